What follows belongs to an exercise in optimizing a design on an open flow for small area, a short achievable clock period and few clock cycles; a production flow would make more cautious choices.
Only simulation tests tie the RTL to the original design; equivalence was not proved.
Order is by start time. A run may have started before the one above it ended, and the first run may already hold edits.
Not every run is shown, and edits may drop behaviour that the tests do not exercise.
Power is estimated from default activity; no workload was simulated.

`flow/design.v`:
```
module Reg_param #(
parameter width=32,
parameter reset_value = 0
) 
(
input rst, clk, enable,
input [width-1:0]D,
output reg [width-1:0]Q);
always@(negedge rst, posedge clk) begin
    if(!rst)
		    Q  <= reset_value;
	 else if(enable)
		      Q <= D;
			else
			   Q <= Q;
	end
endmodule
module Mux2x1 #(parameter DATA_WIDTH = 32)
(
	input						Selector,
	input			[DATA_WIDTH-1:0]	I_0,
	input			[DATA_WIDTH-1:0]	I_1,
	output reg 	[DATA_WIDTH-1:0]	Mux_Out
);
	always@(*) begin
		case (Selector)
			0	:	Mux_Out = I_0;
			1	:	Mux_Out = I_1;
		endcase	
	end
endmodule
module Mux4x1 #(parameter DATA_WIDTH = 32)
(
	input			[1:0]					Selector,
	input			[DATA_WIDTH-1:0]	I_0,
	input			[DATA_WIDTH-1:0]	I_1,
	input			[DATA_WIDTH-1:0]	I_2,
	input			[DATA_WIDTH-1:0]	I_3,
	output reg 	[DATA_WIDTH-1:0]	Mux_Out
);
	always@(*) begin
		case (Selector)
			0	:	Mux_Out = I_0;
			1	:	Mux_Out = I_1;
			2	:	Mux_Out = I_2;
			3	:	Mux_Out = I_3;
		endcase	
	end	
endmodule
module Mux #(parameter WIDTH = 32)(
input [4:0]       Sel,
input [WIDTH-1:0] Din0, 
input [WIDTH-1:0] Din1,
input [WIDTH-1:0] Din2,
input [WIDTH-1:0] Din3,
input [WIDTH-1:0] Din4,
input [WIDTH-1:0] Din5,
input [WIDTH-1:0] Din6,
input [WIDTH-1:0] Din7,
input [WIDTH-1:0] Din8,
input [WIDTH-1:0] Din9,
input [WIDTH-1:0] Din10,
input [WIDTH-1:0] Din11,
input [WIDTH-1:0] Din12,
input [WIDTH-1:0] Din13,
input [WIDTH-1:0] Din14,
input [WIDTH-1:0] Din15,
input [WIDTH-1:0] Din16,
input [WIDTH-1:0] Din17,
input [WIDTH-1:0] Din18,
input [WIDTH-1:0] Din19,
input [WIDTH-1:0] Din20,
input [WIDTH-1:0] Din21,
input [WIDTH-1:0] Din22,
input [WIDTH-1:0] Din23,
input [WIDTH-1:0] Din24,
input [WIDTH-1:0] Din25,
input [WIDTH-1:0] Din26,
input [WIDTH-1:0] Din27,
input [WIDTH-1:0] Din28,
input [WIDTH-1:0] Din29,
input [WIDTH-1:0] Din30,
input [WIDTH-1:0] Din31,
output reg [WIDTH-1:0] Dout );
always @ (*) begin
    case(Sel)
	     5'b00000    : Dout = Din0;
		  5'b00001    : Dout = Din1;
		  5'b00010    : Dout = Din2;
		  5'b00011    : Dout = Din3;
		  5'b00100    : Dout = Din4;
		  5'b00101    : Dout = Din5;
		  5'b00110    : Dout = Din6;
		  5'b00111    : Dout = Din7;
		  5'b01000    : Dout = Din8;
		  5'b01001    : Dout = Din9;
		  5'b01010    : Dout = Din10;
		  5'b01011    : Dout = Din11;
		  5'b01100    : Dout = Din12;
		  5'b01101    : Dout = Din13;
		  5'b01110    : Dout = Din14;
		  5'b01111    : Dout = Din15;
		  5'b10000    : Dout = Din16;
		  5'b10001    : Dout = Din17;
		  5'b10010    : Dout = Din18;
		  5'b10011    : Dout = Din19;
		  5'b10100    : Dout = Din20;
		  5'b10101    : Dout = Din21;
		  5'b10110    : Dout = Din22;
		  5'b10111    : Dout = Din23;
		  5'b11000    : Dout = Din24;
		  5'b11001    : Dout = Din25;
		  5'b11010    : Dout = Din26;
		  5'b11011    : Dout = Din27;
		  5'b11100    : Dout = Din28;
		  5'b11101    : Dout = Din29;
		  5'b11110    : Dout = Din30;
		  5'b11111    : Dout = Din31;
    endcase
end      
endmodule
module Decoder_Onehot
(
	input			[4:0]		Write_Register,
	output reg	[31:0]	one_hot
);
	always@(*) begin
		case (Write_Register)
			0	:	one_hot = 32'b00000000_00000000_00000000_00000001;
			1	:	one_hot = 32'b00000000_00000000_00000000_00000010;
			2	:	one_hot = 32'b00000000_00000000_00000000_00000100;
			3	:	one_hot = 32'b00000000_00000000_00000000_00001000;
			4	:	one_hot = 32'b00000000_00000000_00000000_00010000;
			5	:	one_hot = 32'b00000000_00000000_00000000_00100000;
			6	:	one_hot = 32'b00000000_00000000_00000000_01000000;
			7	:	one_hot = 32'b00000000_00000000_00000000_10000000;
			8	:	one_hot = 32'b00000000_00000000_00000001_00000000;
			9	:	one_hot = 32'b00000000_00000000_00000010_00000000;
			10	:	one_hot = 32'b00000000_00000000_00000100_00000000;
			11	:	one_hot = 32'b00000000_00000000_00001000_00000000;
			12	:	one_hot = 32'b00000000_00000000_00010000_00000000;
			13	:	one_hot = 32'b00000000_00000000_00100000_00000000;
			14	:	one_hot = 32'b00000000_00000000_01000000_00000000;
			15	:	one_hot = 32'b00000000_00000000_10000000_00000000;
			16	:	one_hot = 32'b00000000_00000001_00000000_00000000;
			17	:	one_hot = 32'b00000000_00000010_00000000_00000000;
			18	:	one_hot = 32'b00000000_00000100_00000000_00000000;
			19	:	one_hot = 32'b00000000_00001000_00000000_00000000;
			20	:	one_hot = 32'b00000000_00010000_00000000_00000000;
			21	:	one_hot = 32'b00000000_00100000_00000000_00000000;
			22	:	one_hot = 32'b00000000_01000000_00000000_00000000;
			23	:	one_hot = 32'b00000000_10000000_00000000_00000000;
			24	:	one_hot = 32'b00000001_00000000_00000000_00000000;
			25	:	one_hot = 32'b00000010_00000000_00000000_00000000;
			26	:	one_hot = 32'b00000100_00000000_00000000_00000000;
			27	:	one_hot = 32'b00001000_00000000_00000000_00000000;
			28	:	one_hot = 32'b00010000_00000000_00000000_00000000;
			29	:	one_hot = 32'b00100000_00000000_00000000_00000000;
			30	:	one_hot = 32'b01000000_00000000_00000000_00000000;
			31	:	one_hot = 32'b10000000_00000000_00000000_00000000;
		endcase
	end	
endmodule
module Reg_File # (parameter ADDR_WIDTH=5, parameter DATA_WIDTH=32)
	(
	input [ADDR_WIDTH-1:0] A1, A2, A3,
	input rst, clk,
	input WE3, 
	input [DATA_WIDTH-1:0] WD3, 
	output [DATA_WIDTH-1:0]RD1, RD2
	);
wire [DATA_WIDTH-1:0] q [DATA_WIDTH-1:0];
wire [DATA_WIDTH-1:0] one_hot;
Decoder_Onehot dec (.Write_Register(A3), .one_hot(one_hot) );
Reg_param zero (.rst(rst), .clk(clk), .enable(one_hot[0]  & WE3 ), .D(0),   .Q(q[0]));
Reg_param ra   (.rst(rst), .clk(clk), .enable(one_hot[1]  & WE3 ), .D(WD3), .Q(q[1]));
Reg_param #(.reset_value(32'h7fffeffc)) sp   (.rst(rst), .clk(clk), .enable(one_hot[2]  & WE3),  .D(WD3), .Q(q[2]));
Reg_param gp   (.rst(rst), .clk(clk), .enable(one_hot[3]  & WE3),  .D(WD3), .Q(q[3]));
Reg_param tp   (.rst(rst), .clk(clk), .enable(one_hot[4]  & WE3),  .D(WD3), .Q(q[4]));
Reg_param t0   (.rst(rst), .clk(clk), .enable(one_hot[5]  & WE3),  .D(WD3), .Q(q[5]));
Reg_param t1   (.rst(rst), .clk(clk), .enable(one_hot[6]  & WE3),  .D(WD3), .Q(q[6]));
Reg_param t2   (.rst(rst), .clk(clk), .enable(one_hot[7]  & WE3),  .D(WD3), .Q(q[7]));
Reg_param s0   (.rst(rst), .clk(clk), .enable(one_hot[8]  & WE3),  .D(WD3), .Q(q[8]));
Reg_param s1   (.rst(rst), .clk(clk), .enable(one_hot[9]  & WE3),  .D(WD3), .Q(q[9]));
Reg_param a0   (.rst(rst), .clk(clk), .enable(one_hot[10] & WE3), .D(WD3), .Q(q[10]));
Reg_param a1   (.rst(rst), .clk(clk), .enable(one_hot[11] & WE3), .D(WD3), .Q(q[11]));
Reg_param a2   (.rst(rst), .clk(clk), .enable(one_hot[12] & WE3), .D(WD3), .Q(q[12]));
Reg_param a3   (.rst(rst), .clk(clk), .enable(one_hot[13] & WE3), .D(WD3), .Q(q[13]));
Reg_param a4   (.rst(rst), .clk(clk), .enable(one_hot[14] & WE3), .D(WD3), .Q(q[14]));
Reg_param a5   (.rst(rst), .clk(clk), .enable(one_hot[15] & WE3), .D(WD3), .Q(q[15]));
Reg_param a6   (.rst(rst), .clk(clk), .enable(one_hot[16] & WE3), .D(WD3), .Q(q[16]));
Reg_param a7   (.rst(rst), .clk(clk), .enable(one_hot[17] & WE3), .D(WD3), .Q(q[17]));
Reg_param s2   (.rst(rst), .clk(clk), .enable(one_hot[18] & WE3), .D(WD3), .Q(q[18]));
Reg_param s3   (.rst(rst), .clk(clk), .enable(one_hot[19] & WE3), .D(WD3), .Q(q[19]));
Reg_param s4   (.rst(rst), .clk(clk), .enable(one_hot[20] & WE3), .D(WD3), .Q(q[20]));
Reg_param s5   (.rst(rst), .clk(clk), .enable(one_hot[21] & WE3), .D(WD3), .Q(q[21]));
Reg_param s6   (.rst(rst), .clk(clk), .enable(one_hot[22] & WE3), .D(WD3), .Q(q[22]));
Reg_param s7   (.rst(rst), .clk(clk), .enable(one_hot[23] & WE3), .D(WD3), .Q(q[23]));
Reg_param s8   (.rst(rst), .clk(clk), .enable(one_hot[24] & WE3), .D(WD3), .Q(q[24]));
Reg_param s9   (.rst(rst), .clk(clk), .enable(one_hot[25] & WE3), .D(WD3), .Q(q[25]));
Reg_param s10   (.rst(rst), .clk(clk), .enable(one_hot[26] & WE3), .D(WD3), .Q(q[26]));
Reg_param s11   (.rst(rst), .clk(clk), .enable(one_hot[27] & WE3), .D(WD3), .Q(q[27]));
Reg_param t3   (.rst(rst), .clk(clk), .enable(one_hot[28] & WE3), .D(WD3), .Q(q[28]));
Reg_param t4   (.rst(rst), .clk(clk), .enable(one_hot[29] & WE3), .D(WD3), .Q(q[29]));
Reg_param t5   (.rst(rst), .clk(clk), .enable(one_hot[30] & WE3), .D(WD3), .Q(q[30]));
Reg_param t6   (.rst(rst), .clk(clk), .enable(one_hot[31] & WE3), .D(WD3), .Q(q[31]));
Mux Mux1to32_1 (
						  .Sel(A1),
						  .Din0(q[0]), 
						  .Din1(q[1]),
						  .Din2(q[2]),
						  .Din3(q[3]),
						  .Din4(q[4]),
						  .Din5(q[5]),
						  .Din6(q[6]),
						  .Din7(q[7]),
						  .Din8(q[8]),
						  .Din9(q[9]),
						  .Din10(q[10]),
						  .Din11(q[11]),
						  .Din12(q[12]),
						  .Din13(q[13]),
						  .Din14(q[14]),
						  .Din15(q[15]),
						  .Din16(q[16]),
						  .Din17(q[17]),
						  .Din18(q[18]),
						  .Din19(q[19]),
						  .Din20(q[20]),
						  .Din21(q[21]),
						  .Din22(q[22]),
						  .Din23(q[23]),
						  .Din24(q[24]),
						  .Din25(q[25]),
						  .Din26(q[26]),
						  .Din27(q[27]),
						  .Din28(q[28]),
						  .Din29(q[29]),
						  .Din30(q[30]),
						  .Din31(q[31]),
						  .Dout(RD1) 
					);
Mux Mux1to32_2 (
						  .Sel(A2),
						  .Din0(q[0]), 
						  .Din1(q[1]),
						  .Din2(q[2]),
						  .Din3(q[3]),
						  .Din4(q[4]),
						  .Din5(q[5]),
						  .Din6(q[6]),
						  .Din7(q[7]),
						  .Din8(q[8]),
						  .Din9(q[9]),
						  .Din10(q[10]),
						  .Din11(q[11]),
						  .Din12(q[12]),
						  .Din13(q[13]),
						  .Din14(q[14]),
						  .Din15(q[15]),
						  .Din16(q[16]),
						  .Din17(q[17]),
						  .Din18(q[18]),
						  .Din19(q[19]),
						  .Din20(q[20]),
						  .Din21(q[21]),
						  .Din22(q[22]),
						  .Din23(q[23]),
						  .Din24(q[24]),
						  .Din25(q[25]),
						  .Din26(q[26]),
						  .Din27(q[27]),
						  .Din28(q[28]),
						  .Din29(q[29]),
						  .Din30(q[30]),
						  .Din31(q[31]),
						  .Dout(RD2) 
					);
endmodule
module Decoder(
    input [31:0] instr,
    output [6:0] opcode,
    output [2:0] funct3,
    output [6:0] funct7,
    output [4:0] rs1,
    output [4:0] rs2,
    output [4:0] rd,
    output [11:0] imm
);
assign opcode = instr[6:0];
assign funct3 = instr[14:12];
assign funct7 = instr[31:25];
assign rs1 = instr[19:15];
assign rs2 = instr[24:20];
assign rd = instr[11:7];
assign imm = { {20{instr[31]}}, instr[31:20] };
endmodule
module rv32i_imm_gen (
  input [6:0] opcode,
  input [2:0] funct3,
  input [6:0] funct7,
  input [4:0] rs1,
  input [4:0] rs2,
  input [4:0] rd,
  input [11:0] imm_in,
  output reg [31:0] imm
);
  always @* begin
    case (opcode)
      7'h03:  
        imm = { {20{imm_in[11] }} , {imm_in[11:0]} };
      7'h13:  
        case (funct3)
          3'b000:  
				 imm = { {20{imm_in[11] }} , {imm_in[11:0]} };
          3'b010:  
             imm = { {20{imm_in[11] }} , {imm_in[11:0]} };
          3'b011:  
             imm = { {20{imm_in[11] }} , {imm_in[11:0]} };
          3'b100:  
             imm = { {20{imm_in[11] }} , {imm_in[11:0]} };
          3'b110:  
            imm = { {20{imm_in[11] }} , {imm_in[11:0]} };
          3'b111:  
            imm = { {20{imm_in[11] }} , {imm_in[11:0]} };
          3'b001:  
			   imm = { {27{imm_in[11]}} , {imm_in[4:0]} };
			 3'b101:  
			   imm = { {27{imm_in[11]}} , {imm_in[4:0]} };
			 default:imm = 1;  
		 endcase
      7'h6F:  
		  imm = {  {12{imm_in[11] }},  rs1[4:0]   , funct3[2:0] , imm_in[0], imm_in[10:1], 1'b0};
		7'h63:  
		    imm = {   {20{funct7[6]}} , rd[0], funct7[5:0], rd[4:1], 1'b0};
		7'h23:  
		  imm = {  {20{funct7[6]}} ,funct7[6:0],rd[4:0] };
		7'h67:  
	     imm = { {20{imm_in[11] }} , {imm_in[11:0]} };
		7'h33:  
		  imm = { {16{1'b0}}, rs2[4:0], funct7[6:0] };
		7'h17:   
		  imm = { funct7[6:0], rs2[4:0], rs1[4:0] , funct3[2:0], {12{1'b0}} };
		default:imm = 1;  
    endcase
  end
 endmodule 
module ALU # (parameter DATA_WIDTH = 32)
(
	input			[3: 0]					Control,
	input			[DATA_WIDTH-1: 0]		A,
	input			[DATA_WIDTH-1: 0]		B,
	output reg 	[DATA_WIDTH-1: 0] 	Result
);
	always @ (*) begin
		Result = 32'b0;
		case (Control)
			4'b0000	:	Result = A + B;
			4'b0001	:	Result = A - B;
			4'b0010	:	Result = A * B;
			4'b0011	:	Result = A & B;
			4'b0100	:	Result = A | B;
			4'b0101	: 	Result = A ^ B;
			4'b0110	: 	Result = A << B;
			4'b0111	: 	Result = A >> B;
		    4'b1000	:	Result = (A < B) ? 32'd1 : 32'd0;
			default:		Result = 32'b0;
		endcase
	end
endmodule
module ALU_Decoder
(
	input 		[1:0]	ALU_Op,
	input 		[2:0]	Funct3,
	input       [6:0] Funct7,
	output reg	[3:0]	ALU_Control
);
	localparam	add_d  = 12'b00_xxx_xxxxxxx,
	            add    = 12'b10_000_0000000,
	            addi   = 12'b11_000_xxxxxxx,
	            sub 	 = 12'b01_xxx_xxxxxxx,
					mul    = 12'b10_000_0000001,
					slti   = 12'b11_010_xxxxxxx,
					slli   = 12'b11_001_xxxxxxx,
					sll    = 12'b10_001_0000000,
					andi   = 12'b11_111_xxxxxxx,
					andd   = 12'b10_111_xxxxxxx;
	always@({ALU_Op,Funct3, Funct7}) begin
		casex({ALU_Op,Funct3, Funct7})
		   add_d :  ALU_Control = 4'b0000;
			add	:	ALU_Control = 4'b0000;
			addi	:	ALU_Control = 4'b0000;
			sub	:	ALU_Control = 4'b0001;
			mul	:	ALU_Control = 4'b0010;
			andi	:	ALU_Control = 4'b0011;
			andd	:	ALU_Control = 4'b0011;
			slti   :	ALU_Control = 4'b1000;
			slli  :	ALU_Control = 4'b0110;
			sll   :	ALU_Control = 4'b0110;
			default: 	ALU_Control = 4'b0000;  
		endcase
	end
endmodule
module Control_Signals
(
	input 			clk,
	input 			reset,
	input		[6:0]	Op,
	input 	[2:0] Funct3,
	input 	[6:0] Funct7,
	output  			PC_Write,
	output			I_or_D,
	output 			Mem_Write,
	output 			IR_Write,
	output 	[1:0]	Mem_to_Reg,
	output 			Reg_Write,
	output 	[1:0]	ALU_Src_A,
	output 	[1:0]	ALU_Src_B,
	output 	[1:0]	ALU_Op,
	output 	[1:0]	PC_Src,
	output			Branch_n,
	output			Branch
);
	localparam	IF 			= 6'b000000,
					ID 			= 6'b000001,
					EX_R        = 6'b000010,
					EX_I        = 6'b001100,
					JAL         = 6'b001101,
					BEQ         = 6'b001110,
					BNE         = 6'b001111,
					LWSW        = 6'b010000,
					LW          = 6'b100001,
					SW          = 6'b100010,
					JALR        = 6'b100100,
					EX_U_AUIPC	= 6'b011011,
					EX_R_MUL    = 6'b011100,
					WB_R 	      = 6'b011101,
					WB_I	      = 6'b011110,
					WB_J        = 6'b100011,
					M_WB        = 6'b011111,
				   M_WB2       = 6'b100101;
	reg	[5:0]		state ;
	reg	[5:0]		next_state;
	reg	[16:0]	control_bus;
	always@(posedge clk) begin
		if(!reset) state <= IF; 
		else state <= next_state;
	end
	always@(state or Op or Funct3 or Funct7) begin
		control_bus = 17'b0_0_0_0_00_00_0_00_00_00_00_0;
		case (state)
			IF	:	begin
						control_bus = 17'b1_0_0_1_00_0_00_01_00_00_0_0;     
						next_state = ID;
					end
			ID		:	begin
							  control_bus = 17'b0_0_0_0_00_0_10_10_00_00_0_0;
						   next_state =    					  (Op == 7'b011_0011) ? (Funct7 == 7'b000_0001) ? EX_R_MUL : EX_R : 
							                                (Op == 7'b110_0011) ? (Funct3 == 3'b000)       ? BEQ     : BNE  :
																	  (Op == 7'b001_0011) ? EX_I :
																	  (Op == 7'b110_1111) ? JAL  :
																	  (Op == 7'b010_0011) ? LWSW : 
																	  (Op == 7'b110_0111) ? JALR : 
																	  (Op == 7'b000_0011) ? LWSW :
																	  (Op == 7'b001_0111) ? EX_U_AUIPC : IF;
                     end 
			EX_R	:	begin
							control_bus = 17'b0_0_0_0_00_0_01_00_10_00_0_0; 
							next_state = WB_R;
						end
		EX_R_MUL	:	begin
							control_bus = 17'b0_0_0_0_00_0_01_00_10_00_0_0; 
							next_state = WB_R;
						end
			WB_R	:	begin
							control_bus = 17'b0_0_0_0_00_1_01_00_00_00_0_0;
							next_state = IF;
						end
			EX_I	: 	begin
							control_bus = 17'b0_0_0_0_00_0_01_10_11_00_0_0 ;
							next_state = WB_I;
						end 
			WB_I	:	begin
							control_bus = 17'b0_0_0_0_00_1_01_00_00_00_0_0;
							next_state = IF;
						end
		 LW		:	begin
							  control_bus = 17'b0_1_0_0_00_0_01_10_00_00_0_0;
							next_state = M_WB;
						end
		 SW		:	begin
							control_bus = 17'b0_1_1_0_00_0_00_00_00_00_0_0;
							next_state = IF;
						end
		JAL		:  begin
						  control_bus = 17'b0_0_0_0_00_0_00_11_00_00_0_0;
						  next_state = WB_J;
						end
		WB_J		:	begin
							  control_bus = 17'b1_0_0_0_00_1_10_10_00_00_0_0;
							next_state = IF;
						end
      BEQ	   :  begin
									control_bus = 17'b0_0_0_0_00_0_01_00_01_10_0_1;
									next_state = IF;
								end
		BNE	   :  begin
									control_bus = 17'b0_0_0_0_00_0_01_00_01_10_1_0;
									next_state = IF;
								end
       LWSW	   :	begin
							control_bus = 17'b0_0_0_0_00_0_01_10_00_00_0_0;
							next_state =  (Op == 7'b010_0011) ? SW : LW ;
						end
		JALR		:	begin
							control_bus = 17'b1_0_0_0_00_0_01_00_00_00_0_0;
							next_state = IF;
						end
		 M_WB	   :	begin
							control_bus = 17'b0_1_0_0_01_1_01_00_00_00_0_0;
							next_state = IF;
						end
	EX_U_AUIPC	:  begin
							control_bus = 17'b0_0_0_0_00_1_10_10_00_00_0_0;
							next_state = IF;
						end
			default	:	next_state = IF;
		endcase
	end
	assign PC_Write 		= control_bus[16];
	assign I_or_D 			= control_bus[15];
	assign Mem_Write 		= control_bus[14];
	assign IR_Write 		= control_bus[13];
	assign Mem_to_Reg 	= control_bus[12:11];
	assign Reg_Write   	= control_bus[10];
	assign ALU_Src_A 		= control_bus[9:8];
	assign ALU_Src_B 		= control_bus[7:6];
	assign ALU_Op    		= control_bus[5:4];
	assign PC_Src    		= control_bus[3:2];
	assign Branch_n 		= control_bus[1];
	assign Branch   		= control_bus[0];
endmodule
module Control_Unit
(
	input 			clk,
	input 			reset,
	input		[6:0]	Op,
	input 	[2:0] Funct3,
	input 	[6:0] Funct7,
	input				Zero,
	output  			PC_En,
	output			I_or_D,
	output 			Mem_Write,
	output 			IR_Write,
	output 	[1:0]	Mem_to_Reg,
	output 			Reg_Write,
	output 	[1:0]	ALU_Src_A,
	output 	[1:0]	ALU_Src_B,
	output 	[3:0]	ALU_Control,
	output 	[1:0]	PC_Src
);
	wire			PC_Write;
	wire			Branch, Branch_n;
	wire	[1:0]	ALU_Op;
	Control_Signals	State_and_Signals	(
														.clk			(clk),
														.reset		(reset),
														.Op			(Op),
														.Funct3		(Funct3),
														.Funct7		(Funct7),
														.PC_Write	(PC_Write),
														.I_or_D		(I_or_D),
														.Mem_Write	(Mem_Write),
														.IR_Write	(IR_Write),
														.Mem_to_Reg	(Mem_to_Reg),
														.Reg_Write	(Reg_Write),
														.ALU_Src_A	(ALU_Src_A),
														.ALU_Src_B	(ALU_Src_B),
														.ALU_Op		(ALU_Op),
														.PC_Src		(PC_Src),
														.Branch_n	(Branch_n),
														.Branch		(Branch)
													);
	ALU_Decoder	Operation	(
										.ALU_Op			(ALU_Op),
										.Funct3			(Funct3),
										.Funct7        (Funct7),
										.ALU_Control	(ALU_Control)
									);
	assign PC_En = PC_Write | (Branch & Zero) | (Branch_n & (!Zero) )  ;
endmodule
module Data_Path #(parameter DATA_WIDTH = 32)(
input clk, reset,
input IRWrite, 			 
input [3:0] ALUControl,  
input IorD,					 
input RegWrite,          
input [1:0] ALUSrcA,     
input [1:0] ALUSrcB,     
input MemWrite,          
input [1:0] MemtoReg,    
input PCEn,					 
input [1:0] PCSrc,   	 
output Zero,
output [6:0] Op,
output [2:0] Funct3,
output [6:0] Funct7,
output [DATA_WIDTH-1:0] mem_addr,   
output [DATA_WIDTH-1:0] mem_wdata,  
input [DATA_WIDTH-1:0] mem_rdata    
);
wire [DATA_WIDTH-1:0] pc, pc_next;
wire [DATA_WIDTH-1:0] ALUOut;
wire [DATA_WIDTH-1:0] Adr;
wire [DATA_WIDTH-1:0] Read_Data;
wire [DATA_WIDTH-1:0] Instr;
wire [6:0] op_d, op_q;
wire [2:0] funct3_d, funct3_q;
wire [6:0] funct7_d, funct7_q;
wire [4:0] rs1_d, rs1_q;
wire [4:0] rs2_d, rs2_q;
wire [4:0] rd_d, rd_q;
wire [11:0] imm_d, imm_q;
wire [DATA_WIDTH-1:0] Write_Data;
wire [DATA_WIDTH-1:0] Data;
wire [DATA_WIDTH-1:0] rd1, rd2, a, b;
wire [DATA_WIDTH-1:0] SrcA, SrcB;
wire [DATA_WIDTH-1:0] ALUResult;
wire [DATA_WIDTH-1:0] Sign_Imm;
wire [DATA_WIDTH-1:0] Shifted_Imm;
wire [DATA_WIDTH-1:0] OldPC;
Reg_param  #
					(
								 .reset_value(32'h400000)
					) 
					Pc 
					(
								 .rst(reset), 
								 .clk(clk), 
								 .enable(PCEn), 
								 .D(pc_next), 
								 .Q(pc)
					);
Mux2x1 instr_or_data (
								 .Selector(IorD),
								 .I_0(pc),
								 .I_1(ALUOut),
								 .Mux_Out(Adr)
						   );
assign mem_addr = Adr;
assign mem_wdata = b;
assign Read_Data = mem_rdata;
Decoder Decoder_rv32I (
								 .instr(Read_Data),  
								 .opcode(op_d),
								 .funct3(funct3_d),
								 .funct7(funct7_d),
								 .rs1(rs1_d),
								 .rs2(rs2_d),
								 .rd(rd_d),
								 .imm(imm_d)
                      );
Reg_param #(.width(7)) IR_opcode (
																			.rst(reset), 
																			.clk(clk), 
																			.enable(IRWrite),	
																			.D(op_d),	
																			.Q(op_q)
																	  );
Reg_param #(.width(5)) IR_rd (
																			.rst(reset), 
																			.clk(clk), 
																			.enable(IRWrite),	
																			.D(rd_d),	
																			.Q(rd_q)
																	  );
Reg_param #(.width(5)) IR_rs1 (
																			.rst(reset), 
																			.clk(clk), 
																			.enable(IRWrite),	
																			.D(rs1_d),	
																			.Q(rs1_q)
																	  );
Reg_param #(.width(5)) IR_rs2 (
																			.rst(reset), 
																			.clk(clk), 
																			.enable(IRWrite),	
																			.D(rs2_d),	
																			.Q(rs2_q)
																	  );
Reg_param #(.width(3)) IR_funct3 (
																			.rst(reset), 
																			.clk(clk), 
																			.enable(IRWrite),	
																			.D(funct3_d),	
																			.Q(funct3_q)
																	  );
Reg_param #(.width(7)) IR_funct7 (
																			.rst(reset), 
																			.clk(clk), 
																			.enable(IRWrite),	
																			.D(funct7_d),	
																			.Q(funct7_q)
																	  );
Reg_param #(.width(12)) IR_imm (
																			.rst(reset), 
																			.clk(clk), 
																			.enable(IRWrite),	
																			.D(imm_d),	
																			.Q(imm_q)
																	  );
Reg_param old_PC (
																			.rst(reset), 
																			.clk(clk), 
																			.enable(IRWrite), 
																			.D(pc), 
																			.Q(OldPC)
																	  );
Reg_param Memory_Data_register (
											.rst(reset), 
											.clk(clk), 
											.enable(1'b1), 
											.D(Read_Data), 
											.Q(Data)
								);
Mux4x1 Write_data_mux ( 
													.Selector(MemtoReg), 
													.I_0(ALUOut), 
													.I_1(Data), 
													.I_2(32'b0), 
													.I_3(32'b0), 
													.Mux_Out(Write_Data)
						    );
rv32i_imm_gen imm_gen  (
												  .opcode(op_q),
												  .funct3(funct3_q),
												  .rs1(rs1_q),
												  .rs2(rs2_q),
												  .rd(rd_q),
												  .funct7(funct7_q),
												  .imm_in(imm_q),
												  .imm(Sign_Imm)
												);
Reg_File Reg_file (
													.A1(rs1_q),  
													.A2(rs2_q), 
													.A3(rd_q),
												   .rst(reset), .clk(clk), 
											   	.WE3(RegWrite), .WD3(Write_Data),
													.RD1(rd1), .RD2(rd2)
                  );
Reg_param A_Register (
													.rst(reset), 
													.clk(clk), 
													.enable(1'b1), 
													.D(rd1), 
													.Q(a)
							);
Reg_param B_Register (
													.rst(reset), 
													.clk(clk), 
													.enable(1'b1), 
													.D(rd2), 
													.Q(b)
							);
Mux4x1 mux_a_input    ( 
													.Selector(ALUSrcA), 
													.I_0(pc), 
													.I_1(a), 
													.I_2(OldPC), 
													.I_3(32'h0), 
													.Mux_Out(SrcA)
						    );							
Mux4x1 mux_b_input    ( 
													.Selector(ALUSrcB), 
													.I_0(b), 
													.I_1(4), 
													.I_2(Sign_Imm), 
													.I_3(0), 
													.Mux_Out(SrcB)
						    );
ALU Alu (
													.Control(ALUControl),
													.A(SrcA),
													.B(SrcB),
													.Result(ALUResult)
        );
Reg_param Result_register (
													.rst(reset), 
													.clk(clk), 
													.enable(1'b1), 
													.D(ALUResult), 
													.Q(ALUOut)
							);
Mux4x1 Result_mux (
								 .Selector(PCSrc),
								 .I_0(ALUResult),
								 .I_1(ALUOut),
								 .I_2(ALUOut),
								 .I_3(ALUResult - 4),
								 .Mux_Out(pc_next)
						   );
assign Op = op_q;
assign Funct3 = funct3_q;
assign Funct7 = funct7_q;
assign Zero = !ALUResult;
endmodule
module Riscv_Multi_Cycle
(
	input 			clk,
	input 			reset,
	output	[31:0]	mem_addr,
	output	[31:0]	mem_wdata,
	output			mem_we,
	input		[31:0]	mem_rdata
);
	wire	[6:0]	Op_w;
	wire	[2:0] Funct3_w;
	wire	[6:0] Funct7_w;
	wire			Zero_w;
	wire 			PC_En_w;
	wire 			I_or_D_w;
	wire 			Mem_Write_w;
	wire 			IR_Write_w;
	wire 	[1:0]	Mem_to_Reg_w;
	wire 			Reg_Write_w;
	wire 	[1:0]	ALU_Src_A_w;
	wire	[1:0]	ALU_Src_B_w;
	wire 	[3:0]	ALU_Control_w;
	wire 	[1:0]	PC_Src_w;
	assign mem_we = Mem_Write_w;
	Control_Unit	Control	(
										.clk				(clk),
										.reset			(reset),
										.Op				(Op_w),
										.Funct3			(Funct3_w),
										.Funct7			(Funct7_w),
										.Zero				(Zero_w),
										.PC_En			(PC_En_w),
										.I_or_D			(I_or_D_w),
										.Mem_Write		(Mem_Write_w),
										.IR_Write		(IR_Write_w),
										.Mem_to_Reg		(Mem_to_Reg_w),
										.Reg_Write		(Reg_Write_w),
										.ALU_Src_A		(ALU_Src_A_w),
										.ALU_Src_B		(ALU_Src_B_w),
										.ALU_Control	(ALU_Control_w),
										.PC_Src			(PC_Src_w)
									);
	Data_Path	#
					(
						.DATA_WIDTH(32)
					)
					DataPath	(
									.clk				(clk),
									.reset			(reset),
									.PCEn			   (PC_En_w),
									.IorD			   (I_or_D_w),
									.MemWrite		(Mem_Write_w),
									.IRWrite		   (IR_Write_w),
									.MemtoReg		(Mem_to_Reg_w),
									.RegWrite		(Reg_Write_w),
									.ALUSrcA		   (ALU_Src_A_w),
									.ALUSrcB		   (ALU_Src_B_w),
									.ALUControl	   (ALU_Control_w),
									.PCSrc			(PC_Src_w),
									.Zero				(Zero_w),
									.Op				(Op_w),
									.Funct3			(Funct3_w),
									.Funct7			(Funct7_w),
									.mem_addr      (mem_addr),
									.mem_wdata     (mem_wdata),
									.mem_rdata     (mem_rdata)
								);
endmodule
```
`flow/run.sh`:
```
#!/bin/bash
# synth_recipe.tcl (not shown) runs the flow's synth.tcl, then flattens the netlist and writes it again
# the make line also repeats each setting of config.mk as NAME=value (left out here)
make -C /OpenROAD-flow-scripts/flow DESIGN_CONFIG=/design/flow/config.mk WORK_HOME=/design/flow/orfs CLKGATE_MAP_FILE= SYNTH_SCRIPT=/design/flow/synth_recipe.tcl finish
```
`flow/config.mk`:
```
export PLATFORM = sky130hd
export DESIGN_NAME = Riscv_Multi_Cycle
export DESIGN_NICKNAME = Riscv_Multi_Cycle
export VERILOG_FILES = /design/flow/design.v
export SDC_FILE = /design/flow/constraint.sdc
export NUM_CORES = 4
export LEC_CHECK = 0
export CAP_MARGIN = 20
export CORE_MARGIN = 2
export CORE_UTILIZATION = 40
export SLEW_MARGIN = 20
```
`flow/constraint.sdc`:
```
create_clock -name core_clock -period 12.0 [get_ports {clk}]
set_input_delay 2.4000 -clock core_clock [delete_from_list [all_inputs] [get_ports {clk}]]
set_output_delay 2.4000 -clock core_clock [all_outputs]
set_load 0.01 [all_outputs]
```
==> results of run 1 <==
## worst max-delay path, delay by kind of cell (launching register included)
kind	cells	cell delay [ns]
XOR/XNOR	1	0.40
buffers and inverters	6	1.21
flip-flops	1	0.68
AO/OA/AOI/OAI	9	2.64
multiplexers	1	0.38
AND/OR/NAND/NOR	9	2.65
adder cells (fa/ha/maj)	9	3.66
## timing repair
item / CTS / global route
gates resized for setup: 0 / 5
hold buffers: 0 / 0
buffers inserted: 0 / 1
endpoints found under the hold margin: 0 / 0
endpoints found under the setup margin: 0 / 32
## power breakdown
| part | internal, mW | leakage (nW) | switching [mW] | total (mW) |
|---|---|---|---|---|
| clock network | 2.44 | 2.24 | 1.95 | 4.39 |
| registers | 4.28 | 16.7 | 0.269 | 4.55 |
| logic | 1.57 | 19.8 | 4.00 | 5.57 |
| total | 8.30 | 38.7 | 6.22 | 14.5 |
## synth_stat cells, types with 26 or more instances
library cell  instances
inv_1               481
mux2_4               28
ha_1                187
xnor2_1              74
clkbuf_1            615
mux2i_1              52
a211oi_1             32
nand4_1              98
nor3_1               98
or4_1                61
o211ai_1             29
mux2_2               98
o21ai_0             672
buf_1                38
or3_1                31
a221oi_1            160
nor4_1               26
a31oi_1              46
nand3_1             258
dfstp_2              29
a21oi_1             598
nand2b_1             33
dfrtp_1            1187
a222oi_1             66
o22ai_1              26
a22o_1              160
buf_2                40
a22oi_1             627
nor2_1              997
fa_1                410
nand2_1             867
## routing by layer
layer  up-vias  share of wire [%]
met3      2199                 14
met4        48                9.7
met2      6359                 41
met1     37300                 35
li1      30200                  -
met5         -               0.15
## final cells by class
cell class | count | area share (%)
repair buffers | 420 | 4.14
clock buffers | 183 | 4.24
inverters | 496 | 2.12
flip-flops and latches | 1222 | 34.8
multi-input cells | 6137 | 49.9
clock inverters | 61 | 1.03
diodes | 33 | 0.0941
well taps | 2526 | 3.60
## kinds of logic after synthesis
| family | count (synthesis) |
|---|---|
| compound gates | 2669 |
| simple gates | 2588 |
| flops | 1222 |
| buf+inv | 1201 |
| fa+ha+maj | 597 |
| mux | 183 |
| xor+xnor | 100 |
## stage by stage
stage / power (mW) / hold slack, ns / setup WS, ns / util [%] / cells
after global routing: 14.8 / 0.512 / 0.00937 / 45.5 / 11000
after CTS: 14.2 / 0.496 / 0.154 / 45.4 / 11000
after floorplan: 7.27 / 0.442 / 1.51 / - / 8560
final: 14.5 / 0.493 / 0.241 / 45.5 / 11100
after detailed placement: 9.87 / 0.482 / 0.178 / 43.0 / 10800
after global placement: 9.87 / 0.461 / 0.256 / 43.0 / 10800
## path summary, 6_finish.rpt
check	cells past startpoint	start	end	slack (ns)
max in group asynchronous	3	reset	DataPath.Reg_file.a4.Q[30]	7.94
hold / removal	2	DataPath.old_PC.Q[24]	DataPath.old_PC.Q[24]	0.49
min in group asynchronous	1	reset	DataPath.Reg_file.a2.Q[23]	1.55
setup reg to reg	35	Control.State_and_Signals.state[4]	DataPath.Pc.Q[1]	0.24
setup / recovery	35	Control.State_and_Signals.state[4]	DataPath.Pc.Q[1]	0.24
hold reg to reg	2	DataPath.old_PC.Q[24]	DataPath.old_PC.Q[24]	0.49
==> summary.md, run 1 <==
| Metric | Value |
|---|---|
| Ys flop type | `dfrtp_1` |
| Unique masters post-synth | `111` |
| Met3 usage | `15.5%` |
| Final Cycle Share | `98.0%` |
| Async SR Flop Fraction | `99.5%` |
| Final Skew | `0.0776 ns` |
| Gr usage total | `40.7%` |
| Worst min path class | `reg -> reg` |
| Initial Util | `40.4%` |
| WL/cell | `37.2 microns` |
| Most frequent cells in the layout | `dfrtp_1, nor2_1, nand2_1, o21ai_0, a22oi_1` |
| Worst Setup End Kind | `flop` |
| Synth Area in Compound Gates | `22.7%` |
| Row cnt | `161` |
| Synthesis Warnings | `16` |
| Xor/xnor cell area share of the yosys netlist | `1.27%` |
| CP startpoint kind | `flop` |
| GRT overflow | `0` |
| Pin count of the biggest net entering global routing | `171` |
| Post-detail-place hpwl | `257 mm` |
| Area leader, netlist | `dfrtp_1` |
| Placed Area | `82900 sq um` |
| Clock Tree Buf Depth | `3` |
| Clock transition at path regs | `0.06 ns` |
| Adder-cell share of the synthesized area | `13.5%` |
| GP Congestion | `1.02` |
| Die area | `198000 sq um` |
| Syn-to-layout area delta | `12.7%` |
| Core footprint | `193000 sq um` |
| Largest family of logic cells by synthesized area | `compound AO/OA/AOI/OAI gates` |
| Critical path type | `reg -> reg` |
| GRT met1 Usage | `49.2%` |
| Critical Path AT | `12.43 ns` |
| Max-slew headroom | `17.8%` |
| Via count | `76100` |
| Die Wd | `445 microns` |
| Gr busiest metal | `met2` |
| P_leak | `38.7 nW` |
| 1st-iter DRT viols | `12900` |
| TritonCTS buffer count | `133` |
| Seq/Total Area, Yosys | `39.3%` |
| Num ports | `99` |
| Met2 usage | `58.4%` |
| Mapped Area | `77900 sq um` |
| Post-Synth Simple-Gate Area | `14.5%` |
| Cell area after layout | `87800 sq um` |
| First-pass GRT wire length | `571 mm` |
| CTS tree | `done` |
| DRC Markers | `0` |
| Count of final hold-check violations | `0` |
| Vias in the first global route | `73100` |
| First-pass detailed-route iteration total | `13` |
| Yosys reg bits | `1222` |
| Remaining antenna violation count | `0` |
| Drt via density | `6.87` |
| Slowest CP cell | `a2111oi_1` |
| Multi-input logic area | `43800 sq um` |
| Top cell by count, worst path | `fa_1` |
| Synth top area share | `38.1%` |
| Post-synth EDFFs | `0` |
| TNS Setup | `0 ns` |
| Initial antenna violation count | `34` |
| CTS root buffer | `clkbuf_16` |
| Layout cells sized above 1 | `10.7%` |
| CP max FO | `15` |
| Fillers | `18500` |
| Final setup viols | `0` |
| Die Y | `445 microns` |
| Outcome | `no timing/DRC/antenna violations` |
| Pwr Density | `165 nW/um^2` |
| Final #Nets | `9041` |
| Register area | `30600 sq um` |
| Total clock sinks | `1222` |
| Routed wire length | `412 mm` |
| Syn_area_per_cell | `9.10 sq um` |
| Worst skew pair latency | `0.82 ns` |
| Max Freq | `0.0850 GHz` |
| H-tree depth | `4` |
| Pins Over Slew Limit | `0` |
| Main area contributors after synthesis | `dfrtp_1, fa_1, a22oi_1` |
| # port buffers | `98` |
| Tightest Pin Transition | `1.23 ns` |
| Max IR drop VDD | `0.000114 V` |
| Post-synthesis cell count | `8560` |
| Max cap viols | `0` |
| Post-synthesis mux area share | `2.77%` |
| Worst EP required | `12.68 ns` |
| Most common cell after layout, fill and taps aside | `dfrtp_1` |
| RSZ-0062 raised after global routing | `false` |
| Crit path time final | `11.76 ns` |
| Max stage delay on crit path | `0.73 ns` |
Testbench counts, summed over its fixed seeds: cycles 159,219.
==> run 2, diff against run 1 <==
==> flow/design.v (replaced) <==
module mul_csa (input [31:0] a, input [31:0] b, output [31:0] s, output [31:0] c);
wire one0, two0, neg0;
wire pp0_0;
wire pp0_1;
wire pp0_2;
wire pp0_3;
wire pp0_4;
wire pp0_5;
wire pp0_6;
wire pp0_7;
wire pp0_8;
wire pp0_9;
wire pp0_10;
wire pp0_11;
wire pp0_12;
wire pp0_13;
wire pp0_14;
wire pp0_15;
wire pp0_16;
wire pp0_17;
wire pp0_18;
wire pp0_19;
wire pp0_20;
wire pp0_21;
wire pp0_22;
wire pp0_23;
wire pp0_24;
wire pp0_25;
wire pp0_26;
wire pp0_27;
wire pp0_28;
wire pp0_29;
wire pp0_30;
wire pp0_31;
wire one1, two1, neg1;
wire pp1_2;
wire pp1_3;
wire pp1_4;
wire pp1_5;
wire pp1_6;
wire pp1_7;
wire pp1_8;
wire pp1_9;
wire pp1_10;
wire pp1_11;
wire pp1_12;
wire pp1_13;
wire pp1_14;
wire pp1_15;
wire pp1_16;
wire pp1_17;
wire pp1_18;
wire pp1_19;
wire pp1_20;
wire pp1_21;
wire pp1_22;
wire pp1_23;
wire pp1_24;
wire pp1_25;
wire pp1_26;
wire pp1_27;
wire pp1_28;
wire pp1_29;
wire pp1_30;
wire pp1_31;
wire one2, two2, neg2;
wire pp2_4;
wire pp2_5;
wire pp2_6;
wire pp2_7;
wire pp2_8;
wire pp2_9;
wire pp2_10;
wire pp2_11;
wire pp2_12;
wire pp2_13;
wire pp2_14;
wire pp2_15;
wire pp2_16;
wire pp2_17;
wire pp2_18;
wire pp2_19;
wire pp2_20;
wire pp2_21;
wire pp2_22;
wire pp2_23;
wire pp2_24;
wire pp2_25;
wire pp2_26;
wire pp2_27;
wire pp2_28;
wire pp2_29;
wire pp2_30;
wire pp2_31;
wire one3, two3, neg3;
wire pp3_6;
wire pp3_7;
wire pp3_8;
wire pp3_9;
wire pp3_10;
wire pp3_11;
wire pp3_12;
wire pp3_13;
wire pp3_14;
wire pp3_15;
wire pp3_16;
wire pp3_17;
wire pp3_18;
wire pp3_19;
wire pp3_20;
wire pp3_21;
wire pp3_22;
wire pp3_23;
wire pp3_24;
wire pp3_25;
wire pp3_26;
wire pp3_27;
wire pp3_28;
wire pp3_29;
wire pp3_30;
wire pp3_31;
wire one4, two4, neg4;
wire pp4_8;
wire pp4_9;
wire pp4_10;
wire pp4_11;
wire pp4_12;
wire pp4_13;
wire pp4_14;
wire pp4_15;
wire pp4_16;
wire pp4_17;
wire pp4_18;
wire pp4_19;
wire pp4_20;
wire pp4_21;
wire pp4_22;
wire pp4_23;
wire pp4_24;
wire pp4_25;
wire pp4_26;
wire pp4_27;
wire pp4_28;
wire pp4_29;
wire pp4_30;
wire pp4_31;
wire one5, two5, neg5;
wire pp5_10;
wire pp5_11;
wire pp5_12;
wire pp5_13;
wire pp5_14;
wire pp5_15;
wire pp5_16;
wire pp5_17;
wire pp5_18;
wire pp5_19;
wire pp5_20;
wire pp5_21;
wire pp5_22;
wire pp5_23;
wire pp5_24;
wire pp5_25;
wire pp5_26;
wire pp5_27;
wire pp5_28;
wire pp5_29;
wire pp5_30;
wire pp5_31;
wire one6, two6, neg6;
wire pp6_12;
wire pp6_13;
wire pp6_14;
wire pp6_15;
wire pp6_16;
wire pp6_17;
wire pp6_18;
wire pp6_19;
wire pp6_20;
wire pp6_21;
wire pp6_22;
wire pp6_23;
wire pp6_24;
wire pp6_25;
wire pp6_26;
wire pp6_27;
wire pp6_28;
wire pp6_29;
wire pp6_30;
wire pp6_31;
wire one7, two7, neg7;
wire pp7_14;
wire pp7_15;
wire pp7_16;
wire pp7_17;
wire pp7_18;
wire pp7_19;
wire pp7_20;
wire pp7_21;
wire pp7_22;
wire pp7_23;
wire pp7_24;
wire pp7_25;
wire pp7_26;
wire pp7_27;
wire pp7_28;
wire pp7_29;
wire pp7_30;
wire pp7_31;
wire one8, two8, neg8;
wire pp8_16;
wire pp8_17;
wire pp8_18;
wire pp8_19;
wire pp8_20;
wire pp8_21;
wire pp8_22;
wire pp8_23;
wire pp8_24;
wire pp8_25;
wire pp8_26;
wire pp8_27;
wire pp8_28;
wire pp8_29;
wire pp8_30;
wire pp8_31;
wire one9, two9, neg9;
wire pp9_18;
wire pp9_19;
wire pp9_20;
wire pp9_21;
wire pp9_22;
wire pp9_23;
wire pp9_24;
wire pp9_25;
wire pp9_26;
wire pp9_27;
wire pp9_28;
wire pp9_29;
wire pp9_30;
wire pp9_31;
wire one10, two10, neg10;
wire pp10_20;
wire pp10_21;
wire pp10_22;
wire pp10_23;
wire pp10_24;
wire pp10_25;
wire pp10_26;
wire pp10_27;
wire pp10_28;
wire pp10_29;
wire pp10_30;
wire pp10_31;
wire one11, two11, neg11;
wire pp11_22;
wire pp11_23;
wire pp11_24;
wire pp11_25;
wire pp11_26;
wire pp11_27;
wire pp11_28;
wire pp11_29;
wire pp11_30;
wire pp11_31;
wire one12, two12, neg12;
wire pp12_24;
wire pp12_25;
wire pp12_26;
wire pp12_27;
wire pp12_28;
wire pp12_29;
wire pp12_30;
wire pp12_31;
wire one13, two13, neg13;
wire pp13_26;
wire pp13_27;
wire pp13_28;
wire pp13_29;
wire pp13_30;
wire pp13_31;
wire one14, two14, neg14;
wire pp14_28;
wire pp14_29;
wire pp14_30;
wire pp14_31;
wire one15, two15, neg15;
wire pp15_30;
wire pp15_31;
wire s1, co2;
wire s3, co4;
wire s5, co6;
wire s7, co8;
wire s9, co10;
wire s11, co12;
wire s13, co14;
wire s15, co16;
wire s17, co18;
wire s19, co20;
wire s21, co22;
wire s23, co24;
wire s25, co26;
wire s27, co28;
wire s29, co30;
wire s31, co32;
wire s33, co34;
wire s35, co36;
wire s37, co38;
wire s39, co40;
wire s41, co42;
wire s43, co44;
wire s45, co46;
wire s47, co48;
wire s49, co50;
wire s51, co52;
wire s53, co54;
wire s55, co56;
wire s57, co58;
wire s59, co60;
wire s61, co62;
wire s63, co64;
wire s65, co66;
wire s67, co68;
wire s69, co70;
wire s71, co72;
wire s73, co74;
wire s75, co76;
wire s77, co78;
wire s79, co80;
wire s81, co82;
wire s83, co84;
wire s85, co86;
wire s87, co88;
wire s89, co90;
wire s91, co92;
wire s93, co94;
wire s95, co96;
wire s97, co98;
wire s99, co100;
wire s101, co102;
wire s103, co104;
wire s105, co106;
wire s107, co108;
wire s109, co110;
wire s111, co112;
wire s113, co114;
wire s115, co116;
wire s117, co118;
wire s119, co120;
wire s121, co122;
wire s123, co124;
wire s125, co126;
wire s127, co128;
wire s129, co130;
wire s131, co132;
wire s133, co134;
wire s135, co136;
wire s137, co138;
wire s139, co140;
wire s141, co142;
wire s143, co144;
wire s145, co146;
wire s147, co148;
wire s149, co150;
wire s151, co152;
wire s153, co154;
wire s155, co156;
wire s157, co158;
wire s159, co160;
wire s161, co162;
wire s163, co164;
wire s165, co166;
wire s167, co168;
wire s169, co170;
wire s171, co172;
wire s173, co174;
wire s175, co176;
wire s177, co178;
wire s179, co180;
wire s181, co182;
wire s183, co184;
wire s185, co186;
wire s187, co188;
wire s189, co190;
wire s191, co192;
wire s193, co194;
wire s195, co196;
wire s197, co198;
wire s199, co200;
wire s201, co202;
wire s203, co204;
wire s205, co206;
wire s207, co208;
wire s209, co210;
wire s211, co212;
wire s213, co214;
wire s215, co216;
wire s217, co218;
wire s219, co220;
wire s221, co222;
wire s223, co224;
wire s225, co226;
wire s227, co228;
wire s229, co230;
wire s231, co232;
wire s233, co234;
wire s235, co236;
wire s237, co238;
wire s239, co240;
wire s241, co242;
wire s243, co244;
wire s245, co246;
wire s247, co248;
wire s249, co250;
wire s251, co252;
wire s253, co254;
wire s255, co256;
wire s257, co258;
wire s259, co260;
wire s261, co262;
wire s263, co264;
wire s265, co266;
wire s267, co268;
wire s269, co270;
wire s271, co272;
wire s273, co274;
wire s275, co276;
wire s277, co278;
wire s279, co280;
wire s281, co282;
wire s283, co284;
wire s285, co286;
wire s287, co288;
wire s289, co290;
wire s291, co292;
wire s293, co294;
wire s295, co296;
wire s297, co298;
wire s299, co300;
wire s301, co302;
wire s303, co304;
wire s305, co306;
wire s307, co308;
wire s309, co310;
wire s311, co312;
wire s313, co314;
wire s315, co316;
wire s317, co318;
wire s319, co320;
wire s321, co322;
wire s323, co324;
wire s325, co326;
wire s327, co328;
wire s329, co330;
wire s331, co332;
wire s333, co334;
wire s335, co336;
wire s337, co338;
wire s339, co340;
wire s341, co342;
wire s343, co344;
wire s345, co346;
wire s347, co348;
wire s349, co350;
wire s351, co352;
wire s353, co354;
wire s355, co356;
wire s357, co358;
wire s359, co360;
wire s361, co362;
wire s363, co364;
wire s365, co366;
wire s367, co368;
wire s369, co370;
wire s371, co372;
wire s373, co374;
wire s375, co376;
wire s377, co378;
wire s379, co380;
wire s381, co382;
wire s383, co384;
wire s385, co386;
wire s387, co388;
wire s389, co390;
wire s391, co392;
wire s393, co394;
wire s395, co396;
wire s397, co398;
wire s399, co400;
wire s401, co402;
wire s403, co404;
wire s405, co406;
wire s407, co408;
wire s409, co410;
wire s411, co412;
wire s413, co414;
wire s415, co416;
wire s417, co418;
wire s419, co420;
wire s421, co422;
wire s423, co424;
wire s425, co426;
wire s427, co428;
wire s429, co430;
wire s431, co432;
wire s433, co434;
wire s435, co436;
wire s437, co438;
wire s439, co440;
wire s441, co442;
wire s443, co444;
wire s445, co446;
wire s447, co448;
wire s449, co450;
wire s451, co452;
wire s453, co454;
wire s455, co456;
wire s457, co458;
wire s459, co460;
wire s461, co462;
wire s463, co464;
wire s465, co466;
wire s467, co468;
wire s469, co470;
wire s471, co472;
wire s473, co474;
wire s475, co476;
wire s477, co478;
wire s479, co480;
assign one0 = b[0] ^ 1'b0;
assign two0 = (b[1] & ~b[0] & ~1'b0) | (~b[1] & b[0] & 1'b0);
assign neg0 = b[1];
assign pp0_0 = ((one0 & a[0]) | (two0 & 1'b0)) ^ neg0;
assign pp0_1 = ((one0 & a[1]) | (two0 & a[0])) ^ neg0;
assign pp0_2 = ((one0 & a[2]) | (two0 & a[1])) ^ neg0;
assign pp0_3 = ((one0 & a[3]) | (two0 & a[2])) ^ neg0;
assign pp0_4 = ((one0 & a[4]) | (two0 & a[3])) ^ neg0;
assign pp0_5 = ((one0 & a[5]) | (two0 & a[4])) ^ neg0;
assign pp0_6 = ((one0 & a[6]) | (two0 & a[5])) ^ neg0;
assign pp0_7 = ((one0 & a[7]) | (two0 & a[6])) ^ neg0;
assign pp0_8 = ((one0 & a[8]) | (two0 & a[7])) ^ neg0;
assign pp0_9 = ((one0 & a[9]) | (two0 & a[8])) ^ neg0;
assign pp0_10 = ((one0 & a[10]) | (two0 & a[9])) ^ neg0;
assign pp0_11 = ((one0 & a[11]) | (two0 & a[10])) ^ neg0;
assign pp0_12 = ((one0 & a[12]) | (two0 & a[11])) ^ neg0;
assign pp0_13 = ((one0 & a[13]) | (two0 & a[12])) ^ neg0;
assign pp0_14 = ((one0 & a[14]) | (two0 & a[13])) ^ neg0;
assign pp0_15 = ((one0 & a[15]) | (two0 & a[14])) ^ neg0;
assign pp0_16 = ((one0 & a[16]) | (two0 & a[15])) ^ neg0;
assign pp0_17 = ((one0 & a[17]) | (two0 & a[16])) ^ neg0;
assign pp0_18 = ((one0 & a[18]) | (two0 & a[17])) ^ neg0;
assign pp0_19 = ((one0 & a[19]) | (two0 & a[18])) ^ neg0;
assign pp0_20 = ((one0 & a[20]) | (two0 & a[19])) ^ neg0;
assign pp0_21 = ((one0 & a[21]) | (two0 & a[20])) ^ neg0;
assign pp0_22 = ((one0 & a[22]) | (two0 & a[21])) ^ neg0;
assign pp0_23 = ((one0 & a[23]) | (two0 & a[22])) ^ neg0;
assign pp0_24 = ((one0 & a[24]) | (two0 & a[23])) ^ neg0;
assign pp0_25 = ((one0 & a[25]) | (two0 & a[24])) ^ neg0;
assign pp0_26 = ((one0 & a[26]) | (two0 & a[25])) ^ neg0;
assign pp0_27 = ((one0 & a[27]) | (two0 & a[26])) ^ neg0;
assign pp0_28 = ((one0 & a[28]) | (two0 & a[27])) ^ neg0;
assign pp0_29 = ((one0 & a[29]) | (two0 & a[28])) ^ neg0;
assign pp0_30 = ((one0 & a[30]) | (two0 & a[29])) ^ neg0;
assign pp0_31 = ((one0 & a[31]) | (two0 & a[30])) ^ neg0;
assign one1 = b[2] ^ b[1];
assign two1 = (b[3] & ~b[2] & ~b[1]) | (~b[3] & b[2] & b[1]);
assign neg1 = b[3];
assign pp1_2 = ((one1 & a[0]) | (two1 & 1'b0)) ^ neg1;
assign pp1_3 = ((one1 & a[1]) | (two1 & a[0])) ^ neg1;
assign pp1_4 = ((one1 & a[2]) | (two1 & a[1])) ^ neg1;
assign pp1_5 = ((one1 & a[3]) | (two1 & a[2])) ^ neg1;
assign pp1_6 = ((one1 & a[4]) | (two1 & a[3])) ^ neg1;
assign pp1_7 = ((one1 & a[5]) | (two1 & a[4])) ^ neg1;
assign pp1_8 = ((one1 & a[6]) | (two1 & a[5])) ^ neg1;
assign pp1_9 = ((one1 & a[7]) | (two1 & a[6])) ^ neg1;
assign pp1_10 = ((one1 & a[8]) | (two1 & a[7])) ^ neg1;
assign pp1_11 = ((one1 & a[9]) | (two1 & a[8])) ^ neg1;
assign pp1_12 = ((one1 & a[10]) | (two1 & a[9])) ^ neg1;
assign pp1_13 = ((one1 & a[11]) | (two1 & a[10])) ^ neg1;
assign pp1_14 = ((one1 & a[12]) | (two1 & a[11])) ^ neg1;
assign pp1_15 = ((one1 & a[13]) | (two1 & a[12])) ^ neg1;
assign pp1_16 = ((one1 & a[14]) | (two1 & a[13])) ^ neg1;
assign pp1_17 = ((one1 & a[15]) | (two1 & a[14])) ^ neg1;
assign pp1_18 = ((one1 & a[16]) | (two1 & a[15])) ^ neg1;
assign pp1_19 = ((one1 & a[17]) | (two1 & a[16])) ^ neg1;
assign pp1_20 = ((one1 & a[18]) | (two1 & a[17])) ^ neg1;
assign pp1_21 = ((one1 & a[19]) | (two1 & a[18])) ^ neg1;
assign pp1_22 = ((one1 & a[20]) | (two1 & a[19])) ^ neg1;
assign pp1_23 = ((one1 & a[21]) | (two1 & a[20])) ^ neg1;
assign pp1_24 = ((one1 & a[22]) | (two1 & a[21])) ^ neg1;
assign pp1_25 = ((one1 & a[23]) | (two1 & a[22])) ^ neg1;
assign pp1_26 = ((one1 & a[24]) | (two1 & a[23])) ^ neg1;
assign pp1_27 = ((one1 & a[25]) | (two1 & a[24])) ^ neg1;
assign pp1_28 = ((one1 & a[26]) | (two1 & a[25])) ^ neg1;
assign pp1_29 = ((one1 & a[27]) | (two1 & a[26])) ^ neg1;
assign pp1_30 = ((one1 & a[28]) | (two1 & a[27])) ^ neg1;
assign pp1_31 = ((one1 & a[29]) | (two1 & a[28])) ^ neg1;
assign one2 = b[4] ^ b[3];
assign two2 = (b[5] & ~b[4] & ~b[3]) | (~b[5] & b[4] & b[3]);
assign neg2 = b[5];
assign pp2_4 = ((one2 & a[0]) | (two2 & 1'b0)) ^ neg2;
assign pp2_5 = ((one2 & a[1]) | (two2 & a[0])) ^ neg2;
assign pp2_6 = ((one2 & a[2]) | (two2 & a[1])) ^ neg2;
assign pp2_7 = ((one2 & a[3]) | (two2 & a[2])) ^ neg2;
assign pp2_8 = ((one2 & a[4]) | (two2 & a[3])) ^ neg2;
assign pp2_9 = ((one2 & a[5]) | (two2 & a[4])) ^ neg2;
assign pp2_10 = ((one2 & a[6]) | (two2 & a[5])) ^ neg2;
assign pp2_11 = ((one2 & a[7]) | (two2 & a[6])) ^ neg2;
assign pp2_12 = ((one2 & a[8]) | (two2 & a[7])) ^ neg2;
assign pp2_13 = ((one2 & a[9]) | (two2 & a[8])) ^ neg2;
assign pp2_14 = ((one2 & a[10]) | (two2 & a[9])) ^ neg2;
assign pp2_15 = ((one2 & a[11]) | (two2 & a[10])) ^ neg2;
assign pp2_16 = ((one2 & a[12]) | (two2 & a[11])) ^ neg2;
assign pp2_17 = ((one2 & a[13]) | (two2 & a[12])) ^ neg2;
assign pp2_18 = ((one2 & a[14]) | (two2 & a[13])) ^ neg2;
assign pp2_19 = ((one2 & a[15]) | (two2 & a[14])) ^ neg2;
assign pp2_20 = ((one2 & a[16]) | (two2 & a[15])) ^ neg2;
assign pp2_21 = ((one2 & a[17]) | (two2 & a[16])) ^ neg2;
assign pp2_22 = ((one2 & a[18]) | (two2 & a[17])) ^ neg2;
assign pp2_23 = ((one2 & a[19]) | (two2 & a[18])) ^ neg2;
assign pp2_24 = ((one2 & a[20]) | (two2 & a[19])) ^ neg2;
assign pp2_25 = ((one2 & a[21]) | (two2 & a[20])) ^ neg2;
assign pp2_26 = ((one2 & a[22]) | (two2 & a[21])) ^ neg2;
assign pp2_27 = ((one2 & a[23]) | (two2 & a[22])) ^ neg2;
assign pp2_28 = ((one2 & a[24]) | (two2 & a[23])) ^ neg2;
assign pp2_29 = ((one2 & a[25]) | (two2 & a[24])) ^ neg2;
assign pp2_30 = ((one2 & a[26]) | (two2 & a[25])) ^ neg2;
assign pp2_31 = ((one2 & a[27]) | (two2 & a[26])) ^ neg2;
assign one3 = b[6] ^ b[5];
assign two3 = (b[7] & ~b[6] & ~b[5]) | (~b[7] & b[6] & b[5]);
assign neg3 = b[7];
assign pp3_6 = ((one3 & a[0]) | (two3 & 1'b0)) ^ neg3;
assign pp3_7 = ((one3 & a[1]) | (two3 & a[0])) ^ neg3;
assign pp3_8 = ((one3 & a[2]) | (two3 & a[1])) ^ neg3;
assign pp3_9 = ((one3 & a[3]) | (two3 & a[2])) ^ neg3;
assign pp3_10 = ((one3 & a[4]) | (two3 & a[3])) ^ neg3;
assign pp3_11 = ((one3 & a[5]) | (two3 & a[4])) ^ neg3;
assign pp3_12 = ((one3 & a[6]) | (two3 & a[5])) ^ neg3;
assign pp3_13 = ((one3 & a[7]) | (two3 & a[6])) ^ neg3;
assign pp3_14 = ((one3 & a[8]) | (two3 & a[7])) ^ neg3;
assign pp3_15 = ((one3 & a[9]) | (two3 & a[8])) ^ neg3;
assign pp3_16 = ((one3 & a[10]) | (two3 & a[9])) ^ neg3;
assign pp3_17 = ((one3 & a[11]) | (two3 & a[10])) ^ neg3;
assign pp3_18 = ((one3 & a[12]) | (two3 & a[11])) ^ neg3;
assign pp3_19 = ((one3 & a[13]) | (two3 & a[12])) ^ neg3;
assign pp3_20 = ((one3 & a[14]) | (two3 & a[13])) ^ neg3;
assign pp3_21 = ((one3 & a[15]) | (two3 & a[14])) ^ neg3;
assign pp3_22 = ((one3 & a[16]) | (two3 & a[15])) ^ neg3;
assign pp3_23 = ((one3 & a[17]) | (two3 & a[16])) ^ neg3;
assign pp3_24 = ((one3 & a[18]) | (two3 & a[17])) ^ neg3;
assign pp3_25 = ((one3 & a[19]) | (two3 & a[18])) ^ neg3;
assign pp3_26 = ((one3 & a[20]) | (two3 & a[19])) ^ neg3;
assign pp3_27 = ((one3 & a[21]) | (two3 & a[20])) ^ neg3;
assign pp3_28 = ((one3 & a[22]) | (two3 & a[21])) ^ neg3;
assign pp3_29 = ((one3 & a[23]) | (two3 & a[22])) ^ neg3;
assign pp3_30 = ((one3 & a[24]) | (two3 & a[23])) ^ neg3;
assign pp3_31 = ((one3 & a[25]) | (two3 & a[24])) ^ neg3;
assign one4 = b[8] ^ b[7];
assign two4 = (b[9] & ~b[8] & ~b[7]) | (~b[9] & b[8] & b[7]);
assign neg4 = b[9];
assign pp4_8 = ((one4 & a[0]) | (two4 & 1'b0)) ^ neg4;
assign pp4_9 = ((one4 & a[1]) | (two4 & a[0])) ^ neg4;
assign pp4_10 = ((one4 & a[2]) | (two4 & a[1])) ^ neg4;
assign pp4_11 = ((one4 & a[3]) | (two4 & a[2])) ^ neg4;
assign pp4_12 = ((one4 & a[4]) | (two4 & a[3])) ^ neg4;
assign pp4_13 = ((one4 & a[5]) | (two4 & a[4])) ^ neg4;
assign pp4_14 = ((one4 & a[6]) | (two4 & a[5])) ^ neg4;
assign pp4_15 = ((one4 & a[7]) | (two4 & a[6])) ^ neg4;
assign pp4_16 = ((one4 & a[8]) | (two4 & a[7])) ^ neg4;
assign pp4_17 = ((one4 & a[9]) | (two4 & a[8])) ^ neg4;
assign pp4_18 = ((one4 & a[10]) | (two4 & a[9])) ^ neg4;
assign pp4_19 = ((one4 & a[11]) | (two4 & a[10])) ^ neg4;
assign pp4_20 = ((one4 & a[12]) | (two4 & a[11])) ^ neg4;
assign pp4_21 = ((one4 & a[13]) | (two4 & a[12])) ^ neg4;
assign pp4_22 = ((one4 & a[14]) | (two4 & a[13])) ^ neg4;
assign pp4_23 = ((one4 & a[15]) | (two4 & a[14])) ^ neg4;
assign pp4_24 = ((one4 & a[16]) | (two4 & a[15])) ^ neg4;
assign pp4_25 = ((one4 & a[17]) | (two4 & a[16])) ^ neg4;
assign pp4_26 = ((one4 & a[18]) | (two4 & a[17])) ^ neg4;
assign pp4_27 = ((one4 & a[19]) | (two4 & a[18])) ^ neg4;
assign pp4_28 = ((one4 & a[20]) | (two4 & a[19])) ^ neg4;
assign pp4_29 = ((one4 & a[21]) | (two4 & a[20])) ^ neg4;
assign pp4_30 = ((one4 & a[22]) | (two4 & a[21])) ^ neg4;
assign pp4_31 = ((one4 & a[23]) | (two4 & a[22])) ^ neg4;
assign one5 = b[10] ^ b[9];
assign two5 = (b[11] & ~b[10] & ~b[9]) | (~b[11] & b[10] & b[9]);
assign neg5 = b[11];
assign pp5_10 = ((one5 & a[0]) | (two5 & 1'b0)) ^ neg5;
assign pp5_11 = ((one5 & a[1]) | (two5 & a[0])) ^ neg5;
assign pp5_12 = ((one5 & a[2]) | (two5 & a[1])) ^ neg5;
assign pp5_13 = ((one5 & a[3]) | (two5 & a[2])) ^ neg5;
assign pp5_14 = ((one5 & a[4]) | (two5 & a[3])) ^ neg5;
assign pp5_15 = ((one5 & a[5]) | (two5 & a[4])) ^ neg5;
assign pp5_16 = ((one5 & a[6]) | (two5 & a[5])) ^ neg5;
assign pp5_17 = ((one5 & a[7]) | (two5 & a[6])) ^ neg5;
assign pp5_18 = ((one5 & a[8]) | (two5 & a[7])) ^ neg5;
assign pp5_19 = ((one5 & a[9]) | (two5 & a[8])) ^ neg5;
assign pp5_20 = ((one5 & a[10]) | (two5 & a[9])) ^ neg5;
assign pp5_21 = ((one5 & a[11]) | (two5 & a[10])) ^ neg5;
assign pp5_22 = ((one5 & a[12]) | (two5 & a[11])) ^ neg5;
assign pp5_23 = ((one5 & a[13]) | (two5 & a[12])) ^ neg5;
assign pp5_24 = ((one5 & a[14]) | (two5 & a[13])) ^ neg5;
assign pp5_25 = ((one5 & a[15]) | (two5 & a[14])) ^ neg5;
assign pp5_26 = ((one5 & a[16]) | (two5 & a[15])) ^ neg5;
assign pp5_27 = ((one5 & a[17]) | (two5 & a[16])) ^ neg5;
assign pp5_28 = ((one5 & a[18]) | (two5 & a[17])) ^ neg5;
assign pp5_29 = ((one5 & a[19]) | (two5 & a[18])) ^ neg5;
assign pp5_30 = ((one5 & a[20]) | (two5 & a[19])) ^ neg5;
assign pp5_31 = ((one5 & a[21]) | (two5 & a[20])) ^ neg5;
assign one6 = b[12] ^ b[11];
assign two6 = (b[13] & ~b[12] & ~b[11]) | (~b[13] & b[12] & b[11]);
assign neg6 = b[13];
assign pp6_12 = ((one6 & a[0]) | (two6 & 1'b0)) ^ neg6;
assign pp6_13 = ((one6 & a[1]) | (two6 & a[0])) ^ neg6;
assign pp6_14 = ((one6 & a[2]) | (two6 & a[1])) ^ neg6;
assign pp6_15 = ((one6 & a[3]) | (two6 & a[2])) ^ neg6;
assign pp6_16 = ((one6 & a[4]) | (two6 & a[3])) ^ neg6;
assign pp6_17 = ((one6 & a[5]) | (two6 & a[4])) ^ neg6;
assign pp6_18 = ((one6 & a[6]) | (two6 & a[5])) ^ neg6;
assign pp6_19 = ((one6 & a[7]) | (two6 & a[6])) ^ neg6;
assign pp6_20 = ((one6 & a[8]) | (two6 & a[7])) ^ neg6;
assign pp6_21 = ((one6 & a[9]) | (two6 & a[8])) ^ neg6;
assign pp6_22 = ((one6 & a[10]) | (two6 & a[9])) ^ neg6;
assign pp6_23 = ((one6 & a[11]) | (two6 & a[10])) ^ neg6;
assign pp6_24 = ((one6 & a[12]) | (two6 & a[11])) ^ neg6;
assign pp6_25 = ((one6 & a[13]) | (two6 & a[12])) ^ neg6;
assign pp6_26 = ((one6 & a[14]) | (two6 & a[13])) ^ neg6;
assign pp6_27 = ((one6 & a[15]) | (two6 & a[14])) ^ neg6;
assign pp6_28 = ((one6 & a[16]) | (two6 & a[15])) ^ neg6;
assign pp6_29 = ((one6 & a[17]) | (two6 & a[16])) ^ neg6;
assign pp6_30 = ((one6 & a[18]) | (two6 & a[17])) ^ neg6;
assign pp6_31 = ((one6 & a[19]) | (two6 & a[18])) ^ neg6;
assign one7 = b[14] ^ b[13];
assign two7 = (b[15] & ~b[14] & ~b[13]) | (~b[15] & b[14] & b[13]);
assign neg7 = b[15];
assign pp7_14 = ((one7 & a[0]) | (two7 & 1'b0)) ^ neg7;
assign pp7_15 = ((one7 & a[1]) | (two7 & a[0])) ^ neg7;
assign pp7_16 = ((one7 & a[2]) | (two7 & a[1])) ^ neg7;
assign pp7_17 = ((one7 & a[3]) | (two7 & a[2])) ^ neg7;
assign pp7_18 = ((one7 & a[4]) | (two7 & a[3])) ^ neg7;
assign pp7_19 = ((one7 & a[5]) | (two7 & a[4])) ^ neg7;
assign pp7_20 = ((one7 & a[6]) | (two7 & a[5])) ^ neg7;
assign pp7_21 = ((one7 & a[7]) | (two7 & a[6])) ^ neg7;
assign pp7_22 = ((one7 & a[8]) | (two7 & a[7])) ^ neg7;
assign pp7_23 = ((one7 & a[9]) | (two7 & a[8])) ^ neg7;
assign pp7_24 = ((one7 & a[10]) | (two7 & a[9])) ^ neg7;
assign pp7_25 = ((one7 & a[11]) | (two7 & a[10])) ^ neg7;
assign pp7_26 = ((one7 & a[12]) | (two7 & a[11])) ^ neg7;
assign pp7_27 = ((one7 & a[13]) | (two7 & a[12])) ^ neg7;
assign pp7_28 = ((one7 & a[14]) | (two7 & a[13])) ^ neg7;
assign pp7_29 = ((one7 & a[15]) | (two7 & a[14])) ^ neg7;
assign pp7_30 = ((one7 & a[16]) | (two7 & a[15])) ^ neg7;
assign pp7_31 = ((one7 & a[17]) | (two7 & a[16])) ^ neg7;
assign one8 = b[16] ^ b[15];
assign two8 = (b[17] & ~b[16] & ~b[15]) | (~b[17] & b[16] & b[15]);
assign neg8 = b[17];
assign pp8_16 = ((one8 & a[0]) | (two8 & 1'b0)) ^ neg8;
assign pp8_17 = ((one8 & a[1]) | (two8 & a[0])) ^ neg8;
assign pp8_18 = ((one8 & a[2]) | (two8 & a[1])) ^ neg8;
assign pp8_19 = ((one8 & a[3]) | (two8 & a[2])) ^ neg8;
assign pp8_20 = ((one8 & a[4]) | (two8 & a[3])) ^ neg8;
assign pp8_21 = ((one8 & a[5]) | (two8 & a[4])) ^ neg8;
assign pp8_22 = ((one8 & a[6]) | (two8 & a[5])) ^ neg8;
assign pp8_23 = ((one8 & a[7]) | (two8 & a[6])) ^ neg8;
assign pp8_24 = ((one8 & a[8]) | (two8 & a[7])) ^ neg8;
assign pp8_25 = ((one8 & a[9]) | (two8 & a[8])) ^ neg8;
assign pp8_26 = ((one8 & a[10]) | (two8 & a[9])) ^ neg8;
assign pp8_27 = ((one8 & a[11]) | (two8 & a[10])) ^ neg8;
assign pp8_28 = ((one8 & a[12]) | (two8 & a[11])) ^ neg8;
assign pp8_29 = ((one8 & a[13]) | (two8 & a[12])) ^ neg8;
assign pp8_30 = ((one8 & a[14]) | (two8 & a[13])) ^ neg8;
assign pp8_31 = ((one8 & a[15]) | (two8 & a[14])) ^ neg8;
assign one9 = b[18] ^ b[17];
assign two9 = (b[19] & ~b[18] & ~b[17]) | (~b[19] & b[18] & b[17]);
assign neg9 = b[19];
assign pp9_18 = ((one9 & a[0]) | (two9 & 1'b0)) ^ neg9;
assign pp9_19 = ((one9 & a[1]) | (two9 & a[0])) ^ neg9;
assign pp9_20 = ((one9 & a[2]) | (two9 & a[1])) ^ neg9;
assign pp9_21 = ((one9 & a[3]) | (two9 & a[2])) ^ neg9;
assign pp9_22 = ((one9 & a[4]) | (two9 & a[3])) ^ neg9;
assign pp9_23 = ((one9 & a[5]) | (two9 & a[4])) ^ neg9;
assign pp9_24 = ((one9 & a[6]) | (two9 & a[5])) ^ neg9;
assign pp9_25 = ((one9 & a[7]) | (two9 & a[6])) ^ neg9;
assign pp9_26 = ((one9 & a[8]) | (two9 & a[7])) ^ neg9;
assign pp9_27 = ((one9 & a[9]) | (two9 & a[8])) ^ neg9;
assign pp9_28 = ((one9 & a[10]) | (two9 & a[9])) ^ neg9;
assign pp9_29 = ((one9 & a[11]) | (two9 & a[10])) ^ neg9;
assign pp9_30 = ((one9 & a[12]) | (two9 & a[11])) ^ neg9;
assign pp9_31 = ((one9 & a[13]) | (two9 & a[12])) ^ neg9;
assign one10 = b[20] ^ b[19];
assign two10 = (b[21] & ~b[20] & ~b[19]) | (~b[21] & b[20] & b[19]);
assign neg10 = b[21];
assign pp10_20 = ((one10 & a[0]) | (two10 & 1'b0)) ^ neg10;
assign pp10_21 = ((one10 & a[1]) | (two10 & a[0])) ^ neg10;
assign pp10_22 = ((one10 & a[2]) | (two10 & a[1])) ^ neg10;
assign pp10_23 = ((one10 & a[3]) | (two10 & a[2])) ^ neg10;
assign pp10_24 = ((one10 & a[4]) | (two10 & a[3])) ^ neg10;
assign pp10_25 = ((one10 & a[5]) | (two10 & a[4])) ^ neg10;
assign pp10_26 = ((one10 & a[6]) | (two10 & a[5])) ^ neg10;
assign pp10_27 = ((one10 & a[7]) | (two10 & a[6])) ^ neg10;
assign pp10_28 = ((one10 & a[8]) | (two10 & a[7])) ^ neg10;
assign pp10_29 = ((one10 & a[9]) | (two10 & a[8])) ^ neg10;
assign pp10_30 = ((one10 & a[10]) | (two10 & a[9])) ^ neg10;
assign pp10_31 = ((one10 & a[11]) | (two10 & a[10])) ^ neg10;
assign one11 = b[22] ^ b[21];
assign two11 = (b[23] & ~b[22] & ~b[21]) | (~b[23] & b[22] & b[21]);
assign neg11 = b[23];
assign pp11_22 = ((one11 & a[0]) | (two11 & 1'b0)) ^ neg11;
assign pp11_23 = ((one11 & a[1]) | (two11 & a[0])) ^ neg11;
assign pp11_24 = ((one11 & a[2]) | (two11 & a[1])) ^ neg11;
assign pp11_25 = ((one11 & a[3]) | (two11 & a[2])) ^ neg11;
assign pp11_26 = ((one11 & a[4]) | (two11 & a[3])) ^ neg11;
assign pp11_27 = ((one11 & a[5]) | (two11 & a[4])) ^ neg11;
assign pp11_28 = ((one11 & a[6]) | (two11 & a[5])) ^ neg11;
assign pp11_29 = ((one11 & a[7]) | (two11 & a[6])) ^ neg11;
assign pp11_30 = ((one11 & a[8]) | (two11 & a[7])) ^ neg11;
assign pp11_31 = ((one11 & a[9]) | (two11 & a[8])) ^ neg11;
assign one12 = b[24] ^ b[23];
assign two12 = (b[25] & ~b[24] & ~b[23]) | (~b[25] & b[24] & b[23]);
assign neg12 = b[25];
assign pp12_24 = ((one12 & a[0]) | (two12 & 1'b0)) ^ neg12;
assign pp12_25 = ((one12 & a[1]) | (two12 & a[0])) ^ neg12;
assign pp12_26 = ((one12 & a[2]) | (two12 & a[1])) ^ neg12;
assign pp12_27 = ((one12 & a[3]) | (two12 & a[2])) ^ neg12;
assign pp12_28 = ((one12 & a[4]) | (two12 & a[3])) ^ neg12;
assign pp12_29 = ((one12 & a[5]) | (two12 & a[4])) ^ neg12;
assign pp12_30 = ((one12 & a[6]) | (two12 & a[5])) ^ neg12;
assign pp12_31 = ((one12 & a[7]) | (two12 & a[6])) ^ neg12;
assign one13 = b[26] ^ b[25];
assign two13 = (b[27] & ~b[26] & ~b[25]) | (~b[27] & b[26] & b[25]);
assign neg13 = b[27];
assign pp13_26 = ((one13 & a[0]) | (two13 & 1'b0)) ^ neg13;
assign pp13_27 = ((one13 & a[1]) | (two13 & a[0])) ^ neg13;
assign pp13_28 = ((one13 & a[2]) | (two13 & a[1])) ^ neg13;
assign pp13_29 = ((one13 & a[3]) | (two13 & a[2])) ^ neg13;
assign pp13_30 = ((one13 & a[4]) | (two13 & a[3])) ^ neg13;
assign pp13_31 = ((one13 & a[5]) | (two13 & a[4])) ^ neg13;
assign one14 = b[28] ^ b[27];
assign two14 = (b[29] & ~b[28] & ~b[27]) | (~b[29] & b[28] & b[27]);
assign neg14 = b[29];
assign pp14_28 = ((one14 & a[0]) | (two14 & 1'b0)) ^ neg14;
assign pp14_29 = ((one14 & a[1]) | (two14 & a[0])) ^ neg14;
assign pp14_30 = ((one14 & a[2]) | (two14 & a[1])) ^ neg14;
assign pp14_31 = ((one14 & a[3]) | (two14 & a[2])) ^ neg14;
assign one15 = b[30] ^ b[29];
assign two15 = (b[31] & ~b[30] & ~b[29]) | (~b[31] & b[30] & b[29]);
assign neg15 = b[31];
assign pp15_30 = ((one15 & a[0]) | (two15 & 1'b0)) ^ neg15;
assign pp15_31 = ((one15 & a[1]) | (two15 & a[0])) ^ neg15;
assign s1 = pp0_24 ^ pp1_24;
assign co2 = pp0_24 & pp1_24;
assign s3 = pp0_25 ^ pp1_25;
assign co4 = pp0_25 & pp1_25;
assign s5 = pp0_26 ^ pp1_26 ^ pp2_26;
assign co6 = (pp0_26 & pp1_26) | (pp0_26 & pp2_26) | (pp1_26 & pp2_26);
assign s7 = pp3_26 ^ pp4_26;
assign co8 = pp3_26 & pp4_26;
assign s9 = pp0_27 ^ pp1_27 ^ pp2_27;
assign co10 = (pp0_27 & pp1_27) | (pp0_27 & pp2_27) | (pp1_27 & pp2_27);
assign s11 = pp3_27 ^ pp4_27;
assign co12 = pp3_27 & pp4_27;
assign s13 = pp0_28 ^ pp1_28 ^ pp2_28;
assign co14 = (pp0_28 & pp1_28) | (pp0_28 & pp2_28) | (pp1_28 & pp2_28);
assign s15 = pp3_28 ^ pp4_28 ^ pp5_28;
assign co16 = (pp3_28 & pp4_28) | (pp3_28 & pp5_28) | (pp4_28 & pp5_28);
assign s17 = pp6_28 ^ pp7_28;
assign co18 = pp6_28 & pp7_28;
assign s19 = pp0_29 ^ pp1_29 ^ pp2_29;
assign co20 = (pp0_29 & pp1_29) | (pp0_29 & pp2_29) | (pp1_29 & pp2_29);
assign s21 = pp3_29 ^ pp4_29 ^ pp5_29;
assign co22 = (pp3_29 & pp4_29) | (pp3_29 & pp5_29) | (pp4_29 & pp5_29);
assign s23 = pp6_29 ^ pp7_29;
assign co24 = pp6_29 & pp7_29;
assign s25 = pp0_30 ^ pp1_30 ^ pp2_30;
assign co26 = (pp0_30 & pp1_30) | (pp0_30 & pp2_30) | (pp1_30 & pp2_30);
assign s27 = pp3_30 ^ pp4_30 ^ pp5_30;
assign co28 = (pp3_30 & pp4_30) | (pp3_30 & pp5_30) | (pp4_30 & pp5_30);
assign s29 = pp6_30 ^ pp7_30 ^ pp8_30;
assign co30 = (pp6_30 & pp7_30) | (pp6_30 & pp8_30) | (pp7_30 & pp8_30);
assign s31 = pp9_30 ^ pp10_30;
assign co32 = pp9_30 & pp10_30;
assign s33 = pp0_31 ^ pp1_31 ^ pp2_31;
assign co34 = (pp0_31 & pp1_31) | (pp0_31 & pp2_31) | (pp1_31 & pp2_31);
assign s35 = pp3_31 ^ pp4_31 ^ pp5_31;
assign co36 = (pp3_31 & pp4_31) | (pp3_31 & pp5_31) | (pp4_31 & pp5_31);
assign s37 = pp6_31 ^ pp7_31 ^ pp8_31;
assign co38 = (pp6_31 & pp7_31) | (pp6_31 & pp8_31) | (pp7_31 & pp8_31);
assign s39 = pp9_31 ^ pp10_31;
assign co40 = pp9_31 & pp10_31;
assign s41 = pp0_16 ^ pp1_16;
assign co42 = pp0_16 & pp1_16;
assign s43 = pp0_17 ^ pp1_17;
assign co44 = pp0_17 & pp1_17;
assign s45 = pp0_18 ^ pp1_18 ^ pp2_18;
assign co46 = (pp0_18 & pp1_18) | (pp0_18 & pp2_18) | (pp1_18 & pp2_18);
assign s47 = pp3_18 ^ pp4_18;
assign co48 = pp3_18 & pp4_18;
assign s49 = pp0_19 ^ pp1_19 ^ pp2_19;
assign co50 = (pp0_19 & pp1_19) | (pp0_19 & pp2_19) | (pp1_19 & pp2_19);
assign s51 = pp3_19 ^ pp4_19;
assign co52 = pp3_19 & pp4_19;
assign s53 = pp0_20 ^ pp1_20 ^ pp2_20;
assign co54 = (pp0_20 & pp1_20) | (pp0_20 & pp2_20) | (pp1_20 & pp2_20);
assign s55 = pp3_20 ^ pp4_20 ^ pp5_20;
assign co56 = (pp3_20 & pp4_20) | (pp3_20 & pp5_20) | (pp4_20 & pp5_20);
assign s57 = pp6_20 ^ pp7_20;
assign co58 = pp6_20 & pp7_20;
assign s59 = pp0_21 ^ pp1_21 ^ pp2_21;
assign co60 = (pp0_21 & pp1_21) | (pp0_21 & pp2_21) | (pp1_21 & pp2_21);
assign s61 = pp3_21 ^ pp4_21 ^ pp5_21;
assign co62 = (pp3_21 & pp4_21) | (pp3_21 & pp5_21) | (pp4_21 & pp5_21);
assign s63 = pp6_21 ^ pp7_21;
assign co64 = pp6_21 & pp7_21;
assign s65 = pp0_22 ^ pp1_22 ^ pp2_22;
assign co66 = (pp0_22 & pp1_22) | (pp0_22 & pp2_22) | (pp1_22 & pp2_22);
assign s67 = pp3_22 ^ pp4_22 ^ pp5_22;
assign co68 = (pp3_22 & pp4_22) | (pp3_22 & pp5_22) | (pp4_22 & pp5_22);
assign s69 = pp6_22 ^ pp7_22 ^ pp8_22;
assign co70 = (pp6_22 & pp7_22) | (pp6_22 & pp8_22) | (pp7_22 & pp8_22);
assign s71 = pp9_22 ^ pp10_22;
assign co72 = pp9_22 & pp10_22;
assign s73 = pp0_23 ^ pp1_23 ^ pp2_23;
assign co74 = (pp0_23 & pp1_23) | (pp0_23 & pp2_23) | (pp1_23 & pp2_23);
assign s75 = pp3_23 ^ pp4_23 ^ pp5_23;
assign co76 = (pp3_23 & pp4_23) | (pp3_23 & pp5_23) | (pp4_23 & pp5_23);
assign s77 = pp6_23 ^ pp7_23 ^ pp8_23;
assign co78 = (pp6_23 & pp7_23) | (pp6_23 & pp8_23) | (pp7_23 & pp8_23);
assign s79 = pp9_23 ^ pp10_23;
assign co80 = pp9_23 & pp10_23;
assign s81 = s1 ^ pp2_24 ^ pp3_24;
assign co82 = (s1 & pp2_24) | (s1 & pp3_24) | (pp2_24 & pp3_24);
assign s83 = pp4_24 ^ pp5_24 ^ pp6_24;
assign co84 = (pp4_24 & pp5_24) | (pp4_24 & pp6_24) | (pp5_24 & pp6_24);
assign s85 = pp7_24 ^ pp8_24 ^ pp9_24;
assign co86 = (pp7_24 & pp8_24) | (pp7_24 & pp9_24) | (pp8_24 & pp9_24);
assign s87 = pp10_24 ^ pp11_24 ^ pp12_24;
assign co88 = (pp10_24 & pp11_24) | (pp10_24 & pp12_24) | (pp11_24 & pp12_24);
assign s89 = co2 ^ s3 ^ pp2_25;
assign co90 = (co2 & s3) | (co2 & pp2_25) | (s3 & pp2_25);
assign s91 = pp3_25 ^ pp4_25 ^ pp5_25;
assign co92 = (pp3_25 & pp4_25) | (pp3_25 & pp5_25) | (pp4_25 & pp5_25);
assign s93 = pp6_25 ^ pp7_25 ^ pp8_25;
assign co94 = (pp6_25 & pp7_25) | (pp6_25 & pp8_25) | (pp7_25 & pp8_25);
assign s95 = pp9_25 ^ pp10_25 ^ pp11_25;
assign co96 = (pp9_25 & pp10_25) | (pp9_25 & pp11_25) | (pp10_25 & pp11_25);
assign s97 = co4 ^ s5 ^ s7;
assign co98 = (co4 & s5) | (co4 & s7) | (s5 & s7);
assign s99 = pp5_26 ^ pp6_26 ^ pp7_26;
assign co100 = (pp5_26 & pp6_26) | (pp5_26 & pp7_26) | (pp6_26 & pp7_26);
assign s101 = pp8_26 ^ pp9_26 ^ pp10_26;
assign co102 = (pp8_26 & pp9_26) | (pp8_26 & pp10_26) | (pp9_26 & pp10_26);
assign s103 = pp11_26 ^ pp12_26 ^ pp13_26;
assign co104 = (pp11_26 & pp12_26) | (pp11_26 & pp13_26) | (pp12_26 & pp13_26);
assign s105 = co6 ^ co8 ^ s9;
assign co106 = (co6 & co8) | (co6 & s9) | (co8 & s9);
assign s107 = s11 ^ pp5_27 ^ pp6_27;
assign co108 = (s11 & pp5_27) | (s11 & pp6_27) | (pp5_27 & pp6_27);
assign s109 = pp7_27 ^ pp8_27 ^ pp9_27;
assign co110 = (pp7_27 & pp8_27) | (pp7_27 & pp9_27) | (pp8_27 & pp9_27);
assign s111 = pp10_27 ^ pp11_27 ^ pp12_27;
assign co112 = (pp10_27 & pp11_27) | (pp10_27 & pp12_27) | (pp11_27 & pp12_27);
assign s113 = co10 ^ co12 ^ s13;
assign co114 = (co10 & co12) | (co10 & s13) | (co12 & s13);
assign s115 = s15 ^ s17 ^ pp8_28;
assign co116 = (s15 & s17) | (s15 & pp8_28) | (s17 & pp8_28);
assign s117 = pp9_28 ^ pp10_28 ^ pp11_28;
assign co118 = (pp9_28 & pp10_28) | (pp9_28 & pp11_28) | (pp10_28 & pp11_28);
assign s119 = pp12_28 ^ pp13_28 ^ pp14_28;
assign co120 = (pp12_28 & pp13_28) | (pp12_28 & pp14_28) | (pp13_28 & pp14_28);
assign s121 = co14 ^ co16 ^ co18;
assign co122 = (co14 & co16) | (co14 & co18) | (co16 & co18);
assign s123 = s19 ^ s21 ^ s23;
assign co124 = (s19 & s21) | (s19 & s23) | (s21 & s23);
assign s125 = pp8_29 ^ pp9_29 ^ pp10_29;
assign co126 = (pp8_29 & pp9_29) | (pp8_29 & pp10_29) | (pp9_29 & pp10_29);
assign s127 = pp11_29 ^ pp12_29 ^ pp13_29;
assign co128 = (pp11_29 & pp12_29) | (pp11_29 & pp13_29) | (pp12_29 & pp13_29);
assign s129 = co20 ^ co22 ^ co24;
assign co130 = (co20 & co22) | (co20 & co24) | (co22 & co24);
assign s131 = s25 ^ s27 ^ s29;
assign co132 = (s25 & s27) | (s25 & s29) | (s27 & s29);
assign s133 = s31 ^ pp11_30 ^ pp12_30;
assign co134 = (s31 & pp11_30) | (s31 & pp12_30) | (pp11_30 & pp12_30);
assign s135 = pp13_30 ^ pp14_30 ^ pp15_30;
assign co136 = (pp13_30 & pp14_30) | (pp13_30 & pp15_30) | (pp14_30 & pp15_30);
assign s137 = co26 ^ co28 ^ co30;
assign co138 = (co26 & co28) | (co26 & co30) | (co28 & co30);
assign s139 = co32 ^ s33 ^ s35;
assign co140 = (co32 & s33) | (co32 & s35) | (s33 & s35);
assign s141 = s37 ^ s39 ^ pp11_31;
assign co142 = (s37 & s39) | (s37 & pp11_31) | (s39 & pp11_31);
assign s143 = pp12_31 ^ pp13_31 ^ pp14_31;
assign co144 = (pp12_31 & pp13_31) | (pp12_31 & pp14_31) | (pp13_31 & pp14_31);
assign s145 = pp0_10 ^ pp1_10;
assign co146 = pp0_10 & pp1_10;
assign s147 = pp0_11 ^ pp1_11;
assign co148 = pp0_11 & pp1_11;
assign s149 = pp0_12 ^ pp1_12 ^ pp2_12;
assign co150 = (pp0_12 & pp1_12) | (pp0_12 & pp2_12) | (pp1_12 & pp2_12);
assign s151 = pp3_12 ^ pp4_12;
assign co152 = pp3_12 & pp4_12;
assign s153 = pp0_13 ^ pp1_13 ^ pp2_13;
assign co154 = (pp0_13 & pp1_13) | (pp0_13 & pp2_13) | (pp1_13 & pp2_13);
assign s155 = pp3_13 ^ pp4_13;
assign co156 = pp3_13 & pp4_13;
assign s157 = pp0_14 ^ pp1_14 ^ pp2_14;
assign co158 = (pp0_14 & pp1_14) | (pp0_14 & pp2_14) | (pp1_14 & pp2_14);
assign s159 = pp3_14 ^ pp4_14 ^ pp5_14;
assign co160 = (pp3_14 & pp4_14) | (pp3_14 & pp5_14) | (pp4_14 & pp5_14);
assign s161 = pp6_14 ^ pp7_14;
assign co162 = pp6_14 & pp7_14;
assign s163 = pp0_15 ^ pp1_15 ^ pp2_15;
assign co164 = (pp0_15 & pp1_15) | (pp0_15 & pp2_15) | (pp1_15 & pp2_15);
assign s165 = pp3_15 ^ pp4_15 ^ pp5_15;
assign co166 = (pp3_15 & pp4_15) | (pp3_15 & pp5_15) | (pp4_15 & pp5_15);
assign s167 = pp6_15 ^ pp7_15;
assign co168 = pp6_15 & pp7_15;
assign s169 = s41 ^ pp2_16 ^ pp3_16;
assign co170 = (s41 & pp2_16) | (s41 & pp3_16) | (pp2_16 & pp3_16);
assign s171 = pp4_16 ^ pp5_16 ^ pp6_16;
assign co172 = (pp4_16 & pp5_16) | (pp4_16 & pp6_16) | (pp5_16 & pp6_16);
assign s173 = pp7_16 ^ pp8_16 ^ neg8;
assign co174 = (pp7_16 & pp8_16) | (pp7_16 & neg8) | (pp8_16 & neg8);
assign s175 = co42 ^ s43 ^ pp2_17;
assign co176 = (co42 & s43) | (co42 & pp2_17) | (s43 & pp2_17);
assign s177 = pp3_17 ^ pp4_17 ^ pp5_17;
assign co178 = (pp3_17 & pp4_17) | (pp3_17 & pp5_17) | (pp4_17 & pp5_17);
assign s179 = pp6_17 ^ pp7_17 ^ pp8_17;
assign co180 = (pp6_17 & pp7_17) | (pp6_17 & pp8_17) | (pp7_17 & pp8_17);
assign s181 = co44 ^ s45 ^ s47;
assign co182 = (co44 & s45) | (co44 & s47) | (s45 & s47);
assign s183 = pp5_18 ^ pp6_18 ^ pp7_18;
assign co184 = (pp5_18 & pp6_18) | (pp5_18 & pp7_18) | (pp6_18 & pp7_18);
assign s185 = pp8_18 ^ pp9_18 ^ neg9;
assign co186 = (pp8_18 & pp9_18) | (pp8_18 & neg9) | (pp9_18 & neg9);
assign s187 = co46 ^ co48 ^ s49;
assign co188 = (co46 & co48) | (co46 & s49) | (co48 & s49);
assign s189 = s51 ^ pp5_19 ^ pp6_19;
assign co190 = (s51 & pp5_19) | (s51 & pp6_19) | (pp5_19 & pp6_19);
assign s191 = pp7_19 ^ pp8_19 ^ pp9_19;
assign co192 = (pp7_19 & pp8_19) | (pp7_19 & pp9_19) | (pp8_19 & pp9_19);
assign s193 = co50 ^ co52 ^ s53;
assign co194 = (co50 & co52) | (co50 & s53) | (co52 & s53);
assign s195 = s55 ^ s57 ^ pp8_20;
assign co196 = (s55 & s57) | (s55 & pp8_20) | (s57 & pp8_20);
assign s197 = pp9_20 ^ pp10_20 ^ neg10;
assign co198 = (pp9_20 & pp10_20) | (pp9_20 & neg10) | (pp10_20 & neg10);
assign s199 = co54 ^ co56 ^ co58;
assign co200 = (co54 & co56) | (co54 & co58) | (co56 & co58);
assign s201 = s59 ^ s61 ^ s63;
assign co202 = (s59 & s61) | (s59 & s63) | (s61 & s63);
assign s203 = pp8_21 ^ pp9_21 ^ pp10_21;
assign co204 = (pp8_21 & pp9_21) | (pp8_21 & pp10_21) | (pp9_21 & pp10_21);
assign s205 = co60 ^ co62 ^ co64;
assign co206 = (co60 & co62) | (co60 & co64) | (co62 & co64);
assign s207 = s65 ^ s67 ^ s69;
assign co208 = (s65 & s67) | (s65 & s69) | (s67 & s69);
assign s209 = s71 ^ pp11_22 ^ neg11;
assign co210 = (s71 & pp11_22) | (s71 & neg11) | (pp11_22 & neg11);
assign s211 = co66 ^ co68 ^ co70;
assign co212 = (co66 & co68) | (co66 & co70) | (co68 & co70);
assign s213 = co72 ^ s73 ^ s75;
assign co214 = (co72 & s73) | (co72 & s75) | (s73 & s75);
assign s215 = s77 ^ s79 ^ pp11_23;
assign co216 = (s77 & s79) | (s77 & pp11_23) | (s79 & pp11_23);
assign s217 = co74 ^ co76 ^ co78;
assign co218 = (co74 & co76) | (co74 & co78) | (co76 & co78);
assign s219 = co80 ^ s81 ^ s83;
assign co220 = (co80 & s81) | (co80 & s83) | (s81 & s83);
assign s221 = s85 ^ s87 ^ neg12;
assign co222 = (s85 & s87) | (s85 & neg12) | (s87 & neg12);
assign s223 = co82 ^ co84 ^ co86;
assign co224 = (co82 & co84) | (co82 & co86) | (co84 & co86);
assign s225 = co88 ^ s89 ^ s91;
assign co226 = (co88 & s89) | (co88 & s91) | (s89 & s91);
assign s227 = s93 ^ s95 ^ pp12_25;
assign co228 = (s93 & s95) | (s93 & pp12_25) | (s95 & pp12_25);
assign s229 = co90 ^ co92 ^ co94;
assign co230 = (co90 & co92) | (co90 & co94) | (co92 & co94);
assign s231 = co96 ^ s97 ^ s99;
assign co232 = (co96 & s97) | (co96 & s99) | (s97 & s99);
assign s233 = s101 ^ s103 ^ neg13;
assign co234 = (s101 & s103) | (s101 & neg13) | (s103 & neg13);
assign s235 = co98 ^ co100 ^ co102;
assign co236 = (co98 & co100) | (co98 & co102) | (co100 & co102);
assign s237 = co104 ^ s105 ^ s107;
assign co238 = (co104 & s105) | (co104 & s107) | (s105 & s107);
assign s239 = s109 ^ s111 ^ pp13_27;
assign co240 = (s109 & s111) | (s109 & pp13_27) | (s111 & pp13_27);
assign s241 = co106 ^ co108 ^ co110;
assign co242 = (co106 & co108) | (co106 & co110) | (co108 & co110);
assign s243 = co112 ^ s113 ^ s115;
assign co244 = (co112 & s113) | (co112 & s115) | (s113 & s115);
assign s245 = s117 ^ s119 ^ neg14;
assign co246 = (s117 & s119) | (s117 & neg14) | (s119 & neg14);
assign s247 = co114 ^ co116 ^ co118;
assign co248 = (co114 & co116) | (co114 & co118) | (co116 & co118);
assign s249 = co120 ^ s121 ^ s123;
assign co250 = (co120 & s121) | (co120 & s123) | (s121 & s123);
assign s251 = s125 ^ s127 ^ pp14_29;
assign co252 = (s125 & s127) | (s125 & pp14_29) | (s127 & pp14_29);
assign s253 = co122 ^ co124 ^ co126;
assign co254 = (co122 & co124) | (co122 & co126) | (co124 & co126);
assign s255 = co128 ^ s129 ^ s131;
assign co256 = (co128 & s129) | (co128 & s131) | (s129 & s131);
assign s257 = s133 ^ s135 ^ neg15;
assign co258 = (s133 & s135) | (s133 & neg15) | (s135 & neg15);
assign s259 = co130 ^ co132 ^ co134;
assign co260 = (co130 & co132) | (co130 & co134) | (co132 & co134);
assign s261 = co136 ^ s137 ^ s139;
assign co262 = (co136 & s137) | (co136 & s139) | (s137 & s139);
assign s263 = s141 ^ s143 ^ pp15_31;
assign co264 = (s141 & s143) | (s141 & pp15_31) | (s143 & pp15_31);
assign s265 = pp0_6 ^ pp1_6;
assign co266 = pp0_6 & pp1_6;
assign s267 = pp0_7 ^ pp1_7;
assign co268 = pp0_7 & pp1_7;
assign s269 = pp0_8 ^ pp1_8 ^ pp2_8;
assign co270 = (pp0_8 & pp1_8) | (pp0_8 & pp2_8) | (pp1_8 & pp2_8);
assign s271 = pp3_8 ^ pp4_8;
assign co272 = pp3_8 & pp4_8;
assign s273 = pp0_9 ^ pp1_9 ^ pp2_9;
assign co274 = (pp0_9 & pp1_9) | (pp0_9 & pp2_9) | (pp1_9 & pp2_9);
assign s275 = pp3_9 ^ pp4_9;
assign co276 = pp3_9 & pp4_9;
assign s277 = s145 ^ pp2_10 ^ pp3_10;
assign co278 = (s145 & pp2_10) | (s145 & pp3_10) | (pp2_10 & pp3_10);
assign s279 = pp4_10 ^ pp5_10 ^ neg5;
assign co280 = (pp4_10 & pp5_10) | (pp4_10 & neg5) | (pp5_10 & neg5);
assign s281 = co146 ^ s147 ^ pp2_11;
assign co282 = (co146 & s147) | (co146 & pp2_11) | (s147 & pp2_11);
assign s283 = pp3_11 ^ pp4_11 ^ pp5_11;
assign co284 = (pp3_11 & pp4_11) | (pp3_11 & pp5_11) | (pp4_11 & pp5_11);
assign s285 = co148 ^ s149 ^ s151;
assign co286 = (co148 & s149) | (co148 & s151) | (s149 & s151);
assign s287 = pp5_12 ^ pp6_12 ^ neg6;
assign co288 = (pp5_12 & pp6_12) | (pp5_12 & neg6) | (pp6_12 & neg6);
assign s289 = co150 ^ co152 ^ s153;
assign co290 = (co150 & co152) | (co150 & s153) | (co152 & s153);
assign s291 = s155 ^ pp5_13 ^ pp6_13;
assign co292 = (s155 & pp5_13) | (s155 & pp6_13) | (pp5_13 & pp6_13);
assign s293 = co154 ^ co156 ^ s157;
assign co294 = (co154 & co156) | (co154 & s157) | (co156 & s157);
assign s295 = s159 ^ s161 ^ neg7;
assign co296 = (s159 & s161) | (s159 & neg7) | (s161 & neg7);
assign s297 = co158 ^ co160 ^ co162;
assign co298 = (co158 & co160) | (co158 & co162) | (co160 & co162);
assign s299 = s163 ^ s165 ^ s167;
assign co300 = (s163 & s165) | (s163 & s167) | (s165 & s167);
assign s301 = co164 ^ co166 ^ co168;
assign co302 = (co164 & co166) | (co164 & co168) | (co166 & co168);
assign s303 = s169 ^ s171 ^ s173;
assign co304 = (s169 & s171) | (s169 & s173) | (s171 & s173);
assign s305 = co170 ^ co172 ^ co174;
assign co306 = (co170 & co172) | (co170 & co174) | (co172 & co174);
assign s307 = s175 ^ s177 ^ s179;
assign co308 = (s175 & s177) | (s175 & s179) | (s177 & s179);
assign s309 = co176 ^ co178 ^ co180;
assign co310 = (co176 & co178) | (co176 & co180) | (co178 & co180);
assign s311 = s181 ^ s183 ^ s185;
assign co312 = (s181 & s183) | (s181 & s185) | (s183 & s185);
assign s313 = co182 ^ co184 ^ co186;
assign co314 = (co182 & co184) | (co182 & co186) | (co184 & co186);
assign s315 = s187 ^ s189 ^ s191;
assign co316 = (s187 & s189) | (s187 & s191) | (s189 & s191);
assign s317 = co188 ^ co190 ^ co192;
assign co318 = (co188 & co190) | (co188 & co192) | (co190 & co192);
assign s319 = s193 ^ s195 ^ s197;
assign co320 = (s193 & s195) | (s193 & s197) | (s195 & s197);
assign s321 = co194 ^ co196 ^ co198;
assign co322 = (co194 & co196) | (co194 & co198) | (co196 & co198);
assign s323 = s199 ^ s201 ^ s203;
assign co324 = (s199 & s201) | (s199 & s203) | (s201 & s203);
assign s325 = co200 ^ co202 ^ co204;
assign co326 = (co200 & co202) | (co200 & co204) | (co202 & co204);
assign s327 = s205 ^ s207 ^ s209;
assign co328 = (s205 & s207) | (s205 & s209) | (s207 & s209);
assign s329 = co206 ^ co208 ^ co210;
assign co330 = (co206 & co208) | (co206 & co210) | (co208 & co210);
assign s331 = s211 ^ s213 ^ s215;
assign co332 = (s211 & s213) | (s211 & s215) | (s213 & s215);
assign s333 = co212 ^ co214 ^ co216;
assign co334 = (co212 & co214) | (co212 & co216) | (co214 & co216);
assign s335 = s217 ^ s219 ^ s221;
assign co336 = (s217 & s219) | (s217 & s221) | (s219 & s221);
assign s337 = co218 ^ co220 ^ co222;
assign co338 = (co218 & co220) | (co218 & co222) | (co220 & co222);
assign s339 = s223 ^ s225 ^ s227;
assign co340 = (s223 & s225) | (s223 & s227) | (s225 & s227);
assign s341 = co224 ^ co226 ^ co228;
assign co342 = (co224 & co226) | (co224 & co228) | (co226 & co228);
assign s343 = s229 ^ s231 ^ s233;
assign co344 = (s229 & s231) | (s229 & s233) | (s231 & s233);
assign s345 = co230 ^ co232 ^ co234;
assign co346 = (co230 & co232) | (co230 & co234) | (co232 & co234);
assign s347 = s235 ^ s237 ^ s239;
assign co348 = (s235 & s237) | (s235 & s239) | (s237 & s239);
assign s349 = co236 ^ co238 ^ co240;
assign co350 = (co236 & co238) | (co236 & co240) | (co238 & co240);
assign s351 = s241 ^ s243 ^ s245;
assign co352 = (s241 & s243) | (s241 & s245) | (s243 & s245);
assign s353 = co242 ^ co244 ^ co246;
assign co354 = (co242 & co244) | (co242 & co246) | (co244 & co246);
assign s355 = s247 ^ s249 ^ s251;
assign co356 = (s247 & s249) | (s247 & s251) | (s249 & s251);
assign s357 = co248 ^ co250 ^ co252;
assign co358 = (co248 & co250) | (co248 & co252) | (co250 & co252);
assign s359 = s253 ^ s255 ^ s257;
assign co360 = (s253 & s255) | (s253 & s257) | (s255 & s257);
assign s361 = co254 ^ co256 ^ co258;
assign co362 = (co254 & co256) | (co254 & co258) | (co256 & co258);
assign s363 = s259 ^ s261 ^ s263;
assign co364 = (s259 & s261) | (s259 & s263) | (s261 & s263);
assign s365 = pp0_4 ^ pp1_4;
assign co366 = pp0_4 & pp1_4;
assign s367 = pp0_5 ^ pp1_5;
assign co368 = pp0_5 & pp1_5;
assign s369 = s265 ^ pp2_6 ^ pp3_6;
assign co370 = (s265 & pp2_6) | (s265 & pp3_6) | (pp2_6 & pp3_6);
assign s371 = co266 ^ s267 ^ pp2_7;
assign co372 = (co266 & s267) | (co266 & pp2_7) | (s267 & pp2_7);
assign s373 = co268 ^ s269 ^ s271;
assign co374 = (co268 & s269) | (co268 & s271) | (s269 & s271);
assign s375 = co270 ^ co272 ^ s273;
assign co376 = (co270 & co272) | (co270 & s273) | (co272 & s273);
assign s377 = co274 ^ co276 ^ s277;
assign co378 = (co274 & co276) | (co274 & s277) | (co276 & s277);
assign s379 = co278 ^ co280 ^ s281;
assign co380 = (co278 & co280) | (co278 & s281) | (co280 & s281);
assign s381 = co282 ^ co284 ^ s285;
assign co382 = (co282 & co284) | (co282 & s285) | (co284 & s285);
assign s383 = co286 ^ co288 ^ s289;
assign co384 = (co286 & co288) | (co286 & s289) | (co288 & s289);
assign s385 = co290 ^ co292 ^ s293;
assign co386 = (co290 & co292) | (co290 & s293) | (co292 & s293);
assign s387 = co294 ^ co296 ^ s297;
assign co388 = (co294 & co296) | (co294 & s297) | (co296 & s297);
assign s389 = co298 ^ co300 ^ s301;
assign co390 = (co298 & co300) | (co298 & s301) | (co300 & s301);
assign s391 = co302 ^ co304 ^ s305;
assign co392 = (co302 & co304) | (co302 & s305) | (co304 & s305);
assign s393 = co306 ^ co308 ^ s309;
assign co394 = (co306 & co308) | (co306 & s309) | (co308 & s309);
assign s395 = co310 ^ co312 ^ s313;
assign co396 = (co310 & co312) | (co310 & s313) | (co312 & s313);
assign s397 = co314 ^ co316 ^ s317;
assign co398 = (co314 & co316) | (co314 & s317) | (co316 & s317);
assign s399 = co318 ^ co320 ^ s321;
assign co400 = (co318 & co320) | (co318 & s321) | (co320 & s321);
assign s401 = co322 ^ co324 ^ s325;
assign co402 = (co322 & co324) | (co322 & s325) | (co324 & s325);
assign s403 = co326 ^ co328 ^ s329;
assign co404 = (co326 & co328) | (co326 & s329) | (co328 & s329);
assign s405 = co330 ^ co332 ^ s333;
assign co406 = (co330 & co332) | (co330 & s333) | (co332 & s333);
assign s407 = co334 ^ co336 ^ s337;
assign co408 = (co334 & co336) | (co334 & s337) | (co336 & s337);
assign s409 = co338 ^ co340 ^ s341;
assign co410 = (co338 & co340) | (co338 & s341) | (co340 & s341);
assign s411 = co342 ^ co344 ^ s345;
assign co412 = (co342 & co344) | (co342 & s345) | (co344 & s345);
assign s413 = co346 ^ co348 ^ s349;
assign co414 = (co346 & co348) | (co346 & s349) | (co348 & s349);
assign s415 = co350 ^ co352 ^ s353;
assign co416 = (co350 & co352) | (co350 & s353) | (co352 & s353);
assign s417 = co354 ^ co356 ^ s357;
assign co418 = (co354 & co356) | (co354 & s357) | (co356 & s357);
assign s419 = co358 ^ co360 ^ s361;
assign co420 = (co358 & co360) | (co358 & s361) | (co360 & s361);
assign s421 = pp0_2 ^ pp1_2;
assign co422 = pp0_2 & pp1_2;
assign s423 = pp0_3 ^ pp1_3;
assign co424 = pp0_3 & pp1_3;
assign s425 = s365 ^ pp2_4 ^ neg2;
assign co426 = (s365 & pp2_4) | (s365 & neg2) | (pp2_4 & neg2);
assign s427 = co366 ^ s367 ^ pp2_5;
assign co428 = (co366 & s367) | (co366 & pp2_5) | (s367 & pp2_5);
assign s429 = co368 ^ s369 ^ neg3;
assign co430 = (co368 & s369) | (co368 & neg3) | (s369 & neg3);
assign s431 = co370 ^ s371 ^ pp3_7;
assign co432 = (co370 & s371) | (co370 & pp3_7) | (s371 & pp3_7);
assign s433 = co372 ^ s373 ^ neg4;
assign co434 = (co372 & s373) | (co372 & neg4) | (s373 & neg4);
assign s435 = co374 ^ s375 ^ s275;
assign co436 = (co374 & s375) | (co374 & s275) | (s375 & s275);
assign s437 = co376 ^ s377 ^ s279;
assign co438 = (co376 & s377) | (co376 & s279) | (s377 & s279);
assign s439 = co378 ^ s379 ^ s283;
assign co440 = (co378 & s379) | (co378 & s283) | (s379 & s283);
assign s441 = co380 ^ s381 ^ s287;
assign co442 = (co380 & s381) | (co380 & s287) | (s381 & s287);
assign s443 = co382 ^ s383 ^ s291;
assign co444 = (co382 & s383) | (co382 & s291) | (s383 & s291);
assign s445 = co384 ^ s385 ^ s295;
assign co446 = (co384 & s385) | (co384 & s295) | (s385 & s295);
assign s447 = co386 ^ s387 ^ s299;
assign co448 = (co386 & s387) | (co386 & s299) | (s387 & s299);
assign s449 = co388 ^ s389 ^ s303;
assign co450 = (co388 & s389) | (co388 & s303) | (s389 & s303);
assign s451 = co390 ^ s391 ^ s307;
assign co452 = (co390 & s391) | (co390 & s307) | (s391 & s307);
assign s453 = co392 ^ s393 ^ s311;
assign co454 = (co392 & s393) | (co392 & s311) | (s393 & s311);
assign s455 = co394 ^ s395 ^ s315;
assign co456 = (co394 & s395) | (co394 & s315) | (s395 & s315);
assign s457 = co396 ^ s397 ^ s319;
assign co458 = (co396 & s397) | (co396 & s319) | (s397 & s319);
assign s459 = co398 ^ s399 ^ s323;
assign co460 = (co398 & s399) | (co398 & s323) | (s399 & s323);
assign s461 = co400 ^ s401 ^ s327;
assign co462 = (co400 & s401) | (co400 & s327) | (s401 & s327);
assign s463 = co402 ^ s403 ^ s331;
assign co464 = (co402 & s403) | (co402 & s331) | (s403 & s331);
assign s465 = co404 ^ s405 ^ s335;
assign co466 = (co404 & s405) | (co404 & s335) | (s405 & s335);
assign s467 = co406 ^ s407 ^ s339;
assign co468 = (co406 & s407) | (co406 & s339) | (s407 & s339);
assign s469 = co408 ^ s409 ^ s343;
assign co470 = (co408 & s409) | (co408 & s343) | (s409 & s343);
assign s471 = co410 ^ s411 ^ s347;
assign co472 = (co410 & s411) | (co410 & s347) | (s411 & s347);
assign s473 = co412 ^ s413 ^ s351;
assign co474 = (co412 & s413) | (co412 & s351) | (s413 & s351);
assign s475 = co414 ^ s415 ^ s355;
assign co476 = (co414 & s415) | (co414 & s355) | (s415 & s355);
assign s477 = co416 ^ s417 ^ s359;
assign co478 = (co416 & s417) | (co416 & s359) | (s417 & s359);
assign s479 = co418 ^ s419 ^ s363;
assign co480 = (co418 & s419) | (co418 & s363) | (s419 & s363);
assign s = {co478, co476, co474, co472, co470, co468, co466, co464, co462, co460, co458, co456, co454, co452, co450, co448, co446, co444, co442, co440, co438, co436, co434, co432, co430, co428, co426, co424, co422, s421, pp0_1, pp0_0};
assign c = {s479, s477, s475, s473, s471, s469, s467, s465, s463, s461, s459, s457, s455, s453, s451, s449, s447, s445, s443, s441, s439, s437, s435, s433, s431, s429, s427, s425, s423, neg1, 1'b0, neg0};
endmodule
module Riscv_Multi_Cycle
(
	input 			clk,
	input 			reset,
	output	[31:0]	mem_addr,
	output	[31:0]	mem_wdata,
	output			mem_we,
	input		[31:0]	mem_rdata
);
	reg	[31:0]	f_pc;		 
	reg	[31:0]	tgt;		 
	reg	[31:0]	R;			 
	reg	[31:0]	D;			 
	reg			ir_v;		 
	reg			redir;	 
	reg			mph;		 
	reg			mst;		 
	reg			mulph;	 
	reg	[4:0]	prd;		 
	reg	[31:1]	oh1, oh2;	 
	reg	[4:0]	rd;
	reg	[11:0]	imm;		 
	reg			c_rtype, c_mul, c_lsw, c_sw, c_br, c_bne, c_jal, c_jalr, c_aui;
	reg			s_add, s_and, s_sll, s_slt, c_wr, ptk;
	reg	[31:1]	valid;		 
	wire	[1023:0]	xf;
	wire			wen;
	wire	[4:0]	waddr;
	wire	[31:0]	wdata;
	assign xf[31:0] = 32'b0;
	genvar gi;
	generate
		for (gi = 1; gi < 32; gi = gi + 1) begin : xr
			reg [31:0] q;
			if (gi == 2) begin : sp
				always @(posedge clk or negedge reset)
					if (!reset) q <= 32'h7FFFEFFC;
					else if (wen && waddr == gi) q <= wdata;
			end else begin : gp
				always @(posedge clk)
					if (wen && waddr == gi) q <= wdata;
			end
			assign xf[32*gi +: 32] = q;
		end
	endgenerate
	always @(posedge clk or negedge reset)
		if (!reset) valid <= 31'b0;
		else if (wen && waddr != 5'd0 && waddr != 5'd2) valid[waddr] <= 1'b1;
	wire	[31:1]	sel1 = oh1 & {valid[31:3], 1'b1, valid[1]};
	wire	[31:1]	sel2 = oh2 & {valid[31:3], 1'b1, valid[1]};
	reg	[31:0]	rs1v, rs2v;
	integer k;
	always @* begin
		rs1v = 32'b0;
		rs2v = 32'b0;
		for (k = 1; k < 32; k = k + 1) begin
			rs1v = rs1v | ({32{sel1[k]}} & xf[32*k +: 32]);
			rs2v = rs2v | ({32{sel2[k]}} & xf[32*k +: 32]);
		end
	end
	wire			ex = ir_v & ~mph & ~mulph;
	wire	[31:0]	simm = {{20{imm[11]}}, imm};
	wire	[31:0]	B = c_rtype ? rs2v : simm;
	wire	[31:0]	sum = rs1v + B;
	wire	[4:0]	shamt = c_rtype ? rs2v[4:0] : imm[4:0];
	wire			big = c_rtype & (|rs2v[31:5]);
	wire	[31:0]	sllv = big ? 32'b0 : (rs1v << shamt);
	wire			lo_lt = rs1v[10:0] < imm[10:0];
	wire			sltv = imm[11] ? (~&rs1v[31:11] | lo_lt) : (~|rs1v[31:11] & lo_lt);
	wire	[31:0]	alu_res = ({32{s_add}} & sum) | ({32{s_and}} & (rs1v & B)) |
							  ({32{s_sll}} & sllv) | {31'b0, s_slt & sltv} |
							  ({32{c_aui}} & tgt) | ({32{c_jal}} & f_pc);
	wire			eq = (rs1v == rs2v);
	wire			taken = c_bne ? ~eq : eq;
	wire			mispred = c_br & (taken ^ ptk);
	wire			squash = ex & (mispred | c_jalr);
	wire	[31:0]	ms, mc;
	mul_csa mul (.a(rs1v), .b(rs2v), .s(ms), .c(mc));
	assign wen   = (ex & c_wr) | (mph & ~mst) | mulph;
	assign waddr = (mph | mulph) ? prd : rd;
	assign wdata = mph ? mem_rdata : mulph ? (R + D) : alu_res;
	wire			fetch = ~mph & ~mulph;
	wire	[31:0]	F = redir ? R : (ir_v & ptk) ? tgt : f_pc;
	assign mem_addr  = mph ? R : F;
	assign mem_wdata = D;
	assign mem_we    = mst;
	wire	[31:0]	i = mem_rdata;
	wire	[4:0]	op = i[6:2];
	wire			is_r   = (op == 5'b01100);
	wire			is_i   = (op == 5'b00100);
	wire			is_aui = (op == 5'b00101);
	wire			is_lw  = (op == 5'b00000);
	wire			is_sw  = (op == 5'b01000);
	wire			is_br  = (op == 5'b11000);
	wire			is_jal = (op == 5'b11011);
	wire			is_jalr= (op == 5'b11001);
	wire			is_alu = (is_r & ~i[25]) | is_i;
	wire	[31:0]	dec1 = 32'b1 << i[19:15];
	wire	[31:0]	dec2 = 32'b1 << i[24:20];
	wire	[31:0]	bju = is_br  ? {{20{i[31]}}, i[7], i[30:25], i[11:8], 1'b0} :
							  is_jal ? {{12{i[31]}}, i[19:12], i[20], i[30:21], 1'b0} :
										  {i[31:12], 12'b0};
	always @(posedge clk or negedge reset) begin
		if (!reset) begin
			f_pc  <= 32'h00400000;
			ir_v  <= 1'b0;
			redir <= 1'b0;
			mph   <= 1'b0;
			mst   <= 1'b0;
			mulph <= 1'b0;
		end else begin
			redir <= squash;
			mph   <= ex & c_lsw;
			mst   <= ex & c_sw;
			mulph <= ex & c_mul;
			if (fetch) begin
				f_pc <= F + 32'd4;
				ir_v <= ~squash;
			end
		end
	end
	always @(posedge clk) begin
		if (fetch) begin
			tgt     <= F + bju;
			oh1     <= dec1[31:1];
			oh2     <= dec2[31:1];
			rd      <= i[11:7];
			imm     <= is_sw ? {i[31:25], i[11:7]} : i[31:20];
			c_rtype <= is_r;
			c_mul   <= is_r & i[25];
			c_lsw   <= is_lw | is_sw;
			c_sw    <= is_sw;
			c_br    <= is_br;
			c_bne   <= i[12];
			c_jal   <= is_jal;
			c_jalr  <= is_jalr;
			c_aui   <= is_aui;
			s_add   <= is_alu & (i[14:12] == 3'b000);
			s_sll   <= is_alu & (i[14:12] == 3'b001);
			s_slt   <= is_alu & (i[14:12] == 3'b010);
			s_and   <= is_alu & (i[14:12] == 3'b111);
			c_wr    <= is_alu | is_aui | is_jal;
			ptk     <= is_jal | (is_br & i[12]);
		end
		if (ex) begin
			prd <= rd;
			if (c_lsw)       R <= sum;
			else if (c_mul)  R <= ms;
			else if (c_jalr) R <= rs1v;
			else             R <= ptk ? f_pc : tgt;
			if (c_mul)       D <= mc;
			else             D <= rs2v;
		end
	end
endmodule
==> run 2 against run 1 <==
Net effect: register-to-register slack better by 1.8 ns; wire length grew 15%; flip-flop and latch count increased by 32; still clean on timing, DRC and antenna; core utilization is 0.16 points lower; highest routed layer unchanged; synthesized cell count down 15%; clock skew decreased by 0.0019 ns; non-clock buffer count is 36 higher; critical endpoint is now D[31]; final area down 0.66%; critical path depth decreased by 12; hold slack worse by 0.036 ns; sequential share of layout area grew 7.8 points; global-route usage is 5.8 points higher.
==> summary.md, run 2 <==
| Metric | Value |
|---|---|
| Outcome | `no timing/DRC/antenna violations` |
| CTS resizes | `0 (unchanged)` |
| Core footprint | `192000 sq um (-0.31%)` |
| TritonCTS buffer count | `145 (+9.0%)` |
| Gr usage total | `46.6% (+5.8 points)` |
| Critical Path AT | `10.51 ns (-1.92 ns)` |
| Synth top area share | `44.8% (+6.7 points)` |
| Post-synth EDFFs | `1155 (+1155)` |
| Critical path type | `reg -> reg` |
| Initial Util | `40.3% (-0.11 points)` |
| Final setup viols | `0 (unchanged)` |
| Worst-path cell chain | `and2_1 > a221o_1 > nor4_1 > nand2_1 > inv_1 > ha_1 > a22oi_1 > xnor2_1 > fa_1 > fa_1 > fa_1 > fa_1 > fa_1 > xnor2_1 > xnor2_1 > xnor2_1 > xnor2_1 > xnor2_1 > xnor2_1 > xnor2_1 > xnor3_1 > xnor2_1 > a21oi_1` |
| Post-Synth Simple-Gate Area | `15.3% (+0.77 points)` |
| Post-synthesis cell count | `7249 (-15%)` |
| Seq/Total Area, Yosys | `48.0% (+8.8 points)` |
| RSZ-0062 raised after global routing | `false` |
| WL/cell | `47.8 microns (+29%)` |
| Async SR Flop Fraction | `7.89% (-92 points)` |
| Hold_buf cts | `0 (unchanged)` |
| Synthesis Warnings | `1 (-15)` |
| Final Skew | `0.0757 ns (-0.00192 ns)` |
| Adder-cell share of the synthesized area | `8.10% (-5.4 points)` |
| Fillers | `17900 (-3.1%)` |
| Final #Nets | `7586 (-16%)` |
| GP Congestion | `1.07 (+4.6%)` |
| First-pass detailed-route iteration total | `9 (-4)` |
| Vias in the first global route | `68900 (-5.8%)` |
| CTS root buffer | `clkbuf_16` |
| Most common cell in the netlist | `edfxtp_1` |
| Top cell by count, worst path | `xnor2_1` |
| Max Freq | `0.100 GHz (+18%)` |
| CP startpoint kind | `flop` |
| Total clock sinks | `1254 (+2.6%)` |
| Num ports | `99 (unchanged)` |
| Worst Setup End Kind | `flop` |
| Die area | `197000 sq um (-0.58%)` |
| Ys flop type | `edfxtp_1` |
| Pin count of the biggest net entering global routing | `76 (-56%)` |
| First-pass GRT wire length | `621 mm (+8.8%)` |
| Clock transition at path regs | `0.07 ns (about the same)` |
| Setup Buffers After CTS | `0 (unchanged)` |
| Worst min path class | `reg -> reg` |
| Tightest Pin Transition | `1.44 ns (+0.211 ns)` |
| CP max FO | `22 (+7)` |
| Placed cell count | `9579 (-11%)` |
| Remaining antenna violation count | `0 (unchanged)` |
| Routed wire length | `474 mm (+15%)` |
| Most frequent cells in the layout | `edfxtp_1, nand3_1, a22oi_1, nand2_1, buf_4` |
| Pins Over Slew Limit | `0 (unchanged)` |
| Mapped Area | `77500 sq um (-0.58%)` |
| Post-synthesis mux area share | `2.72% (-0.048 points)` |
| List of most frequent post-synthesis cells | `edfxtp_1, nand3_1, a22oi_1, nand2_1, clkbuf_1` |
| Syn_area_per_cell | `10.7 sq um (+17%)` |
| Post-detail-place hpwl | `311 mm (+21%)` |
| Worst skew pair latency | `0.86 ns (+0.04 ns)` |
| Die Wd | `444 microns (-0.29%)` |
| Worst EP required | `12.54 ns (-0.14 ns)` |
| # port buffers | `98 (unchanged)` |
| TNS Setup | `0 ns (unchanged)` |
| Row cnt | `161 (unchanged)` |
| 1st-iter DRT viols | `16200 (+26%)` |
| Main area contributors after synthesis | `edfxtp_1, nand3_1, fa_1` |
| Syn-to-layout area delta | `12.6% (about the same)` |
| Max stage delay on crit path | `1.00 ns (+0.27 ns)` |
| Final Cycle Share | `83.1% (-15 points)` |
| Hold_ws | `0.457 ns (-0.0355 ns)` |
| GRT overflow | `0 (unchanged)` |
| Finished Core Util | `45.3% (-0.16 points)` |
| Largest family of logic cells by synthesized area | `compound AO/OA/AOI/OAI gates` |
| Area leader, netlist | `edfxtp_1` |
| Drt via density | `7.60 (+11%)` |
| Layout cells sized above 1 | `11.9% (+1.2 points)` |
| Via count | `75300 (-1.1%)` |
| Synth Area in Compound Gates | `16.5% (-6.3 points)` |
| H-tree depth | `4 (unchanged)` |
| Slowest CP cell | `nor4_1` |
| Unique masters post-synth | `99 (-11%)` |
| Count of final hold-check violations | `0 (unchanged)` |
| DRC Markers | `0 (unchanged)` |
| Max FFs per register | `992` |
| Max-slew headroom | `3.70% (-14 points)` |
| Multi-input logic area | `37000 sq um (-16%)` |
| Crit path time final | `9.97 ns (-1.79 ns)` |
| Reg with most FFs | `xr.q` |
| Post-route insts no fill | `9906 (-11%)` |
| Initial antenna violation count | `43 (+26%)` |
| Clock Tree Buf Depth | `3 (unchanged)` |
| Xor/xnor cell area share of the yosys netlist | `4.27% (+3.0 points)` |
| Max cap viols | `0 (unchanged)` |
| Die Y | `444 microns (-0.29%)` |
| Yosys reg bits | `1254 (+2.6%)` |
| Register area | `37200 sq um (+22%)` |
| CTS tree | `done` |
| Most common cell after layout, fill and taps aside | `edfxtp_1` |
==> run 2: cell count changes after synthesis, moves of 456 or more <==
cell      delta
dfrtp_1   -1117
edfxtp_1  +1155
nand2_1    -482
nand3_1    +582
nor2_1     -717
o21ai_0    -456
==> run 2: area by class of cell <==
class	count	area share (%)
Antenna cell	61	0.175
Clock buffer	191	4.55
Clock inverter	75	1.10
Inverter	284	1.23
Multi-Input combinational cell	5059	42.4
Sequential cell	1254	42.7
Tap cell	2526	3.62
Timing Repair Buffer	456	4.27
==> run 2: path summary, 6_finish.rpt <==
check / start / end / slack [ns] / cells after the start
max in group asynchronous: reset / mph / 8.45 / 3
min in group asynchronous: reset / xr[2].q[12] / 1.53 / 1
min reg2reg: rd[4] / prd[4] / 0.46 / 0
min: rd[4] / prd[4] / 0.46 / 0
max reg2reg: oh2[3] / D[31] / 2.03 / 23
max: oh2[3] / D[31] / 2.03 / 23
==> run 2: logic make-up (layout without fill, tap and decap cells) <==
family	after synthesis	after routing
buf+inv	936	1006
other cells	0	61
fa+ha+maj	395	395
mux	197	197
xor+xnor	373	373
flops	1254	1254
compound gates	1789	1789
simple gates	2305	2305
==> run 2: per-layer routing <==
metal  routed length (microns)  part of all wire, %  track usage, %
met1                    158000                   33            54.3
met2                    193000                   41            65.9
met4                     52100                   11            40.2
met5                       234                0.049           0.342
met3                     69600                   15            19.3
==> run 2: metrics by stage <==
step           setup WS, ns  area [sq um]
2_1_floorplan          4.17         77500
3_3_place_gp           2.19         82000
3_5_place_dp           2.54         82100
4_1_cts                2.48         87000
5_1_grt                2.19         87100
6_report               2.03         87200
==> run 2: critical path: cells and delay by family (launching register included) <==
family	cells	cell delay, ns
buf+inv	1	0.68
simple gates	3	2.23
fa+ha+maj	6	3.22
xor+xnor	10	1.98
flops	1	0.67
compound gates	3	0.83
Testbench counts for the RTL of run 2, summed over its fixed seeds: cycles 53,442.
Power of run 2 is left out: the tool's default activity adds up to more than one toggle a clock period on the data nets, which glitch-free logic cannot reach.
==> run 3, diff against run 2 <==
==> flow/design.v (replaced) <==
module mul_hi (input [31:0] a, input [31:0] b, output [15:0] s, output [15:0] c);
wire one8, two8, neg8;
wire pp8_16;
wire pp8_17;
wire pp8_18;
wire pp8_19;
wire pp8_20;
wire pp8_21;
wire pp8_22;
wire pp8_23;
wire pp8_24;
wire pp8_25;
wire pp8_26;
wire pp8_27;
wire pp8_28;
wire pp8_29;
wire pp8_30;
wire pp8_31;
wire one9, two9, neg9;
wire pp9_18;
wire pp9_19;
wire pp9_20;
wire pp9_21;
wire pp9_22;
wire pp9_23;
wire pp9_24;
wire pp9_25;
wire pp9_26;
wire pp9_27;
wire pp9_28;
wire pp9_29;
wire pp9_30;
wire pp9_31;
wire one10, two10, neg10;
wire pp10_20;
wire pp10_21;
wire pp10_22;
wire pp10_23;
wire pp10_24;
wire pp10_25;
wire pp10_26;
wire pp10_27;
wire pp10_28;
wire pp10_29;
wire pp10_30;
wire pp10_31;
wire one11, two11, neg11;
wire pp11_22;
wire pp11_23;
wire pp11_24;
wire pp11_25;
wire pp11_26;
wire pp11_27;
wire pp11_28;
wire pp11_29;
wire pp11_30;
wire pp11_31;
wire one12, two12, neg12;
wire pp12_24;
wire pp12_25;
wire pp12_26;
wire pp12_27;
wire pp12_28;
wire pp12_29;
wire pp12_30;
wire pp12_31;
wire one13, two13, neg13;
wire pp13_26;
wire pp13_27;
wire pp13_28;
wire pp13_29;
wire pp13_30;
wire pp13_31;
wire one14, two14, neg14;
wire pp14_28;
wire pp14_29;
wire pp14_30;
wire pp14_31;
wire one15, two15, neg15;
wire pp15_30;
wire pp15_31;
wire s1, co1;
wire s2, co2;
wire s3, co3;
wire s4, co4;
wire s5, co5;
wire s6, co6;
wire s7, co7;
wire s8, co8;
wire s9, co9;
wire s10, co10;
wire s11, co11;
wire s12, co12;
wire s13, co13;
wire s14, co14;
wire s15, co15;
wire s16, co16;
wire s17, co17;
wire s18, co18;
wire s19, co19;
wire s20, co20;
wire s21, co21;
wire s22, co22;
wire s23, co23;
wire s24, co24;
wire s25, co25;
wire s26, co26;
wire s27, co27;
wire s28, co28;
wire s29, co29;
wire s30, co30;
wire s31, co31;
wire s32, co32;
wire s33, co33;
wire s34, co34;
wire s35, co35;
wire s36, co36;
wire s37, co37;
wire s38, co38;
wire s39, co39;
wire s40, co40;
wire s41, co41;
wire s42, co42;
wire s43, co43;
wire s44, co44;
wire s45, co45;
wire s46, co46;
wire s47, co47;
wire s48, co48;
wire s49, co49;
wire s50, co50;
wire s51, co51;
wire s52, co52;
wire s53, co53;
wire s54, co54;
wire s55, co55;
wire s56, co56;
assign one8 = b[16] ^ b[15];
assign two8 = (b[17] & ~b[16] & ~b[15]) | (~b[17] & b[16] & b[15]);
assign neg8 = b[17];
assign pp8_16 = ((one8 & a[0]) | (two8 & 1'b0)) ^ neg8;
assign pp8_17 = ((one8 & a[1]) | (two8 & a[0])) ^ neg8;
assign pp8_18 = ((one8 & a[2]) | (two8 & a[1])) ^ neg8;
assign pp8_19 = ((one8 & a[3]) | (two8 & a[2])) ^ neg8;
assign pp8_20 = ((one8 & a[4]) | (two8 & a[3])) ^ neg8;
assign pp8_21 = ((one8 & a[5]) | (two8 & a[4])) ^ neg8;
assign pp8_22 = ((one8 & a[6]) | (two8 & a[5])) ^ neg8;
assign pp8_23 = ((one8 & a[7]) | (two8 & a[6])) ^ neg8;
assign pp8_24 = ((one8 & a[8]) | (two8 & a[7])) ^ neg8;
assign pp8_25 = ((one8 & a[9]) | (two8 & a[8])) ^ neg8;
assign pp8_26 = ((one8 & a[10]) | (two8 & a[9])) ^ neg8;
assign pp8_27 = ((one8 & a[11]) | (two8 & a[10])) ^ neg8;
assign pp8_28 = ((one8 & a[12]) | (two8 & a[11])) ^ neg8;
assign pp8_29 = ((one8 & a[13]) | (two8 & a[12])) ^ neg8;
assign pp8_30 = ((one8 & a[14]) | (two8 & a[13])) ^ neg8;
assign pp8_31 = ((one8 & a[15]) | (two8 & a[14])) ^ neg8;
assign one9 = b[18] ^ b[17];
assign two9 = (b[19] & ~b[18] & ~b[17]) | (~b[19] & b[18] & b[17]);
assign neg9 = b[19];
assign pp9_18 = ((one9 & a[0]) | (two9 & 1'b0)) ^ neg9;
assign pp9_19 = ((one9 & a[1]) | (two9 & a[0])) ^ neg9;
assign pp9_20 = ((one9 & a[2]) | (two9 & a[1])) ^ neg9;
assign pp9_21 = ((one9 & a[3]) | (two9 & a[2])) ^ neg9;
assign pp9_22 = ((one9 & a[4]) | (two9 & a[3])) ^ neg9;
assign pp9_23 = ((one9 & a[5]) | (two9 & a[4])) ^ neg9;
assign pp9_24 = ((one9 & a[6]) | (two9 & a[5])) ^ neg9;
assign pp9_25 = ((one9 & a[7]) | (two9 & a[6])) ^ neg9;
assign pp9_26 = ((one9 & a[8]) | (two9 & a[7])) ^ neg9;
assign pp9_27 = ((one9 & a[9]) | (two9 & a[8])) ^ neg9;
assign pp9_28 = ((one9 & a[10]) | (two9 & a[9])) ^ neg9;
assign pp9_29 = ((one9 & a[11]) | (two9 & a[10])) ^ neg9;
assign pp9_30 = ((one9 & a[12]) | (two9 & a[11])) ^ neg9;
assign pp9_31 = ((one9 & a[13]) | (two9 & a[12])) ^ neg9;
assign one10 = b[20] ^ b[19];
assign two10 = (b[21] & ~b[20] & ~b[19]) | (~b[21] & b[20] & b[19]);
assign neg10 = b[21];
assign pp10_20 = ((one10 & a[0]) | (two10 & 1'b0)) ^ neg10;
assign pp10_21 = ((one10 & a[1]) | (two10 & a[0])) ^ neg10;
assign pp10_22 = ((one10 & a[2]) | (two10 & a[1])) ^ neg10;
assign pp10_23 = ((one10 & a[3]) | (two10 & a[2])) ^ neg10;
assign pp10_24 = ((one10 & a[4]) | (two10 & a[3])) ^ neg10;
assign pp10_25 = ((one10 & a[5]) | (two10 & a[4])) ^ neg10;
assign pp10_26 = ((one10 & a[6]) | (two10 & a[5])) ^ neg10;
assign pp10_27 = ((one10 & a[7]) | (two10 & a[6])) ^ neg10;
assign pp10_28 = ((one10 & a[8]) | (two10 & a[7])) ^ neg10;
assign pp10_29 = ((one10 & a[9]) | (two10 & a[8])) ^ neg10;
assign pp10_30 = ((one10 & a[10]) | (two10 & a[9])) ^ neg10;
assign pp10_31 = ((one10 & a[11]) | (two10 & a[10])) ^ neg10;
assign one11 = b[22] ^ b[21];
assign two11 = (b[23] & ~b[22] & ~b[21]) | (~b[23] & b[22] & b[21]);
assign neg11 = b[23];
assign pp11_22 = ((one11 & a[0]) | (two11 & 1'b0)) ^ neg11;
assign pp11_23 = ((one11 & a[1]) | (two11 & a[0])) ^ neg11;
assign pp11_24 = ((one11 & a[2]) | (two11 & a[1])) ^ neg11;
assign pp11_25 = ((one11 & a[3]) | (two11 & a[2])) ^ neg11;
assign pp11_26 = ((one11 & a[4]) | (two11 & a[3])) ^ neg11;
assign pp11_27 = ((one11 & a[5]) | (two11 & a[4])) ^ neg11;
assign pp11_28 = ((one11 & a[6]) | (two11 & a[5])) ^ neg11;
assign pp11_29 = ((one11 & a[7]) | (two11 & a[6])) ^ neg11;
assign pp11_30 = ((one11 & a[8]) | (two11 & a[7])) ^ neg11;
assign pp11_31 = ((one11 & a[9]) | (two11 & a[8])) ^ neg11;
assign one12 = b[24] ^ b[23];
assign two12 = (b[25] & ~b[24] & ~b[23]) | (~b[25] & b[24] & b[23]);
assign neg12 = b[25];
assign pp12_24 = ((one12 & a[0]) | (two12 & 1'b0)) ^ neg12;
assign pp12_25 = ((one12 & a[1]) | (two12 & a[0])) ^ neg12;
assign pp12_26 = ((one12 & a[2]) | (two12 & a[1])) ^ neg12;
assign pp12_27 = ((one12 & a[3]) | (two12 & a[2])) ^ neg12;
assign pp12_28 = ((one12 & a[4]) | (two12 & a[3])) ^ neg12;
assign pp12_29 = ((one12 & a[5]) | (two12 & a[4])) ^ neg12;
assign pp12_30 = ((one12 & a[6]) | (two12 & a[5])) ^ neg12;
assign pp12_31 = ((one12 & a[7]) | (two12 & a[6])) ^ neg12;
assign one13 = b[26] ^ b[25];
assign two13 = (b[27] & ~b[26] & ~b[25]) | (~b[27] & b[26] & b[25]);
assign neg13 = b[27];
assign pp13_26 = ((one13 & a[0]) | (two13 & 1'b0)) ^ neg13;
assign pp13_27 = ((one13 & a[1]) | (two13 & a[0])) ^ neg13;
assign pp13_28 = ((one13 & a[2]) | (two13 & a[1])) ^ neg13;
assign pp13_29 = ((one13 & a[3]) | (two13 & a[2])) ^ neg13;
assign pp13_30 = ((one13 & a[4]) | (two13 & a[3])) ^ neg13;
assign pp13_31 = ((one13 & a[5]) | (two13 & a[4])) ^ neg13;
assign one14 = b[28] ^ b[27];
assign two14 = (b[29] & ~b[28] & ~b[27]) | (~b[29] & b[28] & b[27]);
assign neg14 = b[29];
assign pp14_28 = ((one14 & a[0]) | (two14 & 1'b0)) ^ neg14;
assign pp14_29 = ((one14 & a[1]) | (two14 & a[0])) ^ neg14;
assign pp14_30 = ((one14 & a[2]) | (two14 & a[1])) ^ neg14;
assign pp14_31 = ((one14 & a[3]) | (two14 & a[2])) ^ neg14;
assign one15 = b[30] ^ b[29];
assign two15 = (b[31] & ~b[30] & ~b[29]) | (~b[31] & b[30] & b[29]);
assign neg15 = b[31];
assign pp15_30 = ((one15 & a[0]) | (two15 & 1'b0)) ^ neg15;
assign pp15_31 = ((one15 & a[1]) | (two15 & a[0])) ^ neg15;
assign s1 = pp8_26 ^ pp9_26;
assign co1 = pp8_26 & pp9_26;
assign s2 = pp8_27 ^ pp9_27;
assign co2 = pp8_27 & pp9_27;
assign s3 = pp8_28 ^ pp9_28 ^ pp10_28;
assign co3 = (pp8_28 & pp9_28) | (pp8_28 & pp10_28) | (pp9_28 & pp10_28);
assign s4 = pp11_28 ^ pp12_28;
assign co4 = pp11_28 & pp12_28;
assign s5 = pp8_29 ^ pp9_29 ^ pp10_29;
assign co5 = (pp8_29 & pp9_29) | (pp8_29 & pp10_29) | (pp9_29 & pp10_29);
assign s6 = pp11_29 ^ pp12_29;
assign co6 = pp11_29 & pp12_29;
assign s7 = pp8_30 ^ pp9_30 ^ pp10_30;
assign co7 = (pp8_30 & pp9_30) | (pp8_30 & pp10_30) | (pp9_30 & pp10_30);
assign s8 = pp11_30 ^ pp12_30 ^ pp13_30;
assign co8 = (pp11_30 & pp12_30) | (pp11_30 & pp13_30) | (pp12_30 & pp13_30);
assign s9 = pp14_30 ^ pp15_30;
assign co9 = pp14_30 & pp15_30;
assign s10 = pp8_31 ^ pp9_31 ^ pp10_31;
assign co10 = (pp8_31 & pp9_31) | (pp8_31 & pp10_31) | (pp9_31 & pp10_31);
assign s11 = pp11_31 ^ pp12_31 ^ pp13_31;
assign co11 = (pp11_31 & pp12_31) | (pp11_31 & pp13_31) | (pp12_31 & pp13_31);
assign s12 = pp14_31 ^ pp15_31;
assign co12 = pp14_31 & pp15_31;
assign s13 = pp8_22 ^ pp9_22;
assign co13 = pp8_22 & pp9_22;
assign s14 = pp8_23 ^ pp9_23;
assign co14 = pp8_23 & pp9_23;
assign s15 = pp8_24 ^ pp9_24 ^ pp10_24;
assign co15 = (pp8_24 & pp9_24) | (pp8_24 & pp10_24) | (pp9_24 & pp10_24);
assign s16 = pp11_24 ^ pp12_24;
assign co16 = pp11_24 & pp12_24;
assign s17 = pp8_25 ^ pp9_25 ^ pp10_25;
assign co17 = (pp8_25 & pp9_25) | (pp8_25 & pp10_25) | (pp9_25 & pp10_25);
assign s18 = pp11_25 ^ pp12_25;
assign co18 = pp11_25 & pp12_25;
assign s19 = s1 ^ pp10_26 ^ pp11_26;
assign co19 = (s1 & pp10_26) | (s1 & pp11_26) | (pp10_26 & pp11_26);
assign s20 = pp12_26 ^ pp13_26 ^ neg13;
assign co20 = (pp12_26 & pp13_26) | (pp12_26 & neg13) | (pp13_26 & neg13);
assign s21 = co1 ^ s2 ^ pp10_27;
assign co21 = (co1 & s2) | (co1 & pp10_27) | (s2 & pp10_27);
assign s22 = pp11_27 ^ pp12_27 ^ pp13_27;
assign co22 = (pp11_27 & pp12_27) | (pp11_27 & pp13_27) | (pp12_27 & pp13_27);
assign s23 = co2 ^ s3 ^ s4;
assign co23 = (co2 & s3) | (co2 & s4) | (s3 & s4);
assign s24 = pp13_28 ^ pp14_28 ^ neg14;
assign co24 = (pp13_28 & pp14_28) | (pp13_28 & neg14) | (pp14_28 & neg14);
assign s25 = co3 ^ co4 ^ s5;
assign co25 = (co3 & co4) | (co3 & s5) | (co4 & s5);
assign s26 = s6 ^ pp13_29 ^ pp14_29;
assign co26 = (s6 & pp13_29) | (s6 & pp14_29) | (pp13_29 & pp14_29);
assign s27 = co5 ^ co6 ^ s7;
assign co27 = (co5 & co6) | (co5 & s7) | (co6 & s7);
assign s28 = s8 ^ s9 ^ neg15;
assign co28 = (s8 & s9) | (s8 & neg15) | (s9 & neg15);
assign s29 = co7 ^ co8 ^ co9;
assign co29 = (co7 & co8) | (co7 & co9) | (co8 & co9);
assign s30 = s10 ^ s11 ^ s12;
assign co30 = (s10 & s11) | (s10 & s12) | (s11 & s12);
assign s31 = pp8_20 ^ pp9_20;
assign co31 = pp8_20 & pp9_20;
assign s32 = pp8_21 ^ pp9_21;
assign co32 = pp8_21 & pp9_21;
assign s33 = s13 ^ pp10_22 ^ pp11_22;
assign co33 = (s13 & pp10_22) | (s13 & pp11_22) | (pp10_22 & pp11_22);
assign s34 = co13 ^ s14 ^ pp10_23;
assign co34 = (co13 & s14) | (co13 & pp10_23) | (s14 & pp10_23);
assign s35 = co14 ^ s15 ^ s16;
assign co35 = (co14 & s15) | (co14 & s16) | (s15 & s16);
assign s36 = co15 ^ co16 ^ s17;
assign co36 = (co15 & co16) | (co15 & s17) | (co16 & s17);
assign s37 = co17 ^ co18 ^ s19;
assign co37 = (co17 & co18) | (co17 & s19) | (co18 & s19);
assign s38 = co19 ^ co20 ^ s21;
assign co38 = (co19 & co20) | (co19 & s21) | (co20 & s21);
assign s39 = co21 ^ co22 ^ s23;
assign co39 = (co21 & co22) | (co21 & s23) | (co22 & s23);
assign s40 = co23 ^ co24 ^ s25;
assign co40 = (co23 & co24) | (co23 & s25) | (co24 & s25);
assign s41 = co25 ^ co26 ^ s27;
assign co41 = (co25 & co26) | (co25 & s27) | (co26 & s27);
assign s42 = co27 ^ co28 ^ s29;
assign co42 = (co27 & co28) | (co27 & s29) | (co28 & s29);
assign s43 = pp8_18 ^ pp9_18;
assign co43 = pp8_18 & pp9_18;
assign s44 = pp8_19 ^ pp9_19;
assign co44 = pp8_19 & pp9_19;
assign s45 = s31 ^ pp10_20 ^ neg10;
assign co45 = (s31 & pp10_20) | (s31 & neg10) | (pp10_20 & neg10);
assign s46 = co31 ^ s32 ^ pp10_21;
assign co46 = (co31 & s32) | (co31 & pp10_21) | (s32 & pp10_21);
assign s47 = co32 ^ s33 ^ neg11;
assign co47 = (co32 & s33) | (co32 & neg11) | (s33 & neg11);
assign s48 = co33 ^ s34 ^ pp11_23;
assign co48 = (co33 & s34) | (co33 & pp11_23) | (s34 & pp11_23);
assign s49 = co34 ^ s35 ^ neg12;
assign co49 = (co34 & s35) | (co34 & neg12) | (s35 & neg12);
assign s50 = co35 ^ s36 ^ s18;
assign co50 = (co35 & s36) | (co35 & s18) | (s36 & s18);
assign s51 = co36 ^ s37 ^ s20;
assign co51 = (co36 & s37) | (co36 & s20) | (s37 & s20);
assign s52 = co37 ^ s38 ^ s22;
assign co52 = (co37 & s38) | (co37 & s22) | (s38 & s22);
assign s53 = co38 ^ s39 ^ s24;
assign co53 = (co38 & s39) | (co38 & s24) | (s39 & s24);
assign s54 = co39 ^ s40 ^ s26;
assign co54 = (co39 & s40) | (co39 & s26) | (s40 & s26);
assign s55 = co40 ^ s41 ^ s28;
assign co55 = (co40 & s41) | (co40 & s28) | (s41 & s28);
assign s56 = co41 ^ s42 ^ s30;
assign co56 = (co41 & s42) | (co41 & s30) | (s42 & s30);
assign s = {co55, co54, co53, co52, co51, co50, co49, co48, co47, co46, co45, co44, co43, s43, pp8_17, pp8_16};
assign c = {s56, s55, s54, s53, s52, s51, s50, s49, s48, s47, s46, s45, s44, neg9, 1'b0, neg8};
endmodule
module mul_lo (input [31:0] a, input [31:0] b, input [15:0] xs, input [15:0] xc, output [31:0] s, output [31:0] c);
wire one0, two0, neg0;
wire pp0_0;
wire pp0_1;
wire pp0_2;
wire pp0_3;
wire pp0_4;
wire pp0_5;
wire pp0_6;
wire pp0_7;
wire pp0_8;
wire pp0_9;
wire pp0_10;
wire pp0_11;
wire pp0_12;
wire pp0_13;
wire pp0_14;
wire pp0_15;
wire pp0_16;
wire pp0_17;
wire pp0_18;
wire pp0_19;
wire pp0_20;
wire pp0_21;
wire pp0_22;
wire pp0_23;
wire pp0_24;
wire pp0_25;
wire pp0_26;
wire pp0_27;
wire pp0_28;
wire pp0_29;
wire pp0_30;
wire pp0_31;
wire one1, two1, neg1;
wire pp1_2;
wire pp1_3;
wire pp1_4;
wire pp1_5;
wire pp1_6;
wire pp1_7;
wire pp1_8;
wire pp1_9;
wire pp1_10;
wire pp1_11;
wire pp1_12;
wire pp1_13;
wire pp1_14;
wire pp1_15;
wire pp1_16;
wire pp1_17;
wire pp1_18;
wire pp1_19;
wire pp1_20;
wire pp1_21;
wire pp1_22;
wire pp1_23;
wire pp1_24;
wire pp1_25;
wire pp1_26;
wire pp1_27;
wire pp1_28;
wire pp1_29;
wire pp1_30;
wire pp1_31;
wire one2, two2, neg2;
wire pp2_4;
wire pp2_5;
wire pp2_6;
wire pp2_7;
wire pp2_8;
wire pp2_9;
wire pp2_10;
wire pp2_11;
wire pp2_12;
wire pp2_13;
wire pp2_14;
wire pp2_15;
wire pp2_16;
wire pp2_17;
wire pp2_18;
wire pp2_19;
wire pp2_20;
wire pp2_21;
wire pp2_22;
wire pp2_23;
wire pp2_24;
wire pp2_25;
wire pp2_26;
wire pp2_27;
wire pp2_28;
wire pp2_29;
wire pp2_30;
wire pp2_31;
wire one3, two3, neg3;
wire pp3_6;
wire pp3_7;
wire pp3_8;
wire pp3_9;
wire pp3_10;
wire pp3_11;
wire pp3_12;
wire pp3_13;
wire pp3_14;
wire pp3_15;
wire pp3_16;
wire pp3_17;
wire pp3_18;
wire pp3_19;
wire pp3_20;
wire pp3_21;
wire pp3_22;
wire pp3_23;
wire pp3_24;
wire pp3_25;
wire pp3_26;
wire pp3_27;
wire pp3_28;
wire pp3_29;
wire pp3_30;
wire pp3_31;
wire one4, two4, neg4;
wire pp4_8;
wire pp4_9;
wire pp4_10;
wire pp4_11;
wire pp4_12;
wire pp4_13;
wire pp4_14;
wire pp4_15;
wire pp4_16;
wire pp4_17;
wire pp4_18;
wire pp4_19;
wire pp4_20;
wire pp4_21;
wire pp4_22;
wire pp4_23;
wire pp4_24;
wire pp4_25;
wire pp4_26;
wire pp4_27;
wire pp4_28;
wire pp4_29;
wire pp4_30;
wire pp4_31;
wire one5, two5, neg5;
wire pp5_10;
wire pp5_11;
wire pp5_12;
wire pp5_13;
wire pp5_14;
wire pp5_15;
wire pp5_16;
wire pp5_17;
wire pp5_18;
wire pp5_19;
wire pp5_20;
wire pp5_21;
wire pp5_22;
wire pp5_23;
wire pp5_24;
wire pp5_25;
wire pp5_26;
wire pp5_27;
wire pp5_28;
wire pp5_29;
wire pp5_30;
wire pp5_31;
wire one6, two6, neg6;
wire pp6_12;
wire pp6_13;
wire pp6_14;
wire pp6_15;
wire pp6_16;
wire pp6_17;
wire pp6_18;
wire pp6_19;
wire pp6_20;
wire pp6_21;
wire pp6_22;
wire pp6_23;
wire pp6_24;
wire pp6_25;
wire pp6_26;
wire pp6_27;
wire pp6_28;
wire pp6_29;
wire pp6_30;
wire pp6_31;
wire one7, two7, neg7;
wire pp7_14;
wire pp7_15;
wire pp7_16;
wire pp7_17;
wire pp7_18;
wire pp7_19;
wire pp7_20;
wire pp7_21;
wire pp7_22;
wire pp7_23;
wire pp7_24;
wire pp7_25;
wire pp7_26;
wire pp7_27;
wire pp7_28;
wire pp7_29;
wire pp7_30;
wire pp7_31;
wire s1, co1;
wire s2, co2;
wire s3, co3;
wire s4, co4;
wire s5, co5;
wire s6, co6;
wire s7, co7;
wire s8, co8;
wire s9, co9;
wire s10, co10;
wire s11, co11;
wire s12, co12;
wire s13, co13;
wire s14, co14;
wire s15, co15;
wire s16, co16;
wire s17, co17;
wire s18, co18;
wire s19, co19;
wire s20, co20;
wire s21, co21;
wire s22, co22;
wire s23, co23;
wire s24, co24;
wire s25, co25;
wire s26, co26;
wire s27, co27;
wire s28, co28;
wire s29, co29;
wire s30, co30;
wire s31, co31;
wire s32, co32;
wire s33, co33;
wire s34, co34;
wire s35, co35;
wire s36, co36;
wire s37, co37;
wire s38, co38;
wire s39, co39;
wire s40, co40;
wire s41, co41;
wire s42, co42;
wire s43, co43;
wire s44, co44;
wire s45, co45;
wire s46, co46;
wire s47, co47;
wire s48, co48;
wire s49, co49;
wire s50, co50;
wire s51, co51;
wire s52, co52;
wire s53, co53;
wire s54, co54;
wire s55, co55;
wire s56, co56;
wire s57, co57;
wire s58, co58;
wire s59, co59;
wire s60, co60;
wire s61, co61;
wire s62, co62;
wire s63, co63;
wire s64, co64;
wire s65, co65;
wire s66, co66;
wire s67, co67;
wire s68, co68;
wire s69, co69;
wire s70, co70;
wire s71, co71;
wire s72, co72;
wire s73, co73;
wire s74, co74;
wire s75, co75;
wire s76, co76;
wire s77, co77;
wire s78, co78;
wire s79, co79;
wire s80, co80;
wire s81, co81;
wire s82, co82;
wire s83, co83;
wire s84, co84;
wire s85, co85;
wire s86, co86;
wire s87, co87;
wire s88, co88;
wire s89, co89;
wire s90, co90;
wire s91, co91;
wire s92, co92;
wire s93, co93;
wire s94, co94;
wire s95, co95;
wire s96, co96;
wire s97, co97;
wire s98, co98;
wire s99, co99;
wire s100, co100;
wire s101, co101;
wire s102, co102;
wire s103, co103;
wire s104, co104;
wire s105, co105;
wire s106, co106;
wire s107, co107;
wire s108, co108;
wire s109, co109;
wire s110, co110;
wire s111, co111;
wire s112, co112;
wire s113, co113;
wire s114, co114;
wire s115, co115;
wire s116, co116;
wire s117, co117;
wire s118, co118;
wire s119, co119;
wire s120, co120;
wire s121, co121;
wire s122, co122;
wire s123, co123;
wire s124, co124;
wire s125, co125;
wire s126, co126;
wire s127, co127;
wire s128, co128;
wire s129, co129;
wire s130, co130;
wire s131, co131;
wire s132, co132;
wire s133, co133;
wire s134, co134;
wire s135, co135;
wire s136, co136;
wire s137, co137;
wire s138, co138;
wire s139, co139;
wire s140, co140;
wire s141, co141;
wire s142, co142;
wire s143, co143;
wire s144, co144;
wire s145, co145;
wire s146, co146;
wire s147, co147;
wire s148, co148;
wire s149, co149;
wire s150, co150;
wire s151, co151;
wire s152, co152;
wire s153, co153;
wire s154, co154;
wire s155, co155;
wire s156, co156;
wire s157, co157;
wire s158, co158;
wire s159, co159;
wire s160, co160;
wire s161, co161;
wire s162, co162;
wire s163, co163;
wire s164, co164;
wire s165, co165;
wire s166, co166;
wire s167, co167;
wire s168, co168;
wire s169, co169;
wire s170, co170;
wire s171, co171;
wire s172, co172;
wire s173, co173;
wire s174, co174;
wire s175, co175;
wire s176, co176;
wire s177, co177;
wire s178, co178;
wire s179, co179;
wire s180, co180;
wire s181, co181;
wire s182, co182;
wire s183, co183;
wire s184, co184;
assign one0 = b[0] ^ 1'b0;
assign two0 = (b[1] & ~b[0] & ~1'b0) | (~b[1] & b[0] & 1'b0);
assign neg0 = b[1];
assign pp0_0 = ((one0 & a[0]) | (two0 & 1'b0)) ^ neg0;
assign pp0_1 = ((one0 & a[1]) | (two0 & a[0])) ^ neg0;
assign pp0_2 = ((one0 & a[2]) | (two0 & a[1])) ^ neg0;
assign pp0_3 = ((one0 & a[3]) | (two0 & a[2])) ^ neg0;
assign pp0_4 = ((one0 & a[4]) | (two0 & a[3])) ^ neg0;
assign pp0_5 = ((one0 & a[5]) | (two0 & a[4])) ^ neg0;
assign pp0_6 = ((one0 & a[6]) | (two0 & a[5])) ^ neg0;
assign pp0_7 = ((one0 & a[7]) | (two0 & a[6])) ^ neg0;
assign pp0_8 = ((one0 & a[8]) | (two0 & a[7])) ^ neg0;
assign pp0_9 = ((one0 & a[9]) | (two0 & a[8])) ^ neg0;
assign pp0_10 = ((one0 & a[10]) | (two0 & a[9])) ^ neg0;
assign pp0_11 = ((one0 & a[11]) | (two0 & a[10])) ^ neg0;
assign pp0_12 = ((one0 & a[12]) | (two0 & a[11])) ^ neg0;
assign pp0_13 = ((one0 & a[13]) | (two0 & a[12])) ^ neg0;
assign pp0_14 = ((one0 & a[14]) | (two0 & a[13])) ^ neg0;
assign pp0_15 = ((one0 & a[15]) | (two0 & a[14])) ^ neg0;
assign pp0_16 = ((one0 & a[16]) | (two0 & a[15])) ^ neg0;
assign pp0_17 = ((one0 & a[17]) | (two0 & a[16])) ^ neg0;
assign pp0_18 = ((one0 & a[18]) | (two0 & a[17])) ^ neg0;
assign pp0_19 = ((one0 & a[19]) | (two0 & a[18])) ^ neg0;
assign pp0_20 = ((one0 & a[20]) | (two0 & a[19])) ^ neg0;
assign pp0_21 = ((one0 & a[21]) | (two0 & a[20])) ^ neg0;
assign pp0_22 = ((one0 & a[22]) | (two0 & a[21])) ^ neg0;
assign pp0_23 = ((one0 & a[23]) | (two0 & a[22])) ^ neg0;
assign pp0_24 = ((one0 & a[24]) | (two0 & a[23])) ^ neg0;
assign pp0_25 = ((one0 & a[25]) | (two0 & a[24])) ^ neg0;
assign pp0_26 = ((one0 & a[26]) | (two0 & a[25])) ^ neg0;
assign pp0_27 = ((one0 & a[27]) | (two0 & a[26])) ^ neg0;
assign pp0_28 = ((one0 & a[28]) | (two0 & a[27])) ^ neg0;
assign pp0_29 = ((one0 & a[29]) | (two0 & a[28])) ^ neg0;
assign pp0_30 = ((one0 & a[30]) | (two0 & a[29])) ^ neg0;
assign pp0_31 = ((one0 & a[31]) | (two0 & a[30])) ^ neg0;
assign one1 = b[2] ^ b[1];
assign two1 = (b[3] & ~b[2] & ~b[1]) | (~b[3] & b[2] & b[1]);
assign neg1 = b[3];
assign pp1_2 = ((one1 & a[0]) | (two1 & 1'b0)) ^ neg1;
assign pp1_3 = ((one1 & a[1]) | (two1 & a[0])) ^ neg1;
assign pp1_4 = ((one1 & a[2]) | (two1 & a[1])) ^ neg1;
assign pp1_5 = ((one1 & a[3]) | (two1 & a[2])) ^ neg1;
assign pp1_6 = ((one1 & a[4]) | (two1 & a[3])) ^ neg1;
assign pp1_7 = ((one1 & a[5]) | (two1 & a[4])) ^ neg1;
assign pp1_8 = ((one1 & a[6]) | (two1 & a[5])) ^ neg1;
assign pp1_9 = ((one1 & a[7]) | (two1 & a[6])) ^ neg1;
assign pp1_10 = ((one1 & a[8]) | (two1 & a[7])) ^ neg1;
assign pp1_11 = ((one1 & a[9]) | (two1 & a[8])) ^ neg1;
assign pp1_12 = ((one1 & a[10]) | (two1 & a[9])) ^ neg1;
assign pp1_13 = ((one1 & a[11]) | (two1 & a[10])) ^ neg1;
assign pp1_14 = ((one1 & a[12]) | (two1 & a[11])) ^ neg1;
assign pp1_15 = ((one1 & a[13]) | (two1 & a[12])) ^ neg1;
assign pp1_16 = ((one1 & a[14]) | (two1 & a[13])) ^ neg1;
assign pp1_17 = ((one1 & a[15]) | (two1 & a[14])) ^ neg1;
assign pp1_18 = ((one1 & a[16]) | (two1 & a[15])) ^ neg1;
assign pp1_19 = ((one1 & a[17]) | (two1 & a[16])) ^ neg1;
assign pp1_20 = ((one1 & a[18]) | (two1 & a[17])) ^ neg1;
assign pp1_21 = ((one1 & a[19]) | (two1 & a[18])) ^ neg1;
assign pp1_22 = ((one1 & a[20]) | (two1 & a[19])) ^ neg1;
assign pp1_23 = ((one1 & a[21]) | (two1 & a[20])) ^ neg1;
assign pp1_24 = ((one1 & a[22]) | (two1 & a[21])) ^ neg1;
assign pp1_25 = ((one1 & a[23]) | (two1 & a[22])) ^ neg1;
assign pp1_26 = ((one1 & a[24]) | (two1 & a[23])) ^ neg1;
assign pp1_27 = ((one1 & a[25]) | (two1 & a[24])) ^ neg1;
assign pp1_28 = ((one1 & a[26]) | (two1 & a[25])) ^ neg1;
assign pp1_29 = ((one1 & a[27]) | (two1 & a[26])) ^ neg1;
assign pp1_30 = ((one1 & a[28]) | (two1 & a[27])) ^ neg1;
assign pp1_31 = ((one1 & a[29]) | (two1 & a[28])) ^ neg1;
assign one2 = b[4] ^ b[3];
assign two2 = (b[5] & ~b[4] & ~b[3]) | (~b[5] & b[4] & b[3]);
assign neg2 = b[5];
assign pp2_4 = ((one2 & a[0]) | (two2 & 1'b0)) ^ neg2;
assign pp2_5 = ((one2 & a[1]) | (two2 & a[0])) ^ neg2;
assign pp2_6 = ((one2 & a[2]) | (two2 & a[1])) ^ neg2;
assign pp2_7 = ((one2 & a[3]) | (two2 & a[2])) ^ neg2;
assign pp2_8 = ((one2 & a[4]) | (two2 & a[3])) ^ neg2;
assign pp2_9 = ((one2 & a[5]) | (two2 & a[4])) ^ neg2;
assign pp2_10 = ((one2 & a[6]) | (two2 & a[5])) ^ neg2;
assign pp2_11 = ((one2 & a[7]) | (two2 & a[6])) ^ neg2;
assign pp2_12 = ((one2 & a[8]) | (two2 & a[7])) ^ neg2;
assign pp2_13 = ((one2 & a[9]) | (two2 & a[8])) ^ neg2;
assign pp2_14 = ((one2 & a[10]) | (two2 & a[9])) ^ neg2;
assign pp2_15 = ((one2 & a[11]) | (two2 & a[10])) ^ neg2;
assign pp2_16 = ((one2 & a[12]) | (two2 & a[11])) ^ neg2;
assign pp2_17 = ((one2 & a[13]) | (two2 & a[12])) ^ neg2;
assign pp2_18 = ((one2 & a[14]) | (two2 & a[13])) ^ neg2;
assign pp2_19 = ((one2 & a[15]) | (two2 & a[14])) ^ neg2;
assign pp2_20 = ((one2 & a[16]) | (two2 & a[15])) ^ neg2;
assign pp2_21 = ((one2 & a[17]) | (two2 & a[16])) ^ neg2;
assign pp2_22 = ((one2 & a[18]) | (two2 & a[17])) ^ neg2;
assign pp2_23 = ((one2 & a[19]) | (two2 & a[18])) ^ neg2;
assign pp2_24 = ((one2 & a[20]) | (two2 & a[19])) ^ neg2;
assign pp2_25 = ((one2 & a[21]) | (two2 & a[20])) ^ neg2;
assign pp2_26 = ((one2 & a[22]) | (two2 & a[21])) ^ neg2;
assign pp2_27 = ((one2 & a[23]) | (two2 & a[22])) ^ neg2;
assign pp2_28 = ((one2 & a[24]) | (two2 & a[23])) ^ neg2;
assign pp2_29 = ((one2 & a[25]) | (two2 & a[24])) ^ neg2;
assign pp2_30 = ((one2 & a[26]) | (two2 & a[25])) ^ neg2;
assign pp2_31 = ((one2 & a[27]) | (two2 & a[26])) ^ neg2;
assign one3 = b[6] ^ b[5];
assign two3 = (b[7] & ~b[6] & ~b[5]) | (~b[7] & b[6] & b[5]);
assign neg3 = b[7];
assign pp3_6 = ((one3 & a[0]) | (two3 & 1'b0)) ^ neg3;
assign pp3_7 = ((one3 & a[1]) | (two3 & a[0])) ^ neg3;
assign pp3_8 = ((one3 & a[2]) | (two3 & a[1])) ^ neg3;
assign pp3_9 = ((one3 & a[3]) | (two3 & a[2])) ^ neg3;
assign pp3_10 = ((one3 & a[4]) | (two3 & a[3])) ^ neg3;
assign pp3_11 = ((one3 & a[5]) | (two3 & a[4])) ^ neg3;
assign pp3_12 = ((one3 & a[6]) | (two3 & a[5])) ^ neg3;
assign pp3_13 = ((one3 & a[7]) | (two3 & a[6])) ^ neg3;
assign pp3_14 = ((one3 & a[8]) | (two3 & a[7])) ^ neg3;
assign pp3_15 = ((one3 & a[9]) | (two3 & a[8])) ^ neg3;
assign pp3_16 = ((one3 & a[10]) | (two3 & a[9])) ^ neg3;
assign pp3_17 = ((one3 & a[11]) | (two3 & a[10])) ^ neg3;
assign pp3_18 = ((one3 & a[12]) | (two3 & a[11])) ^ neg3;
assign pp3_19 = ((one3 & a[13]) | (two3 & a[12])) ^ neg3;
assign pp3_20 = ((one3 & a[14]) | (two3 & a[13])) ^ neg3;
assign pp3_21 = ((one3 & a[15]) | (two3 & a[14])) ^ neg3;
assign pp3_22 = ((one3 & a[16]) | (two3 & a[15])) ^ neg3;
assign pp3_23 = ((one3 & a[17]) | (two3 & a[16])) ^ neg3;
assign pp3_24 = ((one3 & a[18]) | (two3 & a[17])) ^ neg3;
assign pp3_25 = ((one3 & a[19]) | (two3 & a[18])) ^ neg3;
assign pp3_26 = ((one3 & a[20]) | (two3 & a[19])) ^ neg3;
assign pp3_27 = ((one3 & a[21]) | (two3 & a[20])) ^ neg3;
assign pp3_28 = ((one3 & a[22]) | (two3 & a[21])) ^ neg3;
assign pp3_29 = ((one3 & a[23]) | (two3 & a[22])) ^ neg3;
assign pp3_30 = ((one3 & a[24]) | (two3 & a[23])) ^ neg3;
assign pp3_31 = ((one3 & a[25]) | (two3 & a[24])) ^ neg3;
assign one4 = b[8] ^ b[7];
assign two4 = (b[9] & ~b[8] & ~b[7]) | (~b[9] & b[8] & b[7]);
assign neg4 = b[9];
assign pp4_8 = ((one4 & a[0]) | (two4 & 1'b0)) ^ neg4;
assign pp4_9 = ((one4 & a[1]) | (two4 & a[0])) ^ neg4;
assign pp4_10 = ((one4 & a[2]) | (two4 & a[1])) ^ neg4;
assign pp4_11 = ((one4 & a[3]) | (two4 & a[2])) ^ neg4;
assign pp4_12 = ((one4 & a[4]) | (two4 & a[3])) ^ neg4;
assign pp4_13 = ((one4 & a[5]) | (two4 & a[4])) ^ neg4;
assign pp4_14 = ((one4 & a[6]) | (two4 & a[5])) ^ neg4;
assign pp4_15 = ((one4 & a[7]) | (two4 & a[6])) ^ neg4;
assign pp4_16 = ((one4 & a[8]) | (two4 & a[7])) ^ neg4;
assign pp4_17 = ((one4 & a[9]) | (two4 & a[8])) ^ neg4;
assign pp4_18 = ((one4 & a[10]) | (two4 & a[9])) ^ neg4;
assign pp4_19 = ((one4 & a[11]) | (two4 & a[10])) ^ neg4;
assign pp4_20 = ((one4 & a[12]) | (two4 & a[11])) ^ neg4;
assign pp4_21 = ((one4 & a[13]) | (two4 & a[12])) ^ neg4;
assign pp4_22 = ((one4 & a[14]) | (two4 & a[13])) ^ neg4;
assign pp4_23 = ((one4 & a[15]) | (two4 & a[14])) ^ neg4;
assign pp4_24 = ((one4 & a[16]) | (two4 & a[15])) ^ neg4;
assign pp4_25 = ((one4 & a[17]) | (two4 & a[16])) ^ neg4;
assign pp4_26 = ((one4 & a[18]) | (two4 & a[17])) ^ neg4;
assign pp4_27 = ((one4 & a[19]) | (two4 & a[18])) ^ neg4;
assign pp4_28 = ((one4 & a[20]) | (two4 & a[19])) ^ neg4;
assign pp4_29 = ((one4 & a[21]) | (two4 & a[20])) ^ neg4;
assign pp4_30 = ((one4 & a[22]) | (two4 & a[21])) ^ neg4;
assign pp4_31 = ((one4 & a[23]) | (two4 & a[22])) ^ neg4;
assign one5 = b[10] ^ b[9];
assign two5 = (b[11] & ~b[10] & ~b[9]) | (~b[11] & b[10] & b[9]);
assign neg5 = b[11];
assign pp5_10 = ((one5 & a[0]) | (two5 & 1'b0)) ^ neg5;
assign pp5_11 = ((one5 & a[1]) | (two5 & a[0])) ^ neg5;
assign pp5_12 = ((one5 & a[2]) | (two5 & a[1])) ^ neg5;
assign pp5_13 = ((one5 & a[3]) | (two5 & a[2])) ^ neg5;
assign pp5_14 = ((one5 & a[4]) | (two5 & a[3])) ^ neg5;
assign pp5_15 = ((one5 & a[5]) | (two5 & a[4])) ^ neg5;
assign pp5_16 = ((one5 & a[6]) | (two5 & a[5])) ^ neg5;
assign pp5_17 = ((one5 & a[7]) | (two5 & a[6])) ^ neg5;
assign pp5_18 = ((one5 & a[8]) | (two5 & a[7])) ^ neg5;
assign pp5_19 = ((one5 & a[9]) | (two5 & a[8])) ^ neg5;
assign pp5_20 = ((one5 & a[10]) | (two5 & a[9])) ^ neg5;
assign pp5_21 = ((one5 & a[11]) | (two5 & a[10])) ^ neg5;
assign pp5_22 = ((one5 & a[12]) | (two5 & a[11])) ^ neg5;
assign pp5_23 = ((one5 & a[13]) | (two5 & a[12])) ^ neg5;
assign pp5_24 = ((one5 & a[14]) | (two5 & a[13])) ^ neg5;
assign pp5_25 = ((one5 & a[15]) | (two5 & a[14])) ^ neg5;
assign pp5_26 = ((one5 & a[16]) | (two5 & a[15])) ^ neg5;
assign pp5_27 = ((one5 & a[17]) | (two5 & a[16])) ^ neg5;
assign pp5_28 = ((one5 & a[18]) | (two5 & a[17])) ^ neg5;
assign pp5_29 = ((one5 & a[19]) | (two5 & a[18])) ^ neg5;
assign pp5_30 = ((one5 & a[20]) | (two5 & a[19])) ^ neg5;
assign pp5_31 = ((one5 & a[21]) | (two5 & a[20])) ^ neg5;
assign one6 = b[12] ^ b[11];
assign two6 = (b[13] & ~b[12] & ~b[11]) | (~b[13] & b[12] & b[11]);
assign neg6 = b[13];
assign pp6_12 = ((one6 & a[0]) | (two6 & 1'b0)) ^ neg6;
assign pp6_13 = ((one6 & a[1]) | (two6 & a[0])) ^ neg6;
assign pp6_14 = ((one6 & a[2]) | (two6 & a[1])) ^ neg6;
assign pp6_15 = ((one6 & a[3]) | (two6 & a[2])) ^ neg6;
assign pp6_16 = ((one6 & a[4]) | (two6 & a[3])) ^ neg6;
assign pp6_17 = ((one6 & a[5]) | (two6 & a[4])) ^ neg6;
assign pp6_18 = ((one6 & a[6]) | (two6 & a[5])) ^ neg6;
assign pp6_19 = ((one6 & a[7]) | (two6 & a[6])) ^ neg6;
assign pp6_20 = ((one6 & a[8]) | (two6 & a[7])) ^ neg6;
assign pp6_21 = ((one6 & a[9]) | (two6 & a[8])) ^ neg6;
assign pp6_22 = ((one6 & a[10]) | (two6 & a[9])) ^ neg6;
assign pp6_23 = ((one6 & a[11]) | (two6 & a[10])) ^ neg6;
assign pp6_24 = ((one6 & a[12]) | (two6 & a[11])) ^ neg6;
assign pp6_25 = ((one6 & a[13]) | (two6 & a[12])) ^ neg6;
assign pp6_26 = ((one6 & a[14]) | (two6 & a[13])) ^ neg6;
assign pp6_27 = ((one6 & a[15]) | (two6 & a[14])) ^ neg6;
assign pp6_28 = ((one6 & a[16]) | (two6 & a[15])) ^ neg6;
assign pp6_29 = ((one6 & a[17]) | (two6 & a[16])) ^ neg6;
assign pp6_30 = ((one6 & a[18]) | (two6 & a[17])) ^ neg6;
assign pp6_31 = ((one6 & a[19]) | (two6 & a[18])) ^ neg6;
assign one7 = b[14] ^ b[13];
assign two7 = (b[15] & ~b[14] & ~b[13]) | (~b[15] & b[14] & b[13]);
assign neg7 = b[15];
assign pp7_14 = ((one7 & a[0]) | (two7 & 1'b0)) ^ neg7;
assign pp7_15 = ((one7 & a[1]) | (two7 & a[0])) ^ neg7;
assign pp7_16 = ((one7 & a[2]) | (two7 & a[1])) ^ neg7;
assign pp7_17 = ((one7 & a[3]) | (two7 & a[2])) ^ neg7;
assign pp7_18 = ((one7 & a[4]) | (two7 & a[3])) ^ neg7;
assign pp7_19 = ((one7 & a[5]) | (two7 & a[4])) ^ neg7;
assign pp7_20 = ((one7 & a[6]) | (two7 & a[5])) ^ neg7;
assign pp7_21 = ((one7 & a[7]) | (two7 & a[6])) ^ neg7;
assign pp7_22 = ((one7 & a[8]) | (two7 & a[7])) ^ neg7;
assign pp7_23 = ((one7 & a[9]) | (two7 & a[8])) ^ neg7;
assign pp7_24 = ((one7 & a[10]) | (two7 & a[9])) ^ neg7;
assign pp7_25 = ((one7 & a[11]) | (two7 & a[10])) ^ neg7;
assign pp7_26 = ((one7 & a[12]) | (two7 & a[11])) ^ neg7;
assign pp7_27 = ((one7 & a[13]) | (two7 & a[12])) ^ neg7;
assign pp7_28 = ((one7 & a[14]) | (two7 & a[13])) ^ neg7;
assign pp7_29 = ((one7 & a[15]) | (two7 & a[14])) ^ neg7;
assign pp7_30 = ((one7 & a[16]) | (two7 & a[15])) ^ neg7;
assign pp7_31 = ((one7 & a[17]) | (two7 & a[16])) ^ neg7;
assign s1 = pp0_16 ^ pp1_16;
assign co1 = pp0_16 & pp1_16;
assign s2 = pp0_17 ^ pp1_17 ^ pp2_17;
assign co2 = (pp0_17 & pp1_17) | (pp0_17 & pp2_17) | (pp1_17 & pp2_17);
assign s3 = pp0_18 ^ pp1_18 ^ pp2_18;
assign co3 = (pp0_18 & pp1_18) | (pp0_18 & pp2_18) | (pp1_18 & pp2_18);
assign s4 = pp0_19 ^ pp1_19 ^ pp2_19;
assign co4 = (pp0_19 & pp1_19) | (pp0_19 & pp2_19) | (pp1_19 & pp2_19);
assign s5 = pp0_20 ^ pp1_20 ^ pp2_20;
assign co5 = (pp0_20 & pp1_20) | (pp0_20 & pp2_20) | (pp1_20 & pp2_20);
assign s6 = pp0_21 ^ pp1_21 ^ pp2_21;
assign co6 = (pp0_21 & pp1_21) | (pp0_21 & pp2_21) | (pp1_21 & pp2_21);
assign s7 = pp0_22 ^ pp1_22 ^ pp2_22;
assign co7 = (pp0_22 & pp1_22) | (pp0_22 & pp2_22) | (pp1_22 & pp2_22);
assign s8 = pp0_23 ^ pp1_23 ^ pp2_23;
assign co8 = (pp0_23 & pp1_23) | (pp0_23 & pp2_23) | (pp1_23 & pp2_23);
assign s9 = pp0_24 ^ pp1_24 ^ pp2_24;
assign co9 = (pp0_24 & pp1_24) | (pp0_24 & pp2_24) | (pp1_24 & pp2_24);
assign s10 = pp0_25 ^ pp1_25 ^ pp2_25;
assign co10 = (pp0_25 & pp1_25) | (pp0_25 & pp2_25) | (pp1_25 & pp2_25);
assign s11 = pp0_26 ^ pp1_26 ^ pp2_26;
assign co11 = (pp0_26 & pp1_26) | (pp0_26 & pp2_26) | (pp1_26 & pp2_26);
assign s12 = pp0_27 ^ pp1_27 ^ pp2_27;
assign co12 = (pp0_27 & pp1_27) | (pp0_27 & pp2_27) | (pp1_27 & pp2_27);
assign s13 = pp0_28 ^ pp1_28 ^ pp2_28;
assign co13 = (pp0_28 & pp1_28) | (pp0_28 & pp2_28) | (pp1_28 & pp2_28);
assign s14 = pp0_29 ^ pp1_29 ^ pp2_29;
assign co14 = (pp0_29 & pp1_29) | (pp0_29 & pp2_29) | (pp1_29 & pp2_29);
assign s15 = pp0_30 ^ pp1_30 ^ pp2_30;
assign co15 = (pp0_30 & pp1_30) | (pp0_30 & pp2_30) | (pp1_30 & pp2_30);
assign s16 = pp0_31 ^ pp1_31 ^ pp2_31;
assign co16 = (pp0_31 & pp1_31) | (pp0_31 & pp2_31) | (pp1_31 & pp2_31);
assign s17 = pp0_10 ^ pp1_10;
assign co17 = pp0_10 & pp1_10;
assign s18 = pp0_11 ^ pp1_11;
assign co18 = pp0_11 & pp1_11;
assign s19 = pp0_12 ^ pp1_12 ^ pp2_12;
assign co19 = (pp0_12 & pp1_12) | (pp0_12 & pp2_12) | (pp1_12 & pp2_12);
assign s20 = pp3_12 ^ pp4_12;
assign co20 = pp3_12 & pp4_12;
assign s21 = pp0_13 ^ pp1_13 ^ pp2_13;
assign co21 = (pp0_13 & pp1_13) | (pp0_13 & pp2_13) | (pp1_13 & pp2_13);
assign s22 = pp3_13 ^ pp4_13;
assign co22 = pp3_13 & pp4_13;
assign s23 = pp0_14 ^ pp1_14 ^ pp2_14;
assign co23 = (pp0_14 & pp1_14) | (pp0_14 & pp2_14) | (pp1_14 & pp2_14);
assign s24 = pp3_14 ^ pp4_14 ^ pp5_14;
assign co24 = (pp3_14 & pp4_14) | (pp3_14 & pp5_14) | (pp4_14 & pp5_14);
assign s25 = pp6_14 ^ pp7_14;
assign co25 = pp6_14 & pp7_14;
assign s26 = pp0_15 ^ pp1_15 ^ pp2_15;
assign co26 = (pp0_15 & pp1_15) | (pp0_15 & pp2_15) | (pp1_15 & pp2_15);
assign s27 = pp3_15 ^ pp4_15 ^ pp5_15;
assign co27 = (pp3_15 & pp4_15) | (pp3_15 & pp5_15) | (pp4_15 & pp5_15);
assign s28 = pp6_15 ^ pp7_15;
assign co28 = pp6_15 & pp7_15;
assign s29 = s1 ^ pp2_16 ^ pp3_16;
assign co29 = (s1 & pp2_16) | (s1 & pp3_16) | (pp2_16 & pp3_16);
assign s30 = pp4_16 ^ pp5_16 ^ pp6_16;
assign co30 = (pp4_16 & pp5_16) | (pp4_16 & pp6_16) | (pp5_16 & pp6_16);
assign s31 = pp7_16 ^ xs[0] ^ xc[0];
assign co31 = (pp7_16 & xs[0]) | (pp7_16 & xc[0]) | (xs[0] & xc[0]);
assign s32 = co1 ^ s2 ^ pp3_17;
assign co32 = (co1 & s2) | (co1 & pp3_17) | (s2 & pp3_17);
assign s33 = pp4_17 ^ pp5_17 ^ pp6_17;
assign co33 = (pp4_17 & pp5_17) | (pp4_17 & pp6_17) | (pp5_17 & pp6_17);
assign s34 = pp7_17 ^ xs[1] ^ xc[1];
assign co34 = (pp7_17 & xs[1]) | (pp7_17 & xc[1]) | (xs[1] & xc[1]);
assign s35 = co2 ^ s3 ^ pp3_18;
assign co35 = (co2 & s3) | (co2 & pp3_18) | (s3 & pp3_18);
assign s36 = pp4_18 ^ pp5_18 ^ pp6_18;
assign co36 = (pp4_18 & pp5_18) | (pp4_18 & pp6_18) | (pp5_18 & pp6_18);
assign s37 = pp7_18 ^ xs[2] ^ xc[2];
assign co37 = (pp7_18 & xs[2]) | (pp7_18 & xc[2]) | (xs[2] & xc[2]);
assign s38 = co3 ^ s4 ^ pp3_19;
assign co38 = (co3 & s4) | (co3 & pp3_19) | (s4 & pp3_19);
assign s39 = pp4_19 ^ pp5_19 ^ pp6_19;
assign co39 = (pp4_19 & pp5_19) | (pp4_19 & pp6_19) | (pp5_19 & pp6_19);
assign s40 = pp7_19 ^ xs[3] ^ xc[3];
assign co40 = (pp7_19 & xs[3]) | (pp7_19 & xc[3]) | (xs[3] & xc[3]);
assign s41 = co4 ^ s5 ^ pp3_20;
assign co41 = (co4 & s5) | (co4 & pp3_20) | (s5 & pp3_20);
assign s42 = pp4_20 ^ pp5_20 ^ pp6_20;
assign co42 = (pp4_20 & pp5_20) | (pp4_20 & pp6_20) | (pp5_20 & pp6_20);
assign s43 = pp7_20 ^ xs[4] ^ xc[4];
assign co43 = (pp7_20 & xs[4]) | (pp7_20 & xc[4]) | (xs[4] & xc[4]);
assign s44 = co5 ^ s6 ^ pp3_21;
assign co44 = (co5 & s6) | (co5 & pp3_21) | (s6 & pp3_21);
assign s45 = pp4_21 ^ pp5_21 ^ pp6_21;
assign co45 = (pp4_21 & pp5_21) | (pp4_21 & pp6_21) | (pp5_21 & pp6_21);
assign s46 = pp7_21 ^ xs[5] ^ xc[5];
assign co46 = (pp7_21 & xs[5]) | (pp7_21 & xc[5]) | (xs[5] & xc[5]);
assign s47 = co6 ^ s7 ^ pp3_22;
assign co47 = (co6 & s7) | (co6 & pp3_22) | (s7 & pp3_22);
assign s48 = pp4_22 ^ pp5_22 ^ pp6_22;
assign co48 = (pp4_22 & pp5_22) | (pp4_22 & pp6_22) | (pp5_22 & pp6_22);
assign s49 = pp7_22 ^ xs[6] ^ xc[6];
assign co49 = (pp7_22 & xs[6]) | (pp7_22 & xc[6]) | (xs[6] & xc[6]);
assign s50 = co7 ^ s8 ^ pp3_23;
assign co50 = (co7 & s8) | (co7 & pp3_23) | (s8 & pp3_23);
assign s51 = pp4_23 ^ pp5_23 ^ pp6_23;
assign co51 = (pp4_23 & pp5_23) | (pp4_23 & pp6_23) | (pp5_23 & pp6_23);
assign s52 = pp7_23 ^ xs[7] ^ xc[7];
assign co52 = (pp7_23 & xs[7]) | (pp7_23 & xc[7]) | (xs[7] & xc[7]);
assign s53 = co8 ^ s9 ^ pp3_24;
assign co53 = (co8 & s9) | (co8 & pp3_24) | (s9 & pp3_24);
assign s54 = pp4_24 ^ pp5_24 ^ pp6_24;
assign co54 = (pp4_24 & pp5_24) | (pp4_24 & pp6_24) | (pp5_24 & pp6_24);
assign s55 = pp7_24 ^ xs[8] ^ xc[8];
assign co55 = (pp7_24 & xs[8]) | (pp7_24 & xc[8]) | (xs[8] & xc[8]);
assign s56 = co9 ^ s10 ^ pp3_25;
assign co56 = (co9 & s10) | (co9 & pp3_25) | (s10 & pp3_25);
assign s57 = pp4_25 ^ pp5_25 ^ pp6_25;
assign co57 = (pp4_25 & pp5_25) | (pp4_25 & pp6_25) | (pp5_25 & pp6_25);
assign s58 = pp7_25 ^ xs[9] ^ xc[9];
assign co58 = (pp7_25 & xs[9]) | (pp7_25 & xc[9]) | (xs[9] & xc[9]);
assign s59 = co10 ^ s11 ^ pp3_26;
assign co59 = (co10 & s11) | (co10 & pp3_26) | (s11 & pp3_26);
assign s60 = pp4_26 ^ pp5_26 ^ pp6_26;
assign co60 = (pp4_26 & pp5_26) | (pp4_26 & pp6_26) | (pp5_26 & pp6_26);
assign s61 = pp7_26 ^ xs[10] ^ xc[10];
assign co61 = (pp7_26 & xs[10]) | (pp7_26 & xc[10]) | (xs[10] & xc[10]);
assign s62 = co11 ^ s12 ^ pp3_27;
assign co62 = (co11 & s12) | (co11 & pp3_27) | (s12 & pp3_27);
assign s63 = pp4_27 ^ pp5_27 ^ pp6_27;
assign co63 = (pp4_27 & pp5_27) | (pp4_27 & pp6_27) | (pp5_27 & pp6_27);
assign s64 = pp7_27 ^ xs[11] ^ xc[11];
assign co64 = (pp7_27 & xs[11]) | (pp7_27 & xc[11]) | (xs[11] & xc[11]);
assign s65 = co12 ^ s13 ^ pp3_28;
assign co65 = (co12 & s13) | (co12 & pp3_28) | (s13 & pp3_28);
assign s66 = pp4_28 ^ pp5_28 ^ pp6_28;
assign co66 = (pp4_28 & pp5_28) | (pp4_28 & pp6_28) | (pp5_28 & pp6_28);
assign s67 = pp7_28 ^ xs[12] ^ xc[12];
assign co67 = (pp7_28 & xs[12]) | (pp7_28 & xc[12]) | (xs[12] & xc[12]);
assign s68 = co13 ^ s14 ^ pp3_29;
assign co68 = (co13 & s14) | (co13 & pp3_29) | (s14 & pp3_29);
assign s69 = pp4_29 ^ pp5_29 ^ pp6_29;
assign co69 = (pp4_29 & pp5_29) | (pp4_29 & pp6_29) | (pp5_29 & pp6_29);
assign s70 = pp7_29 ^ xs[13] ^ xc[13];
assign co70 = (pp7_29 & xs[13]) | (pp7_29 & xc[13]) | (xs[13] & xc[13]);
assign s71 = co14 ^ s15 ^ pp3_30;
assign co71 = (co14 & s15) | (co14 & pp3_30) | (s15 & pp3_30);
assign s72 = pp4_30 ^ pp5_30 ^ pp6_30;
assign co72 = (pp4_30 & pp5_30) | (pp4_30 & pp6_30) | (pp5_30 & pp6_30);
assign s73 = pp7_30 ^ xs[14] ^ xc[14];
assign co73 = (pp7_30 & xs[14]) | (pp7_30 & xc[14]) | (xs[14] & xc[14]);
assign s74 = co15 ^ s16 ^ pp3_31;
assign co74 = (co15 & s16) | (co15 & pp3_31) | (s16 & pp3_31);
assign s75 = pp4_31 ^ pp5_31 ^ pp6_31;
assign co75 = (pp4_31 & pp5_31) | (pp4_31 & pp6_31) | (pp5_31 & pp6_31);
assign s76 = pp7_31 ^ xs[15] ^ xc[15];
assign co76 = (pp7_31 & xs[15]) | (pp7_31 & xc[15]) | (xs[15] & xc[15]);
assign s77 = pp0_6 ^ pp1_6;
assign co77 = pp0_6 & pp1_6;
assign s78 = pp0_7 ^ pp1_7;
assign co78 = pp0_7 & pp1_7;
assign s79 = pp0_8 ^ pp1_8 ^ pp2_8;
assign co79 = (pp0_8 & pp1_8) | (pp0_8 & pp2_8) | (pp1_8 & pp2_8);
assign s80 = pp3_8 ^ pp4_8;
assign co80 = pp3_8 & pp4_8;
assign s81 = pp0_9 ^ pp1_9 ^ pp2_9;
assign co81 = (pp0_9 & pp1_9) | (pp0_9 & pp2_9) | (pp1_9 & pp2_9);
assign s82 = pp3_9 ^ pp4_9;
assign co82 = pp3_9 & pp4_9;
assign s83 = s17 ^ pp2_10 ^ pp3_10;
assign co83 = (s17 & pp2_10) | (s17 & pp3_10) | (pp2_10 & pp3_10);
assign s84 = pp4_10 ^ pp5_10 ^ neg5;
assign co84 = (pp4_10 & pp5_10) | (pp4_10 & neg5) | (pp5_10 & neg5);
assign s85 = co17 ^ s18 ^ pp2_11;
assign co85 = (co17 & s18) | (co17 & pp2_11) | (s18 & pp2_11);
assign s86 = pp3_11 ^ pp4_11 ^ pp5_11;
assign co86 = (pp3_11 & pp4_11) | (pp3_11 & pp5_11) | (pp4_11 & pp5_11);
assign s87 = co18 ^ s19 ^ s20;
assign co87 = (co18 & s19) | (co18 & s20) | (s19 & s20);
assign s88 = pp5_12 ^ pp6_12 ^ neg6;
assign co88 = (pp5_12 & pp6_12) | (pp5_12 & neg6) | (pp6_12 & neg6);
assign s89 = co19 ^ co20 ^ s21;
assign co89 = (co19 & co20) | (co19 & s21) | (co20 & s21);
assign s90 = s22 ^ pp5_13 ^ pp6_13;
assign co90 = (s22 & pp5_13) | (s22 & pp6_13) | (pp5_13 & pp6_13);
assign s91 = co21 ^ co22 ^ s23;
assign co91 = (co21 & co22) | (co21 & s23) | (co22 & s23);
assign s92 = s24 ^ s25 ^ neg7;
assign co92 = (s24 & s25) | (s24 & neg7) | (s25 & neg7);
assign s93 = co23 ^ co24 ^ co25;
assign co93 = (co23 & co24) | (co23 & co25) | (co24 & co25);
assign s94 = s26 ^ s27 ^ s28;
assign co94 = (s26 & s27) | (s26 & s28) | (s27 & s28);
assign s95 = co26 ^ co27 ^ co28;
assign co95 = (co26 & co27) | (co26 & co28) | (co27 & co28);
assign s96 = s29 ^ s30 ^ s31;
assign co96 = (s29 & s30) | (s29 & s31) | (s30 & s31);
assign s97 = co29 ^ co30 ^ co31;
assign co97 = (co29 & co30) | (co29 & co31) | (co30 & co31);
assign s98 = s32 ^ s33 ^ s34;
assign co98 = (s32 & s33) | (s32 & s34) | (s33 & s34);
assign s99 = co32 ^ co33 ^ co34;
assign co99 = (co32 & co33) | (co32 & co34) | (co33 & co34);
assign s100 = s35 ^ s36 ^ s37;
assign co100 = (s35 & s36) | (s35 & s37) | (s36 & s37);
assign s101 = co35 ^ co36 ^ co37;
assign co101 = (co35 & co36) | (co35 & co37) | (co36 & co37);
assign s102 = s38 ^ s39 ^ s40;
assign co102 = (s38 & s39) | (s38 & s40) | (s39 & s40);
assign s103 = co38 ^ co39 ^ co40;
assign co103 = (co38 & co39) | (co38 & co40) | (co39 & co40);
assign s104 = s41 ^ s42 ^ s43;
assign co104 = (s41 & s42) | (s41 & s43) | (s42 & s43);
assign s105 = co41 ^ co42 ^ co43;
assign co105 = (co41 & co42) | (co41 & co43) | (co42 & co43);
assign s106 = s44 ^ s45 ^ s46;
assign co106 = (s44 & s45) | (s44 & s46) | (s45 & s46);
assign s107 = co44 ^ co45 ^ co46;
assign co107 = (co44 & co45) | (co44 & co46) | (co45 & co46);
assign s108 = s47 ^ s48 ^ s49;
assign co108 = (s47 & s48) | (s47 & s49) | (s48 & s49);
assign s109 = co47 ^ co48 ^ co49;
assign co109 = (co47 & co48) | (co47 & co49) | (co48 & co49);
assign s110 = s50 ^ s51 ^ s52;
assign co110 = (s50 & s51) | (s50 & s52) | (s51 & s52);
assign s111 = co50 ^ co51 ^ co52;
assign co111 = (co50 & co51) | (co50 & co52) | (co51 & co52);
assign s112 = s53 ^ s54 ^ s55;
assign co112 = (s53 & s54) | (s53 & s55) | (s54 & s55);
assign s113 = co53 ^ co54 ^ co55;
assign co113 = (co53 & co54) | (co53 & co55) | (co54 & co55);
assign s114 = s56 ^ s57 ^ s58;
assign co114 = (s56 & s57) | (s56 & s58) | (s57 & s58);
assign s115 = co56 ^ co57 ^ co58;
assign co115 = (co56 & co57) | (co56 & co58) | (co57 & co58);
assign s116 = s59 ^ s60 ^ s61;
assign co116 = (s59 & s60) | (s59 & s61) | (s60 & s61);
assign s117 = co59 ^ co60 ^ co61;
assign co117 = (co59 & co60) | (co59 & co61) | (co60 & co61);
assign s118 = s62 ^ s63 ^ s64;
assign co118 = (s62 & s63) | (s62 & s64) | (s63 & s64);
assign s119 = co62 ^ co63 ^ co64;
assign co119 = (co62 & co63) | (co62 & co64) | (co63 & co64);
assign s120 = s65 ^ s66 ^ s67;
assign co120 = (s65 & s66) | (s65 & s67) | (s66 & s67);
assign s121 = co65 ^ co66 ^ co67;
assign co121 = (co65 & co66) | (co65 & co67) | (co66 & co67);
assign s122 = s68 ^ s69 ^ s70;
assign co122 = (s68 & s69) | (s68 & s70) | (s69 & s70);
assign s123 = co68 ^ co69 ^ co70;
assign co123 = (co68 & co69) | (co68 & co70) | (co69 & co70);
assign s124 = s71 ^ s72 ^ s73;
assign co124 = (s71 & s72) | (s71 & s73) | (s72 & s73);
assign s125 = co71 ^ co72 ^ co73;
assign co125 = (co71 & co72) | (co71 & co73) | (co72 & co73);
assign s126 = s74 ^ s75 ^ s76;
assign co126 = (s74 & s75) | (s74 & s76) | (s75 & s76);
assign s127 = pp0_4 ^ pp1_4;
assign co127 = pp0_4 & pp1_4;
assign s128 = pp0_5 ^ pp1_5;
assign co128 = pp0_5 & pp1_5;
assign s129 = s77 ^ pp2_6 ^ pp3_6;
assign co129 = (s77 & pp2_6) | (s77 & pp3_6) | (pp2_6 & pp3_6);
assign s130 = co77 ^ s78 ^ pp2_7;
assign co130 = (co77 & s78) | (co77 & pp2_7) | (s78 & pp2_7);
assign s131 = co78 ^ s79 ^ s80;
assign co131 = (co78 & s79) | (co78 & s80) | (s79 & s80);
assign s132 = co79 ^ co80 ^ s81;
assign co132 = (co79 & co80) | (co79 & s81) | (co80 & s81);
assign s133 = co81 ^ co82 ^ s83;
assign co133 = (co81 & co82) | (co81 & s83) | (co82 & s83);
assign s134 = co83 ^ co84 ^ s85;
assign co134 = (co83 & co84) | (co83 & s85) | (co84 & s85);
assign s135 = co85 ^ co86 ^ s87;
assign co135 = (co85 & co86) | (co85 & s87) | (co86 & s87);
assign s136 = co87 ^ co88 ^ s89;
assign co136 = (co87 & co88) | (co87 & s89) | (co88 & s89);
assign s137 = co89 ^ co90 ^ s91;
assign co137 = (co89 & co90) | (co89 & s91) | (co90 & s91);
assign s138 = co91 ^ co92 ^ s93;
assign co138 = (co91 & co92) | (co91 & s93) | (co92 & s93);
assign s139 = co93 ^ co94 ^ s95;
assign co139 = (co93 & co94) | (co93 & s95) | (co94 & s95);
assign s140 = co95 ^ co96 ^ s97;
assign co140 = (co95 & co96) | (co95 & s97) | (co96 & s97);
assign s141 = co97 ^ co98 ^ s99;
assign co141 = (co97 & co98) | (co97 & s99) | (co98 & s99);
assign s142 = co99 ^ co100 ^ s101;
assign co142 = (co99 & co100) | (co99 & s101) | (co100 & s101);
assign s143 = co101 ^ co102 ^ s103;
assign co143 = (co101 & co102) | (co101 & s103) | (co102 & s103);
assign s144 = co103 ^ co104 ^ s105;
assign co144 = (co103 & co104) | (co103 & s105) | (co104 & s105);
assign s145 = co105 ^ co106 ^ s107;
assign co145 = (co105 & co106) | (co105 & s107) | (co106 & s107);
assign s146 = co107 ^ co108 ^ s109;
assign co146 = (co107 & co108) | (co107 & s109) | (co108 & s109);
assign s147 = co109 ^ co110 ^ s111;
assign co147 = (co109 & co110) | (co109 & s111) | (co110 & s111);
assign s148 = co111 ^ co112 ^ s113;
assign co148 = (co111 & co112) | (co111 & s113) | (co112 & s113);
assign s149 = co113 ^ co114 ^ s115;
assign co149 = (co113 & co114) | (co113 & s115) | (co114 & s115);
assign s150 = co115 ^ co116 ^ s117;
assign co150 = (co115 & co116) | (co115 & s117) | (co116 & s117);
assign s151 = co117 ^ co118 ^ s119;
assign co151 = (co117 & co118) | (co117 & s119) | (co118 & s119);
assign s152 = co119 ^ co120 ^ s121;
assign co152 = (co119 & co120) | (co119 & s121) | (co120 & s121);
assign s153 = co121 ^ co122 ^ s123;
assign co153 = (co121 & co122) | (co121 & s123) | (co122 & s123);
assign s154 = co123 ^ co124 ^ s125;
assign co154 = (co123 & co124) | (co123 & s125) | (co124 & s125);
assign s155 = pp0_2 ^ pp1_2;
assign co155 = pp0_2 & pp1_2;
assign s156 = pp0_3 ^ pp1_3;
assign co156 = pp0_3 & pp1_3;
assign s157 = s127 ^ pp2_4 ^ neg2;
assign co157 = (s127 & pp2_4) | (s127 & neg2) | (pp2_4 & neg2);
assign s158 = co127 ^ s128 ^ pp2_5;
assign co158 = (co127 & s128) | (co127 & pp2_5) | (s128 & pp2_5);
assign s159 = co128 ^ s129 ^ neg3;
assign co159 = (co128 & s129) | (co128 & neg3) | (s129 & neg3);
assign s160 = co129 ^ s130 ^ pp3_7;
assign co160 = (co129 & s130) | (co129 & pp3_7) | (s130 & pp3_7);
assign s161 = co130 ^ s131 ^ neg4;
assign co161 = (co130 & s131) | (co130 & neg4) | (s131 & neg4);
assign s162 = co131 ^ s132 ^ s82;
assign co162 = (co131 & s132) | (co131 & s82) | (s132 & s82);
assign s163 = co132 ^ s133 ^ s84;
assign co163 = (co132 & s133) | (co132 & s84) | (s133 & s84);
assign s164 = co133 ^ s134 ^ s86;
assign co164 = (co133 & s134) | (co133 & s86) | (s134 & s86);
assign s165 = co134 ^ s135 ^ s88;
assign co165 = (co134 & s135) | (co134 & s88) | (s135 & s88);
assign s166 = co135 ^ s136 ^ s90;
assign co166 = (co135 & s136) | (co135 & s90) | (s136 & s90);
assign s167 = co136 ^ s137 ^ s92;
assign co167 = (co136 & s137) | (co136 & s92) | (s137 & s92);
assign s168 = co137 ^ s138 ^ s94;
assign co168 = (co137 & s138) | (co137 & s94) | (s138 & s94);
assign s169 = co138 ^ s139 ^ s96;
assign co169 = (co138 & s139) | (co138 & s96) | (s139 & s96);
assign s170 = co139 ^ s140 ^ s98;
assign co170 = (co139 & s140) | (co139 & s98) | (s140 & s98);
assign s171 = co140 ^ s141 ^ s100;
assign co171 = (co140 & s141) | (co140 & s100) | (s141 & s100);
assign s172 = co141 ^ s142 ^ s102;
assign co172 = (co141 & s142) | (co141 & s102) | (s142 & s102);
assign s173 = co142 ^ s143 ^ s104;
assign co173 = (co142 & s143) | (co142 & s104) | (s143 & s104);
assign s174 = co143 ^ s144 ^ s106;
assign co174 = (co143 & s144) | (co143 & s106) | (s144 & s106);
assign s175 = co144 ^ s145 ^ s108;
assign co175 = (co144 & s145) | (co144 & s108) | (s145 & s108);
assign s176 = co145 ^ s146 ^ s110;
assign co176 = (co145 & s146) | (co145 & s110) | (s146 & s110);
assign s177 = co146 ^ s147 ^ s112;
assign co177 = (co146 & s147) | (co146 & s112) | (s147 & s112);
assign s178 = co147 ^ s148 ^ s114;
assign co178 = (co147 & s148) | (co147 & s114) | (s148 & s114);
assign s179 = co148 ^ s149 ^ s116;
assign co179 = (co148 & s149) | (co148 & s116) | (s149 & s116);
assign s180 = co149 ^ s150 ^ s118;
assign co180 = (co149 & s150) | (co149 & s118) | (s150 & s118);
assign s181 = co150 ^ s151 ^ s120;
assign co181 = (co150 & s151) | (co150 & s120) | (s151 & s120);
assign s182 = co151 ^ s152 ^ s122;
assign co182 = (co151 & s152) | (co151 & s122) | (s152 & s122);
assign s183 = co152 ^ s153 ^ s124;
assign co183 = (co152 & s153) | (co152 & s124) | (s153 & s124);
assign s184 = co153 ^ s154 ^ s126;
assign co184 = (co153 & s154) | (co153 & s126) | (s154 & s126);
assign s = {co183, co182, co181, co180, co179, co178, co177, co176, co175, co174, co173, co172, co171, co170, co169, co168, co167, co166, co165, co164, co163, co162, co161, co160, co159, co158, co157, co156, co155, s155, pp0_1, pp0_0};
assign c = {s184, s183, s182, s181, s180, s179, s178, s177, s176, s175, s174, s173, s172, s171, s170, s169, s168, s167, s166, s165, s164, s163, s162, s161, s160, s159, s158, s157, s156, neg1, 1'b0, neg0};
endmodule
module Riscv_Multi_Cycle
(
	input 			clk,
	input 			reset,
	output	[31:0]	mem_addr,
	output	[31:0]	mem_wdata,
	output			mem_we,
	input		[31:0]	mem_rdata
);
	reg	[31:0]	f_pc;		 
	reg			vD;
	reg	[31:1]	oh1, oh2;	 
	reg	[4:0]	rs1D, rs2D, rdD;
	reg	[19:0]	immD;		 
	reg	[31:0]	tgtD;		 
	reg			d_rtype, d_mul, d_lw, d_sw, d_br, d_bne, d_jal, d_jalr, d_aui;
	reg			d_add, d_and, d_sll, d_slt, d_wr, ptkD;
	reg			vE;
	reg	[31:0]	A, B2;		 
	reg	[31:0]	X;			 
	reg	[4:0]	rdE;
	reg			e_mul, e_lw, e_sw, e_br, e_bne, e_jalr, e_x;
	reg			e_add, e_and, e_sll, e_slt, e_wr, ptkE;
	reg			mul2, mul3;		 
	reg			redir;			 
	reg			s_x, s_t;		 
	reg	[31:1]	valid;		 
	wire	[1023:0]	xf;
	wire			wen;
	wire	[31:0]	wdata;
	assign xf[31:0] = 32'b0;
	genvar gi;
	generate
		for (gi = 1; gi < 32; gi = gi + 1) begin : xr
			reg [31:0] q;
			always @(posedge clk)
				if (wen && rdE == gi) q <= wdata;
			assign xf[32*gi +: 32] = q;
		end
	endgenerate
	always @(posedge clk or negedge reset)
		if (!reset) valid <= 31'b0;
		else if (wen && rdE != 5'd0) valid[rdE] <= 1'b1;
	wire	[31:1]	sel1 = oh1 & valid;
	wire	[31:1]	sel2 = oh2 & valid;
	reg	[31:0]	rs1v, rs2v;
	integer k;
	always @* begin
		rs1v = (oh1[2] & ~valid[2]) ? 32'h7FFFEFFC : 32'b0;
		rs2v = (oh2[2] & ~valid[2]) ? 32'h7FFFEFFC : 32'b0;
		for (k = 1; k < 32; k = k + 1) begin
			rs1v = rs1v | ({32{sel1[k]}} & xf[32*k +: 32]);
			rs2v = rs2v | ({32{sel2[k]}} & xf[32*k +: 32]);
		end
	end
	wire			e_first = vE & ~mul2 & ~mul3;
	wire			e_mem = vE & (e_lw | e_sw);
	wire	[31:0]	sum = A + B2;
	wire	[31:0]	sllv = (|B2[31:5]) ? 32'b0 : (A << B2[4:0]);
	wire			lo_lt = A[10:0] < B2[10:0];
	wire			sltv = B2[11] ? (~&A[31:11] | lo_lt) : (~|A[31:11] & lo_lt);
	wire	[31:0]	alu_res = ({32{e_add | mul3}} & sum) | ({32{e_and}} & (A & B2)) |
							  ({32{e_sll}} & sllv) | {31'b0, e_slt & sltv} |
							  ({32{e_x}} & X);
	wire			taken = e_bne ^ (A == B2);
	wire			squash = e_first & ((e_br & (taken ^ ptkE)) | e_jalr);
	wire	[15:0]	hs, hc;
	wire	[31:0]	ls, lc;
	wire	[31:0]	simmD = {{20{immD[11]}}, immD[11:0]};
	wire	[31:0]	addrD = rs1v + simmD;
	mul_hi mh (.a(A), .b(B2), .s(hs), .c(hc));
	mul_lo ml (.a(A), .b(B2), .xs(X[31:16]), .xc(X[15:0]), .s(ls), .c(lc));
	assign wen   = (e_first & e_wr) | mul3;
	assign wdata = e_lw ? mem_rdata : alu_res;
	wire			e_done = ~vE | mul3 | ~e_mul;
	wire	[31:0]	F = s_x ? X : s_t ? tgtD : f_pc;
	assign mem_addr  = F;
	assign mem_wdata = B2;
	assign mem_we    = e_mem & e_sw;
	wire	[31:0]	i = mem_rdata;
	wire	[4:0]	op = i[6:2];
	wire			is_r   = (op == 5'b01100);
	wire			is_i   = (op == 5'b00100);
	wire			is_aui = (op == 5'b00101);
	wire			is_lw  = (op == 5'b00000);
	wire			is_sw  = (op == 5'b01000);
	wire			is_br  = (op == 5'b11000);
	wire			is_jal = (op == 5'b11011);
	wire			is_jalr= (op == 5'b11001);
	wire			is_alu = (is_r & ~i[25]) | is_i;
	wire	[31:0]	dec1 = 32'b1 << i[19:15];
	wire	[31:0]	dec2 = 32'b1 << i[24:20];
	wire	[20:0]	bj = ~i[2] ? {{9{i[31]}}, i[7], i[30:25], i[11:8], 1'b0} :
							 {i[31], i[19:12], i[20], i[30:21], 1'b0};
	wire	[21:0]	tlo = {1'b0, F[20:0]} + {1'b0, bj};
	wire	[10:0]	fhi_p = F[31:21] + 11'd1;
	wire	[10:0]	fhi_m = F[31:21] - 11'd1;
	wire	[10:0]	thi = (tlo[21] & ~i[31]) ? fhi_p : (~tlo[21] & i[31]) ? fhi_m : F[31:21];
	wire			ptk_in = is_jal | (is_br & i[12]);
	wire			byp1 = wen & (rs1D == rdE) & (rs1D != 5'd0);
	wire			byp2 = wen & (rs2D == rdE) & (rs2D != 5'd0);
	wire			d_adv = e_done & ~((d_lw | d_sw) & byp1);
	wire			ldD = ~e_mem & (d_adv | ~vD);
	wire			s_x_n = squash | (d_adv & vD & ~redir & (d_lw | d_sw));
	wire			s_t_n = ldD ? (~squash & ptk_in) : d_adv ? 1'b0 : (vD & ptkD);
	always @(posedge clk or negedge reset) begin
		if (!reset) begin
			f_pc  <= 32'h00400000;
			vD    <= 1'b0;
			vE    <= 1'b0;
			mul2  <= 1'b0;
			mul3  <= 1'b0;
			redir <= 1'b0;
			s_x   <= 1'b0;
			s_t   <= 1'b0;
		end else begin
			redir <= squash;
			s_x   <= s_x_n;
			s_t   <= s_t_n;
			mul2  <= e_first & e_mul;
			mul3  <= mul2;
			if (ldD) begin
				f_pc <= F + 32'd4;
				vD   <= ~squash;
			end else if (d_adv) begin
				if (vD & ptkD) f_pc <= tgtD;
				vD   <= 1'b0;
			end
			if (d_adv)
				vE   <= vD & ~squash & ~redir;
			else if (e_done)
				vE   <= 1'b0;
		end
	end
	always @(posedge clk) begin
		if (ldD) begin
			tgtD    <= {thi, tlo[20:0]};
			oh1     <= dec1[31:1];
			oh2     <= dec2[31:1];
			rs1D    <= i[19:15];
			rs2D    <= i[24:20];
			rdD     <= i[11:7];
			immD    <= is_aui ? i[31:12] - 20'd1 : {8'b0, is_sw ? {i[31:25], i[11:7]} : i[31:20]};
			d_rtype <= is_r;
			d_mul   <= is_r & i[25];
			d_lw    <= is_lw;
			d_sw    <= is_sw;
			d_br    <= is_br;
			d_bne   <= i[12];
			d_jal   <= is_jal;
			d_jalr  <= is_jalr;
			d_aui   <= is_aui;
			d_add   <= (is_alu & (i[14:12] == 3'b000)) | is_aui;
			d_sll   <= is_alu & (i[14:12] == 3'b001);
			d_slt   <= is_alu & (i[14:12] == 3'b010);
			d_and   <= is_alu & (i[14:12] == 3'b111);
			d_wr    <= is_alu | is_aui | is_jal | is_lw;
			ptkD    <= ptk_in;
		end
		if (d_adv) begin
			A       <= d_aui ? f_pc : byp1 ? wdata : rs1v;
			B2      <= d_aui ? {immD, 12'hFFC} : ~(d_rtype | d_sw | d_br) ? simmD : byp2 ? wdata : rs2v;
			X       <= (d_lw | d_sw) ? addrD : (d_jal | (d_br & ptkD)) ? f_pc : tgtD;
			rdE     <= rdD;
			e_mul   <= d_mul;
			e_lw    <= d_lw;
			e_sw    <= d_sw;
			e_br    <= d_br;
			e_bne   <= d_bne;
			e_jalr  <= d_jalr;
			e_x     <= d_jal;
			e_add   <= d_add;
			e_and   <= d_and;
			e_sll   <= d_sll;
			e_slt   <= d_slt;
			e_wr    <= d_wr;
			ptkE    <= ptkD;
		end else if (e_first & e_mul) begin
			X       <= {hs, hc};
		end else if (mul2) begin
			A       <= ls;
			B2      <= lc;
		end
		if (squash)
			X       <= e_jalr ? A : X;
	end
endmodule
==> flow/flow/run.sh (new file) <==
#!/bin/bash
# The standard layout (standard.sh: its synthesis, floorplan, placement, CTS and
# routing, unchanged), run with a stricter setup target for ORFS's timing repair:
# repair_timing aims for SETUP_SLACK_MARGIN ns of slack at the design's clock.
set -euo pipefail
export SETUP_SLACK_MARGIN=7
bash standard.sh > standard.log 2>&1
==> flow/standard.sh (new file) <==
#!/bin/bash
# synth_recipe.tcl (not shown) runs the flow's synth.tcl, then flattens the netlist and writes it again
# the make line also repeats each setting of config.mk as NAME=value (left out here)
make -C /OpenROAD-flow-scripts/flow DESIGN_CONFIG=/design/flow/config.mk WORK_HOME=/design/flow/orfs CLKGATE_MAP_FILE= SYNTH_SCRIPT=/design/flow/synth_recipe.tcl "${@:-finish}"
removed: flow/run.sh
==> run 3 against run 2 <==
Net effect: first-iteration DRC count decreased by 16%; critical path depth decreased by 9; via count decreased by 7.8%; wire length decreased by 17%; critical endpoint is now tgtD[24]; global-route usage decreased by 8.0 points; core utilization increased by 1.3 points; cell count decreased by 3.9%; flip-flop and latch count increased by 66; largest cell class unchanged; non-clock buffer count increased by 56; area after synthesis decreased by 0.11%; clock skew decreased by 0.052 ns.
==> summary.md, run 3 <==
| Metric | Value |
|---|---|
| Core footprint | `192000 sq um (unchanged)` |
| Final setup viols | `0 (unchanged)` |
| Max FFs per register | `992 (unchanged)` |
| Register area | `39300 sq um (+5.6%)` |
| Final Cycle Share | `42.6% (-40 points)` |
| Row cnt | `161 (unchanged)` |
| Most common cell in the netlist | `edfxtp_1` |
| GP Congestion | `1.01 (-4.9%)` |
| Initial Util | `40.2% (-0.044 points)` |
| Clock transition at path regs | `0.06 ns (about the same)` |
| Total clock sinks | `1320 (+5.3%)` |
| Die Y | `444 microns (about the same)` |
| RSZ-0062 raised after global routing | `true` |
| CTS root buffer | `clkbuf_16` |
| Clock Tree Buf Depth | `3 (unchanged)` |
| First-pass detailed-route iteration total | `11 (+2)` |
| Die area | `197000 sq um (-0.11%)` |
| Routed wire length | `393 mm (-17%)` |
| Worst r2r src | `B2[23]` |
| Seq/Total Area, Yosys | `50.8% (+2.8 points)` |
| Max cap viols | `0 (unchanged)` |
| Hold_buf cts | `0 (unchanged)` |
| Hold Path Sink | `rdE[3]` |
| H-tree depth | `4 (unchanged)` |
| CP startpoint kind | `primary input` |
| GRT overflow | `0 (unchanged)` |
| R2R depth | `10 (-57%)` |
| Num ports | `99 (unchanged)` |
| Setup slack, reg-to-reg | `6.93 ns (+4.90 ns)` |
| Worst skew pair latency | `0.81 ns (-0.05 ns)` |
| List of most frequent post-synthesis cells | `edfxtp_1, a22oi_1, clkbuf_1, nand2_1, a221oi_1` |
| Mapped Area | `77400 sq um (-0.11%)` |
| Unique masters post-synth | `91 (-8.1%)` |
| Synth top area share | `48.5% (+3.7 points)` |
| Via count | `69400 (-7.8%)` |
| Pin count of the biggest net entering global routing | `80 (+5.3%)` |
| CTS tree | `done` |
| Outcome | `no timing/DRC/antenna violations` |
| RR Endpoint | `B2[8]` |
| Worst Setup End Kind | `flop` |
| Ys flop type | `edfxtp_1` |
| Critical path type | `in -> reg` |
| 1st-iter DRT viols | `13600 (-16%)` |
| Syn-to-layout area delta | `16.0%` |
| Syn_area_per_cell | `11.4 sq um (+6.3%)` |
| Hold Startpoint | `rdD[3]` |
| Worst min path class | `reg -> reg` |
| Synthesis Warnings | `1 (unchanged)` |
| Yosys reg bits | `1320 (+5.3%)` |
| Initial antenna violation count | `26 (-40%)` |
| Worst EP required | `12.56 ns (+0.02 ns)` |
| Post-detail-place hpwl | `236 mm (-24%)` |
| Die Wd | `444 microns (about the same)` |
| Post-synth EDFFs | `1250 (+8.2%)` |
| Count of final hold-check violations | `0 (unchanged)` |
| Max-slew headroom | `13.2% (+9.5 points)` |
| Fillers | `17300 (-3.3%)` |
| DRC Markers | `0 (unchanged)` |
| Final #Nets | `7238 (-4.6%)` |
| Drt via density | `7.29 (-4.0%)` |
| Max Freq | `0.196 GHz (+95%)` |
| Final Skew | `0.0242 ns (-0.0515 ns)` |
| WL/cell | `41.3 microns (-14%)` |
| Remaining antenna violation count | `0 (unchanged)` |
| Multi-input logic area | `36200 sq um (-2.0%)` |
| Area leader, netlist | `edfxtp_1` |
| First-pass GRT wire length | `530 mm (-15%)` |
| Critical Path AT | `5.67 ns (-4.84 ns)` |
| Most frequent cells in the layout | `edfxtp_1, a22oi_1, nand2_1, a221oi_1, buf_4` |
| Post-synthesis cell count | `6810 (-6.1%)` |
| CP max FO | `8 (-64%)` |
| Tightest Pin Transition | `1.29 ns (-0.154 ns)` |
| Crit path time final | `5.11 ns (-4.86 ns)` |
| TNS Setup | `0 ns (unchanged)` |
| Finished Core Util | `46.6% (+1.3 points)` |
| Reg with most FFs | `xr.q` |
| Layout cells sized above 1 | `14.9% (+3.0 points)` |
| Gr usage total | `38.5% (-8.0 points)` |
| Pins Over Slew Limit | `0 (unchanged)` |
| TritonCTS buffer count | `138 (-4.8%)` |
| Main area contributors after synthesis | `edfxtp_1, fa_1, a22oi_1` |
| Async SR Flop Fraction | `5.30% (-2.6 points)` |
| Vias in the first global route | `64600 (-6.2%)` |
| # port buffers | `98 (unchanged)` |
| Hold depth | `0 (unchanged)` |
| Most common cell after layout, fill and taps aside | `edfxtp_1` |
run 3: cell families (layout without fill, tap and decap cells):
family	Yosys count	after routing	share of synthesized area [%]
buffers and inverters	900	1056	4.48
AND/OR/NAND/NOR	1472	1472	9.17
XOR/XNOR	356	356	4.03
AO/OA/AOI/OAI	2202	2203	20.9
adder cells (fa/ha/maj)	388	388	8.03
multiplexers	172	172	2.57
flip-flops	1320	1320	50.8
other	0	22	0
run 3: per-stage QoR:
stage / cell area, sq um / cells / worst slack [ns] / hold WS [ns]
after CTS: 88400 / 9436 / 6.74 / 0.417
after global placement: 81700 / 9085 / 5.20 / 0.402
final: 89700 / 9515 / 6.89 / 0.418
after detailed placement: 81700 / 9085 / 5.19 / 0.406
after floorplan: 77500 / 6810 / 6.26 / 0.396
after global routing: 89700 / 9494 / 6.83 / 0.423
run 3: layout make-up:
| cell class | instances | area share, % |
|---|---|---|
| Antenna cell | 22 | 0.0614 |
| Clock buffer | 175 | 4.12 |
| Clock inverter | 78 | 1.00 |
| Inverter | 288 | 1.29 |
| Multi-Input combinational cell | 4591 | 40.4 |
| Sequential cell | 1320 | 43.8 |
| Tap cell | 2526 | 3.52 |
| Timing Repair Buffer | 512 | 5.80 |
| Timing Repair inverter | 3 | 0.0265 |
run 3: how the worst max path moves through the flow:
stage / start / endpoint / slack, ns / cells after the start
final: mem_rdata[29] / tgtD[24] / 6.89 / 14
after global routing: mem_rdata[2] / tgtD[24] / 6.83 / 17
after CTS: mem_rdata[2] / tgtD[24] / 6.74 / 17
after detailed placement: mem_rdata[2] / tgtD[23] / 5.19 / 14
after global placement: mem_rdata[2] / tgtD[23] / 5.20 / 16
after floorplan: mem_rdata[2] / tgtD[22] / 6.26 / 16
run 3: routing by layer:
layer  up-vias  routed length, microns  share of wire [%]  GRT usage [%]
li1      26600                       -                  -              -
met1     33800                  130000                 33           45.3
met2      6941                  164000                 42           56.5
met3      2089                   59400                 15           15.2
met4        32                   39500                 10           29.4
met5         -                     498               0.13          0.293
run 3: worst max-delay path, stage by stage:
cell	delay [ns]
clkdlybuf4s50_1	0.45
buf_4	0.21
ha_1	0.30
and3_1	0.18
a211oi_1	0.31
nand2_1	0.13
a21o_1	0.20
o41a_4	0.39
a311oi_4	0.34
buf_12	0.18
buf_6	0.11
buf_16	0.13
mux2i_4	0.22
xnor2_1	0.09
run 3: repair_timing:
item / in CTS / in global routing
setup buffers: 78 / 52
pin swaps: 54 / 66
cloned: 20 / 4
gates resized for setup: 301 / 215
endpoints found under the setup margin: 370 / 266
hold endpoints to repair: 0 / 0
Testbench counts for the RTL of run 3, summed over its fixed seeds: cycles 57,563.
Power of run 3 is left out for the same reason.
==> run 4, diff against run 3 <==
--- a/flow/design.v
+++ b/flow/design.v
@@ -1346,6 +1346,7 @@
 	reg	[31:0]	f_pc;		 
 	reg			vD;
 	reg	[31:1]	oh1, oh2;	 
+	reg			i2_1, i2_2;	 
 	reg	[4:0]	rs1D, rs2D, rdD;
 	reg	[19:0]	immD;		 
 	reg	[31:0]	tgtD;		 
@@ -1355,7 +1356,7 @@
 	reg	[31:0]	A, B2;		 
 	reg	[31:0]	X;			 
 	reg	[4:0]	rdE;
-	reg			e_mul, e_lw, e_sw, e_br, e_bne, e_jalr, e_x;
+	reg			e_mul, e_lw, e_sw, e_br, e_bne, e_x;
 	reg			e_add, e_and, e_sll, e_slt, e_wr, ptkE;
 	reg			mul2, mul3;		 
 	reg			redir;			 
@@ -1377,16 +1378,14 @@
 	always @(posedge clk or negedge reset)
 		if (!reset) valid <= 31'b0;
 		else if (wen && rdE != 5'd0) valid[rdE] <= 1'b1;
-	wire	[31:1]	sel1 = oh1 & valid;
-	wire	[31:1]	sel2 = oh2 & valid;
 	reg	[31:0]	rs1v, rs2v;
 	integer k;
 	always @* begin
-		rs1v = (oh1[2] & ~valid[2]) ? 32'h7FFFEFFC : 32'b0;
-		rs2v = (oh2[2] & ~valid[2]) ? 32'h7FFFEFFC : 32'b0;
+		rs1v = i2_1 ? 32'h7FFFEFFC : 32'b0;
+		rs2v = i2_2 ? 32'h7FFFEFFC : 32'b0;
 		for (k = 1; k < 32; k = k + 1) begin
-			rs1v = rs1v | ({32{sel1[k]}} & xf[32*k +: 32]);
-			rs2v = rs2v | ({32{sel2[k]}} & xf[32*k +: 32]);
+			rs1v = rs1v | ({32{oh1[k]}} & xf[32*k +: 32]);
+			rs2v = rs2v | ({32{oh2[k]}} & xf[32*k +: 32]);
 		end
 	end
 	wire			e_first = vE & ~mul2 & ~mul3;
@@ -1399,7 +1398,7 @@
 							  ({32{e_sll}} & sllv) | {31'b0, e_slt & sltv} |
 							  ({32{e_x}} & X);
 	wire			taken = e_bne ^ (A == B2);
-	wire			squash = e_first & ((e_br & (taken ^ ptkE)) | e_jalr);
+	wire			squash = e_first & e_br & (taken ^ ptkE);
 	wire	[15:0]	hs, hc;
 	wire	[31:0]	ls, lc;
 	wire	[31:0]	simmD = {{20{immD[11]}}, immD[11:0]};
@@ -1410,7 +1409,7 @@
 	assign wdata = e_lw ? mem_rdata : alu_res;
 	wire			e_done = ~vE | mul3 | ~e_mul;
 	wire	[31:0]	F = s_x ? X : s_t ? tgtD : f_pc;
-	assign mem_addr  = F;
+	assign mem_addr  = {F[31:2], 2'b00};
 	assign mem_wdata = B2;
 	assign mem_we    = e_mem & e_sw;
 	wire	[31:0]	i = mem_rdata;
@@ -1426,6 +1425,10 @@
 	wire			is_alu = (is_r & ~i[25]) | is_i;
 	wire	[31:0]	dec1 = 32'b1 << i[19:15];
 	wire	[31:0]	dec2 = 32'b1 << i[24:20];
+	wire	[31:0]	decw = 32'b1 << rdE;
+	wire	[31:1]	vnext = valid | ({31{wen}} & decw[31:1]);
+	wire	[31:0]	dr1 = 32'b1 << rs1D;
+	wire	[31:0]	dr2 = 32'b1 << rs2D;
 	wire	[20:0]	bj = ~i[2] ? {{9{i[31]}}, i[7], i[30:25], i[11:8], 1'b0} :
 							 {i[31], i[19:12], i[20], i[30:21], 1'b0};
 	wire	[21:0]	tlo = {1'b0, F[20:0]} + {1'b0, bj};
@@ -1435,10 +1438,13 @@
 	wire			ptk_in = is_jal | (is_br & i[12]);
 	wire			byp1 = wen & (rs1D == rdE) & (rs1D != 5'd0);
 	wire			byp2 = wen & (rs2D == rdE) & (rs2D != 5'd0);
-	wire			d_adv = e_done & ~((d_lw | d_sw) & byp1);
-	wire			ldD = ~e_mem & (d_adv | ~vD);
-	wire			s_x_n = squash | (d_adv & vD & ~redir & (d_lw | d_sw));
-	wire			s_t_n = ldD ? (~squash & ptk_in) : d_adv ? 1'b0 : (vD & ptkD);
+	wire			d_adv = e_done & ~((d_lw | d_sw | d_jalr) & byp1);
+	wire			jadv = d_adv & vD & d_jalr;
+	wire			ldD = ~e_mem & (d_adv | ~vD) & ~jadv;
+	wire			d_res = d_br & ~byp1 & ~byp2;
+	wire			d_misp = d_adv & vD & d_res & (d_bne ^ (rs1v == rs2v) ^ ptkD);
+	wire			s_x_n = squash | d_misp | (d_adv & vD & ~redir & (d_lw | d_sw | d_jalr));
+	wire			s_t_n = ldD ? (~squash & ~d_misp & ptk_in) : d_adv ? 1'b0 : (vD & ptkD);
 	always @(posedge clk or negedge reset) begin
 		if (!reset) begin
 			f_pc  <= 32'h00400000;
@@ -1456,8 +1462,8 @@
 			mul2  <= e_first & e_mul;
 			mul3  <= mul2;
 			if (ldD) begin
-				f_pc <= F + 32'd4;
-				vD   <= ~squash;
+				f_pc <= {F[31:2] + 30'd1, 2'b00};
+				vD   <= ~squash & ~d_misp;
 			end else if (d_adv) begin
 				if (vD & ptkD) f_pc <= tgtD;
 				vD   <= 1'b0;
@@ -1470,9 +1476,11 @@
 	end
 	always @(posedge clk) begin
 		if (ldD) begin
-			tgtD    <= {thi, tlo[20:0]};
-			oh1     <= dec1[31:1];
-			oh2     <= dec2[31:1];
+			tgtD    <= {thi, tlo[20:2], 2'b00};
+			oh1     <= dec1[31:1] & vnext;
+			oh2     <= dec2[31:1] & vnext;
+			i2_1    <= dec1[2] & ~vnext[2];
+			i2_2    <= dec2[2] & ~vnext[2];
 			rs1D    <= i[19:15];
 			rs2D    <= i[24:20];
 			rdD     <= i[11:7];
@@ -1493,17 +1501,22 @@
 			d_wr    <= is_alu | is_aui | is_jal | is_lw;
 			ptkD    <= ptk_in;
 		end
+ 		if (!ldD) begin
+			oh1     <= oh1 | ({31{byp1}} & dr1[31:1]);
+			oh2     <= oh2 | ({31{byp2}} & dr2[31:1]);
+			i2_1    <= i2_1 & ~byp1;
+			i2_2    <= i2_2 & ~byp2;
+		end
 		if (d_adv) begin
 			A       <= d_aui ? f_pc : byp1 ? wdata : rs1v;
 			B2      <= d_aui ? {immD, 12'hFFC} : ~(d_rtype | d_sw | d_br) ? simmD : byp2 ? wdata : rs2v;
-			X       <= (d_lw | d_sw) ? addrD : (d_jal | (d_br & ptkD)) ? f_pc : tgtD;
+			X       <= (d_lw | d_sw | d_jalr) ? addrD : (d_jal | (d_br & ptkD)) ? f_pc : tgtD;
 			rdE     <= rdD;
 			e_mul   <= d_mul;
 			e_lw    <= d_lw;
 			e_sw    <= d_sw;
-			e_br    <= d_br;
+			e_br    <= d_br & ~d_res;
 			e_bne   <= d_bne;
-			e_jalr  <= d_jalr;
 			e_x     <= d_jal;
 			e_add   <= d_add;
 			e_and   <= d_and;
@@ -1517,7 +1530,7 @@
 			A       <= ls;
 			B2      <= lc;
 		end
-		if (squash)
-			X       <= e_jalr ? A : X;
+		if (squash)		 
+			X       <= X;
 	end
 endmodule
==> flow/flow/run.sh (replaced) <==
#!/bin/bash
# The standard layout (standard.sh: its synthesis, floorplan, placement, CTS and
# routing, unchanged), run with a stricter setup target for ORFS's timing repair:
# repair_timing aims for SETUP_SLACK_MARGIN ns of slack at the design's clock.
set -euo pipefail
export SETUP_SLACK_MARGIN=8
bash standard.sh > standard.log 2>&1
--- a/flow/config.mk
+++ b/flow/config.mk
@@ -7,5 +7,6 @@
 export LEC_CHECK = 0
 export CAP_MARGIN = 20
 export CORE_MARGIN = 2
-export CORE_UTILIZATION = 40
+export CORE_UTILIZATION = 55
 export SLEW_MARGIN = 20
+export TNS_END_PERCENT = 0
==> run 4 against run 3 <==
Net effect: critical path type is now reg -> reg; clock skew increased by 0.046 ns; global-route usage up 15 points; still clean on timing, DRC and antenna; synthesized cell count increased by 2.1%; core utilization up 17 points; count of clock-buffer cells in the layout down 5; via count increased by 5.5%; non-clock buffer count is 25 higher; area after synthesis increased by 0.49%; critical path depth did not move; final area about the same; die area fell by 27%; maximum frequency rose by 5.5%.
==> summary.md, run 4 <==
| Metric | Value |
|---|---|
| Adder-cell share of the synthesized area | `7.79% (-0.25 points)` |
| Layout cells sized above 1 | `16.1% (+1.2 points)` |
| Worst EP required | `12.56 ns (about the same)` |
| Syn_area_per_cell | `11.2 sq um (-1.6%)` |
| H-tree depth | `4 (unchanged)` |
| R2R depth | `14 (+4)` |
| Post-detail-place hpwl | `244 mm (+3.6%)` |
| Finished Core Util | `64.1% (+17 points)` |
| Max Freq | `0.206 GHz (+5.5%)` |
| Xor/xnor cell area share of the yosys netlist | `4.38% (+0.35 points)` |
| Tightest Pin Transition | `1.23 ns (-0.0645 ns)` |
| List of most frequent post-synthesis cells | `edfxtp_1, a22oi_1, a21oi_1, clkbuf_1` |
| Met3 usage | `23.3% (+8.1 points)` |
| Pins Over Slew Limit | `0 (unchanged)` |
| Worst Setup SP | `A[10]` |
| Clock Tree Buf Depth | `3 (unchanged)` |
| Worst-path cell chain | `buf_6 > ha_1 > nand4b_1 > or4_1 > nor2_1 > o21ai_0 > and2_1 > xnor2_1 > a22oi_1 > a2bb2oi_2 > buf_4 > mux2_2 > a21oi_1 > o21ai_0` |
| First-pass GRT wire length | `543 mm (+2.4%)` |
| Gr busiest metal | `met2` |
| Post-synthesis cell count | `6954 (+2.1%)` |
| Die Wd | `380 microns (-14%)` |
| # port buffers | `96 (-2.0%)` |
| Synthesis Warnings | `1 (unchanged)` |
| Core footprint | `140000 sq um (-27%)` |
| Most frequent cells in the layout | `edfxtp_1, a22oi_1, a21oi_1, nand2_1, buf_4` |
| Syn-to-layout area delta | `15.4%` |
| Reg with most FFs | `xr.q` |
| Largest family of logic cells by synthesized area | `compound AO/OA/AOI/OAI gates` |
| Unique masters post-synth | `91 (unchanged)` |
| Critical Path AT | `5.41 ns (-0.26 ns)` |
| 1st-iter DRT viols | `15800 (+16%)` |
| Final #Nets | `7443 (+2.8%)` |
| Max cap viols | `0 (unchanged)` |
| Worst min path class | `reg -> reg` |
| RSZ-0062 raised after global routing | `true` |
| Max FFs per register | `992 (unchanged)` |
| Final Skew | `0.0698 ns (+0.0456 ns)` |
| CP startpoint kind | `flop` |
| Initial Util | `55.6% (+15 points)` |
| Async SR Flop Fraction | `5.16% (-0.14 points)` |
| Synth Area in Compound Gates | `21.2% (+0.28 points)` |
| GRT overflow | `0 (unchanged)` |
| RR Endpoint | `B2[21]` |
| Die area | `144000 sq um (-27%)` |
| Gr usage total | `53.9% (+15 points)` |
| Most common cell after layout, fill and taps aside | `edfxtp_1` |
| Synth top area share | `45.8% (-2.7 points)` |
| Final Cycle Share | `40.4% (-2.2 points)` |
| TritonCTS buffer count | `142 (+2.9%)` |
| GRT met1 Usage | `63.2% (+18 points)` |
| Routed wire length | `401 mm (+2.1%)` |
| Clock transition at path regs | `0.07 ns (about the same)` |
| Max-slew headroom | `18.3% (+5.0 points)` |
| Worst r2r src | `A[10]` |
| Main area contributors after synthesis | `edfxtp_1, a22oi_1, fa_1` |
| Slowest CP cell | `a22oi_1` |
| Drt via density | `8.07 (+11%)` |
| Max stage delay on crit path | `0.64 ns (+0.19 ns)` |
| Crit path buffers/inverters | `2 (-3)` |
| Final setup viols | `0 (unchanged)` |
| Hold_ws | `0.421 ns (+0.00259 ns)` |
| Mapped Area | `77800 sq um (+0.49%)` |
| Total clock sinks | `1317 (-0.23%)` |
| Pin count of the biggest net entering global routing | `121 (+51%)` |
| Met2 usage | `75.4% (+19 points)` |
| Placed Area | `81100 sq um (-0.73%)` |
| Setup slack, reg-to-reg | `7.16 ns (+0.23 ns)` |
| Hold_buf cts | `0 (unchanged)` |
| Initial antenna violation count | `33 (+27%)` |
| CTS root buffer | `clkbuf_16` |
| Most common cell in the netlist | `edfxtp_1` |
| Worst Setup End Kind | `flop` |
| DRC Markers | `0 (unchanged)` |
| Ys flop type | `edfxtp_1` |
| Worst skew pair latency | `0.84 ns (+0.03 ns)` |
| Yosys reg bits | `1317 (-0.23%)` |
| CP max FO | `33 (+25)` |
| Critical path type | `reg -> reg` |
| Post-synth EDFFs | `1185 (-5.2%)` |
| WL/cell | `44.2 microns (+7.1%)` |
| Area leader, netlist | `edfxtp_1` |
| Remaining antenna violation count | `0 (unchanged)` |
| GP Congestion | `1.07 (+5.1%)` |
| Setup crit end | `B2[21]` |
| Count of final hold-check violations | `0 (unchanged)` |
| Post-Synth Simple-Gate Area | `9.76% (+0.58 points)` |
| TNS Setup | `0 ns (unchanged)` |
| First-pass detailed-route iteration total | `13 (+2)` |
| Row cnt | `137 (-15%)` |
| Levels on crit path | `14 (unchanged)` |
| CTS tree | `done` |
| Outcome | `no timing/DRC/antenna violations` |
| Kind of cell adding the most delay to the critical path | `simple AND/OR/NAND/NOR gates` |
| Vias in the first global route | `67800 (+5.0%)` |
| Crit path time final | `4.84 ns (-0.267 ns)` |
| Via count | `73300 (+5.5%)` |
| Die Y | `380 microns (-14%)` |
| Num ports | `99 (unchanged)` |
| Seq/Total Area, Yosys | `49.6% (-1.2 points)` |
| Cell area after layout | `89700 sq um (about the same)` |
| Top cell by count, worst path | `o21ai_0` |
| Post-synthesis mux area share | `2.59% (+0.013 points)` |
[run 4: cell count changes after synthesis, sizes merged, moves of 65 or more]
cell    before   now
edfxtp    1250  1185
nand2      429   361
buf        130   198
a221oi     348   226
a21oi      305   417
nand3      166   260
clkbuf     482   380
a22oi      482   777
a22o       310   183
[run 4: worst min-delay path by stage]
stage	slack, ns	cells past startpoint	startpoint	end
3_5_place_dp	0.40	0	d_and	e_and
6_report	0.42	0	d_and	e_and
2_1_floorplan	0.39	0	mul2	mul3
5_1_grt	0.42	0	d_and	e_and
3_3_place_gp	0.40	0	d_and	e_and
4_1_cts	0.42	0	d_and	e_and
[run 4: routing by layer]
metal	share of wire (%)	vias to the layer above
met3	17	2808
met5	0.058	-
met4	12	34
met2	40	8198
met1	31	35000
li1	-	27200
[run 4: per-stage QoR]
step,cells,worst slack (ns)
finish,9073,7.16
global route,9058,7.17
CTS,9001,7.32
detailed placement,8616,5.28
global placement,8616,5.30
floorplan,6955,6.67
[run 4: logic make-up after synthesis]
kind of cell               Yosys count
buffers and inverters              868
muxes                              161
and+or+nand+nor                   1516
other                                1
xor gates and xnor gates           389
adders and majority gates          372
DFF                               1317
AOI/OAI and AO/OA                 2330
[run 4: area by class of cell]
class | instances | area (sq um)
Tap cell | 1876 | 2350
Antenna cell | 16 | 40.0
Timing Repair Buffer | 537 | 5270
Inverter | 290 | 1190
Multi-Input combinational cell | 4771 | 37100
Clock buffer | 170 | 3740
Timing Repair inverter | 1 | 8.76
Sequential cell | 1317 | 38700
Clock inverter | 95 | 1290
Fill cell | 10900 | 50200
[run 4: timing repair]
action / in CTS / in global routing
resized for setup: 392 / 198
endpoints found under the setup margin: 1383 / 1153
buffers inserted: 101 / 52
cloned: 19 / 4
pin swaps: 47 / 68
Testbench counts for the RTL of run 4, summed over its fixed seeds: cycles 55,858.
Power of run 4 is left out for the same reason.
==> run 5, diff against run 4 <==
==> flow/flow/run.sh (replaced) <==
#!/bin/bash
# The standard layout (standard.sh: its synthesis, floorplan, placement, CTS and
# routing, unchanged) with three settings of ORFS's own:
#  - repair_timing aims for SETUP_SLACK_MARGIN ns of slack at the design's clock;
#  - the buffers that ORFS puts on every input and output port start as buf_4;
#  - CTS adds no dummy loads to the clock tree.
set -euo pipefail
export SETUP_SLACK_MARGIN=8
export BUFFER_PORTS_ARGS="-buffer_cell sky130_fd_sc_hd__buf_4"
export CTS_ARGS="-sink_clustering_enable -repair_clock_nets -dont_use_dummy_load"
bash standard.sh > standard.log 2>&1
==> run 5 against run 4 <==
Net effect: critical endpoint is now A[14]; wire length is 2.1% higher; area after synthesis unchanged; non-clock buffer count down 15; hold slack worse by 0.00089 ns; clock skew is 0.034 ns higher; register-to-register slack got worse by 0.08 ns; global-route usage rose by 1.3 points; maximum frequency decreased by 1.7%; via count is essentially flat; first-iteration DRC count rose by 7.3%; die area unchanged; cell count is 1.5% lower.
==> summary.md, run 5 <==
| Metric | Value |
|---|---|
| Outcome | `no timing/DRC/antenna violations` |
| Hold Path Sink | `rdE[2]` |
| Post-synthesis cell count | `6954 (unchanged)` |
| Worst min path class | `reg -> reg` |
| Reg with most FFs | `xr.q` |
| Count of final hold-check violations | `0 (unchanged)` |
| CTS root buffer | `clkbuf_16` |
| Syn_area_per_cell | `11.2 sq um (unchanged)` |
| List of most frequent post-synthesis cells | `edfxtp_1, a22oi_1, a21oi_1, clkbuf_1` |
| R2R depth | `14 (unchanged)` |
| GRT overflow | `0 (unchanged)` |
| Worst-path cell chain | `buf_8 > clkinvlp_4 > buf_4 > ha_1 > mux2i_1 > a21oi_1 > a21oi_1 > o21ai_0 > a2bb2oi_2 > buf_4 > nor2_1 > nor3_1 > a21oi_1 > o21ai_0` |
| First-pass GRT wire length | `552 mm (+1.6%)` |
| RR Endpoint | `A[14]` |
| Setup slack, reg-to-reg | `7.07 ns (-0.08 ns)` |
| Routed wire length | `410 mm (+2.1%)` |
| Seq/Total Area, Yosys | `49.6% (unchanged)` |
| Num ports | `99 (unchanged)` |
| Cell area after layout | `87900 sq um (-2.0%)` |
| TritonCTS buffer count | `141 (-0.70%)` |
| Most common cell after layout, fill and taps aside | `edfxtp_1` |
| Worst EP required | `12.50 ns (-0.06 ns)` |
| Async SR Flop Fraction | `5.16% (unchanged)` |
| # port buffers | `96 (unchanged)` |
| Synth top area share | `45.8% (unchanged)` |
| Die Wd | `380 microns (unchanged)` |
| Final Skew | `0.103 ns (+0.0336 ns)` |
| Max cap viols | `0 (unchanged)` |
| Unique masters post-synth | `91 (unchanged)` |
| Initial Util | `55.6% (unchanged)` |
| Crit path time final | `4.93 ns (+0.0833 ns)` |
| Post-detail-place hpwl | `254 mm (+3.9%)` |
| Worst Setup SP | `B2[0]` |
| Tightest Pin Transition | `1.21 ns (-0.0154 ns)` |
| Final #Nets | `7427 (-0.21%)` |
| CTS tree | `done` |
| Drt via density | `8.20 (+1.5%)` |
| Max-slew headroom | `19.3% (+1.0 points)` |
| Clock transition at path regs | `0.06 ns (about the same)` |
| RSZ-0062 raised after global routing | `true` |
| Die Y | `380 microns (unchanged)` |
| Via count | `73300 (+0.030%)` |
| CP startpoint kind | `flop` |
| Main area contributors after synthesis | `edfxtp_1, a22oi_1, fa_1` |
| Worst skew pair latency | `0.83 ns (about the same)` |
| Core footprint | `140000 sq um (unchanged)` |
| Post-synth EDFFs | `1185 (unchanged)` |
| WL/cell | `45.8 microns (+3.6%)` |
| Max stage delay on crit path | `0.64 ns (about the same)` |
| Gr usage total | `55.1% (+1.3 points)` |
| H-tree depth | `4 (unchanged)` |
| Placed Area | `80900 sq um (-0.26%)` |
| Most frequent cells in the layout | `edfxtp_1, a22oi_1, buf_4, a21oi_1, nand2_1` |
| Final Cycle Share | `41.1% (+0.69 points)` |
| Vias in the first global route | `67500 (-0.42%)` |
| Pin count of the biggest net entering global routing | `88 (-27%)` |
| GP Congestion | `1.10 (+2.8%)` |
| Die area | `144000 sq um (unchanged)` |
| Initial antenna violation count | `29 (-12%)` |
| Total clock sinks | `1317 (unchanged)` |
| Ys flop type | `edfxtp_1` |
| Hold depth | `0 (unchanged)` |
| Mapped Area | `77800 sq um (unchanged)` |
| Most common cell in the netlist | `edfxtp_1` |
| Yosys reg bits | `1317 (unchanged)` |
| Critical Path AT | `5.42 ns (about the same)` |
| Syn-to-layout area delta | `13.1%` |
| Pins Over Slew Limit | `0 (unchanged)` |
| Max Freq | `0.203 GHz (-1.7%)` |
| Row cnt | `137 (unchanged)` |
| Critical path type | `reg -> reg` |
| Worst r2r src | `B2[0]` |
| Clock Tree Buf Depth | `3 (unchanged)` |
| Max FFs per register | `992 (unchanged)` |
| Synthesis Warnings | `1 (unchanged)` |
| Area leader, netlist | `edfxtp_1` |
| Layout cells sized above 1 | `15.7% (-0.36 points)` |
| DRC Markers | `0 (unchanged)` |
| Worst Setup End Kind | `flop` |
| Final setup viols | `0 (unchanged)` |
| Hold Startpoint | `rdD[2]` |
| CP max FO | `41 (+24%)` |
| Remaining antenna violation count | `0 (unchanged)` |
| TNS Setup | `0 ns (unchanged)` |
| 1st-iter DRT viols | `16900 (+7.3%)` |
| Top cell by count, worst path | `a21oi_1` |
| Slowest CP cell | `a21oi_1` |
| First-pass detailed-route iteration total | `13 (unchanged)` |
[run 5: cell types whose count changed in the layout (fill, tap and decap cells not counted), sizes merged, moves of 6 or more]
cell	previous run	this run
dlygate4sd2	12	0
clkdlybuf4s15	9	0
clkdlybuf4s50	49	0
diode	16	22
inv	286	275
clkinv	66	4
buf	442	503
bufinv	22	0
clkbuf	180	143
[run 5: stage by stage]
step	worst slack, ns	instances	util, %	hold slack [ns]
CTS	7.43	8900	62.6	0.422
global placement	5.99	8613	57.8	0.401
global route	7.16	8922	62.8	0.424
detailed placement	5.94	8614	57.8	0.405
finish	7.07	8940	62.9	0.420
floorplan	6.67	6955	-	0.388
[run 5: cell type report]
type | instances | area (sq um)
repair buffers | 522 | 5160
inverters | 290 | 1160
diodes | 22 | 55.1
repair inverters | 1 | 7.51
well taps | 1876 | 2350
multi-input cells | 4771 | 37000
flip-flops and latches | 1317 | 38700
fillers | 11000 | 51900
clock buffers | 141 | 3530
[run 5: cell families (layout without fill, tap and decap cells)]
group	count (synthesis)	count (layout)	synth area share [%]
flip-flops	1317	1317	49.6
other	1	24	0.00482
AO/OA/AOI/OAI	2330	2331	21.2
XOR/XNOR	389	389	4.38
AND/OR/NAND/NOR	1516	1516	9.76
multiplexers	161	161	2.59
buffers and inverters	868	954	4.67
adder cells (fa/ha/maj)	372	372	7.79
[run 5: routing by layer]
layer / vias to the layer above / routed length (microns) / GRT usage (%)
met2: 8344 / 161000 / 76.2
met4: 22 / 50500 / 46.8
met5: - / 243 / 0.265
met1: 34900 / 128000 / 64.6
met3: 2984 / 70100 / 25.9
li1: 27100 / - / -
[run 5: how the worst max path moves through the flow]
stage                        to  slack [ns]  cells past startpoint
floorplan              tgtD[20]        6.67                     15
global placement       tgtD[27]        5.99                     14
detailed placement     tgtD[26]        5.94                     15
CTS                 mem_addr[8]        7.43                      7
global route           tgtD[23]        7.16                     17
finish                    A[14]        7.07                     14
[run 5: timing repair]
action,in CTS,in global routing
gates resized for setup,347,43
setup buffers,124,15
gates cloned,21,3
setup endpoints to repair,1383,1049
pin swaps,62,26
hold buffers,0,0
hold endpoints to repair,0,0
[run 5: worst max-delay path, delay by kind of cell (launching register included)]
| kind | cells | cell delay (ns) |
|---|---|---|
| mux | 1 | 0.23 |
| fa+ha+maj | 1 | 0.32 |
| simple gates | 2 | 0.19 |
| flops | 1 | 0.39 |
| buf+inv | 4 | 1.11 |
| compound gates | 6 | 2.36 |
Power of run 5 is left out for the same reason.
==> run 6, diff against run 5 <==
==> flow/design.v (replaced) <==
module mul_csa (input [31:0] a, input [15:0] one, input [15:0] two, input [15:0] neg,
                output [31:0] s, output [31:0] c);
wire pp0_0;
wire pp0_1;
wire pp0_2;
wire pp0_3;
wire pp0_4;
wire pp0_5;
wire pp0_6;
wire pp0_7;
wire pp0_8;
wire pp0_9;
wire pp0_10;
wire pp0_11;
wire pp0_12;
wire pp0_13;
wire pp0_14;
wire pp0_15;
wire pp0_16;
wire pp0_17;
wire pp0_18;
wire pp0_19;
wire pp0_20;
wire pp0_21;
wire pp0_22;
wire pp0_23;
wire pp0_24;
wire pp0_25;
wire pp0_26;
wire pp0_27;
wire pp0_28;
wire pp0_29;
wire pp0_30;
wire pp0_31;
wire pp1_2;
wire pp1_3;
wire pp1_4;
wire pp1_5;
wire pp1_6;
wire pp1_7;
wire pp1_8;
wire pp1_9;
wire pp1_10;
wire pp1_11;
wire pp1_12;
wire pp1_13;
wire pp1_14;
wire pp1_15;
wire pp1_16;
wire pp1_17;
wire pp1_18;
wire pp1_19;
wire pp1_20;
wire pp1_21;
wire pp1_22;
wire pp1_23;
wire pp1_24;
wire pp1_25;
wire pp1_26;
wire pp1_27;
wire pp1_28;
wire pp1_29;
wire pp1_30;
wire pp1_31;
wire pp2_4;
wire pp2_5;
wire pp2_6;
wire pp2_7;
wire pp2_8;
wire pp2_9;
wire pp2_10;
wire pp2_11;
wire pp2_12;
wire pp2_13;
wire pp2_14;
wire pp2_15;
wire pp2_16;
wire pp2_17;
wire pp2_18;
wire pp2_19;
wire pp2_20;
wire pp2_21;
wire pp2_22;
wire pp2_23;
wire pp2_24;
wire pp2_25;
wire pp2_26;
wire pp2_27;
wire pp2_28;
wire pp2_29;
wire pp2_30;
wire pp2_31;
wire pp3_6;
wire pp3_7;
wire pp3_8;
wire pp3_9;
wire pp3_10;
wire pp3_11;
wire pp3_12;
wire pp3_13;
wire pp3_14;
wire pp3_15;
wire pp3_16;
wire pp3_17;
wire pp3_18;
wire pp3_19;
wire pp3_20;
wire pp3_21;
wire pp3_22;
wire pp3_23;
wire pp3_24;
wire pp3_25;
wire pp3_26;
wire pp3_27;
wire pp3_28;
wire pp3_29;
wire pp3_30;
wire pp3_31;
wire pp4_8;
wire pp4_9;
wire pp4_10;
wire pp4_11;
wire pp4_12;
wire pp4_13;
wire pp4_14;
wire pp4_15;
wire pp4_16;
wire pp4_17;
wire pp4_18;
wire pp4_19;
wire pp4_20;
wire pp4_21;
wire pp4_22;
wire pp4_23;
wire pp4_24;
wire pp4_25;
wire pp4_26;
wire pp4_27;
wire pp4_28;
wire pp4_29;
wire pp4_30;
wire pp4_31;
wire pp5_10;
wire pp5_11;
wire pp5_12;
wire pp5_13;
wire pp5_14;
wire pp5_15;
wire pp5_16;
wire pp5_17;
wire pp5_18;
wire pp5_19;
wire pp5_20;
wire pp5_21;
wire pp5_22;
wire pp5_23;
wire pp5_24;
wire pp5_25;
wire pp5_26;
wire pp5_27;
wire pp5_28;
wire pp5_29;
wire pp5_30;
wire pp5_31;
wire pp6_12;
wire pp6_13;
wire pp6_14;
wire pp6_15;
wire pp6_16;
wire pp6_17;
wire pp6_18;
wire pp6_19;
wire pp6_20;
wire pp6_21;
wire pp6_22;
wire pp6_23;
wire pp6_24;
wire pp6_25;
wire pp6_26;
wire pp6_27;
wire pp6_28;
wire pp6_29;
wire pp6_30;
wire pp6_31;
wire pp7_14;
wire pp7_15;
wire pp7_16;
wire pp7_17;
wire pp7_18;
wire pp7_19;
wire pp7_20;
wire pp7_21;
wire pp7_22;
wire pp7_23;
wire pp7_24;
wire pp7_25;
wire pp7_26;
wire pp7_27;
wire pp7_28;
wire pp7_29;
wire pp7_30;
wire pp7_31;
wire pp8_16;
wire pp8_17;
wire pp8_18;
wire pp8_19;
wire pp8_20;
wire pp8_21;
wire pp8_22;
wire pp8_23;
wire pp8_24;
wire pp8_25;
wire pp8_26;
wire pp8_27;
wire pp8_28;
wire pp8_29;
wire pp8_30;
wire pp8_31;
wire pp9_18;
wire pp9_19;
wire pp9_20;
wire pp9_21;
wire pp9_22;
wire pp9_23;
wire pp9_24;
wire pp9_25;
wire pp9_26;
wire pp9_27;
wire pp9_28;
wire pp9_29;
wire pp9_30;
wire pp9_31;
wire pp10_20;
wire pp10_21;
wire pp10_22;
wire pp10_23;
wire pp10_24;
wire pp10_25;
wire pp10_26;
wire pp10_27;
wire pp10_28;
wire pp10_29;
wire pp10_30;
wire pp10_31;
wire pp11_22;
wire pp11_23;
wire pp11_24;
wire pp11_25;
wire pp11_26;
wire pp11_27;
wire pp11_28;
wire pp11_29;
wire pp11_30;
wire pp11_31;
wire pp12_24;
wire pp12_25;
wire pp12_26;
wire pp12_27;
wire pp12_28;
wire pp12_29;
wire pp12_30;
wire pp12_31;
wire pp13_26;
wire pp13_27;
wire pp13_28;
wire pp13_29;
wire pp13_30;
wire pp13_31;
wire pp14_28;
wire pp14_29;
wire pp14_30;
wire pp14_31;
wire pp15_30;
wire pp15_31;
wire s1, co1;
wire s2, co2;
wire s3, co3;
wire s4, co4;
wire s5, co5;
wire s6, co6;
wire s7, co7;
wire s8, co8;
wire s9, co9;
wire s10, co10;
wire s11, co11;
wire s12, co12;
wire s13, co13;
wire s14, co14;
wire s15, co15;
wire s16, co16;
wire s17, co17;
wire s18, co18;
wire s19, co19;
wire s20, co20;
wire s21, co21;
wire s22, co22;
wire s23, co23;
wire s24, co24;
wire s25, co25;
wire s26, co26;
wire s27, co27;
wire s28, co28;
wire s29, co29;
wire s30, co30;
wire s31, co31;
wire s32, co32;
wire s33, co33;
wire s34, co34;
wire s35, co35;
wire s36, co36;
wire s37, co37;
wire s38, co38;
wire s39, co39;
wire s40, co40;
wire s41, co41;
wire s42, co42;
wire s43, co43;
wire s44, co44;
wire s45, co45;
wire s46, co46;
wire s47, co47;
wire s48, co48;
wire s49, co49;
wire s50, co50;
wire s51, co51;
wire s52, co52;
wire s53, co53;
wire s54, co54;
wire s55, co55;
wire s56, co56;
wire s57, co57;
wire s58, co58;
wire s59, co59;
wire s60, co60;
wire s61, co61;
wire s62, co62;
wire s63, co63;
wire s64, co64;
wire s65, co65;
wire s66, co66;
wire s67, co67;
wire s68, co68;
wire s69, co69;
wire s70, co70;
wire s71, co71;
wire s72, co72;
wire s73, co73;
wire s74, co74;
wire s75, co75;
wire s76, co76;
wire s77, co77;
wire s78, co78;
wire s79, co79;
wire s80, co80;
wire s81, co81;
wire s82, co82;
wire s83, co83;
wire s84, co84;
wire s85, co85;
wire s86, co86;
wire s87, co87;
wire s88, co88;
wire s89, co89;
wire s90, co90;
wire s91, co91;
wire s92, co92;
wire s93, co93;
wire s94, co94;
wire s95, co95;
wire s96, co96;
wire s97, co97;
wire s98, co98;
wire s99, co99;
wire s100, co100;
wire s101, co101;
wire s102, co102;
wire s103, co103;
wire s104, co104;
wire s105, co105;
wire s106, co106;
wire s107, co107;
wire s108, co108;
wire s109, co109;
wire s110, co110;
wire s111, co111;
wire s112, co112;
wire s113, co113;
wire s114, co114;
wire s115, co115;
wire s116, co116;
wire s117, co117;
wire s118, co118;
wire s119, co119;
wire s120, co120;
wire s121, co121;
wire s122, co122;
wire s123, co123;
wire s124, co124;
wire s125, co125;
wire s126, co126;
wire s127, co127;
wire s128, co128;
wire s129, co129;
wire s130, co130;
wire s131, co131;
wire s132, co132;
wire s133, co133;
wire s134, co134;
wire s135, co135;
wire s136, co136;
wire s137, co137;
wire s138, co138;
wire s139, co139;
wire s140, co140;
wire s141, co141;
wire s142, co142;
wire s143, co143;
wire s144, co144;
wire s145, co145;
wire s146, co146;
wire s147, co147;
wire s148, co148;
wire s149, co149;
wire s150, co150;
wire s151, co151;
wire s152, co152;
wire s153, co153;
wire s154, co154;
wire s155, co155;
wire s156, co156;
wire s157, co157;
wire s158, co158;
wire s159, co159;
wire s160, co160;
wire s161, co161;
wire s162, co162;
wire s163, co163;
wire s164, co164;
wire s165, co165;
wire s166, co166;
wire s167, co167;
wire s168, co168;
wire s169, co169;
wire s170, co170;
wire s171, co171;
wire s172, co172;
wire s173, co173;
wire s174, co174;
wire s175, co175;
wire s176, co176;
wire s177, co177;
wire s178, co178;
wire s179, co179;
wire s180, co180;
wire s181, co181;
wire s182, co182;
wire s183, co183;
wire s184, co184;
wire s185, co185;
wire s186, co186;
wire s187, co187;
wire s188, co188;
wire s189, co189;
wire s190, co190;
wire s191, co191;
wire s192, co192;
wire s193, co193;
wire s194, co194;
wire s195, co195;
wire s196, co196;
wire s197, co197;
wire s198, co198;
wire s199, co199;
wire s200, co200;
wire s201, co201;
wire s202, co202;
wire s203, co203;
wire s204, co204;
wire s205, co205;
wire s206, co206;
wire s207, co207;
wire s208, co208;
wire s209, co209;
wire s210, co210;
wire s211, co211;
wire s212, co212;
wire s213, co213;
wire s214, co214;
wire s215, co215;
wire s216, co216;
wire s217, co217;
wire s218, co218;
wire s219, co219;
wire s220, co220;
wire s221, co221;
wire s222, co222;
wire s223, co223;
wire s224, co224;
wire s225, co225;
wire x226;
wire x227;
wire x228;
wire x229;
wire x230;
wire x231;
wire x232;
wire x233;
wire x234;
wire x235;
wire x236;
wire x237;
wire x238;
wire x239;
wire x240;
wire x241;
wire x242;
wire x243;
wire x244;
wire x245;
wire x246;
wire x247;
wire x248;
wire x249;
wire x250;
wire x251;
wire x252;
wire x253;
wire x254;
assign pp0_0 = ((one[0] & a[0]) | (two[0] & 1'b0)) ^ neg[0];
assign pp0_1 = ((one[0] & a[1]) | (two[0] & a[0])) ^ neg[0];
assign pp0_2 = ((one[0] & a[2]) | (two[0] & a[1])) ^ neg[0];
assign pp0_3 = ((one[0] & a[3]) | (two[0] & a[2])) ^ neg[0];
assign pp0_4 = ((one[0] & a[4]) | (two[0] & a[3])) ^ neg[0];
assign pp0_5 = ((one[0] & a[5]) | (two[0] & a[4])) ^ neg[0];
assign pp0_6 = ((one[0] & a[6]) | (two[0] & a[5])) ^ neg[0];
assign pp0_7 = ((one[0] & a[7]) | (two[0] & a[6])) ^ neg[0];
assign pp0_8 = ((one[0] & a[8]) | (two[0] & a[7])) ^ neg[0];
assign pp0_9 = ((one[0] & a[9]) | (two[0] & a[8])) ^ neg[0];
assign pp0_10 = ((one[0] & a[10]) | (two[0] & a[9])) ^ neg[0];
assign pp0_11 = ((one[0] & a[11]) | (two[0] & a[10])) ^ neg[0];
assign pp0_12 = ((one[0] & a[12]) | (two[0] & a[11])) ^ neg[0];
assign pp0_13 = ((one[0] & a[13]) | (two[0] & a[12])) ^ neg[0];
assign pp0_14 = ((one[0] & a[14]) | (two[0] & a[13])) ^ neg[0];
assign pp0_15 = ((one[0] & a[15]) | (two[0] & a[14])) ^ neg[0];
assign pp0_16 = ((one[0] & a[16]) | (two[0] & a[15])) ^ neg[0];
assign pp0_17 = ((one[0] & a[17]) | (two[0] & a[16])) ^ neg[0];
assign pp0_18 = ((one[0] & a[18]) | (two[0] & a[17])) ^ neg[0];
assign pp0_19 = ((one[0] & a[19]) | (two[0] & a[18])) ^ neg[0];
assign pp0_20 = ((one[0] & a[20]) | (two[0] & a[19])) ^ neg[0];
assign pp0_21 = ((one[0] & a[21]) | (two[0] & a[20])) ^ neg[0];
assign pp0_22 = ((one[0] & a[22]) | (two[0] & a[21])) ^ neg[0];
assign pp0_23 = ((one[0] & a[23]) | (two[0] & a[22])) ^ neg[0];
assign pp0_24 = ((one[0] & a[24]) | (two[0] & a[23])) ^ neg[0];
assign pp0_25 = ((one[0] & a[25]) | (two[0] & a[24])) ^ neg[0];
assign pp0_26 = ((one[0] & a[26]) | (two[0] & a[25])) ^ neg[0];
assign pp0_27 = ((one[0] & a[27]) | (two[0] & a[26])) ^ neg[0];
assign pp0_28 = ((one[0] & a[28]) | (two[0] & a[27])) ^ neg[0];
assign pp0_29 = ((one[0] & a[29]) | (two[0] & a[28])) ^ neg[0];
assign pp0_30 = ((one[0] & a[30]) | (two[0] & a[29])) ^ neg[0];
assign pp0_31 = ((one[0] & a[31]) | (two[0] & a[30])) ^ neg[0];
assign pp1_2 = ((one[1] & a[0]) | (two[1] & 1'b0)) ^ neg[1];
assign pp1_3 = ((one[1] & a[1]) | (two[1] & a[0])) ^ neg[1];
assign pp1_4 = ((one[1] & a[2]) | (two[1] & a[1])) ^ neg[1];
assign pp1_5 = ((one[1] & a[3]) | (two[1] & a[2])) ^ neg[1];
assign pp1_6 = ((one[1] & a[4]) | (two[1] & a[3])) ^ neg[1];
assign pp1_7 = ((one[1] & a[5]) | (two[1] & a[4])) ^ neg[1];
assign pp1_8 = ((one[1] & a[6]) | (two[1] & a[5])) ^ neg[1];
assign pp1_9 = ((one[1] & a[7]) | (two[1] & a[6])) ^ neg[1];
assign pp1_10 = ((one[1] & a[8]) | (two[1] & a[7])) ^ neg[1];
assign pp1_11 = ((one[1] & a[9]) | (two[1] & a[8])) ^ neg[1];
assign pp1_12 = ((one[1] & a[10]) | (two[1] & a[9])) ^ neg[1];
assign pp1_13 = ((one[1] & a[11]) | (two[1] & a[10])) ^ neg[1];
assign pp1_14 = ((one[1] & a[12]) | (two[1] & a[11])) ^ neg[1];
assign pp1_15 = ((one[1] & a[13]) | (two[1] & a[12])) ^ neg[1];
assign pp1_16 = ((one[1] & a[14]) | (two[1] & a[13])) ^ neg[1];
assign pp1_17 = ((one[1] & a[15]) | (two[1] & a[14])) ^ neg[1];
assign pp1_18 = ((one[1] & a[16]) | (two[1] & a[15])) ^ neg[1];
assign pp1_19 = ((one[1] & a[17]) | (two[1] & a[16])) ^ neg[1];
assign pp1_20 = ((one[1] & a[18]) | (two[1] & a[17])) ^ neg[1];
assign pp1_21 = ((one[1] & a[19]) | (two[1] & a[18])) ^ neg[1];
assign pp1_22 = ((one[1] & a[20]) | (two[1] & a[19])) ^ neg[1];
assign pp1_23 = ((one[1] & a[21]) | (two[1] & a[20])) ^ neg[1];
assign pp1_24 = ((one[1] & a[22]) | (two[1] & a[21])) ^ neg[1];
assign pp1_25 = ((one[1] & a[23]) | (two[1] & a[22])) ^ neg[1];
assign pp1_26 = ((one[1] & a[24]) | (two[1] & a[23])) ^ neg[1];
assign pp1_27 = ((one[1] & a[25]) | (two[1] & a[24])) ^ neg[1];
assign pp1_28 = ((one[1] & a[26]) | (two[1] & a[25])) ^ neg[1];
assign pp1_29 = ((one[1] & a[27]) | (two[1] & a[26])) ^ neg[1];
assign pp1_30 = ((one[1] & a[28]) | (two[1] & a[27])) ^ neg[1];
assign pp1_31 = ((one[1] & a[29]) | (two[1] & a[28])) ^ neg[1];
assign pp2_4 = ((one[2] & a[0]) | (two[2] & 1'b0)) ^ neg[2];
assign pp2_5 = ((one[2] & a[1]) | (two[2] & a[0])) ^ neg[2];
assign pp2_6 = ((one[2] & a[2]) | (two[2] & a[1])) ^ neg[2];
assign pp2_7 = ((one[2] & a[3]) | (two[2] & a[2])) ^ neg[2];
assign pp2_8 = ((one[2] & a[4]) | (two[2] & a[3])) ^ neg[2];
assign pp2_9 = ((one[2] & a[5]) | (two[2] & a[4])) ^ neg[2];
assign pp2_10 = ((one[2] & a[6]) | (two[2] & a[5])) ^ neg[2];
assign pp2_11 = ((one[2] & a[7]) | (two[2] & a[6])) ^ neg[2];
assign pp2_12 = ((one[2] & a[8]) | (two[2] & a[7])) ^ neg[2];
assign pp2_13 = ((one[2] & a[9]) | (two[2] & a[8])) ^ neg[2];
assign pp2_14 = ((one[2] & a[10]) | (two[2] & a[9])) ^ neg[2];
assign pp2_15 = ((one[2] & a[11]) | (two[2] & a[10])) ^ neg[2];
assign pp2_16 = ((one[2] & a[12]) | (two[2] & a[11])) ^ neg[2];
assign pp2_17 = ((one[2] & a[13]) | (two[2] & a[12])) ^ neg[2];
assign pp2_18 = ((one[2] & a[14]) | (two[2] & a[13])) ^ neg[2];
assign pp2_19 = ((one[2] & a[15]) | (two[2] & a[14])) ^ neg[2];
assign pp2_20 = ((one[2] & a[16]) | (two[2] & a[15])) ^ neg[2];
assign pp2_21 = ((one[2] & a[17]) | (two[2] & a[16])) ^ neg[2];
assign pp2_22 = ((one[2] & a[18]) | (two[2] & a[17])) ^ neg[2];
assign pp2_23 = ((one[2] & a[19]) | (two[2] & a[18])) ^ neg[2];
assign pp2_24 = ((one[2] & a[20]) | (two[2] & a[19])) ^ neg[2];
assign pp2_25 = ((one[2] & a[21]) | (two[2] & a[20])) ^ neg[2];
assign pp2_26 = ((one[2] & a[22]) | (two[2] & a[21])) ^ neg[2];
assign pp2_27 = ((one[2] & a[23]) | (two[2] & a[22])) ^ neg[2];
assign pp2_28 = ((one[2] & a[24]) | (two[2] & a[23])) ^ neg[2];
assign pp2_29 = ((one[2] & a[25]) | (two[2] & a[24])) ^ neg[2];
assign pp2_30 = ((one[2] & a[26]) | (two[2] & a[25])) ^ neg[2];
assign pp2_31 = ((one[2] & a[27]) | (two[2] & a[26])) ^ neg[2];
assign pp3_6 = ((one[3] & a[0]) | (two[3] & 1'b0)) ^ neg[3];
assign pp3_7 = ((one[3] & a[1]) | (two[3] & a[0])) ^ neg[3];
assign pp3_8 = ((one[3] & a[2]) | (two[3] & a[1])) ^ neg[3];
assign pp3_9 = ((one[3] & a[3]) | (two[3] & a[2])) ^ neg[3];
assign pp3_10 = ((one[3] & a[4]) | (two[3] & a[3])) ^ neg[3];
assign pp3_11 = ((one[3] & a[5]) | (two[3] & a[4])) ^ neg[3];
assign pp3_12 = ((one[3] & a[6]) | (two[3] & a[5])) ^ neg[3];
assign pp3_13 = ((one[3] & a[7]) | (two[3] & a[6])) ^ neg[3];
assign pp3_14 = ((one[3] & a[8]) | (two[3] & a[7])) ^ neg[3];
assign pp3_15 = ((one[3] & a[9]) | (two[3] & a[8])) ^ neg[3];
assign pp3_16 = ((one[3] & a[10]) | (two[3] & a[9])) ^ neg[3];
assign pp3_17 = ((one[3] & a[11]) | (two[3] & a[10])) ^ neg[3];
assign pp3_18 = ((one[3] & a[12]) | (two[3] & a[11])) ^ neg[3];
assign pp3_19 = ((one[3] & a[13]) | (two[3] & a[12])) ^ neg[3];
assign pp3_20 = ((one[3] & a[14]) | (two[3] & a[13])) ^ neg[3];
assign pp3_21 = ((one[3] & a[15]) | (two[3] & a[14])) ^ neg[3];
assign pp3_22 = ((one[3] & a[16]) | (two[3] & a[15])) ^ neg[3];
assign pp3_23 = ((one[3] & a[17]) | (two[3] & a[16])) ^ neg[3];
assign pp3_24 = ((one[3] & a[18]) | (two[3] & a[17])) ^ neg[3];
assign pp3_25 = ((one[3] & a[19]) | (two[3] & a[18])) ^ neg[3];
assign pp3_26 = ((one[3] & a[20]) | (two[3] & a[19])) ^ neg[3];
assign pp3_27 = ((one[3] & a[21]) | (two[3] & a[20])) ^ neg[3];
assign pp3_28 = ((one[3] & a[22]) | (two[3] & a[21])) ^ neg[3];
assign pp3_29 = ((one[3] & a[23]) | (two[3] & a[22])) ^ neg[3];
assign pp3_30 = ((one[3] & a[24]) | (two[3] & a[23])) ^ neg[3];
assign pp3_31 = ((one[3] & a[25]) | (two[3] & a[24])) ^ neg[3];
assign pp4_8 = ((one[4] & a[0]) | (two[4] & 1'b0)) ^ neg[4];
assign pp4_9 = ((one[4] & a[1]) | (two[4] & a[0])) ^ neg[4];
assign pp4_10 = ((one[4] & a[2]) | (two[4] & a[1])) ^ neg[4];
assign pp4_11 = ((one[4] & a[3]) | (two[4] & a[2])) ^ neg[4];
assign pp4_12 = ((one[4] & a[4]) | (two[4] & a[3])) ^ neg[4];
assign pp4_13 = ((one[4] & a[5]) | (two[4] & a[4])) ^ neg[4];
assign pp4_14 = ((one[4] & a[6]) | (two[4] & a[5])) ^ neg[4];
assign pp4_15 = ((one[4] & a[7]) | (two[4] & a[6])) ^ neg[4];
assign pp4_16 = ((one[4] & a[8]) | (two[4] & a[7])) ^ neg[4];
assign pp4_17 = ((one[4] & a[9]) | (two[4] & a[8])) ^ neg[4];
assign pp4_18 = ((one[4] & a[10]) | (two[4] & a[9])) ^ neg[4];
assign pp4_19 = ((one[4] & a[11]) | (two[4] & a[10])) ^ neg[4];
assign pp4_20 = ((one[4] & a[12]) | (two[4] & a[11])) ^ neg[4];
assign pp4_21 = ((one[4] & a[13]) | (two[4] & a[12])) ^ neg[4];
assign pp4_22 = ((one[4] & a[14]) | (two[4] & a[13])) ^ neg[4];
assign pp4_23 = ((one[4] & a[15]) | (two[4] & a[14])) ^ neg[4];
assign pp4_24 = ((one[4] & a[16]) | (two[4] & a[15])) ^ neg[4];
assign pp4_25 = ((one[4] & a[17]) | (two[4] & a[16])) ^ neg[4];
assign pp4_26 = ((one[4] & a[18]) | (two[4] & a[17])) ^ neg[4];
assign pp4_27 = ((one[4] & a[19]) | (two[4] & a[18])) ^ neg[4];
assign pp4_28 = ((one[4] & a[20]) | (two[4] & a[19])) ^ neg[4];
assign pp4_29 = ((one[4] & a[21]) | (two[4] & a[20])) ^ neg[4];
assign pp4_30 = ((one[4] & a[22]) | (two[4] & a[21])) ^ neg[4];
assign pp4_31 = ((one[4] & a[23]) | (two[4] & a[22])) ^ neg[4];
assign pp5_10 = ((one[5] & a[0]) | (two[5] & 1'b0)) ^ neg[5];
assign pp5_11 = ((one[5] & a[1]) | (two[5] & a[0])) ^ neg[5];
assign pp5_12 = ((one[5] & a[2]) | (two[5] & a[1])) ^ neg[5];
assign pp5_13 = ((one[5] & a[3]) | (two[5] & a[2])) ^ neg[5];
assign pp5_14 = ((one[5] & a[4]) | (two[5] & a[3])) ^ neg[5];
assign pp5_15 = ((one[5] & a[5]) | (two[5] & a[4])) ^ neg[5];
assign pp5_16 = ((one[5] & a[6]) | (two[5] & a[5])) ^ neg[5];
assign pp5_17 = ((one[5] & a[7]) | (two[5] & a[6])) ^ neg[5];
assign pp5_18 = ((one[5] & a[8]) | (two[5] & a[7])) ^ neg[5];
assign pp5_19 = ((one[5] & a[9]) | (two[5] & a[8])) ^ neg[5];
assign pp5_20 = ((one[5] & a[10]) | (two[5] & a[9])) ^ neg[5];
assign pp5_21 = ((one[5] & a[11]) | (two[5] & a[10])) ^ neg[5];
assign pp5_22 = ((one[5] & a[12]) | (two[5] & a[11])) ^ neg[5];
assign pp5_23 = ((one[5] & a[13]) | (two[5] & a[12])) ^ neg[5];
assign pp5_24 = ((one[5] & a[14]) | (two[5] & a[13])) ^ neg[5];
assign pp5_25 = ((one[5] & a[15]) | (two[5] & a[14])) ^ neg[5];
assign pp5_26 = ((one[5] & a[16]) | (two[5] & a[15])) ^ neg[5];
assign pp5_27 = ((one[5] & a[17]) | (two[5] & a[16])) ^ neg[5];
assign pp5_28 = ((one[5] & a[18]) | (two[5] & a[17])) ^ neg[5];
assign pp5_29 = ((one[5] & a[19]) | (two[5] & a[18])) ^ neg[5];
assign pp5_30 = ((one[5] & a[20]) | (two[5] & a[19])) ^ neg[5];
assign pp5_31 = ((one[5] & a[21]) | (two[5] & a[20])) ^ neg[5];
assign pp6_12 = ((one[6] & a[0]) | (two[6] & 1'b0)) ^ neg[6];
assign pp6_13 = ((one[6] & a[1]) | (two[6] & a[0])) ^ neg[6];
assign pp6_14 = ((one[6] & a[2]) | (two[6] & a[1])) ^ neg[6];
assign pp6_15 = ((one[6] & a[3]) | (two[6] & a[2])) ^ neg[6];
assign pp6_16 = ((one[6] & a[4]) | (two[6] & a[3])) ^ neg[6];
assign pp6_17 = ((one[6] & a[5]) | (two[6] & a[4])) ^ neg[6];
assign pp6_18 = ((one[6] & a[6]) | (two[6] & a[5])) ^ neg[6];
assign pp6_19 = ((one[6] & a[7]) | (two[6] & a[6])) ^ neg[6];
assign pp6_20 = ((one[6] & a[8]) | (two[6] & a[7])) ^ neg[6];
assign pp6_21 = ((one[6] & a[9]) | (two[6] & a[8])) ^ neg[6];
assign pp6_22 = ((one[6] & a[10]) | (two[6] & a[9])) ^ neg[6];
assign pp6_23 = ((one[6] & a[11]) | (two[6] & a[10])) ^ neg[6];
assign pp6_24 = ((one[6] & a[12]) | (two[6] & a[11])) ^ neg[6];
assign pp6_25 = ((one[6] & a[13]) | (two[6] & a[12])) ^ neg[6];
assign pp6_26 = ((one[6] & a[14]) | (two[6] & a[13])) ^ neg[6];
assign pp6_27 = ((one[6] & a[15]) | (two[6] & a[14])) ^ neg[6];
assign pp6_28 = ((one[6] & a[16]) | (two[6] & a[15])) ^ neg[6];
assign pp6_29 = ((one[6] & a[17]) | (two[6] & a[16])) ^ neg[6];
assign pp6_30 = ((one[6] & a[18]) | (two[6] & a[17])) ^ neg[6];
assign pp6_31 = ((one[6] & a[19]) | (two[6] & a[18])) ^ neg[6];
assign pp7_14 = ((one[7] & a[0]) | (two[7] & 1'b0)) ^ neg[7];
assign pp7_15 = ((one[7] & a[1]) | (two[7] & a[0])) ^ neg[7];
assign pp7_16 = ((one[7] & a[2]) | (two[7] & a[1])) ^ neg[7];
assign pp7_17 = ((one[7] & a[3]) | (two[7] & a[2])) ^ neg[7];
assign pp7_18 = ((one[7] & a[4]) | (two[7] & a[3])) ^ neg[7];
assign pp7_19 = ((one[7] & a[5]) | (two[7] & a[4])) ^ neg[7];
assign pp7_20 = ((one[7] & a[6]) | (two[7] & a[5])) ^ neg[7];
assign pp7_21 = ((one[7] & a[7]) | (two[7] & a[6])) ^ neg[7];
assign pp7_22 = ((one[7] & a[8]) | (two[7] & a[7])) ^ neg[7];
assign pp7_23 = ((one[7] & a[9]) | (two[7] & a[8])) ^ neg[7];
assign pp7_24 = ((one[7] & a[10]) | (two[7] & a[9])) ^ neg[7];
assign pp7_25 = ((one[7] & a[11]) | (two[7] & a[10])) ^ neg[7];
assign pp7_26 = ((one[7] & a[12]) | (two[7] & a[11])) ^ neg[7];
assign pp7_27 = ((one[7] & a[13]) | (two[7] & a[12])) ^ neg[7];
assign pp7_28 = ((one[7] & a[14]) | (two[7] & a[13])) ^ neg[7];
assign pp7_29 = ((one[7] & a[15]) | (two[7] & a[14])) ^ neg[7];
assign pp7_30 = ((one[7] & a[16]) | (two[7] & a[15])) ^ neg[7];
assign pp7_31 = ((one[7] & a[17]) | (two[7] & a[16])) ^ neg[7];
assign pp8_16 = ((one[8] & a[0]) | (two[8] & 1'b0)) ^ neg[8];
assign pp8_17 = ((one[8] & a[1]) | (two[8] & a[0])) ^ neg[8];
assign pp8_18 = ((one[8] & a[2]) | (two[8] & a[1])) ^ neg[8];
assign pp8_19 = ((one[8] & a[3]) | (two[8] & a[2])) ^ neg[8];
assign pp8_20 = ((one[8] & a[4]) | (two[8] & a[3])) ^ neg[8];
assign pp8_21 = ((one[8] & a[5]) | (two[8] & a[4])) ^ neg[8];
assign pp8_22 = ((one[8] & a[6]) | (two[8] & a[5])) ^ neg[8];
assign pp8_23 = ((one[8] & a[7]) | (two[8] & a[6])) ^ neg[8];
assign pp8_24 = ((one[8] & a[8]) | (two[8] & a[7])) ^ neg[8];
assign pp8_25 = ((one[8] & a[9]) | (two[8] & a[8])) ^ neg[8];
assign pp8_26 = ((one[8] & a[10]) | (two[8] & a[9])) ^ neg[8];
assign pp8_27 = ((one[8] & a[11]) | (two[8] & a[10])) ^ neg[8];
assign pp8_28 = ((one[8] & a[12]) | (two[8] & a[11])) ^ neg[8];
assign pp8_29 = ((one[8] & a[13]) | (two[8] & a[12])) ^ neg[8];
assign pp8_30 = ((one[8] & a[14]) | (two[8] & a[13])) ^ neg[8];
assign pp8_31 = ((one[8] & a[15]) | (two[8] & a[14])) ^ neg[8];
assign pp9_18 = ((one[9] & a[0]) | (two[9] & 1'b0)) ^ neg[9];
assign pp9_19 = ((one[9] & a[1]) | (two[9] & a[0])) ^ neg[9];
assign pp9_20 = ((one[9] & a[2]) | (two[9] & a[1])) ^ neg[9];
assign pp9_21 = ((one[9] & a[3]) | (two[9] & a[2])) ^ neg[9];
assign pp9_22 = ((one[9] & a[4]) | (two[9] & a[3])) ^ neg[9];
assign pp9_23 = ((one[9] & a[5]) | (two[9] & a[4])) ^ neg[9];
assign pp9_24 = ((one[9] & a[6]) | (two[9] & a[5])) ^ neg[9];
assign pp9_25 = ((one[9] & a[7]) | (two[9] & a[6])) ^ neg[9];
assign pp9_26 = ((one[9] & a[8]) | (two[9] & a[7])) ^ neg[9];
assign pp9_27 = ((one[9] & a[9]) | (two[9] & a[8])) ^ neg[9];
assign pp9_28 = ((one[9] & a[10]) | (two[9] & a[9])) ^ neg[9];
assign pp9_29 = ((one[9] & a[11]) | (two[9] & a[10])) ^ neg[9];
assign pp9_30 = ((one[9] & a[12]) | (two[9] & a[11])) ^ neg[9];
assign pp9_31 = ((one[9] & a[13]) | (two[9] & a[12])) ^ neg[9];
assign pp10_20 = ((one[10] & a[0]) | (two[10] & 1'b0)) ^ neg[10];
assign pp10_21 = ((one[10] & a[1]) | (two[10] & a[0])) ^ neg[10];
assign pp10_22 = ((one[10] & a[2]) | (two[10] & a[1])) ^ neg[10];
assign pp10_23 = ((one[10] & a[3]) | (two[10] & a[2])) ^ neg[10];
assign pp10_24 = ((one[10] & a[4]) | (two[10] & a[3])) ^ neg[10];
assign pp10_25 = ((one[10] & a[5]) | (two[10] & a[4])) ^ neg[10];
assign pp10_26 = ((one[10] & a[6]) | (two[10] & a[5])) ^ neg[10];
assign pp10_27 = ((one[10] & a[7]) | (two[10] & a[6])) ^ neg[10];
assign pp10_28 = ((one[10] & a[8]) | (two[10] & a[7])) ^ neg[10];
assign pp10_29 = ((one[10] & a[9]) | (two[10] & a[8])) ^ neg[10];
assign pp10_30 = ((one[10] & a[10]) | (two[10] & a[9])) ^ neg[10];
assign pp10_31 = ((one[10] & a[11]) | (two[10] & a[10])) ^ neg[10];
assign pp11_22 = ((one[11] & a[0]) | (two[11] & 1'b0)) ^ neg[11];
assign pp11_23 = ((one[11] & a[1]) | (two[11] & a[0])) ^ neg[11];
assign pp11_24 = ((one[11] & a[2]) | (two[11] & a[1])) ^ neg[11];
assign pp11_25 = ((one[11] & a[3]) | (two[11] & a[2])) ^ neg[11];
assign pp11_26 = ((one[11] & a[4]) | (two[11] & a[3])) ^ neg[11];
assign pp11_27 = ((one[11] & a[5]) | (two[11] & a[4])) ^ neg[11];
assign pp11_28 = ((one[11] & a[6]) | (two[11] & a[5])) ^ neg[11];
assign pp11_29 = ((one[11] & a[7]) | (two[11] & a[6])) ^ neg[11];
assign pp11_30 = ((one[11] & a[8]) | (two[11] & a[7])) ^ neg[11];
assign pp11_31 = ((one[11] & a[9]) | (two[11] & a[8])) ^ neg[11];
assign pp12_24 = ((one[12] & a[0]) | (two[12] & 1'b0)) ^ neg[12];
assign pp12_25 = ((one[12] & a[1]) | (two[12] & a[0])) ^ neg[12];
assign pp12_26 = ((one[12] & a[2]) | (two[12] & a[1])) ^ neg[12];
assign pp12_27 = ((one[12] & a[3]) | (two[12] & a[2])) ^ neg[12];
assign pp12_28 = ((one[12] & a[4]) | (two[12] & a[3])) ^ neg[12];
assign pp12_29 = ((one[12] & a[5]) | (two[12] & a[4])) ^ neg[12];
assign pp12_30 = ((one[12] & a[6]) | (two[12] & a[5])) ^ neg[12];
assign pp12_31 = ((one[12] & a[7]) | (two[12] & a[6])) ^ neg[12];
assign pp13_26 = ((one[13] & a[0]) | (two[13] & 1'b0)) ^ neg[13];
assign pp13_27 = ((one[13] & a[1]) | (two[13] & a[0])) ^ neg[13];
assign pp13_28 = ((one[13] & a[2]) | (two[13] & a[1])) ^ neg[13];
assign pp13_29 = ((one[13] & a[3]) | (two[13] & a[2])) ^ neg[13];
assign pp13_30 = ((one[13] & a[4]) | (two[13] & a[3])) ^ neg[13];
assign pp13_31 = ((one[13] & a[5]) | (two[13] & a[4])) ^ neg[13];
assign pp14_28 = ((one[14] & a[0]) | (two[14] & 1'b0)) ^ neg[14];
assign pp14_29 = ((one[14] & a[1]) | (two[14] & a[0])) ^ neg[14];
assign pp14_30 = ((one[14] & a[2]) | (two[14] & a[1])) ^ neg[14];
assign pp14_31 = ((one[14] & a[3]) | (two[14] & a[2])) ^ neg[14];
assign pp15_30 = ((one[15] & a[0]) | (two[15] & 1'b0)) ^ neg[15];
assign pp15_31 = ((one[15] & a[1]) | (two[15] & a[0])) ^ neg[15];
assign s1 = pp0_24 ^ pp1_24;
assign co1 = pp0_24 & pp1_24;
assign s2 = pp0_25 ^ pp1_25;
assign co2 = pp0_25 & pp1_25;
assign s3 = pp0_26 ^ pp1_26 ^ pp2_26;
assign co3 = (pp0_26 & pp1_26) | (pp0_26 & pp2_26) | (pp1_26 & pp2_26);
assign s4 = pp3_26 ^ pp4_26;
assign co4 = pp3_26 & pp4_26;
assign s5 = pp0_27 ^ pp1_27 ^ pp2_27;
assign co5 = (pp0_27 & pp1_27) | (pp0_27 & pp2_27) | (pp1_27 & pp2_27);
assign s6 = pp3_27 ^ pp4_27;
assign co6 = pp3_27 & pp4_27;
assign s7 = pp0_28 ^ pp1_28 ^ pp2_28;
assign co7 = (pp0_28 & pp1_28) | (pp0_28 & pp2_28) | (pp1_28 & pp2_28);
assign s8 = pp3_28 ^ pp4_28 ^ pp5_28;
assign co8 = (pp3_28 & pp4_28) | (pp3_28 & pp5_28) | (pp4_28 & pp5_28);
assign s9 = pp6_28 ^ pp7_28;
assign co9 = pp6_28 & pp7_28;
assign s10 = pp0_29 ^ pp1_29 ^ pp2_29;
assign co10 = (pp0_29 & pp1_29) | (pp0_29 & pp2_29) | (pp1_29 & pp2_29);
assign s11 = pp3_29 ^ pp4_29 ^ pp5_29;
assign co11 = (pp3_29 & pp4_29) | (pp3_29 & pp5_29) | (pp4_29 & pp5_29);
assign s12 = pp6_29 ^ pp7_29;
assign co12 = pp6_29 & pp7_29;
assign s13 = pp0_30 ^ pp1_30 ^ pp2_30;
assign co13 = (pp0_30 & pp1_30) | (pp0_30 & pp2_30) | (pp1_30 & pp2_30);
assign s14 = pp3_30 ^ pp4_30 ^ pp5_30;
assign co14 = (pp3_30 & pp4_30) | (pp3_30 & pp5_30) | (pp4_30 & pp5_30);
assign s15 = pp6_30 ^ pp7_30 ^ pp8_30;
assign co15 = (pp6_30 & pp7_30) | (pp6_30 & pp8_30) | (pp7_30 & pp8_30);
assign s16 = pp9_30 ^ pp10_30;
assign co16 = pp9_30 & pp10_30;
assign s17 = pp0_16 ^ pp1_16;
assign co17 = pp0_16 & pp1_16;
assign s18 = pp0_17 ^ pp1_17;
assign co18 = pp0_17 & pp1_17;
assign s19 = pp0_18 ^ pp1_18 ^ pp2_18;
assign co19 = (pp0_18 & pp1_18) | (pp0_18 & pp2_18) | (pp1_18 & pp2_18);
assign s20 = pp3_18 ^ pp4_18;
assign co20 = pp3_18 & pp4_18;
assign s21 = pp0_19 ^ pp1_19 ^ pp2_19;
assign co21 = (pp0_19 & pp1_19) | (pp0_19 & pp2_19) | (pp1_19 & pp2_19);
assign s22 = pp3_19 ^ pp4_19;
assign co22 = pp3_19 & pp4_19;
assign s23 = pp0_20 ^ pp1_20 ^ pp2_20;
assign co23 = (pp0_20 & pp1_20) | (pp0_20 & pp2_20) | (pp1_20 & pp2_20);
assign s24 = pp3_20 ^ pp4_20 ^ pp5_20;
assign co24 = (pp3_20 & pp4_20) | (pp3_20 & pp5_20) | (pp4_20 & pp5_20);
assign s25 = pp6_20 ^ pp7_20;
assign co25 = pp6_20 & pp7_20;
assign s26 = pp0_21 ^ pp1_21 ^ pp2_21;
assign co26 = (pp0_21 & pp1_21) | (pp0_21 & pp2_21) | (pp1_21 & pp2_21);
assign s27 = pp3_21 ^ pp4_21 ^ pp5_21;
assign co27 = (pp3_21 & pp4_21) | (pp3_21 & pp5_21) | (pp4_21 & pp5_21);
assign s28 = pp6_21 ^ pp7_21;
assign co28 = pp6_21 & pp7_21;
assign s29 = pp0_22 ^ pp1_22 ^ pp2_22;
assign co29 = (pp0_22 & pp1_22) | (pp0_22 & pp2_22) | (pp1_22 & pp2_22);
assign s30 = pp3_22 ^ pp4_22 ^ pp5_22;
assign co30 = (pp3_22 & pp4_22) | (pp3_22 & pp5_22) | (pp4_22 & pp5_22);
assign s31 = pp6_22 ^ pp7_22 ^ pp8_22;
assign co31 = (pp6_22 & pp7_22) | (pp6_22 & pp8_22) | (pp7_22 & pp8_22);
assign s32 = pp9_22 ^ pp10_22;
assign co32 = pp9_22 & pp10_22;
assign s33 = pp0_23 ^ pp1_23 ^ pp2_23;
assign co33 = (pp0_23 & pp1_23) | (pp0_23 & pp2_23) | (pp1_23 & pp2_23);
assign s34 = pp3_23 ^ pp4_23 ^ pp5_23;
assign co34 = (pp3_23 & pp4_23) | (pp3_23 & pp5_23) | (pp4_23 & pp5_23);
assign s35 = pp6_23 ^ pp7_23 ^ pp8_23;
assign co35 = (pp6_23 & pp7_23) | (pp6_23 & pp8_23) | (pp7_23 & pp8_23);
assign s36 = pp9_23 ^ pp10_23;
assign co36 = pp9_23 & pp10_23;
assign s37 = s1 ^ pp2_24 ^ pp3_24;
assign co37 = (s1 & pp2_24) | (s1 & pp3_24) | (pp2_24 & pp3_24);
assign s38 = pp4_24 ^ pp5_24 ^ pp6_24;
assign co38 = (pp4_24 & pp5_24) | (pp4_24 & pp6_24) | (pp5_24 & pp6_24);
assign s39 = pp7_24 ^ pp8_24 ^ pp9_24;
assign co39 = (pp7_24 & pp8_24) | (pp7_24 & pp9_24) | (pp8_24 & pp9_24);
assign s40 = pp10_24 ^ pp11_24 ^ pp12_24;
assign co40 = (pp10_24 & pp11_24) | (pp10_24 & pp12_24) | (pp11_24 & pp12_24);
assign s41 = co1 ^ s2 ^ pp2_25;
assign co41 = (co1 & s2) | (co1 & pp2_25) | (s2 & pp2_25);
assign s42 = pp3_25 ^ pp4_25 ^ pp5_25;
assign co42 = (pp3_25 & pp4_25) | (pp3_25 & pp5_25) | (pp4_25 & pp5_25);
assign s43 = pp6_25 ^ pp7_25 ^ pp8_25;
assign co43 = (pp6_25 & pp7_25) | (pp6_25 & pp8_25) | (pp7_25 & pp8_25);
assign s44 = pp9_25 ^ pp10_25 ^ pp11_25;
assign co44 = (pp9_25 & pp10_25) | (pp9_25 & pp11_25) | (pp10_25 & pp11_25);
assign s45 = co2 ^ s3 ^ s4;
assign co45 = (co2 & s3) | (co2 & s4) | (s3 & s4);
assign s46 = pp5_26 ^ pp6_26 ^ pp7_26;
assign co46 = (pp5_26 & pp6_26) | (pp5_26 & pp7_26) | (pp6_26 & pp7_26);
assign s47 = pp8_26 ^ pp9_26 ^ pp10_26;
assign co47 = (pp8_26 & pp9_26) | (pp8_26 & pp10_26) | (pp9_26 & pp10_26);
assign s48 = pp11_26 ^ pp12_26 ^ pp13_26;
assign co48 = (pp11_26 & pp12_26) | (pp11_26 & pp13_26) | (pp12_26 & pp13_26);
assign s49 = co3 ^ co4 ^ s5;
assign co49 = (co3 & co4) | (co3 & s5) | (co4 & s5);
assign s50 = s6 ^ pp5_27 ^ pp6_27;
assign co50 = (s6 & pp5_27) | (s6 & pp6_27) | (pp5_27 & pp6_27);
assign s51 = pp7_27 ^ pp8_27 ^ pp9_27;
assign co51 = (pp7_27 & pp8_27) | (pp7_27 & pp9_27) | (pp8_27 & pp9_27);
assign s52 = pp10_27 ^ pp11_27 ^ pp12_27;
assign co52 = (pp10_27 & pp11_27) | (pp10_27 & pp12_27) | (pp11_27 & pp12_27);
assign s53 = co5 ^ co6 ^ s7;
assign co53 = (co5 & co6) | (co5 & s7) | (co6 & s7);
assign s54 = s8 ^ s9 ^ pp8_28;
assign co54 = (s8 & s9) | (s8 & pp8_28) | (s9 & pp8_28);
assign s55 = pp9_28 ^ pp10_28 ^ pp11_28;
assign co55 = (pp9_28 & pp10_28) | (pp9_28 & pp11_28) | (pp10_28 & pp11_28);
assign s56 = pp12_28 ^ pp13_28 ^ pp14_28;
assign co56 = (pp12_28 & pp13_28) | (pp12_28 & pp14_28) | (pp13_28 & pp14_28);
assign s57 = co7 ^ co8 ^ co9;
assign co57 = (co7 & co8) | (co7 & co9) | (co8 & co9);
assign s58 = s10 ^ s11 ^ s12;
assign co58 = (s10 & s11) | (s10 & s12) | (s11 & s12);
assign s59 = pp8_29 ^ pp9_29 ^ pp10_29;
assign co59 = (pp8_29 & pp9_29) | (pp8_29 & pp10_29) | (pp9_29 & pp10_29);
assign s60 = pp11_29 ^ pp12_29 ^ pp13_29;
assign co60 = (pp11_29 & pp12_29) | (pp11_29 & pp13_29) | (pp12_29 & pp13_29);
assign s61 = co10 ^ co11 ^ co12;
assign co61 = (co10 & co11) | (co10 & co12) | (co11 & co12);
assign s62 = s13 ^ s14 ^ s15;
assign co62 = (s13 & s14) | (s13 & s15) | (s14 & s15);
assign s63 = s16 ^ pp11_30 ^ pp12_30;
assign co63 = (s16 & pp11_30) | (s16 & pp12_30) | (pp11_30 & pp12_30);
assign s64 = pp13_30 ^ pp14_30 ^ pp15_30;
assign co64 = (pp13_30 & pp14_30) | (pp13_30 & pp15_30) | (pp14_30 & pp15_30);
assign s65 = pp0_10 ^ pp1_10;
assign co65 = pp0_10 & pp1_10;
assign s66 = pp0_11 ^ pp1_11;
assign co66 = pp0_11 & pp1_11;
assign s67 = pp0_12 ^ pp1_12 ^ pp2_12;
assign co67 = (pp0_12 & pp1_12) | (pp0_12 & pp2_12) | (pp1_12 & pp2_12);
assign s68 = pp3_12 ^ pp4_12;
assign co68 = pp3_12 & pp4_12;
assign s69 = pp0_13 ^ pp1_13 ^ pp2_13;
assign co69 = (pp0_13 & pp1_13) | (pp0_13 & pp2_13) | (pp1_13 & pp2_13);
assign s70 = pp3_13 ^ pp4_13;
assign co70 = pp3_13 & pp4_13;
assign s71 = pp0_14 ^ pp1_14 ^ pp2_14;
assign co71 = (pp0_14 & pp1_14) | (pp0_14 & pp2_14) | (pp1_14 & pp2_14);
assign s72 = pp3_14 ^ pp4_14 ^ pp5_14;
assign co72 = (pp3_14 & pp4_14) | (pp3_14 & pp5_14) | (pp4_14 & pp5_14);
assign s73 = pp6_14 ^ pp7_14;
assign co73 = pp6_14 & pp7_14;
assign s74 = pp0_15 ^ pp1_15 ^ pp2_15;
assign co74 = (pp0_15 & pp1_15) | (pp0_15 & pp2_15) | (pp1_15 & pp2_15);
assign s75 = pp3_15 ^ pp4_15 ^ pp5_15;
assign co75 = (pp3_15 & pp4_15) | (pp3_15 & pp5_15) | (pp4_15 & pp5_15);
assign s76 = pp6_15 ^ pp7_15;
assign co76 = pp6_15 & pp7_15;
assign s77 = s17 ^ pp2_16 ^ pp3_16;
assign co77 = (s17 & pp2_16) | (s17 & pp3_16) | (pp2_16 & pp3_16);
assign s78 = pp4_16 ^ pp5_16 ^ pp6_16;
assign co78 = (pp4_16 & pp5_16) | (pp4_16 & pp6_16) | (pp5_16 & pp6_16);
assign s79 = pp7_16 ^ pp8_16 ^ neg[8];
assign co79 = (pp7_16 & pp8_16) | (pp7_16 & neg[8]) | (pp8_16 & neg[8]);
assign s80 = co17 ^ s18 ^ pp2_17;
assign co80 = (co17 & s18) | (co17 & pp2_17) | (s18 & pp2_17);
assign s81 = pp3_17 ^ pp4_17 ^ pp5_17;
assign co81 = (pp3_17 & pp4_17) | (pp3_17 & pp5_17) | (pp4_17 & pp5_17);
assign s82 = pp6_17 ^ pp7_17 ^ pp8_17;
assign co82 = (pp6_17 & pp7_17) | (pp6_17 & pp8_17) | (pp7_17 & pp8_17);
assign s83 = co18 ^ s19 ^ s20;
assign co83 = (co18 & s19) | (co18 & s20) | (s19 & s20);
assign s84 = pp5_18 ^ pp6_18 ^ pp7_18;
assign co84 = (pp5_18 & pp6_18) | (pp5_18 & pp7_18) | (pp6_18 & pp7_18);
assign s85 = pp8_18 ^ pp9_18 ^ neg[9];
assign co85 = (pp8_18 & pp9_18) | (pp8_18 & neg[9]) | (pp9_18 & neg[9]);
assign s86 = co19 ^ co20 ^ s21;
assign co86 = (co19 & co20) | (co19 & s21) | (co20 & s21);
assign s87 = s22 ^ pp5_19 ^ pp6_19;
assign co87 = (s22 & pp5_19) | (s22 & pp6_19) | (pp5_19 & pp6_19);
assign s88 = pp7_19 ^ pp8_19 ^ pp9_19;
assign co88 = (pp7_19 & pp8_19) | (pp7_19 & pp9_19) | (pp8_19 & pp9_19);
assign s89 = co21 ^ co22 ^ s23;
assign co89 = (co21 & co22) | (co21 & s23) | (co22 & s23);
assign s90 = s24 ^ s25 ^ pp8_20;
assign co90 = (s24 & s25) | (s24 & pp8_20) | (s25 & pp8_20);
assign s91 = pp9_20 ^ pp10_20 ^ neg[10];
assign co91 = (pp9_20 & pp10_20) | (pp9_20 & neg[10]) | (pp10_20 & neg[10]);
assign s92 = co23 ^ co24 ^ co25;
assign co92 = (co23 & co24) | (co23 & co25) | (co24 & co25);
assign s93 = s26 ^ s27 ^ s28;
assign co93 = (s26 & s27) | (s26 & s28) | (s27 & s28);
assign s94 = pp8_21 ^ pp9_21 ^ pp10_21;
assign co94 = (pp8_21 & pp9_21) | (pp8_21 & pp10_21) | (pp9_21 & pp10_21);
assign s95 = co26 ^ co27 ^ co28;
assign co95 = (co26 & co27) | (co26 & co28) | (co27 & co28);
assign s96 = s29 ^ s30 ^ s31;
assign co96 = (s29 & s30) | (s29 & s31) | (s30 & s31);
assign s97 = s32 ^ pp11_22 ^ neg[11];
assign co97 = (s32 & pp11_22) | (s32 & neg[11]) | (pp11_22 & neg[11]);
assign s98 = co29 ^ co30 ^ co31;
assign co98 = (co29 & co30) | (co29 & co31) | (co30 & co31);
assign s99 = co32 ^ s33 ^ s34;
assign co99 = (co32 & s33) | (co32 & s34) | (s33 & s34);
assign s100 = s35 ^ s36 ^ pp11_23;
assign co100 = (s35 & s36) | (s35 & pp11_23) | (s36 & pp11_23);
assign s101 = co33 ^ co34 ^ co35;
assign co101 = (co33 & co34) | (co33 & co35) | (co34 & co35);
assign s102 = co36 ^ s37 ^ s38;
assign co102 = (co36 & s37) | (co36 & s38) | (s37 & s38);
assign s103 = s39 ^ s40 ^ neg[12];
assign co103 = (s39 & s40) | (s39 & neg[12]) | (s40 & neg[12]);
assign s104 = co37 ^ co38 ^ co39;
assign co104 = (co37 & co38) | (co37 & co39) | (co38 & co39);
assign s105 = co40 ^ s41 ^ s42;
assign co105 = (co40 & s41) | (co40 & s42) | (s41 & s42);
assign s106 = s43 ^ s44 ^ pp12_25;
assign co106 = (s43 & s44) | (s43 & pp12_25) | (s44 & pp12_25);
assign s107 = co41 ^ co42 ^ co43;
assign co107 = (co41 & co42) | (co41 & co43) | (co42 & co43);
assign s108 = co44 ^ s45 ^ s46;
assign co108 = (co44 & s45) | (co44 & s46) | (s45 & s46);
assign s109 = s47 ^ s48 ^ neg[13];
assign co109 = (s47 & s48) | (s47 & neg[13]) | (s48 & neg[13]);
assign s110 = co45 ^ co46 ^ co47;
assign co110 = (co45 & co46) | (co45 & co47) | (co46 & co47);
assign s111 = co48 ^ s49 ^ s50;
assign co111 = (co48 & s49) | (co48 & s50) | (s49 & s50);
assign s112 = s51 ^ s52 ^ pp13_27;
assign co112 = (s51 & s52) | (s51 & pp13_27) | (s52 & pp13_27);
assign s113 = co49 ^ co50 ^ co51;
assign co113 = (co49 & co50) | (co49 & co51) | (co50 & co51);
assign s114 = co52 ^ s53 ^ s54;
assign co114 = (co52 & s53) | (co52 & s54) | (s53 & s54);
assign s115 = s55 ^ s56 ^ neg[14];
assign co115 = (s55 & s56) | (s55 & neg[14]) | (s56 & neg[14]);
assign s116 = co53 ^ co54 ^ co55;
assign co116 = (co53 & co54) | (co53 & co55) | (co54 & co55);
assign s117 = co56 ^ s57 ^ s58;
assign co117 = (co56 & s57) | (co56 & s58) | (s57 & s58);
assign s118 = s59 ^ s60 ^ pp14_29;
assign co118 = (s59 & s60) | (s59 & pp14_29) | (s60 & pp14_29);
assign s119 = co57 ^ co58 ^ co59;
assign co119 = (co57 & co58) | (co57 & co59) | (co58 & co59);
assign s120 = co60 ^ s61 ^ s62;
assign co120 = (co60 & s61) | (co60 & s62) | (s61 & s62);
assign s121 = s63 ^ s64 ^ neg[15];
assign co121 = (s63 & s64) | (s63 & neg[15]) | (s64 & neg[15]);
assign s122 = pp0_6 ^ pp1_6;
assign co122 = pp0_6 & pp1_6;
assign s123 = pp0_7 ^ pp1_7;
assign co123 = pp0_7 & pp1_7;
assign s124 = pp0_8 ^ pp1_8 ^ pp2_8;
assign co124 = (pp0_8 & pp1_8) | (pp0_8 & pp2_8) | (pp1_8 & pp2_8);
assign s125 = pp3_8 ^ pp4_8;
assign co125 = pp3_8 & pp4_8;
assign s126 = pp0_9 ^ pp1_9 ^ pp2_9;
assign co126 = (pp0_9 & pp1_9) | (pp0_9 & pp2_9) | (pp1_9 & pp2_9);
assign s127 = pp3_9 ^ pp4_9;
assign co127 = pp3_9 & pp4_9;
assign s128 = s65 ^ pp2_10 ^ pp3_10;
assign co128 = (s65 & pp2_10) | (s65 & pp3_10) | (pp2_10 & pp3_10);
assign s129 = pp4_10 ^ pp5_10 ^ neg[5];
assign co129 = (pp4_10 & pp5_10) | (pp4_10 & neg[5]) | (pp5_10 & neg[5]);
assign s130 = co65 ^ s66 ^ pp2_11;
assign co130 = (co65 & s66) | (co65 & pp2_11) | (s66 & pp2_11);
assign s131 = pp3_11 ^ pp4_11 ^ pp5_11;
assign co131 = (pp3_11 & pp4_11) | (pp3_11 & pp5_11) | (pp4_11 & pp5_11);
assign s132 = co66 ^ s67 ^ s68;
assign co132 = (co66 & s67) | (co66 & s68) | (s67 & s68);
assign s133 = pp5_12 ^ pp6_12 ^ neg[6];
assign co133 = (pp5_12 & pp6_12) | (pp5_12 & neg[6]) | (pp6_12 & neg[6]);
assign s134 = co67 ^ co68 ^ s69;
assign co134 = (co67 & co68) | (co67 & s69) | (co68 & s69);
assign s135 = s70 ^ pp5_13 ^ pp6_13;
assign co135 = (s70 & pp5_13) | (s70 & pp6_13) | (pp5_13 & pp6_13);
assign s136 = co69 ^ co70 ^ s71;
assign co136 = (co69 & co70) | (co69 & s71) | (co70 & s71);
assign s137 = s72 ^ s73 ^ neg[7];
assign co137 = (s72 & s73) | (s72 & neg[7]) | (s73 & neg[7]);
assign s138 = co71 ^ co72 ^ co73;
assign co138 = (co71 & co72) | (co71 & co73) | (co72 & co73);
assign s139 = s74 ^ s75 ^ s76;
assign co139 = (s74 & s75) | (s74 & s76) | (s75 & s76);
assign s140 = co74 ^ co75 ^ co76;
assign co140 = (co74 & co75) | (co74 & co76) | (co75 & co76);
assign s141 = s77 ^ s78 ^ s79;
assign co141 = (s77 & s78) | (s77 & s79) | (s78 & s79);
assign s142 = co77 ^ co78 ^ co79;
assign co142 = (co77 & co78) | (co77 & co79) | (co78 & co79);
assign s143 = s80 ^ s81 ^ s82;
assign co143 = (s80 & s81) | (s80 & s82) | (s81 & s82);
assign s144 = co80 ^ co81 ^ co82;
assign co144 = (co80 & co81) | (co80 & co82) | (co81 & co82);
assign s145 = s83 ^ s84 ^ s85;
assign co145 = (s83 & s84) | (s83 & s85) | (s84 & s85);
assign s146 = co83 ^ co84 ^ co85;
assign co146 = (co83 & co84) | (co83 & co85) | (co84 & co85);
assign s147 = s86 ^ s87 ^ s88;
assign co147 = (s86 & s87) | (s86 & s88) | (s87 & s88);
assign s148 = co86 ^ co87 ^ co88;
assign co148 = (co86 & co87) | (co86 & co88) | (co87 & co88);
assign s149 = s89 ^ s90 ^ s91;
assign co149 = (s89 & s90) | (s89 & s91) | (s90 & s91);
assign s150 = co89 ^ co90 ^ co91;
assign co150 = (co89 & co90) | (co89 & co91) | (co90 & co91);
assign s151 = s92 ^ s93 ^ s94;
assign co151 = (s92 & s93) | (s92 & s94) | (s93 & s94);
assign s152 = co92 ^ co93 ^ co94;
assign co152 = (co92 & co93) | (co92 & co94) | (co93 & co94);
assign s153 = s95 ^ s96 ^ s97;
assign co153 = (s95 & s96) | (s95 & s97) | (s96 & s97);
assign s154 = co95 ^ co96 ^ co97;
assign co154 = (co95 & co96) | (co95 & co97) | (co96 & co97);
assign s155 = s98 ^ s99 ^ s100;
assign co155 = (s98 & s99) | (s98 & s100) | (s99 & s100);
assign s156 = co98 ^ co99 ^ co100;
assign co156 = (co98 & co99) | (co98 & co100) | (co99 & co100);
assign s157 = s101 ^ s102 ^ s103;
assign co157 = (s101 & s102) | (s101 & s103) | (s102 & s103);
assign s158 = co101 ^ co102 ^ co103;
assign co158 = (co101 & co102) | (co101 & co103) | (co102 & co103);
assign s159 = s104 ^ s105 ^ s106;
assign co159 = (s104 & s105) | (s104 & s106) | (s105 & s106);
assign s160 = co104 ^ co105 ^ co106;
assign co160 = (co104 & co105) | (co104 & co106) | (co105 & co106);
assign s161 = s107 ^ s108 ^ s109;
assign co161 = (s107 & s108) | (s107 & s109) | (s108 & s109);
assign s162 = co107 ^ co108 ^ co109;
assign co162 = (co107 & co108) | (co107 & co109) | (co108 & co109);
assign s163 = s110 ^ s111 ^ s112;
assign co163 = (s110 & s111) | (s110 & s112) | (s111 & s112);
assign s164 = co110 ^ co111 ^ co112;
assign co164 = (co110 & co111) | (co110 & co112) | (co111 & co112);
assign s165 = s113 ^ s114 ^ s115;
assign co165 = (s113 & s114) | (s113 & s115) | (s114 & s115);
assign s166 = co113 ^ co114 ^ co115;
assign co166 = (co113 & co114) | (co113 & co115) | (co114 & co115);
assign s167 = s116 ^ s117 ^ s118;
assign co167 = (s116 & s117) | (s116 & s118) | (s117 & s118);
assign s168 = co116 ^ co117 ^ co118;
assign co168 = (co116 & co117) | (co116 & co118) | (co117 & co118);
assign s169 = s119 ^ s120 ^ s121;
assign co169 = (s119 & s120) | (s119 & s121) | (s120 & s121);
assign s170 = pp0_4 ^ pp1_4;
assign co170 = pp0_4 & pp1_4;
assign s171 = pp0_5 ^ pp1_5;
assign co171 = pp0_5 & pp1_5;
assign s172 = s122 ^ pp2_6 ^ pp3_6;
assign co172 = (s122 & pp2_6) | (s122 & pp3_6) | (pp2_6 & pp3_6);
assign s173 = co122 ^ s123 ^ pp2_7;
assign co173 = (co122 & s123) | (co122 & pp2_7) | (s123 & pp2_7);
assign s174 = co123 ^ s124 ^ s125;
assign co174 = (co123 & s124) | (co123 & s125) | (s124 & s125);
assign s175 = co124 ^ co125 ^ s126;
assign co175 = (co124 & co125) | (co124 & s126) | (co125 & s126);
assign s176 = co126 ^ co127 ^ s128;
assign co176 = (co126 & co127) | (co126 & s128) | (co127 & s128);
assign s177 = co128 ^ co129 ^ s130;
assign co177 = (co128 & co129) | (co128 & s130) | (co129 & s130);
assign s178 = co130 ^ co131 ^ s132;
assign co178 = (co130 & co131) | (co130 & s132) | (co131 & s132);
assign s179 = co132 ^ co133 ^ s134;
assign co179 = (co132 & co133) | (co132 & s134) | (co133 & s134);
assign s180 = co134 ^ co135 ^ s136;
assign co180 = (co134 & co135) | (co134 & s136) | (co135 & s136);
assign s181 = co136 ^ co137 ^ s138;
assign co181 = (co136 & co137) | (co136 & s138) | (co137 & s138);
assign s182 = co138 ^ co139 ^ s140;
assign co182 = (co138 & co139) | (co138 & s140) | (co139 & s140);
assign s183 = co140 ^ co141 ^ s142;
assign co183 = (co140 & co141) | (co140 & s142) | (co141 & s142);
assign s184 = co142 ^ co143 ^ s144;
assign co184 = (co142 & co143) | (co142 & s144) | (co143 & s144);
assign s185 = co144 ^ co145 ^ s146;
assign co185 = (co144 & co145) | (co144 & s146) | (co145 & s146);
assign s186 = co146 ^ co147 ^ s148;
assign co186 = (co146 & co147) | (co146 & s148) | (co147 & s148);
assign s187 = co148 ^ co149 ^ s150;
assign co187 = (co148 & co149) | (co148 & s150) | (co149 & s150);
assign s188 = co150 ^ co151 ^ s152;
assign co188 = (co150 & co151) | (co150 & s152) | (co151 & s152);
assign s189 = co152 ^ co153 ^ s154;
assign co189 = (co152 & co153) | (co152 & s154) | (co153 & s154);
assign s190 = co154 ^ co155 ^ s156;
assign co190 = (co154 & co155) | (co154 & s156) | (co155 & s156);
assign s191 = co156 ^ co157 ^ s158;
assign co191 = (co156 & co157) | (co156 & s158) | (co157 & s158);
assign s192 = co158 ^ co159 ^ s160;
assign co192 = (co158 & co159) | (co158 & s160) | (co159 & s160);
assign s193 = co160 ^ co161 ^ s162;
assign co193 = (co160 & co161) | (co160 & s162) | (co161 & s162);
assign s194 = co162 ^ co163 ^ s164;
assign co194 = (co162 & co163) | (co162 & s164) | (co163 & s164);
assign s195 = co164 ^ co165 ^ s166;
assign co195 = (co164 & co165) | (co164 & s166) | (co165 & s166);
assign s196 = co166 ^ co167 ^ s168;
assign co196 = (co166 & co167) | (co166 & s168) | (co167 & s168);
assign s197 = pp0_2 ^ pp1_2;
assign co197 = pp0_2 & pp1_2;
assign s198 = pp0_3 ^ pp1_3;
assign co198 = pp0_3 & pp1_3;
assign s199 = s170 ^ pp2_4 ^ neg[2];
assign co199 = (s170 & pp2_4) | (s170 & neg[2]) | (pp2_4 & neg[2]);
assign s200 = co170 ^ s171 ^ pp2_5;
assign co200 = (co170 & s171) | (co170 & pp2_5) | (s171 & pp2_5);
assign s201 = co171 ^ s172 ^ neg[3];
assign co201 = (co171 & s172) | (co171 & neg[3]) | (s172 & neg[3]);
assign s202 = co172 ^ s173 ^ pp3_7;
assign co202 = (co172 & s173) | (co172 & pp3_7) | (s173 & pp3_7);
assign s203 = co173 ^ s174 ^ neg[4];
assign co203 = (co173 & s174) | (co173 & neg[4]) | (s174 & neg[4]);
assign s204 = co174 ^ s175 ^ s127;
assign co204 = (co174 & s175) | (co174 & s127) | (s175 & s127);
assign s205 = co175 ^ s176 ^ s129;
assign co205 = (co175 & s176) | (co175 & s129) | (s176 & s129);
assign s206 = co176 ^ s177 ^ s131;
assign co206 = (co176 & s177) | (co176 & s131) | (s177 & s131);
assign s207 = co177 ^ s178 ^ s133;
assign co207 = (co177 & s178) | (co177 & s133) | (s178 & s133);
assign s208 = co178 ^ s179 ^ s135;
assign co208 = (co178 & s179) | (co178 & s135) | (s179 & s135);
assign s209 = co179 ^ s180 ^ s137;
assign co209 = (co179 & s180) | (co179 & s137) | (s180 & s137);
assign s210 = co180 ^ s181 ^ s139;
assign co210 = (co180 & s181) | (co180 & s139) | (s181 & s139);
assign s211 = co181 ^ s182 ^ s141;
assign co211 = (co181 & s182) | (co181 & s141) | (s182 & s141);
assign s212 = co182 ^ s183 ^ s143;
assign co212 = (co182 & s183) | (co182 & s143) | (s183 & s143);
assign s213 = co183 ^ s184 ^ s145;
assign co213 = (co183 & s184) | (co183 & s145) | (s184 & s145);
assign s214 = co184 ^ s185 ^ s147;
assign co214 = (co184 & s185) | (co184 & s147) | (s185 & s147);
assign s215 = co185 ^ s186 ^ s149;
assign co215 = (co185 & s186) | (co185 & s149) | (s186 & s149);
assign s216 = co186 ^ s187 ^ s151;
assign co216 = (co186 & s187) | (co186 & s151) | (s187 & s151);
assign s217 = co187 ^ s188 ^ s153;
assign co217 = (co187 & s188) | (co187 & s153) | (s188 & s153);
assign s218 = co188 ^ s189 ^ s155;
assign co218 = (co188 & s189) | (co188 & s155) | (s189 & s155);
assign s219 = co189 ^ s190 ^ s157;
assign co219 = (co189 & s190) | (co189 & s157) | (s190 & s157);
assign s220 = co190 ^ s191 ^ s159;
assign co220 = (co190 & s191) | (co190 & s159) | (s191 & s159);
assign s221 = co191 ^ s192 ^ s161;
assign co221 = (co191 & s192) | (co191 & s161) | (s192 & s161);
assign s222 = co192 ^ s193 ^ s163;
assign co222 = (co192 & s193) | (co192 & s163) | (s193 & s163);
assign s223 = co193 ^ s194 ^ s165;
assign co223 = (co193 & s194) | (co193 & s165) | (s194 & s165);
assign s224 = co194 ^ s195 ^ s167;
assign co224 = (co194 & s195) | (co194 & s167) | (s195 & s167);
assign s225 = co195 ^ s196 ^ s169;
assign co225 = (co195 & s196) | (co195 & s169) | (s196 & s169);
assign x226 = pp0_31 ^ pp1_31;
assign x227 = pp2_31 ^ pp3_31;
assign x228 = pp4_31 ^ pp5_31;
assign x229 = pp6_31 ^ pp7_31;
assign x230 = pp8_31 ^ pp9_31;
assign x231 = pp10_31 ^ pp11_31;
assign x232 = pp12_31 ^ pp13_31;
assign x233 = pp14_31 ^ pp15_31;
assign x234 = x226 ^ x227;
assign x235 = x228 ^ x229;
assign x236 = x230 ^ x231;
assign x237 = x232 ^ x233;
assign x238 = x234 ^ x235;
assign x239 = x236 ^ x237;
assign x240 = co13 ^ co14;
assign x241 = co15 ^ co16;
assign x242 = x238 ^ x239;
assign x243 = x240 ^ x241;
assign x244 = x242 ^ x243;
assign x245 = co61 ^ co62;
assign x246 = co63 ^ co64;
assign x247 = x244 ^ x245;
assign x248 = x246 ^ x247;
assign x249 = co119 ^ co120;
assign x250 = co121 ^ x248;
assign x251 = x249 ^ x250;
assign x252 = x251 ^ co168;
assign x253 = co169 ^ x252;
assign x254 = x253 ^ co196;
assign s = {co225, co224, co223, co222, co221, co220, co219, co218, co217, co216, co215, co214, co213, co212, co211, co210, co209, co208, co207, co206, co205, co204, co203, co202, co201, co200, co199, co198, co197, s197, pp0_1, pp0_0};
assign c = {x254, s225, s224, s223, s222, s221, s220, s219, s218, s217, s216, s215, s214, s213, s212, s211, s210, s209, s208, s207, s206, s205, s204, s203, s202, s201, s200, s199, s198, neg[1], 1'b0, neg[0]};
endmodule
module Riscv_Multi_Cycle
(
	input 			clk,
	input 			reset,
	output	[31:0]	mem_addr,
	output	[31:0]	mem_wdata,
	output			mem_we,
	input		[31:0]	mem_rdata
);
	reg	[31:0]	f_pc;		 
	reg			vD;
	reg	[31:1]	oh1, oh2;	 
	reg			i2_1, i2_2;	 
	reg	[4:0]	rs1D, rs2D, rdD;
	reg	[19:0]	immD;		 
	reg	[31:0]	tgtD;		 
	reg			d_rtype, d_mul, d_lw, d_sw, d_br, d_bne, d_jal, d_jalr, d_aui;
	reg			d_add, d_and, d_sll, d_slt, d_wr, ptkD;
	reg			vE;
	reg	[31:0]	A, B2;		 
	reg	[31:0]	X;			 
	reg	[15:0]	bone, btwo, bneg;	 
	reg	[4:0]	rdE;
	reg			e_mul, e_lw, e_sw, e_br, e_bne, e_x;
	reg			e_add, e_and, e_sll, e_slt, e_wr, ptkE;
	reg			mul2;			 
	reg			redir;			 
	reg			s_x, s_t;		 
	reg	[31:1]	valid;		 
	wire	[1023:0]	xf;
	wire			wen;
	wire	[31:0]	wdata;
	assign xf[31:0] = 32'b0;
	genvar gi;
	generate
		for (gi = 1; gi < 32; gi = gi + 1) begin : xr
			reg [31:0] q;
			always @(posedge clk)
				if (wen && rdE == gi) q <= wdata;
			assign xf[32*gi +: 32] = q;
		end
	endgenerate
	always @(posedge clk or negedge reset)
		if (!reset) valid <= 31'b0;
		else if (wen && rdE != 5'd0) valid[rdE] <= 1'b1;
	reg	[31:0]	rs1v, rs2v;
	integer k;
	always @* begin
		rs1v = i2_1 ? 32'h7FFFEFFC : 32'b0;
		rs2v = i2_2 ? 32'h7FFFEFFC : 32'b0;
		for (k = 1; k < 32; k = k + 1) begin
			rs1v = rs1v | ({32{oh1[k]}} & xf[32*k +: 32]);
			rs2v = rs2v | ({32{oh2[k]}} & xf[32*k +: 32]);
		end
	end
	wire			e_first = vE & ~mul2;
	wire			e_mem = vE & (e_lw | e_sw);
	wire	[31:0]	sum = A + B2;
	wire	[31:0]	sllv = (|B2[31:5]) ? 32'b0 : (A << B2[4:0]);
	wire			lo_lt = A[10:0] < B2[10:0];
	wire			sltv = B2[11] ? (~&A[31:11] | lo_lt) : (~|A[31:11] & lo_lt);
	wire	[31:0]	alu_res = ({32{e_add | mul2}} & sum) | ({32{e_and}} & (A & B2)) |
							  ({32{e_sll}} & sllv) | {31'b0, e_slt & sltv} |
							  ({32{e_x}} & X);
	wire			taken = e_bne ^ (A == B2);
	wire			squash = e_first & e_br & (taken ^ ptkE);
	wire	[31:0]	ls, lc;
	wire	[31:0]	simmD = {{20{immD[11]}}, immD[11:0]};
	wire	[31:0]	addrD = rs1v + simmD;
	mul_csa mul (.a(A), .one(bone), .two(btwo), .neg(bneg), .s(ls), .c(lc));
	wire	[32:0]	bx = {rs2v, 1'b0};
	reg	[15:0]	d_one, d_two, d_neg;
	integer j;
	always @* begin
		for (j = 0; j < 16; j = j + 1) begin
			d_one[j] = bx[2*j+1] ^ bx[2*j];
			d_two[j] = (bx[2*j+2] & ~bx[2*j+1] & ~bx[2*j]) | (~bx[2*j+2] & bx[2*j+1] & bx[2*j]);
			d_neg[j] = bx[2*j+2];
		end
	end
	assign wen   = (e_first & e_wr) | mul2;
	assign wdata = e_lw ? mem_rdata : alu_res;
	wire			e_done = ~vE | mul2 | ~e_mul;
	wire	[31:0]	F = s_x ? X : s_t ? tgtD : f_pc;
	assign mem_addr  = {F[31:2], 2'b00};
	assign mem_wdata = B2;
	assign mem_we    = e_mem & e_sw;
	wire	[31:0]	i = mem_rdata;
	wire	[4:0]	op = i[6:2];
	wire			is_r   = (op == 5'b01100);
	wire			is_i   = (op == 5'b00100);
	wire			is_aui = (op == 5'b00101);
	wire			is_lw  = (op == 5'b00000);
	wire			is_sw  = (op == 5'b01000);
	wire			is_br  = (op == 5'b11000);
	wire			is_jal = (op == 5'b11011);
	wire			is_jalr= (op == 5'b11001);
	wire			is_alu = (is_r & ~i[25]) | is_i;
	wire	[31:0]	dec1 = 32'b1 << i[19:15];
	wire	[31:0]	dec2 = 32'b1 << i[24:20];
	wire	[31:0]	decw = 32'b1 << rdE;
	wire	[31:1]	vnext = valid | ({31{wen}} & decw[31:1]);
	wire	[31:0]	dr1 = 32'b1 << rs1D;
	wire	[31:0]	dr2 = 32'b1 << rs2D;
	wire	[20:0]	bj = ~i[2] ? {{9{i[31]}}, i[7], i[30:25], i[11:8], 1'b0} :
							 {i[31], i[19:12], i[20], i[30:21], 1'b0};
	wire	[21:0]	tlo = {1'b0, F[20:0]} + {1'b0, bj};
	wire	[10:0]	fhi_p = F[31:21] + 11'd1;
	wire	[10:0]	fhi_m = F[31:21] - 11'd1;
	wire	[10:0]	thi = (tlo[21] & ~i[31]) ? fhi_p : (~tlo[21] & i[31]) ? fhi_m : F[31:21];
	wire			ptk_in = is_jal | (is_br & i[12]);
	wire			byp1 = wen & (rs1D == rdE) & (rs1D != 5'd0);
	wire			byp2 = wen & (rs2D == rdE) & (rs2D != 5'd0);
	wire			d_adv = e_done & ~((d_lw | d_sw | d_jalr) & byp1) & ~(d_mul & byp2);
	wire			jadv = d_adv & vD & d_jalr;
	wire			ldD = ~e_mem & (d_adv | ~vD) & ~jadv;
	wire			d_res = d_br & ~byp1 & ~byp2;
	wire			d_misp = d_adv & vD & d_res & (d_bne ^ (rs1v == rs2v) ^ ptkD);
	wire			s_x_n = squash | d_misp | (d_adv & vD & ~redir & (d_lw | d_sw | d_jalr));
	wire			s_t_n = ldD ? (~squash & ~d_misp & ptk_in) : d_adv ? 1'b0 : (vD & ptkD);
	always @(posedge clk or negedge reset) begin
		if (!reset) begin
			f_pc  <= 32'h00400000;
			vD    <= 1'b0;
			vE    <= 1'b0;
			mul2  <= 1'b0;
			redir <= 1'b0;
			s_x   <= 1'b0;
			s_t   <= 1'b0;
		end else begin
			redir <= squash;
			s_x   <= s_x_n;
			s_t   <= s_t_n;
			mul2  <= e_first & e_mul;
			if (ldD) begin
				f_pc <= {F[31:2] + 30'd1, 2'b00};
				vD   <= ~squash & ~d_misp;
			end else if (d_adv) begin
				if (vD & ptkD) f_pc <= tgtD;
				vD   <= 1'b0;
			end
			if (d_adv)
				vE   <= vD & ~squash & ~redir;
			else if (e_done)
				vE   <= 1'b0;
		end
	end
	always @(posedge clk) begin
		if (ldD) begin
			tgtD    <= {thi, tlo[20:2], 2'b00};
			oh1     <= dec1[31:1] & vnext;
			oh2     <= dec2[31:1] & vnext;
			i2_1    <= dec1[2] & ~vnext[2];
			i2_2    <= dec2[2] & ~vnext[2];
			rs1D    <= i[19:15];
			rs2D    <= i[24:20];
			rdD     <= i[11:7];
			immD    <= is_aui ? i[31:12] - 20'd1 : {8'b0, is_sw ? {i[31:25], i[11:7]} : i[31:20]};
			d_rtype <= is_r;
			d_mul   <= is_r & i[25];
			d_lw    <= is_lw;
			d_sw    <= is_sw;
			d_br    <= is_br;
			d_bne   <= i[12];
			d_jal   <= is_jal;
			d_jalr  <= is_jalr;
			d_aui   <= is_aui;
			d_add   <= (is_alu & (i[14:12] == 3'b000)) | is_aui;
			d_sll   <= is_alu & (i[14:12] == 3'b001);
			d_slt   <= is_alu & (i[14:12] == 3'b010);
			d_and   <= is_alu & (i[14:12] == 3'b111);
			d_wr    <= is_alu | is_aui | is_jal | is_lw;
			ptkD    <= ptk_in;
		end
 		if (!ldD) begin
			oh1     <= oh1 | ({31{byp1}} & dr1[31:1]);
			oh2     <= oh2 | ({31{byp2}} & dr2[31:1]);
			i2_1    <= i2_1 & ~byp1;
			i2_2    <= i2_2 & ~byp2;
		end
		if (d_adv) begin
			A       <= d_aui ? f_pc : byp1 ? wdata : rs1v;
			B2      <= d_aui ? {immD, 12'hFFC} : ~(d_rtype | d_sw | d_br) ? simmD : byp2 ? wdata : rs2v;
			X       <= (d_lw | d_sw | d_jalr) ? addrD : (d_jal | (d_br & ptkD)) ? f_pc : tgtD;
			rdE     <= rdD;
			e_mul   <= d_mul;
			e_lw    <= d_lw;
			e_sw    <= d_sw;
			e_br    <= d_br & ~d_res;
			e_bne   <= d_bne;
			e_x     <= d_jal;
			e_add   <= d_add;
			e_and   <= d_and;
			e_sll   <= d_sll;
			e_slt   <= d_slt;
			e_wr    <= d_wr;
			ptkE    <= ptkD;
			bone    <= d_one;
			btwo    <= d_two;
			bneg    <= d_neg;
		end else if (e_first & e_mul) begin
			A       <= ls;
			B2      <= lc;
		end
		if (squash)		 
			X       <= X;
	end
endmodule
==> run 6 against run 5 <==
Net effect: still clean on timing, DRC and antenna; die area shrank 1.0%; count of clock-buffer cells in the layout grew 5; non-clock buffer count shrank 103; synthesized cell count shrank 5.1%.
==> summary.md, run 6 <==
| Metric | Value |
|---|---|
| Remaining antenna violation count | `0 (unchanged)` |
| Gr usage total | `51.6% (-3.6 points)` |
| CP startpoint kind | `flop` |
| Worst skew pair latency | `0.83 ns (about the same)` |
| Worst Setup End Kind | `flop` |
| Post-synthesis cell count | `6598 (-5.1%)` |
| Crit path time final | `5.14 ns (+0.214 ns)` |
| Most frequent cells in the layout | `edfxtp_1, a22oi_1, buf_4, nand2_1, a21oi_1` |
| First-pass GRT wire length | `508 mm (-8.0%)` |
| Setup crit end | `s_t` |
| Worst r2r src | `oh2[27]` |
| Setup slack, reg-to-reg | `6.86 ns (-0.21 ns)` |
| Clock Tree Buf Depth | `3 (unchanged)` |
| Final #Nets | `6990 (-5.9%)` |
| RR Endpoint | `s_t` |
| Critical path type | `reg -> reg` |
| Post-synth EDFFs | `1233 (+4.1%)` |
| First-pass detailed-route iteration total | `11 (-2)` |
| Async SR Flop Fraction | `4.91% (-0.25 points)` |
| Area leader, netlist | `edfxtp_1` |
| CTS tree | `done` |
| Syn_area_per_cell | `11.7 sq um (+4.3%)` |
| TNS Setup | `0 ns (unchanged)` |
| Gr busiest metal | `met2` |
| Mapped Area | `77000 sq um (-1.0%)` |
| CP max FO | `20 (-51%)` |
| Yosys reg bits | `1364 (+3.6%)` |
| DRC Markers | `0 (unchanged)` |
| Reg with most FFs | `xr.q` |
| Routed wire length | `377 mm (-8.1%)` |
| Layout cells sized above 1 | `13.0% (-2.7 points)` |
| Met3 usage | `22.3% (-3.6 points)` |
| Main area contributors after synthesis | `edfxtp_1, a22oi_1, fa_1` |
| Num ports | `99 (unchanged)` |
| Synth top area share | `48.1% (+2.3 points)` |
| CTS root buffer | `clkbuf_16` |
| Seq/Total Area, Yosys | `51.9% (+2.3 points)` |
| Post-route insts no fill | `8510 (-4.8%)` |
| Post-detail-place hpwl | `229 mm (-9.6%)` |
| Ys flop type | `edfxtp_1` |
| RSZ-0062 raised after global routing | `true` |
| Most common cell after layout, fill and taps aside | `edfxtp_1` |
| Max-slew headroom | `8.84% (-10 points)` |
| Pin count of the biggest net entering global routing | `114 (+30%)` |
| List of most frequent post-synthesis cells | `edfxtp_1, a22oi_1, clkbuf_1, a21oi_1, nand2_1` |
| Max FFs per register | `992 (unchanged)` |
| Outcome | `no timing/DRC/antenna violations` |
| H-tree depth | `4 (unchanged)` |
| Max cap viols | `0 (unchanged)` |
| Drt via density | `8.06 (-1.7%)` |
| Worst EP required | `12.67 ns (+0.17 ns)` |
| Pins Over Slew Limit | `0 (unchanged)` |
| Total clock sinks | `1364 (+3.6%)` |
| Die Y | `378 microns (-0.50%)` |
| Hold_ws | `0.429 ns (+0.00888 ns)` |
| Unique masters post-synth | `85 (-6.6%)` |
| Initial Util | `55.3% (-0.29 points)` |
| Final Cycle Share | `42.8% (+1.8 points)` |
| Vias in the first global route | `63900 (-5.4%)` |
| TritonCTS buffer count | `146 (+3.5%)` |
| Worst Setup SP | `oh2[27]` |
| Most common cell in the netlist | `edfxtp_1` |
| Final setup viols | `0 (unchanged)` |
| Final Skew | `0.0985 ns (-0.00485 ns)` |
| GP Congestion | `1.04 (-4.6%)` |
| Count of final hold-check violations | `0 (unchanged)` |
| Syn-to-layout area delta | `10.9%` |
| # port buffers | `96 (unchanged)` |
| Max Freq | `0.194 GHz (-4.2%)` |
| R2R depth | `11 (-3)` |
| Clock transition at path regs | `0.06 ns (about the same)` |
| Die area | `143000 sq um (-1.0%)` |
| Die Wd | `378 microns (-0.50%)` |
| Placed cell count | `8241 (-4.3%)` |
| GRT overflow | `0 (unchanged)` |
| Initial antenna violation count | `23 (-21%)` |
| Row cnt | `137 (unchanged)` |
| Hold_buf cts | `0 (unchanged)` |
| 1st-iter DRT viols | `14500 (-14%)` |
| Via count | `68600 (-6.4%)` |
| Tightest Pin Transition | `1.37 ns (+0.157 ns)` |
| Synthesis Warnings | `1 (unchanged)` |
| GRT met1 Usage | `61.2% (-3.4 points)` |
| WL/cell | `44.3 microns (-3.4%)` |
| Critical Path AT | `5.81 ns (+0.39 ns)` |
| Met2 usage | `72.5% (-3.7 points)` |
| Core footprint | `139000 sq um (-0.49%)` |
| Worst min path class | `reg -> reg` |
run 6: cell count changes after synthesis, moves of 53 or more:
cell | previous run | this run
xor2_1 | 78 | 227
nor2_1 | 361 | 257
a21oi_1 | 417 | 327
a22oi_1 | 777 | 858
xnor2_1 | 311 | 252
or4_1 | 67 | 120
run 6: logic make-up (layout without fill, tap and decap cells):
group | after synthesis | in the layout | synth area share, %
AO/OA/AOI/OAI | 2096 | 2097 | 19.4
flip-flops | 1364 | 1364 | 51.9
AND/OR/NAND/NOR | 1316 | 1316 | 8.71
buffers and inverters | 827 | 846 | 4.38
XOR/XNOR | 480 | 480 | 5.47
adder cells (fa/ha/maj) | 335 | 335 | 7.32
multiplexers | 179 | 179 | 2.74
other | 1 | 17 | 0.00487
run 6: worst max-delay path, cell delays in order (launching register included):
cell and delay [ns]:
dfxtp_2 0.96, buf_4 0.68, a22oi_1 0.14, nand3_1 0.13, or4_1 0.92, xor2_1 0.24, nor4_4 0.46, nand4_1 0.23
nor2_2 0.40, xnor2_1 0.11, or4_4 0.50, a31o_1 0.22
run 6: cell type report:
cell class | count | area (sq um)
diodes | 15 | 37.5
clock buffers | 146 | 3650
fillers | 11100 | 53800
inverters | 279 | 1080
multi-input cells | 4409 | 34400
flip-flops and latches | 1364 | 40100
well taps | 1876 | 2350
repair buffers | 419 | 3700
repair inverters | 2 | 10.0
run 6: through the flow:
stage / util (%) / area (sq um) / worst slack, ns
6_report: 61.3 / 85300 / 6.86
5_1_grt: 61.3 / 85300 / 6.93
4_1_cts: 60.9 / 84800 / 7.13
3_5_place_dp: 57.4 / 79900 / 6.07
3_3_place_gp: 57.4 / 79900 / 6.09
2_1_floorplan: - / 77100 / 6.74
run 6: routing by layer:
layer  up-vias  share of wire (%)
li1      25500                  -
met1     32900                 32
met2      7644                 40
met3      2500                 17
met4        31                 11
met5         -               0.12
run 6: timing repair:
| action | CTS | global route |
|---|---|---|
| resized for setup | 116 | 66 |
| setup endpoints to repair | 1113 | 1037 |
| buffers inserted | 71 | 27 |
| pin swaps | 16 | 22 |
| gates cloned | 7 | 2 |
run 6: how the worst min path moves through the flow:
stage / end / cells past startpoint / slack (ns) / from
after floorplan: e_add / 0 / 0.40 / d_add
after global placement: e_wr / 0 / 0.40 / d_wr
after detailed placement: e_and / 0 / 0.41 / d_and
after CTS: rdE[4] / 0 / 0.43 / rdD[4]
after global routing: rdE[4] / 0 / 0.44 / rdD[4]
final: e_add / 0 / 0.43 / d_add
Testbench counts for the RTL of run 6, summed over its fixed seeds: cycles 53,448.
Power of run 6 is left out for the same reason.

## port drivers added, routing unchanged
The flow's constraints put no driver on any port. The routed layouts listed below were extracted and timed again, unchanged, in two steps. Step 1 assumes that a clkbuf_16 drives the clock port and a buf_2 every other input. Step 2 times the ports against the registers' clock, not the clock port: input delays grow and output delays shrink by t, the midpoint of the rising clock arrivals with the driver on. Three values: ideal ports, drivers, drivers and shift; two values: the first two.
run | shift t [ns] | setup slack, ns | clock arrival spread, ns | worst slew at a driven data input, ns | cell pins on the clock port's net
run 1 | 0.863 | 0.241 / 0.241 / 0.241 | 0.085 / 0.085 | 0.17 | 1
run 2 | 0.914 | 2.031 / 2.031 / 2.031 | 0.075 / 0.076 | 0.04 | 1
run 3 | 0.879 | 6.888 / 6.822 / 5.943 | 0.025 / 0.024 | 0.14 | 1
run 4 | 0.891 | 7.155 / 7.133 / 6.242 | 0.070 / 0.070 | 0.24 | 1
run 5 | 0.869 | 7.072 / 7.072 / 6.278 | 0.104 / 0.103 | 0.27 | 1
run 6 | 0.865 | 6.858 / 6.858 / 6.249 | 0.103 / 0.103 | 0.21 | 1
After both steps every run listed still meets setup and hold. The setup slack of run 3, which loses most, moves by -0.066 ns with the drivers and by -0.945 ns with both steps.
